What follows belongs to an exercise in optimizing a design on an open flow for small area; a production flow would make more cautious choices. Where RTL was checked, it was by simulation tests only, not by an equivalence proof against the original. Order is by start time. A run may have started before the one above it ended, and the first run may already hold edits. The series may have gaps, and a smaller design here may also do less where the tests do not look. Function not checked in runs 1 and 5: the RTL went through the layout flow alone. No activity file was given, so power comes from the tool's default toggle rates.

--- config.mk ---
export PLATFORM = sky130hd
export DESIGN_NAME = top_full_design
export DESIGN_NICKNAME = top_full_design
export VERILOG_FILES = /design/flow/design.v
export SDC_FILE = /design/flow/constraint.sdc
export NUM_CORES = 4
export LEC_CHECK = 0
export CAP_MARGIN = 20
export CORE_MARGIN = 2
export CORE_UTILIZATION = 40
export SLEW_MARGIN = 20
export SYNTH_MEMORY_MAX_BITS = 16384
--- constraint.sdc ---
create_clock -name core_clock -period 8.0 [get_ports {clock}]
set_input_delay 1.6000 -clock core_clock [delete_from_list [all_inputs] [get_ports {clock}]]
set_output_delay 1.6000 -clock core_clock [all_outputs]
set_load 0.01 [all_outputs]
--- design.v ---
module SatTruncFP
    #(
     parameter NB_XI = 20,
     parameter NBF_XI = 12,
     parameter NB_XO = 8,
     parameter NBF_XO = 6
    )
    (
        input [(NB_XI)-1:0]  i_data,
        output [(NB_XO)-1:0] o_data
    );
localparam NBI_XI = NB_XI - NBF_XI;
localparam NBI_XO = NB_XO - NBF_XO;
wire [NB_XO-1:0] aux_Sat;
wire [NBF_XO-1:0] aux_trunc;
wire condicion;
wire [NB_XO-1:0] resultado1;
wire [NB_XO-1:0] resultado2;
generate
    if (NBF_XI >= NBF_XO) begin
        assign aux_trunc = i_data[(NBF_XI-1):(NBF_XI - NBF_XO)];
    end else begin
        assign aux_trunc = {i_data[NBF_XI-1:0],{(NBF_XO - NBF_XI){1'b0}}};
    end
    if (NBI_XI > NBI_XO) begin
        assign condicion  = (i_data[(NB_XI-2)-:(NBI_XI-NBI_XO)] == {(NBI_XI-NBI_XO){i_data[NB_XI-1]}});
        assign resultado1 = {i_data[(NB_XI-1)],{(NB_XO-1){~i_data[(NB_XI-1)]}}};
        assign resultado2 = {i_data[(NB_XI-1)],i_data[NBF_XI +:NBI_XO-1],aux_trunc};
        assign aux_Sat    = (condicion) ? resultado2 : resultado1;
    end else begin
        if (NBI_XO == NBI_XI)
            assign aux_Sat = {i_data[(NB_XI-1)-:NBI_XI],aux_trunc};
        else
            assign aux_Sat = {{(NBI_XO - NBI_XI){i_data[NB_XI-1]}},i_data[(NB_XI-1)-:NBI_XI],aux_trunc};
    end
endgenerate
assign o_data=aux_Sat;
endmodule
module filtro_fir
#(
    parameter WW_INPUT  = 8,
    parameter WW_OUTPUT = 8
)
(
    input  clk,
    input  i_en,
    input  i_srst,
    input signed [ WW_INPUT-1:0]  i_data,
    output signed [WW_OUTPUT-1:0] o_data
);
localparam WW_COEFF = 8;
reg  signed [WW_INPUT           -1:0] register [14:1];
wire signed [         WW_COEFF  -1:0] coeff    [14:0];
wire signed [WW_INPUT+WW_COEFF  -1:0] prod     [14:0];
wire signed [WW_INPUT+WW_COEFF+1-1:0] sum      [8:1] ;
wire signed [WW_INPUT+WW_COEFF+2-1:0] sum1     [4:1] ;
wire signed [WW_INPUT+WW_COEFF+3-1:0] sum2     [2:1] ;
wire signed [WW_INPUT+WW_COEFF+4-1:0] sum3           ;
reg  signed [WW_INPUT+WW_COEFF  -1:0] prod_d   [14:0];
reg  signed [WW_INPUT+WW_COEFF+4-1:0] sum3_d         ;
reg  signed [WW_INPUT+WW_COEFF+1-1:0] sum_d    [8:1] ;
assign coeff[ 0] = 8'hFF;
assign coeff[ 1] = 8'hFF;
assign coeff[ 2] = 8'hFF;
assign coeff[ 3] = 8'h00;
assign coeff[ 4] = 8'h03;
assign coeff[ 5] = 8'h08;
assign coeff[ 6] = 8'h0D;
assign coeff[ 7] = 8'h10;
assign coeff[ 8] = 8'h0D;
assign coeff[ 9] = 8'h08;
assign coeff[10] = 8'h03;
assign coeff[11] = 8'h00;
assign coeff[12] = 8'hFF;
assign coeff[13] = 8'hFF;
assign coeff[14] = 8'hFF;
integer i;
always @(posedge clk) begin
    if (i_srst == 1'b1) begin
        for (i=0; i<=14; i=i+1)
            register[i] <= {WW_INPUT{1'b0}};
    end else begin
      if (i_en == 1'b1) begin
        register[ 1] <= i_data;
        for (i=1; i<=13; i=i+1) 
            register[i+1] <= register[i];
      end
    end
  end
assign prod[0] = coeff[0] * i_data;
genvar j;
generate
for (j=1; j<=14; j=j+1) begin
    assign prod[j] = coeff[j] * register[j];
end
endgenerate
always@(posedge clk) begin
    for (i=0; i<=14; i=i+1)
        prod_d[i] <= prod[i];
end
assign sum[1] = prod_d[0] + prod_d[1]; 
assign sum[2] = prod_d[2] + prod_d[3];
assign sum[3] = prod_d[4] + prod_d[5];
assign sum[4] = prod_d[6] + prod_d[7];
assign sum[5] = prod_d[8] + prod_d[9];
assign sum[6] = prod_d[10] + prod_d[11];
assign sum[7] = prod_d[12] + prod_d[13];
assign sum[8] = {prod_d[14][WW_INPUT+WW_COEFF-1],prod_d[14]};
always@(posedge clk) begin
    for(i=1; i<=8; i=i+1) begin
        sum_d[i] <= sum[i];
    end
end
assign sum1[1] = sum_d[1] + sum_d[2]; 
assign sum1[2] = sum_d[3] + sum_d[4];
assign sum1[3] = sum_d[5] + sum_d[6];
assign sum1[4] = sum_d[7] + sum_d[8];
assign sum2[1] = sum1[1] + sum1[2]; 
assign sum2[2] = sum1[3] + sum1[4];
assign sum3 = sum2[1] + sum2[2]; 
always@(posedge clk)
    sum3_d <= sum3;
SatTruncFP
    inst_SatTruncFP_dataB
    (
        .i_data(sum3_d),
        .o_data(o_data)
    );
endmodule 
module signal_generator
#(
    parameter NB_DATA = 8,
    parameter NB_SEL = 2,
    parameter NB_COUNT = 10,
    parameter SIGNAL_ID = 0  
)
(
    input i_clock,
    input i_reset,
    output [NB_DATA - 1 : 0] o_signal
);
integer i;
reg [NB_COUNT - 1 : 0] counter;
reg [NB_DATA - 1 : 0] data[1023:0];
generate
    if (SIGNAL_ID == 0) begin : g_rom0
        initial $readmemh("mem17khz.hex", data);
    end else if (SIGNAL_ID == 1) begin : g_rom1
        initial $readmemh("mem4p25khz.hex", data);
    end else if (SIGNAL_ID == 2) begin : g_rom2
        initial $readmemh("mem5p666khz.hex", data);
    end else begin : g_rom3
        initial $readmemh("mem8p5khz.hex", data);
    end
endgenerate
always@(posedge i_clock or posedge i_reset) begin
    if(i_reset) begin
        counter <= {NB_COUNT{1'b0}};
    end
    else begin
        counter <= counter + {{NB_COUNT-1{1'b0}},{1'b1}};
    end
end
assign o_signal = data[counter];
endmodule
(* ram_style="block" *)
module bram 
  #(
	parameter NB_ADDR   = 15,  
	parameter NB_DATA   = 14   
	) 
    (
    output reg [NB_DATA  - 1 : 0] o_data         ,  
    input [NB_DATA       - 1 : 0] i_data         ,  
    input [NB_ADDR       - 1 : 0] i_write_addr   ,
    input [NB_ADDR       - 1 : 0] i_read_addr    ,
    input                         i_write_enable ,
    input                         i_read_enable  ,
    input                         clock
     );
   reg [NB_DATA-1:0]         ram [2**NB_ADDR-1:0];
   always @(posedge clock) begin:writecycle
      if (i_write_enable)
	    ram[i_write_addr] <= i_data;       
   end
   always @(posedge clock) begin:readcycle
      if (i_read_enable)
        o_data <= ram[i_read_addr];
   end
endmodule  
module ram_fsm
  (
    output reg o_rst_cnt      ,
    output reg o_en_cnt       ,
    input      i_run          ,
    input      i_run_complete ,
    input      clock          ,
    input      i_reset	       
   );
   reg [1:0]   state;
   reg [1:0]   next_state;
   always@(posedge clock) begin:state_clock
	  if(i_reset)
        state<=2'b00;
	  else
	    state<=next_state;				 	
   end
   always@(*) begin
	  if(i_reset)
	    next_state=2'b00;
      else begin 
	     case(state) 
	       2'b00: begin:state00
		      if(i_run)
		        next_state=2'b01;	
		      else
		        next_state=2'b00;
	       end
	       2'b01: begin:state01
		      if(i_run_complete)
		        next_state=2'b00;
		      else
		        next_state=2'b01;
	       end
	       default: begin
		      if(i_run)
		        next_state=2'b01;	
		      else
		        next_state=2'b00;
	       end
	     endcase  
	  end  
   end  
   always@(*) begin
	  case(state)	
	    2'b00: begin  
	       o_rst_cnt = 1'b1;
	       o_en_cnt  = 1'b0;
	    end
	    2'b01: begin  
	       o_rst_cnt = 1'b0;
	       o_en_cnt  = 1'b1;
	    end
	    default: begin  
	       o_rst_cnt = 1'b1;
	       o_en_cnt  = 1'b0;
	    end
	  endcase  
   end  
endmodule  
module ram_save
  #(
	  parameter NB_ADDR   = 11,
	  parameter NB_DATA   = 16
  	)
    (
    output reg [NB_DATA  - 1 : 0] out_data_from_ram     ,
    output reg                    out_full_from_ram     ,
    input                         in_log_ram_run  ,
    input [NB_DATA       - 1 : 0] in_data   ,
    input [NB_ADDR       - 1 : 0] in_ram_read_addr ,
    input                         ctrl_valid            ,
    input                         clock                 ,  
    input                         cpu_reset                
     );
   localparam                     NB_COUNTER = NB_ADDR;   
   wire                           counter_rst;
   wire                           counter_en;
   wire                           counter_full;
   reg [NB_COUNTER - 1 : 0]       counter;
   wire [NB_DATA   - 1 : 0]       data_from_ram;
   reg [NB_ADDR    - 1 : 0]       ram_addr_from;
   always@(posedge clock) begin
      out_data_from_ram     <= data_from_ram;
      ram_addr_from         <= in_ram_read_addr;
   end
   always @(posedge clock) begin:adccnt
	  if(counter_rst)
	    counter <=  {NB_COUNTER{1'b0}};
	  else if(counter_en && ctrl_valid) 
	    counter <= counter + {{NB_COUNTER-1{1'b0}},1'b1};	
   end
   assign counter_full = (counter == {NB_COUNTER{1'b1}})? 1'b1 : 1'b0;
   always @ (posedge clock) begin
      if(cpu_reset  | !in_log_ram_run)
        out_full_from_ram<=1'b0;
      else begin
         if(counter_full)
	       out_full_from_ram<=1'b1;
      end 
   end
   ram_fsm
     u_ram_fsm 
       ( 
	    .o_rst_cnt      (counter_rst                                ),
	    .o_en_cnt       (counter_en                                 ),
	    .i_run          (in_log_ram_run && !out_full_from_ram ),
	    .i_run_complete (counter_full                               ),
	    .clock          (clock                                      ),
	    .i_reset        (cpu_reset                                  )	       
	    );
   bram
     #(
       .NB_ADDR   (NB_ADDR   ),
       .NB_DATA   (NB_DATA   )
       ) 
       u_bram
         (
          .o_data         (data_from_ram       ),
          .i_data         (in_data             ),
          .i_write_addr   (counter             ),
          .i_read_addr    (ram_addr_from       ),
          .i_write_enable (counter_en          ),
          .i_read_enable  (1'b1                ),
          .clock          (clock               )
          );
endmodule 	     
module fsmRam
    #(
        parameter NB_ADDR = 10,
        parameter NB_DATA = 16
    )
    (
        output [NB_DATA-1 : 0] o_log_data_from_ram,
        output o_log_ram_full,
        input [NB_DATA-1 : 0] i_data,
        input [2:0] i_enable,
        input i_reset, 
        input clock
    );
reg  [NB_ADDR-1 : 0] countReadAddr;
wire log_in_ram_run;
assign log_in_ram_run = i_enable[1];
always@(posedge clock)begin
    if(!i_reset)
        countReadAddr <= 0;
    else
        if(i_enable[2])
            countReadAddr <= countReadAddr + 1;
        else
            countReadAddr <= countReadAddr;
end  
ram_save
    #(
        .NB_ADDR   (NB_ADDR),
        .NB_DATA   (NB_DATA)
    )
    u_ram_save
    (
        .out_data_from_ram (o_log_data_from_ram),  
        .out_full_from_ram (o_log_ram_full),  
        .in_log_ram_run (log_in_ram_run),  
        .in_data (i_data),  
        .in_ram_read_addr (countReadAddr),  
        .ctrl_valid (1'b1), 
        .clock (clock),  
        .cpu_reset (~i_reset)  
    );
endmodule  
module top_full_design
    #(
        parameter NB_ADDR = 6,
        parameter NB_DATA = 8
    )
    (
        output [NB_DATA - 1 : 0] o_log_data_from_ram,  
        output o_log_ram_full,  
        input [2:0] i_enable,
        input [1:0] i_sel,  
        input i_reset,
        input clock
    );
wire [NB_DATA - 1 : 0] gen_signals [3:0];
wire [NB_DATA - 1 : 0] mux_o_signal;
wire [NB_DATA - 1 : 0] filtered_signal;
wire i_reset_neg;
assign i_reset_neg = ~i_reset;
reg [1:0] i_sel_prevstate;
reg [1:0] i_sel_picker;
signal_generator
    #(
        .SIGNAL_ID (0)
    )
    u_signal_generator_0
    (
        .i_clock(clock),
        .i_reset(i_reset_neg || ~i_enable[0]),
        .o_signal(gen_signals[0])
    );
signal_generator
    #(
        .SIGNAL_ID (1)
    )
    u_signal_generator_1
    (
        .i_clock(clock),
        .i_reset(i_reset_neg || ~i_enable[0]),
        .o_signal(gen_signals[1])
    );
signal_generator
    #(
        .SIGNAL_ID (2)
    )
    u_signal_generator_2
    (
        .i_clock(clock),
        .i_reset(i_reset_neg || ~i_enable[0]),
        .o_signal(gen_signals[2])
    );
signal_generator
    #(
        .SIGNAL_ID (3)
    )
    u_signal_generator_3
    (
        .i_clock(clock),
        .i_reset(i_reset_neg || ~i_enable[0]),
        .o_signal(gen_signals[3])
    );
filtro_fir
    u_filtro_fir
    (
        .clk (clock),
        .i_srst (i_reset_neg),
        .i_en (i_enable[0]),
        .i_data (mux_o_signal),
        .o_data (filtered_signal)
    );
fsmRam
    #(
        .NB_ADDR (NB_ADDR),
        .NB_DATA (NB_DATA)
    )
    u_fsmRam
    (
        .o_log_data_from_ram(o_log_data_from_ram),
        .o_log_ram_full (o_log_ram_full),
        .i_data(filtered_signal),
        .i_enable (i_enable),
        .i_reset (i_reset),
        .clock (clock)
    );
always @ (posedge clock) begin  
    if (i_reset_neg == 1'b1) begin
        i_sel_prevstate <= 2'b00;
        i_sel_picker    <= 2'b00;
    end else begin
        i_sel_prevstate <= i_sel;
        i_sel_picker[0] <= (i_sel[0] && (!i_sel_prevstate[0])) ? ~i_sel_picker[0]:
                                                                  i_sel_picker[0]; 
        i_sel_picker[1] <= (i_sel[1] && (!i_sel_prevstate[1])) ? ~i_sel_picker[1]:
                                                                  i_sel_picker[1]; 
    end  
end  
assign mux_o_signal =  (i_sel_picker == 2'b00) ? gen_signals[0] :
                       (i_sel_picker == 2'b01) ? gen_signals[1] :
                       (i_sel_picker == 2'b10) ? gen_signals[2] :
                                                 gen_signals[3] ;
endmodule 
--- mem17khz.hex ---
00
25
F9
2F
3D
15
51
42
24
5C
32
21
4D
10
10
2A
E4
F7
FE
BC
E2
D7
A5
DA
BF
A7
E3
BE
C2
FC
D0
EF
1B
EE
20
37
0D
48
43
21
5B
3A
24
54
1D
17
37
F3
00
0C
C8
E8
E2
AB
DB
C5
A4
DE
BC
B7
F2
C8
DF
11
E4
10
2F
03
3D
41
1C
58
40
25
5A
28
1D
43
01
08
1B
D5
EF
EF
B2
DE
CD
A3
DB
BD
AE
EA
C2
D0
06
DA
00
25
F9
2F
3D
15
51
42
24
5C
32
21
4D
10
10
2A
E4
F7
FE
BC
E2
D7
A5
DA
C0
A7
E3
BE
C2
FC
D0
EF
1B
EE
20
37
0D
48
43
21
5B
3A
24
54
1D
17
37
F3
FF
0C
C8
E8
E2
AB
DB
C5
A4
DE
BC
B7
F2
C8
DF
11
E4
10
2F
03
3D
41
1C
58
40
25
5A
28
1D
43
01
08
1B
D5
EF
EF
B2
DE
CD
A3
DB
BD
AE
EA
C2
D0
06
DA
00
25
F9
2F
3D
15
51
42
24
5C
32
21
4D
10
10
2A
E4
F7
FE
BC
E2
D7
A5
DA
C0
A7
E3
BE
C2
FC
D0
EF
1B
EE
20
37
0D
48
43
21
5B
3A
24
54
1D
17
37
F3
FF
0C
C8
E8
E2
AB
DB
C5
A4
DE
BC
B7
F2
C8
DF
11
E4
10
2F
03
3D
41
1C
58
40
25
5A
28
1D
43
01
08
1B
D5
EF
EF
B2
DE
CD
A3
DB
BD
AE
EA
C2
D0
06
DA
FF
25
F9
2F
3D
15
51
42
24
5C
32
21
4D
10
10
2A
E4
F7
FE
BC
E2
D7
A5
DA
C0
A7
E3
BE
C2
FC
D0
EF
1B
EE
20
37
0D
48
43
21
5B
3A
24
54
1D
17
37
F3
FF
0C
C8
E8
E2
AB
DB
C5
A4
DE
BC
B7
F2
C8
DF
11
E4
10
2F
03
3D
41
1C
58
40
25
5A
28
1D
43
01
08
1B
D5
EF
EF
B2
DE
CD
A3
DB
BD
AE
EA
C2
D0
06
DA
00
25
F9
2F
3D
15
51
42
24
5C
32
21
4D
10
10
2A
E4
F7
FE
BC
E2
D7
A5
DA
BF
A7
E3
BE
C2
FC
D0
EF
1B
EE
20
37
0D
48
43
21
5B
3A
24
54
1D
17
37
F3
FF
0C
C8
E8
E2
AB
DB
C5
A4
DE
BC
B7
F2
C8
DF
11
E4
10
2F
03
3D
41
1C
58
40
25
5A
28
1D
43
01
08
1B
D5
EF
EF
B2
DE
CD
A3
DB
BD
AE
EA
C2
D0
06
DA
FF
25
F9
2F
3D
15
51
42
24
5C
32
21
4D
10
10
2A
E4
F7
FE
BC
E2
D7
A5
DA
BF
A7
E3
BE
C2
FC
D0
EF
1B
EE
20
37
0D
48
43
21
5B
3A
24
54
1D
17
37
F3
FF
0C
C8
E8
E2
AB
DB
C5
A4
DE
BC
B7
F2
C8
DF
11
E4
10
2F
03
3D
41
1C
58
40
25
5A
28
1D
43
01
08
1B
D5
EF
EF
B2
DE
CD
A3
DB
BD
AE
EA
C2
D0
06
DA
FF
25
F9
2F
3D
15
51
42
24
5C
32
21
4D
10
10
2A
E4
F7
FE
BC
E2
D7
A5
DA
BF
A7
E3
BE
C2
FC
D0
EF
1B
EE
20
37
0D
48
43
21
5B
3A
24
54
1D
17
37
F3
FF
0C
C8
E8
E2
AB
DB
C5
A4
DE
BC
B7
F2
C8
DF
11
E4
10
2F
03
3D
41
1C
58
40
25
5A
28
1D
43
01
08
1B
D5
EF
EF
B2
DE
CD
A3
DB
BD
AE
EA
C2
D0
06
DA
FF
25
F9
2F
3D
15
51
42
24
5C
32
21
4D
10
10
2A
E4
F7
FE
BC
E2
D7
A5
DA
BF
A7
E3
BE
C2
FC
D0
EF
1B
EE
20
37
0D
48
43
21
5B
3A
24
54
1D
17
37
F3
FF
0C
C8
E8
E2
AB
DB
C5
A4
DE
BC
B7
F2
C8
DF
11
E4
10
2F
03
3D
41
1C
58
40
25
5A
28
1D
43
01
08
1B
D5
EF
EF
B2
DE
CD
A3
DB
BD
AE
EA
C2
D0
06
DA
00
25
F9
2F
3D
15
51
42
24
5C
32
21
4D
10
10
2A
E4
F7
FE
BC
E2
D7
A5
DA
C0
A7
E3
BE
C2
FC
D0
EF
1B
EE
20
37
0D
48
43
21
5B
3A
24
54
1D
17
37
F3
00
0C
C8
E8
E2
AB
DB
C5
A4
DE
BC
B7
F2
C8
DF
11
E4
10
2F
03
3D
41
1C
58
3F
25
5A
28
1D
43
01
08
1B
D5
EF
EF
B2
DE
CD
A3
DB
BD
AE
EA
C2
D0
06
DA
FF
25
F9
2F
3D
15
51
42
24
5C
32
21
4D
10
10
2A
E4
F7
FE
BC
E2
D7
A5
DA
C0
A7
E3
BE
C2
FC
D0
EF
1B
EE
20
37
0D
48
43
21
5B
3A
24
54
1D
17
37
F3
FF
0C
C8
E8
E2
AB
DB
C5
A4
DE
BC
B7
F2
C8
DF
11
E4
10
2F
03
3D
41
1C
58
40
25
5A
28
1D
43
01
08
1B
D5
EF
EF
B2
DE
CD
A3
DB
BD
AE
EA
C2
D0
06
DA
FF
25
F9
2F
3D
15
51
42
24
5C
32
21
4D
10
10
2A
E4
F7
FE
BC
E2
D7
A5
DA
BF
A7
E3
BE
C2
FC
D0
EF
1B
EE
20
37
0D
48
43
21
5B
3A
24
54
1D
17
37
F3
00
0C
C8
E8
E2
AB
DB
C5
A4
DE
BC
B7
F2
C8
DF
11
--- mem4p25khz.hex ---
00
1D
35
43
46
40
34
28
21
20
26
30
39
3D
38
28
10
F2
D5
BF
B3
B2
BA
C8
D6
E0
E3
DF
D6
CF
CC
D3
E4
FD
1A
36
4A
54
53
48
37
27
1B
17
19
20
26
27
20
0E
F5
D9
BF
AC
A5
A9
B7
CA
DC
EA
F0
EF
E9
E4
E4
EC
FD
16
31
49
59
5D
56
46
30
1C
0D
06
06
0B
10
0F
07
F6
DE
C5
AF
A2
A1
AB
BE
D6
EC
FC
04
04
FF
FB
FB
03
13
29
41
54
5E
5D
50
3A
21
09
F8
F0
F0
F4
F9
F9
F2
E3
CF
B9
A9
A2
A6
B6
CE
E9
02
13
1B
1B
16
10
0F
15
23
35
48
56
5A
53
40
26
0A
F1
E0
D8
D9
DF
E6
E8
E4
D8
C8
B7
AC
AB
B5
C9
E5
02
1B
2C
33
30
29
20
1C
1F
29
37
45
4D
4C
40
2A
0D
F0
D7
C7
C2
C6
CF
D9
DF
DE
D7
CB
BF
B9
BC
CA
E2
00
1D
35
43
46
40
34
28
21
20
26
30
39
3D
38
28
10
F2
D5
BF
B3
B2
BA
C8
D6
E0
E3
DF
D6
CF
CC
D3
E4
FD
1A
36
4A
54
53
48
37
27
1B
17
19
20
26
27
1F
0E
F5
D9
BF
AC
A5
A9
B7
CA
DC
EA
F0
EF
E9
E4
E4
EC
FD
16
31
49
59
5D
56
46
30
1C
0D
06
06
0B
10
0F
07
F6
DE
C5
AF
A2
A1
AB
BE
D6
EC
FC
04
04
00
FB
FB
03
13
29
41
54
5E
5D
50
3A
21
09
F8
F0
F0
F4
F9
F9
F2
E3
CF
B9
A9
A2
A6
B6
CE
E9
02
13
1B
1B
16
10
0F
15
23
35
48
56
5A
53
40
26
0A
F1
DF
D8
D9
DF
E6
E8
E4
D8
C8
B7
AC
AB
B5
C9
E5
02
1B
2C
33
30
29
20
1C
1F
29
37
45
4D
4C
40
2A
0D
F0
D7
C7
C2
C6
CF
D9
DF
DE
D7
CB
BF
B9
BC
CA
E2
00
1D
35
43
46
40
34
28
21
20
26
30
39
3D
38
28
10
F2
D5
BF
B3
B2
BA
C8
D6
E0
E3
DF
D6
CF
CC
D3
E4
FD
1A
36
4A
54
53
48
37
27
1B
17
19
20
26
27
20
0E
F5
D9
BF
AC
A5
A9
B7
CA
DC
EA
F0
EF
E9
E4
E4
EC
FD
16
31
49
59
5D
56
46
30
1C
0D
06
06
0B
0F
0F
07
F6
DE
C5
AF
A2
A1
AB
BE
D6
EC
FC
04
04
00
FB
FB
03
13
29
41
54
5E
5D
50
3A
21
09
F8
F0
F0
F4
F9
F9
F2
E3
CF
B9
A9
A2
A6
B6
CE
E9
02
13
1B
1B
16
10
0F
15
23
35
48
56
5A
53
40
26
0A
F1
E0
D8
D9
DF
E6
E8
E4
D8
C8
B7
AC
AB
B5
C9
E5
02
1B
2C
33
30
29
20
1C
1F
29
37
45
4D
4C
40
2A
0D
F0
D7
C7
C2
C6
CF
D9
DF
DE
D7
CB
BF
B9
BC
CA
E2
FF
1D
35
43
46
40
34
28
21
20
26
30
39
3D
38
28
10
F2
D5
BF
B3
B2
BA
C8
D6
E0
E3
DF
D6
CF
CC
D3
E4
FD
1A
36
4A
54
53
48
37
27
1B
17
19
20
26
27
20
0E
F5
D9
BF
AC
A5
A9
B7
CA
DC
EA
F0
EF
E9
E4
E4
EC
FD
16
31
49
59
5D
56
46
30
1C
0D
06
06
0B
10
0F
07
F6
DE
C5
AF
A2
A1
AB
BE
D6
EC
FC
04
04
00
FB
FB
03
13
29
41
54
5E
5D
50
3A
21
09
F8
F0
EF
F4
F9
F9
F2
E3
CF
B9
A9
A2
A6
B6
CE
E9
02
13
1B
1B
16
10
0F
15
23
35
48
56
5A
53
40
26
0A
F1
E0
D8
D9
DF
E6
E8
E4
D8
C8
B7
AC
AB
B5
C9
E5
02
1B
2C
33
30
29
20
1C
1F
29
37
45
4D
4C
40
2A
0D
F0
D7
C7
C2
C6
CF
D9
DF
DE
D7
CB
BF
B9
BC
CA
E2
00
1D
35
43
46
40
34
28
21
20
26
30
39
3D
38
28
10
F2
D5
BF
B3
B2
BA
C8
D6
E0
E3
DF
D6
CF
CC
D3
E4
FD
1A
36
4A
54
53
48
37
27
1B
17
19
20
26
27
20
0E
F5
D9
BF
AC
A5
A9
B7
CA
DC
EA
F0
EF
E9
E4
E4
EC
FD
16
31
49
59
5D
56
46
30
1C
0D
06
06
0B
0F
0F
07
F6
DE
C5
AF
A2
A1
AB
BE
D6
EC
FC
04
04
00
FB
FB
03
13
29
41
54
5E
5D
50
3A
21
09
F8
F0
EF
F4
F9
F9
F2
E3
CF
B9
A9
A2
A6
B6
CE
E9
02
13
1B
1B
16
10
0F
15
23
35
48
56
5A
53
40
26
0A
F1
E0
D8
D9
DF
E6
E8
E4
D8
C8
B7
AC
AB
B5
C9
E5
02
1B
2C
33
30
29
20
1C
1F
29
37
45
4D
4C
40
2A
0D
F0
D7
C7
C2
C6
CF
D9
DF
DE
D7
CB
BF
B9
BC
CA
E2
00
1D
35
43
46
40
34
28
21
20
26
30
39
3D
38
28
10
F2
D5
BF
B3
B2
BA
C8
D6
E0
E3
DF
D6
CF
CC
D3
E4
FD
1A
36
4A
54
53
48
37
27
1B
17
19
20
26
27
1F
0E
F5
D9
BF
AC
A5
A9
B7
CA
DC
EA
F0
EF
E9
E4
--- mem5p666khz.hex ---
00
22
38
3C
32
24
1C
22
35
4B
58
53
3D
1C
FE
EC
EB
F4
FE
FC
EB
CE
B2
A1
A4
B7
D2
E8
F0
EB
DF
D8
E0
F9
1B
3B
4D
4C
3D
2B
20
23
32
43
4B
41
26
02
E4
D4
D5
E0
EB
EA
DB
C2
AB
A1
AA
C3
E2
FA
04
FF
F5
F0
F9
12
32
4E
5B
54
3F
29
1B
1B
27
34
37
28
0A
E7
CA
BD
C2
D1
DF
E0
D4
BF
AE
AA
BA
D8
F9
12
1B
16
0A
05
0F
26
43
59
5F
52
38
1D
0D
0B
15
1F
1F
0E
EF
CD
B4
AD
B7
CA
DB
E0
D7
C6
BA
BC
D0
F2
14
2C
32
2A
1D
16
1E
32
4A
5B
5A
46
27
0A
F8
F6
00
09
07
F5
D8
B9
A5
A4
B5
CD
E1
E9
E2
D5
CD
D3
EB
0D
2F
43
45
39
28
1F
24
35
48
52
4B
32
10
F1
E0
E0
EA
F4
F2
E2
C7
AD
A0
A6
BC
D9
F0
FA
F5
E9
E4
ED
06
27
45
55
51
40
2B
1F
20
2E
3D
42
35
18
F5
D7
C8
CB
D8
E4
E4
D6
C0
AB
A4
B1
CD
ED
06
0F
0A
00
FB
05
1D
3C
55
5E
54
3D
24
15
14
1F
2A
2B
1B
FD
D9
BE
B4
BC
CD
DC
DF
D4
C2
B3
B2
C4
E4
06
1F
27
20
14
0F
17
2D
48
5B
5E
4D
31
14
03
01
0B
14
13
01
E3
C2
AC
A7
B4
CA
DD
E3
DB
CD
C3
C7
DD
00
22
38
3C
32
24
1C
22
35
4B
58
53
3D
1C
FE
EC
EB
F4
FE
FC
EB
CE
B2
A1
A4
B7
D2
E8
F0
EB
DF
D8
E0
F9
1B
3B
4D
4C
3D
2B
20
23
32
43
4B
41
26
02
E4
D4
D5
E0
EB
EA
DB
C2
AB
A1
AA
C3
E2
FA
04
FF
F5
F0
F9
12
32
4E
5B
54
40
29
1B
1B
27
34
37
28
0A
E7
CA
BD
C2
D1
DF
E0
D4
BF
AE
AA
BA
D8
F9
12
1B
16
0A
05
0F
26
43
59
5F
52
38
1D
0D
0B
15
1F
1F
0E
EF
CD
B4
AD
B7
CA
DB
E0
D7
C6
BA
BC
D0
F2
14
2C
32
2A
1D
16
1E
32
4A
5B
5A
46
27
0A
F8
F6
FF
09
07
F5
D8
B9
A5
A4
B5
CD
E1
E9
E2
D5
CD
D3
EB
0D
2F
43
45
39
28
1F
24
35
48
52
4B
32
10
F1
E0
E0
EA
F4
F2
E2
C7
AD
A0
A6
BC
D9
F0
FA
F5
E9
E4
ED
06
27
45
55
51
40
2B
1F
20
2E
3D
42
35
18
F5
D7
C8
CB
D8
E4
E4
D6
BF
AB
A4
B1
CD
ED
06
0F
0A
00
FB
05
1D
3C
55
5E
54
3D
24
15
14
1F
2A
2B
1B
FD
D9
BE
B4
BC
CD
DC
DF
D4
C2
B3
B2
C4
E4
06
1F
27
20
14
0F
17
2D
48
5B
5E
4D
31
14
03
01
0B
14
13
01
E3
C2
AC
A7
B4
CA
DD
E3
DB
CD
C3
C7
DD
00
22
38
3C
32
24
1C
22
35
4B
58
53
3D
1C
FE
EC
EB
F4
FE
FC
EB
CE
B2
A1
A4
B7
D2
E8
F0
EB
DF
D8
E0
F9
1B
3B
4D
4C
3D
2B
20
23
32
43
4B
41
26
02
E4
D4
D5
E0
EB
EA
DB
C2
AB
A1
AA
C3
E2
FA
04
FF
F5
F0
F9
12
32
4E
5B
54
40
29
1B
1B
27
34
37
28
0A
E7
CA
BD
C2
D1
DF
E0
D4
BF
AE
AA
BA
D8
F9
12
1B
16
0A
05
0F
26
43
59
5F
52
38
1D
0D
0B
15
1F
1F
0E
EF
CD
B4
AD
B7
CA
DB
E0
D7
C6
BA
BC
D0
F2
14
2C
32
2A
1D
16
1E
32
4A
5B
5A
46
27
0A
F8
F6
FF
09
07
F5
D8
B9
A5
A4
B5
CD
E1
E9
E2
D5
CD
D3
EB
0D
2F
43
45
39
28
1F
24
35
48
52
4B
32
10
F1
E0
E0
EA
F4
F2
E2
C7
AD
A0
A6
BC
D9
F0
FA
F5
E9
E4
ED
06
27
45
55
51
40
2B
1F
20
2E
3D
42
35
18
F5
D7
C8
CB
D8
E4
E4
D6
BF
AB
A4
B1
CD
ED
06
0F
0A
00
FB
05
1D
3C
55
5E
54
3D
24
15
14
1F
2A
2B
1B
FD
D9
BE
B4
BC
CD
DC
DF
D4
C2
B3
B2
C4
E4
06
1F
27
20
14
0F
17
2D
48
5B
5E
4D
31
14
03
01
0B
14
13
01
E3
C2
AC
A7
B4
CA
DD
E3
DB
CD
C3
C7
DD
FF
22
38
3C
32
24
1C
22
35
4B
58
53
3D
1C
FE
EC
EB
F4
FE
FC
EB
CE
B2
A1
A4
B7
D2
E8
F0
EB
DF
D8
E0
F9
1B
3B
4D
4C
3D
2B
20
23
32
43
4B
41
26
02
E4
D4
D5
E0
EB
EA
DB
C2
AB
A1
AA
C3
E2
FA
04
FF
F5
F0
F9
12
32
4E
5B
54
3F
29
1B
1B
27
34
37
28
0A
E7
CA
BD
C2
D1
DF
E0
D4
BF
AE
AA
BA
D8
F9
12
1B
16
0A
05
0F
26
43
59
5F
52
38
1D
0D
0B
15
1F
1F
0E
EF
CD
B4
AD
B7
CA
DB
E0
D7
C6
BA
BC
D0
F2
14
2C
32
2A
1D
16
1E
32
4A
5B
5A
46
27
0A
F8
F6
00
09
07
F5
D8
B9
A5
A4
B5
CD
E1
E9
E2
D5
CD
D3
--- mem8p5khz.hex ---
00
29
31
1D
0E
20
47
5E
50
2C
1B
2A
43
41
1C
F1
E4
F5
05
F4
CA
AB
B1
CF
E0
CF
B1
AB
CA
F4
05
F5
E4
F1
1C
41
43
2A
1B
2C
50
5E
47
20
0E
1D
31
29
FF
D6
CE
E2
F1
DF
B8
A1
B0
D3
E4
D5
BC
BE
E3
0E
1B
0A
FA
0B
35
54
4E
30
20
30
4E
54
35
0B
FA
0A
1B
0E
E3
BE
BC
D5
E4
D3
B0
A1
B8
DF
F1
E2
CE
D6
00
29
31
1D
0E
20
47
5E
50
2C
1B
2A
43
41
1C
F1
E4
F5
05
F4
CA
AB
B1
CF
E0
CF
B1
AB
CA
F4
05
F5
E4
F1
1C
41
43
2A
1B
2C
50
5E
47
20
0E
1D
31
29
00
D6
CE
E2
F1
DF
B8
A1
AF
D3
E4
D5
BC
BE
E3
0E
1B
0A
FA
0B
35
54
4E
30
20
30
4E
54
35
0B
FA
0A
1B
0E
E3
BE
BC
D5
E4
D3
B0
A1
B8
DF
F1
E2
CE
D6
00
29
31
1D
0E
20
47
5E
50
2C
1B
2A
43
41
1C
F1
E4
F5
05
F4
CA
AB
B1
CF
E0
CF
B1
AB
CA
F4
05
F5
E4
F1
1C
41
43
2A
1B
2C
4F
5E
47
20
0E
1D
31
29
00
D6
CE
E2
F1
DF
B8
A1
B0
D3
E4
D5
BC
BE
E3
0E
1B
0A
FA
0B
35
54
4E
30
20
30
4E
54
35
0B
FA
0A
1B
0E
E3
BE
BC
D5
E4
D3
B0
A1
B8
DF
F1
E2
CE
D6
FF
29
31
1D
0E
20
47
5E
50
2C
1B
2A
43
41
1C
F1
E4
F5
05
F4
CA
AB
B1
CF
E0
CF
B1
AB
CA
F4
05
F5
E4
F1
1C
41
43
2A
1B
2C
50
5E
47
20
0E
1D
31
29
00
D6
CE
E2
F1
DF
B8
A1
AF
D3
E4
D5
BC
BE
E3
0E
1B
0A
FA
0B
35
54
4E
30
20
30
4E
54
35
0B
FA
0A
1B
0E
E3
BE
BC
D5
E4
D3
B0
A1
B8
DF
F1
E2
CE
D6
00
29
31
1D
0E
20
47
5E
50
2C
1B
2A
43
41
1C
F1
E4
F5
05
F4
CA
AB
B1
CF
E0
CF
B1
AB
CA
F4
05
F5
E4
F1
1C
41
43
2A
1B
2C
4F
5E
47
20
0E
1D
31
29
00
D6
CE
E2
F1
DF
B8
A1
B0
D3
E4
D5
BC
BE
E3
0E
1B
0A
FA
0B
35
54
4E
30
20
30
4E
54
35
0B
FA
0A
1B
0E
E3
BE
BC
D5
E4
D3
B0
A1
B8
DF
F1
E2
CE
D6
FF
29
31
1D
0E
20
47
5E
50
2C
1B
2A
43
41
1C
F1
E4
F5
05
F4
CA
AB
B1
CF
E0
CF
B1
AB
CA
F4
05
F5
E4
F1
1C
41
43
2A
1B
2C
4F
5E
47
20
0E
1D
31
29
00
D6
CE
E2
F1
DF
B8
A1
AF
D3
E4
D5
BC
BE
E3
0E
1B
0A
FA
0B
35
54
4E
30
20
30
4E
54
35
0B
FA
0A
1B
0E
E3
BE
BC
D5
E4
D3
B0
A1
B8
DF
F1
E2
CE
D6
FF
29
31
1D
0E
20
47
5E
50
2C
1B
2A
43
41
1C
F1
E4
F5
05
F4
CA
AB
B1
CF
E0
CF
B1
AB
CA
F4
05
F5
E4
F1
1C
41
43
2A
1B
2C
4F
5E
47
20
0E
1D
31
29
00
D6
CE
E2
F1
DF
B8
A1
AF
D3
E4
D5
BC
BE
E3
0E
1B
0A
FA
0B
35
54
4E
30
20
30
4E
54
35
0B
FA
0A
1B
0E
E3
BE
BC
D5
E4
D3
B0
A1
B8
DF
F1
E2
CE
D6
FF
29
31
1D
0E
20
47
5E
50
2C
1B
2A
43
41
1C
F1
E4
F5
05
F4
CA
AB
B1
CF
E0
CF
B1
AB
CA
F4
05
F5
E4
F1
1C
41
43
2A
1B
2C
50
5E
47
20
0E
1D
31
29
00
D6
CE
E2
F1
DF
B8
A1
AF
D3
E4
D5
BC
BE
E3
0E
1B
0A
FA
0B
35
54
4E
30
20
30
4E
54
35
0B
FA
0A
1B
0E
E3
BE
BC
D5
E4
D3
AF
A1
B8
DF
F1
E2
CE
D6
00
29
31
1D
0E
20
47
5E
50
2C
1B
2A
43
41
1C
F1
E4
F5
05
F4
CA
AB
B1
CF
E0
CF
B1
AB
CA
F4
05
F5
E4
F1
1C
41
43
2A
1B
2C
4F
5E
47
20
0E
1D
31
29
FF
D6
CE
E2
F1
DF
B8
A1
B0
D3
E4
D5
BC
BE
E3
0E
1B
0A
FA
0B
35
54
4E
30
20
30
4E
54
35
0B
FA
0A
1B
0E
E3
BE
BC
D5
E4
D3
B0
A1
B8
DF
F1
E2
CE
D6
FF
29
31
1D
0E
20
47
5E
4F
2C
1B
2A
43
41
1C
F1
E4
F5
05
F4
CA
AB
B1
CF
E0
CF
B1
AB
CA
F4
05
F5
E4
F1
1C
41
43
2A
1B
2C
4F
5E
47
20
0E
1D
31
29
00
D6
CE
E2
F1
DF
B8
A1
AF
D3
E4
D5
BC
BE
E3
0E
1B
0A
FA
0B
35
54
4E
30
20
30
4E
54
35
0B
FA
0A
1B
0E
E3
BE
BC
D5
E4
D3
AF
A1
B8
DF
F1
E2
CE
D6
FF
29
31
1D
0E
20
47
5E
50
2C
1B
2A
43
41
1C
F1
E4
F5
05
F4
CA
AB
B1
CF
E0
CF
B1
AB
CA
F4
05
F5
E4
F1
1C
41
43
2A
1B
2C
4F
5E
47
20
0E
1D
31
29
FF
D6
CE
E2
F1
DF
B8
A1
B0
D3
E4
D5
BC
BE
E3
0E
--- run.sh ---
#!/bin/bash
# synth_recipe.tcl (not shown) runs the flow's synth.tcl, then flattens the netlist and writes it again
# the make line also repeats each setting of config.mk as NAME=value (left out here)
make -C /OpenROAD-flow-scripts/flow DESIGN_CONFIG=/design/flow/config.mk WORK_HOME=/design/flow/orfs CLKGATE_MAP_FILE= SYNTH_SCRIPT=/design/flow/synth_recipe.tcl finish
==> results.yml, run 1 <==
outcome:
  status: "timing/DRC/antenna clean"
routing:
  initialDrtViolationCount: 5306
  vias: 45300
  post-route-drc-count: 0
  ant_nets: 0
  routedWlPerCell_um: 24.4
  drt-vias-per-instance: 5.97
  drt_wl_total_mm: 185
  drtPass1Iterations: 7
clock_tree:
  clkTransAtPathRegs_ps: 60
  clock_path_buffers: 3
  insertion_delay_ps: 750
  numCtsBuffers: 106
  cts_root_buf: "clkbuf_16"
  h-tree-depth: 3
  cts-resized-gates: 0
  hold_buffers: 0
  cts_tree: "done"
  clock-sinks: 1014
  cts_setup_buffers: 0
synth:
  synth_edf_count: 512
  yosys_warnings: 13
  synth_ff_type: "edfxtp_1"
  synth.distinct_cells: 115
  async_flop_share_pct: 3.94
  yosysSeqAreaShare_pct: 42.5
  synthCells: 5662
  synth_nets: 6060
  syn-mean-instance-area_um2: 10.6
  ys_seq_elements: 1014
  syn_area_mm2: 0.0603
setup_path:
  max_stage_delay_ps: 970
  startpoint_type: "register"
  critPathKind: "reg -> reg"
  worst_path_max_delay_cell: "ha_1"
  reg2reg_slack_ps: 2160
  startpoint: "u_signal_generator_0.counter[1]"
  critPathArrivalTime_ps: 6450
  reg2reg_to: "u_filtro_fir.prod_d[0][7]"
  endpoint: "u_filtro_fir.prod_d[0][7]"
  r2r_start: "u_signal_generator_0.counter[1]"
  worstSetupEndpointType: "register"
  reg2regPathDepth: 15
  path_cells: "inv_1 > ha_1 > nand2b_1 > a21oi_1 > o31ai_1 > a211oi_1 > nor4_1 > nor4_1 > a211oi_1 > nand4_1 > nand2b_2 > nor3_4 > nand3_1 > ha_1 > inv_1"
  crit_required_ps: 8610
  worstPathMaxFanout: 27
sta:
  min_period_ps: 5840
  finalCritPeriodShare_pct: 73.0
  fin_setup_tns_ps: 0
  rsz0062_at_grt: "false"
  fmax_mhz: 171
  drv_slew: 0
  worst_pin_slew_ps: 1070
  max_slew_margin_pct: 28.2
  finalSetupViolCount: 0
  hold_viol_final: 0
  finClkSkew_ps: 64.1
grt:
  grt_pass1_wl_mm: 283
  grt_max_degree: 96
  grt_pass1_vias: 43700
  grt_usage_pct: 23.9
  antenna_found_initial: 2
  grt_overflow: 0
cells_and_area:
  nets: 5881
  antenna_cells: 0
  layout-drive-gt1-share_pct: 11.0
  area_growth_pct: 8.53
  utilization_pct: 43.7
  final_cells: 7587
floorplanning:
  core_region_area_mm2: 0.150
  start_util_pct: 40.2
  rows: 142
  design.die.area_mm2: 0.154
  fp.dieH_um: 392
  fp.dieW_um: 392
  ios: 16
min_path:
  min_path_type: "reg -> reg"
  holdPathStages: 0
run:
  maxCapViolCount: 0
power_and_ir_drop:
  ir_worst_vdd_mv: 0.228
  leakage_nw: 24.2
  p_per_area_mw_per_mm2: 201
  power_mw: 13.2
place:
  dpl.hpwl_mm: 129
  place.port_buffers: 15
  place_inst: 7391
  gp_congestion: 1.01
[routing by layer]
layer	GRT usage (%)	share of wire (%)	vias to the layer above
li1	-	-	20500
met1	34.0	44	22300
met2	36.8	45	2026
met3	3.80	7.5	394
met4	8.47	3.7	2
met5	0	0.011	-
[layout make-up]
| type | instances | area, um2 |
|---|---|---|
| Sequential cell | 1014 | 25700 |
| Clock buffer | 135 | 2870 |
| Tap cell | 2016 | 2520 |
| Fill cell | 14100 | 84400 |
| Inverter | 428 | 1610 |
| Clock inverter | 61 | 689 |
| Multi-Input combinational cell | 3826 | 31200 |
| Timing Repair Buffer | 107 | 852 |
[cells in the final DEF (no fill, tap or decap), types with 23 or more instances in the layout]
cell type	netlist	routed
o21bai_1	31	31
nand2_1	302	295
clkbuf_16	0	108
or2_2	27	27
nand2b_1	97	97
o311ai_0	33	33
or3_1	30	30
xnor2_1	125	125
edfxtp_1	512	512
o21ai_0	238	238
mux4_2	211	211
nor3b_1	23	23
ha_1	260	260
a211o_1	26	26
o31ai_1	44	44
nand3_1	103	103
o211ai_1	69	69
a21oi_1	281	281
fa_1	131	131
dfxtp_1	462	458
clkinv_1	12	27
inv_1	412	412
nor3_1	144	144
a22oi_1	33	33
mux2_2	34	34
and2_1	56	55
o22ai_1	31	31
a21o_1	47	47
o221ai_1	29	29
a311oi_1	34	34
a221oi_1	45	45
a31oi_1	73	73
xor2_1	39	39
nor2b_1	201	201
a211oi_1	95	95
buf_4	30	92
nor2_1	363	363
dfrtp_1	40	23
mux2i_1	171	171
[report_power, final]
group	total [mW]	internal [mW]	switching [mW]
combinational	1.93	0.701	1.22
sequential	6.26	6.12	0.139
clock	4.98	2.82	2.15
[through the flow]
step	hold WS [ps]	instance area (um2)	worst slack, ps
6_report	304	65400	2160
5_1_grt	302	65400	1690
4_1_cts	297	65400	2180
3_5_place_dp	312	61800	2260
3_3_place_gp	311	61800	2350
2_1_floorplan	310	60300	3360
[how the worst min path moves through the flow]
stage | startpoint | to | slack, ps
floorplan | u_filtro_fir.prod_d[2][0] | u_filtro_fir.sum_d[2][0] | 310
global placement | u_filtro_fir.prod_d[14][6] | u_filtro_fir.sum_d[8][6] | 310
detailed placement | u_filtro_fir.prod_d[2][1] | u_filtro_fir.sum_d[2][1] | 310
CTS | u_filtro_fir.prod_d[10][1] | u_filtro_fir.sum_d[6][1] | 300
global route | u_filtro_fir.prod_d[10][1] | u_filtro_fir.sum_d[6][1] | 300
finish | u_filtro_fir.prod_d[10][1] | u_filtro_fir.sum_d[6][1] | 300
[cell usage after synthesis, drive strengths merged (20+ instances only)]
master,count,share of area (%)
a2111oi,20,0.30
a211o,26,0.38
a211oi,97,1.2
a21o,47,0.59
a21oi,284,2.4
a221oi,45,0.65
a22oi,33,0.41
a311oi,35,0.52
a31oi,73,0.76
a32oi,22,0.32
and2,65,0.68
and3,21,0.22
buf,190,1.8
clkbuf,204,1.3
dfrtp,40,1.7
dfxtp,462,15
edfxtp,512,26
fa,131,4.4
ha,260,5.4
inv,416,2.6
mux2,35,0.65
mux2i,172,2.9
mux4,211,7.9
nand2,304,1.9
nand2b,100,1.1
nand3,104,0.88
nor2,366,2.3
nor2b,202,2.1
nor3,145,1.2
nor3b,23,0.29
nor4,21,0.29
o211ai,69,0.86
o21ai,253,2.1
o21bai,31,0.39
o221ai,29,0.42
o22ai,31,0.32
o311ai,41,0.60
o31a,20,0.29
o31ai,44,0.55
or2,28,0.29
or3,30,0.31
xnor2,126,1.8
xor2,40,0.59
[state kept, by name (all words and copies together) (netlist names), 2 cells and up]
signal                                 cells
u_signal_generator_2.counter              10
u_fsmRam.countReadAddr                     6
u_fsmRam.u_ram_save.u_bram.ram           512
u_filtro_fir.register                    112
i_sel_prevstate                            2
i_sel_picker                               2
u_filtro_fir.sum3_d                       14
u_fsmRam.u_ram_save.ram_addr_from          6
u_signal_generator_1.counter              10
u_signal_generator_3.counter              10
u_filtro_fir.sum_d                       128
u_fsmRam.u_ram_save.counter                6
u_fsmRam.u_ram_save.out_data_from_ram      8
u_filtro_fir.prod_d                      168
u_signal_generator_0.counter              10
u_fsmRam.u_ram_save.u_bram.o_data          8
[cell families (layout without fill, tap and decap cells)]
group	after synthesis	after routing	share of synthesized area, %
XOR/XNOR	166	166	2.44
buffers and inverters	822	731	5.76
AO/OA/AOI/OAI	1374	1374	15.7
flip-flops	1014	1014	42.5
AND/OR/NAND/NOR	1477	1477	12.4
multiplexers	418	418	11.4
adder cells (fa/ha/maj)	391	391	9.75
[critical path: cells and delay by family (launching register included)]
| kind | cells | cell delay [ps] |
|---|---|---|
| AOI/OAI and AO/OA | 4 | 1450 |
| adders and majority gates | 2 | 1310 |
| buffers and inverters | 2 | 340 |
| DFF | 1 | 810 |
| and+or+nand+nor | 7 | 1800 |
==> run 2: changes to the inputs <==
==> design.v (replaced) <==
module signal_generator(input [9:0] n, input [1:0] sel, output [7:0] x);
reg [8:0] u; always @* case(n[4:0])
  5'd0: u = 9'h1fd;
  5'd1: u = 9'h16;
  5'd2: u = 9'h2e;
  5'd3: u = 9'h44;
  5'd4: u = 9'h58;
  5'd5: u = 9'h68;
  5'd6: u = 9'h73;
  5'd7: u = 9'h7a;
  5'd8: u = 9'h7d;
  5'd9: u = 9'h7b;
  5'd10: u = 9'h73;
  5'd11: u = 9'h67;
  5'd12: u = 9'h58;
  5'd13: u = 9'h44;
  5'd14: u = 9'h2e;
  5'd15: u = 9'h16;
  5'd16: u = 9'h1fd;
  5'd17: u = 9'h1e4;
  5'd18: u = 9'h1cc;
  5'd19: u = 9'h1b5;
  5'd20: u = 9'h1a3;
  5'd21: u = 9'h193;
  5'd22: u = 9'h186;
  5'd23: u = 9'h17f;
  5'd24: u = 9'h17c;
  5'd25: u = 9'h180;
  5'd26: u = 9'h186;
  5'd27: u = 9'h192;
  5'd28: u = 9'h1a3;
  5'd29: u = 9'h1b5;
  5'd30: u = 9'h1cc;
  5'd31: u = 9'h1e4;
endcase
wire [1:0] r4 = (n[9:4]) % 3; wire [1:0] r6 = n[9:6] % 3; wire [3:0] r9 = n[9:4] % 9; wire [1:0] r5 = n[9:5] % 3;
wire [5:0] i0 = {r4,n[3:0]}; reg [7:0] v0; always @* case(i0)
  6'd0: v0 = 8'h2;
  6'd1: v0 = 8'h35;
  6'd2: v0 = 8'hc4;
  6'd3: v0 = 8'h1b;
  6'd4: v0 = 8'h22;
  6'd5: v0 = 8'hc3;
  6'd6: v0 = 8'h30;
  6'd7: v0 = 8'hb;
  6'd8: v0 = 8'hcc;
  6'd9: v0 = 8'h3d;
  6'd10: v0 = 8'hf2;
  6'd11: v0 = 8'hdc;
  6'd12: v0 = 8'h42;
  6'd13: v0 = 8'hdc;
  6'd14: v0 = 8'hf2;
  6'd15: v0 = 8'h3e;
  6'd16: v0 = 8'hcb;
  6'd17: v0 = 8'ha;
  6'd18: v0 = 8'h30;
  6'd19: v0 = 8'hc3;
  6'd20: v0 = 8'h22;
  6'd21: v0 = 8'h1b;
  6'd22: v0 = 8'hc5;
  6'd23: v0 = 8'h36;
  6'd24: v0 = 8'h3;
  6'd25: v0 = 8'hcf;
  6'd26: v0 = 8'h41;
  6'd27: v0 = 8'hea;
  6'd28: v0 = 8'he2;
  6'd29: v0 = 8'h43;
  6'd30: v0 = 8'hd5;
  6'd31: v0 = 8'hfa;
  6'd32: v0 = 8'h39;
  6'd33: v0 = 8'hc7;
  6'd34: v0 = 8'h13;
  6'd35: v0 = 8'h2a;
  6'd36: v0 = 8'hc2;
  6'd37: v0 = 8'h29;
  6'd38: v0 = 8'h14;
  6'd39: v0 = 8'hc8;
  6'd40: v0 = 8'h3a;
  6'd41: v0 = 8'hfa;
  6'd42: v0 = 8'hd6;
  6'd43: v0 = 8'h42;
  6'd44: v0 = 8'he2;
  6'd45: v0 = 8'heb;
  6'd46: v0 = 8'h40;
  6'd47: v0 = 8'hd0;
  default: v0 = 0; endcase
wire [7:0] i1 = {r6,n[5:0]}; reg [7:0] v1; always @* case(i1)
  8'd0: v1 = 8'h3;
  8'd1: v1 = 8'h24;
  8'd2: v1 = 8'h3c;
  8'd3: v1 = 8'h42;
  8'd4: v1 = 8'h35;
  8'd5: v1 = 8'h19;
  8'd6: v1 = 8'hf6;
  8'd7: v1 = 8'hd6;
  8'd8: v1 = 8'hc5;
  8'd9: v1 = 8'hc5;
  8'd10: v1 = 8'hd9;
  8'd11: v1 = 8'hf9;
  8'd12: v1 = 8'h1a;
  8'd13: v1 = 8'h36;
  8'd14: v1 = 8'h42;
  8'd15: v1 = 8'h3a;
  8'd16: v1 = 8'h23;
  8'd17: v1 = 8'h0;
  8'd18: v1 = 8'hde;
  8'd19: v1 = 8'hc9;
  8'd20: v1 = 8'hc3;
  8'd21: v1 = 8'hd1;
  8'd22: v1 = 8'hee;
  8'd23: v1 = 8'h11;
  8'd24: v1 = 8'h30;
  8'd25: v1 = 8'h40;
  8'd26: v1 = 8'h40;
  8'd27: v1 = 8'h2c;
  8'd28: v1 = 8'ha;
  8'd29: v1 = 8'he9;
  8'd30: v1 = 8'hcd;
  8'd31: v1 = 8'hc2;
  8'd32: v1 = 8'hcb;
  8'd33: v1 = 8'he4;
  8'd34: v1 = 8'h6;
  8'd35: v1 = 8'h28;
  8'd36: v1 = 8'h3d;
  8'd37: v1 = 8'h41;
  8'd38: v1 = 8'h33;
  8'd39: v1 = 8'h16;
  8'd40: v1 = 8'hf1;
  8'd41: v1 = 8'hd3;
  8'd42: v1 = 8'hc3;
  8'd43: v1 = 8'hc7;
  8'd44: v1 = 8'hdb;
  8'd45: v1 = 8'hfc;
  8'd46: v1 = 8'h1e;
  8'd47: v1 = 8'h38;
  8'd48: v1 = 8'h43;
  8'd49: v1 = 8'h38;
  8'd50: v1 = 8'h1e;
  8'd51: v1 = 8'hfd;
  8'd52: v1 = 8'hdb;
  8'd53: v1 = 8'hc6;
  8'd54: v1 = 8'hc4;
  8'd55: v1 = 8'hd3;
  8'd56: v1 = 8'hf2;
  8'd57: v1 = 8'h15;
  8'd58: v1 = 8'h32;
  8'd59: v1 = 8'h42;
  8'd60: v1 = 8'h3d;
  8'd61: v1 = 8'h29;
  8'd62: v1 = 8'h6;
  8'd63: v1 = 8'he4;
  8'd64: v1 = 8'hcb;
  8'd65: v1 = 8'hc2;
  8'd66: v1 = 8'hcd;
  8'd67: v1 = 8'he8;
  8'd68: v1 = 8'ha;
  8'd69: v1 = 8'h2b;
  8'd70: v1 = 8'h3f;
  8'd71: v1 = 8'h40;
  8'd72: v1 = 8'h2f;
  8'd73: v1 = 8'h11;
  8'd74: v1 = 8'hed;
  8'd75: v1 = 8'hd1;
  8'd76: v1 = 8'hc3;
  8'd77: v1 = 8'hc8;
  8'd78: v1 = 8'hde;
  8'd79: v1 = 8'h0;
  8'd80: v1 = 8'h23;
  8'd81: v1 = 8'h3a;
  8'd82: v1 = 8'h42;
  8'd83: v1 = 8'h37;
  8'd84: v1 = 8'h1a;
  8'd85: v1 = 8'hf8;
  8'd86: v1 = 8'hd8;
  8'd87: v1 = 8'hc5;
  8'd88: v1 = 8'hc6;
  8'd89: v1 = 8'hd6;
  8'd90: v1 = 8'hf6;
  8'd91: v1 = 8'h1a;
  8'd92: v1 = 8'h35;
  8'd93: v1 = 8'h43;
  8'd94: v1 = 8'h3c;
  8'd95: v1 = 8'h24;
  8'd96: v1 = 8'h3;
  8'd97: v1 = 8'he0;
  8'd98: v1 = 8'hc9;
  8'd99: v1 = 8'hc2;
  8'd100: v1 = 8'hcf;
  8'd101: v1 = 8'heb;
  8'd102: v1 = 8'hf;
  8'd103: v1 = 8'h2e;
  8'd104: v1 = 8'h40;
  8'd105: v1 = 8'h3f;
  8'd106: v1 = 8'h2d;
  8'd107: v1 = 8'hd;
  8'd108: v1 = 8'hea;
  8'd109: v1 = 8'hce;
  8'd110: v1 = 8'hc2;
  8'd111: v1 = 8'hca;
  8'd112: v1 = 8'he3;
  8'd113: v1 = 8'h4;
  8'd114: v1 = 8'h26;
  8'd115: v1 = 8'h3d;
  8'd116: v1 = 8'h41;
  8'd117: v1 = 8'h33;
  8'd118: v1 = 8'h18;
  8'd119: v1 = 8'hf3;
  8'd120: v1 = 8'hd6;
  8'd121: v1 = 8'hc4;
  8'd122: v1 = 8'hc6;
  8'd123: v1 = 8'hda;
  8'd124: v1 = 8'hfa;
  8'd125: v1 = 8'h1d;
  8'd126: v1 = 8'h38;
  8'd127: v1 = 8'h42;
  8'd128: v1 = 8'h39;
  8'd129: v1 = 8'h20;
  8'd130: v1 = 8'hfe;
  8'd131: v1 = 8'hdd;
  8'd132: v1 = 8'hc7;
  8'd133: v1 = 8'hc3;
  8'd134: v1 = 8'hd3;
  8'd135: v1 = 8'hf0;
  8'd136: v1 = 8'h13;
  8'd137: v1 = 8'h31;
  8'd138: v1 = 8'h41;
  8'd139: v1 = 8'h3f;
  8'd140: v1 = 8'h29;
  8'd141: v1 = 8'h8;
  8'd142: v1 = 8'he6;
  8'd143: v1 = 8'hcc;
  8'd144: v1 = 8'hc3;
  8'd145: v1 = 8'hcc;
  8'd146: v1 = 8'he6;
  8'd147: v1 = 8'h9;
  8'd148: v1 = 8'h29;
  8'd149: v1 = 8'h3e;
  8'd150: v1 = 8'h42;
  8'd151: v1 = 8'h31;
  8'd152: v1 = 8'h14;
  8'd153: v1 = 8'hef;
  8'd154: v1 = 8'hd2;
  8'd155: v1 = 8'hc4;
  8'd156: v1 = 8'hc7;
  8'd157: v1 = 8'hdd;
  8'd158: v1 = 8'hfe;
  8'd159: v1 = 8'h20;
  8'd160: v1 = 8'h39;
  8'd161: v1 = 8'h42;
  8'd162: v1 = 8'h38;
  8'd163: v1 = 8'h1c;
  8'd164: v1 = 8'hfa;
  8'd165: v1 = 8'hd9;
  8'd166: v1 = 8'hc5;
  8'd167: v1 = 8'hc4;
  8'd168: v1 = 8'hd5;
  8'd169: v1 = 8'hf3;
  8'd170: v1 = 8'h17;
  8'd171: v1 = 8'h33;
  8'd172: v1 = 8'h41;
  8'd173: v1 = 8'h3c;
  8'd174: v1 = 8'h26;
  8'd175: v1 = 8'h4;
  8'd176: v1 = 8'he3;
  8'd177: v1 = 8'hca;
  8'd178: v1 = 8'hc2;
  8'd179: v1 = 8'hcf;
  8'd180: v1 = 8'hea;
  8'd181: v1 = 8'hc;
  8'd182: v1 = 8'h2c;
  8'd183: v1 = 8'h3f;
  8'd184: v1 = 8'h40;
  8'd185: v1 = 8'h2e;
  8'd186: v1 = 8'h10;
  8'd187: v1 = 8'hec;
  8'd188: v1 = 8'hcf;
  8'd189: v1 = 8'hc3;
  8'd190: v1 = 8'hc9;
  8'd191: v1 = 8'he0;
  default: v1 = 0; endcase
wire [7:0] i2 = {r9,n[3:0]}; reg [7:0] v2; always @* case(i2)
  8'd0: v2 = 8'h3;
  8'd1: v2 = 8'h2e;
  8'd2: v2 = 8'h42;
  8'd3: v2 = 8'h35;
  8'd4: v2 = 8'hd;
  8'd5: v2 = 8'he0;
  8'd6: v2 = 8'hc5;
  8'd7: v2 = 8'hca;
  8'd8: v2 = 8'hee;
  8'd9: v2 = 8'h1b;
  8'd10: v2 = 8'h3d;
  8'd11: v2 = 8'h40;
  8'd12: v2 = 8'h22;
  8'd13: v2 = 8'hf5;
  8'd14: v2 = 8'hce;
  8'd15: v2 = 8'hc3;
  8'd16: v2 = 8'hd9;
  8'd17: v2 = 8'h5;
  8'd18: v2 = 8'h30;
  8'd19: v2 = 8'h43;
  8'd20: v2 = 8'h33;
  8'd21: v2 = 8'ha;
  8'd22: v2 = 8'hde;
  8'd23: v2 = 8'hc4;
  8'd24: v2 = 8'hcc;
  8'd25: v2 = 8'hef;
  8'd26: v2 = 8'h1e;
  8'd27: v2 = 8'h3e;
  8'd28: v2 = 8'h3e;
  8'd29: v2 = 8'h21;
  8'd30: v2 = 8'hf2;
  8'd31: v2 = 8'hcc;
  8'd32: v2 = 8'hc3;
  8'd33: v2 = 8'hdc;
  8'd34: v2 = 8'h8;
  8'd35: v2 = 8'h33;
  8'd36: v2 = 8'h42;
  8'd37: v2 = 8'h31;
  8'd38: v2 = 8'h8;
  8'd39: v2 = 8'hdc;
  8'd40: v2 = 8'hc4;
  8'd41: v2 = 8'hcc;
  8'd42: v2 = 8'hf2;
  8'd43: v2 = 8'h20;
  8'd44: v2 = 8'h3e;
  8'd45: v2 = 8'h3f;
  8'd46: v2 = 8'h1e;
  8'd47: v2 = 8'hef;
  8'd48: v2 = 8'hcb;
  8'd49: v2 = 8'hc4;
  8'd50: v2 = 8'hde;
  8'd51: v2 = 8'hb;
  8'd52: v2 = 8'h33;
  8'd53: v2 = 8'h42;
  8'd54: v2 = 8'h30;
  8'd55: v2 = 8'h6;
  8'd56: v2 = 8'hda;
  8'd57: v2 = 8'hc3;
  8'd58: v2 = 8'hce;
  8'd59: v2 = 8'hf5;
  8'd60: v2 = 8'h22;
  8'd61: v2 = 8'h40;
  8'd62: v2 = 8'h3c;
  8'd63: v2 = 8'h1a;
  8'd64: v2 = 8'hed;
  8'd65: v2 = 8'hca;
  8'd66: v2 = 8'hc4;
  8'd67: v2 = 8'he1;
  8'd68: v2 = 8'hd;
  8'd69: v2 = 8'h35;
  8'd70: v2 = 8'h43;
  8'd71: v2 = 8'h2e;
  8'd72: v2 = 8'h2;
  8'd73: v2 = 8'hd7;
  8'd74: v2 = 8'hc3;
  8'd75: v2 = 8'hd0;
  8'd76: v2 = 8'hf7;
  8'd77: v2 = 8'h25;
  8'd78: v2 = 8'h40;
  8'd79: v2 = 8'h3b;
  8'd80: v2 = 8'h18;
  8'd81: v2 = 8'hea;
  8'd82: v2 = 8'hc8;
  8'd83: v2 = 8'hc6;
  8'd84: v2 = 8'he2;
  8'd85: v2 = 8'h10;
  8'd86: v2 = 8'h38;
  8'd87: v2 = 8'h42;
  8'd88: v2 = 8'h2c;
  8'd89: v2 = 8'hff;
  8'd90: v2 = 8'hd6;
  8'd91: v2 = 8'hc3;
  8'd92: v2 = 8'hd1;
  8'd93: v2 = 8'hfb;
  8'd94: v2 = 8'h27;
  8'd95: v2 = 8'h40;
  8'd96: v2 = 8'h39;
  8'd97: v2 = 8'h16;
  8'd98: v2 = 8'he7;
  8'd99: v2 = 8'hc7;
  8'd100: v2 = 8'hc6;
  8'd101: v2 = 8'he5;
  8'd102: v2 = 8'h14;
  8'd103: v2 = 8'h39;
  8'd104: v2 = 8'h42;
  8'd105: v2 = 8'h29;
  8'd106: v2 = 8'hfe;
  8'd107: v2 = 8'hd4;
  8'd108: v2 = 8'hc2;
  8'd109: v2 = 8'hd3;
  8'd110: v2 = 8'hfc;
  8'd111: v2 = 8'h29;
  8'd112: v2 = 8'h41;
  8'd113: v2 = 8'h38;
  8'd114: v2 = 8'h13;
  8'd115: v2 = 8'he5;
  8'd116: v2 = 8'hc6;
  8'd117: v2 = 8'hc7;
  8'd118: v2 = 8'he8;
  8'd119: v2 = 8'h16;
  8'd120: v2 = 8'h3a;
  8'd121: v2 = 8'h41;
  8'd122: v2 = 8'h28;
  8'd123: v2 = 8'hfb;
  8'd124: v2 = 8'hd1;
  8'd125: v2 = 8'hc3;
  8'd126: v2 = 8'hd5;
  8'd127: v2 = 8'h0;
  8'd128: v2 = 8'h2b;
  8'd129: v2 = 8'h42;
  8'd130: v2 = 8'h36;
  8'd131: v2 = 8'h11;
  8'd132: v2 = 8'he2;
  8'd133: v2 = 8'hc5;
  8'd134: v2 = 8'hc9;
  8'd135: v2 = 8'hea;
  8'd136: v2 = 8'h18;
  8'd137: v2 = 8'h3b;
  8'd138: v2 = 8'h41;
  8'd139: v2 = 8'h25;
  8'd140: v2 = 8'hf7;
  8'd141: v2 = 8'hd1;
  8'd142: v2 = 8'hc2;
  8'd143: v2 = 8'hd7;
  default: v2 = 0; endcase
wire [6:0] i3 = {r5,n[4:0]}; reg [7:0] v3; always @* case(i3)
  7'd0: v3 = 8'h2;
  7'd1: v3 = 8'h3c;
  7'd2: v3 = 8'h35;
  7'd3: v3 = 8'hf6;
  7'd4: v3 = 8'hc4;
  7'd5: v3 = 8'hd8;
  7'd6: v3 = 8'h1b;
  7'd7: v3 = 8'h42;
  7'd8: v3 = 8'h23;
  7'd9: v3 = 8'hde;
  7'd10: v3 = 8'hc3;
  7'd11: v3 = 8'hed;
  7'd12: v3 = 8'h2f;
  7'd13: v3 = 8'h3f;
  7'd14: v3 = 8'ha;
  7'd15: v3 = 8'hcd;
  7'd16: v3 = 8'hcb;
  7'd17: v3 = 8'h6;
  7'd18: v3 = 8'h3e;
  7'd19: v3 = 8'h33;
  7'd20: v3 = 8'hf1;
  7'd21: v3 = 8'hc3;
  7'd22: v3 = 8'hdc;
  7'd23: v3 = 8'h1f;
  7'd24: v3 = 8'h44;
  7'd25: v3 = 8'h1e;
  7'd26: v3 = 8'hdc;
  7'd27: v3 = 8'hc4;
  7'd28: v3 = 8'hf1;
  7'd29: v3 = 8'h33;
  7'd30: v3 = 8'h3e;
  7'd31: v3 = 8'h6;
  7'd32: v3 = 8'hcb;
  7'd33: v3 = 8'hcd;
  7'd34: v3 = 8'ha;
  7'd35: v3 = 8'h3f;
  7'd36: v3 = 8'h2f;
  7'd37: v3 = 8'hed;
  7'd38: v3 = 8'hc3;
  7'd39: v3 = 8'hde;
  7'd40: v3 = 8'h22;
  7'd41: v3 = 8'h42;
  7'd42: v3 = 8'h1b;
  7'd43: v3 = 8'hd9;
  7'd44: v3 = 8'hc4;
  7'd45: v3 = 8'hf6;
  7'd46: v3 = 8'h35;
  7'd47: v3 = 8'h3c;
  7'd48: v3 = 8'h3;
  7'd49: v3 = 8'hc9;
  7'd50: v3 = 8'hd0;
  7'd51: v3 = 8'hf;
  7'd52: v3 = 8'h40;
  7'd53: v3 = 8'h2c;
  7'd54: v3 = 8'hea;
  7'd55: v3 = 8'hc3;
  7'd56: v3 = 8'he2;
  7'd57: v3 = 8'h26;
  7'd58: v3 = 8'h42;
  7'd59: v3 = 8'h18;
  7'd60: v3 = 8'hd5;
  7'd61: v3 = 8'hc7;
  7'd62: v3 = 8'hfa;
  7'd63: v3 = 8'h38;
  7'd64: v3 = 8'h39;
  7'd65: v3 = 8'hfe;
  7'd66: v3 = 8'hc7;
  7'd67: v3 = 8'hd2;
  7'd68: v3 = 8'h13;
  7'd69: v3 = 8'h41;
  7'd70: v3 = 8'h29;
  7'd71: v3 = 8'he6;
  7'd72: v3 = 8'hc3;
  7'd73: v3 = 8'he6;
  7'd74: v3 = 8'h29;
  7'd75: v3 = 8'h41;
  7'd76: v3 = 8'h13;
  7'd77: v3 = 8'hd2;
  7'd78: v3 = 8'hc7;
  7'd79: v3 = 8'hfe;
  7'd80: v3 = 8'h39;
  7'd81: v3 = 8'h38;
  7'd82: v3 = 8'hfa;
  7'd83: v3 = 8'hc7;
  7'd84: v3 = 8'hd5;
  7'd85: v3 = 8'h17;
  7'd86: v3 = 8'h42;
  7'd87: v3 = 8'h27;
  7'd88: v3 = 8'he4;
  7'd89: v3 = 8'hc2;
  7'd90: v3 = 8'hea;
  7'd91: v3 = 8'h2c;
  7'd92: v3 = 8'h40;
  7'd93: v3 = 8'hf;
  7'd94: v3 = 8'hd0;
  7'd95: v3 = 8'hc9;
  default: v3 = 0; endcase
reg [7:0] v; always @* case(sel) 0: v=v0; 1: v=v1; 2: v=v2; default: v=v3; endcase
wire [9:0] sum = {u[8],u} + {{2{v[7]}},v};
wire [7:0] base = sum[8:1];
reg inc, dec; always @* begin inc=0; dec=0; case({sel,n})
  12'd0: inc=1;
  12'd48: inc=1;
  12'd96: inc=1;
  12'd120: inc=1;
  12'd192: inc=1;
  12'd216: inc=1;
  12'd312: inc=1;
  12'd384: inc=1;
  12'd768: inc=1;
  12'd792: inc=1;
  12'd816: inc=1;
  12'd840: dec=1;
  12'd888: inc=1;
  12'd1008: inc=1;
  12'd1120: dec=1;
  12'd1264: dec=1;
  12'd1360: dec=1;
  12'd1488: dec=1;
  12'd1600: dec=1;
  12'd1712: dec=1;
  12'd1872: dec=1;
  12'd1904: dec=1;
  12'd2032: dec=1;
  12'd2264: inc=1;
  12'd2408: inc=1;
  12'd2480: dec=1;
  12'd2696: inc=1;
  12'd2768: dec=1;
  12'd2912: dec=1;
  12'd3072: inc=1;
  12'd3112: inc=1;
  12'd3120: dec=1;
  12'd3128: inc=1;
  12'd3168: inc=1;
  12'd3208: inc=1;
  12'd3264: inc=1;
  12'd3320: inc=1;
  12'd3400: inc=1;
  12'd3456: inc=1;
  12'd3512: inc=1;
  12'd3784: inc=1;
  12'd3832: dec=1;
  12'd3840: inc=1;
  12'd3888: dec=1;
  12'd3896: inc=1;
  12'd3944: dec=1;
  12'd4024: dec=1;
  12'd4080: dec=1;
  12'd4088: inc=1;
  default: ; endcase end
assign x = base + {{7{dec}},inc|dec};
endmodule
module top_full_design
    #(
        parameter NB_ADDR = 6,
        parameter NB_DATA = 8
    )
    (
        output [NB_DATA - 1 : 0] o_log_data_from_ram,
        output o_log_ram_full,
        input [2:0] i_enable,
        input [1:0] i_sel,
        input i_reset,
        input clock
    );
reg [9:0] gen_cnt;
wire gen_clr = ~i_reset | ~i_enable[0];
always @(posedge clock or posedge gen_clr) begin
    if (gen_clr) gen_cnt <= 10'd0;
    else         gen_cnt <= gen_cnt + 10'd1;
end
reg [1:0] sel_prev;
reg [1:0] sel;
always @(posedge clock) begin
    if (~i_reset) begin
        sel_prev <= 2'b00;
        sel      <= 2'b00;
    end else begin
        sel_prev <= i_sel;
        sel      <= sel ^ (i_sel & ~sel_prev);
    end
end
wire [7:0] x0;
signal_generator u_gen (.n(gen_cnt), .sel(sel), .x(x0));
reg [7:0] dl [1:14];
integer i;
always @(posedge clock) begin
    if (~i_reset) begin
        for (i = 1; i <= 14; i = i + 1) dl[i] <= 8'd0;
    end else if (i_enable[0]) begin
        dl[1] <= x0;
        for (i = 1; i < 14; i = i + 1) dl[i+1] <= dl[i];
    end
end
wire signed [14:0] t0  = {{7{x0[7]}}, x0};
wire signed [14:0] t1  = {{7{dl[1][7]}}, dl[1]};
wire signed [14:0] t2  = {{7{dl[2][7]}}, dl[2]};
wire signed [14:0] t4  = {{7{dl[4][7]}}, dl[4]};
wire signed [14:0] t5  = {{7{dl[5][7]}}, dl[5]};
wire signed [14:0] t6  = {{7{dl[6][7]}}, dl[6]};
wire signed [14:0] t7  = {{7{dl[7][7]}}, dl[7]};
wire signed [14:0] t8  = {{7{dl[8][7]}}, dl[8]};
wire signed [14:0] t9  = {{7{dl[9][7]}}, dl[9]};
wire signed [14:0] t10 = {{7{dl[10][7]}}, dl[10]};
wire signed [14:0] t12 = {{7{dl[12][7]}}, dl[12]};
wire signed [14:0] t13 = {{7{dl[13][7]}}, dl[13]};
wire signed [14:0] t14 = {{7{dl[14][7]}}, dl[14]};
wire signed [14:0] acc = 15'sd3*(t4+t10) + 15'sd8*(t5+t9) + 15'sd13*(t6+t8) + 15'sd16*t7
                       - (t0+t1+t2+t12+t13+t14);
wire sat_ok = (acc[14] == acc[13]);
wire [7:0] y = sat_ok ? {acc[14], acc[12:6]} : {acc[14], {7{~acc[14]}}};
reg [7:0] y1, y2, y3;
always @(posedge clock) begin
    y1 <= y;
    y2 <= y1;
    y3 <= y2;
end
reg        run;
reg [5:0]  wc;
reg        full;
wire       wc_last = &wc;
always @(posedge clock) begin
    if (~i_reset)      run <= 1'b0;
    else if (~run)     run <= i_enable[1] & ~full;
    else               run <= ~wc_last;
    if (~run) wc <= 6'd0;
    else      wc <= wc + 6'd1;
    if (~i_reset | ~i_enable[1]) full <= 1'b0;
    else if (wc_last)            full <= 1'b1;
end
reg [7:0] mem [0:63];
always @(posedge clock) begin
    if (run) mem[wc] <= y3;
end
reg [5:0] rd_addr;
reg       rd_inc, rd_rstn;
wire [5:0] rd_cnt = rd_rstn ? rd_addr + {5'd0, rd_inc} : 6'd0;
reg [7:0] rd_data, dout;
always @(posedge clock) begin
    rd_rstn <= i_reset;
    rd_inc  <= i_enable[2];
    rd_addr <= rd_cnt;
    rd_data <= mem[rd_addr];
    dout    <= rd_data;
end
assign o_log_data_from_ram = dout;
assign o_log_ram_full = full;
endmodule
removed: mem17khz.hex
removed: mem4p25khz.hex
removed: mem5p666khz.hex
removed: mem8p5khz.hex
==> results.yml, run 2 <==
routing:
  routedWlPerCell_um: 25.2
  drt_wl_total_mm: 126
  post-route-drc-count: 0
  drt-vias-per-instance: 5.67
  drtPass1Iterations: 7
  ant_nets: 0
  initialDrtViolationCount: 3216
  vias: 28400
grt:
  grt_usage_pct: 25.6
  grt_pass1_vias: 28500
  antenna_found_initial: 3
  grt_pass1_wl_mm: 188
  grt_max_degree: 121
  grt_overflow: 0
sta:
  worst_pin_slew_ps: 1110
  fmax_mhz: 85.4
  layout_setup_ws_ps: -3710
  min_period_ps: 11710
  finalCritPeriodShare_pct: 146
  max_slew_margin_pct: 25.9
  finClkSkew_ps: 32.3
  finalSetupViolCount: 8
  hold_viol_final: 0
  rsz0062_at_grt: "true"
  drv_slew: 0
synth:
  synth_common_cells: "512 x edfxtp_1, 219 x inv_1, 194 x nor2_1"
  yosysSeqAreaShare_pct: 49.4
  synth.top_cell.area_share_pct: 39.8
  syn_area_mm2: 0.0386
  synthCells: 3167
  synth_area_leaders: "edfxtp_1 40%, mux4_2 11%, dfxtp_1 8.9%, fa_1 5.5%, ha_1 4.2%"
  synth_ff_type: "edfxtp_1"
  async_flop_share_pct: 1.44
  synth_most_common_cell: "edfxtp_1"
  synth.distinct_cells: 102
  ys_seq_elements: 694
  synth_edf_count: 512
  synth_top_area_cell: "edfxtp_1"
  yosys_warnings: 3
  synth_nets: 3410
  syn-mean-instance-area_um2: 12.2
clock_tree:
  clock_path_buffers: 3
  hold_buffers: 0
  clkTransAtPathRegs_ps: 60
  cts_root_buf: "clkbuf_16"
  numCtsBuffers: 75
  cts_tree: "done"
  clock-sinks: 694
  h-tree-depth: 3
  insertion_delay_ps: 650
cells_and_area:
  antenna_cells: 0
  layout-drive-gt1-share_pct: 28.9
  layout_commonest_cell: "buf_4"
  area_growth_pct: 23.8
  nets: 3920
  largest_reg_flops: 512
  final_cells: 5003
  mostFrequentLayoutCells: "603 x buf_4, 512 x edfxtp_1, 213 x inv_1"
  reg_top3: "mem (512), dl (112), gen_cnt (10)"
  max_flop_register: "mem"
outcome:
  status: "finished with violations"
  failed_checks: "negative setup slack"
power_and_ir_drop:
  leakage_nw: 18.0
  ir_worst_vdd_mv: 0.459
  p_per_area_mw_per_mm2: 257
setup_path:
  startpoint_type: "register"
  crit_required_ps: 8500
  worst_path_max_delay_cell: "mux4_2"
  critPathArrivalTime_ps: 12210
  critPathKind: "reg -> reg"
  reg2regPathDepth: 53
  max_stage_delay_ps: 540
  worstSetupEndpointType: "register"
  worstPathMaxFanout: 7
floorplanning:
  design.die.area_mm2: 0.0990
  rows: 113
  fp.dieW_um: 315
  core_region_area_mm2: 0.0953
  ios: 16
  fp.dieH_um: 315
  start_util_pct: 40.5
place:
  place_inst: 4834
  dpl.hpwl_mm: 91.3
  pre_cts_ws_ps: -4180
  place.port_buffers: 15
  gp_congestion: 1.06
run:
  maxCapViolCount: 0
min_path:
  holdPathStages: 0
  min_path_type: "reg -> reg"
==> run 2: timing repair <==
| action | in CTS | in global routing |
|---|---|---|
| setup buffers | 21 | 10 |
| pin swaps | 54 | 28 |
| cloned | 0 | 0 |
| gates resized for setup | 71 | 26 |
| endpoints found under the setup margin | 8 | 8 |
==> run 2: per-stage QoR <==
stage	setup TNS (ps)	utilization, %	hold WS (ps)	instance area [um2]	power (mW)
final	-29430	50.1	317	47800	12.3
after global routing	-33910	50.1	325	47800	13.1
after global placement	-32880	46.7	310	44500	8.16
after CTS	-29600	49.9	316	47600	12.2
after floorplan	-30440	-	310	38800	6.99
after detailed placement	-33130	46.7	312	44500	8.25
==> run 2: logic make-up (layout without fill, tap and decap cells) <==
| family | after synthesis | count (layout) | share of synthesized area (%) |
|---|---|---|---|
| compound gates | 639 | 639 | 10.7 |
| xor+xnor | 83 | 83 | 1.90 |
| fa+ha+maj | 236 | 236 | 9.71 |
| buf+inv | 437 | 1008 | 4.36 |
| flops | 694 | 694 | 49.4 |
| mux | 326 | 326 | 14.4 |
| simple gates | 752 | 752 | 9.56 |
==> run 2: critical path: cells and delay by family (launching register included) <==
family	cells	cell delay [ps]
AO/OA/AOI/OAI	22	3360
XOR/XNOR	4	590
multiplexers	1	540
AND/OR/NAND/NOR	7	1440
buffers and inverters	7	750
flip-flops	1	450
adder cells (fa/ha/maj)	12	4410
==> run 2: power breakdown <==
group,internal [mW],switching (mW),total (mW)
clock network,2.17,1.49,3.66
registers,4.43,0.0608,4.49
logic,1.98,2.17,4.14
total,8.58,3.72,12.3
==> run 2: routing by layer <==
layer / GRT usage (%) / part of all wire (%) / routed length, um
met5: 0 / 0.0087 / 11
met1: 36.1 / 44 / 54800
met2: 39.3 / 45 / 56000
met3: 5.29 / 7.9 / 9920
met4: 9.19 / 4.0 / 5070
==> run 2: area by class of cell <==
class | count | area, um2
clock buffers | 93 | 1960
repair buffers | 647 | 5160
well taps | 1265 | 1580
flip-flops and latches | 694 | 19100
fillers | 8444 | 47500
clock inverters | 45 | 677
inverters | 223 | 837
multi-input cells | 2036 | 18500
==> run 2: final timing paths <==
check                      slack [ps]    endpoint         from
min in group asynchronous        1570  gen_cnt[1]      i_reset
hold / removal                    320       y3[3]        y2[3]
hold reg to reg                   320       y3[3]        y2[3]
setup reg to reg                -3710       y1[3]   gen_cnt[6]
setup / recovery                -3710       y1[3]   gen_cnt[6]
max in group asynchronous        5430  gen_cnt[4]  i_enable[0]
==> run 3: changes to the inputs <==
--- a/design.v
+++ b/design.v
@@ -34,5 +34,188 @@
   5'd31: u = 9'h1e4;
 endcase
-wire [1:0] r4 = (n[9:4]) % 3; wire [1:0] r6 = n[9:6] % 3; wire [3:0] r9 = n[9:4] % 9; wire [1:0] r5 = n[9:5] % 3;
+reg [1:0] r4; always @* case(n[9:4])
+  6'd0: r4 = 2'd0;
+  6'd1: r4 = 2'd1;
+  6'd2: r4 = 2'd2;
+  6'd3: r4 = 2'd0;
+  6'd4: r4 = 2'd1;
+  6'd5: r4 = 2'd2;
+  6'd6: r4 = 2'd0;
+  6'd7: r4 = 2'd1;
+  6'd8: r4 = 2'd2;
+  6'd9: r4 = 2'd0;
+  6'd10: r4 = 2'd1;
+  6'd11: r4 = 2'd2;
+  6'd12: r4 = 2'd0;
+  6'd13: r4 = 2'd1;
+  6'd14: r4 = 2'd2;
+  6'd15: r4 = 2'd0;
+  6'd16: r4 = 2'd1;
+  6'd17: r4 = 2'd2;
+  6'd18: r4 = 2'd0;
+  6'd19: r4 = 2'd1;
+  6'd20: r4 = 2'd2;
+  6'd21: r4 = 2'd0;
+  6'd22: r4 = 2'd1;
+  6'd23: r4 = 2'd2;
+  6'd24: r4 = 2'd0;
+  6'd25: r4 = 2'd1;
+  6'd26: r4 = 2'd2;
+  6'd27: r4 = 2'd0;
+  6'd28: r4 = 2'd1;
+  6'd29: r4 = 2'd2;
+  6'd30: r4 = 2'd0;
+  6'd31: r4 = 2'd1;
+  6'd32: r4 = 2'd2;
+  6'd33: r4 = 2'd0;
+  6'd34: r4 = 2'd1;
+  6'd35: r4 = 2'd2;
+  6'd36: r4 = 2'd0;
+  6'd37: r4 = 2'd1;
+  6'd38: r4 = 2'd2;
+  6'd39: r4 = 2'd0;
+  6'd40: r4 = 2'd1;
+  6'd41: r4 = 2'd2;
+  6'd42: r4 = 2'd0;
+  6'd43: r4 = 2'd1;
+  6'd44: r4 = 2'd2;
+  6'd45: r4 = 2'd0;
+  6'd46: r4 = 2'd1;
+  6'd47: r4 = 2'd2;
+  6'd48: r4 = 2'd0;
+  6'd49: r4 = 2'd1;
+  6'd50: r4 = 2'd2;
+  6'd51: r4 = 2'd0;
+  6'd52: r4 = 2'd1;
+  6'd53: r4 = 2'd2;
+  6'd54: r4 = 2'd0;
+  6'd55: r4 = 2'd1;
+  6'd56: r4 = 2'd2;
+  6'd57: r4 = 2'd0;
+  6'd58: r4 = 2'd1;
+  6'd59: r4 = 2'd2;
+  6'd60: r4 = 2'd0;
+  6'd61: r4 = 2'd1;
+  6'd62: r4 = 2'd2;
+  6'd63: r4 = 2'd0;
+  default: r4 = 0; endcase
+reg [1:0] r6; always @* case(n[9:6])
+  4'd0: r6 = 2'd0;
+  4'd1: r6 = 2'd1;
+  4'd2: r6 = 2'd2;
+  4'd3: r6 = 2'd0;
+  4'd4: r6 = 2'd1;
+  4'd5: r6 = 2'd2;
+  4'd6: r6 = 2'd0;
+  4'd7: r6 = 2'd1;
+  4'd8: r6 = 2'd2;
+  4'd9: r6 = 2'd0;
+  4'd10: r6 = 2'd1;
+  4'd11: r6 = 2'd2;
+  4'd12: r6 = 2'd0;
+  4'd13: r6 = 2'd1;
+  4'd14: r6 = 2'd2;
+  4'd15: r6 = 2'd0;
+  default: r6 = 0; endcase
+reg [3:0] r9; always @* case(n[9:4])
+  6'd0: r9 = 4'd0;
+  6'd1: r9 = 4'd1;
+  6'd2: r9 = 4'd2;
+  6'd3: r9 = 4'd3;
+  6'd4: r9 = 4'd4;
+  6'd5: r9 = 4'd5;
+  6'd6: r9 = 4'd6;
+  6'd7: r9 = 4'd7;
+  6'd8: r9 = 4'd8;
+  6'd9: r9 = 4'd0;
+  6'd10: r9 = 4'd1;
+  6'd11: r9 = 4'd2;
+  6'd12: r9 = 4'd3;
+  6'd13: r9 = 4'd4;
+  6'd14: r9 = 4'd5;
+  6'd15: r9 = 4'd6;
+  6'd16: r9 = 4'd7;
+  6'd17: r9 = 4'd8;
+  6'd18: r9 = 4'd0;
+  6'd19: r9 = 4'd1;
+  6'd20: r9 = 4'd2;
+  6'd21: r9 = 4'd3;
+  6'd22: r9 = 4'd4;
+  6'd23: r9 = 4'd5;
+  6'd24: r9 = 4'd6;
+  6'd25: r9 = 4'd7;
+  6'd26: r9 = 4'd8;
+  6'd27: r9 = 4'd0;
+  6'd28: r9 = 4'd1;
+  6'd29: r9 = 4'd2;
+  6'd30: r9 = 4'd3;
+  6'd31: r9 = 4'd4;
+  6'd32: r9 = 4'd5;
+  6'd33: r9 = 4'd6;
+  6'd34: r9 = 4'd7;
+  6'd35: r9 = 4'd8;
+  6'd36: r9 = 4'd0;
+  6'd37: r9 = 4'd1;
+  6'd38: r9 = 4'd2;
+  6'd39: r9 = 4'd3;
+  6'd40: r9 = 4'd4;
+  6'd41: r9 = 4'd5;
+  6'd42: r9 = 4'd6;
+  6'd43: r9 = 4'd7;
+  6'd44: r9 = 4'd8;
+  6'd45: r9 = 4'd0;
+  6'd46: r9 = 4'd1;
+  6'd47: r9 = 4'd2;
+  6'd48: r9 = 4'd3;
+  6'd49: r9 = 4'd4;
+  6'd50: r9 = 4'd5;
+  6'd51: r9 = 4'd6;
+  6'd52: r9 = 4'd7;
+  6'd53: r9 = 4'd8;
+  6'd54: r9 = 4'd0;
+  6'd55: r9 = 4'd1;
+  6'd56: r9 = 4'd2;
+  6'd57: r9 = 4'd3;
+  6'd58: r9 = 4'd4;
+  6'd59: r9 = 4'd5;
+  6'd60: r9 = 4'd6;
+  6'd61: r9 = 4'd7;
+  6'd62: r9 = 4'd8;
+  6'd63: r9 = 4'd0;
+  default: r9 = 0; endcase
+reg [1:0] r5; always @* case(n[9:5])
+  5'd0: r5 = 2'd0;
+  5'd1: r5 = 2'd1;
+  5'd2: r5 = 2'd2;
+  5'd3: r5 = 2'd0;
+  5'd4: r5 = 2'd1;
+  5'd5: r5 = 2'd2;
+  5'd6: r5 = 2'd0;
+  5'd7: r5 = 2'd1;
+  5'd8: r5 = 2'd2;
+  5'd9: r5 = 2'd0;
+  5'd10: r5 = 2'd1;
+  5'd11: r5 = 2'd2;
+  5'd12: r5 = 2'd0;
+  5'd13: r5 = 2'd1;
+  5'd14: r5 = 2'd2;
+  5'd15: r5 = 2'd0;
+  5'd16: r5 = 2'd1;
+  5'd17: r5 = 2'd2;
+  5'd18: r5 = 2'd0;
+  5'd19: r5 = 2'd1;
+  5'd20: r5 = 2'd2;
+  5'd21: r5 = 2'd0;
+  5'd22: r5 = 2'd1;
+  5'd23: r5 = 2'd2;
+  5'd24: r5 = 2'd0;
+  5'd25: r5 = 2'd1;
+  5'd26: r5 = 2'd2;
+  5'd27: r5 = 2'd0;
+  5'd28: r5 = 2'd1;
+  5'd29: r5 = 2'd2;
+  5'd30: r5 = 2'd0;
+  5'd31: r5 = 2'd1;
+  default: r5 = 0; endcase
 wire [5:0] i0 = {r4,n[3:0]}; reg [7:0] v0; always @* case(i0)
   6'd0: v0 = 8'h2;
@@ -84,5 +267,5 @@
   6'd46: v0 = 8'h40;
   6'd47: v0 = 8'hd0;
-  default: v0 = 0; endcase
+  default: v0 = 8'bx; endcase
 wire [7:0] i1 = {r6,n[5:0]}; reg [7:0] v1; always @* case(i1)
   8'd0: v1 = 8'h3;
@@ -278,5 +461,5 @@
   8'd190: v1 = 8'hc9;
   8'd191: v1 = 8'he0;
-  default: v1 = 0; endcase
+  default: v1 = 8'bx; endcase
 wire [7:0] i2 = {r9,n[3:0]}; reg [7:0] v2; always @* case(i2)
   8'd0: v2 = 8'h3;
@@ -424,5 +607,5 @@
   8'd142: v2 = 8'hc2;
   8'd143: v2 = 8'hd7;
-  default: v2 = 0; endcase
+  default: v2 = 8'bx; endcase
 wire [6:0] i3 = {r5,n[4:0]}; reg [7:0] v3; always @* case(i3)
   7'd0: v3 = 8'h2;
@@ -522,5 +705,5 @@
   7'd94: v3 = 8'hd0;
   7'd95: v3 = 8'hc9;
-  default: v3 = 0; endcase
+  default: v3 = 8'bx; endcase
 reg [7:0] v; always @* case(sel) 0: v=v0; 1: v=v1; 2: v=v2; default: v=v3; endcase
 wire [9:0] sum = {u[8],u} + {{2{v[7]}},v};
@@ -621,25 +804,23 @@
     end
 end
-wire signed [14:0] t0  = {{7{x0[7]}}, x0};
-wire signed [14:0] t1  = {{7{dl[1][7]}}, dl[1]};
-wire signed [14:0] t2  = {{7{dl[2][7]}}, dl[2]};
-wire signed [14:0] t4  = {{7{dl[4][7]}}, dl[4]};
-wire signed [14:0] t5  = {{7{dl[5][7]}}, dl[5]};
-wire signed [14:0] t6  = {{7{dl[6][7]}}, dl[6]};
-wire signed [14:0] t7  = {{7{dl[7][7]}}, dl[7]};
-wire signed [14:0] t8  = {{7{dl[8][7]}}, dl[8]};
-wire signed [14:0] t9  = {{7{dl[9][7]}}, dl[9]};
-wire signed [14:0] t10 = {{7{dl[10][7]}}, dl[10]};
-wire signed [14:0] t12 = {{7{dl[12][7]}}, dl[12]};
-wire signed [14:0] t13 = {{7{dl[13][7]}}, dl[13]};
-wire signed [14:0] t14 = {{7{dl[14][7]}}, dl[14]};
-wire signed [14:0] acc = 15'sd3*(t4+t10) + 15'sd8*(t5+t9) + 15'sd13*(t6+t8) + 15'sd16*t7
-                       - (t0+t1+t2+t12+t13+t14);
+function [14:0] sx;
+    input [7:0] v;
+    sx = {{7{v[7]}}, v};
+endfunction
+wire [14:0] g = 15'd3*(sx(dl[4])+sx(dl[10])) + {sx(dl[5])+sx(dl[9]), 3'd0}
+              + 15'd13*(sx(dl[6])+sx(dl[8])) + {sx(dl[7]), 4'd0}
+              - (sx(dl[1])+sx(dl[2])+sx(dl[12])+sx(dl[13])+sx(dl[14]));
+reg [14:0] g_r;
+reg        shifted;
+always @(posedge clock) begin
+    g_r     <= g;
+    shifted <= i_enable[0];
+end
+wire [14:0] acc = g_r - (shifted ? sx(dl[1]) : 15'd0);
 wire sat_ok = (acc[14] == acc[13]);
 wire [7:0] y = sat_ok ? {acc[14], acc[12:6]} : {acc[14], {7{~acc[14]}}};
-reg [7:0] y1, y2, y3;
+reg [7:0] y2, y3;
 always @(posedge clock) begin
-    y1 <= y;
-    y2 <= y1;
+    y2 <= y;
     y3 <= y2;
 end
==> results.yml, run 3 <==
setup_path:
  critPathTopFamily: "compound AO/OA/AOI/OAI gates"
  critPathArrivalTime_ps: 7520
  worst_path_max_delay_cell: "nor3_2"
  critPathKind: "reg -> reg"
  worstSetupEndpointType: "register"
  worstPathMaxFanout: 20
  startpoint_type: "register"
  cp_common_cell: "a21oi_1"
  crit_required_ps: 8500
  max_stage_delay_ps: 680
  path_buf_inv: 3
sta:
  min_period_ps: 7030
  rsz0062_at_grt: "false"
  fin_setup_tns_ps: 0
  finalCritPeriodShare_pct: 87.8
  finClkSkew_ps: 36.5
  layout_setup_ws_ps: 973
  fmax_mhz: 142
  drv_slew: 0
  worst_pin_slew_ps: 1220
  finalSetupViolCount: 0
  fin_hold_ws_ps: 325
  hold_viol_final: 0
  max_slew_margin_pct: 18.2
clock_tree:
  h-tree-depth: 3
  clkTransAtPathRegs_ps: 60
  cts_tree: "done"
  cts-resized-gates: 0
  numCtsBuffers: 73
  cts_root_buf: "clkbuf_16"
  hold_buffers: 0
  clock-sinks: 702
  insertion_delay_ps: 640
  clock_path_buffers: 3
  cts_setup_buffers: 0
grt:
  grt_overflow: 0
  grt_pass1_vias: 27500
  grt_usage_pct: 23.3
  grt_max_degree: 125
  grt_pass1_wl_mm: 179
  antenna_found_initial: 6
floorplanning:
  core_region_area_mm2: 0.0970
  ios: 16
  design.die.area_mm2: 0.101
  fp.dieW_um: 317
  fp.dieH_um: 317
  rows: 114
  start_util_pct: 40.5
power_and_ir_drop:
  p_per_area_mw_per_mm2: 226
  ir_worst_vdd_mv: 0.192
  leakage_nw: 15.6
  power_mw: 9.80
place:
  dpl_cell_area_mm2: 0.0410
  dpl.hpwl_mm: 80.4
  place.port_buffers: 15
  pre_cts_ws_ps: 1110
  gp_congestion: 1.03
  place_inst: 4571
cells_and_area:
  nets: 3621
  largest_reg_flops: 512
  fin_area_mm2: 0.0434
  layout-drive-gt1-share_pct: 11.8
  mostFrequentLayoutCells: "512 x edfxtp_1, 233 x mux2i_1, 228 x a21oi_1"
  area_growth_pct: 10.5
  max_flop_register: "mem"
  reg_top3: "mem (512), dl (112), g_r (15)"
  final_cells: 4703
  utilization_pct: 44.8
  layout_commonest_cell: "edfxtp_1"
routing:
  post-route-drc-count: 0
  drt-vias-per-instance: 5.92
  routedWlPerCell_um: 25.4
  drt_wl_total_mm: 119
  vias: 27800
  initialDrtViolationCount: 3265
  ant_nets: 0
  drtPass1Iterations: 6
synth:
  synth_compound_area_share_pct: 13.2
  yosys_warnings: 3
  synth_area_leaders: "edfxtp_1 39%, dfxtp_1 9.2%, mux2i_1 5.9%, fa_1 5.1%, mux4_2 4.9%"
  synth.distinct_cells: 89
  syn-mean-instance-area_um2: 11.6
  syn_area_mm2: 0.0393
  synth.top_cell.area_share_pct: 39.1
  synth_common_cells: "512 x edfxtp_1, 233 x mux2i_1, 228 x a21oi_1"
  synthMuxAreaShare_pct: 12.0
  async_flop_share_pct: 1.42
  ys_seq_elements: 702
  synthCells: 3401
  synth_fa_ha_area_share_pct: 9.68
  synth_ff_type: "edfxtp_1"
  synth_simple_gate_area_share_pct: 9.62
  synth_top_family_by_area: "compound AO/OA/AOI/OAI gates"
  yosys.area_share.xor_xnor_pct: 2.17
  yosysSeqAreaShare_pct: 48.9
  synth_edf_count: 512
  synth_nets: 3652
  synth_most_common_cell: "edfxtp_1"
  synth_top_area_cell: "edfxtp_1"
outcome:
  status: "timing/DRC/antenna clean"
min_path:
  min_path_type: "reg -> reg"
run:
  maxCapViolCount: 0
==> run 3: cell types whose count changed after synthesis, sizes merged, moves of 33 or more <==
cell / change
a21oi: +50
buf: +38
inv: -35
mux2: +33
mux2i: +96
mux4: -96
o221ai: +38
o22ai: +39
==> run 3: cell families (layout without fill, tap and decap cells) <==
| family | Yosys count | after routing |
|---|---|---|
| adders and majority gates | 244 | 244 |
| muxes | 359 | 359 |
| and+or+nand+nor | 769 | 769 |
| xor gates and xnor gates | 96 | 96 |
| other | 0 | 1 |
| AOI/OAI and AO/OA | 804 | 804 |
| DFF | 702 | 702 |
| buffers and inverters | 427 | 452 |
==> run 3: power by group <==
group	leakage, nW	total (mW)	internal, mW	switching, mW
clock network	1.19	3.46	2.03	1.42
logic	8.15	1.80	0.675	1.13
registers	6.22	4.54	4.45	0.0934
total	15.6	9.80	7.15	2.64
==> run 3: per-layer routing <==
metal  wire [um]  GRT usage [%]  vias to the layer above
met5          25          0.378                        -
met4        5710           10.3                        4
met3       10000           5.44                      340
met2       51700           34.9                     1312
met1       52000           32.3                    13600
li1            -              -                    12500
==> run 3: area by class of cell <==
cell class | instances | area [um2]
fill | 8952 | 53600
sequential | 702 | 19300
multi-input combinational | 2272 | 18400
clock buffer | 101 | 2090
tap | 1276 | 1600
timing repair buffer | 133 | 1070
inverter | 188 | 706
clock inverter | 30 | 348
antenna | 1 | 2.50
==> run 3: final timing paths <==
kind	slack, ps	end	cells after the start	start
hold reg to reg	330	y3[5]	0	y2[5]
max in group asynchronous	5780	gen_cnt[3]	2	i_reset
setup / recovery	970	dl[1][7]	26	gen_cnt[5]
min in group asynchronous	1650	gen_cnt[8]	2	i_enable[0]
hold / removal	330	y3[5]	0	y2[5]
setup reg to reg	970	dl[1][7]	26	gen_cnt[5]
==> run 3: worst reg2reg max path, delay by kind of cell, from the launching register on <==
| family | cells | cell delay [ps] |
|---|---|---|
| AO/OA/AOI/OAI | 13 | 2450 |
| adder cells (fa/ha/maj) | 3 | 1160 |
| AND/OR/NAND/NOR | 4 | 1120 |
| buffers and inverters | 3 | 820 |
| flip-flops | 1 | 480 |
| multiplexers | 1 | 480 |
| XOR/XNOR | 2 | 380 |
==> run 4: changes to the inputs <==
--- a/config.mk
+++ b/config.mk
@@ -6,4 +6,5 @@
 export NUM_CORES = 4
 export LEC_CHECK = 0
+export ABC_AREA = 1
 export CAP_MARGIN = 20
 export CORE_MARGIN = 2
==> results.yml, run 4 <==
outcome:
  status: "timing/DRC/antenna clean"
clock_tree:
  h-tree-depth: 3
  cts_tree: "done"
  clkTransAtPathRegs_ps: 90
  numCtsBuffers: 76
  cts_root_buf: "clkbuf_16"
  cts-resized-gates: 0
  clock-sinks: 702
  cts_setup_buffers: 0
  clock_path_buffers: 3
  insertion_delay_ps: 670
  hold_buffers: 0
cells_and_area:
  nets: 4317
  layout-drive-gt1-share_pct: 7.85
  max_flop_register: "mem"
  final_cells: 5397
  layout_commonest_cell: "nor2_1"
  fin_area_mm2: 0.0422
  largest_reg_flops: 512
  mostFrequentLayoutCells: "753 x nor2_1, 574 x o21ai_0, 512 x edfxtp_1"
  utilization_pct: 44.4
  area_growth_pct: 10.0
  reg_top3: "mem (512), dl (112), g_r (15)"
synth:
  synth.distinct_cells: 68
  synth_common_cells: "753 x nor2_1, 574 x o21ai_0, 512 x edfxtp_1"
  syn-mean-instance-area_um2: 9.30
  synth_nets: 4374
  async_flop_share_pct: 1.42
  ys_seq_elements: 702
  synth_top_area_cell: "edfxtp_1"
  synth.top_cell.area_share_pct: 40.1
  synth_edf_count: 512
  synth_ff_type: "edfxtp_1"
  yosysSeqAreaShare_pct: 50.1
  yosys_warnings: 3
  synth_most_common_cell: "nor2_1"
  syn_area_mm2: 0.0384
  synth_area_leaders: "edfxtp_1 40%, dfxtp_1 9.4%, o21ai_0 7.5%, nor2_1 7.4%, fa_1 5.2%"
  synthCells: 4123
min_path:
  min_from: "y2[3]"
  min_path_type: "reg -> reg"
routing:
  ant_nets: 0
  initialDrtViolationCount: 3268
  drt-vias-per-instance: 5.77
  post-route-drc-count: 0
  vias: 31100
  drt_wl_total_mm: 134
  routedWlPerCell_um: 24.7
  drtPass1Iterations: 7
sta:
  fmax_mhz: 151
  fin_setup_tns_ps: 0
  rsz0062_at_grt: "false"
  finalCritPeriodShare_pct: 82.6
  drv_slew: 0
  max_slew_margin_pct: 17.1
  min_period_ps: 6610
  finalSetupViolCount: 0
  layout_setup_ws_ps: 1390
  fin_hold_ws_ps: 314
  worst_pin_slew_ps: 1230
  finClkSkew_ps: 77.0
  hold_viol_final: 0
floorplanning:
  design.die.area_mm2: 0.0984
  fp.dieW_um: 314
  core_region_area_mm2: 0.0950
  ios: 16
  start_util_pct: 40.4
  fp.dieH_um: 314
  rows: 113
setup_path:
  worstPathMaxFanout: 30
  worstSetupEndpointType: "register"
  worst_path_max_delay_cell: "nor2_4"
  reg2reg_to: "dl[1][7]"
  critPathKind: "reg -> reg"
  crit_required_ps: 8490
  startpoint_type: "register"
  reg2reg_slack_ps: 1390
  cp_common_cell: "nand2_1"
  endpoint: "dl[1][7]"
  critPathArrivalTime_ps: 7100
  max_stage_delay_ps: 650
  startpoint: "gen_cnt[5]"
  r2r_start: "gen_cnt[5]"
  reg2regPathDepth: 33
place:
  gp_congestion: 1.05
  place.port_buffers: 15
  pre_cts_ws_ps: 1710
  dpl.hpwl_mm: 91.9
  place_inst: 5253
  dpl_cell_area_mm2: 0.0396
grt:
  grt_pass1_wl_mm: 198
  grt_pass1_vias: 29700
  grt_usage_pct: 26.9
  grt_max_degree: 132
  antenna_found_initial: 3
  grt_overflow: 0
run:
  maxCapViolCount: 0
power_and_ir_drop:
  p_per_area_mw_per_mm2: 318
  power_mw: 13.4
  ir_worst_vdd_mv: 0.387
  leakage_nw: 16.2
==> run 4: logic make-up (layout without fill, tap and decap cells) <==
| kind of cell | Yosys count | count (layout) | synth area share (%) |
|---|---|---|---|
| buf+inv | 579 | 585 | 6.20 |
| other cells | 0 | 3 | 0 |
| xor+xnor | 77 | 77 | 1.76 |
| simple gates | 1389 | 1389 | 15.2 |
| compound gates | 1132 | 1132 | 16.8 |
| fa+ha+maj | 244 | 244 | 9.92 |
| flops | 702 | 702 | 50.1 |
==> run 4: worst min-delay path by stage <==
stage,endpoint,slack (ps),cells after the start
2_1_floorplan,dout[0],310,0
3_3_place_gp,y3[4],310,0
3_5_place_dp,y3[3],310,0
4_1_cts,y3[3],310,0
5_1_grt,y3[3],310,0
6_report,y3[3],310,0
==> run 4: cell type report <==
| cell class | count | area, um2 |
|---|---|---|
| repair buffers | 80 | 646 |
| clock inverters | 34 | 417 |
| fillers | 9209 | 52800 |
| flip-flops and latches | 702 | 19200 |
| diodes | 3 | 7.51 |
| multi-input cells | 2842 | 16800 |
| clock buffers | 107 | 2170 |
| inverters | 364 | 1390 |
| well taps | 1265 | 1580 |
==> run 4: per-layer routing <==
metal | share of wire (%) | wire, um | up-vias | global-route usage (%)
li1 | - | - | 14200 | -
met2 | 43 | 57900 | 1368 | 40.2
met3 | 7.7 | 10200 | 365 | 4.99
met1 | 44 | 58100 | 15200 | 37.6
met4 | 5.5 | 7280 | 2 | 12.9
met5 | 0.0097 | 13 | - | 0
==> run 4: power by group <==
part           switching (mW)  internal [mW]  total [mW]  leakage [nW]
clock                    1.51           2.14        3.64          1.26
sequential              0.140           4.57        4.71          6.22
combinational            3.08           2.00        5.08          8.74
==> run 4: worst max-delay path, delay by kind of cell, from the launching register on <==
kind	cells	cell delay (ps)
adder cells (fa/ha/maj)	3	1120
AND/OR/NAND/NOR	17	2180
buffers and inverters	4	550
flip-flops	1	380
AO/OA/AOI/OAI	7	1830
XOR/XNOR	2	310
==> run 5: changes to the inputs <==
--- a/design.v
+++ b/design.v
@@ -1,2 +1,187 @@
+module fir_tree(input [7:0] x0, input [111:0] d, output [14:0] ra, output [14:0] rb);
+wire [7:0] dl1 = d[7:0];
+wire [7:0] dl2 = d[15:8];
+wire [7:0] dl3 = d[23:16];
+wire [7:0] dl4 = d[31:24];
+wire [7:0] dl5 = d[39:32];
+wire [7:0] dl6 = d[47:40];
+wire [7:0] dl7 = d[55:48];
+wire [7:0] dl8 = d[63:56];
+wire [7:0] dl9 = d[71:64];
+wire [7:0] dl10 = d[79:72];
+wire [7:0] dl11 = d[87:80];
+wire [7:0] dl12 = d[95:88];
+wire [7:0] dl13 = d[103:96];
+wire [7:0] dl14 = d[111:104];
+wire s0, c0; my_ha u_ha1(.a(~dl1[2]), .b(~dl2[2]), .s(s0), .co(c0));
+wire s1, c1; my_fa u_fa2(.a(~dl1[3]), .b(~dl2[3]), .c(dl4[3]), .s(s1), .co(c1));
+wire s2, c2; my_fa u_fa3(.a(dl4[2]), .b(dl5[0]), .c(dl6[3]), .s(s2), .co(c2));
+wire s3, c3; my_ha u_ha4(.a(dl6[1]), .b(dl6[0]), .s(s3), .co(c3));
+wire s4, c4; my_fa u_fa5(.a(~dl1[4]), .b(~dl2[4]), .c(dl4[4]), .s(s4), .co(c4));
+wire s5, c5; my_fa u_fa6(.a(dl4[3]), .b(dl5[1]), .c(dl6[4]), .s(s5), .co(c5));
+wire s6, c6; my_fa u_fa7(.a(dl6[2]), .b(dl6[1]), .c(dl7[0]), .s(s6), .co(c6));
+wire s7, c7; my_fa u_fa8(.a(dl8[4]), .b(dl8[2]), .c(dl8[1]), .s(s7), .co(c7));
+wire s8, c8; my_fa u_fa9(.a(~dl1[5]), .b(~dl2[5]), .c(dl4[5]), .s(s8), .co(c8));
+wire s9, c9; my_fa u_fa10(.a(dl4[4]), .b(dl5[2]), .c(dl6[5]), .s(s9), .co(c9));
+wire s10, c10; my_fa u_fa11(.a(dl6[3]), .b(dl6[2]), .c(dl7[1]), .s(s10), .co(c10));
+wire s11, c11; my_fa u_fa12(.a(dl8[5]), .b(dl8[3]), .c(dl8[2]), .s(s11), .co(c11));
+wire s12, c12; my_ha u_ha13(.a(dl9[2]), .b(dl10[5]), .s(s12), .co(c12));
+wire s13, c13; my_fa u_fa14(.a(~dl1[6]), .b(~dl2[6]), .c(dl4[6]), .s(s13), .co(c13));
+wire s14, c14; my_fa u_fa15(.a(dl4[5]), .b(dl5[3]), .c(dl6[6]), .s(s14), .co(c14));
+wire s15, c15; my_fa u_fa16(.a(dl6[4]), .b(dl6[3]), .c(dl7[2]), .s(s15), .co(c15));
+wire s16, c16; my_fa u_fa17(.a(dl8[6]), .b(dl8[4]), .c(dl8[3]), .s(s16), .co(c16));
+wire s17, c17; my_fa u_fa18(.a(dl9[3]), .b(dl10[6]), .c(dl10[5]), .s(s17), .co(c17));
+wire s18, c18; my_fa u_fa19(.a(dl1[7]), .b(dl2[7]), .c(~dl4[7]), .s(s18), .co(c18));
+wire s19, c19; my_fa u_fa20(.a(dl4[6]), .b(dl5[4]), .c(~dl6[7]), .s(s19), .co(c19));
+wire s20, c20; my_fa u_fa21(.a(dl6[5]), .b(dl6[4]), .c(dl7[3]), .s(s20), .co(c20));
+wire s21, c21; my_fa u_fa22(.a(~dl8[7]), .b(dl8[5]), .c(dl8[4]), .s(s21), .co(c21));
+wire s22, c22; my_fa u_fa23(.a(dl9[4]), .b(~dl10[7]), .c(dl10[6]), .s(s22), .co(c22));
+wire s23 = ~(~dl4[7] ^ dl5[5]); wire c23 = ~dl4[7] | dl5[5];
+wire s24 = ~(~dl1[1] ^ ~dl2[1]); wire c24 = ~dl1[1] | ~dl2[1];
+wire s25, c25; my_ha u_ha26(.a(dl4[1]), .b(dl4[0]), .s(s25), .co(c25));
+wire s26 = ~(s0 ^ dl4[2]); wire c26 = s0 | dl4[2];
+wire s27, c27; my_fa u_fa28(.a(dl4[1]), .b(dl6[2]), .c(dl6[0]), .s(s27), .co(c27));
+wire s28, c28; my_fa u_fa29(.a(dl8[2]), .b(dl8[0]), .c(dl10[2]), .s(s28), .co(c28));
+wire s29, c29; my_fa u_fa30(.a(s1), .b(s2), .c(s3), .s(s29), .co(c29));
+wire s30, c30; my_fa u_fa31(.a(dl8[3]), .b(dl8[1]), .c(dl8[0]), .s(s30), .co(c30));
+wire s31, c31; my_fa u_fa32(.a(dl9[0]), .b(dl10[3]), .c(dl10[2]), .s(s31), .co(c31));
+wire s32, c32; my_ha u_ha33(.a(~dl12[3]), .b(~dl13[3]), .s(s32), .co(c32));
+wire s33, c33; my_fa u_fa34(.a(s4), .b(s5), .c(s6), .s(s33), .co(c33));
+wire s34, c34; my_fa u_fa35(.a(s7), .b(dl9[1]), .c(dl10[4]), .s(s34), .co(c34));
+wire s35, c35; my_fa u_fa36(.a(dl10[3]), .b(~dl12[4]), .c(~dl13[4]), .s(s35), .co(c35));
+wire s36, c36; my_fa u_fa37(.a(~dl14[4]), .b(c1), .c(c2), .s(s36), .co(c36));
+wire s37, c37; my_fa u_fa38(.a(s8), .b(s9), .c(s10), .s(s37), .co(c37));
+wire s38, c38; my_fa u_fa39(.a(s11), .b(s12), .c(dl10[4]), .s(s38), .co(c38));
+wire s39, c39; my_fa u_fa40(.a(~dl12[5]), .b(~dl13[5]), .c(~dl14[5]), .s(s39), .co(c39));
+wire s40, c40; my_fa u_fa41(.a(c4), .b(c5), .c(c6), .s(s40), .co(c40));
+wire s41, c41; my_fa u_fa42(.a(s13), .b(s14), .c(s15), .s(s41), .co(c41));
+wire s42, c42; my_fa u_fa43(.a(s16), .b(s17), .c(~dl12[6]), .s(s42), .co(c42));
+wire s43, c43; my_fa u_fa44(.a(~dl13[6]), .b(~dl14[6]), .c(c8), .s(s43), .co(c43));
+wire s44, c44; my_fa u_fa45(.a(c9), .b(c10), .c(c11), .s(s44), .co(c44));
+wire s45, c45; my_fa u_fa46(.a(s18), .b(s19), .c(s20), .s(s45), .co(c45));
+wire s46, c46; my_fa u_fa47(.a(s21), .b(s22), .c(dl12[7]), .s(s46), .co(c46));
+wire s47, c47; my_fa u_fa48(.a(dl13[7]), .b(dl14[7]), .c(c13), .s(s47), .co(c47));
+wire s48, c48; my_fa u_fa49(.a(c14), .b(c15), .c(c16), .s(s48), .co(c48));
+wire s49, c49; my_fa u_fa50(.a(s23), .b(dl6[6]), .c(dl6[5]), .s(s49), .co(c49));
+wire s50, c50; my_fa u_fa51(.a(dl7[4]), .b(dl8[6]), .c(dl8[5]), .s(s50), .co(c50));
+wire s51, c51; my_fa u_fa52(.a(dl9[5]), .b(~dl10[7]), .c(c18), .s(s51), .co(c51));
+wire s52, c52; my_fa u_fa53(.a(c19), .b(c20), .c(c21), .s(s52), .co(c52));
+wire s53, c53; my_fa u_fa54(.a(dl5[6]), .b(~dl6[7]), .c(dl6[6]), .s(s53), .co(c53));
+wire s54, c54; my_ha u_ha55(.a(dl7[5]), .b(~dl8[7]), .s(s54), .co(c54));
+wire s55, c55; my_fa u_fa56(.a(~dl1[0]), .b(~dl2[0]), .c(dl4[0]), .s(s55), .co(c55));
+wire s56, c56; my_ha u_ha57(.a(dl6[0]), .b(dl8[0]), .s(s56), .co(c56));
+wire s57, c57; my_fa u_fa58(.a(s24), .b(s25), .c(dl6[1]), .s(s57), .co(c57));
+wire s58, c58; my_fa u_fa59(.a(dl8[1]), .b(dl10[1]), .c(dl10[0]), .s(s58), .co(c58));
+wire s59, c59; my_ha u_ha60(.a(~dl12[1]), .b(~dl13[1]), .s(s59), .co(c59));
+wire s60, c60; my_fa u_fa61(.a(s26), .b(s27), .c(s28), .s(s60), .co(c60));
+wire s61, c61; my_fa u_fa62(.a(dl10[1]), .b(~dl12[2]), .c(~dl13[2]), .s(s61), .co(c61));
+wire s62, c62; my_fa u_fa63(.a(~dl14[2]), .b(c24), .c(c25), .s(s62), .co(c62));
+wire s63, c63; my_fa u_fa64(.a(s29), .b(s30), .c(s31), .s(s63), .co(c63));
+wire s64, c64; my_fa u_fa65(.a(s32), .b(~dl14[3]), .c(c0), .s(s64), .co(c64));
+wire s65, c65; my_fa u_fa66(.a(c26), .b(c27), .c(c28), .s(s65), .co(c65));
+wire s66, c66; my_fa u_fa67(.a(s33), .b(s34), .c(s35), .s(s66), .co(c66));
+wire s67, c67; my_fa u_fa68(.a(s36), .b(c3), .c(c29), .s(s67), .co(c67));
+wire s68, c68; my_fa u_fa69(.a(c30), .b(c31), .c(c32), .s(s68), .co(c68));
+wire s69, c69; my_fa u_fa70(.a(s37), .b(s38), .c(s39), .s(s69), .co(c69));
+wire s70, c70; my_fa u_fa71(.a(s40), .b(c7), .c(c33), .s(s70), .co(c70));
+wire s71, c71; my_fa u_fa72(.a(c34), .b(c35), .c(c36), .s(s71), .co(c71));
+wire s72, c72; my_fa u_fa73(.a(s41), .b(s42), .c(s43), .s(s72), .co(c72));
+wire s73, c73; my_fa u_fa74(.a(s44), .b(c12), .c(c37), .s(s73), .co(c73));
+wire s74, c74; my_fa u_fa75(.a(c38), .b(c39), .c(c40), .s(s74), .co(c74));
+wire s75, c75; my_fa u_fa76(.a(s45), .b(s46), .c(s47), .s(s75), .co(c75));
+wire s76, c76; my_fa u_fa77(.a(s48), .b(c17), .c(c41), .s(s76), .co(c76));
+wire s77, c77; my_fa u_fa78(.a(c42), .b(c43), .c(c44), .s(s77), .co(c77));
+wire s78, c78; my_fa u_fa79(.a(s49), .b(s50), .c(s51), .s(s78), .co(c78));
+wire s79, c79; my_fa u_fa80(.a(s52), .b(c22), .c(c45), .s(s79), .co(c79));
+wire s80, c80; my_fa u_fa81(.a(c46), .b(c47), .c(c48), .s(s80), .co(c80));
+wire s81, c81; my_fa u_fa82(.a(s53), .b(s54), .c(dl8[6]), .s(s81), .co(c81));
+wire s82, c82; my_fa u_fa83(.a(dl9[6]), .b(c23), .c(c49), .s(s82), .co(c82));
+wire s83, c83; my_fa u_fa84(.a(c50), .b(c51), .c(c52), .s(s83), .co(c83));
+wire s84 = ~(~dl5[7] ^ ~dl6[7]); wire c84 = ~dl5[7] | ~dl6[7];
+wire s85, c85; my_fa u_fa86(.a(dl7[6]), .b(~dl8[7]), .c(~dl9[7]), .s(s85), .co(c85));
+wire s86, c86; my_ha u_ha87(.a(c53), .b(c54), .s(s86), .co(c86));
+wire s87, c87; my_fa u_fa88(.a(s55), .b(s56), .c(dl10[0]), .s(s87), .co(c87));
+wire s88, c88; my_fa u_fa89(.a(s57), .b(s58), .c(s59), .s(s88), .co(c88));
+wire s89, c89; my_ha u_ha90(.a(~dl14[1]), .b(c55), .s(s89), .co(c89));
+wire s90, c90; my_fa u_fa91(.a(s60), .b(s61), .c(s62), .s(s90), .co(c90));
+wire s91, c91; my_fa u_fa92(.a(c57), .b(c58), .c(c59), .s(s91), .co(c91));
+wire s92, c92; my_fa u_fa93(.a(s63), .b(s64), .c(s65), .s(s92), .co(c92));
+wire s93, c93; my_fa u_fa94(.a(c60), .b(c61), .c(c62), .s(s93), .co(c93));
+wire s94, c94; my_fa u_fa95(.a(s66), .b(s67), .c(s68), .s(s94), .co(c94));
+wire s95, c95; my_fa u_fa96(.a(c63), .b(c64), .c(c65), .s(s95), .co(c95));
+wire s96, c96; my_fa u_fa97(.a(s69), .b(s70), .c(s71), .s(s96), .co(c96));
+wire s97, c97; my_fa u_fa98(.a(c66), .b(c67), .c(c68), .s(s97), .co(c97));
+wire s98, c98; my_fa u_fa99(.a(s72), .b(s73), .c(s74), .s(s98), .co(c98));
+wire s99, c99; my_fa u_fa100(.a(c69), .b(c70), .c(c71), .s(s99), .co(c99));
+wire s100, c100; my_fa u_fa101(.a(s75), .b(s76), .c(s77), .s(s100), .co(c100));
+wire s101, c101; my_fa u_fa102(.a(c72), .b(c73), .c(c74), .s(s101), .co(c101));
+wire s102, c102; my_fa u_fa103(.a(s78), .b(s79), .c(s80), .s(s102), .co(c102));
+wire s103, c103; my_fa u_fa104(.a(c75), .b(c76), .c(c77), .s(s103), .co(c103));
+wire s104, c104; my_fa u_fa105(.a(s81), .b(s82), .c(s83), .s(s104), .co(c104));
+wire s105, c105; my_fa u_fa106(.a(c78), .b(c79), .c(c80), .s(s105), .co(c105));
+wire s106, c106; my_fa u_fa107(.a(s84), .b(s85), .c(s86), .s(s106), .co(c106));
+wire s107, c107; my_fa u_fa108(.a(c81), .b(c82), .c(c83), .s(s107), .co(c107));
+wire s108 = ~(~dl7[7] ^ c84); wire c108 = ~dl7[7] | c84;
+wire s109, c109; my_ha u_ha110(.a(c85), .b(c86), .s(s109), .co(c109));
+wire s110, c110; my_ha u_ha111(.a(s87), .b(~dl12[0]), .s(s110), .co(c110));
+wire s111, c111; my_fa u_fa112(.a(s88), .b(s89), .c(c56), .s(s111), .co(c111));
+wire s112, c112; my_fa u_fa113(.a(s90), .b(s91), .c(c88), .s(s112), .co(c112));
+wire s113, c113; my_fa u_fa114(.a(s92), .b(s93), .c(c90), .s(s113), .co(c113));
+wire s114, c114; my_fa u_fa115(.a(s94), .b(s95), .c(c92), .s(s114), .co(c114));
+wire s115, c115; my_fa u_fa116(.a(s96), .b(s97), .c(c94), .s(s115), .co(c115));
+wire s116, c116; my_fa u_fa117(.a(s98), .b(s99), .c(c96), .s(s116), .co(c116));
+wire s117, c117; my_fa u_fa118(.a(s100), .b(s101), .c(c98), .s(s117), .co(c117));
+wire s118, c118; my_fa u_fa119(.a(s102), .b(s103), .c(c100), .s(s118), .co(c118));
+wire s119, c119; my_fa u_fa120(.a(s104), .b(s105), .c(c102), .s(s119), .co(c119));
+wire s120, c120; my_fa u_fa121(.a(s106), .b(s107), .c(c104), .s(s120), .co(c120));
+wire s121, c121; my_fa u_fa122(.a(s108), .b(s109), .c(c106), .s(s121), .co(c121));
+wire s122, c122; my_ha u_ha123(.a(c108), .b(c109), .s(s122), .co(c122));
+wire s123, c123; my_ha u_ha124(.a(s110), .b(~dl13[0]), .s(s123), .co(c123));
+wire s124, c124; my_fa u_fa125(.a(s111), .b(c87), .c(c110), .s(s124), .co(c124));
+wire s125, c125; my_fa u_fa126(.a(s112), .b(c89), .c(c111), .s(s125), .co(c125));
+wire s126, c126; my_fa u_fa127(.a(s113), .b(c91), .c(c112), .s(s126), .co(c126));
+wire s127, c127; my_fa u_fa128(.a(s114), .b(c93), .c(c113), .s(s127), .co(c127));
+wire s128, c128; my_fa u_fa129(.a(s115), .b(c95), .c(c114), .s(s128), .co(c128));
+wire s129, c129; my_fa u_fa130(.a(s116), .b(c97), .c(c115), .s(s129), .co(c129));
+wire s130, c130; my_fa u_fa131(.a(s117), .b(c99), .c(c116), .s(s130), .co(c130));
+wire s131, c131; my_fa u_fa132(.a(s118), .b(c101), .c(c117), .s(s131), .co(c131));
+wire s132, c132; my_fa u_fa133(.a(s119), .b(c103), .c(c118), .s(s132), .co(c132));
+wire s133, c133; my_fa u_fa134(.a(s120), .b(c105), .c(c119), .s(s133), .co(c133));
+wire s134, c134; my_fa u_fa135(.a(s121), .b(c107), .c(c120), .s(s134), .co(c134));
+wire s135 = ~(s122 ^ c121); wire c135 = s122 | c121;
+wire s136, c136; my_ha u_ha137(.a(s123), .b(~dl14[0]), .s(s136), .co(c136));
+wire s137, c137; my_fa u_fa138(.a(s124), .b(c123), .c(~x0[1]), .s(s137), .co(c137));
+wire s138, c138; my_fa u_fa139(.a(s125), .b(c124), .c(~x0[2]), .s(s138), .co(c138));
+wire s139, c139; my_fa u_fa140(.a(s126), .b(c125), .c(~x0[3]), .s(s139), .co(c139));
+wire s140, c140; my_fa u_fa141(.a(s127), .b(c126), .c(~x0[4]), .s(s140), .co(c140));
+wire s141, c141; my_fa u_fa142(.a(s128), .b(c127), .c(~x0[5]), .s(s141), .co(c141));
+wire s142, c142; my_fa u_fa143(.a(s129), .b(c128), .c(~x0[6]), .s(s142), .co(c142));
+wire s143, c143; my_fa u_fa144(.a(s130), .b(c129), .c(x0[7]), .s(s143), .co(c143));
+wire s144, c144; my_ha u_ha145(.a(s131), .b(c130), .s(s144), .co(c144));
+wire s145, c145; my_ha u_ha146(.a(s132), .b(c131), .s(s145), .co(c145));
+wire s146, c146; my_ha u_ha147(.a(s133), .b(c132), .s(s146), .co(c146));
+wire s147, c147; my_ha u_ha148(.a(s134), .b(c133), .s(s147), .co(c147));
+wire s148, c148; my_ha u_ha149(.a(s135), .b(c134), .s(s148), .co(c148));
+wire s149, c149; my_ha u_ha150(.a(c122), .b(c135), .s(s149), .co(c149));
+assign ra = {c149, s149, s148, s147, s146, s145, s144, s143, s142, s141, s140, s139, s138, s137, s136};
+assign rb = {1'b1, c148, c147, c146, c145, c144, c143, c142, c141, c140, c139, c138, c137, c136, ~x0[0]};
+endmodule
+module my_fa(input a, input b, input c, output s, output co);
+assign s  = a ^ b ^ c;
+assign co = (a & b) | (a & c) | (b & c);
+endmodule
+module my_ha(input a, input b, output s, output co);
+assign s  = a ^ b;
+assign co = a & b;
+endmodule
+module fir_cpa(input [14:0] a, input [14:0] b, output [14:0] s);
+wire [15:0] c;
+assign c[0] = 1'b0;
+my_ha u_ha0(.a(a[0]), .b(b[0]), .s(s[0]), .co(c[1]));
+genvar i;
+generate for (i = 1; i < 15; i = i + 1) begin : g
+    my_fa u_fa(.a(a[i]), .b(b[i]), .c(c[i]), .s(s[i]), .co(c[i+1]));
+end endgenerate
+endmodule
 module signal_generator(input [9:0] n, input [1:0] sel, output [7:0] x);
 reg [8:0] u; always @* case(n[4:0])
@@ -804,18 +989,15 @@
     end
 end
-function [14:0] sx;
-    input [7:0] v;
-    sx = {{7{v[7]}}, v};
-endfunction
-wire [14:0] g = 15'd3*(sx(dl[4])+sx(dl[10])) + {sx(dl[5])+sx(dl[9]), 3'd0}
-              + 15'd13*(sx(dl[6])+sx(dl[8])) + {sx(dl[7]), 4'd0}
-              - (sx(dl[1])+sx(dl[2])+sx(dl[12])+sx(dl[13])+sx(dl[14]));
-reg [14:0] g_r;
-reg        shifted;
+wire [14:0] ra, rb;
+fir_tree u_tree(.x0(x0), .d({dl[14], dl[13], dl[12], dl[11], dl[10], dl[9], dl[8],
+                            dl[7], dl[6], dl[5], dl[4], dl[3], dl[2], dl[1]}),
+                .ra(ra), .rb(rb));
+reg [14:0] ra_r, rb_r;
 always @(posedge clock) begin
-    g_r     <= g;
-    shifted <= i_enable[0];
+    ra_r <= ra;
+    rb_r <= rb;
 end
-wire [14:0] acc = g_r - (shifted ? sx(dl[1]) : 15'd0);
+wire [14:0] acc;
+fir_cpa u_cpa(.a(ra_r), .b(rb_r), .s(acc));
 wire sat_ok = (acc[14] == acc[13]);
 wire [7:0] y = sat_ok ? {acc[14], acc[12:6]} : {acc[14], {7{~acc[14]}}};
--- a/config.mk
+++ b/config.mk
@@ -11,3 +11,4 @@
 export CORE_UTILIZATION = 40
 export SLEW_MARGIN = 20
+export SYNTH_HIERARCHICAL = 1
 export SYNTH_MEMORY_MAX_BITS = 16384
==> results.yml, run 5 <==
setup_path:
  worstSetupEndpointType: "register"
  startpoint_type: "register"
  critPathKind: "reg -> reg"
  worstPathMaxFanout: 7
  critPathArrivalTime_ps: 7240
  crit_required_ps: 8480
sta:
  hold_viol_final: 0
  min_period_ps: 6760
  fin_setup_tns_ps: 0
  fin_hold_ws_ps: 310
  finalCritPeriodShare_pct: 84.5
  max_slew_margin_pct: 23.1
  fmax_mhz: 148
  worst_pin_slew_ps: 1150
  finalSetupViolCount: 0
  finClkSkew_ps: 29.4
  drv_slew: 0
  rsz0062_at_grt: "false"
outcome:
  status: "timing/DRC/antenna clean"
cells_and_area:
  mostFrequentLayoutCells: "1075 x nand2_1, 512 x edfxtp_1, 453 x nor2_1"
  largest_reg_flops: 512
  layout_commonest_cell: "nand2_1"
  reg_top3: "mem (512), dl (112)"
  fill_cells: 9067
  layout-drive-gt1-share_pct: 6.53
  area_growth_pct: 9.33
  nets: 4194
  final_cells: 5282
  fin_area_mm2: 0.0409
  utilization_pct: 44.0
  max_flop_register: "mem"
synth:
  synth.distinct_cells: 66
  syn-mean-instance-area_um2: 9.25
  synth_edf_count: 512
  ys_seq_elements: 716
  async_flop_share_pct: 1.40
  yosysSeqAreaShare_pct: 52.2
  synthCells: 4040
  synth_ff_type: "edfxtp_1"
  synth.top_cell.area_share_pct: 41.1
  synth_top_area_cell: "edfxtp_1"
  synth_nets: 4267
  yosys_warnings: 9
  synth_area_leaders: "edfxtp_1 41%, nand2_1 11%, dfxtp_1 10%, fa_1 7.4%, nand3_1 5.7%"
  syn_area_mm2: 0.0374
  synth_most_common_cell: "nand2_1"
  synth_common_cells: "1075 x nand2_1, 512 x edfxtp_1, 455 x nor2_1"
power_and_ir_drop:
  p_switching_mw: 3.35
  p_per_area_mw_per_mm2: 269
  ir_worst_vdd_mv: 0.237
  power_frac_clock_pct: 31.8
  seqPwrFrac_pct: 43.2
  cell_internal_pwr_mw: 7.63
  leakage_nw: 16.3
  switching_share_pct: 30.5
  comb_power_share_pct: 25.0
routing:
  drt-vias-per-instance: 5.46
  drtPass1Iterations: 6
  vias: 28900
  drt_wl_total_mm: 127
  post-route-drc-count: 0
  ant_nets: 0
  routedWlPerCell_um: 24.0
  initialDrtViolationCount: 3058
floorplanning:
  fp.dieH_um: 310
  design.die.area_mm2: 0.0959
  rows: 112
  fp.dieW_um: 310
  start_util_pct: 40.2
  ios: 16
  core_region_area_mm2: 0.0929
grt:
  grt_pass1_wl_mm: 188
  antenna_found_initial: 2
  grt_overflow: 0
  grt_max_degree: 191
  grt_usage_pct: 26.5
  grt_pass1_vias: 28100
clock_tree:
  insertion_delay_ps: 640
  cts_setup_buffers: 0
  cts-resized-gates: 0
  cts_root_buf: "clkbuf_16"
  numCtsBuffers: 77
  h-tree-depth: 3
  hold_buffers: 0
  cts_tree: "done"
  clock_path_buffers: 3
  clock-sinks: 716
  clkTransAtPathRegs_ps: 60
place:
  place_inst: 5142
  dpl.hpwl_mm: 86.8
  place.port_buffers: 15
  gp_congestion: 1.09
  dpl_cell_area_mm2: 0.0384
min_path:
  min_path_type: "reg -> reg"
run:
  maxCapViolCount: 0
==> run 5: cell count changes in the layout (fill, tap and decap cells not counted), moves of 17 or more <==
cell     change
fa_1        +39
xnor2_1     -17
nor2_1     -300
o22ai_1    -156
inv_1       -89
xor2_1      -41
o21ai_0    -342
nand3_1    +293
o21ai_1     -20
nand2_1    +702
ha_1        -63
==> run 5: area by class of cell <==
| class | instances | area (um2) | area share (%) |
|---|---|---|---|
| diodes | 1 | 2.50 | 0.00613 |
| clock buffers | 108 | 2160 | 5.28 |
| clock inverters | 31 | 328 | 0.802 |
| inverters | 268 | 1040 | 2.54 |
| multi-input cells | 2831 | 15600 | 38.3 |
| flip-flops and latches | 716 | 19500 | 47.8 |
| well taps | 1254 | 1570 | 3.84 |
| repair buffers | 73 | 606 | 1.48 |
==> run 5: cell families after synthesis <==
family / share of synthesized area (%)
adders and majority gates: 10.2
and+or+nand+nor: 22.7
AOI/OAI and AO/OA: 8.47
xor gates and xnor gates: 0.445
buffers and inverters: 5.99
DFF: 52.2
other: 0.0100
==> run 5: metal layers <==
layer	share of wire [%]	routed length (um)	track usage [%]
met5	0.015	19	0
met4	5.7	7170	13.4
met3	6.4	8070	3.76
met2	44	56300	40.8
met1	44	55100	36.6
==> run 5: final timing paths <==
kind	to	start	slack, ps	cells after the start
min reg2reg	y3[0]	y2[0]	310	0
max in group asynchronous	gen_cnt[3]	i_reset	5650	4
min	y3[0]	y2[0]	310	0
min in group asynchronous	gen_cnt[8]	i_enable[0]	1810	4
max reg2reg	y2[0]	ra_r[0]	1240	18
max	y2[0]	ra_r[0]	1240	18
==> run 5: Yosys stat by module (local to each module, per instance), excerpt <==
module	cell area, um2	flops+latches	copies in the design	cells inside
top_full_design	27100	716	1	2496
my_ha	12.5	0	22	1
signal_generator	6750	0	1	1288
fir_tree	526	0	1	97
my_fa	20.0	0	137	1
==> run 5: metrics by stage <==
stage | power [mW] | setup slack [ps]
global route | 11.6 | 962
global placement | 7.55 | 1330
CTS | 11.1 | 1250
floorplan | 7.38 | 1620
finish | 11.0 | 1240
detailed placement | 7.64 | 1300
==> run 5: critical path: stages (launching register included) <==
cell	delay [ps]
dfxtp_1	300
ha_1	200
fa_1	380
fa_1	390
fa_1	410
fa_1	390
fa_1	430
fa_1	420
fa_1	390
fa_1	390
fa_1	400
fa_1	400
fa_1	400
fa_1	390
fa_1	390
fa_1	510
inv_1	50
nor2_1	310
a21oi_1	70
==> run 5: power groups by stage <==
stage / Combinational, mW / Clock (mW) / Sequential, mW
global placement: 2.72 / 0 / 4.82
detailed placement: 2.81 / 0 / 4.83
global route: 3.13 / 3.70 / 4.77
floorplan: 2.39 / 0 / 4.99
CTS: 2.82 / 3.56 / 4.75
finish: 2.75 / 3.49 / 4.74
==> run 6: changes to the inputs <==
==> design.v: back to that of run 3 <==
--- a/config.mk
+++ b/config.mk
@@ -10,5 +10,7 @@
 export CORE_MARGIN = 2
 export CORE_UTILIZATION = 40
+export CTS_BUF_LIST = sky130_fd_sc_hd__clkbuf_8
+export CTS_CLUSTER_DIAMETER = 50
+export CTS_CLUSTER_SIZE = 12
 export SLEW_MARGIN = 20
-export SYNTH_HIERARCHICAL = 1
 export SYNTH_MEMORY_MAX_BITS = 16384
==> results.yml, run 6 <==
grt:
  grtUsageMet3_pct: 5.11
  antenna_found_initial: 3
  grt_overflow: 0
  grt_pass1_vias: 29600
  grt.met1_usage_pct: 37.2
  grt_max_degree: 132
  grt_pass1_wl_mm: 197
  use_met2_pct: 40.4
  grt_usage_pct: 26.8
  busiest_layer: "met2"
setup_path:
  reg2reg_slack_ps: 1520
  startpoint_type: "register"
  worst_path_max_delay_cell: "nor2_4"
  max_stage_delay_ps: 660
  crit_required_ps: 8630
  critPathKind: "reg -> reg"
  worstPathMaxFanout: 30
  critPathArrivalTime_ps: 7110
  worstSetupEndpointType: "register"
  cp_common_cell: "nand2_1"
routing:
  vias: 31000
  drt-vias-per-instance: 5.73
  drt_wl_total_mm: 133
  initialDrtViolationCount: 3566
  routedWlPerCell_um: 24.6
  post-route-drc-count: 0
  drtPass1Iterations: 6
  ant_nets: 0
clock_tree:
  clock-sinks: 702
  insertion_delay_ps: 770
  clkTransAtPathRegs_ps: 80
  cts-resized-gates: 0
  h-tree-depth: 3
  hold_buffers: 0
  cts_tree: "done"
  cts_setup_buffers: 0
  clock_path_buffers: 3
  cts_root_buf: "clkbuf_8"
  numCtsBuffers: 84
sta:
  fin_hold_ws_ps: 328
  hold_viol_final: 0
  rsz0062_at_grt: "false"
  fmax_mhz: 154
  drv_slew: 0
  min_period_ps: 6480
  finalCritPeriodShare_pct: 81.0
  finalSetupViolCount: 0
  fin_setup_tns_ps: 0
  layout_setup_ws_ps: 1520
  finClkSkew_ps: 45.9
  max_slew_margin_pct: 16.7
  worst_pin_slew_ps: 1240
synth:
  synth_top_family_by_area: "compound AO/OA/AOI/OAI gates"
  synth_ff_type: "edfxtp_1"
  synth_compound_area_share_pct: 16.8
  synth_fa_ha_area_share_pct: 9.92
  synth_simple_gate_area_share_pct: 15.2
  syn_area_mm2: 0.0384
  synth_edf_count: 512
  synth_most_common_cell: "nor2_1"
  synth_common_cells: "753 x nor2_1, 574 x o21ai_0, 512 x edfxtp_1"
  synthMuxAreaShare_pct: 0
  yosysSeqAreaShare_pct: 50.1
  synth_nets: 4374
  synth.distinct_cells: 68
  yosys.area_share.xor_xnor_pct: 1.76
  synthCells: 4123
  synth_area_leaders: "edfxtp_1 40%, dfxtp_1 9.4%, o21ai_0 7.5%, nor2_1 7.4%, fa_1 5.2%"
  synth_top_area_cell: "edfxtp_1"
  async_flop_share_pct: 1.42
  ys_seq_elements: 702
  syn-mean-instance-area_um2: 9.30
  synth.top_cell.area_share_pct: 40.1
  yosys_warnings: 3
power_and_ir_drop:
  seqPwrFrac_pct: 38.0
  switching_share_pct: 37.3
  power_mw: 12.4
  power_frac_clock_pct: 21.1
  p_per_area_mw_per_mm2: 299
  comb_power_share_pct: 40.9
  leakage_nw: 15.9
  cell_internal_pwr_mw: 7.75
  p_switching_mw: 4.61
  ir_worst_vdd_mv: 0.343
cells_and_area:
  nets: 4325
  layout-drive-gt1-share_pct: 7.85
  utilization_pct: 43.5
  mostFrequentLayoutCells: "753 x nor2_1, 574 x o21ai_0, 512 x edfxtp_1"
  area_growth_pct: 7.73
  layout_commonest_cell: "nor2_1"
  largest_reg_flops: 512
  reg_top3: "mem (512), dl (112), g_r (15)"
  max_flop_register: "mem"
floorplanning:
  fp.dieH_um: 314
  ios: 16
  core_region_area_mm2: 0.0950
  fp.dieW_um: 314
  start_util_pct: 40.4
  design.die.area_mm2: 0.0984
  rows: 113
place:
  dpl.hpwl_mm: 91.9
  pre_cts_ws_ps: 1710
  gp_congestion: 1.05
  place.port_buffers: 15
run:
  maxCapViolCount: 0
min_path:
  min_path_type: "reg -> reg"
outcome:
  status: "timing/DRC/antenna clean"
==> run 6: cells by family after synthesis <==
group | count (synthesis)
AOI/OAI and AO/OA | 1132
xor gates and xnor gates | 77
adders and majority gates | 244
buffers and inverters | 579
DFF | 702
and+or+nand+nor | 1389
==> run 6: cell type report <==
type,instances,area (um2)
multi-input combinational,2842,16800
fill,9326,53700
sequential,702,19200
timing repair buffer,80,646
clock buffer,91,1250
inverter,364,1390
tap,1265,1580
clock inverter,59,445
antenna,3,7.51
==> run 6: power by group through the flow <==
stage	Clock (mW)	Sequential, mW	Combinational [mW]
global route	2.81	4.73	5.87
finish	2.61	4.70	5.05
global placement	0	4.78	5.06
CTS	2.66	4.71	5.14
floorplan	0	4.90	3.78
detailed placement	0	4.79	5.11
==> run 6: critical path, delay by kind of cell, from the launching register on <==
kind,cells,cell delay [ps]
AO/OA/AOI/OAI,7,1710
AND/OR/NAND/NOR,20,2400
XOR/XNOR,1,150
flip-flops,1,380
adder cells (fa/ha/maj),3,1080
buffers and inverters,5,600
==> run 6: per-stage QoR <==
step                      area [um2]  cells
after CTS                      41300   5403
after global routing           41300   5404
final                          41300   5406
after global placement         39600   5253
after floorplan                38400   4123
after detailed placement       39600   5253
==> run 6: final timing paths <==
path / startpoint / cells after the start / endpoint
max in group asynchronous: i_enable[0] / 3 / gen_cnt[3]
min: y2[4] / 0 / y3[4]
min reg2reg: y2[4] / 0 / y3[4]
max reg2reg: gen_cnt[5] / 36 / dl[1][7]
max: gen_cnt[5] / 36 / dl[1][7]
min in group asynchronous: i_reset / 3 / gen_cnt[4]
==> run 6: routing by layer <==
metal / vias to the layer above / wire [um]
li1: 14200 / -
met1: 15100 / 58100
met2: 1296 / 57800
met3: 350 / 10100
met4: 0 / 7070
met5: - / 0
==> run 7: changes to the inputs <==
==> design.v (replaced) <==
module fir_tree(input [7:0] x0, input [111:0] d, output [14:0] ra, output [14:0] rb);
wire [7:0] dl1 = d[7:0];
wire [7:0] dl2 = d[15:8];
wire [7:0] dl3 = d[23:16];
wire [7:0] dl4 = d[31:24];
wire [7:0] dl5 = d[39:32];
wire [7:0] dl6 = d[47:40];
wire [7:0] dl7 = d[55:48];
wire [7:0] dl8 = d[63:56];
wire [7:0] dl9 = d[71:64];
wire [7:0] dl10 = d[79:72];
wire [7:0] dl11 = d[87:80];
wire [7:0] dl12 = d[95:88];
wire [7:0] dl13 = d[103:96];
wire [7:0] dl14 = d[111:104];
wire s0, c0; my_ha u_ha1(.a(~dl1[2]), .b(~dl2[2]), .s(s0), .co(c0));
wire s1, c1; my_fa u_fa2(.a(~dl1[3]), .b(~dl2[3]), .c(dl4[3]), .s(s1), .co(c1));
wire s2, c2; my_fa u_fa3(.a(dl4[2]), .b(dl5[0]), .c(dl6[3]), .s(s2), .co(c2));
wire s3, c3; my_ha u_ha4(.a(dl6[1]), .b(dl6[0]), .s(s3), .co(c3));
wire s4, c4; my_fa u_fa5(.a(~dl1[4]), .b(~dl2[4]), .c(dl4[4]), .s(s4), .co(c4));
wire s5, c5; my_fa u_fa6(.a(dl4[3]), .b(dl5[1]), .c(dl6[4]), .s(s5), .co(c5));
wire s6, c6; my_fa u_fa7(.a(dl6[2]), .b(dl6[1]), .c(dl7[0]), .s(s6), .co(c6));
wire s7, c7; my_fa u_fa8(.a(dl8[4]), .b(dl8[2]), .c(dl8[1]), .s(s7), .co(c7));
wire s8, c8; my_fa u_fa9(.a(~dl1[5]), .b(~dl2[5]), .c(dl4[5]), .s(s8), .co(c8));
wire s9, c9; my_fa u_fa10(.a(dl4[4]), .b(dl5[2]), .c(dl6[5]), .s(s9), .co(c9));
wire s10, c10; my_fa u_fa11(.a(dl6[3]), .b(dl6[2]), .c(dl7[1]), .s(s10), .co(c10));
wire s11, c11; my_fa u_fa12(.a(dl8[5]), .b(dl8[3]), .c(dl8[2]), .s(s11), .co(c11));
wire s12, c12; my_ha u_ha13(.a(dl9[2]), .b(dl10[5]), .s(s12), .co(c12));
wire s13, c13; my_fa u_fa14(.a(~dl1[6]), .b(~dl2[6]), .c(dl4[6]), .s(s13), .co(c13));
wire s14, c14; my_fa u_fa15(.a(dl4[5]), .b(dl5[3]), .c(dl6[6]), .s(s14), .co(c14));
wire s15, c15; my_fa u_fa16(.a(dl6[4]), .b(dl6[3]), .c(dl7[2]), .s(s15), .co(c15));
wire s16, c16; my_fa u_fa17(.a(dl8[6]), .b(dl8[4]), .c(dl8[3]), .s(s16), .co(c16));
wire s17, c17; my_fa u_fa18(.a(dl9[3]), .b(dl10[6]), .c(dl10[5]), .s(s17), .co(c17));
wire s18, c18; my_fa u_fa19(.a(dl1[7]), .b(dl2[7]), .c(~dl4[7]), .s(s18), .co(c18));
wire s19, c19; my_fa u_fa20(.a(dl4[6]), .b(dl5[4]), .c(~dl6[7]), .s(s19), .co(c19));
wire s20, c20; my_fa u_fa21(.a(dl6[5]), .b(dl6[4]), .c(dl7[3]), .s(s20), .co(c20));
wire s21, c21; my_fa u_fa22(.a(~dl8[7]), .b(dl8[5]), .c(dl8[4]), .s(s21), .co(c21));
wire s22, c22; my_fa u_fa23(.a(dl9[4]), .b(~dl10[7]), .c(dl10[6]), .s(s22), .co(c22));
wire s23 = ~(~dl4[7] ^ dl5[5]); wire c23 = ~dl4[7] | dl5[5];
wire s24 = ~(~dl1[1] ^ ~dl2[1]); wire c24 = ~dl1[1] | ~dl2[1];
wire s25, c25; my_ha u_ha26(.a(dl4[1]), .b(dl4[0]), .s(s25), .co(c25));
wire s26 = ~(s0 ^ dl4[2]); wire c26 = s0 | dl4[2];
wire s27, c27; my_fa u_fa28(.a(dl4[1]), .b(dl6[2]), .c(dl6[0]), .s(s27), .co(c27));
wire s28, c28; my_fa u_fa29(.a(dl8[2]), .b(dl8[0]), .c(dl10[2]), .s(s28), .co(c28));
wire s29, c29; my_fa u_fa30(.a(s1), .b(s2), .c(s3), .s(s29), .co(c29));
wire s30, c30; my_fa u_fa31(.a(dl8[3]), .b(dl8[1]), .c(dl8[0]), .s(s30), .co(c30));
wire s31, c31; my_fa u_fa32(.a(dl9[0]), .b(dl10[3]), .c(dl10[2]), .s(s31), .co(c31));
wire s32, c32; my_ha u_ha33(.a(~dl12[3]), .b(~dl13[3]), .s(s32), .co(c32));
wire s33, c33; my_fa u_fa34(.a(s4), .b(s5), .c(s6), .s(s33), .co(c33));
wire s34, c34; my_fa u_fa35(.a(s7), .b(dl9[1]), .c(dl10[4]), .s(s34), .co(c34));
wire s35, c35; my_fa u_fa36(.a(dl10[3]), .b(~dl12[4]), .c(~dl13[4]), .s(s35), .co(c35));
wire s36, c36; my_fa u_fa37(.a(~dl14[4]), .b(c1), .c(c2), .s(s36), .co(c36));
wire s37, c37; my_fa u_fa38(.a(s8), .b(s9), .c(s10), .s(s37), .co(c37));
wire s38, c38; my_fa u_fa39(.a(s11), .b(s12), .c(dl10[4]), .s(s38), .co(c38));
wire s39, c39; my_fa u_fa40(.a(~dl12[5]), .b(~dl13[5]), .c(~dl14[5]), .s(s39), .co(c39));
wire s40, c40; my_fa u_fa41(.a(c4), .b(c5), .c(c6), .s(s40), .co(c40));
wire s41, c41; my_fa u_fa42(.a(s13), .b(s14), .c(s15), .s(s41), .co(c41));
wire s42, c42; my_fa u_fa43(.a(s16), .b(s17), .c(~dl12[6]), .s(s42), .co(c42));
wire s43, c43; my_fa u_fa44(.a(~dl13[6]), .b(~dl14[6]), .c(c8), .s(s43), .co(c43));
wire s44, c44; my_fa u_fa45(.a(c9), .b(c10), .c(c11), .s(s44), .co(c44));
wire s45, c45; my_fa u_fa46(.a(s18), .b(s19), .c(s20), .s(s45), .co(c45));
wire s46, c46; my_fa u_fa47(.a(s21), .b(s22), .c(dl12[7]), .s(s46), .co(c46));
wire s47, c47; my_fa u_fa48(.a(dl13[7]), .b(dl14[7]), .c(c13), .s(s47), .co(c47));
wire s48, c48; my_fa u_fa49(.a(c14), .b(c15), .c(c16), .s(s48), .co(c48));
wire s49, c49; my_fa u_fa50(.a(s23), .b(dl6[6]), .c(dl6[5]), .s(s49), .co(c49));
wire s50, c50; my_fa u_fa51(.a(dl7[4]), .b(dl8[6]), .c(dl8[5]), .s(s50), .co(c50));
wire s51, c51; my_fa u_fa52(.a(dl9[5]), .b(~dl10[7]), .c(c18), .s(s51), .co(c51));
wire s52, c52; my_fa u_fa53(.a(c19), .b(c20), .c(c21), .s(s52), .co(c52));
wire s53, c53; my_fa u_fa54(.a(dl5[6]), .b(~dl6[7]), .c(dl6[6]), .s(s53), .co(c53));
wire s54, c54; my_ha u_ha55(.a(dl7[5]), .b(~dl8[7]), .s(s54), .co(c54));
wire s55, c55; my_fa u_fa56(.a(~dl1[0]), .b(~dl2[0]), .c(dl4[0]), .s(s55), .co(c55));
wire s56, c56; my_ha u_ha57(.a(dl6[0]), .b(dl8[0]), .s(s56), .co(c56));
wire s57, c57; my_fa u_fa58(.a(s24), .b(s25), .c(dl6[1]), .s(s57), .co(c57));
wire s58, c58; my_fa u_fa59(.a(dl8[1]), .b(dl10[1]), .c(dl10[0]), .s(s58), .co(c58));
wire s59, c59; my_ha u_ha60(.a(~dl12[1]), .b(~dl13[1]), .s(s59), .co(c59));
wire s60, c60; my_fa u_fa61(.a(s26), .b(s27), .c(s28), .s(s60), .co(c60));
wire s61, c61; my_fa u_fa62(.a(dl10[1]), .b(~dl12[2]), .c(~dl13[2]), .s(s61), .co(c61));
wire s62, c62; my_fa u_fa63(.a(~dl14[2]), .b(c24), .c(c25), .s(s62), .co(c62));
wire s63, c63; my_fa u_fa64(.a(s29), .b(s30), .c(s31), .s(s63), .co(c63));
wire s64, c64; my_fa u_fa65(.a(s32), .b(~dl14[3]), .c(c0), .s(s64), .co(c64));
wire s65, c65; my_fa u_fa66(.a(c26), .b(c27), .c(c28), .s(s65), .co(c65));
wire s66, c66; my_fa u_fa67(.a(s33), .b(s34), .c(s35), .s(s66), .co(c66));
wire s67, c67; my_fa u_fa68(.a(s36), .b(c3), .c(c29), .s(s67), .co(c67));
wire s68, c68; my_fa u_fa69(.a(c30), .b(c31), .c(c32), .s(s68), .co(c68));
wire s69, c69; my_fa u_fa70(.a(s37), .b(s38), .c(s39), .s(s69), .co(c69));
wire s70, c70; my_fa u_fa71(.a(s40), .b(c7), .c(c33), .s(s70), .co(c70));
wire s71, c71; my_fa u_fa72(.a(c34), .b(c35), .c(c36), .s(s71), .co(c71));
wire s72, c72; my_fa u_fa73(.a(s41), .b(s42), .c(s43), .s(s72), .co(c72));
wire s73, c73; my_fa u_fa74(.a(s44), .b(c12), .c(c37), .s(s73), .co(c73));
wire s74, c74; my_fa u_fa75(.a(c38), .b(c39), .c(c40), .s(s74), .co(c74));
wire s75, c75; my_fa u_fa76(.a(s45), .b(s46), .c(s47), .s(s75), .co(c75));
wire s76, c76; my_fa u_fa77(.a(s48), .b(c17), .c(c41), .s(s76), .co(c76));
wire s77, c77; my_fa u_fa78(.a(c42), .b(c43), .c(c44), .s(s77), .co(c77));
wire s78, c78; my_fa u_fa79(.a(s49), .b(s50), .c(s51), .s(s78), .co(c78));
wire s79, c79; my_fa u_fa80(.a(s52), .b(c22), .c(c45), .s(s79), .co(c79));
wire s80, c80; my_fa u_fa81(.a(c46), .b(c47), .c(c48), .s(s80), .co(c80));
wire s81, c81; my_fa u_fa82(.a(s53), .b(s54), .c(dl8[6]), .s(s81), .co(c81));
wire s82, c82; my_fa u_fa83(.a(dl9[6]), .b(c23), .c(c49), .s(s82), .co(c82));
wire s83, c83; my_fa u_fa84(.a(c50), .b(c51), .c(c52), .s(s83), .co(c83));
wire s84 = ~(~dl5[7] ^ ~dl6[7]); wire c84 = ~dl5[7] | ~dl6[7];
wire s85, c85; my_fa u_fa86(.a(dl7[6]), .b(~dl8[7]), .c(~dl9[7]), .s(s85), .co(c85));
wire s86, c86; my_ha u_ha87(.a(c53), .b(c54), .s(s86), .co(c86));
wire s87, c87; my_fa u_fa88(.a(s55), .b(s56), .c(dl10[0]), .s(s87), .co(c87));
wire s88, c88; my_fa u_fa89(.a(s57), .b(s58), .c(s59), .s(s88), .co(c88));
wire s89, c89; my_ha u_ha90(.a(~dl14[1]), .b(c55), .s(s89), .co(c89));
wire s90, c90; my_fa u_fa91(.a(s60), .b(s61), .c(s62), .s(s90), .co(c90));
wire s91, c91; my_fa u_fa92(.a(c57), .b(c58), .c(c59), .s(s91), .co(c91));
wire s92, c92; my_fa u_fa93(.a(s63), .b(s64), .c(s65), .s(s92), .co(c92));
wire s93, c93; my_fa u_fa94(.a(c60), .b(c61), .c(c62), .s(s93), .co(c93));
wire s94, c94; my_fa u_fa95(.a(s66), .b(s67), .c(s68), .s(s94), .co(c94));
wire s95, c95; my_fa u_fa96(.a(c63), .b(c64), .c(c65), .s(s95), .co(c95));
wire s96, c96; my_fa u_fa97(.a(s69), .b(s70), .c(s71), .s(s96), .co(c96));
wire s97, c97; my_fa u_fa98(.a(c66), .b(c67), .c(c68), .s(s97), .co(c97));
wire s98, c98; my_fa u_fa99(.a(s72), .b(s73), .c(s74), .s(s98), .co(c98));
wire s99, c99; my_fa u_fa100(.a(c69), .b(c70), .c(c71), .s(s99), .co(c99));
wire s100, c100; my_fa u_fa101(.a(s75), .b(s76), .c(s77), .s(s100), .co(c100));
wire s101, c101; my_fa u_fa102(.a(c72), .b(c73), .c(c74), .s(s101), .co(c101));
wire s102, c102; my_fa u_fa103(.a(s78), .b(s79), .c(s80), .s(s102), .co(c102));
wire s103, c103; my_fa u_fa104(.a(c75), .b(c76), .c(c77), .s(s103), .co(c103));
wire s104, c104; my_fa u_fa105(.a(s81), .b(s82), .c(s83), .s(s104), .co(c104));
wire s105, c105; my_fa u_fa106(.a(c78), .b(c79), .c(c80), .s(s105), .co(c105));
wire s106, c106; my_fa u_fa107(.a(s84), .b(s85), .c(s86), .s(s106), .co(c106));
wire s107, c107; my_fa u_fa108(.a(c81), .b(c82), .c(c83), .s(s107), .co(c107));
wire s108 = ~(~dl7[7] ^ c84); wire c108 = ~dl7[7] | c84;
wire s109, c109; my_ha u_ha110(.a(c85), .b(c86), .s(s109), .co(c109));
wire s110, c110; my_ha u_ha111(.a(s87), .b(~dl12[0]), .s(s110), .co(c110));
wire s111, c111; my_fa u_fa112(.a(s88), .b(s89), .c(c56), .s(s111), .co(c111));
wire s112, c112; my_fa u_fa113(.a(s90), .b(s91), .c(c88), .s(s112), .co(c112));
wire s113, c113; my_fa u_fa114(.a(s92), .b(s93), .c(c90), .s(s113), .co(c113));
wire s114, c114; my_fa u_fa115(.a(s94), .b(s95), .c(c92), .s(s114), .co(c114));
wire s115, c115; my_fa u_fa116(.a(s96), .b(s97), .c(c94), .s(s115), .co(c115));
wire s116, c116; my_fa u_fa117(.a(s98), .b(s99), .c(c96), .s(s116), .co(c116));
wire s117, c117; my_fa u_fa118(.a(s100), .b(s101), .c(c98), .s(s117), .co(c117));
wire s118, c118; my_fa u_fa119(.a(s102), .b(s103), .c(c100), .s(s118), .co(c118));
wire s119, c119; my_fa u_fa120(.a(s104), .b(s105), .c(c102), .s(s119), .co(c119));
wire s120, c120; my_fa u_fa121(.a(s106), .b(s107), .c(c104), .s(s120), .co(c120));
wire s121, c121; my_fa u_fa122(.a(s108), .b(s109), .c(c106), .s(s121), .co(c121));
wire s122, c122; my_ha u_ha123(.a(c108), .b(c109), .s(s122), .co(c122));
wire s123, c123; my_ha u_ha124(.a(s110), .b(~dl13[0]), .s(s123), .co(c123));
wire s124, c124; my_fa u_fa125(.a(s111), .b(c87), .c(c110), .s(s124), .co(c124));
wire s125, c125; my_fa u_fa126(.a(s112), .b(c89), .c(c111), .s(s125), .co(c125));
wire s126, c126; my_fa u_fa127(.a(s113), .b(c91), .c(c112), .s(s126), .co(c126));
wire s127, c127; my_fa u_fa128(.a(s114), .b(c93), .c(c113), .s(s127), .co(c127));
wire s128, c128; my_fa u_fa129(.a(s115), .b(c95), .c(c114), .s(s128), .co(c128));
wire s129, c129; my_fa u_fa130(.a(s116), .b(c97), .c(c115), .s(s129), .co(c129));
wire s130, c130; my_fa u_fa131(.a(s117), .b(c99), .c(c116), .s(s130), .co(c130));
wire s131, c131; my_fa u_fa132(.a(s118), .b(c101), .c(c117), .s(s131), .co(c131));
wire s132, c132; my_fa u_fa133(.a(s119), .b(c103), .c(c118), .s(s132), .co(c132));
wire s133, c133; my_fa u_fa134(.a(s120), .b(c105), .c(c119), .s(s133), .co(c133));
wire s134, c134; my_fa u_fa135(.a(s121), .b(c107), .c(c120), .s(s134), .co(c134));
wire s135 = ~(s122 ^ c121); wire c135 = s122 | c121;
wire s136, c136; my_ha u_ha137(.a(s123), .b(~dl14[0]), .s(s136), .co(c136));
wire s137, c137; my_fa u_fa138(.a(s124), .b(c123), .c(~x0[1]), .s(s137), .co(c137));
wire s138, c138; my_fa u_fa139(.a(s125), .b(c124), .c(~x0[2]), .s(s138), .co(c138));
wire s139, c139; my_fa u_fa140(.a(s126), .b(c125), .c(~x0[3]), .s(s139), .co(c139));
wire s140, c140; my_fa u_fa141(.a(s127), .b(c126), .c(~x0[4]), .s(s140), .co(c140));
wire s141, c141; my_fa u_fa142(.a(s128), .b(c127), .c(~x0[5]), .s(s141), .co(c141));
wire s142, c142; my_fa u_fa143(.a(s129), .b(c128), .c(~x0[6]), .s(s142), .co(c142));
wire s143, c143; my_fa u_fa144(.a(s130), .b(c129), .c(x0[7]), .s(s143), .co(c143));
wire s144, c144; my_ha u_ha145(.a(s131), .b(c130), .s(s144), .co(c144));
wire s145, c145; my_ha u_ha146(.a(s132), .b(c131), .s(s145), .co(c145));
wire s146, c146; my_ha u_ha147(.a(s133), .b(c132), .s(s146), .co(c146));
wire s147, c147; my_ha u_ha148(.a(s134), .b(c133), .s(s147), .co(c147));
wire s148, c148; my_ha u_ha149(.a(s135), .b(c134), .s(s148), .co(c148));
wire s149, c149; my_ha u_ha150(.a(c122), .b(c135), .s(s149), .co(c149));
assign ra = {c149, s149, s148, s147, s146, s145, s144, s143, s142, s141, s140, s139, s138, s137, s136};
assign rb = {1'b1, c148, c147, c146, c145, c144, c143, c142, c141, c140, c139, c138, c137, c136, ~x0[0]};
endmodule
module my_fa(input a, input b, input c, output s, output co);
assign s  = a ^ b ^ c;
assign co = (a & b) | (a & c) | (b & c);
endmodule
module my_ha(input a, input b, output s, output co);
assign s  = a ^ b;
assign co = a & b;
endmodule
module fir_cpa(input [14:0] a, input [14:0] b, output [14:0] s);
wire [15:0] c;
assign c[0] = 1'b0;
my_ha u_ha0(.a(a[0]), .b(b[0]), .s(s[0]), .co(c[1]));
genvar i;
generate for (i = 1; i < 15; i = i + 1) begin : g
    my_fa u_fa(.a(a[i]), .b(b[i]), .c(c[i]), .s(s[i]), .co(c[i+1]));
end endgenerate
endmodule
module signal_generator(input [9:0] n, input [3:0] q9, input [1:0] sel, output [7:0] x);
reg [10:0] u; always @* case(n[4:0])
  5'd0: u = 11'h1;
  5'd1: u = 11'h61;
  5'd2: u = 11'hc4;
  5'd3: u = 11'h11c;
  5'd4: u = 11'h169;
  5'd5: u = 11'h1a8;
  5'd6: u = 11'h1d9;
  5'd7: u = 11'h1f7;
  5'd8: u = 11'h203;
  5'd9: u = 11'h1f8;
  5'd10: u = 11'h1d9;
  5'd11: u = 11'h1a9;
  5'd12: u = 11'h169;
  5'd13: u = 11'h11c;
  5'd14: u = 11'hc4;
  5'd15: u = 11'h64;
  5'd16: u = 11'h1;
  5'd17: u = 11'h79c;
  5'd18: u = 11'h73c;
  5'd19: u = 11'h6e1;
  5'd20: u = 11'h697;
  5'd21: u = 11'h657;
  5'd22: u = 11'h627;
  5'd23: u = 11'h608;
  5'd24: u = 11'h5fe;
  5'd25: u = 11'h609;
  5'd26: u = 11'h627;
  5'd27: u = 11'h658;
  5'd28: u = 11'h697;
  5'd29: u = 11'h6e3;
  5'd30: u = 11'h73c;
  5'd31: u = 11'h79c;
endcase
reg [1:0] q3; always @* case(q9)
  4'd0: q3 = 2'd0;
  4'd1: q3 = 2'd1;
  4'd2: q3 = 2'd2;
  4'd3: q3 = 2'd0;
  4'd4: q3 = 2'd1;
  4'd5: q3 = 2'd2;
  4'd6: q3 = 2'd0;
  4'd7: q3 = 2'd1;
  4'd8: q3 = 2'd2;
  4'd9: q3 = 2'd0;
  4'd10: q3 = 2'd0;
  4'd11: q3 = 2'd0;
  4'd12: q3 = 2'd0;
  4'd13: q3 = 2'd0;
  4'd14: q3 = 2'd0;
  4'd15: q3 = 2'd0;
  default: q3 = 0; endcase
wire [4:0] i0 = {q3, n[2:0]};
reg [9:0] v0; always @* case(i0)
  5'd0: v0 = 10'h3fe;
  5'd1: v0 = 10'h313;
  5'd2: v0 = 10'hb4;
  5'd3: v0 = 10'h61;
  5'd4: v0 = 10'h2ff;
  5'd5: v0 = 10'h61;
  5'd6: v0 = 10'hb4;
  5'd7: v0 = 10'h313;
  5'd8: v0 = 10'h323;
  5'd9: v0 = 10'hc9;
  5'd10: v0 = 10'h43;
  5'd11: v0 = 10'h301;
  5'd12: v0 = 10'h80;
  5'd13: v0 = 10'h9b;
  5'd14: v0 = 10'h308;
  5'd15: v0 = 10'h20;
  5'd16: v0 = 10'hdd;
  5'd17: v0 = 10'h20;
  5'd18: v0 = 10'h308;
  5'd19: v0 = 10'h9e;
  5'd20: v0 = 10'h80;
  5'd21: v0 = 10'h301;
  5'd22: v0 = 10'h43;
  5'd23: v0 = 10'hc9;
  default: v0 = 0; endcase
wire [6:0] i1 = {q3, n[4:0]};
reg [9:0] v1; always @* case(i1)
  7'd0: v1 = 10'h0;
  7'd1: v1 = 10'h77;
  7'd2: v1 = 10'h328;
  7'd3: v1 = 10'h100;
  7'd4: v1 = 10'h316;
  7'd5: v1 = 10'ha0;
  7'd6: v1 = 10'h3c9;
  7'd7: v1 = 10'h3b6;
  7'd8: v1 = 10'hb3;
  7'd9: v1 = 10'h308;
  7'd10: v1 = 10'hfe;
  7'd11: v1 = 10'h339;
  7'd12: v1 = 10'h60;
  7'd13: v1 = 10'h17;
  7'd14: v1 = 10'h370;
  7'd15: v1 = 10'he0;
  7'd16: v1 = 10'h2ff;
  7'd17: v1 = 10'he0;
  7'd18: v1 = 10'h370;
  7'd19: v1 = 10'h17;
  7'd20: v1 = 10'h60;
  7'd21: v1 = 10'h339;
  7'd22: v1 = 10'hfe;
  7'd23: v1 = 10'h308;
  7'd24: v1 = 10'hb2;
  7'd25: v1 = 10'h3b6;
  7'd26: v1 = 10'h3c9;
  7'd27: v1 = 10'ha0;
  7'd28: v1 = 10'h316;
  7'd29: v1 = 10'hfd;
  7'd30: v1 = 10'h328;
  7'd31: v1 = 10'h77;
  7'd32: v1 = 10'h321;
  7'd33: v1 = 10'h88;
  7'd34: v1 = 10'h3ef;
  7'd35: v1 = 10'h398;
  7'd36: v1 = 10'hc9;
  7'd37: v1 = 10'h307;
  7'd38: v1 = 10'hf1;
  7'd39: v1 = 10'h350;
  7'd40: v1 = 10'h44;
  7'd41: v1 = 10'h38;
  7'd42: v1 = 10'h358;
  7'd43: v1 = 10'hef;
  7'd44: v1 = 10'h301;
  7'd45: v1 = 10'hd0;
  7'd46: v1 = 10'h38f;
  7'd47: v1 = 10'h3f8;
  7'd48: v1 = 10'h80;
  7'd49: v1 = 10'h32b;
  7'd50: v1 = 10'h100;
  7'd51: v1 = 10'h318;
  7'd52: v1 = 10'h9e;
  7'd53: v1 = 10'h3d8;
  7'd54: v1 = 10'h3a9;
  7'd55: v1 = 10'hbf;
  7'd56: v1 = 10'h30a;
  7'd57: v1 = 10'hf8;
  7'd58: v1 = 10'h33f;
  7'd59: v1 = 10'h58;
  7'd60: v1 = 10'h20;
  7'd61: v1 = 10'h367;
  7'd62: v1 = 10'he4;
  7'd63: v1 = 10'h300;
  7'd64: v1 = 10'hde;
  7'd65: v1 = 10'h300;
  7'd66: v1 = 10'he8;
  7'd67: v1 = 10'h367;
  7'd68: v1 = 10'h1f;
  7'd69: v1 = 10'h58;
  7'd70: v1 = 10'h33f;
  7'd71: v1 = 10'hf8;
  7'd72: v1 = 10'h30b;
  7'd73: v1 = 10'hbf;
  7'd74: v1 = 10'h3a9;
  7'd75: v1 = 10'h3d8;
  7'd76: v1 = 10'h9e;
  7'd77: v1 = 10'h318;
  7'd78: v1 = 10'h100;
  7'd79: v1 = 10'h327;
  7'd80: v1 = 10'h80;
  7'd81: v1 = 10'h3f8;
  7'd82: v1 = 10'h393;
  7'd83: v1 = 10'hd0;
  7'd84: v1 = 10'h301;
  7'd85: v1 = 10'hef;
  7'd86: v1 = 10'h358;
  7'd87: v1 = 10'h38;
  7'd88: v1 = 10'h45;
  7'd89: v1 = 10'h350;
  7'd90: v1 = 10'hf1;
  7'd91: v1 = 10'h307;
  7'd92: v1 = 10'hc9;
  7'd93: v1 = 10'h398;
  7'd94: v1 = 10'h3ef;
  7'd95: v1 = 10'h84;
  default: v1 = 0; endcase
wire [6:0] i2 = {q9, n[2:0]};
reg [9:0] v2; always @* case(i2)
  7'd0: v2 = 10'h3;
  7'd1: v2 = 10'h39f;
  7'd2: v2 = 10'hb4;
  7'd3: v2 = 10'h313;
  7'd4: v2 = 10'h100;
  7'd5: v2 = 10'h312;
  7'd6: v2 = 10'hb4;
  7'd7: v2 = 10'h39f;
  7'd8: v2 = 10'h3ab;
  7'd9: v2 = 10'haf;
  7'd10: v2 = 10'h317;
  7'd11: v2 = 10'h100;
  7'd12: v2 = 10'h30f;
  7'd13: v2 = 10'hbc;
  7'd14: v2 = 10'h393;
  7'd15: v2 = 10'h9;
  7'd16: v2 = 10'ha5;
  7'd17: v2 = 10'h31f;
  7'd18: v2 = 10'h100;
  7'd19: v2 = 10'h30e;
  7'd20: v2 = 10'hc1;
  7'd21: v2 = 10'h38a;
  7'd22: v2 = 10'h14;
  7'd23: v2 = 10'h4f;
  7'd24: v2 = 10'h323;
  7'd25: v2 = 10'hff;
  7'd26: v2 = 10'h308;
  7'd27: v2 = 10'hc9;
  7'd28: v2 = 10'h37f;
  7'd29: v2 = 10'h20;
  7'd30: v2 = 10'h43;
  7'd31: v2 = 10'h364;
  7'd32: v2 = 10'hfd;
  7'd33: v2 = 10'h307;
  7'd34: v2 = 10'hd3;
  7'd35: v2 = 10'h378;
  7'd36: v2 = 10'h29;
  7'd37: v2 = 10'h38;
  7'd38: v2 = 10'h36c;
  7'd39: v2 = 10'hd8;
  7'd40: v2 = 10'h303;
  7'd41: v2 = 10'hd8;
  7'd42: v2 = 10'h36c;
  7'd43: v2 = 10'h38;
  7'd44: v2 = 10'h29;
  7'd45: v2 = 10'h378;
  7'd46: v2 = 10'hd3;
  7'd47: v2 = 10'h304;
  7'd48: v2 = 10'hdd;
  7'd49: v2 = 10'h367;
  7'd50: v2 = 10'h43;
  7'd51: v2 = 10'h20;
  7'd52: v2 = 10'h37f;
  7'd53: v2 = 10'hc9;
  7'd54: v2 = 10'h308;
  7'd55: v2 = 10'hff;
  7'd56: v2 = 10'h35b;
  7'd57: v2 = 10'h4f;
  7'd58: v2 = 10'h14;
  7'd59: v2 = 10'h38b;
  7'd60: v2 = 10'hc1;
  7'd61: v2 = 10'h30b;
  7'd62: v2 = 10'h100;
  7'd63: v2 = 10'h31c;
  7'd64: v2 = 10'h55;
  7'd65: v2 = 10'h9;
  7'd66: v2 = 10'h393;
  7'd67: v2 = 10'hbf;
  7'd68: v2 = 10'h30f;
  7'd69: v2 = 10'h100;
  7'd70: v2 = 10'h317;
  7'd71: v2 = 10'hac;
  default: v2 = 0; endcase
wire [5:0] i3 = {q3, n[3:0]};
reg [9:0] v3; always @* case(i3)
  6'd0: v3 = 10'h3f9;
  6'd1: v3 = 10'h328;
  6'd2: v3 = 10'h30f;
  6'd3: v3 = 10'h3d0;
  6'd4: v3 = 10'hb0;
  6'd5: v3 = 10'hfe;
  6'd6: v3 = 10'h60;
  6'd7: v3 = 10'h369;
  6'd8: v3 = 10'h2fd;
  6'd9: v3 = 10'h369;
  6'd10: v3 = 10'h60;
  6'd11: v3 = 10'hfe;
  6'd12: v3 = 10'hb0;
  6'd13: v3 = 10'h3d0;
  6'd14: v3 = 10'h30f;
  6'd15: v3 = 10'h328;
  6'd16: v3 = 10'hde;
  6'd17: v3 = 10'he8;
  6'd18: v3 = 10'h20;
  6'd19: v3 = 10'h33f;
  6'd20: v3 = 10'h308;
  6'd21: v3 = 10'h3a8;
  6'd22: v3 = 10'h97;
  6'd23: v3 = 10'hf9;
  6'd24: v3 = 10'h78;
  6'd25: v3 = 10'h38f;
  6'd26: v3 = 10'h300;
  6'd27: v3 = 10'h358;
  6'd28: v3 = 10'h3f;
  6'd29: v3 = 10'hf0;
  6'd30: v3 = 10'hc8;
  6'd31: v3 = 10'h3ef;
  6'd32: v3 = 10'h321;
  6'd33: v3 = 10'h3ef;
  6'd34: v3 = 10'hc8;
  6'd35: v3 = 10'hf0;
  6'd36: v3 = 10'h3f;
  6'd37: v3 = 10'h358;
  6'd38: v3 = 10'h300;
  6'd39: v3 = 10'h38f;
  6'd40: v3 = 10'h80;
  6'd41: v3 = 10'hf9;
  6'd42: v3 = 10'h97;
  6'd43: v3 = 10'h3a8;
  6'd44: v3 = 10'h308;
  6'd45: v3 = 10'h33f;
  6'd46: v3 = 10'h20;
  6'd47: v3 = 10'he8;
  default: v3 = 0; endcase
reg [9:0] vh; reg h; always @* case(sel) 0: begin vh=v0; h=n[3]; end 1: begin vh=v1; h=n[5]; end 2: begin vh=v2; h=n[3]; end default: begin vh=v3; h=n[4]; end endcase
wire [9:0] v = vh ^ {10{h}};
wire [11:0] sum = {{1{u[10]}},u} + {{2{v[9]}},v};
wire [7:0] base = sum[10:3];
reg inc, dec; always @* begin inc=0; dec=0; case({sel,n})
  12'd0: inc=1;
  12'd48: inc=1;
  12'd96: inc=1;
  12'd120: inc=1;
  12'd192: inc=1;
  12'd216: inc=1;
  12'd312: inc=1;
  12'd384: inc=1;
  12'd768: inc=1;
  12'd792: inc=1;
  12'd816: inc=1;
  12'd840: dec=1;
  12'd888: inc=1;
  12'd1008: inc=1;
  12'd1120: dec=1;
  12'd1264: dec=1;
  12'd1360: dec=1;
  12'd1488: dec=1;
  12'd1600: dec=1;
  12'd1712: dec=1;
  12'd1872: dec=1;
  12'd1904: dec=1;
  12'd2032: dec=1;
  12'd2264: inc=1;
  12'd2408: inc=1;
  12'd2480: dec=1;
  12'd2696: inc=1;
  12'd2768: dec=1;
  12'd2912: dec=1;
  12'd3072: inc=1;
  12'd3112: inc=1;
  12'd3120: dec=1;
  12'd3128: inc=1;
  12'd3168: inc=1;
  12'd3208: inc=1;
  12'd3264: inc=1;
  12'd3320: inc=1;
  12'd3400: inc=1;
  12'd3456: inc=1;
  12'd3512: inc=1;
  12'd3784: inc=1;
  12'd3832: dec=1;
  12'd3840: inc=1;
  12'd3888: dec=1;
  12'd3896: inc=1;
  12'd3944: dec=1;
  12'd4024: dec=1;
  12'd4080: dec=1;
  12'd4088: inc=1;
  default: ; endcase end
assign x = base + {{7{dec}},inc|dec};
endmodule
module g_nand2(input a, input b, output y);  assign y = ~(a & b); endmodule
module g_nand3(input a, input b, input c, output y);  assign y = ~(a & b & c); endmodule
module g_nand4(input a, input b, input c, input d, output y);  assign y = ~(a & b & c & d); endmodule
module g_nor2(input a, input b, output y);  assign y = ~(a | b); endmodule
module g_nor4(input a, input b, input c, input d, output y);  assign y = ~(a | b | c | d); endmodule
module g_inv(input a, output y);  assign y = ~a; endmodule
module g_a222oi(input a1, input a2, input b1, input b2, input c1, input c2, output y);
    assign y = ~((a1 & a2) | (b1 & b2) | (c1 & c2));
endmodule
module ram_rdec(input [5:0] a, output [63:0] s);
wire [5:0] an;
wire [7:0] pl, ph;
genvar i, j;
generate
    for (i = 0; i < 6; i = i + 1) begin : ginv
        g_inv u(.a(a[i]), .y(an[i]));
    end
    for (i = 0; i < 8; i = i + 1) begin : gpre
        g_nand3 ul(.a(i & 1 ? a[0] : an[0]), .b(i & 2 ? a[1] : an[1]), .c(i & 4 ? a[2] : an[2]), .y(pl[i]));
        g_nand3 uh(.a(i & 1 ? a[3] : an[3]), .b(i & 2 ? a[4] : an[4]), .c(i & 4 ? a[5] : an[5]), .y(ph[i]));
    end
    for (j = 0; j < 8; j = j + 1) begin : gh
        for (i = 0; i < 8; i = i + 1) begin : gl
            g_nor2 u(.a(pl[i]), .b(ph[j]), .y(s[j*8+i]));
        end
    end
endgenerate
endmodule
module ram_rbit(input [63:0] d, input [63:0] s, output q);
wire [21:0] t;
wire [5:0] u;
wire [1:0] v;
genvar i;
generate
    for (i = 0; i < 21; i = i + 1) begin : ga
        g_a222oi ua(.a1(s[3*i]), .a2(d[3*i]), .b1(s[3*i+1]), .b2(d[3*i+1]), .c1(s[3*i+2]), .c2(d[3*i+2]), .y(t[i]));
    end
endgenerate
g_nand2 ul(.a(s[63]), .b(d[63]), .y(t[21]));
g_nand4 u0(.a(t[0]),  .b(t[1]),  .c(t[2]),  .d(t[3]),  .y(u[0]));
g_nand4 u1(.a(t[4]),  .b(t[5]),  .c(t[6]),  .d(t[7]),  .y(u[1]));
g_nand4 u2(.a(t[8]),  .b(t[9]),  .c(t[10]), .d(t[11]), .y(u[2]));
g_nand4 u3(.a(t[12]), .b(t[13]), .c(t[14]), .d(t[15]), .y(u[3]));
g_nand4 u4(.a(t[16]), .b(t[17]), .c(t[18]), .d(t[19]), .y(u[4]));
g_nand2 u5(.a(t[20]), .b(t[21]), .y(u[5]));
g_nor4  v0(.a(u[0]), .b(u[1]), .c(u[2]), .d(u[3]), .y(v[0]));
g_nor2  v1(.a(u[4]), .b(u[5]), .y(v[1]));
g_nand2 w0(.a(v[0]), .b(v[1]), .y(q));
endmodule
module top_full_design
    #(
        parameter NB_ADDR = 6,
        parameter NB_DATA = 8
    )
    (
        output [NB_DATA - 1 : 0] o_log_data_from_ram,
        output o_log_ram_full,
        input [2:0] i_enable,
        input [1:0] i_sel,
        input i_reset,
        input clock
    );
reg [9:0] gen_cnt;
reg [3:0] gen_q9;
wire gen_clr = ~i_reset | ~i_enable[0];
always @(posedge clock or posedge gen_clr) begin
    if (gen_clr) begin
        gen_cnt <= 10'd0;
        gen_q9  <= 4'd0;
    end else begin
        gen_cnt <= gen_cnt + 10'd1;
        gen_q9  <= (&gen_cnt || gen_q9 == 4'd8) ? 4'd0 : gen_q9 + 4'd1;
    end
end
reg [1:0] sel_prev;
reg [1:0] sel;
always @(posedge clock) begin
    if (~i_reset) begin
        sel_prev <= 2'b00;
        sel      <= 2'b00;
    end else begin
        sel_prev <= i_sel;
        sel      <= sel ^ (i_sel & ~sel_prev);
    end
end
wire [7:0] x0;
signal_generator u_gen (.n(gen_cnt), .q9(gen_q9), .sel(sel), .x(x0));
reg [7:0] dl [1:14];
integer i;
always @(posedge clock) begin
    if (~i_reset) begin
        for (i = 1; i <= 14; i = i + 1) dl[i] <= 8'd0;
    end else if (i_enable[0]) begin
        dl[1] <= x0;
        for (i = 1; i < 14; i = i + 1) dl[i+1] <= dl[i];
    end
end
wire [14:0] ra, rb;
fir_tree u_tree(.x0(x0), .d({dl[14], dl[13], dl[12], dl[11], dl[10], dl[9], dl[8],
                            dl[7], dl[6], dl[5], dl[4], dl[3], dl[2], dl[1]}),
                .ra(ra), .rb(rb));
reg [14:0] ra_r, rb_r;
always @(posedge clock) begin
    ra_r <= ra;
    rb_r <= rb;
end
wire [14:0] acc;
fir_cpa u_cpa(.a(ra_r), .b(rb_r), .s(acc));
wire sat_ok = (acc[14] == acc[13]);
wire [7:0] y = sat_ok ? {acc[14], acc[12:6]} : {acc[14], {7{~acc[14]}}};
reg [7:0] y2, y3;
always @(posedge clock) begin
    y2 <= y;
    y3 <= y2;
end
reg        run;
reg [5:0]  wc;
reg        full;
wire       wc_last = &wc;
always @(posedge clock) begin
    if (~i_reset)      run <= 1'b0;
    else if (~run)     run <= i_enable[1] & ~full;
    else               run <= ~wc_last;
    if (~run) wc <= 6'd0;
    else      wc <= wc + 6'd1;
    if (~i_reset | ~i_enable[1]) full <= 1'b0;
    else if (wc_last)            full <= 1'b1;
end
reg [7:0] mem [0:63];
always @(posedge clock) begin
    if (run) mem[wc] <= y3;
end
reg [5:0] rd_addr;
reg       rd_inc, rd_rstn;
wire [5:0] rd_cnt = rd_rstn ? rd_addr + {5'd0, rd_inc} : 6'd0;
reg [7:0] rd_data, dout;
wire [63:0] rd_sel;
wire [7:0] rd_mux;
wire [511:0] mem_flat;
genvar gw, gb;
generate
    for (gw = 0; gw < 64; gw = gw + 1) begin : gmem
        assign mem_flat[gw*8 +: 8] = mem[gw];
    end
    for (gb = 0; gb < 8; gb = gb + 1) begin : grd
        wire [63:0] col;
        for (gw = 0; gw < 64; gw = gw + 1) begin : gc
            assign col[gw] = mem_flat[gw*8 + gb];
        end
        ram_rbit u_rbit(.d(col), .s(rd_sel), .q(rd_mux[gb]));
    end
endgenerate
ram_rdec u_rdec(.a(rd_addr), .s(rd_sel));
always @(posedge clock) begin
    rd_rstn <= i_reset;
    rd_inc  <= i_enable[2];
    rd_addr <= rd_cnt;
    rd_data <= rd_mux;
    dout    <= rd_data;
end
assign o_log_data_from_ram = dout;
assign o_log_ram_full = full;
endmodule
--- a/config.mk
+++ b/config.mk
@@ -6,11 +6,8 @@
 export NUM_CORES = 4
 export LEC_CHECK = 0
-export ABC_AREA = 1
 export CAP_MARGIN = 20
 export CORE_MARGIN = 2
 export CORE_UTILIZATION = 40
-export CTS_BUF_LIST = sky130_fd_sc_hd__clkbuf_8
-export CTS_CLUSTER_DIAMETER = 50
-export CTS_CLUSTER_SIZE = 12
 export SLEW_MARGIN = 20
+export SYNTH_HIERARCHICAL = 1
 export SYNTH_MEMORY_MAX_BITS = 16384
==> results.yml, run 7 <==
outcome:
  status: "timing/DRC/antenna clean"
routing:
  drt-vias-per-instance: 5.94
  routedWlPerCell_um: 23.8
  drtPass1Iterations: 9
  vias: 23400
  initialDrtViolationCount: 2984
  ant_nets: 0
  post-route-drc-count: 0
  drt_wl_total_mm: 93.5
clock_tree:
  cts_tree: "done"
  clock_path_buffers: 3
  numCtsBuffers: 77
  cts-resized-gates: 0
  clkTransAtPathRegs_ps: 60
  insertion_delay_ps: 640
  hold_buffers: 0
  cts_setup_buffers: 0
  clock-sinks: 720
  h-tree-depth: 3
  cts_root_buf: "clkbuf_16"
power_and_ir_drop:
  leakage_nw: 13.3
  p_per_area_mw_per_mm2: 260
  power_mw: 10.0
  ir_worst_vdd_mv: 0.212
sta:
  min_period_ps: 7390
  fin_hold_ws_ps: 325
  fin_setup_tns_ps: 0
  rsz0062_at_grt: "false"
  hold_viol_final: 0
  finClkSkew_ps: 23.6
  finalCritPeriodShare_pct: 92.4
  drv_slew: 0
  layout_setup_ws_ps: 609
  max_slew_margin_pct: 38.3
  finalSetupViolCount: 0
  fmax_mhz: 135
  worst_pin_slew_ps: 926
min_path:
  min_path_type: "reg -> reg"
setup_path:
  startpoint_type: "register"
  endpoint: "ra_r[7]"
  reg2regPathDepth: 33
  worstPathMaxFanout: 17
  path_buf_inv: 4
  worst_path_max_delay_cell: "fa_1"
  startpoint: "gen_cnt[0]"
  critPathArrivalTime_ps: 7890
  cp.depth: 33
  r2r_start: "gen_cnt[0]"
  max_stage_delay_ps: 440
  critPathKind: "reg -> reg"
  worstSetupEndpointType: "register"
  reg2reg_to: "ra_r[7]"
  critPathTopFamily: "compound AO/OA/AOI/OAI gates"
  crit_required_ps: 8500
  reg2reg_slack_ps: 610
synth:
  synth_common_cells: "512 x edfxtp_1, 247 x nor2_1, 194 x dfxtp_1"
  synth_area_leaders: "edfxtp_1 44%, dfxtp_1 11%, fa_1 8.0%, a222oi_1 4.8%, mux2i_1 3.6%"
  synth_most_common_cell: "edfxtp_1"
  synth_ff_type: "edfxtp_1"
  synthMuxAreaShare_pct: 4.16
  synth_edf_count: 512
  ys_seq_elements: 720
  synth_fa_ha_area_share_pct: 10.4
  syn-mean-instance-area_um2: 12.7
  async_flop_share_pct: 1.94
  synth_nets: 2950
  synth_compound_area_share_pct: 12.2
  synthCells: 2736
  syn_area_mm2: 0.0347
  yosysSeqAreaShare_pct: 56.5
  synth_top_family_by_area: "compound AO/OA/AOI/OAI gates"
  synth.distinct_cells: 93
  synth_simple_gate_area_share_pct: 11.6
  synth.top_cell.area_share_pct: 44.3
  yosys.area_share.xor_xnor_pct: 1.20
  synth_top_area_cell: "edfxtp_1"
  yosys_warnings: 9
cells_and_area:
  layout-drive-gt1-share_pct: 8.67
  area_growth_pct: 10.9
  mostFrequentLayoutCells: "512 x edfxtp_1, 247 x nor2_1, 186 x dfxtp_1"
  nets: 2929
  antenna_cells: 0
  max_flop_register: "mem"
  reg_top3: "mem (512), dl (112)"
  layout_commonest_cell: "edfxtp_1"
  largest_reg_flops: 512
grt:
  grt_pass1_vias: 22900
  grt_pass1_wl_mm: 143
  grt_max_degree: 66
  antenna_found_initial: 0
  grt_usage_pct: 20.8
  grt_overflow: 0
floorplanning:
  design.die.area_mm2: 0.0892
  fp.dieH_um: 299
  core_region_area_mm2: 0.0863
  start_util_pct: 40.2
  fp.dieW_um: 299
  ios: 16
  rows: 108
place:
  gp_congestion: 0.941
  pre_cts_ws_ps: 524
  dpl.hpwl_mm: 62.1
  place.port_buffers: 15
run:
  maxCapViolCount: 0
-- run 7: changes by cell type in the layout (fill, tap and decap cells not counted), moves of 168 or more --
cell / previous run / this run
inv_1: 348 / 93
a222oi_1: 0 / 168
nor2_1: 753 / 247
nand2_1: 373 / 160
o21ai_0: 574 / 98
o22ai_1: 182 / 8
-- run 7: metal layers --
layer  GRT usage, %  up-vias  wire [um]
li1               -    10400          -
met1           28.8    11700      38900
met2           33.2     1137      43700
met3           2.98      212       7360
met4           7.87        0       3530
met5              0        -          0
-- run 7: worst reg2reg max path: cells and delay by family (launching register included) --
kind	cells	cell delay, ps
adders and majority gates	4	1160
DFF	1	340
AOI/OAI and AO/OA	16	3570
xor gates and xnor gates	5	1070
buffers and inverters	4	630
and+or+nand+nor	4	510
-- run 7: power by group --
group	switching (mW)	total [mW]	leakage, nW	internal (mW)
Sequential	0.0751	4.63	6.33	4.56
Clock	1.48	3.65	1.28	2.17
Combinational	1.12	1.72	5.64	0.599
-- run 7: kinds of logic (layout without fill, tap and decap cells) --
group	count (synthesis)	count (layout)
and+or+nand+nor	804	804
other	1	1
buffers and inverters	273	317
muxes	134	134
DFF	720	720
AOI/OAI and AO/OA	551	551
adders and majority gates	207	207
xor gates and xnor gates	46	46
-- run 7: worst min-delay path by stage --
stage | from | endpoint | slack [ps] | cells past startpoint
floorplan | rd_data[0] | dout[0] | 310 | 0
global placement | rd_data[4] | dout[4] | 310 | 0
detailed placement | rd_data[1] | dout[1] | 310 | 0
CTS | y2[7] | y3[7] | 320 | 0
global route | y2[7] | y3[7] | 330 | 0
finish | y2[3] | y3[3] | 330 | 0
-- run 7: Yosys stat by module, one instance, submodules excluded, a selection --
module            copies in the design  cells  area [um2]  flops+latches
top_full_design                      1   1180       22800            720
signal_generator                     1    966        5850              0
fir_tree                             1     97         526              0
my_fa                              137      1        20.0              0
g_nor4                               8      1        12.5              0
my_ha                               22      1        12.5              0
g_a222oi                           168      1        10.0              0
g_nand4                             40      1        6.26              0
g_nand3                             16      1        5.00              0
g_inv                                6      1        3.75              0
g_nand2                             24      1        3.75              0
g_nor2                              72      1        3.75              0
-- run 7: metrics by stage --
step	cell area (um2)	std cells	utilization (%)
2_1_floorplan	34700	2736	-
3_3_place_gp	35800	3791	41.5
3_5_place_dp	35800	3791	41.5
4_1_cts	38500	3935	44.6
5_1_grt	38500	3935	44.6
6_report	38500	3935	44.6
-- run 7: cell type report --
class	count	area, um2
inverters	95	359
clock buffers	104	2160
flip-flops and latches	720	19600
multi-input cells	1743	13800
well taps	1155	1450
fillers	7738	47800
clock inverters	40	480
repair buffers	78	651
==> run 8: changes to the inputs <==
--- a/config.mk
+++ b/config.mk
@@ -9,4 +9,7 @@
 export CORE_MARGIN = 2
 export CORE_UTILIZATION = 40
+export CTS_BUF_LIST = sky130_fd_sc_hd__clkbuf_8
+export CTS_CLUSTER_DIAMETER = 60
+export CTS_CLUSTER_SIZE = 16
 export SLEW_MARGIN = 20
 export SYNTH_HIERARCHICAL = 1
==> results.yml, run 8 <==
cells_and_area:
  area_growth_pct: 6.94
  fin_area_mm2: 0.0371
  max_flop_register: "mem"
  nets: 2913
  layout_commonest_cell: "edfxtp_1"
  utilization_pct: 43.0
  fill_cells: 7910
  mostFrequentLayoutCells: "512 x edfxtp_1, 247 x nor2_1, 186 x dfxtp_1"
  largest_reg_flops: 512
  final_cells: 3906
  layout-drive-gt1-share_pct: 7.71
  reg_top3: "mem (512), dl (112)"
synth:
  synth_simple_gate_area_share_pct: 11.6
  synth_top_family_by_area: "compound AO/OA/AOI/OAI gates"
  yosys_warnings: 9
  synth.top_cell.area_share_pct: 44.3
  syn-mean-instance-area_um2: 12.7
  yosys.area_share.xor_xnor_pct: 1.20
  synth_nets: 2950
  synth_edf_count: 512
  synthMuxAreaShare_pct: 4.16
  synth_common_cells: "512 x edfxtp_1, 247 x nor2_1, 194 x dfxtp_1"
  async_flop_share_pct: 1.94
  synth_fa_ha_area_share_pct: 10.4
  synth_top_area_cell: "edfxtp_1"
  syn_area_mm2: 0.0347
  ys_seq_elements: 720
  synth_ff_type: "edfxtp_1"
  synth_most_common_cell: "edfxtp_1"
  synth_compound_area_share_pct: 12.2
  synth.distinct_cells: 93
  synthCells: 2736
  synth_area_leaders: "edfxtp_1 44%, dfxtp_1 11%, fa_1 8.0%, a222oi_1 4.8%, mux2i_1 3.6%"
  yosysSeqAreaShare_pct: 56.5
routing:
  drt-vias-per-instance: 5.94
  ant_nets: 0
  drtPass1Iterations: 6
  routedWlPerCell_um: 23.9
  post-route-drc-count: 0
  initialDrtViolationCount: 3067
  vias: 23200
  drt_wl_total_mm: 93.2
grt:
  grt_usage_pct: 20.6
  grt_pass1_wl_mm: 142
  grt_max_degree: 66
  antenna_found_initial: 1
  grt_pass1_vias: 22700
  grt_overflow: 0
floorplanning:
  core_region_area_mm2: 0.0863
  start_util_pct: 40.2
  design.die.area_mm2: 0.0892
  fp.dieW_um: 299
  rows: 108
  ios: 16
  fp.dieH_um: 299
place:
  dpl_cell_area_mm2: 0.0358
  place.port_buffers: 15
  gp_congestion: 0.941
  dpl.hpwl_mm: 62.1
  place_inst: 3791
setup_path:
  r2r_start: "gen_cnt[0]"
  worst_path_max_delay_cell: "fa_1"
  startpoint: "gen_cnt[0]"
  max_stage_delay_ps: 440
  worstSetupEndpointType: "register"
  worstPathMaxFanout: 17
  critPathKind: "reg -> reg"
  critPathArrivalTime_ps: 7980
  startpoint_type: "register"
  crit_required_ps: 8590
power_and_ir_drop:
  leakage_nw: 12.7
  ir_worst_vdd_mv: 0.204
  p_per_area_mw_per_mm2: 229
clock_tree:
  numCtsBuffers: 61
  cts_tree: "done"
  clock_path_buffers: 3
  hold_buffers: 0
  clkTransAtPathRegs_ps: 100
  cts_setup_buffers: 0
  clock-sinks: 720
  cts_root_buf: "clkbuf_8"
  insertion_delay_ps: 740
  h-tree-depth: 2
  cts-resized-gates: 0
sta:
  min_period_ps: 7390
  finalCritPeriodShare_pct: 92.3
  fmax_mhz: 135
  max_slew_margin_pct: 36.1
  rsz0062_at_grt: "false"
  worst_pin_slew_ps: 951
  finalSetupViolCount: 0
  fin_setup_tns_ps: 0
  hold_viol_final: 0
  finClkSkew_ps: 44.2
  drv_slew: 0
  fin_hold_ws_ps: 308
min_path:
  min_path_type: "reg -> reg"
  min_from: "y2[2]"
run:
  maxCapViolCount: 0
outcome:
  status: "timing/DRC/antenna clean"
[run 8: cell types whose count changed in the layout (fill, tap and decap cells not counted), sizes merged]
cell | previous run | this run
clkinv | 24 | 8
diode | 0 | 1
inv | 99 | 132
clkbuf | 104 | 62
clkinvlp | 4 | 5
bufinv | 8 | 2
[run 8: Yosys stat by module (local to each module, per instance), excerpt]
module            cell area [um2]  times used  cells  flip-flops and latches
g_nand2                      3.75          24      1                       0
g_nor2                       3.75          72      1                       0
g_inv                        3.75           6      1                       0
top_full_design             22800           1   1180                     720
g_a222oi                     10.0         168      1                       0
g_nand4                      6.26          40      1                       0
my_ha                        12.5          22      1                       0
signal_generator             5850           1    966                       0
fir_tree                      526           1     97                       0
[run 8: kinds of logic (layout without fill, tap and decap cells)]
family	after synthesis	in the layout
xor gates and xnor gates	46	46
adders and majority gates	207	207
AOI/OAI and AO/OA	551	551
DFF	720	720
muxes	134	134
buffers and inverters	273	287
and+or+nand+nor	804	804
other	1	2
[run 8: area by class of cell]
type | count | area, um2 | share of cell area (%)
flip-flops and latches | 720 | 19600 | 52.9
multi-input cells | 1743 | 13800 | 37.1
well taps | 1155 | 1450 | 3.89
inverters | 95 | 359 | 0.967
clock buffers | 62 | 853 | 2.30
diodes | 1 | 2.50 | 0.00674
repair buffers | 78 | 651 | 1.75
clock inverters | 52 | 405 | 1.09
[run 8: worst max-delay path: cells and delay by family, from the launching register on]
kind | cells | cell delay, ps
AOI/OAI and AO/OA | 16 | 3550
xor gates and xnor gates | 5 | 1000
adders and majority gates | 4 | 1220
buffers and inverters | 4 | 630
DFF | 1 | 350
and+or+nand+nor | 4 | 520
[run 8: layer usage]
layer,GRT usage [%],vias up,share of wire [%]
met5,0,-,0
met4,7.26,0,3.6
met3,2.88,195,7.7
met2,33.0,1107,47
met1,28.7,11600,42
li1,-,10300,-
[run 8: where the power goes]
part	switching, mW	internal (mW)
Sequential	0.0751	4.55
Clock	1.31	0.840
Combinational	1.12	0.596
[run 8: final timing paths]
check	to	slack [ps]	depth (start not counted)
worst min register to register	y3[2]	310	0
max in group asynchronous	gen_cnt[2]	5600	2
worst max register to register	ra_r[7]	610	33
worst min-delay path	y3[2]	310	0
worst max-delay path	ra_r[7]	610	33
min in group asynchronous	gen_cnt[8]	1540	2
[run 8: through the flow]
stage	worst slack (ps)	power [mW]
after floorplan	292	6.19
after global placement	539	6.43
after detailed placement	524	6.49
after CTS	475	8.64
after global routing	17.8	8.96
final	613	8.50
==> run 9: changes to the inputs <==
--- a/config.mk
+++ b/config.mk
@@ -9,7 +9,7 @@
 export CORE_MARGIN = 2
 export CORE_UTILIZATION = 40
-export CTS_BUF_LIST = sky130_fd_sc_hd__clkbuf_8
-export CTS_CLUSTER_DIAMETER = 60
-export CTS_CLUSTER_SIZE = 16
+export CTS_BUF_LIST = sky130_fd_sc_hd__clkbuf_16
+export CTS_CLUSTER_DIAMETER = 100
+export CTS_CLUSTER_SIZE = 30
 export SLEW_MARGIN = 20
 export SYNTH_HIERARCHICAL = 1
==> results.yml, run 9 <==
clock_tree:
  insertion_delay_ps: 660
  clock_path_buffers: 3
  cts_root_buf: "clkbuf_16"
  clock-sinks: 720
  cts-resized-gates: 0
  numCtsBuffers: 30
  clkTransAtPathRegs_ps: 110
  h-tree-depth: 1
  cts_setup_buffers: 0
  hold_buffers: 0
  cts_tree: "done"
power_and_ir_drop:
  comb_power_share_pct: 20.9
  power_frac_clock_pct: 23.1
  leakage_nw: 12.5
  cell_internal_pwr_mw: 5.89
  switching_share_pct: 28.7
  p_per_area_mw_per_mm2: 224
  ir_worst_vdd_mv: 0.188
  p_switching_mw: 2.37
  seqPwrFrac_pct: 56.0
  power_mw: 8.26
synth:
  synthCells: 2736
  async_flop_share_pct: 1.94
  synth_ff_type: "edfxtp_1"
  synth_most_common_cell: "edfxtp_1"
  synth.distinct_cells: 93
  syn_area_mm2: 0.0347
  syn-mean-instance-area_um2: 12.7
  synth_top_area_cell: "edfxtp_1"
  synth_nets: 2950
  synth_area_leaders: "edfxtp_1 44%, dfxtp_1 11%, fa_1 8.0%, a222oi_1 4.8%, mux2i_1 3.6%"
  synth_edf_count: 512
  ys_seq_elements: 720
  synth_common_cells: "512 x edfxtp_1, 247 x nor2_1, 194 x dfxtp_1"
  synth.top_cell.area_share_pct: 44.3
  yosysSeqAreaShare_pct: 56.5
  yosys_warnings: 9
sta:
  finClkSkew_ps: 27.3
  drv_slew: 0
  fin_setup_tns_ps: 0
  max_slew_margin_pct: 37.4
  min_period_ps: 7360
  rsz0062_at_grt: "false"
  finalSetupViolCount: 0
  fmax_mhz: 136
  worst_pin_slew_ps: 939
  finalCritPeriodShare_pct: 92.0
  hold_viol_final: 0
  layout_setup_ws_ps: 642
grt:
  grt_max_degree: 66
  grt_pass1_vias: 22500
  grt_overflow: 0
  grt_pass1_wl_mm: 141
  grt_usage_pct: 20.3
  antenna_found_initial: 0
routing:
  routedWlPerCell_um: 24.0
  ant_nets: 0
  initialDrtViolationCount: 2855
  post-route-drc-count: 0
  vias: 23000
  drt_wl_total_mm: 92.4
  drt-vias-per-instance: 5.99
  drtPass1Iterations: 10
floorplanning:
  fp.dieW_um: 299
  core_region_area_mm2: 0.0863
  ios: 16
  fp.dieH_um: 299
  design.die.area_mm2: 0.0892
  start_util_pct: 40.2
  rows: 108
setup_path:
  critPathTopFamily: "compound AO/OA/AOI/OAI gates"
  crit_required_ps: 8530
  worstSetupEndpointType: "register"
  reg2reg_slack_ps: 640
  startpoint_type: "register"
  reg2regPathDepth: 33
  max_stage_delay_ps: 440
  critPathArrivalTime_ps: 7890
  worst_path_max_delay_cell: "fa_1"
  worstPathMaxFanout: 17
  reg2reg_to: "ra_r[7]"
  critPathKind: "reg -> reg"
  r2r_start: "gen_cnt[0]"
  path_buf_inv: 4
place:
  dpl.hpwl_mm: 62.1
  pre_cts_ws_ps: 524
  place.port_buffers: 15
  gp_congestion: 0.941
  dpl_cell_area_mm2: 0.0358
cells_and_area:
  antenna_cells: 0
  largest_reg_flops: 512
  nets: 2882
  layout-drive-gt1-share_pct: 5.95
  layout_commonest_cell: "edfxtp_1"
  mostFrequentLayoutCells: "512 x edfxtp_1, 247 x nor2_1, 186 x dfxtp_1"
  area_growth_pct: 6.07
  max_flop_register: "mem"
  fin_area_mm2: 0.0368
  utilization_pct: 42.6
  reg_top3: "mem (512), dl (112)"
min_path:
  holdPathEnd: "y3[7]"
  min_path_type: "reg -> reg"
  min_from: "y2[7]"
  holdPathStages: 0
outcome:
  status: "timing/DRC/antenna clean"
run:
  maxCapViolCount: 0
[run 9: layer usage]
| layer | up-vias | GRT usage [%] | share of wire (%) | wire length [um] |
|---|---|---|---|---|
| met1 | 11500 | 28.7 | 42 | 38900 |
| met3 | 184 | 2.39 | 7.5 | 6970 |
| met5 | - | 0 | 0 | 0 |
| met4 | 0 | 6.28 | 3.5 | 3230 |
| li1 | 10200 | - | - | - |
| met2 | 1101 | 32.8 | 47 | 43300 |
[run 9: cell type report]
cell class	count	area (um2)
clock buffers	31	776
flip-flops and latches	720	19600
inverters	95	359
well taps	1155	1450
multi-input cells	1743	13800
clock inverters	23	185
fillers	7903	49500
repair buffers	78	651
[run 9: power groups by stage]
stage                     combinational [mW]  sequential [mW]  clock, mW
after global placement                  1.72             4.71          0
after global routing                    1.97             4.65       2.07
after CTS                               1.78             4.63       1.95
after floorplan                         1.30             4.88          0
final                                   1.72             4.63       1.90
after detailed placement                1.78             4.72          0
[run 9: how the worst max path moves through the flow]
stage | start | to | slack (ps) | depth (start not counted)
4_1_cts | gen_cnt[1] | ra_r[7] | 490 | 30
3_5_place_dp | gen_q9[1] | ra_r[7] | 520 | 31
5_1_grt | gen_cnt[0] | ra_r[7] | 40 | 32
6_report | gen_cnt[0] | ra_r[7] | 640 | 33
2_1_floorplan | gen_q9[1] | ra_r[7] | 290 | 35
3_3_place_gp | gen_cnt[1] | ra_r[7] | 540 | 30
[run 9: logic make-up (layout without fill, tap and decap cells)]
family | Yosys count | count (layout) | synth area share, %
AOI/OAI and AO/OA | 551 | 551 | 12.2
xor gates and xnor gates | 46 | 46 | 1.20
adders and majority gates | 207 | 207 | 10.4
buffers and inverters | 273 | 227 | 3.87
DFF | 720 | 720 | 56.5
muxes | 134 | 134 | 4.16
other | 1 | 1 | 0.0108
and+or+nand+nor | 804 | 804 | 11.6
[run 9: modules after synthesis (local to each module, per instance), a selection]
| module | cell area [um2] | flip-flops and latches | cells inside |
|---|---|---|---|
| g_inv | 3.75 | 0 | 1 |
| g_nor2 | 3.75 | 0 | 1 |
| my_ha | 12.5 | 0 | 1 |
| g_nand4 | 6.26 | 0 | 1 |
| signal_generator | 5850 | 0 | 966 |
| my_fa | 20.0 | 0 | 1 |
| top_full_design | 22800 | 720 | 1180 |
| g_nor4 | 12.5 | 0 | 1 |
[run 9: metrics by stage]
| step | hold slack (ps) | cells |
|---|---|---|
| floorplan | 310 | 2736 |
| global placement | 312 | 3791 |
| detailed placement | 312 | 3791 |
| CTS | 331 | 3845 |
| global route | 338 | 3845 |
| finish | 325 | 3845 |
==> run 10: changes to the inputs <==
==> design.v (replaced) <==
module fir_tree(input [7:0] x0, input [111:0] d, output [14:0] ra, output [14:0] rb);
wire [7:0] dl1 = d[7:0];
wire [7:0] dl2 = d[15:8];
wire [7:0] dl3 = d[23:16];
wire [7:0] dl4 = d[31:24];
wire [7:0] dl5 = d[39:32];
wire [7:0] dl6 = d[47:40];
wire [7:0] dl7 = d[55:48];
wire [7:0] dl8 = d[63:56];
wire [7:0] dl9 = d[71:64];
wire [7:0] dl10 = d[79:72];
wire [7:0] dl11 = d[87:80];
wire [7:0] dl12 = d[95:88];
wire [7:0] dl13 = d[103:96];
wire [7:0] dl14 = d[111:104];
wire s1, c1; my_ha u_s1(.a(dl4[0]), .b(dl10[0]), .s(s1), .co(c1));
wire s2, c2; my_fa u_s2(.a(dl4[1]), .b(dl10[1]), .c(c1), .s(s2), .co(c2));
wire s3, c3; my_fa u_s3(.a(dl4[2]), .b(dl10[2]), .c(c2), .s(s3), .co(c3));
wire s4, c4; my_fa u_s4(.a(dl4[3]), .b(dl10[3]), .c(c3), .s(s4), .co(c4));
wire s5, c5; my_fa u_s5(.a(dl4[4]), .b(dl10[4]), .c(c4), .s(s5), .co(c5));
wire s6, c6; my_fa u_s6(.a(dl4[5]), .b(dl10[5]), .c(c5), .s(s6), .co(c6));
wire s7, c7; my_fa u_s7(.a(dl4[6]), .b(dl10[6]), .c(c6), .s(s7), .co(c7));
wire s8, c8; my_fa u_s8(.a(dl4[7]), .b(dl10[7]), .c(c7), .s(s8), .co(c8));
wire s9, c9; my_ha u_s9(.a(dl6[0]), .b(dl8[0]), .s(s9), .co(c9));
wire s10, c10; my_fa u_s10(.a(dl6[1]), .b(dl8[1]), .c(c9), .s(s10), .co(c10));
wire s11, c11; my_fa u_s11(.a(dl6[2]), .b(dl8[2]), .c(c10), .s(s11), .co(c11));
wire s12, c12; my_fa u_s12(.a(dl6[3]), .b(dl8[3]), .c(c11), .s(s12), .co(c12));
wire s13, c13; my_fa u_s13(.a(dl6[4]), .b(dl8[4]), .c(c12), .s(s13), .co(c13));
wire s14, c14; my_fa u_s14(.a(dl6[5]), .b(dl8[5]), .c(c13), .s(s14), .co(c14));
wire s15, c15; my_fa u_s15(.a(dl6[6]), .b(dl8[6]), .c(c14), .s(s15), .co(c15));
wire s16, c16; my_fa u_s16(.a(dl6[7]), .b(dl8[7]), .c(c15), .s(s16), .co(c16));
wire s17, c17; my_fa u_s17(.a(dl1[0]), .b(dl2[0]), .c(dl12[0]), .s(s17), .co(c17));
wire s18, c18; my_fa u_s18(.a(dl13[0]), .b(dl14[0]), .c(s1), .s(s18), .co(c18));
wire s19, c19; my_ha u_s19(.a(s9), .b(s17), .s(s19), .co(c19));
wire s20 = ~(dl1[1] ^ dl2[1]); wire c20 = dl1[1] | dl2[1];
wire s21, c21; my_fa u_s21(.a(dl12[1]), .b(dl13[1]), .c(dl14[1]), .s(s21), .co(c21));
wire s22, c22; my_fa u_s22(.a(s1), .b(c17), .c(s20), .s(s22), .co(c22));
wire s23, c23; my_fa u_s23(.a(s21), .b(s2), .c(s10), .s(s23), .co(c23));
wire s24, c24; my_fa u_s24(.a(c18), .b(c19), .c(s22), .s(s24), .co(c24));
wire s25 = ~(dl1[2] ^ dl2[2]); wire c25 = dl1[2] | dl2[2];
wire s26, c26; my_fa u_s26(.a(dl12[2]), .b(dl13[2]), .c(dl14[2]), .s(s26), .co(c26));
wire s27, c27; my_fa u_s27(.a(s9), .b(c20), .c(c21), .s(s27), .co(c27));
wire s28, c28; my_fa u_s28(.a(s25), .b(s26), .c(s2), .s(s28), .co(c28));
wire s29, c29; my_fa u_s29(.a(c22), .b(s27), .c(s3), .s(s29), .co(c29));
wire s30, c30; my_fa u_s30(.a(s11), .b(c23), .c(c24), .s(s30), .co(c30));
wire s31, c31; my_ha u_s31(.a(s28), .b(s29), .s(s31), .co(c31));
wire s32, c32; my_fa u_s32(.a(dl1[3]), .b(dl2[3]), .c(dl5[0]), .s(s32), .co(c32));
wire s33, c33; my_fa u_s33(.a(dl9[0]), .b(dl12[3]), .c(dl13[3]), .s(s33), .co(c33));
wire s34, c34; my_fa u_s34(.a(dl14[3]), .b(s9), .c(c25), .s(s34), .co(c34));
wire s35, c35; my_fa u_s35(.a(c26), .b(s32), .c(s33), .s(s35), .co(c35));
wire s36, c36; my_fa u_s36(.a(s10), .b(c27), .c(s34), .s(s36), .co(c36));
wire s37, c37; my_fa u_s37(.a(s35), .b(s3), .c(c28), .s(s37), .co(c37));
wire s38, c38; my_fa u_s38(.a(s36), .b(s4), .c(s12), .s(s38), .co(c38));
wire s39, c39; my_fa u_s39(.a(c29), .b(c30), .c(s37), .s(s39), .co(c39));
wire s40, c40; my_ha u_s40(.a(c31), .b(s38), .s(s40), .co(c40));
wire s41, c41; my_fa u_s41(.a(dl1[4]), .b(dl2[4]), .c(dl5[1]), .s(s41), .co(c41));
wire s42, c42; my_fa u_s42(.a(dl7[0]), .b(dl9[1]), .c(dl12[4]), .s(s42), .co(c42));
wire s43, c43; my_fa u_s43(.a(dl13[4]), .b(dl14[4]), .c(c32), .s(s43), .co(c43));
wire s44, c44; my_fa u_s44(.a(c33), .b(s41), .c(s42), .s(s44), .co(c44));
wire s45, c45; my_fa u_s45(.a(s10), .b(c34), .c(c35), .s(s45), .co(c45));
wire s46, c46; my_fa u_s46(.a(s43), .b(s44), .c(s11), .s(s46), .co(c46));
wire s47, c47; my_fa u_s47(.a(c36), .b(s45), .c(s4), .s(s47), .co(c47));
wire s48, c48; my_fa u_s48(.a(c37), .b(s46), .c(s5), .s(s48), .co(c48));
wire s49, c49; my_fa u_s49(.a(s13), .b(c38), .c(c39), .s(s49), .co(c49));
wire s50, c50; my_fa u_s50(.a(s47), .b(c40), .c(s48), .s(s50), .co(c50));
wire s51, c51; my_fa u_s51(.a(dl1[5]), .b(dl2[5]), .c(dl5[2]), .s(s51), .co(c51));
wire s52, c52; my_fa u_s52(.a(dl7[1]), .b(dl9[2]), .c(dl12[5]), .s(s52), .co(c52));
wire s53, c53; my_fa u_s53(.a(dl13[5]), .b(dl14[5]), .c(c41), .s(s53), .co(c53));
wire s54, c54; my_fa u_s54(.a(c42), .b(s51), .c(s52), .s(s54), .co(c54));
wire s55, c55; my_fa u_s55(.a(c43), .b(c44), .c(s53), .s(s55), .co(c55));
wire s56, c56; my_fa u_s56(.a(s54), .b(s11), .c(c45), .s(s56), .co(c56));
wire s57, c57; my_fa u_s57(.a(s55), .b(s12), .c(c46), .s(s57), .co(c57));
wire s58, c58; my_fa u_s58(.a(s56), .b(s5), .c(c47), .s(s58), .co(c58));
wire s59, c59; my_fa u_s59(.a(s57), .b(s6), .c(s14), .s(s59), .co(c59));
wire s60, c60; my_fa u_s60(.a(c48), .b(c49), .c(s58), .s(s60), .co(c60));
wire s61, c61; my_ha u_s61(.a(c50), .b(s59), .s(s61), .co(c61));
wire s62, c62; my_fa u_s62(.a(dl1[6]), .b(dl2[6]), .c(dl5[3]), .s(s62), .co(c62));
wire s63, c63; my_fa u_s63(.a(dl7[2]), .b(dl9[3]), .c(dl12[6]), .s(s63), .co(c63));
wire s64, c64; my_fa u_s64(.a(dl13[6]), .b(dl14[6]), .c(c51), .s(s64), .co(c64));
wire s65, c65; my_fa u_s65(.a(c52), .b(s62), .c(s63), .s(s65), .co(c65));
wire s66, c66; my_fa u_s66(.a(c53), .b(c54), .c(s64), .s(s66), .co(c66));
wire s67, c67; my_fa u_s67(.a(s65), .b(c55), .c(s66), .s(s67), .co(c67));
wire s68, c68; my_fa u_s68(.a(s12), .b(c56), .c(s67), .s(s68), .co(c68));
wire s69, c69; my_fa u_s69(.a(s13), .b(c57), .c(s68), .s(s69), .co(c69));
wire s70, c70; my_fa u_s70(.a(s6), .b(c58), .c(s69), .s(s70), .co(c70));
wire s71, c71; my_fa u_s71(.a(s7), .b(s15), .c(c59), .s(s71), .co(c71));
wire s72, c72; my_fa u_s72(.a(c60), .b(s70), .c(c61), .s(s72), .co(c72));
wire s73, c73; my_fa u_s73(.a(dl1[7]), .b(dl2[7]), .c(dl5[4]), .s(s73), .co(c73));
wire s74, c74; my_fa u_s74(.a(dl7[3]), .b(dl9[4]), .c(dl12[7]), .s(s74), .co(c74));
wire s75, c75; my_fa u_s75(.a(dl13[7]), .b(dl14[7]), .c(c62), .s(s75), .co(c75));
wire s76, c76; my_fa u_s76(.a(c63), .b(s73), .c(s74), .s(s76), .co(c76));
wire s77, c77; my_fa u_s77(.a(c64), .b(c65), .c(s75), .s(s77), .co(c77));
wire s78, c78; my_fa u_s78(.a(s76), .b(c66), .c(s77), .s(s78), .co(c78));
wire s79, c79; my_fa u_s79(.a(c67), .b(s78), .c(s13), .s(s79), .co(c79));
wire s80, c80; my_fa u_s80(.a(c68), .b(s14), .c(c69), .s(s80), .co(c80));
wire s81, c81; my_fa u_s81(.a(s79), .b(s7), .c(c70), .s(s81), .co(c81));
wire s82, c82; my_fa u_s82(.a(s80), .b(s8), .c(s16), .s(s82), .co(c82));
wire s83, c83; my_fa u_s83(.a(c71), .b(s81), .c(c72), .s(s83), .co(c83));
wire s84 = ~(dl5[5] ^ dl7[4]); wire c84 = dl5[5] | dl7[4];
wire s85, c85; my_fa u_s85(.a(dl9[5]), .b(c73), .c(c74), .s(s85), .co(c85));
wire s86, c86; my_fa u_s86(.a(s84), .b(c75), .c(c76), .s(s86), .co(c86));
wire s87, c87; my_fa u_s87(.a(s85), .b(c77), .c(s86), .s(s87), .co(c87));
wire s88, c88; my_fa u_s88(.a(c78), .b(s87), .c(s14), .s(s88), .co(c88));
wire s89, c89; my_fa u_s89(.a(c79), .b(s15), .c(c80), .s(s89), .co(c89));
wire s90, c90; my_fa u_s90(.a(s88), .b(c8), .c(s8), .s(s90), .co(c90));
wire s91, c91; my_fa u_s91(.a(c16), .b(c81), .c(s89), .s(s91), .co(c91));
wire s92, c92; my_fa u_s92(.a(c82), .b(s90), .c(s91), .s(s92), .co(c92));
wire s93, c93; my_ha u_s93(.a(c83), .b(s92), .s(s93), .co(c93));
wire s94, c94; my_fa u_s94(.a(dl5[6]), .b(dl7[5]), .c(dl9[6]), .s(s94), .co(c94));
wire s95, c95; my_fa u_s95(.a(c84), .b(s94), .c(c85), .s(s95), .co(c95));
wire s96, c96; my_fa u_s96(.a(c86), .b(s95), .c(c87), .s(s96), .co(c96));
wire s97, c97; my_fa u_s97(.a(s96), .b(s15), .c(c88), .s(s97), .co(c97));
wire s98, c98; my_fa u_s98(.a(c8), .b(s16), .c(c89), .s(s98), .co(c98));
wire s99, c99; my_fa u_s99(.a(s97), .b(c90), .c(c91), .s(s99), .co(c99));
wire s100, c100; my_fa u_s100(.a(s98), .b(c92), .c(s99), .s(s100), .co(c100));
wire s101 = ~(dl5[7] ^ dl7[6]); wire c101 = dl5[7] | dl7[6];
wire s102, c102; my_fa u_s102(.a(dl9[7]), .b(c94), .c(s101), .s(s102), .co(c102));
wire s103, c103; my_fa u_s103(.a(s102), .b(c95), .c(c96), .s(s103), .co(c103));
wire s104, c104; my_fa u_s104(.a(s103), .b(c16), .c(s16), .s(s104), .co(c104));
wire s105, c105; my_fa u_s105(.a(c97), .b(c98), .c(s104), .s(s105), .co(c105));
wire s106, c106; my_ha u_s106(.a(c99), .b(s105), .s(s106), .co(c106));
wire s107 = ~(dl7[7] ^ c101); wire c107 = dl7[7] | c101;
wire s108, c108; my_fa u_s108(.a(c102), .b(s107), .c(c103), .s(s108), .co(c108));
wire s109, c109; my_fa u_s109(.a(s108), .b(c16), .c(c104), .s(s109), .co(c109));
wire s110, c110; my_ha u_s110(.a(c105), .b(s109), .s(s110), .co(c110));
wire s111 = ~(c107 ^ c108); wire c111 = c107 | c108;
wire s112, c112; my_ha u_s112(.a(s111), .b(c109), .s(s112), .co(c112));
wire s113, c113; my_ha u_s113(.a(s18), .b(s19), .s(s113), .co(c113));
wire s114, c114; my_fa u_s114(.a(s23), .b(s24), .c(c113), .s(s114), .co(c114));
wire s115, c115; my_fa u_s115(.a(s30), .b(c114), .c(s31), .s(s115), .co(c115));
wire s116, c116; my_fa u_s116(.a(s39), .b(s40), .c(c115), .s(s116), .co(c116));
wire s117, c117; my_fa u_s117(.a(s49), .b(s50), .c(c116), .s(s117), .co(c117));
wire s118, c118; my_fa u_s118(.a(s60), .b(s61), .c(c117), .s(s118), .co(c118));
wire s119, c119; my_fa u_s119(.a(s71), .b(s72), .c(c118), .s(s119), .co(c119));
wire s120, c120; my_fa u_s120(.a(s82), .b(s83), .c(c119), .s(s120), .co(c120));
assign ra = {1'b1, c111, c110, c106, c100, c93, s93, s120, s119, s118, s117, s116, s115, s114, s113};
assign rb = {1'b0, c112, s112, s110, s106, s100, c120, x0[7], x0[6], x0[5], x0[4], x0[3], x0[2], x0[1], x0[0]};
endmodule
module my_fa(input a, input b, input c, output s, output co);
assign s  = a ^ b ^ c;
assign co = (a & b) | (a & c) | (b & c);
endmodule
module my_ha(input a, input b, output s, output co);
assign s  = a ^ b;
assign co = a & b;
endmodule
module fir_cpa(input [14:0] a, input [14:0] b, output [14:0] s);
wire [15:0] c;
assign c[0] = 1'b0;
my_ha u_ha0(.a(a[0]), .b(b[0]), .s(s[0]), .co(c[1]));
genvar i;
generate for (i = 1; i < 15; i = i + 1) begin : g
    my_fa u_fa(.a(a[i]), .b(b[i]), .c(c[i]), .s(s[i]), .co(c[i+1]));
end endgenerate
endmodule
module sg_exc(input [9:0] n, input [1:0] sel, output reg inc, output reg dec);
always @* begin inc=0; dec=0; case({sel,n})
  12'd0: inc=1;
  12'd48: inc=1;
  12'd96: inc=1;
  12'd120: inc=1;
  12'd192: inc=1;
  12'd216: inc=1;
  12'd312: inc=1;
  12'd384: inc=1;
  12'd768: inc=1;
  12'd792: inc=1;
  12'd816: inc=1;
  12'd840: dec=1;
  12'd888: inc=1;
  12'd1008: inc=1;
  12'd1120: dec=1;
  12'd1264: dec=1;
  12'd1360: dec=1;
  12'd1488: dec=1;
  12'd1600: dec=1;
  12'd1712: dec=1;
  12'd1872: dec=1;
  12'd1904: dec=1;
  12'd2032: dec=1;
  12'd2264: inc=1;
  12'd2408: inc=1;
  12'd2480: dec=1;
  12'd2696: inc=1;
  12'd2768: dec=1;
  12'd2912: dec=1;
  12'd3072: inc=1;
  12'd3112: inc=1;
  12'd3120: dec=1;
  12'd3128: inc=1;
  12'd3168: inc=1;
  12'd3208: inc=1;
  12'd3264: inc=1;
  12'd3320: inc=1;
  12'd3400: inc=1;
  12'd3456: inc=1;
  12'd3512: inc=1;
  12'd3784: inc=1;
  12'd3832: dec=1;
  12'd3840: inc=1;
  12'd3888: dec=1;
  12'd3896: inc=1;
  12'd3944: dec=1;
  12'd4024: dec=1;
  12'd4080: dec=1;
  12'd4088: inc=1;
  default: ; endcase end
endmodule
module signal_generator(input [9:0] n, input [3:0] q9, input [1:0] sel, output [7:0] x);
reg [10:0] u; wire [4:0] a = n[4:0];
always @* case(a)
  5'd0: u = 11'h1;
  5'd1: u = 11'h61;
  5'd2: u = 11'hc4;
  5'd3: u = 11'h11c;
  5'd4: u = 11'h169;
  5'd5: u = 11'h1a8;
  5'd6: u = 11'h1d9;
  5'd7: u = 11'h1f7;
  5'd8: u = 11'h203;
  5'd9: u = 11'h1f8;
  5'd10: u = 11'h1d9;
  5'd11: u = 11'h1a9;
  5'd12: u = 11'h169;
  5'd13: u = 11'h11c;
  5'd14: u = 11'hc4;
  5'd15: u = 11'h64;
  5'd16: u = 11'h1;
  5'd17: u = 11'h79c;
  5'd18: u = 11'h73c;
  5'd19: u = 11'h6e1;
  5'd20: u = 11'h697;
  5'd21: u = 11'h657;
  5'd22: u = 11'h627;
  5'd23: u = 11'h608;
  5'd24: u = 11'h5fe;
  5'd25: u = 11'h609;
  5'd26: u = 11'h627;
  5'd27: u = 11'h658;
  5'd28: u = 11'h697;
  5'd29: u = 11'h6e3;
  5'd30: u = 11'h73c;
  5'd31: u = 11'h79c;
endcase
reg [1:0] q3; always @* case(q9)
  4'd0: q3 = 2'd0;
  4'd1: q3 = 2'd1;
  4'd2: q3 = 2'd2;
  4'd3: q3 = 2'd0;
  4'd4: q3 = 2'd1;
  4'd5: q3 = 2'd2;
  4'd6: q3 = 2'd0;
  4'd7: q3 = 2'd1;
  4'd8: q3 = 2'd2;
  4'd9: q3 = 2'd0;
  4'd10: q3 = 2'd0;
  4'd11: q3 = 2'd0;
  4'd12: q3 = 2'd0;
  4'd13: q3 = 2'd0;
  4'd14: q3 = 2'd0;
  4'd15: q3 = 2'd0;
  default: q3 = 0; endcase
wire [4:0] i0 = {q3, n[2:0]}; reg [9:0] v0;
always @* case(i0)
  5'd0: v0 = 10'h3fe;
  5'd1: v0 = 10'h313;
  5'd2: v0 = 10'hb4;
  5'd3: v0 = 10'h61;
  5'd4: v0 = 10'h2ff;
  5'd5: v0 = 10'h61;
  5'd6: v0 = 10'hb4;
  5'd7: v0 = 10'h313;
  5'd8: v0 = 10'h323;
  5'd9: v0 = 10'hc9;
  5'd10: v0 = 10'h43;
  5'd11: v0 = 10'h301;
  5'd12: v0 = 10'h80;
  5'd13: v0 = 10'h9b;
  5'd14: v0 = 10'h308;
  5'd15: v0 = 10'h20;
  5'd16: v0 = 10'hdd;
  5'd17: v0 = 10'h20;
  5'd18: v0 = 10'h308;
  5'd19: v0 = 10'h9e;
  5'd20: v0 = 10'h80;
  5'd21: v0 = 10'h301;
  5'd22: v0 = 10'h43;
  5'd23: v0 = 10'hc9;
  default: v0 = 0; endcase
wire [6:0] i1 = {q3, n[4:0]}; reg [9:0] v1;
always @* case(i1)
  7'd0: v1 = 10'h0;
  7'd1: v1 = 10'h77;
  7'd2: v1 = 10'h328;
  7'd3: v1 = 10'h100;
  7'd4: v1 = 10'h316;
  7'd5: v1 = 10'ha0;
  7'd6: v1 = 10'h3c9;
  7'd7: v1 = 10'h3b6;
  7'd8: v1 = 10'hb3;
  7'd9: v1 = 10'h308;
  7'd10: v1 = 10'hfe;
  7'd11: v1 = 10'h339;
  7'd12: v1 = 10'h60;
  7'd13: v1 = 10'h17;
  7'd14: v1 = 10'h370;
  7'd15: v1 = 10'he0;
  7'd16: v1 = 10'h2ff;
  7'd17: v1 = 10'he0;
  7'd18: v1 = 10'h370;
  7'd19: v1 = 10'h17;
  7'd20: v1 = 10'h60;
  7'd21: v1 = 10'h339;
  7'd22: v1 = 10'hfe;
  7'd23: v1 = 10'h308;
  7'd24: v1 = 10'hb2;
  7'd25: v1 = 10'h3b6;
  7'd26: v1 = 10'h3c9;
  7'd27: v1 = 10'ha0;
  7'd28: v1 = 10'h316;
  7'd29: v1 = 10'hfd;
  7'd30: v1 = 10'h328;
  7'd31: v1 = 10'h77;
  7'd32: v1 = 10'h321;
  7'd33: v1 = 10'h88;
  7'd34: v1 = 10'h3ef;
  7'd35: v1 = 10'h398;
  7'd36: v1 = 10'hc9;
  7'd37: v1 = 10'h307;
  7'd38: v1 = 10'hf1;
  7'd39: v1 = 10'h350;
  7'd40: v1 = 10'h44;
  7'd41: v1 = 10'h38;
  7'd42: v1 = 10'h358;
  7'd43: v1 = 10'hef;
  7'd44: v1 = 10'h301;
  7'd45: v1 = 10'hd0;
  7'd46: v1 = 10'h38f;
  7'd47: v1 = 10'h3f8;
  7'd48: v1 = 10'h80;
  7'd49: v1 = 10'h32b;
  7'd50: v1 = 10'h100;
  7'd51: v1 = 10'h318;
  7'd52: v1 = 10'h9e;
  7'd53: v1 = 10'h3d8;
  7'd54: v1 = 10'h3a9;
  7'd55: v1 = 10'hbf;
  7'd56: v1 = 10'h30a;
  7'd57: v1 = 10'hf8;
  7'd58: v1 = 10'h33f;
  7'd59: v1 = 10'h58;
  7'd60: v1 = 10'h20;
  7'd61: v1 = 10'h367;
  7'd62: v1 = 10'he4;
  7'd63: v1 = 10'h300;
  7'd64: v1 = 10'hde;
  7'd65: v1 = 10'h300;
  7'd66: v1 = 10'he8;
  7'd67: v1 = 10'h367;
  7'd68: v1 = 10'h1f;
  7'd69: v1 = 10'h58;
  7'd70: v1 = 10'h33f;
  7'd71: v1 = 10'hf8;
  7'd72: v1 = 10'h30b;
  7'd73: v1 = 10'hbf;
  7'd74: v1 = 10'h3a9;
  7'd75: v1 = 10'h3d8;
  7'd76: v1 = 10'h9e;
  7'd77: v1 = 10'h318;
  7'd78: v1 = 10'h100;
  7'd79: v1 = 10'h327;
  7'd80: v1 = 10'h80;
  7'd81: v1 = 10'h3f8;
  7'd82: v1 = 10'h393;
  7'd83: v1 = 10'hd0;
  7'd84: v1 = 10'h301;
  7'd85: v1 = 10'hef;
  7'd86: v1 = 10'h358;
  7'd87: v1 = 10'h38;
  7'd88: v1 = 10'h45;
  7'd89: v1 = 10'h350;
  7'd90: v1 = 10'hf1;
  7'd91: v1 = 10'h307;
  7'd92: v1 = 10'hc9;
  7'd93: v1 = 10'h398;
  7'd94: v1 = 10'h3ef;
  7'd95: v1 = 10'h84;
  default: v1 = 0; endcase
wire [6:0] i2 = {q9, n[2:0]}; reg [9:0] v2;
always @* case(i2)
  7'd0: v2 = 10'h3;
  7'd1: v2 = 10'h39f;
  7'd2: v2 = 10'hb4;
  7'd3: v2 = 10'h313;
  7'd4: v2 = 10'h100;
  7'd5: v2 = 10'h312;
  7'd6: v2 = 10'hb4;
  7'd7: v2 = 10'h39f;
  7'd8: v2 = 10'h3ab;
  7'd9: v2 = 10'haf;
  7'd10: v2 = 10'h317;
  7'd11: v2 = 10'h100;
  7'd12: v2 = 10'h30f;
  7'd13: v2 = 10'hbc;
  7'd14: v2 = 10'h393;
  7'd15: v2 = 10'h9;
  7'd16: v2 = 10'ha5;
  7'd17: v2 = 10'h31f;
  7'd18: v2 = 10'h100;
  7'd19: v2 = 10'h30e;
  7'd20: v2 = 10'hc1;
  7'd21: v2 = 10'h38a;
  7'd22: v2 = 10'h14;
  7'd23: v2 = 10'h4f;
  7'd24: v2 = 10'h323;
  7'd25: v2 = 10'hff;
  7'd26: v2 = 10'h308;
  7'd27: v2 = 10'hc9;
  7'd28: v2 = 10'h37f;
  7'd29: v2 = 10'h20;
  7'd30: v2 = 10'h43;
  7'd31: v2 = 10'h364;
  7'd32: v2 = 10'hfd;
  7'd33: v2 = 10'h307;
  7'd34: v2 = 10'hd3;
  7'd35: v2 = 10'h378;
  7'd36: v2 = 10'h29;
  7'd37: v2 = 10'h38;
  7'd38: v2 = 10'h36c;
  7'd39: v2 = 10'hd8;
  7'd40: v2 = 10'h303;
  7'd41: v2 = 10'hd8;
  7'd42: v2 = 10'h36c;
  7'd43: v2 = 10'h38;
  7'd44: v2 = 10'h29;
  7'd45: v2 = 10'h378;
  7'd46: v2 = 10'hd3;
  7'd47: v2 = 10'h304;
  7'd48: v2 = 10'hdd;
  7'd49: v2 = 10'h367;
  7'd50: v2 = 10'h43;
  7'd51: v2 = 10'h20;
  7'd52: v2 = 10'h37f;
  7'd53: v2 = 10'hc9;
  7'd54: v2 = 10'h308;
  7'd55: v2 = 10'hff;
  7'd56: v2 = 10'h35b;
  7'd57: v2 = 10'h4f;
  7'd58: v2 = 10'h14;
  7'd59: v2 = 10'h38b;
  7'd60: v2 = 10'hc1;
  7'd61: v2 = 10'h30b;
  7'd62: v2 = 10'h100;
  7'd63: v2 = 10'h31c;
  7'd64: v2 = 10'h55;
  7'd65: v2 = 10'h9;
  7'd66: v2 = 10'h393;
  7'd67: v2 = 10'hbf;
  7'd68: v2 = 10'h30f;
  7'd69: v2 = 10'h100;
  7'd70: v2 = 10'h317;
  7'd71: v2 = 10'hac;
  default: v2 = 0; endcase
wire [5:0] i3 = {q3, n[3:0]}; reg [9:0] v3;
always @* case(i3)
  6'd0: v3 = 10'h3f9;
  6'd1: v3 = 10'h328;
  6'd2: v3 = 10'h30f;
  6'd3: v3 = 10'h3d0;
  6'd4: v3 = 10'hb0;
  6'd5: v3 = 10'hfe;
  6'd6: v3 = 10'h60;
  6'd7: v3 = 10'h369;
  6'd8: v3 = 10'h2fd;
  6'd9: v3 = 10'h369;
  6'd10: v3 = 10'h60;
  6'd11: v3 = 10'hfe;
  6'd12: v3 = 10'hb0;
  6'd13: v3 = 10'h3d0;
  6'd14: v3 = 10'h30f;
  6'd15: v3 = 10'h328;
  6'd16: v3 = 10'hde;
  6'd17: v3 = 10'he8;
  6'd18: v3 = 10'h20;
  6'd19: v3 = 10'h33f;
  6'd20: v3 = 10'h308;
  6'd21: v3 = 10'h3a8;
  6'd22: v3 = 10'h97;
  6'd23: v3 = 10'hf9;
  6'd24: v3 = 10'h78;
  6'd25: v3 = 10'h38f;
  6'd26: v3 = 10'h300;
  6'd27: v3 = 10'h358;
  6'd28: v3 = 10'h3f;
  6'd29: v3 = 10'hf0;
  6'd30: v3 = 10'hc8;
  6'd31: v3 = 10'h3ef;
  6'd32: v3 = 10'h321;
  6'd33: v3 = 10'h3ef;
  6'd34: v3 = 10'hc8;
  6'd35: v3 = 10'hf0;
  6'd36: v3 = 10'h3f;
  6'd37: v3 = 10'h358;
  6'd38: v3 = 10'h300;
  6'd39: v3 = 10'h38f;
  6'd40: v3 = 10'h80;
  6'd41: v3 = 10'hf9;
  6'd42: v3 = 10'h97;
  6'd43: v3 = 10'h3a8;
  6'd44: v3 = 10'h308;
  6'd45: v3 = 10'h33f;
  6'd46: v3 = 10'h20;
  6'd47: v3 = 10'he8;
  default: v3 = 0; endcase
reg [9:0] vh; reg h; always @* case(sel) 0: begin vh=v0; h=n[3]; end 1: begin vh=v1; h=n[5]; end 2: begin vh=v2; h=n[3]; end default: begin vh=v3; h=n[4]; end endcase
wire inc, dec; sg_exc u_exc(.n(n), .sel(sel), .inc(inc), .dec(dec));
wire [9:0] v = vh ^ {10{h}};
wire [11:0] sum = {{1{u[10]}},u} + {{2{v[9]}},v};
assign x = (sum[10:3] + {{7{dec}},inc|dec}) ^ 8'h7f;
endmodule
module g_nand2(input a, input b, output y);  assign y = ~(a & b); endmodule
module g_nand3(input a, input b, input c, output y);  assign y = ~(a & b & c); endmodule
module g_nand4(input a, input b, input c, input d, output y);  assign y = ~(a & b & c & d); endmodule
module g_nor2(input a, input b, output y);  assign y = ~(a | b); endmodule
module g_nor4(input a, input b, input c, input d, output y);  assign y = ~(a | b | c | d); endmodule
module g_inv(input a, output y);  assign y = ~a; endmodule
module g_a222oi(input a1, input a2, input b1, input b2, input c1, input c2, output y);
    assign y = ~((a1 & a2) | (b1 & b2) | (c1 & c2));
endmodule
module ram_rdec(input [5:0] a, output [63:0] s);
wire [5:0] an;
wire [7:0] pl, ph;
genvar i, j;
generate
    for (i = 0; i < 6; i = i + 1) begin : ginv
        g_inv u(.a(a[i]), .y(an[i]));
    end
    for (i = 0; i < 8; i = i + 1) begin : gpre
        g_nand3 ul(.a((i & 1) != 0 ? a[0] : an[0]), .b((i & 2) != 0 ? a[1] : an[1]), .c((i & 4) != 0 ? a[2] : an[2]), .y(pl[i]));
        g_nand3 uh(.a((i & 1) != 0 ? a[3] : an[3]), .b((i & 2) != 0 ? a[4] : an[4]), .c((i & 4) != 0 ? a[5] : an[5]), .y(ph[i]));
    end
    for (j = 0; j < 8; j = j + 1) begin : gh
        for (i = 0; i < 8; i = i + 1) begin : gl
            g_nor2 u(.a(pl[i]), .b(ph[j]), .y(s[j*8+i]));
        end
    end
endgenerate
endmodule
module ram_rbit(input [63:0] d, input [63:0] s, output q);
wire [21:0] t;
wire [5:0] u;
wire [1:0] v;
genvar i;
generate
    for (i = 0; i < 21; i = i + 1) begin : ga
        g_a222oi ua(.a1(s[3*i]), .a2(d[3*i]), .b1(s[3*i+1]), .b2(d[3*i+1]), .c1(s[3*i+2]), .c2(d[3*i+2]), .y(t[i]));
    end
endgenerate
g_nand2 ul(.a(s[63]), .b(d[63]), .y(t[21]));
g_nand4 u0(.a(t[0]),  .b(t[1]),  .c(t[2]),  .d(t[3]),  .y(u[0]));
g_nand4 u1(.a(t[4]),  .b(t[5]),  .c(t[6]),  .d(t[7]),  .y(u[1]));
g_nand4 u2(.a(t[8]),  .b(t[9]),  .c(t[10]), .d(t[11]), .y(u[2]));
g_nand4 u3(.a(t[12]), .b(t[13]), .c(t[14]), .d(t[15]), .y(u[3]));
g_nand4 u4(.a(t[16]), .b(t[17]), .c(t[18]), .d(t[19]), .y(u[4]));
g_nand2 u5(.a(t[20]), .b(t[21]), .y(u[5]));
g_nor4  v0(.a(u[0]), .b(u[1]), .c(u[2]), .d(u[3]), .y(v[0]));
g_nor2  v1(.a(u[4]), .b(u[5]), .y(v[1]));
g_nand2 w0(.a(v[0]), .b(v[1]), .y(q));
endmodule
module top_full_design
    #(
        parameter NB_ADDR = 6,
        parameter NB_DATA = 8
    )
    (
        output [NB_DATA - 1 : 0] o_log_data_from_ram,
        output o_log_ram_full,
        input [2:0] i_enable,
        input [1:0] i_sel,
        input i_reset,
        input clock
    );
reg [9:0] gen_cnt;
reg [3:0] gen_q9;
wire gen_clr = ~i_reset | ~i_enable[0];
always @(posedge clock or posedge gen_clr) begin
    if (gen_clr) begin
        gen_cnt <= 10'd0;
        gen_q9  <= 4'd0;
    end else begin
        gen_cnt <= gen_cnt + 10'd1;
        gen_q9  <= (&gen_cnt || gen_q9 == 4'd8) ? 4'd0 : gen_q9 + 4'd1;
    end
end
reg [1:0] sel_prev;
reg [1:0] sel;
always @(posedge clock) begin
    if (~i_reset) begin
        sel_prev <= 2'b00;
        sel      <= 2'b00;
    end else begin
        sel_prev <= i_sel;
        sel      <= sel ^ (i_sel & ~sel_prev);
    end
end
wire [7:0] x0s;
signal_generator u_gen (.n(gen_cnt), .q9(gen_q9), .sel(sel), .x(x0s));
localparam [8*15-1:0] POL = {
    8'h7f, 8'h7f, 8'h7f,                       
    8'h80, 8'h80, 8'h80, 8'h80, 8'h80, 8'h80,  
    8'h80, 8'h80,                              
    8'h7f, 8'h7f, 8'h7f, 8'h7f };              
wire [7:0] dl [0:14];
assign dl[0] = x0s;
genvar gk, gi;
generate
    for (gk = 1; gk <= 14; gk = gk + 1) begin : gdl
        for (gi = 0; gi < 8; gi = gi + 1) begin : gbit
            localparam P  = POL[8*gk + gi];
            localparam FL = POL[8*gk + gi] ^ POL[8*(gk-1) + gi];
            reg q;
            if (FL) begin : gflip
                always @(posedge clock)
                    if (~i_reset | i_enable[0])
                        q <= i_reset ? ~dl[gk-1][gi] : P;
            end else begin : gkeep
                always @(posedge clock)
                    if (~i_reset)          q <= P;
                    else if (i_enable[0])  q <= dl[gk-1][gi];
            end
            assign dl[gk][gi] = q;
        end
    end
endgenerate
wire [14:0] ra, rb;
fir_tree u_tree(.x0(x0s), .d({dl[14], dl[13], dl[12], dl[11], dl[10], dl[9], dl[8],
                            dl[7], dl[6], dl[5], dl[4], dl[3], dl[2], dl[1]}),
                .ra(ra), .rb(rb));
reg [14:0] ra_r, rb_r;
always @(posedge clock) begin
    ra_r <= ra;
    rb_r <= rb;
end
wire [14:0] acc;
fir_cpa u_cpa(.a(ra_r), .b(rb_r), .s(acc));
wire sat_ok = (acc[14] == acc[13]);
wire [7:0] y = sat_ok ? {acc[14], acc[12:6]} : {acc[14], {7{~acc[14]}}};
reg [7:0] y2, y3;
always @(posedge clock) begin
    y2 <= y;
    y3 <= y2;
end
reg        run;
reg [5:0]  wc;
reg        full;
wire       wc_last = &wc;
always @(posedge clock) begin
    if (~i_reset)      run <= 1'b0;
    else if (~run)     run <= i_enable[1] & ~full;
    else               run <= ~wc_last;
    if (~run) wc <= 6'd0;
    else      wc <= wc + 6'd1;
    if (~i_reset | ~i_enable[1]) full <= 1'b0;
    else if (wc_last)            full <= 1'b1;
end
reg [7:0] mem [0:63];
always @(posedge clock) begin
    if (run) mem[wc] <= y3;
end
reg [5:0] rd_addr;
reg       rd_inc, rd_rstn;
wire [5:0] rd_cnt = rd_rstn ? rd_addr + {5'd0, rd_inc} : 6'd0;
reg [7:0] rd_data, dout;
wire [63:0] rd_sel;
wire [7:0] rd_mux;
wire [511:0] mem_flat;
genvar gw, gb;
generate
    for (gw = 0; gw < 64; gw = gw + 1) begin : gmem
        assign mem_flat[gw*8 +: 8] = mem[gw];
    end
    for (gb = 0; gb < 8; gb = gb + 1) begin : grd
        wire [63:0] col;
        for (gw = 0; gw < 64; gw = gw + 1) begin : gc
            assign col[gw] = mem_flat[gw*8 + gb];
        end
        ram_rbit u_rbit(.d(col), .s(rd_sel), .q(rd_mux[gb]));
    end
endgenerate
ram_rdec u_rdec(.a(rd_addr), .s(rd_sel));
always @(posedge clock) begin
    rd_rstn <= i_reset;
    rd_inc  <= i_enable[2];
    rd_addr <= rd_cnt;
    rd_data <= rd_mux;
    dout    <= rd_data;
end
assign o_log_data_from_ram = dout;
assign o_log_ram_full = full;
endmodule
==> results.yml, run 10 <==
grt:
  grt_overflow: 0
  antenna_found_initial: 1
  grt_usage_pct: 21.0
  grt_pass1_wl_mm: 139
  grt_pass1_vias: 21600
  grt_max_degree: 122
cells_and_area:
  antenna_cells: 0
  reg_top3: "mem (512), gdl.gbit.q (112)"
  multiInputGateArea_mm2: 0.0127
  layout-drive-gt1-share_pct: 5.82
  max_flop_register: "mem"
  utilization_pct: 42.7
  mostFrequentLayoutCells: "528 x edfxtp_1, 239 x nor2_1, 180 x nand2_1"
  nets: 2717
  fin_area_mm2: 0.0356
  largest_reg_flops: 512
  ff_latch_area_mm2: 0.0198
  area_growth_pct: 6.12
  layout_commonest_cell: "edfxtp_1"
  fill_cells: 7691
  final_cells: 3640
sta:
  fin_setup_tns_ps: 0
  layout_setup_ws_ps: 1180
  hold_viol_final: 0
  fin_hold_ws_ps: 332
  rsz0062_at_grt: "false"
  worst_pin_slew_ps: 1080
  drv_slew: 0
  finalCritPeriodShare_pct: 85.2
  finClkSkew_ps: 37.6
  finalSetupViolCount: 0
  min_period_ps: 6820
  fmax_mhz: 147
  max_slew_margin_pct: 27.2
synth:
  synth.distinct_cells: 91
  synth_common_cells: "528 x edfxtp_1, 239 x nor2_1, 180 x nand2_1"
  synth_nets: 2780
  yosysSeqAreaShare_pct: 58.9
  synth_most_common_cell: "edfxtp_1"
  synth_edf_count: 528
  async_flop_share_pct: 1.94
  ys_seq_elements: 720
  syn_area_mm2: 0.0336
  synth_top_area_cell: "edfxtp_1"
  synth.top_cell.area_share_pct: 47.2
  synth_area_leaders: "edfxtp_1 47%, dfxtp_1 11%, fa_1 7.0%, a222oi_1 5.0%, mux2i_1 3.2%"
  synth_ff_type: "edfxtp_1"
  syn-mean-instance-area_um2: 12.9
  synthCells: 2600
  yosys_warnings: 9
setup_path:
  r2r_start: "gen_cnt[1]"
  critPathKind: "reg -> reg"
  worst_path_max_delay_cell: "ha_1"
  reg2reg_to: "gdl[1].gbit[7].q"
  reg2reg_slack_ps: 1180
  crit_required_ps: 8530
  worstPathMaxFanout: 19
  worstSetupEndpointType: "register"
  startpoint_type: "register"
  critPathArrivalTime_ps: 7350
  reg2regPathDepth: 32
  max_stage_delay_ps: 530
floorplanning:
  fp.dieW_um: 294
  start_util_pct: 40.2
  core_region_area_mm2: 0.0834
  ios: 16
  design.die.area_mm2: 0.0863
  fp.dieH_um: 294
  rows: 106
routing:
  drt_wl_total_mm: 92.3
  vias: 22200
  drt-vias-per-instance: 6.09
  ant_nets: 0
  routedWlPerCell_um: 25.4
  drtPass1Iterations: 6
  post-route-drc-count: 0
  initialDrtViolationCount: 3275
place:
  place.port_buffers: 15
  dpl_cell_area_mm2: 0.0347
  pre_cts_ws_ps: 1200
  dpl.hpwl_mm: 62.9
  place_inst: 3586
  gp_congestion: 0.972
outcome:
  status: "timing/DRC/antenna clean"
min_path:
  holdPathEnd: "y3[0]"
  holdPathStages: 0
  min_from: "y2[0]"
  min_path_type: "reg -> reg"
clock_tree:
  insertion_delay_ps: 660
  cts_tree: "done"
  cts-resized-gates: 0
  cts_setup_buffers: 0
  hold_buffers: 0
  numCtsBuffers: 29
  clkTransAtPathRegs_ps: 110
  h-tree-depth: 1
  clock_path_buffers: 3
  cts_root_buf: "clkbuf_16"
  clock-sinks: 720
power_and_ir_drop:
  p_per_area_mw_per_mm2: 233
  ir_worst_vdd_mv: 0.193
  leakage_nw: 12.0
  power_mw: 8.32
run:
  maxCapViolCount: 0
## run 10: changes by cell type after synthesis, moves of 16 or more
| cell | change |
|---|---|
| nor2b_1 | -58 |
| nand2_1 | +20 |
| inv_1 | -43 |
| mux2i_1 | -19 |
| o21ai_0 | -17 |
| dfxtp_1 | -16 |
| fa_1 | -20 |
| buf_2 | +21 |
| edfxtp_1 | +16 |
## run 10: final cells by class
| class | count | share of cell area (%) |
|---|---|---|
| flip-flops and latches | 720 | 55.5 |
| multi-input cells | 1651 | 35.8 |
| well taps | 1080 | 3.79 |
| clock buffers | 29 | 2.04 |
| repair buffers | 80 | 1.81 |
| inverters | 55 | 0.579 |
| clock inverters | 25 | 0.481 |
## run 10: critical path, delay by kind of cell, from the launching register on
kind            cells  cell delay (ps)
compound gates     13             2670
fa+ha+maj           3             1130
simple gates        9             1020
xor+xnor            4              830
buf+inv             2              530
flops               1              380
mux                 1              160
## run 10: worst max path at each step
stage | from | endpoint | slack [ps] | cells past startpoint
2_1_floorplan | gen_q9[0] | gdl[1].gbit[7].q | 1370 | 34
3_3_place_gp | gen_cnt[1] | gdl[1].gbit[7].q | 1140 | 32
5_1_grt | gen_cnt[1] | gdl[1].gbit[7].q | 530 | 32
4_1_cts | gen_cnt[1] | gdl[1].gbit[7].q | 1170 | 32
3_5_place_dp | gen_cnt[1] | gdl[1].gbit[7].q | 1200 | 32
6_report | gen_cnt[1] | gdl[1].gbit[7].q | 1180 | 32
## run 10: per-module statistics from Yosys (local to each module, per instance), a selection
module | area, um2 | times used | cells | flops+latches
g_nor2 | 3.75 | 72 | 1 | 0
fir_tree | 383 | 1 | 58 | 0
g_inv | 3.75 | 6 | 1 | 0
sg_exc | 676 | 1 | 104 | 0
g_a222oi | 10.0 | 168 | 1 | 0
my_ha | 12.5 | 12 | 1 | 0
g_nor4 | 12.5 | 8 | 1 | 0
g_nand3 | 5.00 | 16 | 1 | 0
g_nand2 | 3.75 | 24 | 1 | 0
signal_generator | 4960 | 1 | 807 | 0
top_full_design | 22600 | 1 | 1168 | 720
## run 10: cells by family (layout without fill, tap and decap cells)
kind of cell,after synthesis,after routing,share of synthesized area (%)
compound gates,547,547,12.5
fa+ha+maj,173,173,9.09
xor+xnor,59,59,1.58
other cells,2,2,0.0224
mux,117,117,3.86
buf+inv,229,189,3.18
flops,720,720,58.9
simple gates,753,753,10.9
## run 10: metal layers
| metal | track usage (%) | vias to the layer above | wire, um |
|---|---|---|---|
| met4 | 6.45 | 2 | 2980 |
| met3 | 2.71 | 174 | 6710 |
| met5 | 0 | - | 13 |
| li1 | - | 9841 | - |
| met1 | 29.7 | 11100 | 39400 |
| met2 | 33.9 | 1013 | 43200 |
## run 10: power by group
part / internal, mW / switching, mW / total (mW)
clock network: 0.691 / 1.14 / 1.83
registers: 4.59 / 0.0853 / 4.68
logic: 0.668 / 1.14 / 1.81
total: 5.95 / 2.37 / 8.32
==> run 11: changes to the inputs <==
--- a/config.mk
+++ b/config.mk
@@ -9,7 +9,7 @@
 export CORE_MARGIN = 2
 export CORE_UTILIZATION = 40
-export CTS_BUF_LIST = sky130_fd_sc_hd__clkbuf_16
-export CTS_CLUSTER_DIAMETER = 100
-export CTS_CLUSTER_SIZE = 30
+export CTS_BUF_LIST = sky130_fd_sc_hd__clkbuf_8
+export CTS_CLUSTER_DIAMETER = 60
+export CTS_CLUSTER_SIZE = 16
 export SLEW_MARGIN = 20
 export SYNTH_HIERARCHICAL = 1
==> results.yml, run 11 <==
setup_path:
  critPathKind: "reg -> reg"
  worstSetupEndpointType: "register"
  worst_path_max_delay_cell: "ha_1"
  startpoint: "gen_cnt[1]"
  startpoint_type: "register"
  max_stage_delay_ps: 550
  reg2regPathDepth: 32
  reg2reg_slack_ps: 1110
  worstPathMaxFanout: 19
  critPathArrivalTime_ps: 7450
  crit_required_ps: 8570
  reg2reg_to: "gdl[1].gbit[7].q"
  r2r_start: "gen_cnt[1]"
synth:
  synth_top_area_cell: "edfxtp_1"
  yosysSeqAreaShare_pct: 58.9
  synth.distinct_cells: 91
  synth_area_leaders: "edfxtp_1 47%, dfxtp_1 11%, fa_1 7.0%, a222oi_1 5.0%, mux2i_1 3.2%"
  synth_common_cells: "528 x edfxtp_1, 239 x nor2_1, 180 x nand2_1"
  synth.top_cell.area_share_pct: 47.2
  syn-mean-instance-area_um2: 12.9
  synth_nets: 2780
  synthCells: 2600
  synth_most_common_cell: "edfxtp_1"
  ys_seq_elements: 720
  synth_edf_count: 528
  yosys_warnings: 9
  syn_area_mm2: 0.0336
  synth_ff_type: "edfxtp_1"
  async_flop_share_pct: 1.94
routing:
  drtPass1Iterations: 6
  drt_wl_total_mm: 93.3
  initialDrtViolationCount: 3338
  post-route-drc-count: 0
  ant_nets: 0
  vias: 22400
  drt-vias-per-instance: 6.06
  routedWlPerCell_um: 25.3
outcome:
  status: "timing/DRC/antenna clean"
floorplanning:
  rows: 106
  fp.dieW_um: 294
  start_util_pct: 40.2
  ios: 16
  fp.dieH_um: 294
  design.die.area_mm2: 0.0863
  core_region_area_mm2: 0.0834
cells_and_area:
  area_growth_pct: 6.67
  layout_commonest_cell: "edfxtp_1"
  fill_cells: 7689
  utilization_pct: 42.9
  max_flop_register: "mem"
  reg_top3: "mem (512), gdl.gbit.q (112)"
  layout-drive-gt1-share_pct: 7.24
  largest_reg_flops: 512
  mostFrequentLayoutCells: "528 x edfxtp_1, 239 x nor2_1, 180 x nand2_1"
  fin_area_mm2: 0.0358
  nets: 2744
sta:
  rsz0062_at_grt: "false"
  hold_viol_final: 0
  finClkSkew_ps: 58.5
  fmax_mhz: 145
  fin_hold_ws_ps: 330
  finalCritPeriodShare_pct: 86.1
  drv_slew: 0
  fin_setup_tns_ps: 0
  finalSetupViolCount: 0
  min_period_ps: 6890
  worst_pin_slew_ps: 1110
  layout_setup_ws_ps: 1110
  max_slew_margin_pct: 25.1
min_path:
  min_path_type: "reg -> reg"
  min_from: "y2[6]"
  holdPathStages: 0
  holdPathEnd: "y3[6]"
place:
  pre_cts_ws_ps: 1200
  place.port_buffers: 15
  gp_congestion: 0.972
  dpl.hpwl_mm: 62.9
  dpl_cell_area_mm2: 0.0347
clock_tree:
  cts-resized-gates: 0
  cts_setup_buffers: 0
  clock-sinks: 720
  clock_path_buffers: 3
  cts_tree: "done"
  hold_buffers: 0
  numCtsBuffers: 56
  h-tree-depth: 2
  cts_root_buf: "clkbuf_8"
  insertion_delay_ps: 730
  clkTransAtPathRegs_ps: 90
power_and_ir_drop:
  p_per_area_mw_per_mm2: 236
  ir_worst_vdd_mv: 0.193
  leakage_nw: 12.2
run:
  maxCapViolCount: 0
grt:
  grt_max_degree: 122
  grt_pass1_wl_mm: 141
  antenna_found_initial: 2
  grt_pass1_vias: 21900
  grt_overflow: 0
  grt_usage_pct: 21.3
-- run 11: cell counts after synthesis --
Identical to the previous run, type by type.
-- run 11: how the worst max path moves through the flow --
| stage | to | slack [ps] |
|---|---|---|
| finish | gdl[1].gbit[7].q | 1110 |
| global route | gdl[1].gbit[7].q | 510 |
| CTS | gdl[1].gbit[7].q | 1130 |
| detailed placement | gdl[1].gbit[7].q | 1200 |
| global placement | gdl[1].gbit[7].q | 1140 |
| floorplan | gdl[1].gbit[7].q | 1370 |
-- run 11: critical path, delay by kind of cell (launching register included) --
family,cells,cell delay [ps]
and+or+nand+nor,9,1030
adders and majority gates,3,1150
xor gates and xnor gates,4,830
AOI/OAI and AO/OA,13,2660
DFF,1,380
buffers and inverters,2,550
muxes,1,160
-- run 11: layout make-up --
| class | count | area [um2] | area share, % |
|---|---|---|---|
| clock inverters | 50 | 310 | 0.866 |
| multi-input cells | 1651 | 12700 | 35.6 |
| inverters | 55 | 206 | 0.576 |
| well taps | 1080 | 1350 | 3.77 |
| diodes | 1 | 2.50 | 0.00699 |
| flip-flops and latches | 720 | 19800 | 55.2 |
| repair buffers | 80 | 646 | 1.80 |
| clock buffers | 56 | 771 | 2.15 |
-- run 11: kinds of logic after synthesis --
logic type      count (synthesis)  share of synthesized area, %
xor+xnor                       59                          1.58
simple gates                  753                          10.9
mux                           117                          3.86
buf+inv                       229                          3.18
fa+ha+maj                     173                          9.09
other cells                     2                        0.0224
compound gates                547                          12.5
flops                         720                          58.9
-- run 11: layer usage --
metal / part of all wire [%] / vias to the layer above / GRT usage, %
met5: 0.014 / - / 0
met4: 3.3 / 2 / 6.78
met3: 7.7 / 202 / 3.44
met2: 47 / 1076 / 34.0
met1: 42 / 11200 / 29.9
li1: - / 9923 / -
-- run 11: Yosys stat by module, one instance, submodules excluded, a selection --
module    flip-flops and latches  cells  times used  cell area, um2
my_ha                          0      1          12            12.5
g_nand2                        0      1          24            3.75
g_nor4                         0      1           8            12.5
sg_exc                         0    104           1             676
fir_tree                       0     58           1             383
g_nand4                        0      1          40            6.26
g_inv                          0      1           6            3.75
-- run 11: per-stage QoR --
step           cells  power (mW)
2_1_floorplan   2600        6.44
3_3_place_gp    3586        6.58
3_5_place_dp    3586        6.62
4_1_cts         3692        8.57
5_1_grt         3693        8.94
6_report        3693        8.46
-- run 11: report_power, final --
group	switching (mW)	leakage, nW	total (mW)	internal, mW
Combinational	1.14	5.13	1.81	0.669
Clock	1.24	0.672	1.97	0.722
Sequential	0.0851	6.37	4.68	4.59
==> run 12: changes to the inputs <==
--- a/config.mk
+++ b/config.mk
@@ -6,11 +6,11 @@
 export NUM_CORES = 4
 export LEC_CHECK = 0
-export CAP_MARGIN = 20
+export CAP_MARGIN = 0
 export CORE_MARGIN = 2
-export CORE_UTILIZATION = 40
+export CORE_UTILIZATION = 60
 export CTS_BUF_LIST = sky130_fd_sc_hd__clkbuf_8
 export CTS_CLUSTER_DIAMETER = 60
 export CTS_CLUSTER_SIZE = 16
-export SLEW_MARGIN = 20
+export SLEW_MARGIN = 0
 export SYNTH_HIERARCHICAL = 1
 export SYNTH_MEMORY_MAX_BITS = 16384
==> results.yml, run 12 <==
synth:
  synth_common_cells: "528 x edfxtp_1, 239 x nor2_1, 180 x nand2_1"
  synth.distinct_cells: 91
  synth_top_area_cell: "edfxtp_1"
  synth_edf_count: 528
  synthCells: 2600
  yosysSeqAreaShare_pct: 58.9
  syn-mean-instance-area_um2: 12.9
  synth_area_leaders: "edfxtp_1 47%, dfxtp_1 11%, fa_1 7.0%, a222oi_1 5.0%, mux2i_1 3.2%"
  synth_most_common_cell: "edfxtp_1"
  yosys_warnings: 9
  ys_seq_elements: 720
  synth_ff_type: "edfxtp_1"
  syn_area_mm2: 0.0336
  synth.top_cell.area_share_pct: 47.2
  async_flop_share_pct: 1.94
  synth_nets: 2780
grt:
  grt_overflow: 0
  grt_usage_pct: 31.7
  antenna_found_initial: 2
  grt_pass1_vias: 21600
  grt_max_degree: 121
  grt_pass1_wl_mm: 137
clock_tree:
  hold_buffers: 0
  cts_setup_buffers: 0
  clock_path_buffers: 3
  clkTransAtPathRegs_ps: 90
  insertion_delay_ps: 730
  h-tree-depth: 2
  cts-resized-gates: 0
  clock-sinks: 720
  cts_root_buf: "clkbuf_8"
  cts_tree: "done"
  numCtsBuffers: 54
floorplanning:
  rows: 86
  start_util_pct: 60.8
  core_region_area_mm2: 0.0552
  fp.dieW_um: 241
  fp.dieH_um: 241
  ios: 16
  design.die.area_mm2: 0.0579
setup_path:
  worstPathMaxFanout: 16
  critPathArrivalTime_ps: 7580
  cp.depth: 32
  worst_path_max_delay_cell: "dfrtp_1"
  reg2reg_to: "gdl[1].gbit[7].q"
  path_buf_inv: 4
  reg2reg_slack_ps: 1010
  crit_required_ps: 8600
  worstSetupEndpointType: "register"
  r2r_start: "gen_q9[0]"
  critPathTopFamily: "compound AO/OA/AOI/OAI gates"
  startpoint_type: "register"
  max_stage_delay_ps: 540
  critPathKind: "reg -> reg"
  reg2regPathDepth: 32
sta:
  drv_slew: 0
  finClkSkew_ps: 44.6
  finalCritPeriodShare_pct: 87.3
  fin_hold_ws_ps: 330
  min_period_ps: 6990
  fmax_mhz: 143
  max_slew_margin_pct: 14.7
  rsz0062_at_grt: "false"
  worst_pin_slew_ps: 1280
  finalSetupViolCount: 0
  hold_viol_final: 0
  fin_setup_tns_ps: 0
routing:
  initialDrtViolationCount: 3312
  routedWlPerCell_um: 27.3
  vias: 22600
  drt_wl_total_mm: 91.2
  drt-vias-per-instance: 6.75
  ant_nets: 0
  post-route-drc-count: 0
  drtPass1Iterations: 10
power_and_ir_drop:
  seqPwrFrac_pct: 56.9
  p_switching_mw: 2.49
  leakage_nw: 12.1
  p_per_area_mw_per_mm2: 240
  switching_share_pct: 29.4
  cell_internal_pwr_mw: 5.96
  comb_power_share_pct: 21.1
  power_frac_clock_pct: 22.0
  ir_worst_vdd_mv: 0.240
cells_and_area:
  max_flop_register: "mem"
  mostFrequentLayoutCells: "528 x edfxtp_1, 239 x nor2_1, 180 x nand2_1"
  layout-drive-gt1-share_pct: 6.33
  multiInputGateArea_mm2: 0.0127
  area_growth_pct: 4.85
  ff_latch_area_mm2: 0.0198
  largest_reg_flops: 512
  fill_cells: 4223
  reg_top3: "mem (512), gdl.gbit.q (112)"
  layout_commonest_cell: "edfxtp_1"
  nets: 2726
run:
  maxCapViolCount: 0
min_path:
  holdPathStages: 0
  holdPathEnd: "y3[7]"
  min_path_type: "reg -> reg"
  min_from: "y2[7]"
place:
  gp_congestion: 1.02
  place.port_buffers: 15
  dpl.hpwl_mm: 61.3
outcome:
  status: "timing/DRC/antenna clean"
-- run 12: cell types whose count changed in the layout (fill, tap and decap cells not counted) --
| cell | previous run | this run |
|---|---|---|
| bufinv_16 | 1 | 0 |
| inv_12 | 1 | 0 |
| buf_4 | 66 | 50 |
| inv_4 | 3 | 0 |
| clkinv_2 | 5 | 1 |
| inv_1 | 82 | 87 |
| clkbuf_8 | 56 | 54 |
| inv_6 | 1 | 3 |
-- run 12: per-module statistics from Yosys (local to each module, per instance), excerpt --
module,cell area (um2),flops+latches,cells inside,copies in the design
g_nand4,6.26,0,1,40
g_a222oi,10.0,0,1,168
g_inv,3.75,0,1,6
signal_generator,4960,0,807,1
g_nand3,5.00,0,1,16
top_full_design,22600,720,1168,1
g_nand2,3.75,0,1,24
my_ha,12.5,0,1,12
fir_tree,383,0,58,1
my_fa,20.0,0,1,117
g_nor2,3.75,0,1,72
g_nor4,12.5,0,1,8
-- run 12: power groups by stage --
stage,registers [mW],clock network [mW],logic [mW]
after floorplan,4.93,0,1.50
after global placement,4.88,0,1.71
after detailed placement,4.89,0,1.81
after CTS,4.81,1.89,1.82
after global routing,4.83,2.01,2.04
final,4.80,1.86,1.78
-- run 12: logic make-up after synthesis --
kind of cell | share of synthesized area (%)
xor+xnor | 1.58
simple gates | 10.9
flops | 58.9
buf+inv | 3.18
compound gates | 12.5
mux | 3.86
fa+ha+maj | 9.09
other cells | 0.0224
-- run 12: area by class of cell --
cell class,instances,area share [%]
Sequential cell,720,56.2
Multi-Input combinational cell,1651,36.2
Tap cell,748,2.66
Clock buffer,54,2.11
Timing Repair Buffer,64,1.49
Clock inverter,48,0.743
Inverter,55,0.586
Antenna cell,1,0.00711
-- run 12: metal layers --
layer / GRT usage (%) / vias to the layer above / share of wire (%)
met5: 0 / - / 0.015
met4: 13.7 / 2 / 4.7
met3: 6.22 / 285 / 9.8
met2: 49.5 / 1232 / 46
met1: 43.8 / 11200 / 40
li1: - / 9883 / -
-- run 12: worst register-to-register path, delay by kind of cell, from the launching register on --
| family | cells | cell delay (ps) |
|---|---|---|
| xor+xnor | 4 | 830 |
| compound gates | 11 | 2120 |
| buf+inv | 4 | 590 |
| fa+ha+maj | 3 | 890 |
| simple gates | 8 | 1250 |
| mux | 2 | 670 |
| flops | 1 | 540 |
-- run 12: metrics by stage --
step           util [%]  power [mW]  area (um2)  cells  worst slack [ps]
2_1_floorplan         -        6.44       33600   2600              1370
3_3_place_gp       61.9        6.58       34200   3238              1140
3_5_place_dp       61.9        6.71       34200   3238              1090
4_1_cts            63.8        8.52       35200   3340              1060
5_1_grt            63.8        8.88       35200   3341               456
6_report           63.8        8.44       35200   3341              1010
-- run 12: worst max-delay path by stage --
stage	endpoint	slack [ps]	start
final	gdl[1].gbit[7].q	1010	gen_q9[0]
after global routing	gdl[1].gbit[7].q	460	gen_q9[0]
after CTS	gdl[1].gbit[7].q	1060	gen_q9[0]
after detailed placement	gdl[1].gbit[7].q	1090	gen_q9[0]
after global placement	gdl[1].gbit[7].q	1140	gen_cnt[2]
after floorplan	gdl[1].gbit[7].q	1370	gen_q9[0]
==> run 13: changes to the inputs <==
--- a/design.v
+++ b/design.v
@@ -1,2 +1,19 @@
+module dl_keep0(input prev, input q, input en, input rst, output d);
+wire m_n = ~(en ? prev : q);
+assign d = ~(m_n | rst);
+endmodule
+module dl_keep1(input prev, input q, input en, input rst_n, output d);
+wire m_n = ~(en ? prev : q);
+assign d = ~(m_n & rst_n);
+endmodule
+module dl_flip0(input prev, input rst, output d);
+assign d = ~(prev | rst);
+endmodule
+module dl_flip1(input prev, input rst_n, output d);
+assign d = ~(prev & rst_n);
+endmodule
+module g_not(input a, output y);
+assign y = ~a;
+endmodule
 module fir_tree(input [7:0] x0, input [111:0] d, output [14:0] ra, output [14:0] rb);
 wire [7:0] dl1 = d[7:0];
@@ -208,38 +225,21 @@
 endmodule
 module signal_generator(input [9:0] n, input [3:0] q9, input [1:0] sel, output [7:0] x);
-reg [10:0] u; wire [4:0] a = n[4:0];
-always @* case(a)
-  5'd0: u = 11'h1;
-  5'd1: u = 11'h61;
-  5'd2: u = 11'hc4;
-  5'd3: u = 11'h11c;
-  5'd4: u = 11'h169;
-  5'd5: u = 11'h1a8;
-  5'd6: u = 11'h1d9;
-  5'd7: u = 11'h1f7;
-  5'd8: u = 11'h203;
-  5'd9: u = 11'h1f8;
-  5'd10: u = 11'h1d9;
-  5'd11: u = 11'h1a9;
-  5'd12: u = 11'h169;
-  5'd13: u = 11'h11c;
-  5'd14: u = 11'hc4;
-  5'd15: u = 11'h64;
-  5'd16: u = 11'h1;
-  5'd17: u = 11'h79c;
-  5'd18: u = 11'h73c;
-  5'd19: u = 11'h6e1;
-  5'd20: u = 11'h697;
-  5'd21: u = 11'h657;
-  5'd22: u = 11'h627;
-  5'd23: u = 11'h608;
-  5'd24: u = 11'h5fe;
-  5'd25: u = 11'h609;
-  5'd26: u = 11'h627;
-  5'd27: u = 11'h658;
-  5'd28: u = 11'h697;
-  5'd29: u = 11'h6e3;
-  5'd30: u = 11'h73c;
-  5'd31: u = 11'h79c;
+reg [10:0] uh; always @* case(n[3:0])
+  4'd0: uh = 11'h0;
+  4'd1: uh = 11'h64;
+  4'd2: uh = 11'hc4;
+  4'd3: uh = 11'h11d;
+  4'd4: uh = 11'h16b;
+  4'd5: uh = 11'h1a9;
+  4'd6: uh = 11'h1d9;
+  4'd7: uh = 11'h1f7;
+  4'd8: uh = 11'h202;
+  4'd9: uh = 11'h1f7;
+  4'd10: uh = 11'h1d9;
+  4'd11: uh = 11'h1a9;
+  4'd12: uh = 11'h16b;
+  4'd13: uh = 11'h11d;
+  4'd14: uh = 11'hc4;
+  4'd15: uh = 11'h64;
 endcase
 reg [1:0] q3; always @* case(q9)
@@ -261,260 +261,257 @@
   4'd15: q3 = 2'd0;
   default: q3 = 0; endcase
-wire [4:0] i0 = {q3, n[2:0]}; reg [9:0] v0;
-always @* case(i0)
-  5'd0: v0 = 10'h3fe;
-  5'd1: v0 = 10'h313;
+wire [4:0] i0 = {q3, n[2:0]}; reg [9:0] v0; always @* case(i0)
+  5'd0: v0 = 10'h3ff;
+  5'd1: v0 = 10'h312;
   5'd2: v0 = 10'hb4;
-  5'd3: v0 = 10'h61;
-  5'd4: v0 = 10'h2ff;
-  5'd5: v0 = 10'h61;
-  5'd6: v0 = 10'hb4;
-  5'd7: v0 = 10'h313;
-  5'd8: v0 = 10'h323;
-  5'd9: v0 = 10'hc9;
-  5'd10: v0 = 10'h43;
-  5'd11: v0 = 10'h301;
-  5'd12: v0 = 10'h80;
-  5'd13: v0 = 10'h9b;
-  5'd14: v0 = 10'h308;
-  5'd15: v0 = 10'h20;
-  5'd16: v0 = 10'hdd;
+  5'd3: v0 = 10'h62;
+  5'd4: v0 = 10'h302;
+  5'd5: v0 = 10'h63;
+  5'd6: v0 = 10'hb5;
+  5'd7: v0 = 10'h311;
+  5'd8: v0 = 10'h326;
+  5'd9: v0 = 10'hcb;
+  5'd10: v0 = 10'h42;
+  5'd11: v0 = 10'h302;
+  5'd12: v0 = 10'h7e;
+  5'd13: v0 = 10'h9d;
+  5'd14: v0 = 10'h307;
+  5'd15: v0 = 10'h1f;
+  5'd16: v0 = 10'hdb;
   5'd17: v0 = 10'h20;
-  5'd18: v0 = 10'h308;
-  5'd19: v0 = 10'h9e;
-  5'd20: v0 = 10'h80;
-  5'd21: v0 = 10'h301;
-  5'd22: v0 = 10'h43;
+  5'd18: v0 = 10'h309;
+  5'd19: v0 = 10'h9b;
+  5'd20: v0 = 10'h82;
+  5'd21: v0 = 10'h303;
+  5'd22: v0 = 10'h44;
   5'd23: v0 = 10'hc9;
   default: v0 = 0; endcase
-wire [6:0] i1 = {q3, n[4:0]}; reg [9:0] v1;
-always @* case(i1)
+wire [6:0] i1 = {q3, n[4:0]}; reg [9:0] v1; always @* case(i1)
   7'd0: v1 = 10'h0;
-  7'd1: v1 = 10'h77;
-  7'd2: v1 = 10'h328;
-  7'd3: v1 = 10'h100;
-  7'd4: v1 = 10'h316;
-  7'd5: v1 = 10'ha0;
-  7'd6: v1 = 10'h3c9;
-  7'd7: v1 = 10'h3b6;
-  7'd8: v1 = 10'hb3;
-  7'd9: v1 = 10'h308;
-  7'd10: v1 = 10'hfe;
-  7'd11: v1 = 10'h339;
-  7'd12: v1 = 10'h60;
-  7'd13: v1 = 10'h17;
-  7'd14: v1 = 10'h370;
-  7'd15: v1 = 10'he0;
-  7'd16: v1 = 10'h2ff;
-  7'd17: v1 = 10'he0;
-  7'd18: v1 = 10'h370;
-  7'd19: v1 = 10'h17;
-  7'd20: v1 = 10'h60;
+  7'd1: v1 = 10'h7b;
+  7'd2: v1 = 10'h32b;
+  7'd3: v1 = 10'h102;
+  7'd4: v1 = 10'h314;
+  7'd5: v1 = 10'ha6;
+  7'd6: v1 = 10'h3ca;
+  7'd7: v1 = 10'h3b1;
+  7'd8: v1 = 10'hb5;
+  7'd9: v1 = 10'h309;
+  7'd10: v1 = 10'hfa;
+  7'd11: v1 = 10'h33a;
+  7'd12: v1 = 10'h5d;
+  7'd13: v1 = 10'h1a;
+  7'd14: v1 = 10'h373;
+  7'd15: v1 = 10'he3;
+  7'd16: v1 = 10'h300;
+  7'd17: v1 = 10'he3;
+  7'd18: v1 = 10'h373;
+  7'd19: v1 = 10'h1b;
+  7'd20: v1 = 10'h5e;
   7'd21: v1 = 10'h339;
-  7'd22: v1 = 10'hfe;
-  7'd23: v1 = 10'h308;
+  7'd22: v1 = 10'hff;
+  7'd23: v1 = 10'h30a;
   7'd24: v1 = 10'hb2;
   7'd25: v1 = 10'h3b6;
-  7'd26: v1 = 10'h3c9;
-  7'd27: v1 = 10'ha0;
-  7'd28: v1 = 10'h316;
+  7'd26: v1 = 10'h3cf;
+  7'd27: v1 = 10'ha1;
+  7'd28: v1 = 10'h313;
   7'd29: v1 = 10'hfd;
-  7'd30: v1 = 10'h328;
-  7'd31: v1 = 10'h77;
+  7'd30: v1 = 10'h325;
+  7'd31: v1 = 10'h7b;
   7'd32: v1 = 10'h321;
-  7'd33: v1 = 10'h88;
-  7'd34: v1 = 10'h3ef;
-  7'd35: v1 = 10'h398;
-  7'd36: v1 = 10'hc9;
-  7'd37: v1 = 10'h307;
-  7'd38: v1 = 10'hf1;
+  7'd33: v1 = 10'h8b;
+  7'd34: v1 = 10'h3f3;
+  7'd35: v1 = 10'h39a;
+  7'd36: v1 = 10'hcc;
+  7'd37: v1 = 10'h302;
+  7'd38: v1 = 10'hf6;
   7'd39: v1 = 10'h350;
-  7'd40: v1 = 10'h44;
-  7'd41: v1 = 10'h38;
-  7'd42: v1 = 10'h358;
+  7'd40: v1 = 10'h45;
+  7'd41: v1 = 10'h39;
+  7'd42: v1 = 10'h357;
   7'd43: v1 = 10'hef;
-  7'd44: v1 = 10'h301;
-  7'd45: v1 = 10'hd0;
-  7'd46: v1 = 10'h38f;
-  7'd47: v1 = 10'h3f8;
+  7'd44: v1 = 10'h304;
+  7'd45: v1 = 10'hd2;
+  7'd46: v1 = 10'h38d;
+  7'd47: v1 = 10'h3f5;
   7'd48: v1 = 10'h80;
   7'd49: v1 = 10'h32b;
-  7'd50: v1 = 10'h100;
-  7'd51: v1 = 10'h318;
-  7'd52: v1 = 10'h9e;
+  7'd50: v1 = 10'h103;
+  7'd51: v1 = 10'h31b;
+  7'd52: v1 = 10'h9b;
   7'd53: v1 = 10'h3d8;
-  7'd54: v1 = 10'h3a9;
-  7'd55: v1 = 10'hbf;
-  7'd56: v1 = 10'h30a;
-  7'd57: v1 = 10'hf8;
-  7'd58: v1 = 10'h33f;
-  7'd59: v1 = 10'h58;
-  7'd60: v1 = 10'h20;
-  7'd61: v1 = 10'h367;
-  7'd62: v1 = 10'he4;
-  7'd63: v1 = 10'h300;
-  7'd64: v1 = 10'hde;
-  7'd65: v1 = 10'h300;
-  7'd66: v1 = 10'he8;
-  7'd67: v1 = 10'h367;
-  7'd68: v1 = 10'h1f;
-  7'd69: v1 = 10'h58;
+  7'd54: v1 = 10'h3af;
+  7'd55: v1 = 10'hba;
+  7'd56: v1 = 10'h30e;
+  7'd57: v1 = 10'hf9;
+  7'd58: v1 = 10'h340;
+  7'd59: v1 = 10'h59;
+  7'd60: v1 = 10'h22;
+  7'd61: v1 = 10'h36b;
+  7'd62: v1 = 10'heb;
+  7'd63: v1 = 10'h303;
+  7'd64: v1 = 10'hd9;
+  7'd65: v1 = 10'h2fd;
+  7'd66: v1 = 10'heb;
+  7'd67: v1 = 10'h36a;
+  7'd68: v1 = 10'h1d;
+  7'd69: v1 = 10'h5a;
   7'd70: v1 = 10'h33f;
   7'd71: v1 = 10'hf8;
   7'd72: v1 = 10'h30b;
   7'd73: v1 = 10'hbf;
-  7'd74: v1 = 10'h3a9;
-  7'd75: v1 = 10'h3d8;
-  7'd76: v1 = 10'h9e;
-  7'd77: v1 = 10'h318;
-  7'd78: v1 = 10'h100;
-  7'd79: v1 = 10'h327;
+  7'd74: v1 = 10'h3aa;
+  7'd75: v1 = 10'h3d9;
+  7'd76: v1 = 10'h9c;
+  7'd77: v1 = 10'h316;
+  7'd78: v1 = 10'hfd;
+  7'd79: v1 = 10'h325;
   7'd80: v1 = 10'h80;
-  7'd81: v1 = 10'h3f8;
+  7'd81: v1 = 10'h3fb;
   7'd82: v1 = 10'h393;
-  7'd83: v1 = 10'hd0;
-  7'd84: v1 = 10'h301;
-  7'd85: v1 = 10'hef;
+  7'd83: v1 = 10'hcd;
+  7'd84: v1 = 10'h303;
+  7'd85: v1 = 10'hf0;
   7'd86: v1 = 10'h358;
-  7'd87: v1 = 10'h38;
-  7'd88: v1 = 10'h45;
-  7'd89: v1 = 10'h350;
+  7'd87: v1 = 10'h3e;
+  7'd88: v1 = 10'h42;
+  7'd89: v1 = 10'h351;
   7'd90: v1 = 10'hf1;
   7'd91: v1 = 10'h307;
-  7'd92: v1 = 10'hc9;
-  7'd93: v1 = 10'h398;
-  7'd94: v1 = 10'h3ef;
-  7'd95: v1 = 10'h84;
+  7'd92: v1 = 10'hcd;
+  7'd93: v1 = 10'h395;
+  7'd94: v1 = 10'h3ed;
+  7'd95: v1 = 10'h8b;
   default: v1 = 0; endcase
-wire [6:0] i2 = {q9, n[2:0]}; reg [9:0] v2;
-always @* case(i2)
-  7'd0: v2 = 10'h3;
-  7'd1: v2 = 10'h39f;
-  7'd2: v2 = 10'hb4;
-  7'd3: v2 = 10'h313;
-  7'd4: v2 = 10'h100;
-  7'd5: v2 = 10'h312;
-  7'd6: v2 = 10'hb4;
-  7'd7: v2 = 10'h39f;
+wire [6:0] i2 = {q9, n[2:0]}; reg [9:0] v2; always @* case(i2)
+  7'd0: v2 = 10'h6;
+  7'd1: v2 = 10'h39c;
+  7'd2: v2 = 10'hb7;
+  7'd3: v2 = 10'h312;
+  7'd4: v2 = 10'h102;
+  7'd5: v2 = 10'h313;
+  7'd6: v2 = 10'hb6;
+  7'd7: v2 = 10'h39d;
   7'd8: v2 = 10'h3ab;
   7'd9: v2 = 10'haf;
-  7'd10: v2 = 10'h317;
+  7'd10: v2 = 10'h318;
   7'd11: v2 = 10'h100;
-  7'd12: v2 = 10'h30f;
-  7'd13: v2 = 10'hbc;
-  7'd14: v2 = 10'h393;
+  7'd12: v2 = 10'h312;
+  7'd13: v2 = 10'hbe;
+  7'd14: v2 = 10'h391;
   7'd15: v2 = 10'h9;
-  7'd16: v2 = 10'ha5;
-  7'd17: v2 = 10'h31f;
+  7'd16: v2 = 10'ha6;
+  7'd17: v2 = 10'h31c;
   7'd18: v2 = 10'h100;
-  7'd19: v2 = 10'h30e;
-  7'd20: v2 = 10'hc1;
-  7'd21: v2 = 10'h38a;
-  7'd22: v2 = 10'h14;
-  7'd23: v2 = 10'h4f;
+  7'd19: v2 = 10'h30c;
+  7'd20: v2 = 10'hc4;
+  7'd21: v2 = 10'h38b;
+  7'd22: v2 = 10'h16;
+  7'd23: v2 = 10'h4e;
   7'd24: v2 = 10'h323;
-  7'd25: v2 = 10'hff;
-  7'd26: v2 = 10'h308;
-  7'd27: v2 = 10'hc9;
-  7'd28: v2 = 10'h37f;
-  7'd29: v2 = 10'h20;
-  7'd30: v2 = 10'h43;
-  7'd31: v2 = 10'h364;
-  7'd32: v2 = 10'hfd;
+  7'd25: v2 = 10'hfc;
+  7'd26: v2 = 10'h309;
+  7'd27: v2 = 10'hca;
+  7'd28: v2 = 10'h382;
+  7'd29: v2 = 10'h1f;
+  7'd30: v2 = 10'h44;
+  7'd31: v2 = 10'h365;
+  7'd32: v2 = 10'hfb;
   7'd33: v2 = 10'h307;
   7'd34: v2 = 10'hd3;
   7'd35: v2 = 10'h378;
-  7'd36: v2 = 10'h29;
-  7'd37: v2 = 10'h38;
-  7'd38: v2 = 10'h36c;
+  7'd36: v2 = 10'h2c;
+  7'd37: v2 = 10'h37;
+  7'd38: v2 = 10'h36e;
   7'd39: v2 = 10'hd8;
-  7'd40: v2 = 10'h303;
+  7'd40: v2 = 10'h306;
   7'd41: v2 = 10'hd8;
-  7'd42: v2 = 10'h36c;
+  7'd42: v2 = 10'h36f;
   7'd43: v2 = 10'h38;
-  7'd44: v2 = 10'h29;
-  7'd45: v2 = 10'h378;
-  7'd46: v2 = 10'hd3;
-  7'd47: v2 = 10'h304;
-  7'd48: v2 = 10'hdd;
+  7'd44: v2 = 10'h2c;
+  7'd45: v2 = 10'h377;
+  7'd46: v2 = 10'hd4;
+  7'd47: v2 = 10'h306;
+  7'd48: v2 = 10'hde;
   7'd49: v2 = 10'h367;
   7'd50: v2 = 10'h43;
   7'd51: v2 = 10'h20;
-  7'd52: v2 = 10'h37f;
-  7'd53: v2 = 10'hc9;
+  7'd52: v2 = 10'h382;
+  7'd53: v2 = 10'hcb;
   7'd54: v2 = 10'h308;
-  7'd55: v2 = 10'hff;
-  7'd56: v2 = 10'h35b;
-  7'd57: v2 = 10'h4f;
-  7'd58: v2 = 10'h14;
-  7'd59: v2 = 10'h38b;
-  7'd60: v2 = 10'hc1;
-  7'd61: v2 = 10'h30b;
+  7'd55: v2 = 10'hfd;
+  7'd56: v2 = 10'h35e;
+  7'd57: v2 = 10'h4c;
+  7'd58: v2 = 10'h17;
+  7'd59: v2 = 10'h38a;
+  7'd60: v2 = 10'hc4;
+  7'd61: v2 = 10'h30d;
   7'd62: v2 = 10'h100;
-  7'd63: v2 = 10'h31c;
-  7'd64: v2 = 10'h55;
-  7'd65: v2 = 10'h9;
-  7'd66: v2 = 10'h393;
-  7'd67: v2 = 10'hbf;
-  7'd68: v2 = 10'h30f;
-  7'd69: v2 = 10'h100;
-  7'd70: v2 = 10'h317;
-  7'd71: v2 = 10'hac;
+  7'd63: v2 = 10'h31e;
+  7'd64: v2 = 10'h56;
+  7'd65: v2 = 10'hb;
+  7'd66: v2 = 10'h392;
+  7'd67: v2 = 10'hbd;
+  7'd68: v2 = 10'h312;
+  7'd69: v2 = 10'hff;
+  7'd70: v2 = 10'h318;
+  7'd71: v2 = 10'had;
   default: v2 = 0; endcase
-wire [5:0] i3 = {q3, n[3:0]}; reg [9:0] v3;
-always @* case(i3)
-  6'd0: v3 = 10'h3f9;
-  6'd1: v3 = 10'h328;
-  6'd2: v3 = 10'h30f;
-  6'd3: v3 = 10'h3d0;
-  6'd4: v3 = 10'hb0;
-  6'd5: v3 = 10'hfe;
-  6'd6: v3 = 10'h60;
-  6'd7: v3 = 10'h369;
-  6'd8: v3 = 10'h2fd;
-  6'd9: v3 = 10'h369;
-  6'd10: v3 = 10'h60;
+wire [5:0] i3 = {q3, n[3:0]}; reg [9:0] v3; always @* case(i3)
+  6'd0: v3 = 10'h3ff;
+  6'd1: v3 = 10'h32b;
+  6'd2: v3 = 10'h30d;
+  6'd3: v3 = 10'h3d2;
+  6'd4: v3 = 10'hae;
+  6'd5: v3 = 10'hf8;
+  6'd6: v3 = 10'h66;
+  6'd7: v3 = 10'h36a;
+  6'd8: v3 = 10'h2fe;
+  6'd9: v3 = 10'h370;
+  6'd10: v3 = 10'h66;
   6'd11: v3 = 10'hfe;
-  6'd12: v3 = 10'hb0;
-  6'd13: v3 = 10'h3d0;
-  6'd14: v3 = 10'h30f;
-  6'd15: v3 = 10'h328;
-  6'd16: v3 = 10'hde;
-  6'd17: v3 = 10'he8;
-  6'd18: v3 = 10'h20;
-  6'd19: v3 = 10'h33f;
-  6'd20: v3 = 10'h308;
-  6'd21: v3 = 10'h3a8;
-  6'd22: v3 = 10'h97;
-  6'd23: v3 = 10'hf9;
-  6'd24: v3 = 10'h78;
-  6'd25: v3 = 10'h38f;
-  6'd26: v3 = 10'h300;
-  6'd27: v3 = 10'h358;
-  6'd28: v3 = 10'h3f;
-  6'd29: v3 = 10'hf0;
-  6'd30: v3 = 10'hc8;
-  6'd31: v3 = 10'h3ef;
+  6'd12: v3 = 10'hb4;
+  6'd13: v3 = 10'h3d2;
+  6'd14: v3 = 10'h30d;
+  6'd15: v3 = 10'h32b;
+  6'd16: v3 = 10'hd9;
+  6'd17: v3 = 10'heb;
+  6'd18: v3 = 10'h1d;
+  6'd19: v3 = 10'h342;
+  6'd20: v3 = 10'h30c;
+  6'd21: v3 = 10'h3ae;
+  6'd22: v3 = 10'h9e;
+  6'd23: v3 = 10'h100;
+  6'd24: v3 = 10'h7d;
+  6'd25: v3 = 10'h38a;
+  6'd26: v3 = 10'h306;
+  6'd27: v3 = 10'h35e;
+  6'd28: v3 = 10'h3e;
+  6'd29: v3 = 10'hec;
+  6'd30: v3 = 10'hc5;
+  6'd31: v3 = 10'h3ed;
   6'd32: v3 = 10'h321;
-  6'd33: v3 = 10'h3ef;
-  6'd34: v3 = 10'hc8;
-  6'd35: v3 = 10'hf0;
-  6'd36: v3 = 10'h3f;
-  6'd37: v3 = 10'h358;
-  6'd38: v3 = 10'h300;
-  6'd39: v3 = 10'h38f;
-  6'd40: v3 = 10'h80;
-  6'd41: v3 = 10'hf9;
-  6'd42: v3 = 10'h97;
+  6'd33: v3 = 10'h3ed;
+  6'd34: v3 = 10'hc5;
+  6'd35: v3 = 10'hf2;
+  6'd36: v3 = 10'h3e;
+  6'd37: v3 = 10'h35e;
+  6'd38: v3 = 10'h306;
+  6'd39: v3 = 10'h390;
+  6'd40: v3 = 10'h85;
+  6'd41: v3 = 10'hfa;
+  6'd42: v3 = 10'h9e;
   6'd43: v3 = 10'h3a8;
-  6'd44: v3 = 10'h308;
-  6'd45: v3 = 10'h33f;
-  6'd46: v3 = 10'h20;
-  6'd47: v3 = 10'he8;
+  6'd44: v3 = 10'h306;
+  6'd45: v3 = 10'h342;
+  6'd46: v3 = 10'h23;
+  6'd47: v3 = 10'heb;
   default: v3 = 0; endcase
 reg [9:0] vh; reg h; always @* case(sel) 0: begin vh=v0; h=n[3]; end 1: begin vh=v1; h=n[5]; end 2: begin vh=v2; h=n[3]; end default: begin vh=v3; h=n[4]; end endcase
 wire inc, dec; sg_exc u_exc(.n(n), .sel(sel), .inc(inc), .dec(dec));
-wire [9:0] v = vh ^ {10{h}};
-wire [11:0] sum = {{1{u[10]}},u} + {{2{v[9]}},v};
+wire [11:0] un = {12{n[4]}} ^ {{1{uh[10]}}, uh};
+wire [11:0] vn = {12{h}} ^ {{2{vh[9]}}, vh};
+wire [11:0] sum = un + vn + {11'd0, n[4]} + {11'd0, h};
 assign x = (sum[10:3] + {{7{dec}},inc|dec}) ^ 8'h7f;
 endmodule
@@ -613,4 +610,6 @@
 wire [7:0] dl [0:14];
 assign dl[0] = x0s;
+wire dl_rst;
+g_not u_dl_rst(.a(i_reset), .y(dl_rst));
 genvar gk, gi;
 generate
@@ -620,12 +619,20 @@
             localparam FL = POL[8*gk + gi] ^ POL[8*(gk-1) + gi];
             reg q;
+            wire d;
             if (FL) begin : gflip
+                if (P) begin : g1
+                    dl_flip1 u(.prev(dl[gk-1][gi]), .rst_n(i_reset), .d(d));
+                end else begin : g0
+                    dl_flip0 u(.prev(dl[gk-1][gi]), .rst(dl_rst), .d(d));
+                end
                 always @(posedge clock)
-                    if (~i_reset | i_enable[0])
-                        q <= i_reset ? ~dl[gk-1][gi] : P;
+                    if (dl_rst | i_enable[0]) q <= d;
             end else begin : gkeep
-                always @(posedge clock)
-                    if (~i_reset)          q <= P;
-                    else if (i_enable[0])  q <= dl[gk-1][gi];
+                if (P) begin : g1
+                    dl_keep1 u(.prev(dl[gk-1][gi]), .q(q), .en(i_enable[0]), .rst_n(i_reset), .d(d));
+                end else begin : g0
+                    dl_keep0 u(.prev(dl[gk-1][gi]), .q(q), .en(i_enable[0]), .rst(dl_rst), .d(d));
+                end
+                always @(posedge clock) q <= d;
             end
             assign dl[gk][gi] = q;
==> results.yml, run 13 <==
floorplanning:
  design.die.area_mm2: 0.0574
  core_region_area_mm2: 0.0550
  rows: 86
  fp.dieH_um: 240
  fp.dieW_um: 240
  ios: 16
  start_util_pct: 60.6
power_and_ir_drop:
  leakage_nw: 12.1
  p_per_area_mw_per_mm2: 247
  power_mw: 8.66
  ir_worst_vdd_mv: 0.230
synth:
  synthMuxAreaShare_pct: 4.24
  ys_seq_elements: 720
  synth.top_cell.area_share_pct: 47.6
  synth_compound_area_share_pct: 11.7
  synth_most_common_cell: "edfxtp_1"
  synth_nets: 2710
  syn_area_mm2: 0.0333
  yosysSeqAreaShare_pct: 59.4
  synth_top_area_cell: "edfxtp_1"
  synth_fa_ha_area_share_pct: 9.72
  synth_simple_gate_area_share_pct: 10.6
  synth_edf_count: 528
  synth.distinct_cells: 100
  synth_top_family_by_area: "compound AO/OA/AOI/OAI gates"
  yosys_warnings: 9
  async_flop_share_pct: 1.94
  synthCells: 2515
  synth_area_leaders: "edfxtp_1 48%, dfxtp_1 11%, fa_1 7.1%, a222oi_1 5.0%, mux2i_1 3.2%"
  syn-mean-instance-area_um2: 13.2
  synth_ff_type: "edfxtp_1"
  synth_common_cells: "528 x edfxtp_1, 285 x nor2_1, 178 x dfxtp_1"
  yosys.area_share.xor_xnor_pct: 1.55
sta:
  finClkSkew_ps: 23.9
  worst_pin_slew_ps: 1190
  hold_viol_final: 0
  rsz0062_at_grt: "false"
  drv_slew: 0
  finalCritPeriodShare_pct: 87.1
  max_slew_margin_pct: 19.9
  layout_setup_ws_ps: 1030
  min_period_ps: 6970
  fin_hold_ws_ps: 328
  fin_setup_tns_ps: 0
  finalSetupViolCount: 0
  fmax_mhz: 143
cells_and_area:
  layout-drive-gt1-share_pct: 7.38
  antenna_cells: 0
  reg_top3: "mem (512), gdl.gbit.q (112)"
  mostFrequentLayoutCells: "528 x edfxtp_1, 285 x nor2_1, 170 x dfxtp_1"
  nets: 2684
  layout_commonest_cell: "edfxtp_1"
  area_growth_pct: 5.19
  max_flop_register: "mem"
  fill_cells: 4143
  final_cells: 3282
  largest_reg_flops: 512
place:
  place.port_buffers: 15
  dpl.hpwl_mm: 57.9
  pre_cts_ws_ps: 1110
  place_inst: 3181
  gp_congestion: 1.02
clock_tree:
  numCtsBuffers: 54
  insertion_delay_ps: 720
  clock_path_buffers: 3
  clock-sinks: 720
  h-tree-depth: 2
  hold_buffers: 0
  cts-resized-gates: 0
  cts_root_buf: "clkbuf_8"
  clkTransAtPathRegs_ps: 100
  cts_tree: "done"
  cts_setup_buffers: 0
routing:
  initialDrtViolationCount: 2889
  wl_met1_mm: 34.7
  highest-signal-layer: "met4"
  drt-vias-per-instance: 6.61
  routedWlPerCell_um: 26.4
  dr_wl_met3_mm: 7.06
  wl_met2_mm: 41.2
  ant_nets: 0
  drtPass1Iterations: 9
  post-route-drc-count: 0
  drt_wl_total_mm: 86.8
  vias: 21700
setup_path:
  critPathKind: "reg -> reg"
  worstSetupEndpointType: "register"
  reg2reg_slack_ps: 1030
  startpoint_type: "register"
  max_stage_delay_ps: 610
  worst_path_max_delay_cell: "dfrtp_1"
  r2r_start: "gen_q9[0]"
  reg2reg_to: "gdl[1].gbit[7].q"
  reg2regPathDepth: 28
  endpoint: "gdl[1].gbit[7].q"
  startpoint: "gen_q9[0]"
  critPathArrivalTime_ps: 7550
  worstPathMaxFanout: 14
  crit_required_ps: 8580
grt:
  grt_pass1_vias: 21100
  grt_usage_pct: 30.3
  antenna_found_initial: 0
  grt_max_degree: 65
  grt_pass1_wl_mm: 130
  grt_overflow: 0
outcome:
  status: "timing/DRC/antenna clean"
min_path:
  min_path_type: "reg -> reg"
run:
  maxCapViolCount: 0
-- run 13: logic make-up (layout without fill, tap and decap cells) --
family,after synthesis,after routing
AOI/OAI and AO/OA,499,499
xor gates and xnor gates,59,59
adders and majority gates,188,188
buffers and inverters,187,206
DFF,720,720
muxes,125,125
other,2,2
and+or+nand+nor,735,735
-- run 13: worst min path at each step --
stage / start / depth (start not counted) / end / slack [ps]
final: y2[4] / 0 / y3[4] / 330
after detailed placement: y2[1] / 0 / y3[1] / 310
after floorplan: rd_data[0] / 0 / dout[0] / 310
after global routing: y2[5] / 0 / y3[5] / 330
after global placement: y2[0] / 0 / y3[0] / 310
after CTS: y2[4] / 0 / y3[4] / 320
-- run 13: area by class of cell --
cell class	instances	area, um2	share of cell area (%)
flip-flops and latches	720	19800	56.5
clock inverters	45	300	0.857
well taps	748	936	2.67
inverters	50	188	0.536
repair buffers	55	447	1.27
multi-input cells	1608	12600	36.0
clock buffers	56	771	2.20
-- run 13: layer usage --
metal  global-route usage [%]  vias to the layer above
met5                        0                        -
met4                     12.3                        0
met3                     4.73                      208
met2                     49.0                     1077
met1                     41.4                    10800
li1                         -                     9646
-- run 13: power by group --
part	internal [mW]	switching [mW]	leakage, nW
clock network	0.743	1.22	0.665
logic	0.747	1.26	5.02
registers	4.60	0.0898	6.37
total	6.09	2.57	12.1
-- run 13: through the flow --
step	instance area, um2	util, %
floorplan	33300	-
global route	35000	63.7
detailed placement	34000	61.8
finish	35000	63.7
global placement	34000	61.8
CTS	35000	63.7
-- run 13: critical path, delay by kind of cell (launching register included) --
family,cells,cell delay [ps]
and+or+nand+nor,4,900
AOI/OAI and AO/OA,10,1990
adders and majority gates,4,1260
DFF,1,610
muxes,3,950
buffers and inverters,3,590
xor gates and xnor gates,4,560
-- run 13: per-module statistics from Yosys (local to each module, per instance), excerpt --
| module | area, um2 | flip-flops and latches | times used | cells inside |
|---|---|---|---|---|
| dl_flip1 | 3.75 | 0 | 8 | 1 |
| dl_keep0 | 13.8 | 0 | 54 | 2 |
| fir_tree | 383 | 0 | 1 | 58 |
| g_a222oi | 10.0 | 0 | 168 | 1 |
| g_inv | 3.75 | 0 | 6 | 1 |
| g_nand2 | 3.75 | 0 | 24 | 1 |
| g_nand3 | 5.00 | 0 | 16 | 1 |
| g_nand4 | 6.26 | 0 | 40 | 1 |
| g_nor2 | 3.75 | 0 | 72 | 1 |
| g_nor4 | 12.5 | 0 | 8 | 1 |
| g_not | 3.75 | 0 | 1 | 1 |
| my_fa | 20.0 | 0 | 117 | 1 |
| my_ha | 12.5 | 0 | 12 | 1 |
| signal_generator | 4920 | 0 | 1 | 751 |
| top_full_design | 21000 | 720 | 1 | 930 |
==> run 14: changes to the inputs <==
--- a/design.v
+++ b/design.v
@@ -225,21 +225,37 @@
 endmodule
 module signal_generator(input [9:0] n, input [3:0] q9, input [1:0] sel, output [7:0] x);
-reg [10:0] uh; always @* case(n[3:0])
-  4'd0: uh = 11'h0;
-  4'd1: uh = 11'h64;
-  4'd2: uh = 11'hc4;
-  4'd3: uh = 11'h11d;
-  4'd4: uh = 11'h16b;
-  4'd5: uh = 11'h1a9;
-  4'd6: uh = 11'h1d9;
-  4'd7: uh = 11'h1f7;
-  4'd8: uh = 11'h202;
-  4'd9: uh = 11'h1f7;
-  4'd10: uh = 11'h1d9;
-  4'd11: uh = 11'h1a9;
-  4'd12: uh = 11'h16b;
-  4'd13: uh = 11'h11d;
-  4'd14: uh = 11'hc4;
-  4'd15: uh = 11'h64;
+reg [9:0] u; always @* case(n[4:0])
+  5'd0: u = 10'h1;
+  5'd1: u = 10'h32;
+  5'd2: u = 10'h63;
+  5'd3: u = 10'h8f;
+  5'd4: u = 10'hb6;
+  5'd5: u = 10'hd5;
+  5'd6: u = 10'hed;
+  5'd7: u = 10'hfc;
+  5'd8: u = 10'h102;
+  5'd9: u = 10'hfd;
+  5'd10: u = 10'hed;
+  5'd11: u = 10'hd6;
+  5'd12: u = 10'hb5;
+  5'd13: u = 10'h90;
+  5'd14: u = 10'h63;
+  5'd15: u = 10'h33;
+  5'd16: u = 10'h1;
+  5'd17: u = 10'h3cf;
+  5'd18: u = 10'h39f;
+  5'd19: u = 10'h372;
+  5'd20: u = 10'h34c;
+  5'd21: u = 10'h32c;
+  5'd22: u = 10'h314;
+  5'd23: u = 10'h305;
+  5'd24: u = 10'h300;
+  5'd25: u = 10'h306;
+  5'd26: u = 10'h314;
+  5'd27: u = 10'h32d;
+  5'd28: u = 10'h34c;
+  5'd29: u = 10'h373;
+  5'd30: u = 10'h39f;
+  5'd31: u = 10'h3cf;
 endcase
 reg [1:0] q3; always @* case(q9)
@@ -261,258 +277,262 @@
   4'd15: q3 = 2'd0;
   default: q3 = 0; endcase
-wire [4:0] i0 = {q3, n[2:0]}; reg [9:0] v0; always @* case(i0)
-  5'd0: v0 = 10'h3ff;
-  5'd1: v0 = 10'h312;
-  5'd2: v0 = 10'hb4;
-  5'd3: v0 = 10'h62;
-  5'd4: v0 = 10'h302;
-  5'd5: v0 = 10'h63;
-  5'd6: v0 = 10'hb5;
-  5'd7: v0 = 10'h311;
-  5'd8: v0 = 10'h326;
-  5'd9: v0 = 10'hcb;
-  5'd10: v0 = 10'h42;
-  5'd11: v0 = 10'h302;
-  5'd12: v0 = 10'h7e;
-  5'd13: v0 = 10'h9d;
-  5'd14: v0 = 10'h307;
-  5'd15: v0 = 10'h1f;
-  5'd16: v0 = 10'hdb;
-  5'd17: v0 = 10'h20;
-  5'd18: v0 = 10'h309;
-  5'd19: v0 = 10'h9b;
-  5'd20: v0 = 10'h82;
-  5'd21: v0 = 10'h303;
-  5'd22: v0 = 10'h44;
-  5'd23: v0 = 10'hc9;
+wire [4:0] i0 = {q3, n[2:0]}; reg [8:0] v0; always @* case(i0)
+  5'd0: v0 = 9'h1fe;
+  5'd1: v0 = 9'h188;
+  5'd2: v0 = 9'h59;
+  5'd3: v0 = 9'h30;
+  5'd4: v0 = 9'h17e;
+  5'd5: v0 = 9'h30;
+  5'd6: v0 = 9'h59;
+  5'd7: v0 = 9'h188;
+  5'd8: v0 = 9'h190;
+  5'd9: v0 = 9'h64;
+  5'd10: v0 = 9'h1f;
+  5'd11: v0 = 9'h180;
+  5'd12: v0 = 9'h3e;
+  5'd13: v0 = 9'h4d;
+  5'd14: v0 = 9'h183;
+  5'd15: v0 = 9'hf;
+  5'd16: v0 = 9'h6c;
+  5'd17: v0 = 9'hf;
+  5'd18: v0 = 9'h182;
+  5'd19: v0 = 9'h4d;
+  5'd20: v0 = 9'h3e;
+  5'd21: v0 = 9'h180;
+  5'd22: v0 = 9'h20;
+  5'd23: v0 = 9'h64;
   default: v0 = 0; endcase
-wire [6:0] i1 = {q3, n[4:0]}; reg [9:0] v1; always @* case(i1)
-  7'd0: v1 = 10'h0;
-  7'd1: v1 = 10'h7b;
-  7'd2: v1 = 10'h32b;
-  7'd3: v1 = 10'h102;
-  7'd4: v1 = 10'h314;
-  7'd5: v1 = 10'ha6;
-  7'd6: v1 = 10'h3ca;
-  7'd7: v1 = 10'h3b1;
-  7'd8: v1 = 10'hb5;
-  7'd9: v1 = 10'h309;
-  7'd10: v1 = 10'hfa;
-  7'd11: v1 = 10'h33a;
-  7'd12: v1 = 10'h5d;
-  7'd13: v1 = 10'h1a;
-  7'd14: v1 = 10'h373;
-  7'd15: v1 = 10'he3;
-  7'd16: v1 = 10'h300;
-  7'd17: v1 = 10'he3;
-  7'd18: v1 = 10'h373;
-  7'd19: v1 = 10'h1b;
-  7'd20: v1 = 10'h5e;
-  7'd21: v1 = 10'h339;
-  7'd22: v1 = 10'hff;
-  7'd23: v1 = 10'h30a;
-  7'd24: v1 = 10'hb2;
-  7'd25: v1 = 10'h3b6;
-  7'd26: v1 = 10'h3cf;
-  7'd27: v1 = 10'ha1;
-  7'd28: v1 = 10'h313;
-  7'd29: v1 = 10'hfd;
-  7'd30: v1 = 10'h325;
-  7'd31: v1 = 10'h7b;
-  7'd32: v1 = 10'h321;
-  7'd33: v1 = 10'h8b;
-  7'd34: v1 = 10'h3f3;
-  7'd35: v1 = 10'h39a;
-  7'd36: v1 = 10'hcc;
-  7'd37: v1 = 10'h302;
-  7'd38: v1 = 10'hf6;
-  7'd39: v1 = 10'h350;
-  7'd40: v1 = 10'h45;
-  7'd41: v1 = 10'h39;
-  7'd42: v1 = 10'h357;
-  7'd43: v1 = 10'hef;
-  7'd44: v1 = 10'h304;
-  7'd45: v1 = 10'hd2;
-  7'd46: v1 = 10'h38d;
-  7'd47: v1 = 10'h3f5;
-  7'd48: v1 = 10'h80;
-  7'd49: v1 = 10'h32b;
-  7'd50: v1 = 10'h103;
-  7'd51: v1 = 10'h31b;
-  7'd52: v1 = 10'h9b;
-  7'd53: v1 = 10'h3d8;
-  7'd54: v1 = 10'h3af;
-  7'd55: v1 = 10'hba;
-  7'd56: v1 = 10'h30e;
-  7'd57: v1 = 10'hf9;
-  7'd58: v1 = 10'h340;
-  7'd59: v1 = 10'h59;
-  7'd60: v1 = 10'h22;
-  7'd61: v1 = 10'h36b;
-  7'd62: v1 = 10'heb;
-  7'd63: v1 = 10'h303;
-  7'd64: v1 = 10'hd9;
-  7'd65: v1 = 10'h2fd;
-  7'd66: v1 = 10'heb;
-  7'd67: v1 = 10'h36a;
-  7'd68: v1 = 10'h1d;
-  7'd69: v1 = 10'h5a;
-  7'd70: v1 = 10'h33f;
-  7'd71: v1 = 10'hf8;
-  7'd72: v1 = 10'h30b;
-  7'd73: v1 = 10'hbf;
-  7'd74: v1 = 10'h3aa;
-  7'd75: v1 = 10'h3d9;
-  7'd76: v1 = 10'h9c;
-  7'd77: v1 = 10'h316;
-  7'd78: v1 = 10'hfd;
-  7'd79: v1 = 10'h325;
-  7'd80: v1 = 10'h80;
-  7'd81: v1 = 10'h3fb;
-  7'd82: v1 = 10'h393;
-  7'd83: v1 = 10'hcd;
-  7'd84: v1 = 10'h303;
-  7'd85: v1 = 10'hf0;
-  7'd86: v1 = 10'h358;
-  7'd87: v1 = 10'h3e;
-  7'd88: v1 = 10'h42;
-  7'd89: v1 = 10'h351;
-  7'd90: v1 = 10'hf1;
-  7'd91: v1 = 10'h307;
-  7'd92: v1 = 10'hcd;
-  7'd93: v1 = 10'h395;
-  7'd94: v1 = 10'h3ed;
-  7'd95: v1 = 10'h8b;
+wire [6:0] i1 = {q3, n[4:0]}; reg [8:0] v1; always @* case(i1)
+  7'd0: v1 = 9'h1ff;
+  7'd1: v1 = 9'h3c;
+  7'd2: v1 = 9'h192;
+  7'd3: v1 = 9'h80;
+  7'd4: v1 = 9'h189;
+  7'd5: v1 = 9'h50;
+  7'd6: v1 = 9'h1e4;
+  7'd7: v1 = 9'h1d8;
+  7'd8: v1 = 9'h59;
+  7'd9: v1 = 9'h186;
+  7'd10: v1 = 9'h7e;
+  7'd11: v1 = 9'h19d;
+  7'd12: v1 = 9'h2f;
+  7'd13: v1 = 9'hb;
+  7'd14: v1 = 9'h1b6;
+  7'd15: v1 = 9'h6e;
+  7'd16: v1 = 9'h17f;
+  7'd17: v1 = 9'h70;
+  7'd18: v1 = 9'h1b6;
+  7'd19: v1 = 9'hc;
+  7'd20: v1 = 9'h2f;
+  7'd21: v1 = 9'h19c;
+  7'd22: v1 = 9'h7c;
+  7'd23: v1 = 9'h186;
+  7'd24: v1 = 9'h58;
+  7'd25: v1 = 9'h1d9;
+  7'd26: v1 = 9'h1e4;
+  7'd27: v1 = 9'h52;
+  7'd28: v1 = 9'h18a;
+  7'd29: v1 = 9'h80;
+  7'd30: v1 = 9'h192;
+  7'd31: v1 = 9'h3a;
+  7'd32: v1 = 9'h190;
+  7'd33: v1 = 9'h42;
+  7'd34: v1 = 9'h1f8;
+  7'd35: v1 = 9'h1ca;
+  7'd36: v1 = 9'h65;
+  7'd37: v1 = 9'h182;
+  7'd38: v1 = 9'h7a;
+  7'd39: v1 = 9'h1a7;
+  7'd40: v1 = 9'h21;
+  7'd41: v1 = 9'h1e;
+  7'd42: v1 = 9'h1ab;
+  7'd43: v1 = 9'h76;
+  7'd44: v1 = 9'h180;
+  7'd45: v1 = 9'h67;
+  7'd46: v1 = 9'h1c6;
+  7'd47: v1 = 9'h1fc;
+  7'd48: v1 = 9'h3f;
+  7'd49: v1 = 9'h192;
+  7'd50: v1 = 9'h80;
+  7'd51: v1 = 9'h18c;
+  7'd52: v1 = 9'h4e;
+  7'd53: v1 = 9'h1eb;
+  7'd54: v1 = 9'h1d6;
+  7'd55: v1 = 9'h5c;
+  7'd56: v1 = 9'h186;
+  7'd57: v1 = 9'h7c;
+  7'd58: v1 = 9'h19f;
+  7'd59: v1 = 9'h2c;
+  7'd60: v1 = 9'hf;
+  7'd61: v1 = 9'h1b2;
+  7'd62: v1 = 9'h74;
+  7'd63: v1 = 9'h180;
+  7'd64: v1 = 9'h6c;
+  7'd65: v1 = 9'h17e;
+  7'd66: v1 = 9'h74;
+  7'd67: v1 = 9'h1b4;
+  7'd68: v1 = 9'h10;
+  7'd69: v1 = 9'h2e;
+  7'd70: v1 = 9'h19f;
+  7'd71: v1 = 9'h7b;
+  7'd72: v1 = 9'h185;
+  7'd73: v1 = 9'h5e;
+  7'd74: v1 = 9'h1d4;
+  7'd75: v1 = 9'h1ea;
+  7'd76: v1 = 9'h4c;
+  7'd77: v1 = 9'h18b;
+  7'd78: v1 = 9'h7e;
+  7'd79: v1 = 9'h194;
+  7'd80: v1 = 9'h3f;
+  7'd81: v1 = 9'h1fa;
+  7'd82: v1 = 9'h1c8;
+  7'd83: v1 = 9'h68;
+  7'd84: v1 = 9'h182;
+  7'd85: v1 = 9'h77;
+  7'd86: v1 = 9'h1ab;
+  7'd87: v1 = 9'h1c;
+  7'd88: v1 = 9'h22;
+  7'd89: v1 = 9'h1a8;
+  7'd90: v1 = 9'h7a;
+  7'd91: v1 = 9'h180;
+  7'd92: v1 = 9'h64;
+  7'd93: v1 = 9'h1ca;
+  7'd94: v1 = 9'h1f6;
+  7'd95: v1 = 9'h42;
   default: v1 = 0; endcase
-wire [6:0] i2 = {q9, n[2:0]}; reg [9:0] v2; always @* case(i2)
-  7'd0: v2 = 10'h6;
-  7'd1: v2 = 10'h39c;
-  7'd2: v2 = 10'hb7;
-  7'd3: v2 = 10'h312;
-  7'd4: v2 = 10'h102;
-  7'd5: v2 = 10'h313;
-  7'd6: v2 = 10'hb6;
-  7'd7: v2 = 10'h39d;
-  7'd8: v2 = 10'h3ab;
-  7'd9: v2 = 10'haf;
-  7'd10: v2 = 10'h318;
-  7'd11: v2 = 10'h100;
-  7'd12: v2 = 10'h312;
-  7'd13: v2 = 10'hbe;
-  7'd14: v2 = 10'h391;
-  7'd15: v2 = 10'h9;
-  7'd16: v2 = 10'ha6;
-  7'd17: v2 = 10'h31c;
-  7'd18: v2 = 10'h100;
-  7'd19: v2 = 10'h30c;
-  7'd20: v2 = 10'hc4;
-  7'd21: v2 = 10'h38b;
-  7'd22: v2 = 10'h16;
-  7'd23: v2 = 10'h4e;
-  7'd24: v2 = 10'h323;
-  7'd25: v2 = 10'hfc;
-  7'd26: v2 = 10'h309;
-  7'd27: v2 = 10'hca;
-  7'd28: v2 = 10'h382;
-  7'd29: v2 = 10'h1f;
-  7'd30: v2 = 10'h44;
-  7'd31: v2 = 10'h365;
-  7'd32: v2 = 10'hfb;
-  7'd33: v2 = 10'h307;
-  7'd34: v2 = 10'hd3;
-  7'd35: v2 = 10'h378;
-  7'd36: v2 = 10'h2c;
-  7'd37: v2 = 10'h37;
-  7'd38: v2 = 10'h36e;
-  7'd39: v2 = 10'hd8;
-  7'd40: v2 = 10'h306;
-  7'd41: v2 = 10'hd8;
-  7'd42: v2 = 10'h36f;
-  7'd43: v2 = 10'h38;
-  7'd44: v2 = 10'h2c;
-  7'd45: v2 = 10'h377;
-  7'd46: v2 = 10'hd4;
-  7'd47: v2 = 10'h306;
-  7'd48: v2 = 10'hde;
-  7'd49: v2 = 10'h367;
-  7'd50: v2 = 10'h43;
-  7'd51: v2 = 10'h20;
-  7'd52: v2 = 10'h382;
-  7'd53: v2 = 10'hcb;
-  7'd54: v2 = 10'h308;
-  7'd55: v2 = 10'hfd;
-  7'd56: v2 = 10'h35e;
-  7'd57: v2 = 10'h4c;
-  7'd58: v2 = 10'h17;
-  7'd59: v2 = 10'h38a;
-  7'd60: v2 = 10'hc4;
-  7'd61: v2 = 10'h30d;
-  7'd62: v2 = 10'h100;
-  7'd63: v2 = 10'h31e;
-  7'd64: v2 = 10'h56;
-  7'd65: v2 = 10'hb;
-  7'd66: v2 = 10'h392;
-  7'd67: v2 = 10'hbd;
-  7'd68: v2 = 10'h312;
-  7'd69: v2 = 10'hff;
-  7'd70: v2 = 10'h318;
-  7'd71: v2 = 10'had;
+wire [6:0] i2 = {q9, n[2:0]}; reg [8:0] v2; always @* case(i2)
+  7'd0: v2 = 9'h0;
+  7'd1: v2 = 9'h1ce;
+  7'd2: v2 = 9'h59;
+  7'd3: v2 = 9'h188;
+  7'd4: v2 = 9'h7e;
+  7'd5: v2 = 9'h188;
+  7'd6: v2 = 9'h59;
+  7'd7: v2 = 9'h1ce;
+  7'd8: v2 = 9'h1d5;
+  7'd9: v2 = 9'h56;
+  7'd10: v2 = 9'h18a;
+  7'd11: v2 = 9'h7f;
+  7'd12: v2 = 9'h186;
+  7'd13: v2 = 9'h5e;
+  7'd14: v2 = 9'h1c8;
+  7'd15: v2 = 9'h4;
+  7'd16: v2 = 9'h51;
+  7'd17: v2 = 9'h18e;
+  7'd18: v2 = 9'h7e;
+  7'd19: v2 = 9'h185;
+  7'd20: v2 = 9'h61;
+  7'd21: v2 = 9'h1c4;
+  7'd22: v2 = 9'ha;
+  7'd23: v2 = 9'h26;
+  7'd24: v2 = 9'h190;
+  7'd25: v2 = 9'h7e;
+  7'd26: v2 = 9'h182;
+  7'd27: v2 = 9'h64;
+  7'd28: v2 = 9'h1be;
+  7'd29: v2 = 9'hf;
+  7'd30: v2 = 9'h20;
+  7'd31: v2 = 9'h1b1;
+  7'd32: v2 = 9'h7c;
+  7'd33: v2 = 9'h182;
+  7'd34: v2 = 9'h67;
+  7'd35: v2 = 9'h1bb;
+  7'd36: v2 = 9'h14;
+  7'd37: v2 = 9'h1b;
+  7'd38: v2 = 9'h1b6;
+  7'd39: v2 = 9'h6b;
+  7'd40: v2 = 9'h180;
+  7'd41: v2 = 9'h6b;
+  7'd42: v2 = 9'h1b5;
+  7'd43: v2 = 9'h1b;
+  7'd44: v2 = 9'h14;
+  7'd45: v2 = 9'h1bb;
+  7'd46: v2 = 9'h68;
+  7'd47: v2 = 9'h181;
+  7'd48: v2 = 9'h6d;
+  7'd49: v2 = 9'h1b2;
+  7'd50: v2 = 9'h1f;
+  7'd51: v2 = 9'hf;
+  7'd52: v2 = 9'h1be;
+  7'd53: v2 = 9'h64;
+  7'd54: v2 = 9'h183;
+  7'd55: v2 = 9'h7e;
+  7'd56: v2 = 9'h1ac;
+  7'd57: v2 = 9'h26;
+  7'd58: v2 = 9'h9;
+  7'd59: v2 = 9'h1c4;
+  7'd60: v2 = 9'h60;
+  7'd61: v2 = 9'h185;
+  7'd62: v2 = 9'h7f;
+  7'd63: v2 = 9'h18d;
+  7'd64: v2 = 9'h29;
+  7'd65: v2 = 9'h4;
+  7'd66: v2 = 9'h1c7;
+  7'd67: v2 = 9'h5e;
+  7'd68: v2 = 9'h186;
+  7'd69: v2 = 9'h7f;
+  7'd70: v2 = 9'h18b;
+  7'd71: v2 = 9'h56;
   default: v2 = 0; endcase
-wire [5:0] i3 = {q3, n[3:0]}; reg [9:0] v3; always @* case(i3)
-  6'd0: v3 = 10'h3ff;
-  6'd1: v3 = 10'h32b;
-  6'd2: v3 = 10'h30d;
-  6'd3: v3 = 10'h3d2;
-  6'd4: v3 = 10'hae;
-  6'd5: v3 = 10'hf8;
-  6'd6: v3 = 10'h66;
-  6'd7: v3 = 10'h36a;
-  6'd8: v3 = 10'h2fe;
-  6'd9: v3 = 10'h370;
-  6'd10: v3 = 10'h66;
-  6'd11: v3 = 10'hfe;
-  6'd12: v3 = 10'hb4;
-  6'd13: v3 = 10'h3d2;
-  6'd14: v3 = 10'h30d;
-  6'd15: v3 = 10'h32b;
-  6'd16: v3 = 10'hd9;
-  6'd17: v3 = 10'heb;
-  6'd18: v3 = 10'h1d;
-  6'd19: v3 = 10'h342;
-  6'd20: v3 = 10'h30c;
-  6'd21: v3 = 10'h3ae;
-  6'd22: v3 = 10'h9e;
-  6'd23: v3 = 10'h100;
-  6'd24: v3 = 10'h7d;
-  6'd25: v3 = 10'h38a;
-  6'd26: v3 = 10'h306;
-  6'd27: v3 = 10'h35e;
-  6'd28: v3 = 10'h3e;
-  6'd29: v3 = 10'hec;
-  6'd30: v3 = 10'hc5;
-  6'd31: v3 = 10'h3ed;
-  6'd32: v3 = 10'h321;
-  6'd33: v3 = 10'h3ed;
-  6'd34: v3 = 10'hc5;
-  6'd35: v3 = 10'hf2;
-  6'd36: v3 = 10'h3e;
-  6'd37: v3 = 10'h35e;
-  6'd38: v3 = 10'h306;
-  6'd39: v3 = 10'h390;
-  6'd40: v3 = 10'h85;
-  6'd41: v3 = 10'hfa;
-  6'd42: v3 = 10'h9e;
-  6'd43: v3 = 10'h3a8;
-  6'd44: v3 = 10'h306;
-  6'd45: v3 = 10'h342;
-  6'd46: v3 = 10'h23;
-  6'd47: v3 = 10'heb;
+wire [5:0] i3 = {q3, n[3:0]}; reg [8:0] v3; always @* case(i3)
+  6'd0: v3 = 9'h1fe;
+  6'd1: v3 = 9'h195;
+  6'd2: v3 = 9'h188;
+  6'd3: v3 = 9'h1e5;
+  6'd4: v3 = 9'h57;
+  6'd5: v3 = 9'h7e;
+  6'd6: v3 = 9'h32;
+  6'd7: v3 = 9'h1b4;
+  6'd8: v3 = 9'h17e;
+  6'd9: v3 = 9'h1b5;
+  6'd10: v3 = 9'h2f;
+  6'd11: v3 = 9'h7d;
+  6'd12: v3 = 9'h57;
+  6'd13: v3 = 9'h1e7;
+  6'd14: v3 = 9'h188;
+  6'd15: v3 = 9'h194;
+  6'd16: v3 = 9'h6c;
+  6'd17: v3 = 9'h75;
+  6'd18: v3 = 9'he;
+  6'd19: v3 = 9'h1a0;
+  6'd20: v3 = 9'h185;
+  6'd21: v3 = 9'h1d6;
+  6'd22: v3 = 9'h4e;
+  6'd23: v3 = 9'h7f;
+  6'd24: v3 = 9'h3b;
+  6'd25: v3 = 9'h1c5;
+  6'd26: v3 = 9'h182;
+  6'd27: v3 = 9'h1ad;
+  6'd28: v3 = 9'h22;
+  6'd29: v3 = 9'h77;
+  6'd30: v3 = 9'h62;
+  6'd31: v3 = 9'h1f8;
+  6'd32: v3 = 9'h190;
+  6'd33: v3 = 9'h1f6;
+  6'd34: v3 = 9'h62;
+  6'd35: v3 = 9'h78;
+  6'd36: v3 = 9'h1f;
+  6'd37: v3 = 9'h1ab;
+  6'd38: v3 = 9'h182;
+  6'd39: v3 = 9'h1c7;
+  6'd40: v3 = 9'h3f;
+  6'd41: v3 = 9'h7e;
+  6'd42: v3 = 9'h4e;
+  6'd43: v3 = 9'h1d4;
+  6'd44: v3 = 9'h186;
+  6'd45: v3 = 9'h19e;
+  6'd46: v3 = 9'h10;
+  6'd47: v3 = 9'h72;
   default: v3 = 0; endcase
-reg [9:0] vh; reg h; always @* case(sel) 0: begin vh=v0; h=n[3]; end 1: begin vh=v1; h=n[5]; end 2: begin vh=v2; h=n[3]; end default: begin vh=v3; h=n[4]; end endcase
+reg [8:0] vh; reg h; reg [2:0] ac; always @* case(sel)
+  0: begin vh=v0; h=n[3]; ac=3'h6; end
+  1: begin vh=v1; h=n[5]; ac=3'h7; end
+  2: begin vh=v2; h=n[3]; ac=3'h6; end
+  3: begin vh=v3; h=n[4]; ac=3'h7; end
+endcase
 wire inc, dec; sg_exc u_exc(.n(n), .sel(sel), .inc(inc), .dec(dec));
-wire [11:0] un = {12{n[4]}} ^ {{1{uh[10]}}, uh};
-wire [11:0] vn = {12{h}} ^ {{2{vh[9]}}, vh};
-wire [11:0] sum = un + vn + {11'd0, n[4]} + {11'd0, h};
-assign x = (sum[10:3] + {{7{dec}},inc|dec}) ^ 8'h7f;
+wire [10:0] vn = {11{h}} ^ {{2{vh[8]}}, vh};
+wire [10:0] sum = {{1{u[9]}}, u} + vn + ({{8{ac[2]}}, ac} & {11{h}});
+assign x = (sum[9:2] + {{7{dec}},inc|dec}) ^ 8'h7f;
 endmodule
 module g_nand2(input a, input b, output y);  assign y = ~(a & b); endmodule
==> results.yml, run 14 <==
synth:
  synth_common_cells: "528 x edfxtp_1, 290 x nor2_1, 184 x nand2_1"
  synth_nets: 2699
  synth_area_leaders: "edfxtp_1 48%, dfxtp_1 11%, fa_1 7.2%, a222oi_1 5.1%, mux2i_1 3.3%"
  ys_seq_elements: 720
  synth_top_area_cell: "edfxtp_1"
  synth_edf_count: 528
  yosys_warnings: 9
  synth_ff_type: "edfxtp_1"
  synth_most_common_cell: "edfxtp_1"
  async_flop_share_pct: 1.94
  synthCells: 2513
  yosysSeqAreaShare_pct: 59.9
  synth.distinct_cells: 96
  syn-mean-instance-area_um2: 13.1
  syn_area_mm2: 0.0330
  synth.top_cell.area_share_pct: 48.0
floorplanning:
  fp.dieW_um: 239
  fp.dieH_um: 239
  ios: 16
  core_region_area_mm2: 0.0541
  rows: 85
  start_util_pct: 61.0
  design.die.area_mm2: 0.0569
routing:
  routedWlPerCell_um: 26.8
  drt-vias-per-instance: 6.74
  post-route-drc-count: 0
  initialDrtViolationCount: 3035
  drt_wl_total_mm: 86.8
  vias: 21800
  drtPass1Iterations: 7
  ant_nets: 0
setup_path:
  startpoint_type: "register"
  worst_path_max_delay_cell: "a2111oi_0"
  path_buf_inv: 2
  cp.depth: 27
  max_stage_delay_ps: 1120
  worstPathMaxFanout: 19
  critPathTopFamily: "compound AO/OA/AOI/OAI gates"
  worstSetupEndpointType: "register"
  reg2regPathDepth: 27
  crit_required_ps: 8560
  critPathKind: "reg -> reg"
  critPathArrivalTime_ps: 7140
power_and_ir_drop:
  leakage_nw: 12.0
  p_per_area_mw_per_mm2: 246
  ir_worst_vdd_mv: 0.190
  power_mw: 8.51
cells_and_area:
  nets: 2678
  final_cells: 3234
  ff_latch_area_mm2: 0.0198
  layout-drive-gt1-share_pct: 6.62
  area_growth_pct: 4.88
  mostFrequentLayoutCells: "528 x edfxtp_1, 290 x nor2_1, 184 x nand2_1"
  max_flop_register: "mem"
  multiInputGateArea_mm2: 0.0123
  reg_top3: "mem (512), gdl.gbit.q (112)"
  largest_reg_flops: 512
  layout_commonest_cell: "edfxtp_1"
  fin_area_mm2: 0.0346
  fill_cells: 4122
sta:
  drv_slew: 0
  min_period_ps: 6580
  finClkSkew_ps: 51.9
  fmax_mhz: 152
  finalCritPeriodShare_pct: 82.3
  max_slew_margin_pct: 15.2
  rsz0062_at_grt: "false"
  fin_hold_ws_ps: 331
  worst_pin_slew_ps: 1240
  finalSetupViolCount: 0
  fin_setup_tns_ps: 0
  hold_viol_final: 0
clock_tree:
  insertion_delay_ps: 720
  numCtsBuffers: 54
  clock_path_buffers: 3
  cts_tree: "done"
  hold_buffers: 0
  clock-sinks: 720
  clkTransAtPathRegs_ps: 100
  cts-resized-gates: 0
  cts_setup_buffers: 0
  cts_root_buf: "clkbuf_8"
  h-tree-depth: 2
run:
  maxCapViolCount: 0
outcome:
  status: "timing/DRC/antenna clean"
min_path:
  holdPathStages: 0
  min_path_type: "reg -> reg"
grt:
  grt_pass1_wl_mm: 132
  grt_usage_pct: 30.9
  grt_max_degree: 80
  grt_pass1_vias: 21600
  grt_overflow: 0
  antenna_found_initial: 1
place:
  place_inst: 3132
  dpl_cell_area_mm2: 0.0336
  place.port_buffers: 15
  gp_congestion: 1.00
  dpl.hpwl_mm: 58.5
[run 14: cell count changes after synthesis, sizes merged, moves of 5 or more]
cell / before / now
xnor2: 40 / 30
buf: 95 / 81
inv: 47 / 59
a311oi: 13 / 7
nand2: 169 / 184
nand2b: 24 / 18
a21oi: 87 / 92
a31oi: 21 / 14
ha: 70 / 60
o21ai: 73 / 100
nor2: 295 / 300
[run 14: stage by stage]
stage                     util (%)  setup slack, ps
after floorplan                  -             1820
after global placement        62.1             1620
after detailed placement      62.1             1550
after CTS                     64.0             1530
after global routing          64.0              888
final                         64.0             1420
[run 14: report_power, final]
| group | internal [mW] | switching, mW |
|---|---|---|
| registers | 4.60 | 0.0875 |
| logic | 0.727 | 1.24 |
| clock network | 0.680 | 1.18 |
[run 14: layer usage]
layer  wire length, um  GRT usage (%)
met1             34800           42.6
met4              3880           13.0
met3              6990           4.34
met5                 0              0
met2             41100           49.6
[run 14: layout make-up]
cell class              instances  share of cell area, %
clock buffers                  56                   2.23
inverters                      62                  0.672
diodes                          2                 0.0145
repair buffers                 49                   1.20
flip-flops and latches        720                   57.1
clock inverters                44                  0.690
multi-input cells            1605                   35.6
well taps                     696                   2.51
[run 14: modules after synthesis (local to each module, per instance), a selection]
| module | flip-flops and latches | cells | area (um2) | copies in the design |
|---|---|---|---|---|
| dl_flip1 | 0 | 1 | 3.75 | 8 |
| my_fa | 0 | 1 | 20.0 | 117 |
| sg_exc | 0 | 104 | 676 | 1 |
| g_nand2 | 0 | 1 | 3.75 | 24 |
| g_a222oi | 0 | 1 | 10.0 | 168 |
| my_ha | 0 | 1 | 12.5 | 12 |
| g_not | 0 | 1 | 3.75 | 1 |
| dl_keep0 | 0 | 2 | 13.8 | 54 |
[run 14: worst paths after layout]
kind	start	slack (ps)	to
worst max register to register	gen_q9[1]	1420	gdl[1].gbit[7].q
worst min-delay path	y2[7]	330	y3[7]
max in group asynchronous	i_reset	5710	gen_cnt[3]
worst max-delay path	gen_q9[1]	1420	gdl[1].gbit[7].q
worst min register to register	y2[7]	330	y3[7]
min in group asynchronous	i_enable[0]	1570	gen_cnt[6]
[run 14: cells by family (layout without fill, tap and decap cells)]
family          after synthesis  after routing  share of synthesized area, %
simple gates                737            737                          10.5
other cells                   2              4                        0.0227
compound gates              516            516                          11.9
xor+xnor                     50             50                          1.35
mux                         121            121                          3.99
flops                       720            720                          59.9
buf+inv                     188            211                          2.85
fa+ha+maj                   179            179                          9.49
==> run 15: changes to the inputs <==
==> flow/run.sh (new file) <==
#!/bin/bash
# The standard layout (standard.sh, unchanged synthesis, floorplan, placement,
# routing), with clock tree synthesis told not to add dummy loads for balancing.
set -euo pipefail
export CTS_ARGS="-sink_clustering_enable -repair_clock_nets -sink_clustering_size 16 -sink_clustering_max_diameter 60 -buf_list sky130_fd_sc_hd__clkbuf_8 -dont_use_dummy_load"
bash standard.sh finish > standard.log 2>&1
==> standard.sh (new file) <==
#!/bin/bash
# synth_recipe.tcl (not shown) runs the flow's synth.tcl, then flattens the netlist and writes it again
# the make line also repeats each setting of config.mk as NAME=value (left out here)
make -C /OpenROAD-flow-scripts/flow DESIGN_CONFIG=/design/flow/config.mk WORK_HOME=/design/flow/orfs CLKGATE_MAP_FILE= SYNTH_SCRIPT=/design/flow/synth_recipe.tcl "${@:-finish}"
removed: run.sh
==> results.yml, run 15 <==
grt:
  grt_pass1_wl_mm: 132
  grt.met1_usage_pct: 42.6
  antenna_found_initial: 1
  grt_max_degree: 80
  grt_overflow: 0
  busiest_layer: "met2"
  grt_pass1_vias: 21500
  grt_usage_pct: 30.8
  use_met2_pct: 49.6
  grtUsageMet3_pct: 4.18
routing:
  drt_wl_total_mm: 87.0
  ant_nets: 0
  drtPass1Iterations: 9
  drt-vias-per-instance: 6.82
  vias: 21700
  initialDrtViolationCount: 2984
  routedWlPerCell_um: 27.3
  post-route-drc-count: 0
place:
  pre_cts_ws_ps: 1550
  dpl.hpwl_mm: 58.5
  gp_congestion: 1.00
  place_inst: 3132
  place.port_buffers: 15
synth:
  synthCells: 2513
  synth.distinct_cells: 96
  synth.top_cell.area_share_pct: 48.0
  synth_simple_gate_area_share_pct: 10.5
  yosysSeqAreaShare_pct: 59.9
  yosys.area_share.xor_xnor_pct: 1.35
  synth_edf_count: 528
  syn_area_mm2: 0.0330
  synth_ff_type: "edfxtp_1"
  synth_top_family_by_area: "compound AO/OA/AOI/OAI gates"
  synth_nets: 2699
  async_flop_share_pct: 1.94
  synthMuxAreaShare_pct: 3.99
  syn-mean-instance-area_um2: 13.1
  synth_most_common_cell: "edfxtp_1"
  synth_compound_area_share_pct: 11.9
  yosys_warnings: 9
  synth_common_cells: "528 x edfxtp_1, 290 x nor2_1, 184 x nand2_1"
  synth_fa_ha_area_share_pct: 9.49
  ys_seq_elements: 720
  synth_top_area_cell: "edfxtp_1"
  synth_area_leaders: "edfxtp_1 48%, dfxtp_1 11%, fa_1 7.2%, a222oi_1 5.1%, mux2i_1 3.3%"
sta:
  fin_setup_tns_ps: 0
  drv_slew: 0
  finClkSkew_ps: 132
  fin_hold_ws_ps: 330
  min_period_ps: 6530
  layout_setup_ws_ps: 1470
  finalSetupViolCount: 0
  worst_pin_slew_ps: 1200
  max_slew_margin_pct: 18.2
  hold_viol_final: 0
  finalCritPeriodShare_pct: 81.6
  rsz0062_at_grt: "false"
  fmax_mhz: 153
clock_tree:
  cts_setup_buffers: 0
  hold_buffers: 0
  numCtsBuffers: 54
  cts_tree: "done"
  clkTransAtPathRegs_ps: 100
  clock-sinks: 720
  clock_path_buffers: 3
  h-tree-depth: 2
  cts-resized-gates: 0
  cts_root_buf: "clkbuf_8"
  insertion_delay_ps: 730
setup_path:
  critPathArrivalTime_ps: 7030
  worst_path_max_delay_cell: "a2111oi_0"
  path_buf_inv: 2
  worstSetupEndpointType: "register"
  worstPathMaxFanout: 19
  startpoint_type: "register"
  max_stage_delay_ps: 1100
  critPathKind: "reg -> reg"
  critPathTopFamily: "compound AO/OA/AOI/OAI gates"
  crit_required_ps: 8500
power_and_ir_drop:
  ir_worst_vdd_mv: 0.196
  leakage_nw: 11.8
  p_per_area_mw_per_mm2: 242
  power_mw: 8.33
cells_and_area:
  largest_reg_flops: 512
  reg_top3: "mem (512), gdl.gbit.q (112)"
  nets: 2678
  mostFrequentLayoutCells: "528 x edfxtp_1, 290 x nor2_1, 184 x nand2_1"
  area_growth_pct: 4.07
  layout_commonest_cell: "edfxtp_1"
  max_flop_register: "mem"
  layout-drive-gt1-share_pct: 6.31
  final_cells: 3188
floorplanning:
  fp.dieW_um: 239
  core_region_area_mm2: 0.0541
  rows: 85
  fp.dieH_um: 239
  design.die.area_mm2: 0.0569
  ios: 16
  start_util_pct: 61.0
min_path:
  min_path_type: "reg -> reg"
outcome:
  status: "timing/DRC/antenna clean"
run:
  maxCapViolCount: 0
==> run 15: report_power, final <==
part / switching, mW / leakage (nW) / internal, mW
Sequential: 0.0879 / 6.37 / 4.60
Combinational: 1.24 / 5.00 / 0.726
Clock: 1.07 / 0.388 / 0.601
==> run 15: cell type report <==
| cell class | count | area [um2] |
|---|---|---|
| multi-input cells | 1605 | 12300 |
| flip-flops and latches | 720 | 19800 |
| fillers | 4129 | 19800 |
| well taps | 696 | 871 |
| diodes | 2 | 5.00 |
| repair buffers | 49 | 414 |
| inverters | 62 | 233 |
| clock buffers | 54 | 743 |
==> run 15: stage by stage <==
stage          area [um2]  utilization, %
2_1_floorplan       33000               -
3_3_place_gp        33600            62.1
3_5_place_dp        33600            62.1
4_1_cts             34400            63.5
5_1_grt             34400            63.5
6_report            34400            63.5
==> run 15: Yosys stat by module (local to each module, per instance), excerpt <==
| module | copies in the design | flip-flops and latches | cells | area [um2] |
|---|---|---|---|---|
| dl_keep0 | 54 | 0 | 2 | 13.8 |
| dl_keep1 | 42 | 0 | 2 | 13.8 |
| g_not | 1 | 0 | 1 | 3.75 |
| g_nand2 | 24 | 0 | 1 | 3.75 |
| top_full_design | 1 | 720 | 930 | 21000 |
| g_inv | 6 | 0 | 1 | 3.75 |
| g_a222oi | 168 | 0 | 1 | 10.0 |
| signal_generator | 1 | 0 | 749 | 4630 |
| fir_tree | 1 | 0 | 58 | 383 |
| g_nor4 | 8 | 0 | 1 | 12.5 |
| g_nand4 | 40 | 0 | 1 | 6.26 |
| my_fa | 117 | 0 | 1 | 20.0 |
| dl_flip1 | 8 | 0 | 1 | 3.75 |
| g_nand3 | 16 | 0 | 1 | 5.00 |
| my_ha | 12 | 0 | 1 | 12.5 |
| sg_exc | 1 | 0 | 104 | 676 |
==> run 15: final timing paths <==
path / from / endpoint / slack (ps) / cells after the start
worst max register to register: gen_q9[1] / gdl[1].gbit[7].q / 1470 / 27
max in group asynchronous: i_reset / gen_cnt[3] / 5640 / 3
worst max-delay path: gen_q9[1] / gdl[1].gbit[7].q / 1470 / 27
min in group asynchronous: i_enable[0] / gen_cnt[6] / 1600 / 2
worst min register to register: y2[7] / y3[7] / 330 / 0
worst min-delay path: y2[7] / y3[7] / 330 / 0
==> run 15: metal layers <==
| layer | routed length (um) | share of wire, % |
|---|---|---|
| met3 | 6500 | 7.5 |
| met1 | 35400 | 41 |
| met5 | 0 | 0 |
| met4 | 3930 | 4.5 |
| met2 | 41200 | 47 |
==> run 15: cell families after synthesis <==
family / count (synthesis)
other: 2
flip-flops: 720
multiplexers: 121
AO/OA/AOI/OAI: 516
buffers and inverters: 188
AND/OR/NAND/NOR: 737
XOR/XNOR: 50
adder cells (fa/ha/maj): 179
==> run 16: changes to the inputs <==
--- a/config.mk
+++ b/config.mk
@@ -8,5 +8,5 @@
 export CAP_MARGIN = 0
 export CORE_MARGIN = 2
-export CORE_UTILIZATION = 60
+export CORE_UTILIZATION = 72
 export CTS_BUF_LIST = sky130_fd_sc_hd__clkbuf_8
 export CTS_CLUSTER_DIAMETER = 60
==> results.yml, run 16 <==
outcome:
  status: "timing/DRC/antenna clean"
grt:
  grt_max_degree: 76
  grt_pass1_wl_mm: 133
  grt_overflow: 0
  grt_usage_pct: 37.4
  antenna_found_initial: 1
  grt_pass1_vias: 22100
cells_and_area:
  layout-drive-gt1-share_pct: 6.12
  multiInputGateArea_mm2: 0.0123
  mostFrequentLayoutCells: "528 x edfxtp_1, 290 x nor2_1, 184 x nand2_1"
  ff_latch_area_mm2: 0.0198
  reg_top3: "mem (512), gdl.gbit.q (112)"
  nets: 2673
  fill_cells: 2666
  fin_area_mm2: 0.0342
  layout_commonest_cell: "edfxtp_1"
  max_flop_register: "mem"
  area_growth_pct: 3.55
  largest_reg_flops: 512
synth:
  synth_top_area_cell: "edfxtp_1"
  ys_seq_elements: 720
  syn-mean-instance-area_um2: 13.1
  synthCells: 2513
  async_flop_share_pct: 1.94
  synth_ff_type: "edfxtp_1"
  synth_edf_count: 528
  synth_most_common_cell: "edfxtp_1"
  yosys_warnings: 9
  synth.top_cell.area_share_pct: 48.0
  synth_area_leaders: "edfxtp_1 48%, dfxtp_1 11%, fa_1 7.2%, a222oi_1 5.1%, mux2i_1 3.3%"
  yosysSeqAreaShare_pct: 59.9
  syn_area_mm2: 0.0330
  synth_common_cells: "528 x edfxtp_1, 290 x nor2_1, 184 x nand2_1"
  synth_nets: 2699
  synth.distinct_cells: 96
setup_path:
  worst_path_max_delay_cell: "o21a_1"
  startpoint: "gen_q9[1]"
  path_buf_inv: 1
  cp_common_cell: "xnor2_1"
  reg2reg_slack_ps: 1080
  reg2reg_to: "gdl[1].gbit[7].q"
  startpoint_type: "register"
  max_stage_delay_ps: 860
  worstSetupEndpointType: "register"
  endpoint: "gdl[1].gbit[7].q"
  crit_required_ps: 8480
  worstPathMaxFanout: 22
  critPathTopFamily: "compound AO/OA/AOI/OAI gates"
  cp.depth: 27
  critPathKind: "reg -> reg"
  r2r_start: "gen_q9[1]"
  critPathArrivalTime_ps: 7410
  reg2regPathDepth: 27
sta:
  finalSetupViolCount: 0
  finalCritPeriodShare_pct: 86.6
  max_slew_margin_pct: 10.7
  hold_viol_final: 0
  rsz0062_at_grt: "false"
  min_period_ps: 6920
  fin_setup_tns_ps: 0
  finClkSkew_ps: 158
  drv_slew: 0
  fmax_mhz: 144
  worst_pin_slew_ps: 1340
routing:
  vias: 22400
  drt-vias-per-instance: 7.26
  routedWlPerCell_um: 28.2
  initialDrtViolationCount: 4270
  drtPass1Iterations: 8
  post-route-drc-count: 0
  ant_nets: 0
  drt_wl_total_mm: 87.0
power_and_ir_drop:
  p_per_area_mw_per_mm2: 246
  leakage_nw: 11.7
  ir_worst_vdd_mv: 0.214
place:
  place.port_buffers: 15
  gp_congestion: 1.04
  dpl.hpwl_mm: 59.1
  dpl_cell_area_mm2: 0.0334
floorplanning:
  ios: 16
  design.die.area_mm2: 0.0476
  start_util_pct: 72.9
  fp.dieW_um: 218
  fp.dieH_um: 218
  rows: 78
  core_region_area_mm2: 0.0453
clock_tree:
  cts_tree: "done"
  cts-resized-gates: 0
  numCtsBuffers: 54
  clkTransAtPathRegs_ps: 100
  insertion_delay_ps: 720
  cts_root_buf: "clkbuf_8"
  h-tree-depth: 2
  hold_buffers: 0
  clock-sinks: 720
  clock_path_buffers: 3
  cts_setup_buffers: 0
min_path:
  holdPathStages: 0
  min_path_type: "reg -> reg"
run:
  maxCapViolCount: 0
## run 16: cell counts after synthesis
Identical to the previous run, type by type.
## run 16: area by class of cell
cell class / instances / area share [%]
sequential: 720 / 57.9
multi-input combinational: 1605 / 36.0
tap: 600 / 2.20
clock buffer: 54 / 2.17
timing repair buffer: 44 / 1.06
inverter: 62 / 0.681
antenna: 1 / 0.00732
## run 16: cells by family (layout without fill, tap and decap cells)
family	Yosys count	count (layout)	share of synthesized area, %
fa+ha+maj	179	179	9.49
flops	720	720	59.9
compound gates	516	516	11.9
simple gates	737	737	10.5
mux	121	121	3.99
xor+xnor	50	50	1.35
buf+inv	188	160	2.85
other cells	2	3	0.0227
## run 16: worst min path at each step
stage,end,from,slack [ps]
after floorplan,dout[0],rd_data[0],310
after CTS,y3[0],y2[0],310
final,y3[0],y2[0],300
after global routing,y3[0],y2[0],300
after global placement,dout[2],rd_data[2],310
after detailed placement,dout[3],rd_data[3],310
## run 16: metal layers
layer	global-route usage (%)	wire, um	part of all wire [%]	vias to the layer above
met5	0	0	0	-
met4	21.4	5900	6.8	0
met3	6.62	9510	11	341
met2	59.2	40700	47	1670
met1	49.6	30900	35	10900
li1	-	-	-	9544
## run 16: Yosys stat by module, one instance, submodules excluded, a selection
module | flip-flops and latches | times used
dl_keep0 | 0 | 54
g_nand4 | 0 | 40
sg_exc | 0 | 1
g_inv | 0 | 6
top_full_design | 720 | 1
g_a222oi | 0 | 168
my_ha | 0 | 12
dl_flip1 | 0 | 8
g_nand3 | 0 | 16
dl_keep1 | 0 | 42
signal_generator | 0 | 1
g_nor2 | 0 | 72
g_nand2 | 0 | 24
my_fa | 0 | 117
g_not | 0 | 1
## run 16: metrics by stage
step	setup slack (ps)	hold slack [ps]	instances	util (%)	total power, mW
floorplan	1820	310	2513	-	6.63
global placement	1580	312	3031	73.9	6.65
detailed placement	1230	312	3031	73.9	6.85
CTS	1220	307	3085	75.5	8.44
global route	494	302	3085	75.5	8.81
finish	1080	296	3086	75.5	8.43
## run 16: power by group
group / internal, mW / leakage, nW / switching [mW]
registers: 4.61 / 6.37 / 0.340
logic: 0.754 / 4.98 / 1.07
clock network: 0.601 / 0.388 / 1.05
==> run 17: changes to the inputs <==
--- a/design.v
+++ b/design.v
@@ -226,36 +226,36 @@
 module signal_generator(input [9:0] n, input [3:0] q9, input [1:0] sel, output [7:0] x);
 reg [9:0] u; always @* case(n[4:0])
-  5'd0: u = 10'h1;
-  5'd1: u = 10'h32;
-  5'd2: u = 10'h63;
-  5'd3: u = 10'h8f;
-  5'd4: u = 10'hb6;
-  5'd5: u = 10'hd5;
-  5'd6: u = 10'hed;
-  5'd7: u = 10'hfc;
-  5'd8: u = 10'h102;
-  5'd9: u = 10'hfd;
-  5'd10: u = 10'hed;
-  5'd11: u = 10'hd6;
-  5'd12: u = 10'hb5;
-  5'd13: u = 10'h90;
-  5'd14: u = 10'h63;
-  5'd15: u = 10'h33;
-  5'd16: u = 10'h1;
-  5'd17: u = 10'h3cf;
-  5'd18: u = 10'h39f;
-  5'd19: u = 10'h372;
-  5'd20: u = 10'h34c;
-  5'd21: u = 10'h32c;
-  5'd22: u = 10'h314;
-  5'd23: u = 10'h305;
-  5'd24: u = 10'h300;
-  5'd25: u = 10'h306;
-  5'd26: u = 10'h314;
-  5'd27: u = 10'h32d;
-  5'd28: u = 10'h34c;
-  5'd29: u = 10'h373;
-  5'd30: u = 10'h39f;
-  5'd31: u = 10'h3cf;
+  5'd0: u = 10'h3ff;
+  5'd1: u = 10'h31;
+  5'd2: u = 10'h61;
+  5'd3: u = 10'h8d;
+  5'd4: u = 10'hb3;
+  5'd5: u = 10'hd3;
+  5'd6: u = 10'heb;
+  5'd7: u = 10'hf9;
+  5'd8: u = 10'h100;
+  5'd9: u = 10'hfa;
+  5'd10: u = 10'heb;
+  5'd11: u = 10'hd4;
+  5'd12: u = 10'hb4;
+  5'd13: u = 10'h8e;
+  5'd14: u = 10'h61;
+  5'd15: u = 10'h32;
+  5'd16: u = 10'h3ff;
+  5'd17: u = 10'h3cd;
+  5'd18: u = 10'h39d;
+  5'd19: u = 10'h370;
+  5'd20: u = 10'h34a;
+  5'd21: u = 10'h32a;
+  5'd22: u = 10'h312;
+  5'd23: u = 10'h302;
+  5'd24: u = 10'h2fe;
+  5'd25: u = 10'h303;
+  5'd26: u = 10'h312;
+  5'd27: u = 10'h32b;
+  5'd28: u = 10'h349;
+  5'd29: u = 10'h371;
+  5'd30: u = 10'h39d;
+  5'd31: u = 10'h3ce;
 endcase
 reg [1:0] q3; always @* case(q9)
@@ -278,256 +278,256 @@
   default: q3 = 0; endcase
 wire [4:0] i0 = {q3, n[2:0]}; reg [8:0] v0; always @* case(i0)
-  5'd0: v0 = 9'h1fe;
-  5'd1: v0 = 9'h188;
-  5'd2: v0 = 9'h59;
-  5'd3: v0 = 9'h30;
-  5'd4: v0 = 9'h17e;
-  5'd5: v0 = 9'h30;
-  5'd6: v0 = 9'h59;
-  5'd7: v0 = 9'h188;
-  5'd8: v0 = 9'h190;
-  5'd9: v0 = 9'h64;
-  5'd10: v0 = 9'h1f;
-  5'd11: v0 = 9'h180;
-  5'd12: v0 = 9'h3e;
-  5'd13: v0 = 9'h4d;
-  5'd14: v0 = 9'h183;
-  5'd15: v0 = 9'hf;
-  5'd16: v0 = 9'h6c;
-  5'd17: v0 = 9'hf;
-  5'd18: v0 = 9'h182;
-  5'd19: v0 = 9'h4d;
-  5'd20: v0 = 9'h3e;
-  5'd21: v0 = 9'h180;
-  5'd22: v0 = 9'h20;
-  5'd23: v0 = 9'h64;
+  5'd0: v0 = 9'h0;
+  5'd1: v0 = 9'h18a;
+  5'd2: v0 = 9'h5b;
+  5'd3: v0 = 9'h32;
+  5'd4: v0 = 9'h181;
+  5'd5: v0 = 9'h32;
+  5'd6: v0 = 9'h5b;
+  5'd7: v0 = 9'h18b;
+  5'd8: v0 = 9'h192;
+  5'd9: v0 = 9'h65;
+  5'd10: v0 = 9'h21;
+  5'd11: v0 = 9'h182;
+  5'd12: v0 = 9'h41;
+  5'd13: v0 = 9'h4f;
+  5'd14: v0 = 9'h185;
+  5'd15: v0 = 9'h12;
+  5'd16: v0 = 9'h6e;
+  5'd17: v0 = 9'h10;
+  5'd18: v0 = 9'h184;
+  5'd19: v0 = 9'h4f;
+  5'd20: v0 = 9'h41;
+  5'd21: v0 = 9'h182;
+  5'd22: v0 = 9'h22;
+  5'd23: v0 = 9'h67;
   default: v0 = 0; endcase
 wire [6:0] i1 = {q3, n[4:0]}; reg [8:0] v1; always @* case(i1)
-  7'd0: v1 = 9'h1ff;
+  7'd0: v1 = 9'h1;
   7'd1: v1 = 9'h3c;
-  7'd2: v1 = 9'h192;
-  7'd3: v1 = 9'h80;
-  7'd4: v1 = 9'h189;
-  7'd5: v1 = 9'h50;
-  7'd6: v1 = 9'h1e4;
-  7'd7: v1 = 9'h1d8;
-  7'd8: v1 = 9'h59;
-  7'd9: v1 = 9'h186;
+  7'd2: v1 = 9'h196;
+  7'd3: v1 = 9'h82;
+  7'd4: v1 = 9'h18a;
+  7'd5: v1 = 9'h52;
+  7'd6: v1 = 9'h1e8;
+  7'd7: v1 = 9'h1db;
+  7'd8: v1 = 9'h5b;
+  7'd9: v1 = 9'h188;
   7'd10: v1 = 9'h7e;
-  7'd11: v1 = 9'h19d;
-  7'd12: v1 = 9'h2f;
-  7'd13: v1 = 9'hb;
-  7'd14: v1 = 9'h1b6;
-  7'd15: v1 = 9'h6e;
-  7'd16: v1 = 9'h17f;
-  7'd17: v1 = 9'h70;
-  7'd18: v1 = 9'h1b6;
+  7'd11: v1 = 9'h19f;
+  7'd12: v1 = 9'h30;
+  7'd13: v1 = 9'hd;
+  7'd14: v1 = 9'h1b8;
+  7'd15: v1 = 9'h71;
+  7'd16: v1 = 9'h181;
+  7'd17: v1 = 9'h72;
+  7'd18: v1 = 9'h1ba;
   7'd19: v1 = 9'hc;
-  7'd20: v1 = 9'h2f;
-  7'd21: v1 = 9'h19c;
-  7'd22: v1 = 9'h7c;
-  7'd23: v1 = 9'h186;
-  7'd24: v1 = 9'h58;
-  7'd25: v1 = 9'h1d9;
-  7'd26: v1 = 9'h1e4;
-  7'd27: v1 = 9'h52;
-  7'd28: v1 = 9'h18a;
-  7'd29: v1 = 9'h80;
-  7'd30: v1 = 9'h192;
-  7'd31: v1 = 9'h3a;
-  7'd32: v1 = 9'h190;
-  7'd33: v1 = 9'h42;
-  7'd34: v1 = 9'h1f8;
-  7'd35: v1 = 9'h1ca;
-  7'd36: v1 = 9'h65;
-  7'd37: v1 = 9'h182;
-  7'd38: v1 = 9'h7a;
-  7'd39: v1 = 9'h1a7;
-  7'd40: v1 = 9'h21;
-  7'd41: v1 = 9'h1e;
-  7'd42: v1 = 9'h1ab;
-  7'd43: v1 = 9'h76;
-  7'd44: v1 = 9'h180;
-  7'd45: v1 = 9'h67;
-  7'd46: v1 = 9'h1c6;
-  7'd47: v1 = 9'h1fc;
-  7'd48: v1 = 9'h3f;
-  7'd49: v1 = 9'h192;
-  7'd50: v1 = 9'h80;
-  7'd51: v1 = 9'h18c;
+  7'd20: v1 = 9'h31;
+  7'd21: v1 = 9'h1a0;
+  7'd22: v1 = 9'h80;
+  7'd23: v1 = 9'h188;
+  7'd24: v1 = 9'h5c;
+  7'd25: v1 = 9'h1da;
+  7'd26: v1 = 9'h1e6;
+  7'd27: v1 = 9'h54;
+  7'd28: v1 = 9'h18b;
+  7'd29: v1 = 9'h82;
+  7'd30: v1 = 9'h196;
+  7'd31: v1 = 9'h3d;
+  7'd32: v1 = 9'h194;
+  7'd33: v1 = 9'h46;
+  7'd34: v1 = 9'h1fa;
+  7'd35: v1 = 9'h1ce;
+  7'd36: v1 = 9'h68;
+  7'd37: v1 = 9'h184;
+  7'd38: v1 = 9'h7c;
+  7'd39: v1 = 9'h1a8;
+  7'd40: v1 = 9'h23;
+  7'd41: v1 = 9'h20;
+  7'd42: v1 = 9'h1ad;
+  7'd43: v1 = 9'h78;
+  7'd44: v1 = 9'h183;
+  7'd45: v1 = 9'h69;
+  7'd46: v1 = 9'h1ca;
+  7'd47: v1 = 9'h1fd;
+  7'd48: v1 = 9'h41;
+  7'd49: v1 = 9'h196;
+  7'd50: v1 = 9'h82;
+  7'd51: v1 = 9'h18e;
   7'd52: v1 = 9'h4e;
-  7'd53: v1 = 9'h1eb;
+  7'd53: v1 = 9'h1ed;
   7'd54: v1 = 9'h1d6;
-  7'd55: v1 = 9'h5c;
-  7'd56: v1 = 9'h186;
-  7'd57: v1 = 9'h7c;
-  7'd58: v1 = 9'h19f;
-  7'd59: v1 = 9'h2c;
-  7'd60: v1 = 9'hf;
-  7'd61: v1 = 9'h1b2;
-  7'd62: v1 = 9'h74;
-  7'd63: v1 = 9'h180;
-  7'd64: v1 = 9'h6c;
-  7'd65: v1 = 9'h17e;
-  7'd66: v1 = 9'h74;
+  7'd55: v1 = 9'h60;
+  7'd56: v1 = 9'h188;
+  7'd57: v1 = 9'h7d;
+  7'd58: v1 = 9'h1a1;
+  7'd59: v1 = 9'h30;
+  7'd60: v1 = 9'h10;
+  7'd61: v1 = 9'h1b6;
+  7'd62: v1 = 9'h76;
+  7'd63: v1 = 9'h181;
+  7'd64: v1 = 9'h6e;
+  7'd65: v1 = 9'h182;
+  7'd66: v1 = 9'h76;
   7'd67: v1 = 9'h1b4;
-  7'd68: v1 = 9'h10;
+  7'd68: v1 = 9'h11;
   7'd69: v1 = 9'h2e;
-  7'd70: v1 = 9'h19f;
-  7'd71: v1 = 9'h7b;
-  7'd72: v1 = 9'h185;
-  7'd73: v1 = 9'h5e;
-  7'd74: v1 = 9'h1d4;
-  7'd75: v1 = 9'h1ea;
-  7'd76: v1 = 9'h4c;
-  7'd77: v1 = 9'h18b;
-  7'd78: v1 = 9'h7e;
-  7'd79: v1 = 9'h194;
-  7'd80: v1 = 9'h3f;
-  7'd81: v1 = 9'h1fa;
+  7'd70: v1 = 9'h1a1;
+  7'd71: v1 = 9'h7c;
+  7'd72: v1 = 9'h187;
+  7'd73: v1 = 9'h60;
+  7'd74: v1 = 9'h1d8;
+  7'd75: v1 = 9'h1ec;
+  7'd76: v1 = 9'h4f;
+  7'd77: v1 = 9'h18d;
+  7'd78: v1 = 9'h80;
+  7'd79: v1 = 9'h195;
+  7'd80: v1 = 9'h41;
+  7'd81: v1 = 9'h1fc;
   7'd82: v1 = 9'h1c8;
   7'd83: v1 = 9'h68;
-  7'd84: v1 = 9'h182;
-  7'd85: v1 = 9'h77;
-  7'd86: v1 = 9'h1ab;
-  7'd87: v1 = 9'h1c;
+  7'd84: v1 = 9'h184;
+  7'd85: v1 = 9'h79;
+  7'd86: v1 = 9'h1ad;
+  7'd87: v1 = 9'h1e;
   7'd88: v1 = 9'h22;
-  7'd89: v1 = 9'h1a8;
-  7'd90: v1 = 9'h7a;
-  7'd91: v1 = 9'h180;
-  7'd92: v1 = 9'h64;
-  7'd93: v1 = 9'h1ca;
-  7'd94: v1 = 9'h1f6;
-  7'd95: v1 = 9'h42;
+  7'd89: v1 = 9'h1a9;
+  7'd90: v1 = 9'h7c;
+  7'd91: v1 = 9'h184;
+  7'd92: v1 = 9'h67;
+  7'd93: v1 = 9'h1ce;
+  7'd94: v1 = 9'h1fa;
+  7'd95: v1 = 9'h45;
   default: v1 = 0; endcase
 wire [6:0] i2 = {q9, n[2:0]}; reg [8:0] v2; always @* case(i2)
-  7'd0: v2 = 9'h0;
-  7'd1: v2 = 9'h1ce;
-  7'd2: v2 = 9'h59;
-  7'd3: v2 = 9'h188;
-  7'd4: v2 = 9'h7e;
-  7'd5: v2 = 9'h188;
-  7'd6: v2 = 9'h59;
-  7'd7: v2 = 9'h1ce;
-  7'd8: v2 = 9'h1d5;
-  7'd9: v2 = 9'h56;
-  7'd10: v2 = 9'h18a;
-  7'd11: v2 = 9'h7f;
-  7'd12: v2 = 9'h186;
-  7'd13: v2 = 9'h5e;
-  7'd14: v2 = 9'h1c8;
-  7'd15: v2 = 9'h4;
-  7'd16: v2 = 9'h51;
-  7'd17: v2 = 9'h18e;
-  7'd18: v2 = 9'h7e;
-  7'd19: v2 = 9'h185;
-  7'd20: v2 = 9'h61;
-  7'd21: v2 = 9'h1c4;
-  7'd22: v2 = 9'ha;
-  7'd23: v2 = 9'h26;
-  7'd24: v2 = 9'h190;
-  7'd25: v2 = 9'h7e;
-  7'd26: v2 = 9'h182;
-  7'd27: v2 = 9'h64;
-  7'd28: v2 = 9'h1be;
-  7'd29: v2 = 9'hf;
-  7'd30: v2 = 9'h20;
-  7'd31: v2 = 9'h1b1;
-  7'd32: v2 = 9'h7c;
-  7'd33: v2 = 9'h182;
-  7'd34: v2 = 9'h67;
-  7'd35: v2 = 9'h1bb;
-  7'd36: v2 = 9'h14;
-  7'd37: v2 = 9'h1b;
-  7'd38: v2 = 9'h1b6;
-  7'd39: v2 = 9'h6b;
-  7'd40: v2 = 9'h180;
-  7'd41: v2 = 9'h6b;
-  7'd42: v2 = 9'h1b5;
-  7'd43: v2 = 9'h1b;
-  7'd44: v2 = 9'h14;
-  7'd45: v2 = 9'h1bb;
-  7'd46: v2 = 9'h68;
-  7'd47: v2 = 9'h181;
-  7'd48: v2 = 9'h6d;
-  7'd49: v2 = 9'h1b2;
-  7'd50: v2 = 9'h1f;
-  7'd51: v2 = 9'hf;
-  7'd52: v2 = 9'h1be;
-  7'd53: v2 = 9'h64;
-  7'd54: v2 = 9'h183;
-  7'd55: v2 = 9'h7e;
-  7'd56: v2 = 9'h1ac;
-  7'd57: v2 = 9'h26;
-  7'd58: v2 = 9'h9;
-  7'd59: v2 = 9'h1c4;
-  7'd60: v2 = 9'h60;
-  7'd61: v2 = 9'h185;
-  7'd62: v2 = 9'h7f;
-  7'd63: v2 = 9'h18d;
-  7'd64: v2 = 9'h29;
-  7'd65: v2 = 9'h4;
-  7'd66: v2 = 9'h1c7;
-  7'd67: v2 = 9'h5e;
-  7'd68: v2 = 9'h186;
-  7'd69: v2 = 9'h7f;
-  7'd70: v2 = 9'h18b;
-  7'd71: v2 = 9'h56;
+  7'd0: v2 = 9'h3;
+  7'd1: v2 = 9'h1cf;
+  7'd2: v2 = 9'h5b;
+  7'd3: v2 = 9'h18a;
+  7'd4: v2 = 9'h81;
+  7'd5: v2 = 9'h18a;
+  7'd6: v2 = 9'h5b;
+  7'd7: v2 = 9'h1d1;
+  7'd8: v2 = 9'h1d7;
+  7'd9: v2 = 9'h57;
+  7'd10: v2 = 9'h18c;
+  7'd11: v2 = 9'h81;
+  7'd12: v2 = 9'h189;
+  7'd13: v2 = 9'h60;
+  7'd14: v2 = 9'h1ca;
+  7'd15: v2 = 9'h7;
+  7'd16: v2 = 9'h52;
+  7'd17: v2 = 9'h18f;
+  7'd18: v2 = 9'h80;
+  7'd19: v2 = 9'h187;
+  7'd20: v2 = 9'h62;
+  7'd21: v2 = 9'h1c6;
+  7'd22: v2 = 9'hc;
+  7'd23: v2 = 9'h28;
+  7'd24: v2 = 9'h193;
+  7'd25: v2 = 9'h7f;
+  7'd26: v2 = 9'h184;
+  7'd27: v2 = 9'h66;
+  7'd28: v2 = 9'h1c1;
+  7'd29: v2 = 9'h11;
+  7'd30: v2 = 9'h22;
+  7'd31: v2 = 9'h1b5;
+  7'd32: v2 = 9'h7e;
+  7'd33: v2 = 9'h183;
+  7'd34: v2 = 9'h69;
+  7'd35: v2 = 9'h1bd;
+  7'd36: v2 = 9'h16;
+  7'd37: v2 = 9'h1d;
+  7'd38: v2 = 9'h1b8;
+  7'd39: v2 = 9'h6e;
+  7'd40: v2 = 9'h183;
+  7'd41: v2 = 9'h6c;
+  7'd42: v2 = 9'h1b7;
+  7'd43: v2 = 9'h1d;
+  7'd44: v2 = 9'h16;
+  7'd45: v2 = 9'h1bd;
+  7'd46: v2 = 9'h6a;
+  7'd47: v2 = 9'h185;
+  7'd48: v2 = 9'h6e;
+  7'd49: v2 = 9'h1b3;
+  7'd50: v2 = 9'h21;
+  7'd51: v2 = 9'h11;
+  7'd52: v2 = 9'h1c1;
+  7'd53: v2 = 9'h66;
+  7'd54: v2 = 9'h185;
+  7'd55: v2 = 9'h81;
+  7'd56: v2 = 9'h1af;
+  7'd57: v2 = 9'h27;
+  7'd58: v2 = 9'hb;
+  7'd59: v2 = 9'h1c6;
+  7'd60: v2 = 9'h62;
+  7'd61: v2 = 9'h187;
+  7'd62: v2 = 9'h81;
+  7'd63: v2 = 9'h190;
+  7'd64: v2 = 9'h2b;
+  7'd65: v2 = 9'h6;
+  7'd66: v2 = 9'h1ca;
+  7'd67: v2 = 9'h60;
+  7'd68: v2 = 9'h189;
+  7'd69: v2 = 9'h81;
+  7'd70: v2 = 9'h18d;
+  7'd71: v2 = 9'h59;
   default: v2 = 0; endcase
 wire [5:0] i3 = {q3, n[3:0]}; reg [8:0] v3; always @* case(i3)
-  6'd0: v3 = 9'h1fe;
-  6'd1: v3 = 9'h195;
-  6'd2: v3 = 9'h188;
-  6'd3: v3 = 9'h1e5;
-  6'd4: v3 = 9'h57;
-  6'd5: v3 = 9'h7e;
-  6'd6: v3 = 9'h32;
-  6'd7: v3 = 9'h1b4;
-  6'd8: v3 = 9'h17e;
-  6'd9: v3 = 9'h1b5;
-  6'd10: v3 = 9'h2f;
-  6'd11: v3 = 9'h7d;
-  6'd12: v3 = 9'h57;
-  6'd13: v3 = 9'h1e7;
+  6'd0: v3 = 9'h0;
+  6'd1: v3 = 9'h196;
+  6'd2: v3 = 9'h18a;
+  6'd3: v3 = 9'h1e7;
+  6'd4: v3 = 9'h5c;
+  6'd5: v3 = 9'h7d;
+  6'd6: v3 = 9'h31;
+  6'd7: v3 = 9'h1b8;
+  6'd8: v3 = 9'h180;
+  6'd9: v3 = 9'h1b6;
+  6'd10: v3 = 9'h34;
+  6'd11: v3 = 9'h7e;
+  6'd12: v3 = 9'h58;
+  6'd13: v3 = 9'h1e9;
   6'd14: v3 = 9'h188;
-  6'd15: v3 = 9'h194;
-  6'd16: v3 = 9'h6c;
-  6'd17: v3 = 9'h75;
-  6'd18: v3 = 9'he;
-  6'd19: v3 = 9'h1a0;
+  6'd15: v3 = 9'h195;
+  6'd16: v3 = 9'h70;
+  6'd17: v3 = 9'h74;
+  6'd18: v3 = 9'h12;
+  6'd19: v3 = 9'h1a2;
   6'd20: v3 = 9'h185;
-  6'd21: v3 = 9'h1d6;
-  6'd22: v3 = 9'h4e;
-  6'd23: v3 = 9'h7f;
-  6'd24: v3 = 9'h3b;
-  6'd25: v3 = 9'h1c5;
-  6'd26: v3 = 9'h182;
-  6'd27: v3 = 9'h1ad;
-  6'd28: v3 = 9'h22;
-  6'd29: v3 = 9'h77;
-  6'd30: v3 = 9'h62;
-  6'd31: v3 = 9'h1f8;
-  6'd32: v3 = 9'h190;
-  6'd33: v3 = 9'h1f6;
-  6'd34: v3 = 9'h62;
-  6'd35: v3 = 9'h78;
-  6'd36: v3 = 9'h1f;
-  6'd37: v3 = 9'h1ab;
-  6'd38: v3 = 9'h182;
+  6'd21: v3 = 9'h1d8;
+  6'd22: v3 = 9'h50;
+  6'd23: v3 = 9'h80;
+  6'd24: v3 = 9'h3d;
+  6'd25: v3 = 9'h1c6;
+  6'd26: v3 = 9'h181;
+  6'd27: v3 = 9'h1ae;
+  6'd28: v3 = 9'h20;
+  6'd29: v3 = 9'h79;
+  6'd30: v3 = 9'h64;
+  6'd31: v3 = 9'h1f9;
+  6'd32: v3 = 9'h194;
+  6'd33: v3 = 9'h1fa;
+  6'd34: v3 = 9'h66;
+  6'd35: v3 = 9'h7a;
+  6'd36: v3 = 9'h21;
+  6'd37: v3 = 9'h1ad;
+  6'd38: v3 = 9'h184;
   6'd39: v3 = 9'h1c7;
-  6'd40: v3 = 9'h3f;
-  6'd41: v3 = 9'h7e;
-  6'd42: v3 = 9'h4e;
-  6'd43: v3 = 9'h1d4;
-  6'd44: v3 = 9'h186;
-  6'd45: v3 = 9'h19e;
+  6'd40: v3 = 9'h43;
+  6'd41: v3 = 9'h81;
+  6'd42: v3 = 9'h4d;
+  6'd43: v3 = 9'h1d6;
+  6'd44: v3 = 9'h184;
+  6'd45: v3 = 9'h1a0;
   6'd46: v3 = 9'h10;
-  6'd47: v3 = 9'h72;
+  6'd47: v3 = 9'h75;
   default: v3 = 0; endcase
 reg [8:0] vh; reg h; reg [2:0] ac; always @* case(sel)
-  0: begin vh=v0; h=n[3]; ac=3'h6; end
-  1: begin vh=v1; h=n[5]; ac=3'h7; end
-  2: begin vh=v2; h=n[3]; ac=3'h6; end
-  3: begin vh=v3; h=n[4]; ac=3'h7; end
+  0: begin vh=v0; h=n[3]; ac=3'h2; end
+  1: begin vh=v1; h=n[5]; ac=3'h3; end
+  2: begin vh=v2; h=n[3]; ac=3'h2; end
+  3: begin vh=v3; h=n[4]; ac=3'h3; end
 endcase
 wire inc, dec; sg_exc u_exc(.n(n), .sel(sel), .inc(inc), .dec(dec));
--- a/config.mk
+++ b/config.mk
@@ -8,5 +8,5 @@
 export CAP_MARGIN = 0
 export CORE_MARGIN = 2
-export CORE_UTILIZATION = 72
+export CORE_UTILIZATION = 60
 export CTS_BUF_LIST = sky130_fd_sc_hd__clkbuf_8
 export CTS_CLUSTER_DIAMETER = 60
==> results.yml, run 17 <==
synth:
  synth_top_area_cell: "edfxtp_1"
  synth_area_leaders: "edfxtp_1 48%, dfxtp_1 11%, fa_1 7.3%, a222oi_1 5.2%, mux2i_1 3.2%"
  syn-mean-instance-area_um2: 13.2
  synth.top_cell.area_share_pct: 48.3
  synth.distinct_cells: 85
  synth_common_cells: "528 x edfxtp_1, 270 x nor2_1, 188 x nand2_1"
  synth_most_common_cell: "edfxtp_1"
  yosys_warnings: 9
  synthCells: 2477
  ys_seq_elements: 720
  synth_nets: 2669
  synth_edf_count: 528
  syn_area_mm2: 0.0328
  async_flop_share_pct: 1.94
  yosysSeqAreaShare_pct: 60.3
  synth_ff_type: "edfxtp_1"
power_and_ir_drop:
  cell_internal_pwr_mw: 6.08
  p_per_area_mw_per_mm2: 252
  power_mw: 8.62
  leakage_nw: 11.6
  ir_worst_vdd_mv: 0.266
  seqPwrFrac_pct: 54.7
  switching_share_pct: 29.5
  p_switching_mw: 2.54
  power_frac_clock_pct: 19.4
  comb_power_share_pct: 25.9
floorplanning:
  ios: 16
  core_region_area_mm2: 0.0539
  start_util_pct: 60.8
  fp.dieW_um: 238
  rows: 85
  design.die.area_mm2: 0.0566
  fp.dieH_um: 238
clock_tree:
  insertion_delay_ps: 700
  cts_root_buf: "clkbuf_8"
  h-tree-depth: 2
  cts-resized-gates: 0
  clock-sinks: 720
  clock_path_buffers: 3
  numCtsBuffers: 54
  clkTransAtPathRegs_ps: 100
  cts_setup_buffers: 0
  cts_tree: "done"
  hold_buffers: 0
grt:
  grt_pass1_wl_mm: 133
  grt_overflow: 0
  grt_usage_pct: 31.3
  antenna_found_initial: 1
  grt_max_degree: 65
  grt_pass1_vias: 21100
sta:
  finalCritPeriodShare_pct: 87.0
  worst_pin_slew_ps: 1230
  rsz0062_at_grt: "false"
  drv_slew: 0
  hold_viol_final: 0
  finalSetupViolCount: 0
  fin_hold_ws_ps: 291
  max_slew_margin_pct: 17.7
  min_period_ps: 6960
  fmax_mhz: 144
  finClkSkew_ps: 114
  fin_setup_tns_ps: 0
cells_and_area:
  layout_commonest_cell: "edfxtp_1"
  largest_reg_flops: 512
  max_flop_register: "mem"
  layout-drive-gt1-share_pct: 5.80
  ff_latch_area_mm2: 0.0198
  fill_cells: 4047
  reg_top3: "mem (512), gdl.gbit.q (112)"
  fin_area_mm2: 0.0341
  multiInputGateArea_mm2: 0.0121
  nets: 2643
  area_growth_pct: 4.10
  mostFrequentLayoutCells: "528 x edfxtp_1, 270 x nor2_1, 188 x nand2_1"
min_path:
  min_from: "y2[5]"
  min_path_type: "reg -> reg"
setup_path:
  startpoint_type: "register"
  crit_required_ps: 8520
  worstPathMaxFanout: 29
  max_stage_delay_ps: 790
  worst_path_max_delay_cell: "o22a_1"
  r2r_start: "gen_q9[1]"
  worstSetupEndpointType: "register"
  critPathKind: "reg -> reg"
  critPathArrivalTime_ps: 7470
  startpoint: "gen_q9[1]"
routing:
  routedWlPerCell_um: 28.0
  ant_nets: 0
  drtPass1Iterations: 8
  drt_wl_total_mm: 88.2
  post-route-drc-count: 0
  drt-vias-per-instance: 6.92
  initialDrtViolationCount: 3199
  vias: 21800
place:
  gp_congestion: 0.954
  place.port_buffers: 15
  dpl_cell_area_mm2: 0.0334
  dpl.hpwl_mm: 59.8
outcome:
  status: "timing/DRC/antenna clean"
run:
  maxCapViolCount: 0
-- run 17: cell types whose count changed after synthesis, moves of 5 or more --
cell / before / now
o21ai_0: 97 / 84
o211ai_1: 19 / 25
a221oi_1: 3 / 8
nor2_1: 290 / 270
buf_2: 31 / 25
mux2i_1: 110 / 104
clkbuf_1: 44 / 49
nor2b_1: 19 / 13
nor4_1: 2 / 7
ha_1: 60 / 66
buf_1: 8 / 15
-- run 17: metal layers --
| metal | GRT usage, % | share of wire [%] | routed length (um) |
|---|---|---|---|
| met5 | 0 | 0 | 0 |
| met4 | 10.3 | 3.3 | 2880 |
| met3 | 5.60 | 11 | 9650 |
| met2 | 46.4 | 44 | 39200 |
| met1 | 47.3 | 41 | 36500 |
-- run 17: logic make-up after synthesis --
| logic type | synth area share (%) |
|---|---|
| AO/OA/AOI/OAI | 11.8 |
| XOR/XNOR | 1.44 |
| adder cells (fa/ha/maj) | 9.78 |
| buffers and inverters | 2.73 |
| flip-flops | 60.3 |
| multiplexers | 3.69 |
| other | 0.0229 |
| AND/OR/NAND/NOR | 10.3 |
-- run 17: path summary, 6_finish.rpt --
path | endpoint | slack (ps) | cells past startpoint
max | gdl[1].gbit[7].q | 1040 | 29
min | y3[5] | 290 | 0
max reg2reg | gdl[1].gbit[7].q | 1040 | 29
min reg2reg | y3[5] | 290 | 0
max in group asynchronous | gen_cnt[3] | 5520 | 3
min in group asynchronous | gen_cnt[4] | 1690 | 2
-- run 17: critical path: cells and delay by family (launching register included) --
family,cells,cell delay [ps]
XOR/XNOR,5,690
AND/OR/NAND/NOR,7,870
AO/OA/AOI/OAI,9,2840
multiplexers,2,350
buffers and inverters,2,520
flip-flops,1,330
adder cells (fa/ha/maj),4,1260
-- run 17: layout make-up --
class	count	area share [%]
sequential	720	57.9
multi-input combinational	1572	35.6
tap	696	2.55
clock buffer	54	2.18
timing repair buffer	46	1.15
inverter	57	0.627
antenna	1	0.00733
-- run 17: modules after synthesis (local to each module, per instance), a selection --
module            flip-flops and latches  area [um2]  times used
top_full_design                      720       21000           1
signal_generator                       0        4410           1
sg_exc                                 0         676           1
my_fa                                  0        20.0         117
dl_keep0                               0        13.8          54
dl_keep1                               0        13.8          42
my_ha                                  0        12.5          12
g_nor4                                 0        12.5           8
g_a222oi                               0        10.0         168
g_nand4                                0        6.26          40
g_nand3                                0        5.00          16
g_nand2                                0        3.75          24
g_inv                                  0        3.75           6
dl_flip0                               0        3.75           8
dl_flip1                               0        3.75           8
g_nor2                                 0        3.75          72
-- run 17: stage by stage --
stage / instances / setup slack (ps) / utilization [%]
after CTS: 3145 / 1190 / 63.3
after detailed placement: 3091 / 1160 / 61.9
after global placement: 3091 / 1120 / 61.9
after floorplan: 2477 / 1820 / -
final: 3146 / 1040 / 63.3
after global routing: 3146 / 607 / 63.3
-- run 17: power groups by stage --
stage	clock (mW)	sequential, mW	combinational, mW
6_report	1.67	4.71	2.23
5_1_grt	1.84	4.73	2.56
4_1_cts	1.71	4.71	2.28
3_5_place_dp	0	4.80	2.26
3_3_place_gp	0	4.79	2.21
2_1_floorplan	0	4.96	1.91
## Run 18: large edit since run 17, in outline
design.v: 727 -> 2281 lines; modules unchanged: 16
  fir_tree: edited, 138 -> 138 lines
  fir_cpa: edited, 9 -> 9 lines
  signal_generator: edited, 312 -> 1920 lines, shown in part
  top_full_design: edited, 141 -> 140 lines
  removed: sg_exc
==> module fir_tree, changes in run 18 <==
@@ -1,3 +1,3 @@
-module fir_tree(input [7:0] x0, input [111:0] d, output [14:0] ra, output [14:0] rb);
+module fir_tree(input [7:0] x0, input [111:0] d, output [13:0] ra, output [13:0] rb);
 wire [7:0] dl1 = d[7:0];
 wire [7:0] dl2 = d[15:8];
@@ -134,5 +134,5 @@
 wire s119, c119; my_fa u_s119(.a(s71), .b(s72), .c(c118), .s(s119), .co(c119));
 wire s120, c120; my_fa u_s120(.a(s82), .b(s83), .c(c119), .s(s120), .co(c120));
-assign ra = {1'b1, c111, c110, c106, c100, c93, s93, s120, s119, s118, s117, s116, s115, s114, s113};
-assign rb = {1'b0, c112, s112, s110, s106, s100, c120, x0[7], x0[6], x0[5], x0[4], x0[3], x0[2], x0[1], x0[0]};
+assign ra = {c111, c110, c106, c100, c93, s93, s120, s119, s118, s117, s116, s115, s114, s113};
+assign rb = {c112, s112, s110, s106, s100, c120, x0[7], x0[6], x0[5], x0[4], x0[3], x0[2], x0[1], x0[0]};
 endmodule
==> module fir_cpa as of run 18 <==
module fir_cpa(input [13:0] a, input [13:0] b, output [13:0] s);
wire [14:0] c;
assign c[0] = 1'b0;
my_ha u_ha0(.a(a[0]), .b(b[0]), .s(s[0]), .co(c[1]));
genvar i;
generate for (i = 1; i < 14; i = i + 1) begin : g
    my_fa u_fa(.a(a[i]), .b(b[i]), .c(c[i]), .s(s[i]), .co(c[i+1]));
end endgenerate
endmodule
==> module signal_generator as of run 18, first 117 of 1920 lines <==
module signal_generator(n, q9, sel, x);
  input [9:0] n;
  wire [9:0] n;
  input [3:0] q9;
  wire [3:0] q9;
  input [1:0] sel;
  wire [1:0] sel;
  output [7:0] x;
  wire [7:0] x;
  wire _0000_;
  wire _0001_;
  wire _0002_;
  wire _0003_;
  wire _0004_;
  wire _0005_;
  wire _0006_;
  wire _0007_;
  wire _0008_;
  wire _0009_;
  wire _0010_;
  wire _0011_;
  wire _0012_;
  wire _0013_;
  wire _0014_;
  wire _0015_;
  wire _0016_;
  wire _0017_;
  wire _0018_;
  wire _0019_;
  wire _0020_;
  wire _0021_;
  wire _0022_;
  wire _0023_;
  wire _0024_;
  wire _0025_;
  wire _0026_;
  wire _0027_;
  wire _0028_;
  wire _0029_;
  wire _0030_;
  wire _0031_;
  wire _0032_;
  wire _0033_;
  wire _0034_;
  wire _0035_;
  wire _0036_;
  wire _0037_;
  wire _0038_;
  wire _0039_;
  wire _0040_;
  wire _0041_;
  wire _0042_;
  wire _0043_;
  wire _0044_;
  wire _0045_;
  wire _0046_;
  wire _0047_;
  wire _0048_;
  wire _0049_;
  wire _0050_;
  wire _0051_;
  wire _0052_;
  wire _0053_;
  wire _0054_;
  wire _0055_;
  wire _0056_;
  wire _0057_;
  wire _0058_;
  wire _0059_;
  wire _0060_;
  wire _0061_;
  wire _0062_;
  wire _0063_;
  wire _0064_;
  wire _0065_;
  wire _0066_;
  wire _0067_;
  wire _0068_;
  wire _0069_;
  wire _0070_;
  wire _0071_;
  wire _0072_;
  wire _0073_;
  wire _0074_;
  wire _0075_;
  wire _0076_;
  wire _0077_;
  wire _0078_;
  wire _0079_;
  wire _0080_;
  wire _0081_;
  wire _0082_;
  wire _0083_;
  wire _0084_;
  wire _0085_;
  wire _0086_;
  wire _0087_;
  wire _0088_;
  wire _0089_;
  wire _0090_;
  wire _0091_;
  wire _0092_;
  wire _0093_;
  wire _0094_;
  wire _0095_;
  wire _0096_;
  wire _0097_;
  wire _0098_;
  wire _0099_;
  wire _0100_;
  wire _0101_;
  wire _0102_;
  wire _0103_;
  wire _0104_;
  wire _0105_;
  wire _0106_;
  wire _0107_;
==> module top_full_design, changes in run 18 <==
@@ -74,17 +74,16 @@
     end
 endgenerate
-wire [14:0] ra, rb;
+wire [13:0] ra, rb;
 fir_tree u_tree(.x0(x0s), .d({dl[14], dl[13], dl[12], dl[11], dl[10], dl[9], dl[8],
-                            dl[7], dl[6], dl[5], dl[4], dl[3], dl[2], dl[1]}),
+                             dl[7], dl[6], dl[5], dl[4], dl[3], dl[2], dl[1]}),
                 .ra(ra), .rb(rb));
-reg [14:0] ra_r, rb_r;
+reg [13:0] ra_r, rb_r;
 always @(posedge clock) begin
     ra_r <= ra;
     rb_r <= rb;
 end
-wire [14:0] acc;
+wire [13:0] acc;
 fir_cpa u_cpa(.a(ra_r), .b(rb_r), .s(acc));
-wire sat_ok = (acc[14] == acc[13]);
-wire [7:0] y = sat_ok ? {acc[14], acc[12:6]} : {acc[14], {7{~acc[14]}}};
+wire [7:0] y = acc[13:6];
 reg [7:0] y2, y3;
 always @(posedge clock) begin
==> results.yml, run 18 <==
outcome:
  status: "timing/DRC/antenna clean"
synth:
  synth_nets: 2505
  synth.top_cell.area_share_pct: 49.5
  synth_most_common_cell: "edfxtp_1"
  synth_top_family_by_area: "compound AO/OA/AOI/OAI gates"
  synth_compound_area_share_pct: 11.2
  ys_seq_elements: 718
  synthMuxAreaShare_pct: 3.77
  yosysSeqAreaShare_pct: 61.6
  syn-mean-instance-area_um2: 13.8
  synth_edf_count: 528
  synthCells: 2314
  async_flop_share_pct: 1.95
  synth_top_area_cell: "edfxtp_1"
  synth.distinct_cells: 95
  synth_common_cells: "528 x edfxtp_1, 257 x nor2_1, 176 x dfxtp_1"
  yosys_warnings: 7
  synth_fa_ha_area_share_pct: 10.2
  yosys.area_share.xor_xnor_pct: 0.766
  synth_area_leaders: "edfxtp_1 50%, dfxtp_1 11%, fa_1 7.9%, a222oi_1 5.3%, mux2i_1 3.3%"
  synth_simple_gate_area_share_pct: 9.79
  syn_area_mm2: 0.0320
  synth_ff_type: "edfxtp_1"
run:
  maxCapViolCount: 0
cells_and_area:
  area_growth_pct: 4.89
  final_cells: 3015
  largest_reg_flops: 512
  fill_cells: 3918
  mostFrequentLayoutCells: "528 x edfxtp_1, 257 x nor2_1, 168 x a222oi_1, 168 x dfxtp_1, 139 x nand2_1"
  reg_top3: "mem (512), gdl.gbit.q (112)"
  layout-drive-gt1-share_pct: 6.57
  layout_commonest_cell: "edfxtp_1"
  nets: 2520
  ff_latch_area_mm2: 0.0197
  antenna_cells: 0
  multiInputGateArea_mm2: 0.0114
  fin_area_mm2: 0.0336
  max_flop_register: "mem"
  utilization_pct: 63.8
clock_tree:
  cts-resized-gates: 0
  clkTransAtPathRegs_ps: 100
  h-tree-depth: 2
  hold_buffers: 0
  numCtsBuffers: 54
  clock_path_buffers: 3
  clock-sinks: 718
  cts_setup_buffers: 0
  cts_tree: "done"
  cts_root_buf: "clkbuf_8"
  insertion_delay_ps: 670
sta:
  fmax_mhz: 137
  min_period_ps: 7300
  drv_slew: 0
  fin_setup_tns_ps: 0
  hold_viol_final: 0
  finalCritPeriodShare_pct: 91.2
  finClkSkew_ps: 104
  finalSetupViolCount: 0
  worst_pin_slew_ps: 1290
  max_slew_margin_pct: 13.8
  rsz0062_at_grt: "false"
place:
  dpl.hpwl_mm: 55.6
  place.port_buffers: 15
  gp_congestion: 0.986
  place_inst: 2961
  dpl_cell_area_mm2: 0.0328
setup_path:
  max_stage_delay_ps: 530
  critPathArrivalTime_ps: 7910
  critPathKind: "reg -> reg"
  startpoint_type: "register"
  critPathTopFamily: "adder cells"
  worstSetupEndpointType: "register"
  cp_common_cell: "fa_1"
  crit_required_ps: 8610
  worst_path_max_delay_cell: "ha_1"
  path_buf_inv: 6
  reg2reg_slack_ps: 700
  worstPathMaxFanout: 11
routing:
  vias: 20300
  drt_wl_total_mm: 81.7
  ant_nets: 0
  initialDrtViolationCount: 2882
  routedWlPerCell_um: 27.1
  drt-vias-per-instance: 6.74
  post-route-drc-count: 0
  drtPass1Iterations: 8
grt:
  grt_usage_pct: 29.2
  antenna_found_initial: 0
  grt_pass1_wl_mm: 124
  grt_overflow: 0
  grt_pass1_vias: 19900
  grt_max_degree: 65
floorplanning:
  fp.dieH_um: 235
  start_util_pct: 60.8
  core_region_area_mm2: 0.0527
  rows: 84
  ios: 16
  fp.dieW_um: 235
  design.die.area_mm2: 0.0552
power_and_ir_drop:
  ir_worst_vdd_mv: 0.250
  p_per_area_mw_per_mm2: 250
  leakage_nw: 11.4
  power_mw: 8.38
min_path:
  min_path_type: "reg -> reg"
run 18: layout make-up:
cell class                      count  share of cell area [%]
Clock buffer                       54                    2.21
Inverter                           74                   0.831
Multi-Input combinational cell   1416                    34.0
Sequential cell                   718                    58.8
Tap cell                          688                    2.56
Timing Repair Buffer               65                    1.55
run 18: kinds of logic after synthesis:
| group | count (synthesis) |
|---|---|
| DFF | 718 |
| and+or+nand+nor | 650 |
| AOI/OAI and AO/OA | 439 |
| adders and majority gates | 184 |
| buffers and inverters | 180 |
| muxes | 115 |
| xor gates and xnor gates | 28 |
run 18: metal layers:
metal | global-route usage, % | wire (um) | vias to the layer above | share of wire (%)
li1 | - | - | 8960 | -
met1 | 40.5 | 33000 | 10200 | 40
met2 | 47.4 | 39000 | 979 | 48
met3 | 4.28 | 6270 | 188 | 7.7
met4 | 11.0 | 3370 | 0 | 4.1
met5 | 0 | 0 | - | 0
run 18: modules after synthesis (local to each module, per instance), a selection:
module / cells / area, um2 / copies in the design
dl_keep0: 2 / 13.8 / 54
dl_keep1: 2 / 13.8 / 42
g_a222oi: 1 / 10.0 / 168
g_nor4: 1 / 12.5 / 8
g_not: 1 / 3.75 / 1
my_fa: 1 / 20.0 / 116
my_ha: 1 / 12.5 / 12
signal_generator: 684 / 4490 / 1
run 18: power by group:
part	internal [mW]	switching, mW	leakage, nW
clock	0.602	1.07	0.388
sequential	4.61	0.193	6.37
combinational	0.763	1.15	4.67
total	5.98	2.41	11.4
run 18: path summary, 6_finish.rpt:
kind                              from          endpoint  depth (start not counted)
max in group asynchronous  i_enable[0]        gen_cnt[3]                          3
setup reg to reg            gen_cnt[2]  gdl[1].gbit[7].q                         29
min in group asynchronous      i_reset        gen_cnt[5]                          3
hold reg to reg                  y2[7]             y3[7]                          0
hold / removal                   y2[7]             y3[7]                          0
setup / recovery            gen_cnt[2]  gdl[1].gbit[7].q                         29
run 18: per-stage QoR:
| stage | hold WS, ps | setup slack, ps |
|---|---|---|
| global placement | 310 | 841 |
| detailed placement | 312 | 752 |
| CTS | 330 | 809 |
| finish | 327 | 701 |
| global route | 341 | 425 |
| floorplan | 310 | 1140 |
## Run 19: large edit since run 18, in outline
design.v: 2281 -> 4805 lines; modules unchanged: 19
  cw_a2111o_1: new, 1 line
  cw_a21o_1: new, 1 line
  cw_a222oi_1: new, 1 line
  cw_a32o_1: new, 1 line
  cw_and2_0: new, 1 line
  cw_and3_1: new, 1 line
  cw_and3b_1: new, 1 line
  cw_and4_1: new, 1 line
  cw_clkinv_1: new, 1 line
  cw_nand2_1: new, 1 line
  cw_nand2b_1: new, 1 line
  cw_nand3_1: new, 1 line
  cw_nand3b_1: new, 1 line
  cw_nand4_1: new, 1 line
  cw_nor2_1: new, 1 line
  cw_o2111ai_1: new, 1 line
  cw_o211a_1: new, 1 line
  cw_o21a_1: new, 1 line
  cw_o21ai_0: new, 1 line
  cw_o221a_1: new, 1 line
  cw_o22a_1: new, 1 line
  cw_o22ai_1: new, 1 line
  cw_o311a_1: new, 1 line
  cw_o311ai_1: new, 1 line
  cw_o31a_1: new, 1 line
  cw_o32a_1: new, 1 line
  cw_or2_0: new, 1 line
  cw_or3_1: new, 1 line
  cw_xor2_1: new, 1 line
  signal_generator: edited, 1920 -> 4415 lines, shown in part
==> module cw_a2111o_1 as of run 19 <==
module cw_a2111o_1(input A1, input A2, input B1, input C1, input D1, output X); assign X = (A1&A2) | (B1) | (C1) | (D1); endmodule
==> module cw_a21o_1 as of run 19 <==
module cw_a21o_1(input A1, input A2, input B1, output X); assign X = (A1&A2) | (B1); endmodule
==> module cw_a222oi_1 as of run 19 <==
module cw_a222oi_1(input A1, input A2, input B1, input B2, input C1, input C2, output Y); assign Y = (~A1&~B1&~C1) | (~A1&~B1&~C2) | (~A1&~B2&~C1) | (~A2&~B1&~C1) | (~A1&~B2&~C2) | (~A2&~B1&~C2) | (~A2&~B2&~C1) | (~A2&~B2&~C2); endmodule
==> module cw_a32o_1 as of run 19 <==
module cw_a32o_1(input A1, input A2, input A3, input B1, input B2, output X); assign X = (A1&A2&A3) | (B1&B2); endmodule
==> module cw_and2_0 as of run 19 <==
module cw_and2_0(input A, input B, output X); assign X = (A&B); endmodule
==> module cw_and3_1 as of run 19 <==
module cw_and3_1(input A, input B, input C, output X); assign X = (A&B&C); endmodule
==> module cw_and3b_1 as of run 19 <==
module cw_and3b_1(input A_N, input B, input C, output X); assign X = (~A_N&B&C); endmodule
==> module cw_and4_1 as of run 19 <==
module cw_and4_1(input A, input B, input C, input D, output X); assign X = (A&B&C&D); endmodule
==> module cw_clkinv_1 as of run 19 <==
module cw_clkinv_1(input A, output Y); assign Y = (~A); endmodule
==> module cw_nand2_1 as of run 19 <==
module cw_nand2_1(input A, input B, output Y); assign Y = (~A) | (~B); endmodule
==> module cw_nand2b_1 as of run 19 <==
module cw_nand2b_1(input A_N, input B, output Y); assign Y = (A_N) | (~B); endmodule
==> module cw_nand3_1 as of run 19 <==
module cw_nand3_1(input A, input B, input C, output Y); assign Y = (~A) | (~B) | (~C); endmodule
==> module cw_nand3b_1 as of run 19 <==
module cw_nand3b_1(input A_N, input B, input C, output Y); assign Y = (A_N) | (~B) | (~C); endmodule
==> module cw_nand4_1 as of run 19 <==
module cw_nand4_1(input A, input B, input C, input D, output Y); assign Y = (~A) | (~B) | (~C) | (~D); endmodule
==> module cw_nor2_1 as of run 19 <==
module cw_nor2_1(input A, input B, output Y); assign Y = (~A&~B); endmodule
==> module cw_o2111ai_1 as of run 19 <==
module cw_o2111ai_1(input A1, input A2, input B1, input C1, input D1, output Y); assign Y = (~A1&~A2) | (~B1) | (~C1) | (~D1); endmodule
==> module cw_o211a_1 as of run 19 <==
module cw_o211a_1(input A1, input A2, input B1, input C1, output X); assign X = (A1&B1&C1) | (A2&B1&C1); endmodule
==> module cw_o21a_1 as of run 19 <==
module cw_o21a_1(input A1, input A2, input B1, output X); assign X = (A1&B1) | (A2&B1); endmodule
==> module cw_o21ai_0 as of run 19 <==
module cw_o21ai_0(input A1, input A2, input B1, output Y); assign Y = (~A1&~A2) | (~B1); endmodule
==> module cw_o221a_1 as of run 19 <==
module cw_o221a_1(input A1, input A2, input B1, input B2, input C1, output X); assign X = (A1&B1&C1) | (A2&B1&C1) | (A1&B2&C1) | (A2&B2&C1); endmodule
==> module cw_o22a_1 as of run 19 <==
module cw_o22a_1(input A1, input A2, input B1, input B2, output X); assign X = (A1&B1) | (A2&B1) | (A1&B2) | (A2&B2); endmodule
==> module cw_o22ai_1 as of run 19 <==
module cw_o22ai_1(input A1, input A2, input B1, input B2, output Y); assign Y = (~B1&~B2) | (~A1&~A2); endmodule
==> module cw_o311a_1 as of run 19 <==
module cw_o311a_1(input A1, input A2, input A3, input B1, input C1, output X); assign X = (A1&B1&C1) | (A2&B1&C1) | (A3&B1&C1); endmodule
==> module cw_o311ai_1 as of run 19 <==
module cw_o311ai_1(input A1, input A2, input A3, input B1, input C1, output Y); assign Y = (~A1&~A2&~A3) | (~B1) | (~C1); endmodule
==> module cw_o31a_1 as of run 19 <==
module cw_o31a_1(input A1, input A2, input A3, input B1, output X); assign X = (A1&B1) | (A2&B1) | (A3&B1); endmodule
==> module cw_o32a_1 as of run 19 <==
module cw_o32a_1(input A1, input A2, input A3, input B1, input B2, output X); assign X = (A1&B1) | (A1&B2) | (A2&B1) | (A3&B1) | (A2&B2) | (A3&B2); endmodule
==> module cw_or2_0 as of run 19 <==
module cw_or2_0(input A, input B, output X); assign X = (A) | (B); endmodule
==> module cw_or3_1 as of run 19 <==
module cw_or3_1(input A, input B, input C, output X); assign X = (A) | (B) | (C); endmodule
==> module cw_xor2_1 as of run 19 <==
module cw_xor2_1(input A, input B, output X); assign X = (A&~B) | (~A&B); endmodule
==> module signal_generator as of run 19, first 117 of 4415 lines <==
module signal_generator(n, q9, sel, x);
  input [9:0] n;
  wire [9:0] n;
  input [3:0] q9;
  wire [3:0] q9;
  input [1:0] sel;
  wire [1:0] sel;
  output [7:0] x;
  wire [7:0] x;
  wire _0000_;
  wire _0001_;
  wire _0002_;
  wire _0003_;
  wire _0004_;
  wire _0005_;
  wire _0006_;
  wire _0007_;
  wire _0008_;
  wire _0009_;
  wire _0010_;
  wire _0011_;
  wire _0012_;
  wire _0013_;
  wire _0014_;
  wire _0015_;
  wire _0016_;
  wire _0017_;
  wire _0018_;
  wire _0019_;
  wire _0020_;
  wire _0021_;
  wire _0022_;
  wire _0023_;
  wire _0024_;
  wire _0025_;
  wire _0026_;
  wire _0027_;
  wire _0028_;
  wire _0029_;
  wire _0030_;
  wire _0031_;
  wire _0032_;
  wire _0033_;
  wire _0034_;
  wire _0035_;
  wire _0036_;
  wire _0037_;
  wire _0038_;
  wire _0039_;
  wire _0040_;
  wire _0041_;
  wire _0042_;
  wire _0043_;
  wire _0044_;
  wire _0045_;
  wire _0046_;
  wire _0047_;
  wire _0048_;
  wire _0049_;
  wire _0050_;
  wire _0051_;
  wire _0052_;
  wire _0053_;
  wire _0054_;
  wire _0055_;
  wire _0056_;
  wire _0057_;
  wire _0058_;
  wire _0059_;
  wire _0060_;
  wire _0061_;
  wire _0062_;
  wire _0063_;
  wire _0064_;
  wire _0065_;
  wire _0066_;
  wire _0067_;
  wire _0068_;
  wire _0069_;
  wire _0070_;
  wire _0071_;
  wire _0072_;
  wire _0073_;
  wire _0074_;
  wire _0075_;
  wire _0076_;
  wire _0077_;
  wire _0078_;
  wire _0079_;
  wire _0080_;
  wire _0081_;
  wire _0082_;
  wire _0083_;
  wire _0084_;
  wire _0085_;
  wire _0086_;
  wire _0087_;
  wire _0088_;
  wire _0089_;
  wire _0090_;
  wire _0091_;
  wire _0092_;
  wire _0093_;
  wire _0094_;
  wire _0095_;
  wire _0096_;
  wire _0097_;
  wire _0098_;
  wire _0099_;
  wire _0100_;
  wire _0101_;
  wire _0102_;
  wire _0103_;
  wire _0104_;
  wire _0105_;
  wire _0106_;
  wire _0107_;
==> results.yml, run 19 <==
place:
  place.port_buffers: 15
  dpl_cell_area_mm2: 0.0319
  pre_cts_ws_ps: 1310
  dpl.hpwl_mm: 55.4
  gp_congestion: 1.01
run:
  maxCapViolCount: 0
synth:
  synth.distinct_cells: 60
  synth_top_area_cell: "edfxtp_1"
  synth_nets: 2452
  synth_most_common_cell: "edfxtp_1"
  ys_seq_elements: 718
  synth_ff_type: "edfxtp_1"
  yosysSeqAreaShare_pct: 63.7
  syn-mean-instance-area_um2: 13.4
  synth_common_cells: "528 x edfxtp_1, 410 x nor2_1, 176 x dfxtp_1"
  syn_area_mm2: 0.0310
  synth.top_cell.area_share_pct: 51.2
  yosys_warnings: 7
  async_flop_share_pct: 1.95
  synthCells: 2305
  synth_area_leaders: "edfxtp_1 51%, dfxtp_1 11%, fa_1 7.5%, a222oi_1 5.5%, nor2_1 5.0%"
  synth_edf_count: 528
sta:
  hold_viol_final: 0
  drv_slew: 0
  finClkSkew_ps: 90.9
  min_period_ps: 6830
  fin_setup_tns_ps: 0
  fmax_mhz: 146
  finalCritPeriodShare_pct: 85.4
  max_slew_margin_pct: 9.36
  worst_pin_slew_ps: 1350
  finalSetupViolCount: 0
  layout_setup_ws_ps: 1170
  rsz0062_at_grt: "false"
setup_path:
  reg2reg_to: "gdl[1].gbit[7].q"
  reg2regPathDepth: 37
  crit_required_ps: 8530
  startpoint_type: "register"
  max_stage_delay_ps: 520
  worstPathMaxFanout: 15
  cp_common_cell: "nor2_1"
  critPathKind: "reg -> reg"
  worstSetupEndpointType: "register"
  worst_path_max_delay_cell: "nor2_1"
  reg2reg_slack_ps: 1170
  r2r_start: "gen_cnt[0]"
  critPathArrivalTime_ps: 7360
grt:
  grt_max_degree: 65
  grt_pass1_wl_mm: 121
  antenna_found_initial: 2
  grt_overflow: 0
  grt_pass1_vias: 19800
  grt_usage_pct: 30.2
routing:
  ant_nets: 0
  drt-vias-per-instance: 6.58
  routedWlPerCell_um: 26.1
  post-route-drc-count: 0
  drt_wl_total_mm: 79.6
  initialDrtViolationCount: 2750
  vias: 20000
  drtPass1Iterations: 7
min_path:
  holdPathStages: 0
  min_path_type: "reg -> reg"
  min_from: "y2[3]"
  holdPathEnd: "y3[3]"
cells_and_area:
  mostFrequentLayoutCells: "528 x edfxtp_1, 410 x nor2_1, 171 x a222oi_1"
  reg_top3: "mem (512), gdl.gbit.q (112)"
  area_growth_pct: 5.46
  nets: 2512
  layout_commonest_cell: "edfxtp_1"
  layout-drive-gt1-share_pct: 5.12
  max_flop_register: "mem"
  utilization_pct: 63.8
  largest_reg_flops: 512
  fin_area_mm2: 0.0327
  fill_cells: 3793
power_and_ir_drop:
  switching_share_pct: 28.1
  p_per_area_mw_per_mm2: 248
  comb_power_share_pct: 20.4
  power_frac_clock_pct: 20.6
  leakage_nw: 11.3
  cell_internal_pwr_mw: 5.82
  ir_worst_vdd_mv: 0.203
  seqPwrFrac_pct: 59.0
  power_mw: 8.09
  p_switching_mw: 2.27
clock_tree:
  clkTransAtPathRegs_ps: 100
  hold_buffers: 0
  insertion_delay_ps: 710
  cts_root_buf: "clkbuf_8"
  h-tree-depth: 2
  clock-sinks: 718
  cts-resized-gates: 0
  cts_setup_buffers: 0
  numCtsBuffers: 54
  cts_tree: "done"
  clock_path_buffers: 3
floorplanning:
  start_util_pct: 60.5
  fp.dieH_um: 231
  design.die.area_mm2: 0.0535
  ios: 16
  rows: 83
  fp.dieW_um: 231
  core_region_area_mm2: 0.0512
outcome:
  status: "timing/DRC/antenna clean"
run 19: worst max-delay path by stage:
stage | endpoint | slack [ps] | start
6_report | gdl[1].gbit[7].q | 1170 | gen_cnt[0]
5_1_grt | gdl[1].gbit[7].q | 520 | gen_cnt[0]
4_1_cts | gdl[1].gbit[7].q | 1360 | gen_cnt[0]
3_5_place_dp | gdl[1].gbit[7].q | 1310 | gen_cnt[0]
3_3_place_gp | gdl[1].gbit[7].q | 1510 | gen_cnt[0]
2_1_floorplan | y2[7] | 2440 | ra_r[0]
run 19: metrics by stage:
stage / hold WS [ps] / instances
floorplan: 310 / 2305
finish: 254 / 3044
global placement: 310 / 2989
detailed placement: 312 / 2989
CTS: 262 / 3043
global route: 279 / 3044
run 19: area by class of cell:
cell class,count,area [um2],area share (%)
Antenna cell,1,2.50,0.00766
Clock buffer,54,743,2.28
Inverter,107,402,1.23
Multi-Input combinational cell,1442,10600,32.4
Sequential cell,718,19700,60.4
Tap cell,680,851,2.60
Timing Repair Buffer,42,345,1.06
run 19: kinds of logic after synthesis:
kind of cell / Yosys count / synth area share [%]
xor+xnor: 24 / 0.679
compound gates: 397 / 10.7
buf+inv: 145 / 2.16
fa+ha+maj: 140 / 8.47
mux: 97 / 3.13
flops: 718 / 63.7
simple gates: 784 / 11.2
run 19: power by group through the flow:
| stage | Clock (mW) | Sequential [mW] | Combinational (mW) |
|---|---|---|---|
| final | 1.67 | 4.77 | 1.65 |
| after global routing | 1.83 | 4.80 | 1.90 |
| after global placement | 0 | 4.85 | 1.61 |
| after detailed placement | 0 | 4.86 | 1.68 |
| after CTS | 1.71 | 4.78 | 1.67 |
| after floorplan | 0 | 4.95 | 1.43 |
run 19: Yosys stat by module (local to each module, per instance), excerpt:
module | cells | flip-flops and latches | area (um2)
dl_flip1 | 1 | 0 | 3.75
cw_o311a_1 | 1 | 0 | 10.0
cw_a32o_1 | 1 | 0 | 10.0
cw_and3_1 | 1 | 0 | 6.26
cw_and4_1 | 1 | 0 | 8.76
cw_a222oi_1 | 1 | 0 | 10.0
g_not | 1 | 0 | 3.75
cw_o221a_1 | 1 | 0 | 11.3
cw_o31a_1 | 1 | 0 | 8.76
top_full_design | 909 | 718 | 20800
run 19: layer usage:
layer / wire (um) / up-vias / global-route usage, % / part of all wire, %
li1: - / 8883 / - / -
met1: 31900 / 9978 / 41.4 / 40
met2: 37900 / 971 / 49.0 / 48
met3: 6270 / 188 / 4.43 / 7.9
met4: 3400 / 2 / 12.1 / 4.3
met5: 13 / - / 0 / 0.016
run 19: worst max-delay path: cells and delay by family, from the launching register on:
kind	cells	cell delay [ps]
buf+inv	4	1050
xor+xnor	1	250
mux	1	140
compound gates	15	2470
simple gates	16	2410
flops	1	430
==> run 20: changes to the inputs <==
==> flow/run.sh (replaced) <==
#!/bin/bash
# The standard layout (standard.sh, unchanged synthesis, floorplan, placement,
# routing), with clock tree synthesis told not to add dummy loads for balancing.
set -euo pipefail
export CTS_ARGS="-sink_clustering_enable -repair_clock_nets -sink_clustering_size 20 -sink_clustering_max_diameter 60 -buf_list sky130_fd_sc_hd__clkbuf_8 -dont_use_dummy_load"
bash standard.sh finish > standard.log 2>&1
--- a/config.mk
+++ b/config.mk
@@ -11,5 +11,5 @@
 export CTS_BUF_LIST = sky130_fd_sc_hd__clkbuf_8
 export CTS_CLUSTER_DIAMETER = 60
-export CTS_CLUSTER_SIZE = 16
+export CTS_CLUSTER_SIZE = 20
 export SLEW_MARGIN = 0
 export SYNTH_HIERARCHICAL = 1
==> results.yml, run 20 <==
outcome:
  status: "timing/DRC/antenna clean"
cells_and_area:
  layout_commonest_cell: "edfxtp_1"
  layout-drive-gt1-share_pct: 4.80
  max_flop_register: "mem"
  reg_top3: "mem (512), gdl.gbit.q (112)"
  nets: 2504
  area_growth_pct: 5.10
  mostFrequentLayoutCells: "528 x edfxtp_1, 410 x nor2_1, 171 x a222oi_1"
  largest_reg_flops: 512
grt:
  grt_overflow: 0
  grt_max_degree: 65
  grt_pass1_vias: 19700
  grt.met1_usage_pct: 41.5
  antenna_found_initial: 1
  use_met2_pct: 49.0
  grt_pass1_wl_mm: 120
  grt_usage_pct: 30.0
  busiest_layer: "met2"
  grtUsageMet3_pct: 3.84
place:
  place.port_buffers: 15
  gp_congestion: 1.01
  dpl.hpwl_mm: 55.4
floorplanning:
  core_region_area_mm2: 0.0512
  fp.dieW_um: 231
  design.die.area_mm2: 0.0535
  start_util_pct: 60.5
  rows: 83
  fp.dieH_um: 231
  ios: 16
sta:
  fin_setup_tns_ps: 0
  fmax_mhz: 146
  worst_pin_slew_ps: 1340
  max_slew_margin_pct: 10.0
  hold_viol_final: 0
  drv_slew: 0
  fin_hold_ws_ps: 298
  rsz0062_at_grt: "false"
  finalSetupViolCount: 0
  finClkSkew_ps: 81.6
  finalCritPeriodShare_pct: 85.6
  min_period_ps: 6850
clock_tree:
  insertion_delay_ps: 650
  clock-sinks: 718
  numCtsBuffers: 46
  cts_tree: "done"
  cts_root_buf: "clkbuf_8"
  clkTransAtPathRegs_ps: 110
  hold_buffers: 0
  clock_path_buffers: 3
  h-tree-depth: 2
  cts_setup_buffers: 0
  cts-resized-gates: 0
setup_path:
  worstSetupEndpointType: "register"
  worst_path_max_delay_cell: "nor2_1"
  worstPathMaxFanout: 15
  reg2regPathDepth: 37
  cp_common_cell: "nor2_1"
  critPathArrivalTime_ps: 7360
  startpoint_type: "register"
  max_stage_delay_ps: 520
  crit_required_ps: 8510
  critPathKind: "reg -> reg"
routing:
  post-route-drc-count: 0
  ant_nets: 0
  drt-vias-per-instance: 6.59
  drt_wl_total_mm: 79.2
  initialDrtViolationCount: 2811
  drtPass1Iterations: 10
  vias: 20000
  routedWlPerCell_um: 26.1
power_and_ir_drop:
  p_per_area_mw_per_mm2: 245
  leakage_nw: 11.3
  ir_worst_vdd_mv: 0.218
run:
  maxCapViolCount: 0
synth:
  yosysSeqAreaShare_pct: 63.7
  syn-mean-instance-area_um2: 13.4
  async_flop_share_pct: 1.95
  synthCells: 2305
  syn_area_mm2: 0.0310
  synth_most_common_cell: "edfxtp_1"
  synth_edf_count: 528
  synth_nets: 2452
  synth.distinct_cells: 60
  synth_common_cells: "528 x edfxtp_1, 410 x nor2_1, 176 x dfxtp_1"
  ys_seq_elements: 718
  synth.top_cell.area_share_pct: 51.2
  synth_ff_type: "edfxtp_1"
  synth_top_area_cell: "edfxtp_1"
  synth_area_leaders: "edfxtp_1 51%, dfxtp_1 11%, fa_1 7.5%, a222oi_1 5.5%, nor2_1 5.0%"
  yosys_warnings: 7
min_path:
  min_path_type: "reg -> reg"
  holdPathStages: 0
## run 20: worst paths after layout
check / start / end / slack, ps
worst min-delay path: y2[3] / y3[3] / 300
worst min register to register: y2[3] / y3[3] / 300
max in group asynchronous: i_enable[0] / gen_cnt[9] / 4720
worst max-delay path: gen_cnt[0] / gdl[1].gbit[7].q / 1150
worst max register to register: gen_cnt[0] / gdl[1].gbit[7].q / 1150
min in group asynchronous: i_reset / gen_q9[3] / 1890
## run 20: layer usage
layer | up-vias | routed length [um]
li1 | 8872 | -
met1 | 10000 | 32200
met5 | - | 0
met4 | 0 | 3390
met3 | 180 | 5860
met2 | 937 | 37700
## run 20: worst max-delay path, delay by kind of cell, from the launching register on
family          cells  cell delay (ps)
compound gates     15             2500
simple gates       16             2410
buf+inv             4             1050
flops               1              430
xor+xnor            1              260
mux                 1              140
## run 20: logic make-up (layout without fill, tap and decap cells)
group | after synthesis | count (layout) | synth area share [%]
muxes | 97 | 97 | 3.13
other | 0 | 1 | 0
and+or+nand+nor | 784 | 784 | 11.2
buffers and inverters | 145 | 195 | 2.16
DFF | 718 | 718 | 63.7
xor gates and xnor gates | 24 | 24 | 0.679
adders and majority gates | 140 | 140 | 8.47
AOI/OAI and AO/OA | 397 | 397 | 10.7
## run 20: power by group
| group | total [mW] | switching, mW | internal (mW) |
|---|---|---|---|
| clock network | 1.55 | 1.04 | 0.518 |
| logic | 1.65 | 1.03 | 0.622 |
| registers | 4.77 | 0.174 | 4.60 |
| total | 7.97 | 2.24 | 5.73 |
## run 20: cell type report
cell class,instances,area [um2]
Sequential cell,718,19700
Clock buffer,46,633
Multi-Input combinational cell,1442,10600
Fill cell,3805,18600
Inverter,107,402
Antenna cell,1,2.50
Timing Repair Buffer,42,345
Tap cell,680,851
## run 20: modules after synthesis (local to each module, per instance), excerpt
module / copies in the design / flops+latches / area (um2)
cw_or3_1: 5 / 0 / 6.26
cw_and2_0: 8 / 0 / 6.26
cw_o2111ai_1: 10 / 0 / 15.0
cw_nand4_1: 2 / 0 / 6.26
cw_a21o_1: 5 / 0 / 7.51
cw_o211a_1: 2 / 0 / 10.0
## run 20: through the flow
stage               instance area [um2]  std cells  worst slack [ps]  total power, mW  util [%]
floorplan                         31000       2305              2440             6.38         -
CTS                               32600       3035              1350             8.04      63.6
global route                      32600       3036               532             8.41      63.6
global placement                  31900       2989              1510             6.46      62.3
finish                            32600       3036              1150             7.97      63.6
detailed placement                31900       2989              1310             6.54      62.3
==> run 21: changes to the inputs <==
--- a/design.v
+++ b/design.v
@@ -4619,6 +4619,7 @@
 module g_nand4(input a, input b, input c, input d, output y);  assign y = ~(a & b & c & d); endmodule
 module g_nor2(input a, input b, output y);  assign y = ~(a | b); endmodule
-module g_nor4(input a, input b, input c, input d, output y);  assign y = ~(a | b | c | d); endmodule
 module g_inv(input a, output y);  assign y = ~a; endmodule
+module g_or4(input a, input b, input c, input d, output y);  assign y = a | b | c | d; endmodule
+module g_or3(input a, input b, input c, output y);  assign y = a | b | c; endmodule
 module g_a222oi(input a1, input a2, input b1, input b2, input c1, input c2, output y);
     assign y = ~((a1 & a2) | (b1 & b2) | (c1 & c2));
@@ -4646,5 +4647,5 @@
 wire [21:0] t;
 wire [5:0] u;
-wire [1:0] v;
+wire v;
 genvar i;
 generate
@@ -4660,7 +4661,6 @@
 g_nand4 u4(.a(t[16]), .b(t[17]), .c(t[18]), .d(t[19]), .y(u[4]));
 g_nand2 u5(.a(t[20]), .b(t[21]), .y(u[5]));
-g_nor4  v0(.a(u[0]), .b(u[1]), .c(u[2]), .d(u[3]), .y(v[0]));
-g_nor2  v1(.a(u[4]), .b(u[5]), .y(v[1]));
-g_nand2 w0(.a(v[0]), .b(v[1]), .y(q));
+g_or4   v0(.a(u[0]), .b(u[1]), .c(u[2]), .d(u[3]), .y(v));
+g_or3   w0(.a(v), .b(u[4]), .c(u[5]), .y(q));
 endmodule
 module top_full_design
==> flow/run.sh (replaced) <==
#!/bin/bash
# The standard layout (standard.sh, unchanged synthesis, floorplan, placement,
# routing), with clock tree synthesis told not to add dummy loads for balancing.
set -euo pipefail
export CTS_ARGS="-sink_clustering_enable -repair_clock_nets -sink_clustering_size 16 -sink_clustering_max_diameter 60 -buf_list sky130_fd_sc_hd__clkbuf_8 -dont_use_dummy_load"
bash standard.sh finish > standard.log 2>&1
--- a/config.mk
+++ b/config.mk
@@ -11,5 +11,5 @@
 export CTS_BUF_LIST = sky130_fd_sc_hd__clkbuf_8
 export CTS_CLUSTER_DIAMETER = 60
-export CTS_CLUSTER_SIZE = 20
+export CTS_CLUSTER_SIZE = 16
 export SLEW_MARGIN = 0
 export SYNTH_HIERARCHICAL = 1
==> results.yml, run 21 <==
setup_path:
  worstPathMaxFanout: 15
  reg2reg_to: "gdl[1].gbit[7].q"
  critPathArrivalTime_ps: 7330
  r2r_start: "gen_cnt[2]"
  critPathKind: "reg -> reg"
  reg2regPathDepth: 36
  reg2reg_slack_ps: 1180
  cp_common_cell: "nor2_1"
  startpoint: "gen_cnt[2]"
  crit_required_ps: 8510
  startpoint_type: "register"
  max_stage_delay_ps: 560
  worstSetupEndpointType: "register"
  endpoint: "gdl[1].gbit[7].q"
  worst_path_max_delay_cell: "dfrtp_1"
synth:
  synth_top_family_by_area: "simple AND/OR/NAND/NOR gates"
  synth_common_cells: "528 x edfxtp_1, 402 x nor2_1, 176 x dfxtp_1"
  synth.top_cell.area_share_pct: 51.3
  yosys.area_share.xor_xnor_pct: 0.680
  synth_most_common_cell: "edfxtp_1"
  synth_edf_count: 528
  synth.distinct_cells: 60
  syn-mean-instance-area_um2: 13.5
  synth_ff_type: "edfxtp_1"
  yosys_warnings: 7
  synthMuxAreaShare_pct: 3.14
  yosysSeqAreaShare_pct: 63.8
  synth_area_leaders: "edfxtp_1 51%, dfxtp_1 11%, fa_1 7.5%, a222oi_1 5.5%, nor2_1 4.9%"
  synthCells: 2297
  synth_nets: 2444
  async_flop_share_pct: 1.95
  synth_simple_gate_area_share_pct: 11.1
  ys_seq_elements: 718
  syn_area_mm2: 0.0309
  synth_compound_area_share_pct: 10.7
  synth_top_area_cell: "edfxtp_1"
  synth_fa_ha_area_share_pct: 8.48
routing:
  ant_nets: 0
  initialDrtViolationCount: 2663
  drt-vias-per-instance: 6.61
  vias: 20000
  routedWlPerCell_um: 26.5
  drtPass1Iterations: 8
  post-route-drc-count: 0
  drt_wl_total_mm: 80.3
clock_tree:
  clock-sinks: 718
  clock_path_buffers: 3
  clkTransAtPathRegs_ps: 100
  h-tree-depth: 2
  cts_setup_buffers: 0
  cts_tree: "done"
  hold_buffers: 0
  insertion_delay_ps: 690
  cts_root_buf: "clkbuf_8"
  numCtsBuffers: 53
  cts-resized-gates: 0
sta:
  fin_setup_tns_ps: 0
  min_period_ps: 6820
  max_slew_margin_pct: 7.45
  finalCritPeriodShare_pct: 85.2
  finalSetupViolCount: 0
  finClkSkew_ps: 81.1
  worst_pin_slew_ps: 1380
  drv_slew: 0
  rsz0062_at_grt: "false"
  hold_viol_final: 0
  fmax_mhz: 147
floorplanning:
  ios: 16
  fp.dieW_um: 231
  rows: 83
  fp.dieH_um: 231
  core_region_area_mm2: 0.0511
  design.die.area_mm2: 0.0534
  start_util_pct: 60.5
cells_and_area:
  antenna_cells: 0
  largest_reg_flops: 512
  max_flop_register: "mem"
  reg_top3: "mem (512), gdl.gbit.q (112)"
  area_growth_pct: 5.37
  nets: 2502
  layout-drive-gt1-share_pct: 4.67
  layout_commonest_cell: "edfxtp_1"
  mostFrequentLayoutCells: "528 x edfxtp_1, 402 x nor2_1, 171 x a222oi_1"
grt:
  grt_pass1_wl_mm: 122
  grt_pass1_vias: 19700
  grt_overflow: 0
  grt_max_degree: 65
  grt_usage_pct: 30.4
  antenna_found_initial: 2
run:
  maxCapViolCount: 0
min_path:
  min_path_type: "reg -> reg"
power_and_ir_drop:
  leakage_nw: 11.3
  ir_worst_vdd_mv: 0.201
  p_per_area_mw_per_mm2: 250
  power_mw: 8.15
place:
  dpl.hpwl_mm: 55.9
  gp_congestion: 0.999
  place.port_buffers: 15
outcome:
  status: "timing/DRC/antenna clean"
==> run 21: metrics by stage <==
stage / setup slack, ps / hold slack, ps / util [%] / std cells / instance area, um2
global placement: 1610 / 310 / 62.3 / 2980 / 31900
finish: 1180 / 330 / 63.8 / 3033 / 32600
global route: 498 / 330 / 63.8 / 3033 / 32600
CTS: 1440 / 332 / 63.8 / 3033 / 32600
floorplan: 2440 / 310 / - / 2297 / 30900
detailed placement: 1420 / 312 / 62.3 / 2980 / 31900
==> run 21: area by class of cell <==
class,instances,area (um2)
clock buffer,53,729
sequential,718,19700
fill,3873,18500
inverter,107,402
timing repair buffer,41,338
tap,680,851
multi-input combinational,1434,10500
==> run 21: how the worst min path moves through the flow <==
stage / start / to / slack, ps / cells past startpoint
2_1_floorplan: rd_data[0] / dout[0] / 310 / 0
3_3_place_gp: y2[4] / y3[4] / 310 / 0
3_5_place_dp: rd_data[6] / dout[6] / 310 / 0
4_1_cts: y2[2] / y3[2] / 330 / 0
5_1_grt: y2[5] / y3[5] / 330 / 0
6_report: y2[2] / y3[2] / 330 / 0
==> run 21: report_power, final <==
group	internal [mW]	switching, mW
clock network	0.590	1.07
logic	0.642	1.01
registers	4.60	0.233
==> run 21: logic make-up after synthesis <==
logic type               after synthesis
AO/OA/AOI/OAI                        397
AND/OR/NAND/NOR                      776
flip-flops                           718
XOR/XNOR                              24
adder cells (fa/ha/maj)              140
multiplexers                          97
buffers and inverters                145
==> run 21: critical path: cells and delay by family (launching register included) <==
| kind | cells | cell delay (ps) |
|---|---|---|
| AO/OA/AOI/OAI | 15 | 2480 |
| XOR/XNOR | 1 | 300 |
| buffers and inverters | 3 | 800 |
| flip-flops | 1 | 560 |
| multiplexers | 1 | 140 |
| AND/OR/NAND/NOR | 16 | 2460 |
==> run 21: modules after synthesis, one instance, submodules excluded, a selection <==
module,cells,times used
g_a222oi,1,168
g_inv,1,6
g_nand4,1,40
my_fa,1,116
cw_o32a_1,1,10
g_or4,1,8
g_or3,1,8
==> run 21: routing by layer <==
metal  share of wire, %  track usage, %  up-vias
met1                 40            41.7     9946
li1                   -               -     8866
met3                8.3            4.33      209
met4                4.4            12.4        0
met5                  0               0        -
met2                 47            49.6     1012
==> run 22: changes to the inputs <==
==> flow/run.sh (replaced) <==
#!/bin/bash
# The standard layout (standard.sh, unchanged synthesis, floorplan, placement,
# routing), with clock tree synthesis told not to add dummy loads for balancing.
set -euo pipefail
export CTS_ARGS="-sink_clustering_enable -repair_clock_nets -sink_clustering_size 20 -sink_clustering_max_diameter 60 -buf_list sky130_fd_sc_hd__clkbuf_8 -dont_use_dummy_load"
bash standard.sh finish > standard.log 2>&1
--- a/config.mk
+++ b/config.mk
@@ -11,5 +11,5 @@
 export CTS_BUF_LIST = sky130_fd_sc_hd__clkbuf_8
 export CTS_CLUSTER_DIAMETER = 60
-export CTS_CLUSTER_SIZE = 16
+export CTS_CLUSTER_SIZE = 20
 export SLEW_MARGIN = 0
 export SYNTH_HIERARCHICAL = 1
==> results.yml, run 22 <==
outcome:
  status: "timing/DRC/antenna clean"
min_path:
  min_from: "y2[4]"
  holdPathEnd: "y3[4]"
  min_path_type: "reg -> reg"
  holdPathStages: 0
grt:
  grt_pass1_vias: 19600
  antenna_found_initial: 3
  grt_overflow: 0
  grt_pass1_wl_mm: 122
  grt_usage_pct: 30.3
  grt_max_degree: 65
floorplanning:
  fp.dieW_um: 231
  ios: 16
  rows: 83
  core_region_area_mm2: 0.0511
  start_util_pct: 60.5
  design.die.area_mm2: 0.0534
  fp.dieH_um: 231
setup_path:
  reg2regPathDepth: 36
  r2r_start: "gen_cnt[2]"
  critPathKind: "reg -> reg"
  cp_common_cell: "nor2_1"
  max_stage_delay_ps: 560
  path_buf_inv: 3
  critPathTopFamily: "compound AO/OA/AOI/OAI gates"
  startpoint: "gen_cnt[2]"
  worst_path_max_delay_cell: "dfrtp_1"
  worstSetupEndpointType: "register"
  worstPathMaxFanout: 15
  startpoint_type: "register"
  critPathArrivalTime_ps: 7290
  crit_required_ps: 8500
  reg2reg_slack_ps: 1210
  reg2reg_to: "gdl[1].gbit[7].q"
routing:
  drt_wl_total_mm: 80.0
  initialDrtViolationCount: 2537
  post-route-drc-count: 0
  drtPass1Iterations: 8
  ant_nets: 0
  dr_wl_met3_mm: 6.72
  routedWlPerCell_um: 26.4
  wl_met1_mm: 31.9
  vias: 20000
  wl_met2_mm: 38.0
  drt-vias-per-instance: 6.60
  highest-signal-layer: "met4"
sta:
  worst_pin_slew_ps: 1370
  finClkSkew_ps: 88.4
  rsz0062_at_grt: "false"
  fmax_mhz: 147
  finalSetupViolCount: 0
  fin_hold_ws_ps: 320
  min_period_ps: 6790
  finalCritPeriodShare_pct: 84.8
  max_slew_margin_pct: 8.00
  fin_setup_tns_ps: 0
  drv_slew: 0
  hold_viol_final: 0
synth:
  synthCells: 2297
  synth_ff_type: "edfxtp_1"
  yosys_warnings: 7
  syn-mean-instance-area_um2: 13.5
  syn_area_mm2: 0.0309
  synth.top_cell.area_share_pct: 51.3
  async_flop_share_pct: 1.95
  synth_common_cells: "528 x edfxtp_1, 402 x nor2_1, 176 x dfxtp_1"
  synth_edf_count: 528
  synth_nets: 2444
  synth_area_leaders: "edfxtp_1 51%, dfxtp_1 11%, fa_1 7.5%, a222oi_1 5.5%, nor2_1 4.9%"
  synth_top_area_cell: "edfxtp_1"
  synth_most_common_cell: "edfxtp_1"
  yosysSeqAreaShare_pct: 63.8
  synth.distinct_cells: 60
  ys_seq_elements: 718
cells_and_area:
  area_growth_pct: 5.11
  fill_cells: 3874
  layout-drive-gt1-share_pct: 4.43
  layout_commonest_cell: "edfxtp_1"
  ff_latch_area_mm2: 0.0197
  max_flop_register: "mem"
  largest_reg_flops: 512
  mostFrequentLayoutCells: "528 x edfxtp_1, 402 x nor2_1, 171 x a222oi_1"
  nets: 2496
  reg_top3: "mem (512), gdl.gbit.q (112)"
  multiInputGateArea_mm2: 0.0105
clock_tree:
  insertion_delay_ps: 680
  cts-resized-gates: 0
  clock-sinks: 718
  clock_path_buffers: 3
  hold_buffers: 0
  cts_setup_buffers: 0
  h-tree-depth: 2
  cts_root_buf: "clkbuf_8"
  numCtsBuffers: 47
  cts_tree: "done"
  clkTransAtPathRegs_ps: 100
power_and_ir_drop:
  p_per_area_mw_per_mm2: 248
  ir_worst_vdd_mv: 0.202
  leakage_nw: 11.3
place:
  place.port_buffers: 15
  gp_congestion: 0.999
  dpl.hpwl_mm: 55.9
run:
  maxCapViolCount: 0
==> run 22: per-stage QoR <==
stage,std cells,setup slack (ps),utilization (%),total power [mW],cell area (um2)
6_report,3028,1210,63.6,8.05,32500
5_1_grt,3027,491,63.6,8.49,32500
4_1_cts,3027,1420,63.6,8.12,32500
3_5_place_dp,2980,1420,62.3,6.60,31900
3_3_place_gp,2980,1610,62.3,6.45,31900
2_1_floorplan,2297,2440,-,6.37,30900
==> run 22: worst reg2reg max path: cells and delay by family, from the launching register on <==
family                    cells  cell delay (ps)
DFF                           1              560
buffers and inverters         3              790
xor gates and xnor gates      1              290
and+or+nand+nor              16             2430
muxes                         1              140
AOI/OAI and AO/OA            15             2500
==> run 22: Yosys stat by module, one instance, submodules excluded, excerpt <==
| module | cells | flip-flops and latches |
|---|---|---|
| g_not | 1 | 0 |
| cw_o311a_1 | 1 | 0 |
| cw_o2111ai_1 | 1 | 0 |
| my_fa | 1 | 0 |
| g_or4 | 1 | 0 |
| cw_and3_1 | 1 | 0 |
| cw_nand2_1 | 1 | 0 |
| g_nand2 | 1 | 0 |
| dl_keep0 | 2 | 0 |
| g_inv | 1 | 0 |
| g_or3 | 1 | 0 |
| cw_and4_1 | 1 | 0 |
| top_full_design | 909 | 718 |
| cw_or2_0 | 1 | 0 |
| cw_o32a_1 | 1 | 0 |
==> run 22: final cells by class <==
cell class                      count  share of cell area, %
Multi-Input combinational cell   1434                   32.4
Timing Repair Buffer               41                   1.04
Sequential cell                   718                   60.7
Tap cell                          680                   2.62
Inverter                          107                   1.24
Antenna cell                        1                0.00770
Clock buffer                       47                   1.99
==> run 22: logic make-up (layout without fill, tap and decap cells) <==
family | Yosys count | in the layout | share of synthesized area [%]
compound gates | 397 | 397 | 10.7
xor+xnor | 24 | 24 | 0.680
fa+ha+maj | 140 | 140 | 8.48
buf+inv | 145 | 195 | 2.16
flops | 718 | 718 | 63.8
mux | 97 | 97 | 3.14
other cells | 0 | 1 | 0
simple gates | 776 | 776 | 11.1
==> run 22: worst max path at each step <==
| stage | cells after the start | end | slack, ps |
|---|---|---|---|
| 2_1_floorplan | 14 | y2[7] | 2440 |
| 3_3_place_gp | 36 | gdl[1].gbit[7].q | 1610 |
| 3_5_place_dp | 36 | gdl[1].gbit[7].q | 1420 |
| 4_1_cts | 36 | gdl[1].gbit[7].q | 1420 |
| 5_1_grt | 35 | gdl[1].gbit[7].q | 490 |
| 6_report | 36 | gdl[1].gbit[7].q | 1210 |
==> run 22: power breakdown <==
part / switching (mW) / internal, mW
clock: 1.04 / 0.528
sequential: 0.232 / 4.60
combinational: 1.01 / 0.642
total: 2.28 / 5.77
==> run 22: per-layer routing <==
metal | up-vias | GRT usage [%]
met3 | 186 | 4.50
met4 | 0 | 11.7
met1 | 9913 | 41.7
li1 | 8853 | -
met5 | - | 0
met2 | 1035 | 49.3

==> what the ideal ports hide <==
No port has a modelled driver above. Below, the same layouts with a new extraction and two added sets of constraints. Step 1 assumes that a clkbuf_16 drives the clock port and a buf_2 every other input. Step 2 moves the port delays by t, midway between the first and last clock arrival at a register: inputs arrive t later, outputs are due t later. That takes back most of the time a late clock gives input paths. a / b / c = ideal / step 1 / step 2; a / b = the first two.
| run | t (ns) | setup slack, ns | worst register clock-pin slew, ns |
|---|---|---|---|
| run 1 | 0.799 | 2.157 / 2.157 / 2.157 | 0.07 / 0.07 |
| run 2 | 0.703 | -3.709 / -3.709 / -3.709 | 0.07 / 0.07 |
| run 3 | 0.679 | 0.973 / 0.973 / 0.973 | 0.07 / 0.07 |
| run 4 | 0.700 | 1.395 / 1.395 / 1.395 | 0.09 / 0.09 |
| run 5 | 0.684 | 1.241 / 1.241 / 1.241 | 0.07 / 0.07 |
| run 6 | 0.810 | 1.517 / 1.517 / 1.517 | 0.09 / 0.09 |
| run 7 | 0.682 | 0.609 / 0.609 / 0.609 | 0.07 / 0.07 |
| run 8 | 0.774 | 0.613 / 0.613 / 0.613 | 0.11 / 0.11 |
| run 9 | 0.710 | 0.642 / 0.642 / 0.642 | 0.12 / 0.12 |
| run 10 | 0.705 | 1.182 / 1.182 / 1.182 | 0.12 / 0.12 |
| run 11 | 0.763 | 1.114 / 1.114 / 1.114 | 0.11 / 0.11 |
| run 12 | 0.768 | 1.013 / 1.013 / 1.013 | 0.11 / 0.11 |
| run 13 | 0.762 | 1.028 / 1.028 / 1.028 | 0.11 / 0.11 |
| run 14 | 0.748 | 1.420 / 1.420 / 1.420 | 0.11 / 0.11 |
| run 15 | 0.705 | 1.470 / 1.470 / 1.470 | 0.10 / 0.10 |
| run 16 | 0.692 | 1.076 / 1.076 / 1.076 | 0.10 / 0.10 |
| run 17 | 0.707 | 1.043 / 1.043 / 1.043 | 0.10 / 0.10 |
| run 18 | 0.677 | 0.701 / 0.701 / 0.701 | 0.10 / 0.10 |
| run 19 | 0.705 | 1.168 / 1.168 / 1.168 | 0.10 / 0.10 |
| run 20 | 0.674 | 1.148 / 1.148 / 1.148 | 0.12 / 0.12 |
| run 21 | 0.701 | 1.183 / 1.183 / 1.183 | 0.10 / 0.10 |
| run 22 | 0.690 | 1.212 / 1.212 / 1.212 | 0.12 / 0.12 |
